What follows belongs to an exercise in optimizing a design on an open flow for small area, a short achievable clock period and few clock cycles; a production flow would make more cautious choices. Where RTL was checked, it was by simulation tests only, not by an equivalence proof against the original. The runs stand in the order in which they began. Some may have run side by side, so a run need not build on the results above it, and the first need not be the original design. Some runs may be left out. An edit can pass the tests and still lose a function that they never use. Only the layout flow was run in runs 2, 7, 11 to 16 and 19 to 22; the RTL was not checked for function there.

===== flow/design.v =====
module keccak(clk, reset, in, in_ready, is_last, byte_num, buffer_full, out, out_ready);
    input              clk, reset;
    input      [31:0]  in;
    input              in_ready, is_last;
    input      [1:0]   byte_num;
    output             buffer_full;  
    output     [511:0] out;
    output reg         out_ready;
    reg                state;     
    wire       [575:0] padder_out,
                       padder_out_1;  
    wire               padder_out_ready;
    wire               f_ack;
    wire      [1599:0] f_out;
    wire               f_out_ready;
    wire       [511:0] out1;       
    reg        [22:0]  i;          
    genvar w, b;
    assign out1 = f_out[1599:1599-511];
    always @ (posedge clk)
      if (reset)
        i <= 0;
      else
        i <= {i[21:0], state & f_ack};
    always @ (posedge clk)
      if (reset)
        state <= 0;
      else if (is_last & in_ready & (~ buffer_full))  
        state <= 1;
    generate
      for(w=0; w<8; w=w+1)
        begin : L0
          for(b=0; b<8; b=b+1)
            begin : L1
              assign out[(((w)*64 + (b)*8) + 7):((w)*64 + (b)*8)] = out1[(((w)*64 + (7-b)*8) + 7):((w)*64 + (7-b)*8)];
            end
        end
    endgenerate
    generate
      for(w=0; w<9; w=w+1)
        begin : L2
          for(b=0; b<8; b=b+1)
            begin : L3
              assign padder_out[(((w)*64 + (b)*8) + 7):((w)*64 + (b)*8)] = padder_out_1[(((w)*64 + (7-b)*8) + 7):((w)*64 + (7-b)*8)];
            end
        end
    endgenerate
    always @ (posedge clk)
      if (reset)
        out_ready <= 0;
      else if (i[22])
        out_ready <= 1;
    padder
      padder_ (clk, reset, in, in_ready, is_last, byte_num, buffer_full, padder_out_1, padder_out_ready, f_ack);
    f_permutation
      f_permutation_ (clk, reset, padder_out, padder_out_ready, f_ack, f_out, f_out_ready);
endmodule
module padder(clk, reset, in, in_ready, is_last, byte_num, buffer_full, out, out_ready, f_ack);
    input              clk, reset;
    input      [31:0]  in;
    input              in_ready, is_last;
    input      [1:0]   byte_num;
    output             buffer_full;  
    output reg [575:0] out;          
    output             out_ready;    
    input              f_ack;        
    reg                state;       
    reg                done;         
    reg        [17:0]  i;             
    wire       [31:0]  v0;           
    reg        [31:0]  v1;           
    wire               accept,       
                       update;
    assign buffer_full = i[17]; 
    assign out_ready = buffer_full;
    assign accept = (~ state) & in_ready & (~ buffer_full);  
    assign update = (accept | (state & (~ buffer_full))) & (~ done);  
    always @ (posedge clk)
      if (reset)
        out <= 0;
      else if (update)
        out <= {out[575-32:0], v1};
    always @ (posedge clk)
      if (reset)
        i <= 0;
      else if (f_ack | update)
        i <= {i[16:0], 1'b1} & {18{~ f_ack}};
    always @ (posedge clk)
      if (reset)
        state <= 0;
      else if (accept & is_last)  
        state <= 1;
    always @ (posedge clk)
      if (reset)
        done <= 0;
      else if (state & out_ready)
        done <= 1;
    padder1 p0 (in, byte_num, v0);
    always @ (*)
      begin
        if (state)
          begin
            v1 = 0;
            v1[7] = v1[7] | i[16];  
          end
        else if (is_last == 0)
          v1 = in;
        else
          begin
            v1 = v0;
            v1[7] = v1[7] | i[16];
          end
      end
endmodule
module padder1(in, byte_num, out);
    input      [31:0] in;
    input      [1:0]  byte_num;
    output reg [31:0] out;
    always @ (*)
      case (byte_num)
        0: out = 32'h6000000;
        1: out = {in[31:24], 24'h060000};
        2: out = {in[31:16], 16'h0600};
        3: out = {in[31:8],   8'h06};
      endcase
endmodule
module f_permutation(clk, reset, in, in_ready, ack, out, out_ready);
    input               clk, reset;
    input      [575:0]  in;
    input               in_ready;
    output              ack;
    output reg [1599:0] out;
    output reg          out_ready;
    reg        [22:0]   i;  
    wire       [1599:0] round_in, round_out;
    wire       [63:0]   rc;  
    wire                update;
    wire                accept;
    reg                 calc;  
    assign accept = in_ready & (~ calc);  
    always @ (posedge clk)
      if (reset) i <= 0;
      else       i <= {i[21:0], accept};
    always @ (posedge clk)
      if (reset) calc <= 0;
      else       calc <= (calc & (~ i[22])) | accept;
    assign update = calc | accept;
    assign ack = accept;
    always @ (posedge clk)
      if (reset)
        out_ready <= 0;
      else if (accept)
        out_ready <= 0;
      else if (i[22])  
        out_ready <= 1;
    assign round_in = accept ? {in ^ out[1599:1599-575], out[1599-576:0]} : out;
    rconst
      rconst_ ({i, accept}, rc);
    round
      round_ (round_in, rc, round_out);
    always @ (posedge clk)
      if (reset)
        out <= 0;
      else if (update)
        out <= round_out;
endmodule
module rconst(i, rc);
    input      [23:0] i;
    output reg [63:0] rc;
    always @ (i)
      begin
        rc = 0;
        rc[0] = i[0] | i[4] | i[5] | i[6] | i[7] | i[10] | i[12] | i[13] | i[14] | i[15] | i[20] | i[22];
        rc[1] = i[1] | i[2] | i[4] | i[8] | i[11] | i[12] | i[13] | i[15] | i[16] | i[18] | i[19];
        rc[3] = i[2] | i[4] | i[7] | i[8] | i[9] | i[10] | i[11] | i[12] | i[13] | i[14] | i[18] | i[19] | i[23];
        rc[7] = i[1] | i[2] | i[4] | i[6] | i[8] | i[9] | i[12] | i[13] | i[14] | i[17] | i[20] | i[21];
        rc[15] = i[1] | i[2] | i[3] | i[4] | i[6] | i[7] | i[10] | i[12] | i[14] | i[15] | i[16] | i[18] | i[20] | i[21] | i[23];
        rc[31] = i[3] | i[5] | i[6] | i[10] | i[11] | i[12] | i[19] | i[20] | i[22] | i[23];
        rc[63] = i[2] | i[3] | i[6] | i[7] | i[13] | i[14] | i[15] | i[16] | i[17] | i[19] | i[20] | i[21] | i[23];
      end
endmodule
module round(in, round_const, out);
    input  [1599:0] in;
    input  [63:0]   round_const;
    output [1599:0] out;
    wire   [63:0]   a[4:0][4:0];
    wire   [63:0]   b[4:0];
    wire   [63:0]   c[4:0][4:0], d[4:0][4:0], e[4:0][4:0], f[4:0][4:0], g[4:0][4:0];
    genvar x, y;
    generate
      for(y=0; y<5; y=y+1)
        begin : L0
          for(x=0; x<5; x=x+1)
            begin : L1
              assign a[x][y] = in[1599 - 64*(5*y+x) : 1599 - 64*(5*y+x) - 63];
            end
        end
    endgenerate
    generate
      for(x=0; x<5; x=x+1)
        begin : L2
          assign b[x] = a[x][0] ^ a[x][1] ^ a[x][2] ^ a[x][3] ^ a[x][4];
        end
    endgenerate
    generate
      for(y=0; y<5; y=y+1)
        begin : L3
          for(x=0; x<5; x=x+1)
            begin : L4
              assign c[x][y] = a[x][y] ^ b[(x == 0 ? 4 : x - 1)] ^ {b[(x == 4 ? 0 : x + 1)][62:0], b[(x == 4 ? 0 : x + 1)][63]};
            end
        end
    endgenerate
    assign d[0][0] = c[0][0];
    assign d[1][0] = {c[1][0][62:0], c[1][0][63]};
    assign d[2][0] = {c[2][0][63-62:0], c[2][0][63:63-62+1]};
    assign d[3][0] = {c[3][0][63-28:0], c[3][0][63:63-28+1]};
    assign d[4][0] = {c[4][0][63-27:0], c[4][0][63:63-27+1]};
    assign d[0][1] = {c[0][1][63-36:0], c[0][1][63:63-36+1]};
    assign d[1][1] = {c[1][1][63-44:0], c[1][1][63:63-44+1]};
    assign d[2][1] = {c[2][1][63-6:0], c[2][1][63:63-6+1]};
    assign d[3][1] = {c[3][1][63-55:0], c[3][1][63:63-55+1]};
    assign d[4][1] = {c[4][1][63-20:0], c[4][1][63:63-20+1]};
    assign d[0][2] = {c[0][2][63-3:0], c[0][2][63:63-3+1]};
    assign d[1][2] = {c[1][2][63-10:0], c[1][2][63:63-10+1]};
    assign d[2][2] = {c[2][2][63-43:0], c[2][2][63:63-43+1]};
    assign d[3][2] = {c[3][2][63-25:0], c[3][2][63:63-25+1]};
    assign d[4][2] = {c[4][2][63-39:0], c[4][2][63:63-39+1]};
    assign d[0][3] = {c[0][3][63-41:0], c[0][3][63:63-41+1]};
    assign d[1][3] = {c[1][3][63-45:0], c[1][3][63:63-45+1]};
    assign d[2][3] = {c[2][3][63-15:0], c[2][3][63:63-15+1]};
    assign d[3][3] = {c[3][3][63-21:0], c[3][3][63:63-21+1]};
    assign d[4][3] = {c[4][3][63-8:0], c[4][3][63:63-8+1]};
    assign d[0][4] = {c[0][4][63-18:0], c[0][4][63:63-18+1]};
    assign d[1][4] = {c[1][4][63-2:0], c[1][4][63:63-2+1]};
    assign d[2][4] = {c[2][4][63-61:0], c[2][4][63:63-61+1]};
    assign d[3][4] = {c[3][4][63-56:0], c[3][4][63:63-56+1]};
    assign d[4][4] = {c[4][4][63-14:0], c[4][4][63:63-14+1]};
    assign e[0][0] = d[0][0];
    assign e[0][2] = d[1][0];
    assign e[0][4] = d[2][0];
    assign e[0][1] = d[3][0];
    assign e[0][3] = d[4][0];
    assign e[1][3] = d[0][1];
    assign e[1][0] = d[1][1];
    assign e[1][2] = d[2][1];
    assign e[1][4] = d[3][1];
    assign e[1][1] = d[4][1];
    assign e[2][1] = d[0][2];
    assign e[2][3] = d[1][2];
    assign e[2][0] = d[2][2];
    assign e[2][2] = d[3][2];
    assign e[2][4] = d[4][2];
    assign e[3][4] = d[0][3];
    assign e[3][1] = d[1][3];
    assign e[3][3] = d[2][3];
    assign e[3][0] = d[3][3];
    assign e[3][2] = d[4][3];
    assign e[4][2] = d[0][4];
    assign e[4][4] = d[1][4];
    assign e[4][1] = d[2][4];
    assign e[4][3] = d[3][4];
    assign e[4][0] = d[4][4];
    generate
      for(y=0; y<5; y=y+1)
        begin : L5
          for(x=0; x<5; x=x+1)
            begin : L6
              assign f[x][y] = e[x][y] ^ ((~ e[(x == 4 ? 0 : x + 1)][y]) & e[(x == 3 ? 0 : x == 4 ? 1 : x + 2)][y]);
            end
        end
    endgenerate
    generate
      for(x=0; x<64; x=x+1)
        begin : L60
          if(x==0 || x==1 || x==3 || x==7 || x==15 || x==31 || x==63)
            assign g[0][0][x] = f[0][0][x] ^ round_const[x];
          else
            assign g[0][0][x] = f[0][0][x];
        end
    endgenerate
    generate
      for(y=0; y<5; y=y+1)
        begin : L7
          for(x=0; x<5; x=x+1)
            begin : L8
              if(x!=0 || y!=0)
                assign g[x][y] = f[x][y];
            end
        end
    endgenerate
    generate
      for(y=0; y<5; y=y+1)
        begin : L99
          for(x=0; x<5; x=x+1)
            begin : L100
              assign out[1599 - 64*(5*y+x) : 1599 - 64*(5*y+x) - 63] = g[x][y];
            end
        end
    endgenerate
endmodule

===== flow/run.sh =====
#!/bin/bash
# synth_recipe.tcl (not shown) runs the flow's synth.tcl, then flattens the netlist and writes it again
# the make line also repeats each setting of config.mk as NAME=value (left out here)
make -C /OpenROAD-flow-scripts/flow DESIGN_CONFIG=/design/flow/config.mk WORK_HOME=/design/flow/orfs CLKGATE_MAP_FILE= SYNTH_SCRIPT=/design/flow/synth_recipe.tcl finish

===== flow/config.mk =====
export PLATFORM = sky130hd
export DESIGN_NAME = keccak
export DESIGN_NICKNAME = keccak
export VERILOG_FILES = /design/flow/design.v
export SDC_FILE = /design/flow/constraint.sdc
export NUM_CORES = 8
export LEC_CHECK = 0
export CAP_MARGIN = 20
export CORE_MARGIN = 2
export CORE_UTILIZATION = 25
export GPL_ROUTABILITY_DRIVEN = 1
export PLACE_DENSITY = 0.35
export SLEW_MARGIN = 20

===== flow/constraint.sdc =====
create_clock -name core_clock -period 5.5 [get_ports {clk}]
set_input_delay 1.1000 -clock core_clock [delete_from_list [all_inputs] [get_ports {clk}]]
set_output_delay 1.1000 -clock core_clock [all_outputs]
set_load 0.01 [all_outputs]

==> impl_metrics.csv, run 1 <==
group,metric,value,unit
floorplan,die_h,819,microns
critical_path,worst-setup-path-type,"flip-flop to flip-flop",
route,ant_nets,0,
sta,setup_viol,0,
clocking,clkSlewWorstSetupHoldPaths,0.06,ns
sta,final.setup.worst_slack,0.670,ns
route,routed_via_density,5.71,
clocking,root_buffer,"clkbuf_16",
clocking,clkSinkCount,2245,
route,wl_met1,691000,microns
logic_synthesis,synth_area,166000,sq um
route,top_layer_used,"met5",
cells_and_area,area_growth_syn_to_layout,23.6,%
clocking,clk_latency,1.11,ns
placed_design,finalWeightedCongestion,1.15,
logic_synthesis,yosys.cell_count.top_type,"nand2_1",
route,drt_iter0_drc,27543,
logic_synthesis,ys_warn_count,6,
min_path,hold_depth,1,
critical_path,arrival,5.82,ns
route,post_drt_wl_per_cell,65.4,microns
placed_design,port_buffers,551,
floorplan,io_pins,552,
logic_synthesis,netlist_top_cells_count,"2253 x nand2_1, 2245 x dfxtp_1, 1824 x xnor3_1, 1731 x nor2_1, 1620 x xnor2_1",
critical_path,end_kind,"flip-flop",
route,detail_route.wirelength,1810000,microns
logic_synthesis,synthFlopType,"dfxtp_1",
logic_synthesis,synth_seq_cells,2245,
sta,hold_violations,0,
floorplan,std_cell_rows,299,
run,maxCapViolations,0,
floorplan,die_area,671000,sq um
sta,fin_skew,0.0882,ns
sta,min_period_over_period,87.8,%
critical_path,cp-startpoint,"padder_.i[17]",
logic_synthesis,synth_seq_area_share,27.1,%
clocking,ctsHtreeMaxLevel,5,
sta,slew_viol_final,0,
clocking,clock_path_buffers,4,
logic_synthesis,synth_cells,16902,
floorplan,initial_utilization,25.1,%
cells_and_area,drive_gt1_share,15.8,%
route,drt_first_pass_iters,6,
critical_path,cp-start-kind,"flip-flop",
floorplan,die_w,819,microns
placed_design,hpwl,1580000,microns
logic_synthesis,postSynth.asyncResetShare,0,%
critical_path,cp.required,6.49,ns
floorplan,core,663000,sq um
critical_path,critical_path.max_fanout,25,
route,vias,157767,
clocking,cts_buffers,332,
clocking,post_cts_buffers,0,
run_status,status,"finished clean",
logic_synthesis,synthTopCellsByArea,"dfxtp_1 27%, xnor3_1 25%, xnor2_1 8.5%, xor2_1 8.1%, nand2_1 5.1%",
placed_design,post-place-ws,0.965,ns
min_path,hp-start,"i[13]",
logic_synthesis,syn_area_per_cell,9.83,sq um
min_path,hold_path_class,"flip-flop to flip-flop",
min_path,worstHoldEndpoint,"i[14]",
sta,slew_headroom,3.14,%
critical_path,r2r_start,"padder_.i[17]",
route,dr_wl_met3,213000,microns
critical_path,r2r-end,"f_permutation_.out[1194]",
route,route.detailed.drc,0,
logic_synthesis,synth.distinct_cells,61,
cells_and_area,n_fill_cell,69230,
clocking,cts_tree,"built",
critical_path,worst-r2r-setup-slack,0.67,ns
route,wl_met2,684000,microns
sta,rsz0062_at_grt,"false",
global_routing,grt_max_degree,183,
logic_synthesis,synth_edf_count,0,
critical_path,rr_worst_depth,8,
logic_synthesis,synth_top_area_cell,"dfxtp_1",
clocking,ctsResizeCount,0,
sta,tightest_slew,1.45,ns
global_routing,antenna_found_initial,372,
sta,max_freq,207,MHz
clocking,hold_buffers,0,
global_routing,grt_overflow,0,
cells_and_area,nets,18218,
sta,fin_crit,4.83,ns
global_routing,grt.total_usage,52.0,%
logic_synthesis,synth_top_area_share,27.1,%
global_routing,grt_pass1_vias,132721,
global_routing,grt_first_pass_wirelength,2100000,microns
## critical path, cell delays in order (launching register included)
cell and delay [ns]:
dfxtp_4 0.60, buf_12 0.31, nand3b_1 0.17, xor2_1 0.61, xnor3_1 0.93, xnor3_1 1.13, xnor2_1 0.35, buf_4 0.23
a211oi_1 0.21
## stage by stage
step | hold WS [ns] | instances | util [%] | area (sq um) | TNS [ns]
3_3_place_gp | 0.415 | 26682 | 29.0 | 192000 | -2.42
2_1_floorplan | 0.411 | 16902 | - | 166000 | 0
6_report | 0.432 | 27625 | 31.0 | 205000 | 0
4_1_cts | 0.423 | 27312 | 30.9 | 204000 | 0
5_1_grt | 0.459 | 27364 | 30.9 | 205000 | 0
3_5_place_dp | 0.420 | 26725 | 29.2 | 193000 | 0
## layer usage
metal / vias to the layer above / track usage [%]
met5: - / 0.170
met4: 84 / 52.1
met1: 82861 / 62.3
met3: 2950 / 21.5
li1: 59452 / -
met2: 12420 / 67.8
## worst max path at each step
stage,endpoint,slack (ns),cells past startpoint
4_1_cts,f_permutation_.out[1037],0.94,9
5_1_grt,f_permutation_.out[1037],0.84,9
2_1_floorplan,f_permutation_.out[550],2.59,8
6_report,f_permutation_.out[1194],0.67,8
3_5_place_dp,f_permutation_.out[1037],0.97,9
3_3_place_gp,f_permutation_.out[1197],-0.53,9
## layout by cell type (no fill, tap or decap), types with 76 or more instances in the layout
| cell type | instances |
|---|---|
| a211oi_1 | 912 |
| a21oi_1 | 623 |
| buf_12 | 213 |
| buf_4 | 1744 |
| clkbuf_16 | 333 |
| clkbuf_8 | 76 |
| clkdlybuf4s50_1 | 550 |
| dfxtp_1 | 2200 |
| diode_2 | 313 |
| nand2_1 | 2252 |
| nand2b_1 | 145 |
| nand3_1 | 646 |
| nand3b_1 | 107 |
| nor2_1 | 1728 |
| nor2b_1 | 257 |
| o21ai_0 | 584 |
| or3_1 | 152 |
| xnor2_1 | 1556 |
| xnor3_1 | 1719 |
| xnor3_2 | 106 |
| xor2_1 | 1527 |
| xor3_1 | 96 |
## final cells by class
cell class,count,area [sq um],share of cell area (%)
well taps,8879,11100,5.41
inverters,14,60.1,0.0293
flip-flops and latches,2245,45000,21.9
clock inverters,103,1480,0.723
clock buffers,484,9660,4.71
repair buffers,2551,23700,11.5
diodes,313,783,0.382
multi-input cells,13036,113000,55.3
## sequential cells by signal, summed over array words and instances, names as in the netlist, 18 cells and up
register	count
padder_.i	18
padder_.out	576
f_permutation_.out	1600
i	23
f_permutation_.i	23
## kinds of logic after synthesis
| group | share of synthesized area (%) |
|---|---|
| AOI/OAI and AO/OA | 8.90 |
| xor gates and xnor gates | 44.6 |
| buffers and inverters | 5.14 |
| DFF | 27.1 |
| muxes | 0.0181 |
| and+or+nand+nor | 14.3 |
Testbench counts, summed over its fixed seeds: cycles 8,440.
Power of run 1 is not shown: the default activity estimate is doubtful for this run.
==> run 2: changes to the inputs <==
==> flow/design.v (replaced) <==
module keccak(clk, reset, in, in_ready, is_last, byte_num, buffer_full, out, out_ready);
    input              clk, reset;
    input      [31:0]  in;
    input              in_ready, is_last;
    input      [1:0]   byte_num;
    output             buffer_full;
    output     [511:0] out;
    output reg         out_ready;
    reg       [1599:0] st;      
    reg        [4:0]   wc;      
    reg        [4:0]   rnd;     
    reg                perm;    
    reg                fin;     
    wire               accept = in_ready & ~buffer_full;
    wire               blk_end = accept & (is_last | (wc == 5'd17));
    wire       [31:0]  padded, word;
    wire       [63:0]  rc;
    wire     [1599:0]  round_out;
    assign buffer_full = perm | fin;
    padder1 padder1_ (in, byte_num, padded);
    assign word = is_last ? padded : in;
    rconst rconst_ (rnd, rc);
    round  round_  (st, rc, round_out);
    always @ (posedge clk)
      if (reset) begin
        wc <= 0; rnd <= 0; perm <= 0; fin <= 0; out_ready <= 0;
      end else begin
        if (accept)
          wc <= blk_end ? 5'd0 : wc + 5'd1;
        if (blk_end)
          perm <= 1;
        if (accept & is_last)
          fin <= 1;
        if (perm) begin
          rnd <= (rnd == 5'd23) ? 5'd0 : rnd + 5'd1;
          if (rnd == 5'd23) begin
            perm <= 0;
            if (fin) out_ready <= 1;
          end
        end
      end
    genvar j;
    generate
      for (j = 0; j < 18; j = j + 1) begin : ABS
        always @ (posedge clk)
          if (reset)
            st[32*j +: 32] <= 0;
          else if (perm)
            st[32*j +: 32] <= round_out[32*j +: 32];
          else if (accept && wc == j)
            st[32*j +: 32] <= st[32*j +: 32]
                            ^ {word[7:0], word[15:8], word[23:16], word[31:24]}
                            ^ {(j == 17) & is_last, 31'b0};
          else if (accept && is_last && j == 17)
            st[32*j + 31] <= ~st[32*j + 31];    
      end
    endgenerate
    always @ (posedge clk)
      if (reset)
        st[1599:576] <= 0;
      else if (perm)
        st[1599:576] <= round_out[1599:576];
    generate
      for (j = 0; j < 64; j = j + 1) begin : OUT
        assign out[511-8*j -: 8] = st[8*j +: 8];
      end
    endgenerate
endmodule
module padder1(in, byte_num, out);
    input      [31:0] in;
    input      [1:0]  byte_num;
    output reg [31:0] out;
    always @ (*)
      case (byte_num)
        2'd0: out = 32'h06000000;
        2'd1: out = {in[31:24], 24'h060000};
        2'd2: out = {in[31:16], 16'h0600};
        default: out = {in[31:8], 8'h06};
      endcase
endmodule
module rconst(r, rc);
    input      [4:0]  r;
    output reg [63:0] rc;
    always @ (*)
      case (r)
        5'd0:    rc = 64'h0000000000000001;
        5'd1:    rc = 64'h0000000000008082;
        5'd2:    rc = 64'h800000000000808A;
        5'd3:    rc = 64'h8000000080008000;
        5'd4:    rc = 64'h000000000000808B;
        5'd5:    rc = 64'h0000000080000001;
        5'd6:    rc = 64'h8000000080008081;
        5'd7:    rc = 64'h8000000000008009;
        5'd8:    rc = 64'h000000000000008A;
        5'd9:    rc = 64'h0000000000000088;
        5'd10:   rc = 64'h0000000080008009;
        5'd11:   rc = 64'h000000008000000A;
        5'd12:   rc = 64'h000000008000808B;
        5'd13:   rc = 64'h800000000000008B;
        5'd14:   rc = 64'h8000000000008089;
        5'd15:   rc = 64'h8000000000008003;
        5'd16:   rc = 64'h8000000000008002;
        5'd17:   rc = 64'h8000000000000080;
        5'd18:   rc = 64'h000000000000800A;
        5'd19:   rc = 64'h800000008000000A;
        5'd20:   rc = 64'h8000000080008081;
        5'd21:   rc = 64'h8000000000008080;
        5'd22:   rc = 64'h0000000080000001;
        5'd23:   rc = 64'h8000000080008008;
        default: rc = 64'h0;
      endcase
endmodule
module round(in, round_const, out);
    input  [1599:0] in;
    input  [63:0]   round_const;
    output [1599:0] out;
    wire   [63:0]   c[0:4], d[0:4], b[0:24];
    genvar x, y;
    function integer rho;
        input integer k;
        case (k)
          0: rho = 0;   1: rho = 1;   2: rho = 62;  3: rho = 28;  4: rho = 27;
          5: rho = 36;  6: rho = 44;  7: rho = 6;   8: rho = 55;  9: rho = 20;
          10: rho = 3;  11: rho = 10; 12: rho = 43; 13: rho = 25; 14: rho = 39;
          15: rho = 41; 16: rho = 45; 17: rho = 15; 18: rho = 21; 19: rho = 8;
          20: rho = 18; 21: rho = 2;  22: rho = 61; 23: rho = 56; default: rho = 14;
        endcase
    endfunction
    generate
      for (x = 0; x < 5; x = x + 1) begin : TC
        assign c[x] = in[64*x +: 64] ^ in[64*(x+5) +: 64] ^ in[64*(x+10) +: 64]
                    ^ in[64*(x+15) +: 64] ^ in[64*(x+20) +: 64];
      end
      for (x = 0; x < 5; x = x + 1) begin : TD
        assign d[x] = c[(x+4)%5] ^ {c[(x+1)%5][62:0], c[(x+1)%5][63]};
      end
    endgenerate
    generate
      for (y = 0; y < 5; y = y + 1) begin : RY
        for (x = 0; x < 5; x = x + 1) begin : RX
          wire [63:0] t = in[64*(x+5*y) +: 64] ^ d[x];
          wire [127:0] tt = {t, t} << rho(x+5*y);
          assign b[y + 5*((2*x+3*y)%5)] = tt[127:64];
        end
      end
    endgenerate
    generate
      for (y = 0; y < 5; y = y + 1) begin : CY
        for (x = 0; x < 5; x = x + 1) begin : CX
          if (x == 0 && y == 0)
            assign out[0 +: 64] = b[0] ^ (~b[1] & b[2]) ^ round_const;
          else
            assign out[64*(x+5*y) +: 64] = b[x+5*y] ^ (~b[(x+1)%5+5*y] & b[(x+2)%5+5*y]);
        end
      end
    endgenerate
endmodule
==> run 2 against run 1 <==
Still clean. Cell count is 23% lower. Sequential share of layout area decreased by 2.2 points. Worst setup slack gained 0.73 ns. Maximum frequency up 18%. Utilization decreased by 2.0 points. Flip-flop and latch count down 625. Clock skew fell by 0.0055 ns. Die area is 14% lower. Critical path type unchanged. Highest routed layer unchanged.
==> impl_metrics.csv, run 2 <==
group,metric,value,unit
run_status,status,"finished clean",
logic_synthesis,yosys.cell_count.top_type,"nor2_1",
logic_synthesis,synth_top_area_share,23.7,%
critical_path,critical_path.max_fanout,10,
logic_synthesis,synth_top_area_cell,"xnor3_1",
logic_synthesis,synthTopCellsByArea,"xnor3_1 24%, dfxtp_1 23%, xnor2_1 11%, a211oi_1 6.8%, xor3_1 6.5%",
global_routing,grt_pass1_vias,100532,
floorplan,io_pins,552,
route,post_drt_wl_per_cell,56.1,microns
critical_path,worst-setup-path-type,"flip-flop to flip-flop",
clocking,ctsResizeCount,0,
sta,rsz0062_at_grt,"false",
placed_design,hpwl,1020000,microns
clocking,cts_tree,"built",
run,maxCapViolations,0,
placed_design,post-place-ws,1.05,ns
placed_design,placement.cell_area,156000,sq um
clocking,clkSinkCount,1620,
logic_synthesis,synth_area,143000,sq um
floorplan,die_w,759,microns
cells_and_area,final_common_cell,"nor2_1",
logic_synthesis,synthFlopType,"dfxtp_1",
cells_and_area,area_growth_syn_to_layout,15.4,%
sta,fin_crit,4.10,ns
logic_synthesis,synth_edf_count,0,
logic_synthesis,synth_cells,13296,
clocking,hold_buffers,0,
critical_path,cp.required,6.34,ns
cells_and_area,regMostFlops,"st",
cells_and_area,n_fill_cell,59139,
global_routing,grt_first_pass_wirelength,1430000,microns
logic_synthesis,netlist_top_cells_count,"1850 x nor2_1, 1722 x xnor2_1, 1620 x dfxtp_1, 1499 x xnor3_1, 1299 x a211oi_1",
route,vias,115118,
sta,setup_viol,0,
clocking,root_buffer,"clkbuf_16",
clocking,post_cts_buffers,0,
clocking,cts_buffers,242,
sta,hold_violations,0,
logic_synthesis,synth_seq_area_share,22.8,%
clocking,clock_path_buffers,4,
cells_and_area,nets,13535,
floorplan,std_cell_rows,277,
sta,min_period_over_period,74.6,%
sta,max_freq,244,MHz
route,route.detailed.drc,0,
sta,fin_skew,0.0827,ns
logic_synthesis,ys_warn_count,4,
min_path,hold_path_class,"flip-flop to flip-flop",
logic_synthesis,synth_seq_cells,1620,
route,drt_first_pass_iters,7,
global_routing,grt_overflow,0,
placed_design,port_buffers,551,
critical_path,cp-start-kind,"flip-flop",
cells_and_area,layout_common_cells,"1839 x nor2_1, 1722 x xnor2_1, 1619 x dfxtp_1",
sta,tightest_slew,1.41,ns
floorplan,core,568000,sq um
cells_and_area,utilization,28.9,%
global_routing,grt_max_degree,217,
route,ant_nets,0,
placed_design,finalWeightedCongestion,1.10,
sta,setup_tns,0,ns
clocking,clkSlewWorstSetupHoldPaths,0.06,ns
logic_synthesis,synth.distinct_cells,59,
sta,slew_viol_final,0,
floorplan,die_h,759,microns
floorplan,initial_utilization,25.1,%
clocking,ctsHtreeMaxLevel,4,
sta,final.setup.worst_slack,1.40,ns
floorplan,die_area,576000,sq um
sta,slew_headroom,6.10,%
critical_path,end_kind,"flip-flop",
logic_synthesis,postSynth.asyncResetShare,0,%
cells_and_area,final_area,165000,sq um
clocking,clk_latency,1.08,ns
route,routed_via_density,5.40,
global_routing,antenna_found_initial,211,
logic_synthesis,syn_area_per_cell,10.7,sq um
route,detail_route.wirelength,1190000,microns
cells_and_area,largest_register_ffs,1600,
route,drt_iter0_drc,19275,
cells_and_area,drive_gt1_share,10.4,%
global_routing,grt.total_usage,40.0,%
critical_path,arrival,4.95,ns
## run 2: changes by cell type in the layout (fill, tap and decap cells not counted), sizes merged, moves of 140 or more
cell / delta
a211oi: +387
nand2: -1658
buf: -1408
xor2: -1174
xnor3: -292
xnor2: +394
o21ai: -295
nand2b: +459
xor3: +276
dfxtp: -625
diode: -216
nand3: -604
a31oi: +140
a21oi: -244
## run 2: worst paths after layout
kind	start	to	slack (ns)	cells past startpoint
min	st[1419]	st[1419]	0.51	2
max	st[450]	st[1146]	1.40	6
max reg2reg	st[450]	st[1146]	1.40	6
min reg2reg	st[1419]	st[1419]	0.51	2
## run 2: cell type report
cell class	instances	area (sq um)	area share, %
repair buffers	1143	10400	6.35
flip-flops and latches	1620	32400	19.7
inverters	87	327	0.198
well taps	7533	9430	5.73
multi-input cells	10390	104000	63.0
clock inverters	57	717	0.436
clock buffers	384	7330	4.45
diodes	97	243	0.148
## run 2: metal layers
layer / up-vias / global-route usage, % / routed length [microns]
met1: 60135 / 50.9 / 478000
met5: - / 0 / 369
met3: 1536 / 13.3 / 130000
met4: 54 / 32.7 / 122000
met2: 7279 / 54.5 / 466000
li1: 46114 / - / -
## run 2: critical path, stage by stage, from the launching register on
cell and delay, ns:
dfxtp_1 0.58, xnor3_1 0.50, xnor2_4 0.59, xor3_1 1.04
nand2b_1 0.15, xnor2_1 0.81, a211oi_1 0.17
## run 2: stage by stage
step | std cells | hold WS (ns)
global placement | 20773 | 0.490
finish | 21311 | 0.508
floorplan | 13296 | 0.474
detailed placement | 20773 | 0.494
global route | 21215 | 0.521
CTS | 21214 | 0.506
## run 2: logic make-up after synthesis
group	after synthesis	share of synthesized area, %
XOR/XNOR	4414	49.6
AND/OR/NAND/NOR	3662	11.7
AO/OA/AOI/OAI	2300	11.0
flip-flops	1620	22.8
buffers and inverters	1286	4.75
adder cells (fa/ha/maj)	13	0.114
multiplexers	1	0.00702
Power of run 2 is left out: the tool's default activity adds up to more than one toggle a clock period on the data nets, which glitch-free logic cannot reach.
==> run 3: changes to the inputs <==
--- a/flow/design.v
+++ b/flow/design.v
@@ -15,5 +15,7 @@
     wire               blk_end = accept & (is_last | (wc == 5'd17));
-    wire       [31:0]  padded, word;
+    wire       [31:0]  padded, word, w;
     wire       [63:0]  rc;
-    wire     [1599:0]  round_out;
+    wire     [1599:0]  chi_out, round_out, absorbed, st_next;
+    wire               p = perm & ~reset;      
+    wire               h = ~perm & ~reset;     
     assign buffer_full = perm | fin;
@@ -21,4 +23,6 @@
     assign word = is_last ? padded : in;
+    assign w = {word[7:0], word[15:8], word[23:16], word[31:24]};
     rconst rconst_ (rnd, rc);
-    round  round_  (st, rc, round_out);
+    round  round_  (st, chi_out);
+    assign round_out = {chi_out[1599:64], chi_out[63:0] ^ rc};
     always @ (posedge clk)
@@ -41,16 +45,18 @@
       end
-    genvar j;
+    genvar j, k;
     generate
       for (j = 0; j < 18; j = j + 1) begin : ABS
-        always @ (posedge clk)
-          if (reset)
-            st[32*j +: 32] <= 0;
-          else if (perm)
-            st[32*j +: 32] <= round_out[32*j +: 32];
-          else if (accept && wc == j)
-            st[32*j +: 32] <= st[32*j +: 32]
-                            ^ {word[7:0], word[15:8], word[23:16], word[31:24]}
-                            ^ {(j == 17) & is_last, 31'b0};
-          else if (accept && is_last && j == 17)
-            st[32*j + 31] <= ~st[32*j + 31];    
+        wire e = accept & (wc == j);
+        for (k = 0; k < 32; k = k + 1) begin : B
+          if (j == 17 && k == 31)
+            assign absorbed[32*j + k] = st[32*j + k] ^ (w[k] & e) ^ (accept & is_last);
+          else
+            kab ab (st[32*j + k], w[k], e, absorbed[32*j + k]);
+        end
+      end
+    endgenerate
+    assign absorbed[1599:576] = st[1599:576];
+    generate
+      for (j = 0; j < 1600; j = j + 1) begin : NX
+        knx nx (p, round_out[j], h, absorbed[j], st_next[j]);
       end
@@ -58,6 +64,3 @@
     always @ (posedge clk)
-      if (reset)
-        st[1599:576] <= 0;
-      else if (perm)
-        st[1599:576] <= round_out[1599:576];
+      st <= st_next;
     generate
@@ -79,2 +82,12 @@
       endcase
+endmodule
+module knx(p, r, h, s, y);
+    input p, r, h, s;
+    output y;
+    assign y = (p & r) | (h & s);
+endmodule
+module kab(s, w, e, y);
+    input s, w, e;
+    output y;
+    assign y = s ^ (w & e);
 endmodule
@@ -112,8 +125,31 @@
 endmodule
-module round(in, round_const, out);
+module kx2(a, b, y);
+    input a, b;
+    output y;
+    assign y = a ^ b;
+endmodule
+module kxn(a, b, y);
+    input a, b;
+    output y;
+    assign y = ~(a ^ b);
+endmodule
+module kan(b, c, y);
+    input b, c;
+    output y;
+    assign y = b | ~c;
+endmodule
+module kchi(a, b, c, y);
+    input a, b, c;
+    output y;
+    wire t;
+    kan an (b, c, t);
+    kxn xo (a, t, y);
+endmodule
+module round(in, out);
     input  [1599:0] in;
-    input  [63:0]   round_const;
     output [1599:0] out;
-    wire   [63:0]   c[0:4], d[0:4], b[0:24];
-    genvar x, y;
+    wire   [63:0]   c01[0:4], c23[0:4], c4[0:4], c[0:4], d[0:4];
+    wire   [63:0]   b[0:24];
+    wire [1599:0]   t;
+    genvar x, y, z;
     function integer rho;
@@ -130,25 +166,27 @@
       for (x = 0; x < 5; x = x + 1) begin : TC
-        assign c[x] = in[64*x +: 64] ^ in[64*(x+5) +: 64] ^ in[64*(x+10) +: 64]
-                    ^ in[64*(x+15) +: 64] ^ in[64*(x+20) +: 64];
+        for (z = 0; z < 64; z = z + 1) begin : Z
+          kx2 x01 (in[64*x + z],      in[64*(x+5) + z],  c01[x][z]);
+          kx2 x23 (in[64*(x+10) + z], in[64*(x+15) + z], c23[x][z]);
+          kx2 x03 (c01[x][z], c23[x][z], c4[x][z]);
+          kx2 x04 (c4[x][z], in[64*(x+20) + z], c[x][z]);
+        end
       end
       for (x = 0; x < 5; x = x + 1) begin : TD
-        assign d[x] = c[(x+4)%5] ^ {c[(x+1)%5][62:0], c[(x+1)%5][63]};
+        for (z = 0; z < 64; z = z + 1) begin : Z
+          kx2 xd (c[(x+4)%5][z], c[(x+1)%5][(z+63)%64], d[x][z]);
+        end
       end
-    endgenerate
-    generate
       for (y = 0; y < 5; y = y + 1) begin : RY
         for (x = 0; x < 5; x = x + 1) begin : RX
-          wire [63:0] t = in[64*(x+5*y) +: 64] ^ d[x];
-          wire [127:0] tt = {t, t} << rho(x+5*y);
-          assign b[y + 5*((2*x+3*y)%5)] = tt[127:64];
+          for (z = 0; z < 64; z = z + 1) begin : Z
+            kx2 xt (in[64*(x+5*y) + z], d[x][z], t[64*(x+5*y) + z]);
+          end
+          assign b[y + 5*((2*x+3*y)%5)] = {t[64*(x+5*y) +: 64], t[64*(x+5*y) +: 64]} >> (64 - rho(x+5*y));
         end
       end
-    endgenerate
-    generate
       for (y = 0; y < 5; y = y + 1) begin : CY
         for (x = 0; x < 5; x = x + 1) begin : CX
-          if (x == 0 && y == 0)
-            assign out[0 +: 64] = b[0] ^ (~b[1] & b[2]) ^ round_const;
-          else
-            assign out[64*(x+5*y) +: 64] = b[x+5*y] ^ (~b[(x+1)%5+5*y] & b[(x+2)%5+5*y]);
+          for (z = 0; z < 64; z = z + 1) begin : Z
+            kchi ch (b[x+5*y][z], b[(x+1)%5+5*y][z], b[(x+2)%5+5*y][z], out[64*(x+5*y) + z]);
+          end
         end
--- a/flow/config.mk
+++ b/flow/config.mk
@@ -13 +13,2 @@
 export SLEW_MARGIN = 20
+export SYNTH_HIERARCHICAL = 1
==> run 3 against run 2 <==
Still clean. Die area down 21%. Critical path depth up 3. Worst setup slack worse by 0.61 ns. Hold slack worse by 0.041 ns. Sequential share of layout area up 3.2 points. Maximum frequency down 13%. Global-route usage up 0.36 points. Register-to-register slack worse by 0.61 ns. Non-clock buffer count up 407. Largest cell class unchanged. Highest routed layer unchanged.
==> impl_metrics.csv, run 3 <==
group,metric,value,unit
run_status,status,"finished clean",
floorplan,core,446000,sq um
critical_path,cp.required,6.43,ns
critical_path,worst-setup-path-type,"flip-flop to flip-flop",
run,maxCapViolations,0,
clocking,cts_buffers,234,
sta,setup_tns,0,ns
global_routing,grt_max_degree,125,
floorplan,std_cell_rows,245,
logic_synthesis,ys_warn_count,10,
cells_and_area,final_common_cell,"xor2_1",
sta,tightest_slew,1.40,ns
route,vias,98968,
cells_and_area,nets,12931,
clocking,post_cts_buffers,0,
critical_path,rr_worst_depth,9,
global_routing,antenna_found_initial,140,
cells_and_area,area_growth_syn_to_layout,25.6,%
floorplan,initial_utilization,25.1,%
floorplan,die_w,673,microns
cells_and_area,regMostFlops,"st",
logic_synthesis,synth_seq_area_share,28.8,%
sta,slew_headroom,6.47,%
sta,final.setup.worst_slack,0.781,ns
logic_synthesis,synth_area,112000,sq um
route,detail_route.wirelength,948000,microns
clocking,cts_tree,"built",
critical_path,critical_path.max_fanout,5,
sta,fin_crit,4.72,ns
placed_design,port_buffers,551,
route,post_drt_wl_per_cell,49.6,microns
critical_path,end_kind,"flip-flop",
logic_synthesis,synth_top_area_share,28.8,%
floorplan,io_pins,552,
global_routing,grt_overflow,0,
clocking,ctsResizeCount,0,
floorplan,die_h,673,microns
route,route.detailed.drc,0,
logic_synthesis,synth_seq_cells,1613,
cells_and_area,drive_gt1_share,14.1,%
logic_synthesis,syn_area_per_cell,9.64,sq um
sta,fin_skew,0.0617,ns
global_routing,grt_pass1_vias,91522,
sta,whs,0.467,ns
clocking,hold_buffers,0,
cells_and_area,n_fill_cell,46343,
min_path,hold_depth,2,
cells_and_area,largest_register_ffs,1600,
clocking,clk_latency,1.02,ns
sta,rsz0062_at_grt,"false",
logic_synthesis,synthFlopType,"dfxtp_1",
sta,hold_violations,0,
sta,setup_viol,0,
sta,min_period_over_period,85.8,%
route,drt_iter0_drc,13161,
critical_path,cp-start-kind,"flip-flop",
cells_and_area,ff_latch_area,32300,sq um
floorplan,die_area,453000,sq um
critical_path,arrival,5.65,ns
logic_synthesis,synth.distinct_cells,53,
route,ant_nets,0,
route,routed_via_density,5.18,
clocking,clock_path_buffers,4,
route,drt_first_pass_iters,5,
logic_synthesis,synthTopCellsByArea,"dfxtp_1 29%, xor2_1 26%, xnor2_1 17%, a22o_1 13%, nand2b_1 9.0%",
clocking,clkSinkCount,1613,
logic_synthesis,postSynth.asyncResetShare,0,%
logic_synthesis,yosys.cell_count.top_type,"xor2_1",
logic_synthesis,synth_cells,11624,
clocking,ctsHtreeMaxLevel,4,
cells_and_area,layout_common_cells,"2871 x xor2_1, 2177 x xnor2_1, 1613 x dfxtp_1",
placed_design,hpwl,814000,microns
critical_path,worst-r2r-setup-slack,0.78,ns
min_path,hold_path_class,"flip-flop to flip-flop",
logic_synthesis,synth_top_area_cell,"dfxtp_1",
global_routing,grt.total_usage,40.4,%
placed_design,finalWeightedCongestion,1.06,
logic_synthesis,synth_edf_count,0,
cells_and_area,multi_input_area,79100,sq um
clocking,root_buffer,"clkbuf_16",
sta,max_freq,212,MHz
clocking,clkSlewWorstSetupHoldPaths,0.06,ns
placed_design,post-place-ws,1.03,ns
sta,slew_viol_final,0,
global_routing,grt_first_pass_wirelength,1150000,microns
logic_synthesis,netlist_top_cells_count,"3266 x xor2_1, 2177 x xnor2_1, 1613 x dfxtp_1, 1606 x nand2b_1, 1601 x a22o_1",
## run 3: cell count changes in the layout (fill, tap and decap cells not counted), sizes merged, moves of 371 or more
cell / previous run / this run
xor2: 452 / 3266
nor2: 1850 / 26
a22o: 0 / 1601
xnor3: 1533 / 0
a211oi: 1299 / 0
nand2b: 605 / 1606
buf: 593 / 999
xor3: 387 / 0
a21oi: 379 / 8
## run 3: Yosys stat by module, one instance, submodules excluded, a selection
module / flops+latches / area [sq um] / copies in the design / cells
keccak: 1613 / 37600 / 1 / 2320
kxn: 0 / 8.76 / 1600 / 1
knx: 0 / 8.76 / 1600 / 1
kan: 0 / 6.26 / 1600 / 1
rconst: 0 / 862 / 1 / 113
kab: 0 / 12.5 / 575 / 2
padder1: 0 / 278 / 1 / 41
kx2: 0 / 8.76 / 3200 / 1
## run 3: layout make-up
class,instances,area share (%)
Clock buffer,360,5.08
Sequential cell,1613,22.9
Inverter,11,0.0293
Timing Repair Buffer,1550,9.78
Clock inverter,63,0.467
Tap cell,5928,5.27
Antenna cell,106,0.188
Multi-Input combinational cell,9470,56.2
## run 3: cell families (layout without fill, tap and decap cells)
logic type	Yosys count	in the layout	synth area share, %
AO/OA/AOI/OAI	1629	1629	12.7
XOR/XNOR	5443	5443	42.6
adder cells (fa/ha/maj)	13	13	0.145
buffers and inverters	602	1984	3.98
flip-flops	1613	1613	28.8
multiplexers	39	39	0.402
other	2	169	0.00670
AND/OR/NAND/NOR	2283	2283	11.4
## run 3: critical path: stages (launching register included)
cell and delay (ns):
dfxtp_1 0.57, xor2_1 0.25, xor2_1 0.20, xor2_1 0.86
xor2_1 0.93, xor2_2 0.26, buf_4 0.32, nand2b_1 0.11
xnor2_1 0.80, a22o_1 0.26
## run 3: final timing paths
check,start,endpoint
worst max register to register,st[1263],st[1128]
worst max-delay path,st[1263],st[1128]
worst min-delay path,out_ready,out_ready
worst min register to register,out_ready,out_ready
## run 3: layer usage
metal	track usage [%]	up-vias	wire length (microns)
met5	0	-	318
met4	26.9	48	74900
met3	11.5	1193	84600
met2	58.6	5457	391000
met1	51.8	51856	397000
li1	-	40414	-
## run 3: metrics by stage
| step | area (sq um) | instances | util (%) |
|---|---|---|---|
| floorplan | 112000 | 11685 | - |
| global placement | 132000 | 18567 | 29.6 |
| detailed placement | 132000 | 18570 | 29.7 |
| CTS | 140000 | 18993 | 31.5 |
| global route | 140000 | 18997 | 31.5 |
| finish | 141000 | 19101 | 31.6 |
Testbench counts for the RTL of run 3, summed over its fixed seeds: cycles 7,568.
Power of run 3 is left out for the same reason.
==> run 4: changes to the inputs <==
--- a/flow/config.mk
+++ b/flow/config.mk
@@ -9,5 +9,7 @@
 export CORE_MARGIN = 2
-export CORE_UTILIZATION = 25
+export CORE_UTILIZATION = 50
 export GPL_ROUTABILITY_DRIVEN = 1
-export PLACE_DENSITY = 0.35
+export GPL_TIMING_DRIVEN = 1
+export PLACE_DENSITY = 0.6
+export SETUP_SLACK_MARGIN = 1.5
 export SLEW_MARGIN = 20
==> run 4 against run 3 <==
Cell count shrank 18%. Worst setup slack improved by 0.24 ns. Synthesized cell count stayed put. Critical path depth fell by 1. Die area decreased by 50%. Highest routed layer unchanged. Routed wire length down 22%. Clock skew down 0.021 ns. Now fails the layout checks on capacitance limit, slew limit. Flip-flop and latch count unchanged. Critical endpoint is now st[679].
==> impl_metrics.csv, run 4 <==
group,metric,value,unit
logic_synthesis,netlist_top_cells_count,"3266 x xor2_1, 2177 x xnor2_1, 1613 x dfxtp_1, 1606 x nand2b_1, 1601 x a22o_1",
critical_path,crit_path_frequent_cell,"xor2_1",
cells_and_area,n_fill_cell,19715,
logic_synthesis,synth_cells,11624,
cells_and_area,nets,12411,
critical_path,cpPeakStageDelay,1.03,ns
floorplan,die_area,228000,sq um
logic_synthesis,synth_edf_count,0,
critical_path,arrival,5.32,ns
placed_design,port_buffers,551,
logic_synthesis,synth.distinct_cells,53,
run_status,check.faults,"capacitance limit, slew limit",
clocking,cts_tree,"built",
route,route.detailed.drc,0,
clocking,root_buffer,"clkbuf_16",
critical_path,end_kind,"flip-flop",
critical_path,cp-start-kind,"flip-flop",
cells_and_area,largest_register_ffs,1600,
global_routing,grt_first_pass_wirelength,934000,microns
floorplan,initial_utilization,50.3,%
route,post_drt_wl_per_cell,47.6,microns
run,maxCapViolations,4,
cells_and_area,final_common_cell,"xor2_1",
clocking,clkSlewWorstSetupHoldPaths,0.06,ns
logic_synthesis,synth_area,112000,sq um
cells_and_area,final_area,131000,sq um
critical_path,critical_path.max_fanout,5,
sta,setup_viol,0,
logic_synthesis,synth_top_area_share,28.8,%
critical_path,cp.required,6.34,ns
sta,hold_violations,0,
cells_and_area,area_growth_syn_to_layout,16.9,%
sta,min_period_over_period,81.4,%
critical_path,worst-setup-path-type,"flip-flop to flip-flop",
route,ant_nets,0,
logic_synthesis,yosys.cell_count.top_type,"xor2_1",
clocking,clock_path_buffers,3,
logic_synthesis,synthTopCellsByArea,"dfxtp_1 29%, xor2_1 26%, xnor2_1 17%, a22o_1 13%, nand2b_1 9.0%",
sta,fin_crit,4.48,ns
global_routing,grt.total_usage,62.2,%
route,detail_route.wirelength,742000,microns
placed_design,post-place-ws,0.652,ns
critical_path,slowest_stage,"xor2_1",
min_path,hold_path_class,"flip-flop to flip-flop",
placed_design,hpwl,617000,microns
logic_synthesis,synthFlopType,"dfxtp_1",
cells_and_area,layout_common_cells,"3013 x xor2_1, 2171 x xnor2_1, 1613 x dfxtp_1",
sta,fin_skew,0.0412,ns
clocking,clkSinkCount,1613,
floorplan,die_h,477,microns
sta,rsz0062_at_grt,"true",
clocking,cts_buffers,191,
sta,tightest_slew,1.58,ns
sta,slew_headroom,-5.69,%
logic_synthesis,synth_top_area_cell,"dfxtp_1",
global_routing,grt_max_degree,97,
placed_design,finalWeightedCongestion,1.24,
sta,max_freq,223,MHz
clocking,clk_latency,0.91,ns
logic_synthesis,postSynth.asyncResetShare,0,%
route,drt_first_pass_iters,10,
floorplan,io_pins,552,
logic_synthesis,synth_seq_cells,1613,
logic_synthesis,syn_area_per_cell,9.64,sq um
sta,slew_viol_final,8,
sta,final.setup.worst_slack,1.02,ns
logic_synthesis,synth_seq_area_share,28.8,%
global_routing,grt_overflow,0,
placed_design,placement.cell_area,123000,sq um
floorplan,std_cell_rows,173,
global_routing,antenna_found_initial,96,
run_status,status,"finished with violations",
cells_and_area,regMostFlops,"st",
route,vias,105108,
floorplan,core,223000,sq um
route,routed_via_density,6.74,
floorplan,die_w,477,microns
cells_and_area,drive_gt1_share,9.31,%
sta,setup_tns,0,ns
global_routing,grt_pass1_vias,93234,
route,drt_iter0_drc,18872,
logic_synthesis,ys_warn_count,10,
critical_path,crit_path_cell_trace,"xor2_1 -> xor2_1 -> xor2_1 -> xor2_1 -> xor2_1 -> nand2b_1 -> xnor2_1 -> a22o_1",
clocking,ctsHtreeMaxLevel,4,
==> run 4: path summary, 6_finish.rpt <==
check	from	end	slack, ns	depth (start not counted)
setup / recovery	st[269]	st[679]	1.02	8
hold / removal	out_ready	out_ready	0.47	2
setup reg to reg	st[269]	st[679]	1.02	8
hold reg to reg	out_ready	out_ready	0.47	2
==> run 4: through the flow <==
stage	instances	utilization [%]	hold slack, ns
3_5_place_dp	15138	55.4	0.457
4_1_cts	15490	58.4	0.471
6_report	15586	58.8	0.470
2_1_floorplan	11685	-	0.470
5_1_grt	15500	58.8	0.533
3_3_place_gp	15135	55.3	0.448
==> run 4: final cells by class <==
cell class	count	area, sq um	area share (%)
tap	2975	3720	2.84
sequential	1613	32300	24.7
antenna	92	230	0.176
inverter	11	41.3	0.0315
clock inverter	68	786	0.600
multi-input combinational	9470	78000	59.5
clock buffer	284	5660	4.32
timing repair buffer	1073	10200	7.82
==> run 4: logic make-up (layout without fill, tap and decap cells) <==
family                     count (synthesis)  count (layout)  share of synthesized area, %
and+or+nand+nor                         2283            2283                          11.4
muxes                                     39              39                         0.402
AOI/OAI and AO/OA                       1629            1629                          12.7
adders and majority gates                 13              13                         0.145
buffers and inverters                    602            1436                          3.98
xor gates and xnor gates                5443            5443                          42.6
DFF                                     1613            1613                          28.8
other                                      2             155                       0.00670
==> run 4: worst max-delay path: cells and delay by family, from the launching register on <==
family | cells | cell delay (ns)
compound gates | 1 | 0.19
xor+xnor | 6 | 3.32
flops | 1 | 0.74
simple gates | 1 | 0.16
==> run 4: modules after synthesis, one instance, submodules excluded, a selection <==
module   times used  cell area, sq um  cells  flops+latches
keccak            1             37600   2320           1613
rconst            1               862    113              0
padder1           1               278     41              0
kab             575              12.5      2              0
knx            1600              8.76      1              0
kxn            1600              8.76      1              0
kx2            3200              8.76      1              0
==> run 4: timing repair <==
item,4_1_cts,5_1_grt
hold buffers,0,0
setup endpoints to repair,24,76
gates resized for setup,18,44
buffers inserted,0,4
pin swaps,0,1
==> run 4: routing by layer <==
metal  share of wire (%)  GRT usage (%)
met2                  36           78.9
met3                  18           39.2
met4                  13           63.6
met1                  33           66.7
met5                0.47           7.58
Power of run 4 is left out for the same reason.
==> run 5: changes to the inputs <==
--- a/flow/config.mk
+++ b/flow/config.mk
@@ -13,3 +13,2 @@
 export PLACE_DENSITY = 0.6
-export SETUP_SLACK_MARGIN = 1.5
 export SLEW_MARGIN = 20
==> run 5 against run 4 <==
Still fails the layout checks on capacitance limit, slew limit. Die area did not move. Routed wire length about the same. Utilization down 0.22 points. Non-clock buffer count down 1. Sequential share of layout area is 0.093 points higher. Clock skew fell by 0.0094 ns. Design area shrank 0.37%. Hold slack better by 0.0047 ns. Flip-flop and latch count stayed put. Critical path type unchanged. Critical endpoint is now st[964]. Highest routed layer unchanged.
==> impl_metrics.csv, run 5 <==
group,metric,value,unit
run,maxCapViolations,6,
logic_synthesis,yosys.cell_count.top_type,"xor2_1",
logic_synthesis,synth_cells,11624,
logic_synthesis,postSynth.asyncResetShare,0,%
clocking,clkSlewWorstSetupHoldPaths,0.06,ns
floorplan,std_cell_rows,173,
sta,max_freq,208,MHz
logic_synthesis,synth_compound_area_share,12.7,%
logic_synthesis,syn_area_per_cell,9.64,sq um
critical_path,worst-setup-path-type,"flip-flop to flip-flop",
global_routing,grt_max_degree,97,
sta,setup_tns,0,ns
critical_path,cp-start-kind,"flip-flop",
floorplan,die_w,477,microns
floorplan,core,223000,sq um
placed_design,finalWeightedCongestion,1.24,
sta,slew_headroom,-1.82,%
sta,fin_skew,0.0318,ns
critical_path,arrival,5.59,ns
logic_synthesis,synth_area,112000,sq um
logic_synthesis,yosys.area_share.adder,0.145,%
route,drt_first_pass_iters,7,
cells_and_area,n_fill_cell,19743,
cells_and_area,layout_common_cells,"3051 x xor2_1, 2176 x xnor2_1, 1613 x dfxtp_1",
route,drt_iter0_drc,19147,
clocking,cts_tree,"built",
logic_synthesis,ys_warn_count,10,
cells_and_area,nets,12410,
logic_synthesis,synth-simple-area-share,11.4,%
logic_synthesis,synth-xor-area-share,42.6,%
logic_synthesis,synth_edf_count,0,
global_routing,grt_pass1_vias,93207,
logic_synthesis,synth_seq_cells,1613,
logic_synthesis,synth_top_family_by_area,"XOR/XNOR gates",
logic_synthesis,netlist_top_cells_count,"3266 x xor2_1, 2177 x xnor2_1, 1613 x dfxtp_1, 1606 x nand2b_1, 1601 x a22o_1",
min_path,hold_path_class,"flip-flop to flip-flop",
route,vias,104419,
logic_synthesis,synthTopCellsByArea,"dfxtp_1 29%, xor2_1 26%, xnor2_1 17%, a22o_1 13%, nand2b_1 9.0%",
critical_path,end_kind,"flip-flop",
clocking,clk_latency,0.90,ns
clocking,clkSinkCount,1613,
cells_and_area,final_common_cell,"xor2_1",
placed_design,port_buffers,551,
sta,fin_crit,4.81,ns
cells_and_area,largest_register_ffs,1600,
run_status,status,"finished with violations",
clocking,post_cts_buffers,0,
clocking,hold_buffers,0,
logic_synthesis,synth_seq_area_share,28.8,%
sta,rsz0062_at_grt,"false",
clocking,clock_path_buffers,3,
floorplan,die_h,477,microns
logic_synthesis,synth_top_area_cell,"dfxtp_1",
clocking,root_buffer,"clkbuf_16",
min_path,hold_depth,2,
floorplan,initial_utilization,50.3,%
sta,setup_viol,0,
clocking,ctsHtreeMaxLevel,4,
global_routing,grt_first_pass_wirelength,933000,microns
route,routed_via_density,6.70,
logic_synthesis,synth_top_area_share,28.8,%
global_routing,grt_overflow,0,
placed_design,hpwl,617000,microns
route,route.detailed.drc,0,
route,ant_nets,0,
global_routing,antenna_found_initial,86,
route,detail_route.wirelength,741000,microns
global_routing,grt.total_usage,62.1,%
route,post_drt_wl_per_cell,47.6,microns
sta,min_period_over_period,87.4,%
sta,hold_violations,0,
critical_path,rr_worst_depth,8,
clocking,cts_buffers,191,
critical_path,cp.required,6.28,ns
clocking,ctsResizeCount,0,
logic_synthesis,synthMuxAreaShare,0.402,%
sta,slew_viol_final,16,
cells_and_area,regMostFlops,"st",
floorplan,die_area,228000,sq um
cells_and_area,area_growth_syn_to_layout,16.5,%
sta,tightest_slew,1.52,ns
cells_and_area,drive_gt1_share,8.96,%
logic_synthesis,synth.distinct_cells,53,
logic_synthesis,synthFlopType,"dfxtp_1",
floorplan,io_pins,552,
critical_path,critical_path.max_fanout,5,
run_status,check.faults,"capacitance limit, slew limit",
[run 5: changes by cell type in the layout (fill, tap and decap cells not counted)]
| cell | previous run | this run |
|---|---|---|
| buf_12 | 62 | 61 |
| buf_16 | 2 | 3 |
| buf_4 | 458 | 455 |
| buf_6 | 0 | 1 |
| buf_8 | 0 | 1 |
| diode_2 | 92 | 81 |
| mux2_2 | 33 | 34 |
| mux2_4 | 2 | 1 |
| xnor2_1 | 2171 | 2176 |
| xnor2_2 | 4 | 1 |
| xnor2_4 | 2 | 0 |
| xor2_1 | 3013 | 3051 |
| xor2_2 | 220 | 193 |
| xor2_4 | 33 | 22 |
[run 5: metal layers]
layer	track usage [%]	part of all wire (%)
met5	5.17	0.33
met4	63.4	13
met3	38.5	18
met2	79.0	36
met1	67.3	33
[run 5: worst paths after layout]
kind	start	endpoint	slack, ns
worst min register to register	out_ready	out_ready	0.47
worst max register to register	st[1055]	st[964]	0.69
worst max-delay path	st[1055]	st[964]	0.69
worst min-delay path	out_ready	out_ready	0.47
[run 5: kinds of logic after synthesis]
logic type      after synthesis
flops                      1613
mux                          39
simple gates               2283
buf+inv                     602
other cells                   2
xor+xnor                   5443
compound gates             1629
fa+ha+maj                    13
[run 5: worst max-delay path, stage by stage, from the launching register on]
cell      delay (ns)
dfxtp_1         0.44
xor2_1          0.62
xor2_1          0.35
xor2_1          0.67
xor2_1          0.79
xor2_1          1.07
nand2b_1        0.23
xnor2_1         0.21
a22o_1          0.30
[run 5: cell type report]
| class | count | area [sq um] | share of cell area (%) |
|---|---|---|---|
| multi-input cells | 9470 | 77500 | 59.4 |
| flip-flops and latches | 1613 | 32300 | 24.8 |
| repair buffers | 1072 | 10300 | 7.86 |
| clock buffers | 284 | 5660 | 4.34 |
| well taps | 2975 | 3720 | 2.85 |
| clock inverters | 68 | 786 | 0.602 |
| diodes | 81 | 203 | 0.155 |
| inverters | 11 | 41.3 | 0.0316 |
[run 5: metrics by stage]
stage               cell area [sq um]  hold WS (ns)  cells  setup slack, ns  utilization, %
floorplan                      112000         0.470  11685           -13.93               -
global placement               123000         0.448  15135            0.691            55.3
detailed placement             123000         0.457  15138            0.652            55.4
CTS                            130000         0.471  15490             1.20            58.3
global route                   130000         0.533  15503             1.09            58.5
finish                         130000         0.475  15574            0.695            58.6
[run 5: Yosys stat by module, one instance, submodules excluded, excerpt]
module   times used  flops+latches
kan            1600              0
keccak            1           1613
knx            1600              0
kx2            3200              0
kxn            1600              0
padder1           1              0
Power of run 5 is left out for the same reason.
==> run 6: changes to the inputs <==
--- a/flow/config.mk
+++ b/flow/config.mk
@@ -7,9 +7,9 @@
 export LEC_CHECK = 0
-export CAP_MARGIN = 20
+export CAP_MARGIN = 40
 export CORE_MARGIN = 2
-export CORE_UTILIZATION = 50
+export CORE_UTILIZATION = 40
 export GPL_ROUTABILITY_DRIVEN = 1
 export GPL_TIMING_DRIVEN = 1
-export PLACE_DENSITY = 0.6
-export SLEW_MARGIN = 20
+export PLACE_DENSITY = 0.5
+export SLEW_MARGIN = 60
 export SYNTH_HIERARCHICAL = 1
==> run 6 against run 5 <==
The layout fails its checks (antenna rules). Clock skew up 0.025 ns. Critical path depth is 2 higher. Hold slack worse by 0.014 ns. Routed wire length is 6.1% higher. Design area rose by 17%. Maximum frequency rose by 22%. First-iteration DRC count shrank 17%. Cell count increased by 6.2%. Sequential share of layout area fell by 3.6 points. Clock-buffer cell count rose by 18. Critical endpoint is now st[795]. Largest cell class unchanged.
==> impl_metrics.csv, run 6 <==
group,metric,value,unit
clocking,clk_latency,0.98,ns
logic_synthesis,synth_area,112000,sq um
route,vias,101273,
logic_synthesis,postSynth.asyncResetShare,0,%
critical_path,path_buf_inv,2,
sta,tightest_slew,0.738,ns
critical_path,crit_path_frequent_cell,"xor2_1",
critical_path,arrival,4.78,ns
clocking,root_buffer,"clkbuf_16",
floorplan,die_w,533,microns
clocking,hold_buffers,0,
run,maxCapViolations,0,
sta,max_freq,254,MHz
critical_path,critPathTopFamily,"XOR/XNOR gates",
sta,fin_crit,3.94,ns
sta,slew_headroom,50.8,%
clocking,ctsHtreeMaxLevel,4,
global_routing,grt_pass1_vias,92609,
sta,setup_tns,0,ns
cells_and_area,stdcell_count,16544,
run_status,check.faults,"antenna rules",
critical_path,cp-start-kind,"flip-flop",
sta,setup_viol,0,
logic_synthesis,synth_seq_area_share,28.8,%
route,route.detailed.drc,0,
floorplan,std_cell_rows,194,
run_status,status,"finished with violations",
floorplan,io_pins,552,
clocking,cts_tree,"built",
min_path,hold_path_class,"flip-flop to flip-flop",
logic_synthesis,synthTopCellsByArea,"dfxtp_1 29%, xor2_1 26%, xnor2_1 17%, a22o_1 13%, nand2b_1 9.0%",
critical_path,critical_path.max_fanout,4,
floorplan,die_area,284000,sq um
floorplan,core,279000,sq um
cells_and_area,layout_common_cells,"2144 x xnor2_1, 1786 x xor2_1, 1606 x nand2b_1",
cells_and_area,final_area,153000,sq um
logic_synthesis,synth_top_area_share,28.8,%
logic_synthesis,synth_top_area_cell,"dfxtp_1",
clocking,post_cts_buffers,0,
global_routing,grt.total_usage,53.6,%
route,ant_nets,1,
critical_path,cp.required,6.34,ns
cells_and_area,area_growth_syn_to_layout,36.3,%
placed_design,placement.cell_area,144000,sq um
clocking,clkSlewWorstSetupHoldPaths,0.06,ns
critical_path,slowest_stage,"dfxtp_1",
placed_design,port_buffers,551,
floorplan,initial_utilization,40.2,%
clocking,ctsResizeCount,0,
min_path,hp-start,"out_ready",
route,post_drt_wl_per_cell,47.5,microns
cells_and_area,n_fill_cell,23812,
critical_path,cpPeakStageDelay,0.57,ns
logic_synthesis,ys_warn_count,10,
logic_synthesis,synth_seq_cells,1613,
logic_synthesis,synth_cells,11624,
logic_synthesis,syn_area_per_cell,9.64,sq um
floorplan,die_h,533,microns
route,drt_iter0_drc,15870,
critical_path,end_kind,"flip-flop",
sta,slew_viol_final,0,
sta,min_period_over_period,71.6,%
cells_and_area,nets,12631,
route,detail_route.wirelength,786000,microns
cells_and_area,largest_register_ffs,1600,
global_routing,grt_max_degree,107,
sta,fin_skew,0.0565,ns
cells_and_area,utilization,54.8,%
critical_path,crit_path_cell_trace,"xor2_1 -> xor2_1 -> xor2_2 -> xor2_2 -> buf_4 -> xor2_1 -> buf_4 -> nand2b_1 -> xnor2_1 -> a22o_1",
critical_path,cp-startpoint,"st[338]",
cells_and_area,drive_gt1_share,21.0,%
route,drt_first_pass_iters,6,
sta,hold_violations,0,
placed_design,dp_cells,16061,
placed_design,finalWeightedCongestion,1.18,
placed_design,hpwl,669000,microns
clocking,clkSinkCount,1613,
logic_synthesis,synthFlopType,"dfxtp_1",
route,routed_via_density,6.12,
critical_path,r2r_start,"st[338]",
clocking,clock_path_buffers,4,
global_routing,antenna_found_initial,86,
sta,rsz0062_at_grt,"false",
logic_synthesis,netlist_top_cells_count,"3266 x xor2_1, 2177 x xnor2_1, 1613 x dfxtp_1, 1606 x nand2b_1, 1601 x a22o_1",
global_routing,grt_first_pass_wirelength,987000,microns
clocking,cts_buffers,209,
global_routing,grt_overflow,0,
logic_synthesis,yosys.cell_count.top_type,"xor2_1",
critical_path,worst-setup-path-type,"flip-flop to flip-flop",
logic_synthesis,synth_edf_count,0,
cells_and_area,final_common_cell,"xnor2_1",
logic_synthesis,synth.distinct_cells,53,
cells_and_area,regMostFlops,"st",
run 6: cell types whose count changed in the layout (fill, tap and decap cells not counted), sizes merged, moves of 5 or more:
cell,previous run,this run
buf,522,726
clkbuf,284,304
clkinv,37,52
clkinvlp,9,3
inv,20,15
run 6: area by class of cell:
type	count	area, sq um	share of cell area, %
Clock inverter	71	682	0.447
Timing Repair Buffer	1275	13100	8.61
Multi-Input combinational cell	9470	95400	62.5
Clock buffer	302	6270	4.11
Sequential cell	1613	32300	21.2
Tap cell	3724	4660	3.05
Antenna cell	78	195	0.128
Inverter	11	41.3	0.0270
run 6: worst paths after layout:
| kind | to | slack [ns] | depth (start not counted) |
|---|---|---|---|
| worst max-delay path | st[795] | 1.56 | 10 |
| worst min-delay path | out_ready | 0.46 | 2 |
| worst max register to register | st[795] | 1.56 | 10 |
| worst min register to register | out_ready | 0.46 | 2 |
run 6: tightest hold or removal path: stages, from the launching register on:
cell and delay (ns):
dfxtp_1 0.32, a21oi_1 0.04, nor2_1 0.07
run 6: logic make-up after synthesis:
kind of cell / Yosys count / synth area share [%]
xor+xnor: 5443 / 42.6
simple gates: 2283 / 11.4
compound gates: 1629 / 12.7
flops: 1613 / 28.8
buf+inv: 602 / 3.98
mux: 39 / 0.402
fa+ha+maj: 13 / 0.145
other cells: 2 / 0.00670
run 6: per-layer routing:
layer	up-vias	global-route usage, %	part of all wire, %
met1	52052	63.0	36
met4	34	48.9	11
li1	38960	-	-
met3	2060	26.1	15
met2	8167	70.9	38
met5	-	0.416	0.054
run 6: modules after synthesis (local to each module, per instance), a selection:
module	times used	flip-flops and latches	cell area, sq um	cells
kxn	1600	0	8.76	1
padder1	1	0	278	41
kab	575	0	12.5	2
knx	1600	0	8.76	1
rconst	1	0	862	113
kan	1600	0	6.26	1
kx2	3200	0	8.76	1
keccak	1	1613	37600	2320
run 6: stage by stage:
stage	hold slack [ns]	worst slack, ns
final	0.461	1.56
after global routing	0.500	1.62
after detailed placement	0.457	1.29
after CTS	0.470	1.81
after floorplan	0.470	-13.93
after global placement	0.459	0.944
Power of run 6 is left out for the same reason.
==> run 7: changes to the inputs <==
==> flow/design.v: back to that of run 2 <==
--- a/flow/config.mk
+++ b/flow/config.mk
@@ -7,3 +7,3 @@
 export LEC_CHECK = 0
-export CAP_MARGIN = 40
+export CAP_MARGIN = 30
 export CORE_MARGIN = 2
@@ -13,3 +13,3 @@
 export PLACE_DENSITY = 0.5
-export SLEW_MARGIN = 60
-export SYNTH_HIERARCHICAL = 1
+export SETUP_SLACK_MARGIN = 2.5
+export SLEW_MARGIN = 30
==> run 7 against run 6 <==
Now clean on timing, DRC and antenna. Flip-flop and latch count rose by 7. Critical path type is now input port to flip-flop. Utilization fell by 6.7 points. Synthesized cell count rose by 14%. Maximum frequency rose by 21%. First-iteration DRC count rose by 64%. Global-route usage rose by 4.7 points. Via count rose by 28%. Register-to-register slack improved by 0.72 ns.
==> impl_metrics.csv, run 7 <==
group,metric,value,unit
floorplan,io_pins,552,
global_routing,antenna_found_initial,211,
cells_and_area,area_growth_syn_to_layout,19.7,%
global_routing,grt_max_degree,244,
clocking,clkSlewWorstSetupHoldPaths,0.06,ns
floorplan,std_cell_rows,219,
clocking,clkSinkCount,1620,
floorplan,core,355000,sq um
min_path,hold_depth,2,
sta,setup_tns,0,ns
clocking,clock_path_buffers,4,
route,route.detailed.drc,0,
critical_path,critical_path.max_fanout,7,
route,ant_nets,0,
logic_synthesis,synth_top_family_by_area,"XOR/XNOR gates",
logic_synthesis,synth.distinct_cells,59,
sta,rsz0062_at_grt,"true",
logic_synthesis,ys_warn_count,4,
cells_and_area,nets,14079,
route,dr_wl_met3,202000,microns
logic_synthesis,postSynth.asyncResetShare,0,%
logic_synthesis,synth_area,143000,sq um
critical_path,rr_worst_depth,5,
min_path,hold_path_class,"flip-flop to flip-flop",
route,vias,130101,
global_routing,grt_overflow,0,
logic_synthesis,synth_seq_area_share,22.8,%
min_path,worstHoldEndpoint,"out_ready",
cells_and_area,largest_register_ffs,1600,
sta,hold_violations,0,
logic_synthesis,synth_seq_cells,1620,
clocking,root_buffer,"clkbuf_16",
placed_design,finalWeightedCongestion,1.24,
logic_synthesis,syn_area_per_cell,10.7,sq um
route,routed_via_density,6.77,
floorplan,die_area,361000,sq um
cells_and_area,layout_common_cells,"1837 x nor2_1, 1706 x xnor2_1, 1299 x a211oi_1",
critical_path,end_kind,"flip-flop",
logic_synthesis,synth_top_area_cell,"xnor3_1",
logic_synthesis,yosys.area_share.adder,0.114,%
critical_path,cp-start-kind,"input port",
cells_and_area,final_common_cell,"nor2_1",
critical_path,r2r_start,"st[668]",
sta,fin_crit,3.27,ns
logic_synthesis,synth-xor-area-share,49.6,%
logic_synthesis,synth-simple-area-share,11.7,%
clocking,ctsHtreeMaxLevel,4,
critical_path,worst-r2r-setup-slack,2.28,ns
floorplan,die_w,601,microns
global_routing,grt.total_usage,58.3,%
cells_and_area,regMostFlops,"st",
critical_path,worst-setup-path-type,"input port to flip-flop",
route,detail_route.wirelength,1100000,microns
logic_synthesis,synthTopCellsByArea,"xnor3_1 24%, dfxtp_1 23%, xnor2_1 11%, a211oi_1 6.8%, xor3_1 6.5%",
sta,max_freq,306,MHz
route,drt_iter0_drc,26070,
logic_synthesis,synth_top_area_share,23.7,%
sta,slew_headroom,16.1,%
floorplan,die_h,601,microns
route,wl_met1,351000,microns
cells_and_area,drive_gt1_share,21.1,%
critical_path,cp.required,6.42,ns
logic_synthesis,synthFlopType,"dfxtp_1",
route,drt_first_pass_iters,10,
global_routing,grt_pass1_vias,110540,
floorplan,initial_utilization,40.1,%
route,wl_met2,400000,microns
sta,min_period_over_period,59.4,%
global_routing,grt_first_pass_wirelength,1330000,microns
logic_synthesis,synth_cells,13296,
min_path,hp-start,"out_ready",
critical_path,r2r-end,"st[1412]",
sta,slew_viol_final,0,
logic_synthesis,yosys.cell_count.top_type,"nor2_1",
logic_synthesis,synth_compound_area_share,11.0,%
placed_design,hpwl,888000,microns
sta,fin_skew,0.0763,ns
sta,setup_viol,0,
route,top_layer_used,"met5",
run,maxCapViolations,0,
clocking,cts_tree,"built",
clocking,cts_buffers,221,
route,post_drt_wl_per_cell,57.1,microns
logic_synthesis,synthMuxAreaShare,0.00702,%
logic_synthesis,synth_edf_count,0,
critical_path,arrival,4.18,ns
logic_synthesis,netlist_top_cells_count,"1850 x nor2_1, 1722 x xnor2_1, 1620 x dfxtp_1, 1499 x xnor3_1, 1299 x a211oi_1",
sta,tightest_slew,1.26,ns
clocking,clk_latency,1.05,ns
run_status,status,"finished clean",
placed_design,port_buffers,551,
run 7: what timing repair did:
item,4_1_cts,5_1_grt
gates cloned,1,3
buffers inserted,622,166
gates resized for setup,1749,181
hold endpoints to repair,0,0
endpoints found under the setup margin,1946,465
pin swaps,181,51
hold buffers,0,0
run 7: final cells by class:
| type | count | area (sq um) |
|---|---|---|
| fillers | 32281 | 185000 |
| multi-input cells | 10391 | 105000 |
| flip-flops and latches | 1620 | 33700 |
| repair buffers | 1707 | 16900 |
| clock buffers | 330 | 6550 |
| well taps | 4751 | 5940 |
| clock inverters | 70 | 1120 |
| diodes | 258 | 646 |
| inverters | 87 | 327 |
run 7: stage by stage:
| step | instances | hold slack, ns | instance area, sq um | utilization (%) | setup WS (ns) |
|---|---|---|---|---|---|
| after floorplan | 13296 | 0.474 | 143000 | - | 2.51 |
| after detailed placement | 17759 | 0.468 | 151000 | 42.6 | 1.18 |
| after CTS | 18782 | 0.484 | 168000 | 47.2 | 2.48 |
| final | 19214 | 0.474 | 171000 | 48.0 | 2.23 |
| after global routing | 18975 | 0.530 | 170000 | 47.8 | 2.39 |
| after global placement | 17750 | 0.463 | 151000 | 42.5 | 1.01 |
run 7: worst max-delay path by stage:
stage	from	endpoint	slack (ns)	cells after the start
global placement	in_ready	st[237]	1.01	9
global route	perm	round_.round_const[7]	2.39	11
CTS	in[4]	st[348]	2.48	7
floorplan	in_ready	st[178]	2.51	9
detailed placement	in_ready	st[276]	1.18	9
finish	in[4]	st[252]	2.23	7
run 7: metal layers:
metal	GRT usage, %	vias up
li1	-	47427
met1	60.9	64369
met2	73.9	14075
met3	40.4	4132
met4	59.3	98
met5	5.44	-
run 7: critical path, cell delays in order:
cell	delay, ns
clkdlybuf4s50_1	0.82
nor2b_2	0.85
nand2_2	0.57
nor2_1	0.36
xor2_1	0.17
nor2_1	0.05
a211oi_1	0.25
run 7: kinds of logic after synthesis:
logic type      after synthesis
compound gates             2300
xor+xnor                   4414
fa+ha+maj                    13
buf+inv                    1286
flops                      1620
mux                           1
simple gates               3662
Power of run 7 is left out for the same reason.
==> run 8: changes to the inputs <==
==> flow/design.v: back to that of run 3 <==
--- a/flow/config.mk
+++ b/flow/config.mk
@@ -10,2 +10,3 @@
 export CORE_UTILIZATION = 40
+export CTS_BUF_LIST = sky130_fd_sc_hd__clkbuf_4 sky130_fd_sc_hd__clkbuf_8
 export GPL_ROUTABILITY_DRIVEN = 1
@@ -13,3 +14,4 @@
 export PLACE_DENSITY = 0.5
-export SETUP_SLACK_MARGIN = 2.5
+export SETUP_SLACK_MARGIN = 2.0
 export SLEW_MARGIN = 30
+export SYNTH_HIERARCHICAL = 1
==> run 8 against run 7 <==
Hold slack worse by 0.0093 ns. First-iteration DRC count down 39%. Still clean. Die area down 21%. Critical path type is now flip-flop to flip-flop. Routed wire length down 28%. Register-to-register slack worse by 0.65 ns. Via count down 23%. Global-route usage down 5.0 points. Clock-buffer cell count up 224.
==> impl_metrics.csv, run 8 <==
group,metric,value,unit
run_status,status,"finished clean",
logic_synthesis,yosys.cell_count.top_type,"xor2_1",
cells_and_area,nets,12594,
placed_design,finalWeightedCongestion,1.18,
cells_and_area,largest_register_ffs,1600,
critical_path,worst-r2r-setup-slack,1.63,ns
cells_and_area,n_fill_cell,25542,
sta,tightest_slew,1.29,ns
clocking,cts_buffers,331,
cells_and_area,ff_latch_area,32300,sq um
critical_path,slowest_stage,"xnor2_1",
logic_synthesis,synth_seq_area_share,28.8,%
logic_synthesis,synthTopCellsByArea,"dfxtp_1 29%, xor2_1 26%, xnor2_1 17%, a22o_1 13%, nand2b_1 9.0%",
critical_path,r2r_start,"st[257]",
floorplan,std_cell_rows,194,
logic_synthesis,synth_top_area_share,28.8,%
route,drt_first_pass_iters,8,
route,routed_via_density,6.05,
cells_and_area,area_growth_syn_to_layout,27.1,%
critical_path,rr_worst_depth,8,
floorplan,die_w,533,microns
critical_path,cp.required,6.55,ns
logic_synthesis,netlist_top_cells_count,"3266 x xor2_1, 2177 x xnor2_1, 1613 x dfxtp_1, 1606 x nand2b_1, 1601 x a22o_1",
floorplan,io_pins,552,
route,route.detailed.drc,0,
critical_path,cp-startpoint,"st[257]",
clocking,clock_path_buffers,4,
global_routing,grt_max_degree,156,
route,post_drt_wl_per_cell,47.4,microns
global_routing,grt_first_pass_wirelength,981000,microns
cells_and_area,final_common_cell,"xor2_1",
clocking,hold_buffers,0,
clocking,ctsHtreeMaxLevel,5,
sta,final.setup.worst_slack,1.63,ns
critical_path,worst-setup-path-type,"flip-flop to flip-flop",
logic_synthesis,synthFlopType,"dfxtp_1",
cells_and_area,multi_input_area,87200,sq um
sta,min_period_over_period,70.3,%
placed_design,post-place-ws,1.29,ns
run,maxCapViolations,0,
logic_synthesis,synth.distinct_cells,53,
critical_path,crit_path_end,"st[1146]",
global_routing,grt.total_usage,53.3,%
logic_synthesis,synth_edf_count,0,
min_path,hold_path_class,"flip-flop to flip-flop",
sta,fin_skew,0.0576,ns
sta,slew_headroom,13.4,%
critical_path,path_buf_inv,0,
floorplan,die_area,284000,sq um
logic_synthesis,synth_cells,11624,
sta,max_freq,259,MHz
logic_synthesis,synth_top_area_cell,"dfxtp_1",
cells_and_area,regMostFlops,"st",
logic_synthesis,syn_area_per_cell,9.64,sq um
clocking,cts_tree,"built",
critical_path,arrival,4.92,ns
global_routing,grt_overflow,0,
clocking,root_buffer,"clkbuf_8",
placed_design,hpwl,663000,microns
sta,setup_tns,0,ns
route,drt_iter0_drc,15940,
critical_path,path_depth,8,
sta,rsz0062_at_grt,"true",
critical_path,crit_path_frequent_cell,"xor2_1",
global_routing,antenna_found_initial,112,
floorplan,initial_utilization,40.2,%
logic_synthesis,postSynth.asyncResetShare,0,%
sta,slew_viol_final,0,
logic_synthesis,synth_seq_cells,1613,
floorplan,die_h,533,microns
logic_synthesis,ys_warn_count,10,
global_routing,grt_pass1_vias,91660,
clocking,clk_latency,1.15,ns
critical_path,end_kind,"flip-flop",
route,detail_route.wirelength,787000,microns
placed_design,port_buffers,551,
critical_path,critPathTopFamily,"XOR/XNOR gates",
route,vias,100563,
route,ant_nets,0,
clocking,clkSinkCount,1613,
cells_and_area,layout_common_cells,"2232 x xor2_1, 2151 x xnor2_1, 1606 x nand2b_1",
sta,setup_viol,0,
critical_path,cpPeakStageDelay,0.74,ns
sta,fin_crit,3.87,ns
critical_path,crit_path_cell_trace,"xor2_1 -> xor2_1 -> xor2_1 -> xor2_1 -> xor2_2 -> nand2b_1 -> xnor2_1 -> a22o_1",
floorplan,core,279000,sq um
cells_and_area,drive_gt1_share,18.2,%
logic_synthesis,synth_area,112000,sq um
critical_path,r2r-end,"st[1146]",
clocking,clkSlewWorstSetupHoldPaths,0.06,ns
sta,hold_violations,0,
critical_path,cp-start-kind,"flip-flop",
critical_path,critical_path.max_fanout,5,
run 8: per-stage QoR:
stage	hold WS, ns	util [%]	cells	instance area [sq um]
floorplan	0.470	-	11685	112000
global placement	0.459	44.6	15900	124000
detailed placement	0.462	45.5	15905	127000
CTS	0.475	49.8	16504	139000
global route	0.513	51.0	16536	142000
finish	0.464	51.1	16612	142000
run 8: kinds of logic (layout without fill, tap and decap cells):
family / Yosys count / after routing / synth area share [%]
XOR/XNOR: 5443 / 5443 / 42.6
AND/OR/NAND/NOR: 2283 / 2283 / 11.4
other: 2 / 148 / 0.00670
multiplexers: 39 / 39 / 0.402
buffers and inverters: 602 / 1720 / 3.98
AO/OA/AOI/OAI: 1629 / 1629 / 12.7
flip-flops: 1613 / 1613 / 28.8
adder cells (fa/ha/maj): 13 / 13 / 0.145
run 8: Yosys stat by module (local to each module, per instance), a selection:
module / copies in the design / flops+latches / cells / cell area, sq um
kxn: 1600 / 0 / 1 / 8.76
kan: 1600 / 0 / 1 / 6.26
rconst: 1 / 0 / 113 / 862
kab: 575 / 0 / 2 / 12.5
keccak: 1 / 1613 / 2320 / 37600
kx2: 3200 / 0 / 1 / 8.76
padder1: 1 / 0 / 41 / 278
knx: 1600 / 0 / 1 / 8.76
run 8: final cells by class:
type	count	area share [%]
antenna	85	0.149
clock buffer	554	4.92
clock inverter	39	0.199
inverter	11	0.0290
multi-input combinational	9470	61.2
sequential	1613	22.7
tap	3724	3.27
timing repair buffer	1116	7.49
run 8: how the worst min path moves through the flow:
| stage | start | to | cells after the start |
|---|---|---|---|
| 3_3_place_gp | out_ready | out_ready | 2 |
| 2_1_floorplan | wc[4] | wc[4] | 2 |
| 6_report | out_ready | out_ready | 2 |
| 4_1_cts | out_ready | out_ready | 2 |
| 5_1_grt | out_ready | out_ready | 2 |
| 3_5_place_dp | out_ready | out_ready | 2 |
run 8: worst min-delay path, delay by kind of cell (launching register included):
kind,cells,cell delay (ns)
flops,1,0.32
compound gates,1,0.04
simple gates,1,0.07
run 8: what timing repair did:
item,in CTS,in global routing
gates resized for setup,587,311
setup endpoints to repair,934,612
buffers inserted,6,23
pin swaps,7,37
run 8: routing by layer:
metal,wire (microns),part of all wire (%),GRT usage (%),up-vias
met5,445,0.057,0.433,-
met4,90100,11,48.2,36
met3,117000,15,24.8,1999
met2,297000,38,70.6,7984
met1,283000,36,63.3,51372
li1,-,-,-,39172
Testbench counts for the RTL of run 8, summed over its fixed seeds: cycles 7,568.
Power of run 8 is left out for the same reason.
==> run 9: changes to the inputs <==
--- a/flow/config.mk
+++ b/flow/config.mk
@@ -9,8 +9,7 @@
 export CORE_MARGIN = 2
-export CORE_UTILIZATION = 40
-export CTS_BUF_LIST = sky130_fd_sc_hd__clkbuf_4 sky130_fd_sc_hd__clkbuf_8
+export CORE_UTILIZATION = 45
 export GPL_ROUTABILITY_DRIVEN = 1
 export GPL_TIMING_DRIVEN = 1
-export PLACE_DENSITY = 0.5
-export SETUP_SLACK_MARGIN = 2.0
+export PLACE_DENSITY = 0.55
+export SETUP_SLACK_MARGIN = 2.5
 export SLEW_MARGIN = 30
==> run 9 against run 8 <==
Maximum frequency is 18% higher. Flip-flop and latch count stayed put. Synthesized area stayed put. Critical path depth is 3 higher. Die area is 11% lower. Clock skew is 0.033 ns lower. Via count is 9.7% higher. Critical endpoint is now st[817]. Global-route usage is 7.4 points higher.
==> impl_metrics.csv, run 9 <==
group,metric,value,unit
run_status,status,"finished clean",
critical_path,critical_path.max_fanout,3,
sta,whs,0.492,ns
critical_path,cp-start-kind,"flip-flop",
logic_synthesis,synth_top_area_cell,"dfxtp_1",
cells_and_area,nets,13510,
sta,rsz0062_at_grt,"true",
placed_design,port_buffers,551,
critical_path,path_buf_inv,3,
sta,fin_crit,3.27,ns
route,post_drt_wl_per_cell,46.8,microns
cells_and_area,drive_gt1_share,32.1,%
global_routing,grt.total_usage,60.7,%
sta,slew_headroom,19.0,%
logic_synthesis,synthFlopType,"dfxtp_1",
global_routing,antenna_found_initial,91,
route,detail_route.wirelength,798000,microns
sta,min_period_over_period,59.5,%
logic_synthesis,synth_top_area_share,28.8,%
logic_synthesis,netlist_top_cells_count,"3266 x xor2_1, 2177 x xnor2_1, 1613 x dfxtp_1, 1606 x nand2b_1, 1601 x a22o_1",
sta,tightest_slew,1.22,ns
sta,setup_tns,0,ns
global_routing,grt_max_degree,91,
floorplan,core,248000,sq um
clocking,cts_buffers,196,
placed_design,hpwl,644000,microns
min_path,hold_path_class,"flip-flop to flip-flop",
critical_path,cpPeakStageDelay,0.42,ns
floorplan,io_pins,552,
route,route.detailed.drc,0,
route,vias,110302,
critical_path,cp-startpoint,"st[927]",
clocking,ctsHtreeMaxLevel,4,
logic_synthesis,synth.distinct_cells,53,
route,drt_iter0_drc,18834,
floorplan,die_w,503,microns
placed_design,finalWeightedCongestion,1.23,
critical_path,arrival,4.13,ns
route,routed_via_density,6.47,
cells_and_area,largest_register_ffs,1600,
sta,fin_skew,0.0246,ns
floorplan,die_area,253000,sq um
critical_path,crit_path_cell_trace,"xor2_2 -> xor2_2 -> xor2_2 -> buf_4 -> buf_4 -> xor2_4 -> buf_4 -> xor2_4 -> nand2b_1 -> xnor2_1 -> a22o_1",
clocking,root_buffer,"clkbuf_16",
clocking,clock_path_buffers,3,
sta,slew_viol_final,0,
logic_synthesis,synth_cells,11624,
floorplan,initial_utilization,45.2,%
logic_synthesis,ys_warn_count,10,
run,maxCapViolations,0,
global_routing,grt_pass1_vias,100295,
clocking,clkSlewWorstSetupHoldPaths,0.06,ns
global_routing,grt_first_pass_wirelength,998000,microns
critical_path,critPathTopFamily,"XOR/XNOR gates",
clocking,clkSinkCount,1613,
logic_synthesis,synthTopCellsByArea,"dfxtp_1 29%, xor2_1 26%, xnor2_1 17%, a22o_1 13%, nand2b_1 9.0%",
clocking,cts_tree,"built",
floorplan,std_cell_rows,183,
logic_synthesis,postSynth.asyncResetShare,0,%
clocking,hold_buffers,0,
route,ant_nets,0,
critical_path,r2r_start,"st[927]",
critical_path,cp.required,6.36,ns
cells_and_area,final_common_cell,"xnor2_1",
sta,max_freq,306,MHz
critical_path,worst-setup-path-type,"flip-flop to flip-flop",
global_routing,grt_overflow,0,
min_path,hp-start,"out_ready",
clocking,clk_latency,0.92,ns
route,drt_first_pass_iters,9,
critical_path,end_kind,"flip-flop",
logic_synthesis,synth_edf_count,0,
sta,hold_violations,0,
logic_synthesis,synth_seq_cells,1613,
sta,setup_viol,0,
critical_path,slowest_stage,"dfxtp_2",
logic_synthesis,synth_area,112000,sq um
cells_and_area,layout_common_cells,"2083 x xnor2_1, 1605 x nand2b_1, 1600 x a22o_1",
floorplan,die_h,503,microns
logic_synthesis,syn_area_per_cell,9.64,sq um
logic_synthesis,yosys.cell_count.top_type,"xor2_1",
cells_and_area,regMostFlops,"st",
logic_synthesis,synth_seq_area_share,28.8,%
cells_and_area,area_growth_syn_to_layout,51.0,%
[run 9: cell count changes in the layout (fill, tap and decap cells not counted), sizes merged]
cell,before,now
clkdlybuf4s50,549,261
dlygate4sd2,0,211
dlymetal6s2s,0,77
bufinv,2,13
diode,85,106
clkinvlp,11,4
clkdlybuf4s15,0,1
clkbuf,554,288
clkinv,23,44
buf,567,1617
inv,14,18
[run 9: per-layer routing]
metal / GRT usage, % / wire [microns]
met5: 1.88 / 2690
met4: 62.7 / 109000
met3: 37.2 / 141000
met2: 78.2 / 293000
met1: 65.1 / 253000
[run 9: cell families (layout without fill, tap and decap cells)]
family	after synthesis	count (layout)	share of synthesized area (%)
other cells	2	169	0.00670
simple gates	2283	2283	11.4
buf+inv	602	2534	3.98
fa+ha+maj	13	13	0.145
compound gates	1629	1629	12.7
flops	1613	1613	28.8
mux	39	39	0.402
xor+xnor	5443	5443	42.6
[run 9: modules after synthesis (local to each module, per instance), excerpt]
module,flip-flops and latches,cell area [sq um],cells inside
keccak,1613,37600,2320
rconst,0,862,113
padder1,0,278,41
kab,0,12.5,2
knx,0,8.76,1
kx2,0,8.76,1
kxn,0,8.76,1
kan,0,6.26,1
[run 9: path summary, 6_finish.rpt]
| kind | depth (start not counted) | slack, ns | endpoint |
|---|---|---|---|
| worst max register to register | 11 | 2.23 | st[817] |
| worst min-delay path | 2 | 0.49 | out_ready |
| worst max-delay path | 11 | 2.23 | st[817] |
| worst min register to register | 2 | 0.49 | out_ready |
[run 9: cell type report]
type                    count  area (sq um)
clock buffers             288          5810
multi-input cells        9470        101000
well taps                3330          4170
fillers                 17976         78800
inverters                  11          41.3
repair buffers           2167         23900
clock inverters            68           751
diodes                    106           265
flip-flops and latches   1613         33600
[run 9: per-stage QoR]
| stage | area (sq um) | instances | utilization, % | setup WS [ns] |
|---|---|---|---|---|
| final | 169000 | 17053 | 68.2 | 2.23 |
| after global routing | 169000 | 16959 | 68.1 | 2.20 |
| after CTS | 161000 | 16581 | 64.9 | 2.32 |
| after detailed placement | 126000 | 15491 | 50.7 | 1.07 |
| after global placement | 123000 | 15485 | 49.8 | 0.753 |
| after floorplan | 112000 | 11685 | - | -13.93 |
[run 9: what timing repair did]
| action | CTS | global route |
|---|---|---|
| resized for setup | 3031 | 499 |
| gates cloned | 1 | 0 |
| setup endpoints to repair | 2108 | 1143 |
| pin swaps | 321 | 154 |
| buffers inserted | 733 | 366 |
[run 9: worst min-delay path: cells and delay by family, from the launching register on]
kind	cells	cell delay [ns]
flip-flops	1	0.33
AND/OR/NAND/NOR	1	0.08
AO/OA/AOI/OAI	1	0.04
Power of run 9 is left out for the same reason.
==> run 10: changes to the inputs <==
--- a/flow/config.mk
+++ b/flow/config.mk
@@ -9,6 +9,6 @@
 export CORE_MARGIN = 2
-export CORE_UTILIZATION = 45
+export CORE_UTILIZATION = 40
 export GPL_ROUTABILITY_DRIVEN = 1
 export GPL_TIMING_DRIVEN = 1
-export PLACE_DENSITY = 0.55
+export PLACE_DENSITY = 0.5
 export SETUP_SLACK_MARGIN = 2.5
==> run 10 against run 9 <==
Synthesized cell count unchanged. Utilization down 7.7 points. Cell count rose by 2.4%. Sequential share of layout area about the same. Still clean. Maximum frequency rose by 2.8%. Clock skew rose by 0.028 ns. Design area down 0.15%. Global-route usage shrank 5.8 points. Register-to-register slack gained 0.09 ns. First-iteration DRC count fell by 15%. Critical path depth fell by 3. Synthesized area stayed put.
==> impl_metrics.csv, run 10 <==
group,metric,value,unit
sta,max_freq,314,MHz
global_routing,grt_pass1_vias,96244,
floorplan,die_w,533,microns
critical_path,crit_path_cell_trace,"xor2_1 -> xor2_1 -> xor2_2 -> xor2_2 -> xor2_2 -> nand2b_1 -> xnor2_2 -> a22o_1",
placed_design,finalWeightedCongestion,1.18,
floorplan,die_h,533,microns
cells_and_area,drive_gt1_share,32.0,%
global_routing,grt_overflow,0,
global_routing,met1_usage,62.7,%
clocking,clkSinkCount,1613,
sta,min_period_over_period,57.9,%
sta,slew_viol_final,0,
sta,whs,0.466,ns
logic_synthesis,syn_area_per_cell,9.64,sq um
floorplan,io_pins,552,
global_routing,grt.total_usage,54.9,%
min_path,hp-start,"out_ready",
sta,fin_skew,0.0530,ns
critical_path,worst-setup-path-type,"flip-flop to flip-flop",
global_routing,grt_busiest_layer,"met2",
sta,final.setup.worst_slack,2.32,ns
clocking,hold_buffers,0,
route,drt_first_pass_iters,8,
placed_design,port_buffers,551,
route,vias,105290,
logic_synthesis,synth_top_area_share,28.8,%
sta,rsz0062_at_grt,"true",
sta,slew_headroom,19.7,%
placed_design,hpwl,663000,microns
clocking,ctsHtreeMaxLevel,4,
global_routing,antenna_found_initial,127,
route,post_drt_wl_per_cell,46.3,microns
critical_path,arrival,4.06,ns
cells_and_area,area_growth_syn_to_layout,50.8,%
global_routing,use_met3,28.7,%
logic_synthesis,synth_cells,11624,
logic_synthesis,synthTopCellsByArea,"dfxtp_1 29%, xor2_1 26%, xnor2_1 17%, a22o_1 13%, nand2b_1 9.0%",
critical_path,crit_path_frequent_cell,"xor2_2",
global_routing,grt_max_degree,156,
route,ant_nets,0,
clocking,clock_path_buffers,4,
run_status,status,"finished clean",
logic_synthesis,synth_seq_area_share,28.8,%
logic_synthesis,ys_warn_count,10,
route,detail_route.wirelength,808000,microns
cells_and_area,regMostFlops,"st",
sta,tightest_slew,1.21,ns
run,maxCapViolations,0,
sta,fin_crit,3.18,ns
cells_and_area,largest_register_ffs,1600,
clocking,root_buffer,"clkbuf_16",
clocking,cts_buffers,208,
logic_synthesis,synthFlopType,"dfxtp_1",
logic_synthesis,synth_edf_count,0,
clocking,clk_latency,0.96,ns
clocking,cts_tree,"built",
logic_synthesis,synth_top_area_cell,"dfxtp_1",
floorplan,core,279000,sq um
critical_path,cp-start-kind,"flip-flop",
sta,setup_tns,0,ns
cells_and_area,layout_common_cells,"2106 x xnor2_1, 1605 x nand2b_1, 1600 x a22o_1",
logic_synthesis,netlist_top_cells_count,"3266 x xor2_1, 2177 x xnor2_1, 1613 x dfxtp_1, 1606 x nand2b_1, 1601 x a22o_1",
critical_path,worst-r2r-setup-slack,2.32,ns
global_routing,grt_first_pass_wirelength,1010000,microns
critical_path,cp-startpoint,"st[1090]",
critical_path,r2r_start,"st[1090]",
critical_path,critical_path.max_fanout,3,
clocking,clkSlewWorstSetupHoldPaths,0.06,ns
floorplan,initial_utilization,40.2,%
route,route.detailed.drc,0,
floorplan,die_area,284000,sq um
critical_path,cp.required,6.38,ns
cells_and_area,nets,13513,
min_path,hold_depth,2,
sta,hold_violations,0,
placed_design,post-place-ws,1.29,ns
sta,setup_viol,0,
logic_synthesis,synth_area,112000,sq um
cells_and_area,final_common_cell,"xnor2_1",
logic_synthesis,synth.distinct_cells,53,
critical_path,end_kind,"flip-flop",
critical_path,slowest_stage,"xor2_2",
min_path,hold_path_class,"flip-flop to flip-flop",
logic_synthesis,yosys.cell_count.top_type,"xor2_1",
critical_path,rr_worst_depth,8,
logic_synthesis,postSynth.asyncResetShare,0,%
global_routing,grt_util_met2,71.9,%
floorplan,std_cell_rows,194,
logic_synthesis,synth_seq_cells,1613,
critical_path,cpPeakStageDelay,0.54,ns
route,drt_iter0_drc,16031,
route,routed_via_density,6.03,
[run 10: cell type report]
class / count / area (sq um)
multi-input cells: 9470 / 100000
flip-flops and latches: 1613 / 33600
clock inverters: 58 / 533
fillers: 22683 / 110000
clock buffers: 317 / 6210
diodes: 112 / 280
inverters: 11 / 41.3
repair buffers: 2158 / 23400
well taps: 3724 / 4660
[run 10: Yosys stat by module, one instance, submodules excluded, excerpt]
module / flip-flops and latches / cells inside
kxn: 0 / 1
padder1: 0 / 41
kab: 0 / 2
kx2: 0 / 1
keccak: 1613 / 2320
knx: 0 / 1
kan: 0 / 1
rconst: 0 / 113
[run 10: kinds of logic (layout without fill, tap and decap cells)]
family,Yosys count,in the layout,synth area share (%)
AOI/OAI and AO/OA,1629,1629,12.7
and+or+nand+nor,2283,2283,11.4
DFF,1613,1613,28.8
xor gates and xnor gates,5443,5443,42.6
other,2,175,0.00670
buffers and inverters,602,2544,3.98
adders and majority gates,13,13,0.145
muxes,39,39,0.402
[run 10: worst paths after layout]
| kind | to |
|---|---|
| worst max-delay path | st[1146] |
| worst min-delay path | out_ready |
| worst max register to register | st[1146] |
| worst min register to register | out_ready |
[run 10: repair_timing]
action,4_1_cts,5_1_grt
endpoints found under the setup margin,2113,1174
gates resized for setup,3238,385
setup buffers,711,358
pin swaps,346,158
[run 10: layer usage]
metal	vias up	share of wire, %
met2	8495	38
li1	40619	-
met5	-	0.17
met1	53786	34
met3	2346	16
met4	44	12
[run 10: metrics by stage]
step	util, %	std cells	cell area [sq um]
after floorplan	-	11685	112000
after global placement	44.6	15900	124000
after detailed placement	45.5	15905	127000
after CTS	58.0	16991	162000
after global routing	60.5	17361	169000
final	60.6	17463	169000
[run 10: critical path: cells and delay by family, from the launching register on]
kind            cells  cell delay (ns)
simple gates        1             0.19
flops               1             0.44
xor+xnor            6             2.24
compound gates      1             0.23
Power of run 10 is left out for the same reason.
==> run 11: changes to the inputs <==
--- a/flow/design.v
+++ b/flow/design.v
@@ -13,10 +13,13 @@
     reg                fin;     
-    wire               accept = in_ready & ~buffer_full;
+    reg                bf;      
+    wire               accept = in_ready & ~bf;
     wire               blk_end = accept & (is_last | (wc == 5'd17));
+    wire               last_rnd = perm & (rnd == 5'd23);
+    wire               perm_n = blk_end | (perm & ~last_rnd);
+    wire               fin_n = fin | (accept & is_last);
     wire       [31:0]  padded, word, w;
     wire       [63:0]  rc;
-    wire     [1599:0]  chi_out, round_out, absorbed, st_next;
-    wire               p = perm & ~reset;      
-    wire               h = ~perm & ~reset;     
-    assign buffer_full = perm | fin;
+    wire     [1599:0]  round_out, absorbed, st_next;
+    wire       [63:0]  p, h;    
+    assign buffer_full = bf;
     padder1 padder1_ (in, byte_num, padded);
@@ -25,7 +28,6 @@
     rconst rconst_ (rnd, rc);
-    round  round_  (st, chi_out);
-    assign round_out = {chi_out[1599:64], chi_out[63:0] ^ rc};
+    round  round_  (st, rc, round_out);
     always @ (posedge clk)
       if (reset) begin
-        wc <= 0; rnd <= 0; perm <= 0; fin <= 0; out_ready <= 0;
+        wc <= 0; rnd <= 0; perm <= 0; fin <= 0; bf <= 0; out_ready <= 0;
       end else begin
@@ -33,13 +35,9 @@
           wc <= blk_end ? 5'd0 : wc + 5'd1;
-        if (blk_end)
-          perm <= 1;
-        if (accept & is_last)
-          fin <= 1;
-        if (perm) begin
-          rnd <= (rnd == 5'd23) ? 5'd0 : rnd + 5'd1;
-          if (rnd == 5'd23) begin
-            perm <= 0;
-            if (fin) out_ready <= 1;
-          end
-        end
+        perm <= perm_n;
+        fin <= fin_n;
+        bf <= perm_n | fin_n;
+        if (perm)
+          rnd <= last_rnd ? 5'd0 : rnd + 5'd1;
+        if (last_rnd & fin)
+          out_ready <= 1;
       end
@@ -59,4 +57,7 @@
     generate
+      for (j = 0; j < 64; j = j + 1) begin : CT
+        kctl ct (perm, reset, p[j], h[j]);
+      end
       for (j = 0; j < 1600; j = j + 1) begin : NX
-        knx nx (p, round_out[j], h, absorbed[j], st_next[j]);
+        knx nx (p[j % 64], round_out[j], h[j % 64], absorbed[j], st_next[j]);
       end
@@ -92,2 +93,8 @@
     assign y = s ^ (w & e);
+endmodule
+module kctl(perm, reset, p, h);
+    input perm, reset;
+    output p, h;
+    assign p = perm & ~reset;
+    assign h = ~perm & ~reset;
 endmodule
@@ -147,4 +154,5 @@
 endmodule
-module round(in, out);
+module round(in, rc, out);
     input  [1599:0] in;
+    input  [63:0]   rc;      
     output [1599:0] out;
@@ -153,2 +161,3 @@
     wire [1599:0]   t;
+    wire   [63:0]   b0;      
     genvar x, y, z;
@@ -186,2 +195,11 @@
       end
+      for (z = 0; z < 64; z = z + 1) begin : IO
+        if (z == 0 || z == 1 || z == 3 || z == 7 || z == 15 || z == 31 || z == 63) begin : K
+          wire ar;
+          kx2 xa (in[z], rc[z], ar);
+          kx2 xb (ar, d[0][z], b0[z]);
+        end else begin : N
+          assign b0[z] = b[0][z];
+        end
+      end
       for (y = 0; y < 5; y = y + 1) begin : CY
@@ -189,3 +207,3 @@
           for (z = 0; z < 64; z = z + 1) begin : Z
-            kchi ch (b[x+5*y][z], b[(x+1)%5+5*y][z], b[(x+2)%5+5*y][z], out[64*(x+5*y) + z]);
+            kchi ch ((x == 0 && y == 0) ? b0[z] : b[x+5*y][z], b[(x+1)%5+5*y][z], b[(x+2)%5+5*y][z], out[64*(x+5*y) + z]);
           end
==> run 11 against run 10 <==
Still clean on timing, DRC and antenna. Clock-buffer cell count shrank 11. Sequential share of layout area about the same. Design area about the same. Non-clock buffer count is 89 lower. Hold slack better by 0.021 ns. Flip-flop and latch count rose by 1. Die area is 0.28% higher. Global-route usage rose by 0.72 points. Cell count decreased by 0.52%. Synthesized area rose by 0.28%. Largest cell class unchanged.
==> impl_metrics.csv, run 11 <==
group,metric,value,unit
run,maxCapViolations,0,
floorplan,std_cell_rows,194,
sta,setup_viol,0,
route,drt_iter0_drc,16342,
critical_path,cp.required,6.37,ns
cells_and_area,nets,13450,
clocking,clock_path_buffers,4,
clocking,clkSlewWorstSetupHoldPaths,0.06,ns
run_status,status,"finished clean",
cells_and_area,layout_common_cells,"2092 x xnor2_1, 1608 x nand2b_1, 1601 x a22o_1",
critical_path,cp-start-kind,"flip-flop",
sta,tightest_slew,1.09,ns
cells_and_area,ff_latch_area,33600,sq um
critical_path,arrival,4.03,ns
sta,setup_tns,0,ns
logic_synthesis,synth_cells,11649,
floorplan,die_area,285000,sq um
route,routed_via_density,6.11,
route,drt_first_pass_iters,7,
cells_and_area,n_fill_cell,22590,
sta,slew_headroom,27.2,%
cells_and_area,area_growth_syn_to_layout,50.3,%
clocking,clk_latency,0.96,ns
sta,fin_skew,0.0424,ns
placed_design,finalWeightedCongestion,1.19,
sta,max_freq,316,MHz
placed_design,hpwl,680000,microns
critical_path,crit_path_cell_trace,"xor2_1 -> xor2_1 -> xor2_4 -> buf_12 -> xor2_4 -> buf_12 -> xor2_2 -> nand2b_1 -> xnor2_1 -> a22o_1",
logic_synthesis,synth_area,112000,sq um
floorplan,core,279000,sq um
sta,fin_crit,3.16,ns
clocking,cts_buffers,207,
cells_and_area,final_common_cell,"xnor2_1",
global_routing,grt_overflow,0,
placed_design,dp_cells,15918,
global_routing,grt_first_pass_wirelength,1020000,microns
global_routing,antenna_found_initial,118,
placed_design,port_buffers,551,
floorplan,io_pins,552,
route,route.detailed.drc,0,
cells_and_area,stdcell_count,17372,
critical_path,cpPeakStageDelay,0.51,ns
sta,hold_violations,0,
global_routing,grt_pass1_vias,96698,
cells_and_area,multi_input_area,101000,sq um
route,detail_route.wirelength,820000,microns
clocking,clkSinkCount,1614,
cells_and_area,largest_register_ffs,1600,
min_path,hold_path_class,"flip-flop to flip-flop",
floorplan,initial_utilization,40.2,%
clocking,root_buffer,"clkbuf_16",
clocking,ctsHtreeMaxLevel,4,
sta,slew_viol_final,0,
global_routing,grt_max_degree,55,
cells_and_area,drive_gt1_share,32.0,%
global_routing,grt.total_usage,55.6,%
route,vias,106157,
logic_synthesis,syn_area_per_cell,9.64,sq um
floorplan,die_h,534,microns
sta,min_period_over_period,57.5,%
critical_path,worst-setup-path-type,"flip-flop to flip-flop",
route,post_drt_wl_per_cell,47.2,microns
floorplan,die_w,534,microns
route,ant_nets,0,
sta,rsz0062_at_grt,"true",
critical_path,slowest_stage,"dfxtp_1",
clocking,cts_tree,"built",
critical_path,end_kind,"flip-flop",
logic_synthesis,ys_warn_count,10,
critical_path,critical_path.max_fanout,5,
cells_and_area,regMostFlops,"st",
## run 11: final timing paths
check / start / endpoint / slack [ns] / depth (start not counted)
hold reg to reg: out_ready / out_ready / 0.49 / 2
hold / removal: out_ready / out_ready / 0.49 / 2
setup / recovery: st[342] / st[387] / 2.34 / 10
setup reg to reg: st[342] / st[387] / 2.34 / 10
## run 11: layout make-up
cell class | instances | area share, %
multi-input cells | 9494 | 60.0
flip-flops and latches | 1614 | 19.9
repair buffers | 2069 | 13.2
clock buffers | 306 | 3.63
well taps | 3724 | 2.76
clock inverters | 58 | 0.388
diodes | 94 | 0.139
inverters | 13 | 0.0319
## run 11: through the flow
step,utilization (%),setup WS (ns),instance area [sq um],hold slack [ns]
global placement,44.8,1.04,125000,0.463
finish,60.4,2.34,169000,0.486
detailed placement,45.5,1.26,127000,0.473
floorplan,-,2.45,112000,0.449
CTS,58.0,2.23,162000,0.490
global route,60.3,2.36,169000,0.501
## run 11: repair_timing
item                                     CTS  global route
buffers inserted                         685           309
gates resized for setup                 3267           335
pin swaps                                347           129
hold buffers                               0             0
endpoints found under the setup margin  2108          1035
## run 11: routing by layer
metal / GRT usage [%] / vias up / routed length (microns)
met5: 3.00 / - / 1230
met4: 54.0 / 52 / 101000
met3: 28.4 / 2429 / 131000
met2: 72.5 / 8870 / 308000
met1: 63.8 / 54096 / 280000
li1: - / 40710 / -
## run 11: worst max-delay path, delay by kind of cell, from the launching register on
kind / cells / cell delay, ns
xor gates and xnor gates: 6 / 1.90
DFF: 1 / 0.51
AOI/OAI and AO/OA: 1 / 0.20
buffers and inverters: 2 / 0.32
and+or+nand+nor: 1 / 0.13
Power of run 11 is left out for the same reason.
==> run 12: changes to the inputs <==
--- a/flow/design.v
+++ b/flow/design.v
@@ -19,3 +19,3 @@
     wire               fin_n = fin | (accept & is_last);
-    wire       [31:0]  padded, word, w;
+    wire       [31:0]  word, w;
     wire       [63:0]  rc;
@@ -24,4 +24,3 @@
     assign buffer_full = bf;
-    padder1 padder1_ (in, byte_num, padded);
-    assign word = is_last ? padded : in;
+    padder1 padder1_ (in, is_last, byte_num, word);
     assign w = {word[7:0], word[15:8], word[23:16], word[31:24]};
@@ -72,13 +71,15 @@
 endmodule
-module padder1(in, byte_num, out);
+module padder1(in, is_last, byte_num, out);
     input      [31:0] in;
+    input             is_last;
     input      [1:0]  byte_num;
-    output reg [31:0] out;
-    always @ (*)
-      case (byte_num)
-        2'd0: out = 32'h06000000;
-        2'd1: out = {in[31:24], 24'h060000};
-        2'd2: out = {in[31:16], 16'h0600};
-        default: out = {in[31:8], 8'h06};
-      endcase
+    output     [31:0] out;
+    genvar b;
+    generate
+      for (b = 0; b < 4; b = b + 1) begin : B
+        wire keep = ~is_last | (byte_num > b);
+        wire pad  = is_last & (byte_num == b);
+        assign out[31-8*b -: 8] = (in[31-8*b -: 8] & {8{keep}}) | (8'h06 & {8{pad}});
+      end
+    endgenerate
 endmodule
==> flow/flow/run.sh (new file) <==
#!/bin/bash
# The standard ORFS flow (standard.sh), with plain buffers instead of
# delay cells on the ports. The make output goes to flow.log; each ORFS step
# keeps its own log under orfs/logs.
set -euo pipefail
export BUFFER_PORTS_ARGS="-buffer_cell sky130_fd_sc_hd__buf_2"
bash standard.sh > flow.log 2>&1
==> flow/standard.sh (new file) <==
#!/bin/bash
# synth_recipe.tcl (not shown) runs the flow's synth.tcl, then flattens the netlist and writes it again
# the make line also repeats each setting of config.mk as NAME=value (left out here)
make -C /OpenROAD-flow-scripts/flow DESIGN_CONFIG=/design/flow/config.mk WORK_HOME=/design/flow/orfs CLKGATE_MAP_FILE= SYNTH_SCRIPT=/design/flow/synth_recipe.tcl "${@:-finish}"
removed: flow/run.sh
==> run 12 against run 11 <==
Worst setup slack better by 0.0022 ns. Synthesized area fell by 0.62%. Utilization fell by 0.62 points. Die area down 0.62%. Clock skew grew 0.0066 ns. First-iteration DRC count is 0.62% lower. Flip-flop and latch count stayed put. Critical path depth decreased by 3. Clock-buffer cell count rose by 21. Maximum frequency about the same. Cell count fell by 0.22%. Largest cell class unchanged.
==> impl_metrics.csv, run 12 <==
group,metric,value,unit
clocking,clkSlewWorstSetupHoldPaths,0.06,ns
sta,setup_tns,0,ns
route,post_drt_wl_per_cell,48.1,microns
global_routing,grt_max_degree,61,
global_routing,grt_pass1_vias,96618,
sta,hold_violations,0,
floorplan,die_h,532,microns
clocking,clkSinkCount,1614,
run,maxCapViolations,0,
sta,slew_viol_final,0,
clocking,clk_latency,0.96,ns
logic_synthesis,synth_cells,11613,
logic_synthesis,syn_area_per_cell,9.61,sq um
sta,max_freq,317,MHz
sta,slew_headroom,25.1,%
route,detail_route.wirelength,834000,microns
placed_design,hpwl,696000,microns
floorplan,core,277000,sq um
logic_synthesis,synth_area,112000,sq um
sta,fin_crit,3.16,ns
cells_and_area,regMostFlops,"st",
cells_and_area,nets,13443,
sta,tightest_slew,1.12,ns
cells_and_area,layout_common_cells,"2084 x xnor2_1, 1609 x nand2b_1, 1600 x a22o_1",
logic_synthesis,ys_warn_count,9,
clocking,clock_path_buffers,4,
route,drt_iter0_drc,16241,
route,routed_via_density,6.11,
cells_and_area,final_common_cell,"xnor2_1",
route,drt_first_pass_iters,8,
clocking,cts_tree,"built",
clocking,cts_buffers,209,
critical_path,cp.required,6.32,ns
floorplan,die_area,283000,sq um
critical_path,critical_path.max_fanout,5,
global_routing,grt_first_pass_wirelength,1040000,microns
floorplan,io_pins,552,
cells_and_area,multi_input_area,101000,sq um
critical_path,cp-start-kind,"flip-flop",
cells_and_area,drive_gt1_share,34.1,%
sta,fin_skew,0.0490,ns
clocking,root_buffer,"clkbuf_16",
floorplan,die_w,532,microns
sta,setup_viol,0,
clocking,ctsHtreeMaxLevel,4,
critical_path,worst-setup-path-type,"flip-flop to flip-flop",
global_routing,grt_overflow,0,
sta,min_period_over_period,57.4,%
cells_and_area,ff_latch_area,32600,sq um
cells_and_area,n_fill_cell,22822,
placed_design,port_buffers,551,
critical_path,arrival,3.98,ns
route,vias,105923,
route,ant_nets,0,
critical_path,end_kind,"flip-flop",
global_routing,antenna_found_initial,101,
global_routing,grt.total_usage,56.6,%
floorplan,initial_utilization,40.3,%
route,route.detailed.drc,0,
min_path,hold_path_class,"flip-flop to flip-flop",
cells_and_area,largest_register_ffs,1600,
run_status,status,"finished clean",
floorplan,std_cell_rows,193,
placed_design,finalWeightedCongestion,1.19,
sta,rsz0062_at_grt,"true",
cells_and_area,area_growth_syn_to_layout,48.4,%
-- run 12: final cells by class --
cell class | count | area share [%]
repair buffers | 2090 | 12.2
flip-flops and latches | 1614 | 19.7
multi-input cells | 9462 | 61.0
clock inverters | 40 | 0.303
well taps | 3705 | 2.80
clock buffers | 327 | 3.82
inverters | 15 | 0.0370
diodes | 80 | 0.121
-- run 12: metal layers --
| metal | routed length (microns) | vias to the layer above | global-route usage [%] |
|---|---|---|---|
| li1 | - | 40604 | - |
| met1 | 280000 | 54149 | 62.8 |
| met2 | 313000 | 8550 | 73.9 |
| met3 | 134000 | 2588 | 31.3 |
| met4 | 106000 | 32 | 57.2 |
| met5 | 465 | - | 0.692 |
-- run 12: worst paths after layout --
kind | startpoint | to | slack (ns) | cells after the start
max reg2reg | st[1525] | st[131] | 2.34 | 7
max | st[1525] | st[131] | 2.34 | 7
min reg2reg | out_ready | out_ready | 0.48 | 2
min | out_ready | out_ready | 0.48 | 2
-- run 12: worst max-delay path: stages, from the launching register on --
cell	delay, ns
dfxtp_1	1.06
xor2_2	0.30
xor2_1	0.20
buf_4	0.28
xor2_4	0.64
nand2b_1	0.17
xnor2_1	0.17
a22o_1	0.21
-- run 12: repair_timing --
item,in CTS,in global routing
endpoints found under the setup margin,1602,1215
setup buffers,616,376
hold buffers,0,0
pin swaps,299,137
gates resized for setup,2096,504
-- run 12: stage by stage --
step / cells / cell area [sq um] / util (%) / hold WS (ns) / setup slack, ns
after floorplan: 11613 / 112000 / - / 0.449 / 2.41
after global placement: 15881 / 122000 / 43.9 / 0.464 / -0.130
after detailed placement: 15894 / 124000 / 44.9 / 0.472 / 1.33
after CTS: 16877 / 158000 / 56.9 / 0.486 / 2.25
after global routing: 17262 / 165000 / 59.7 / 0.540 / 2.37
final: 17333 / 166000 / 59.8 / 0.480 / 2.34
Power of run 12 is left out for the same reason.
==> run 13: changes to the inputs <==
--- a/flow/design.v
+++ b/flow/design.v
@@ -17,3 +17,5 @@
     wire               last_rnd = perm & (rnd == 5'd23);
+    wire               spec = accept & is_last & (byte_num == 2'd0);
     wire               perm_n = blk_end | (perm & ~last_rnd);
+    wire               go = perm | spec;    
     wire               fin_n = fin | (accept & is_last);
@@ -21,3 +23,3 @@
     wire       [63:0]  rc;
-    wire     [1599:0]  round_out, absorbed, st_next;
+    wire     [1599:0]  round_out, absorbed, st_next, pf;
     wire       [63:0]  p, h;    
@@ -27,3 +29,3 @@
     rconst rconst_ (rnd, rc);
-    round  round_  (st, rc, round_out);
+    round  round_  (st, pf, rc, round_out);
     always @ (posedge clk)
@@ -39,2 +41,4 @@
           rnd <= last_rnd ? 5'd0 : rnd + 5'd1;
+        else if (spec)
+          rnd <= 5'd1;
         if (last_rnd & fin)
@@ -56,4 +60,14 @@
     generate
+      for (j = 0; j < 1600; j = j + 1) begin : PF
+        if (j < 576 && (j % 32 == 1 || j % 32 == 2))
+          assign pf[j] = spec & (wc == j / 32);
+        else if (j == 575)
+          assign pf[j] = spec;
+        else
+          assign pf[j] = 1'b0;
+      end
+    endgenerate
+    generate
       for (j = 0; j < 64; j = j + 1) begin : CT
-        kctl ct (perm, reset, p[j], h[j]);
+        kctl ct (go, reset, p[j], h[j]);
       end
@@ -155,4 +169,5 @@
 endmodule
-module round(in, rc, out);
+module round(in, pf, rc, out);
     input  [1599:0] in;
+    input  [1599:0] pf;     
     input  [63:0]   rc;      
@@ -163,2 +178,5 @@
     wire   [63:0]   b0;      
+    wire   [63:0]   fc[0:4], fd[0:4];   
+    wire [1599:0]   g;       
+    wire [1599:0]   ae;      
     genvar x, y, z;
@@ -174,3 +192,36 @@
     endfunction
-    generate
+    function canflip;
+        input integer lane, z;
+        canflip = (lane <= 8 && (z == 1 || z == 2 || z == 33 || z == 34)) || (lane == 8 && z == 63);
+    endfunction
+    function colflip;
+        input integer x, z;
+        colflip = canflip(x, z) || canflip(x+5, z) || canflip(x+10, z) || canflip(x+15, z) || canflip(x+20, z);
+    endfunction
+    function gflip;
+        input integer x, y, z;
+        gflip = canflip(x+5*y, z) || colflip((x+4)%5, z) || colflip((x+1)%5, (z+63)%64);
+    endfunction
+    generate
+      for (x = 0; x < 5; x = x + 1) begin : FC
+        for (z = 0; z < 64; z = z + 1) begin : Z
+          if (colflip(x, z))
+            assign fc[x][z] = pf[64*x + z] ^ pf[64*(x+5) + z] ^ pf[64*(x+10) + z]
+                            ^ pf[64*(x+15) + z] ^ pf[64*(x+20) + z];
+          else
+            assign fc[x][z] = 1'b0;
+          assign fd[x][z] = fc[(x+4)%5][z] ^ fc[(x+1)%5][(z+63)%64];
+        end
+      end
+      for (y = 0; y < 5; y = y + 1) begin : GY
+        for (x = 0; x < 5; x = x + 1) begin : GX
+          for (z = 0; z < 64; z = z + 1) begin : Z
+            assign g[64*(x+5*y) + z] = pf[64*(x+5*y) + z] ^ fd[x][z];
+            if (gflip(x, y, z))
+              kx2 xg (in[64*(x+5*y) + z], g[64*(x+5*y) + z], ae[64*(x+5*y) + z]);
+            else
+              assign ae[64*(x+5*y) + z] = in[64*(x+5*y) + z];
+          end
+        end
+      end
       for (x = 0; x < 5; x = x + 1) begin : TC
@@ -191,3 +242,3 @@
           for (z = 0; z < 64; z = z + 1) begin : Z
-            kx2 xt (in[64*(x+5*y) + z], d[x][z], t[64*(x+5*y) + z]);
+            kx2 xt (ae[64*(x+5*y) + z], d[x][z], t[64*(x+5*y) + z]);
           end
@@ -199,3 +250,6 @@
           wire ar;
-          kx2 xa (in[z], rc[z], ar);
+          if (gflip(0, 0, z))
+            kx2 xa (in[z], g[z] ^ rc[z], ar);
+          else
+            kx2 xa (in[z], rc[z], ar);
           kx2 xb (ar, d[0][z], b0[z]);
--- a/flow/config.mk
+++ b/flow/config.mk
@@ -10,2 +10,4 @@
 export CORE_UTILIZATION = 40
+export CTS_CLUSTER_DIAMETER = 100
+export CTS_CLUSTER_SIZE = 30
 export GPL_ROUTABILITY_DRIVEN = 1
==> run 13 against run 12 <==
Largest cell class unchanged. Clock skew rose by 0.025 ns. Critical endpoint is now st[714]. Design area up 5.4%. Via count up 5.6%. Highest routed layer unchanged. Critical path depth rose by 8. Still clean on timing, DRC and antenna. Worst setup slack worse by 0.75 ns. First-iteration DRC count is 7.4% higher. Clock-buffer cell count is 198 lower. Register-to-register slack got worse by 0.75 ns. Non-clock buffer count up 409. Sequential share of layout area down 0.92 points. Critical path type unchanged.
==> impl_metrics.csv, run 13 <==
group,metric,value,unit
run_status,status,"finished clean",
logic_synthesis,syn_area_per_cell,9.69,sq um
cells_and_area,ff_latch_area,32800,sq um
critical_path,critical_path.max_fanout,6,
global_routing,grt_overflow,0,
floorplan,die_h,544,microns
clocking,cts_buffers,120,
critical_path,cp-start-kind,"flip-flop",
critical_path,rr_worst_depth,15,
route,ant_nets,0,
floorplan,die_area,296000,sq um
sta,final.setup.worst_slack,1.59,ns
route,drt_first_pass_iters,8,
clocking,cts_tree,"built",
critical_path,slowest_stage,"xor2_4",
critical_path,path_depth,15,
placed_design,port_buffers,551,
global_routing,grt.total_usage,57.0,%
critical_path,crit_path_frequent_cell,"buf_6",
sta,hold_violations,0,
sta,setup_viol,0,
clocking,clkSlewWorstSetupHoldPaths,0.10,ns
min_path,hold_path_class,"flip-flop to flip-flop",
route,routed_via_density,6.07,
critical_path,cp.required,6.34,ns
critical_path,cpPeakStageDelay,0.43,ns
sta,fin_crit,3.91,ns
global_routing,grt_pass1_vias,101030,
sta,max_freq,256,MHz
cells_and_area,regMostFlops,"st",
logic_synthesis,synth_cells,12050,
floorplan,initial_utilization,40.2,%
critical_path,crit_path_cell_trace,"inv_6 -> ha_4 -> nand2b_4 -> or3_4 -> buf_6 -> nor2_4 -> xnor3_2 -> xnor2_4 -> xnor3_1 -> xor2_2 -> xor2_4 -> buf_6 -> nand2b_1 -> xnor2_1 -> a22o_1",
cells_and_area,multi_input_area,109000,sq um
critical_path,worst-setup-path-type,"flip-flop to flip-flop",
critical_path,end_kind,"flip-flop",
sta,tightest_slew,1.29,ns
logic_synthesis,ys_warn_count,9,
cells_and_area,nets,14389,
placed_design,post-place-ws,-0.0277,ns
floorplan,std_cell_rows,198,
logic_synthesis,synth_area,117000,sq um
clocking,clock_path_buffers,4,
critical_path,crit_path_end,"st[714]",
cells_and_area,area_growth_syn_to_layout,49.5,%
critical_path,worst-r2r-setup-slack,1.59,ns
clocking,clkSinkCount,1614,
clocking,clk_latency,1.01,ns
global_routing,antenna_found_initial,109,
min_path,hp-start,"out_ready",
cells_and_area,layout_common_cells,"1996 x xnor2_1, 1705 x xor2_1, 1600 x a22o_1",
critical_path,arrival,4.75,ns
route,route.detailed.drc,0,
placed_design,hpwl,725000,microns
cells_and_area,largest_register_ffs,1600,
sta,setup_tns,0,ns
critical_path,r2r-end,"st[714]",
sta,min_period_over_period,71.1,%
floorplan,core,291000,sq um
sta,fin_skew,0.0736,ns
sta,slew_headroom,14.3,%
global_routing,grt_first_pass_wirelength,1080000,microns
route,detail_route.wirelength,875000,microns
run,maxCapViolations,0,
cells_and_area,n_fill_cell,23846,
global_routing,grt_max_degree,62,
sta,whs,0.531,ns
cells_and_area,drive_gt1_share,38.3,%
clocking,root_buffer,"clkbuf_16",
critical_path,path_buf_inv,3,
route,vias,111869,
critical_path,cp-startpoint,"wc[0]",
critical_path,critPathTopFamily,"XOR/XNOR gates",
floorplan,io_pins,552,
clocking,ctsHtreeMaxLevel,3,
route,drt_iter0_drc,17449,
critical_path,r2r_start,"wc[0]",
sta,slew_viol_final,0,
sta,rsz0062_at_grt,"true",
floorplan,die_w,544,microns
placed_design,finalWeightedCongestion,1.18,
cells_and_area,final_common_cell,"xnor2_1",
route,post_drt_wl_per_cell,47.5,microns
==> run 13: routing by layer <==
metal | vias up | GRT usage [%] | part of all wire, %
met5 | - | 1.07 | 0.21
met4 | 48 | 56.5 | 13
met3 | 2545 | 30.1 | 16
met2 | 9384 | 73.9 | 37
met1 | 57158 | 64.8 | 34
li1 | 42734 | - | -
==> run 13: what timing repair did <==
action / CTS / global route
hold buffers: 0 / 0
cloned: 1 / 0
gates resized for setup: 2552 / 902
setup endpoints to repair: 1620 / 1369
pin swaps: 487 / 335
endpoints found under the hold margin: 0 / 0
setup buffers: 809 / 409
==> run 13: worst register-to-register path, cell delays in order, from the launching register on <==
cell and delay (ns):
dfxtp_4 0.40, inv_6 0.08, ha_4 0.14, nand2b_4 0.05
or3_4 0.40, buf_6 0.15, nor2_4 0.17, xnor3_2 0.41
xnor2_4 0.30, xnor3_1 0.35, xor2_2 0.24, xor2_4 0.43
buf_6 0.23, nand2b_1 0.10, xnor2_1 0.14, a22o_1 0.20
==> run 13: cell type report <==
type / instances / share of cell area, %
Antenna cell: 89 / 0.128
Clock buffer: 129 / 1.78
Clock inverter: 90 / 0.726
Inverter: 16 / 0.0444
Multi-Input combinational cell: 10087 / 62.4
Sequential cell: 1614 / 18.8
Tap cell: 3900 / 2.79
Timing Repair Buffer: 2499 / 13.3
==> run 13: stage by stage <==
step                      util (%)  instance area [sq um]  cells
after floorplan                  -                 118000  12242
after global placement        44.5                 129000  16893
after detailed placement      45.2                 131000  16897
after CTS                     56.6                 165000  17926
after global routing          60.0                 174000  18345
final                         60.0                 175000  18424
==> run 13: worst min-delay path by stage <==
stage                     end  slack [ns]  depth (start not counted)
floorplan                 fin        0.45                          2
global placement    out_ready        0.48                          2
detailed placement  out_ready        0.48                          2
CTS                 out_ready        0.51                          2
global route        out_ready        0.56                          2
finish              out_ready        0.53                          2
Power of run 13 is left out for the same reason.
==> run 14: changes to the inputs <==
--- a/flow/config.mk
+++ b/flow/config.mk
@@ -10,4 +10,2 @@
 export CORE_UTILIZATION = 40
-export CTS_CLUSTER_DIAMETER = 100
-export CTS_CLUSTER_SIZE = 30
 export GPL_ROUTABILITY_DRIVEN = 1
==> run 14 against run 13 <==
Still clean on timing, DRC and antenna. Maximum frequency rose by 0.35%. Synthesized area stayed put. Cell count up 1.2%. Die area stayed put. Design area up 1.9%. Critical path depth is 1 higher. Non-clock buffer count grew 21. Synthesized cell count unchanged. Routed wire length up 0.52%. First-iteration DRC count shrank 4.9%. Sequential share of layout area down 0.41 points. Clock skew fell by 0.0089 ns.
==> impl_metrics.csv, run 14 <==
group,metric,value,unit
route,detail_route.wirelength,879000,microns
cells_and_area,drive_gt1_share,38.7,%
clocking,clock_path_buffers,4,
critical_path,r2r_start,"wc[1]",
min_path,hp-start,"out_ready",
cells_and_area,layout_common_cells,"1977 x xnor2_1, 1701 x xor2_1, 1600 x a22o_1",
run_status,status,"finished clean",
critical_path,crit_path_cell_trace,"inv_4 -> ha_4 -> nand2b_4 -> or3_4 -> buf_6 -> nor2_4 -> buf_6 -> xnor3_2 -> xnor2_4 -> xnor3_1 -> xor2_1 -> xor2_1 -> buf_4 -> nand2b_4 -> xnor2_2 -> a22o_1",
critical_path,worst-r2r-setup-slack,1.60,ns
clocking,clk_latency,0.98,ns
floorplan,core,291000,sq um
placed_design,dp_cells,16897,
critical_path,worst-setup-path-type,"flip-flop to flip-flop",
clocking,clkSinkCount,1614,
placed_design,hpwl,725000,microns
clocking,root_buffer,"clkbuf_16",
sta,hold_violations,0,
clocking,cts_buffers,210,
critical_path,end_kind,"flip-flop",
route,vias,112807,
cells_and_area,multi_input_area,109000,sq um
global_routing,antenna_found_initial,109,
logic_synthesis,ys_warn_count,9,
min_path,hold_path_class,"flip-flop to flip-flop",
sta,slew_viol_final,0,
route,ant_nets,0,
route,drt_iter0_drc,16600,
floorplan,io_pins,552,
critical_path,cp-startpoint,"wc[1]",
floorplan,initial_utilization,40.2,%
route,post_drt_wl_per_cell,47.2,microns
logic_synthesis,synth_area,117000,sq um
cells_and_area,stdcell_count,18638,
floorplan,die_w,544,microns
sta,fin_crit,3.90,ns
critical_path,arrival,4.73,ns
floorplan,std_cell_rows,198,
global_routing,grt.total_usage,57.3,%
floorplan,die_h,544,microns
placed_design,port_buffers,551,
critical_path,slowest_stage,"or3_4",
logic_synthesis,syn_area_per_cell,9.69,sq um
cells_and_area,area_growth_syn_to_layout,52.4,%
sta,final.setup.worst_slack,1.60,ns
global_routing,grt_max_degree,62,
critical_path,critPathTopFamily,"XOR/XNOR gates",
cells_and_area,final_common_cell,"xnor2_1",
critical_path,cp.required,6.34,ns
cells_and_area,regMostFlops,"st",
placed_design,post-place-ws,-0.0277,ns
sta,tightest_slew,1.38,ns
run,maxCapViolations,0,
min_path,worstHoldEndpoint,"out_ready",
floorplan,die_area,296000,sq um
critical_path,path_buf_inv,4,
min_path,hold_depth,2,
clocking,clkSlewWorstSetupHoldPaths,0.06,ns
route,route.detailed.drc,0,
critical_path,cp-start-kind,"flip-flop",
cells_and_area,n_fill_cell,23491,
cells_and_area,largest_register_ffs,1600,
sta,whs,0.511,ns
route,routed_via_density,6.05,
critical_path,rr_worst_depth,16,
sta,setup_viol,0,
placed_design,finalWeightedCongestion,1.18,
cells_and_area,nets,14502,
sta,rsz0062_at_grt,"true",
sta,slew_headroom,7.67,%
global_routing,grt_overflow,0,
critical_path,cpPeakStageDelay,0.49,ns
global_routing,grt_first_pass_wirelength,1090000,microns
sta,fin_skew,0.0647,ns
sta,min_period_over_period,70.8,%
route,drt_first_pass_iters,6,
global_routing,grt_pass1_vias,102860,
critical_path,r2r-end,"st[543]",
clocking,cts_tree,"built",
logic_synthesis,synth_cells,12050,
critical_path,critical_path.max_fanout,6,
clocking,ctsHtreeMaxLevel,4,
sta,max_freq,257,MHz
cells_and_area,ff_latch_area,32700,sq um
run 14: through the flow:
step	setup TNS, ns	utilization [%]	area (sq um)
finish	0	61.2	178000
global route	0	61.1	178000
CTS	0	57.7	168000
detailed placement	-0.0376	45.2	131000
global placement	-1.07	44.5	129000
floorplan	0	-	118000
run 14: cell type report:
class	instances	share of cell area, %
Clock buffer	321	3.58
Antenna cell	117	0.164
Inverter	16	0.0457
Multi-Input combinational cell	10089	61.4
Timing Repair Buffer	2520	13.3
Sequential cell	1614	18.4
Tap cell	3900	2.74
Clock inverter	61	0.346
run 14: per-layer routing:
layer,up-vias,track usage [%],routed length [microns]
li1,43073,-,-
met1,57563,64.6,296000
met2,9447,74.1,329000
met3,2698,31.1,146000
met4,26,56.9,109000
met5,-,2.53,540
run 14: worst max-delay path by stage:
stage                     slack, ns  depth (start not counted)  endpoint
final                          1.60                         16   st[543]
after global routing           1.60                         17   st[680]
after CTS                      1.74                         15   st[177]
after detailed placement      -0.03                         13   st[778]
after global placement        -0.42                         13   st[176]
after floorplan                1.36                          4     st[0]
run 14: worst min-delay path: cells and delay by family, from the launching register on:
family           cells  cell delay (ns)
flip-flops           1             0.35
AND/OR/NAND/NOR      1             0.07
AO/OA/AOI/OAI        1             0.05
run 14: repair_timing:
item / in CTS / in global routing
resized for setup: 2573 / 878
buffers inserted: 836 / 403
pin swaps: 511 / 338
hold buffers: 0 / 0
gates cloned: 3 / 0
setup endpoints to repair: 1611 / 1366
Power of run 14 is left out for the same reason.
==> run 15: changes to the inputs <==
--- a/flow/design.v
+++ b/flow/design.v
@@ -23,3 +23,4 @@
     wire       [63:0]  rc;
-    wire     [1599:0]  round_out, absorbed, st_next, pf;
+    wire     [1599:0]  round_out, absorbed, st_next;
+    wire       [17:0]  wsel;
     wire       [63:0]  p, h;    
@@ -29,3 +30,3 @@
     rconst rconst_ (rnd, rc);
-    round  round_  (st, pf, rc, round_out);
+    round  round_  (st, spec, wsel, rc, round_out);
     always @ (posedge clk)
@@ -60,9 +61,4 @@
     generate
-      for (j = 0; j < 1600; j = j + 1) begin : PF
-        if (j < 576 && (j % 32 == 1 || j % 32 == 2))
-          assign pf[j] = spec & (wc == j / 32);
-        else if (j == 575)
-          assign pf[j] = spec;
-        else
-          assign pf[j] = 1'b0;
+      for (j = 0; j < 18; j = j + 1) begin : WS
+        assign wsel[j] = (wc == j);
       end
@@ -169,5 +165,6 @@
 endmodule
-module round(in, pf, rc, out);
+module round(in, spec, wsel, rc, out);
     input  [1599:0] in;
-    input  [1599:0] pf;     
+    input           spec;    
+    input  [17:0]   wsel;    
     input  [63:0]   rc;      
@@ -178,3 +175,2 @@
     wire   [63:0]   b0;      
-    wire   [63:0]   fc[0:4], fd[0:4];   
     wire [1599:0]   g;       
@@ -192,25 +188,170 @@
     endfunction
-    function canflip;
-        input integer lane, z;
-        canflip = (lane <= 8 && (z == 1 || z == 2 || z == 33 || z == 34)) || (lane == 8 && z == 63);
-    endfunction
-    function colflip;
-        input integer x, z;
-        colflip = canflip(x, z) || canflip(x+5, z) || canflip(x+10, z) || canflip(x+15, z) || canflip(x+20, z);
-    endfunction
-    function gflip;
-        input integer x, y, z;
-        gflip = canflip(x+5*y, z) || colflip((x+4)%5, z) || colflip((x+1)%5, (z+63)%64);
+    function [17:0] gmask;
+        input integer i;     
+        case (i)
+          1: gmask = 18'h00101;
+          2: gmask = 18'h01105;
+          3: gmask = 18'h01004;
+          33: gmask = 18'h00202;
+          34: gmask = 18'h0220a;
+          35: gmask = 18'h02008;
+          65: gmask = 18'h00405;
+          66: gmask = 18'h04415;
+          67: gmask = 18'h04010;
+          97: gmask = 18'h0080a;
+          98: gmask = 18'h0882a;
+          99: gmask = 18'h08020;
+          128: gmask = 18'h3ffff;
+          129: gmask = 18'h01014;
+          130: gmask = 18'h11054;
+          131: gmask = 18'h10040;
+          161: gmask = 18'h02028;
+          162: gmask = 18'h220a8;
+          163: gmask = 18'h20080;
+          193: gmask = 18'h04050;
+          194: gmask = 18'h04150;
+          195: gmask = 18'h00100;
+          225: gmask = 18'h080a0;
+          226: gmask = 18'h082a0;
+          227: gmask = 18'h00200;
+          257: gmask = 18'h10140;
+          258: gmask = 18'h10541;
+          259: gmask = 18'h00401;
+          289: gmask = 18'h20280;
+          290: gmask = 18'h20a82;
+          291: gmask = 18'h00802;
+          319: gmask = 18'h3ffff;
+          321: gmask = 18'h00500;
+          322: gmask = 18'h01504;
+          323: gmask = 18'h01004;
+          353: gmask = 18'h00a00;
+          354: gmask = 18'h02a08;
+          355: gmask = 18'h02008;
+          385: gmask = 18'h01401;
+          386: gmask = 18'h05411;
+          387: gmask = 18'h04010;
+          417: gmask = 18'h02802;
+          418: gmask = 18'h0a822;
+          419: gmask = 18'h08020;
+          448: gmask = 18'h3ffff;
+          449: gmask = 18'h05004;
+          450: gmask = 18'h15044;
+          451: gmask = 18'h10040;
+          481: gmask = 18'h0a008;
+          482: gmask = 18'h2a088;
+          483: gmask = 18'h20080;
+          513: gmask = 18'h14010;
+          514: gmask = 18'h14110;
+          515: gmask = 18'h00100;
+          545: gmask = 18'h28020;
+          546: gmask = 18'h28220;
+          547: gmask = 18'h00200;
+          575: gmask = 18'h3ffff;
+          577: gmask = 18'h10040;
+          578: gmask = 18'h10441;
+          579: gmask = 18'h00401;
+          609: gmask = 18'h20080;
+          610: gmask = 18'h20882;
+          611: gmask = 18'h00802;
+          639: gmask = 18'h3ffff;
+          641: gmask = 18'h00100;
+          642: gmask = 18'h01104;
+          643: gmask = 18'h01004;
+          673: gmask = 18'h00200;
+          674: gmask = 18'h02208;
+          675: gmask = 18'h02008;
+          705: gmask = 18'h00401;
+          706: gmask = 18'h04411;
+          707: gmask = 18'h04010;
+          737: gmask = 18'h00802;
+          738: gmask = 18'h08822;
+          739: gmask = 18'h08020;
+          768: gmask = 18'h3ffff;
+          769: gmask = 18'h01004;
+          770: gmask = 18'h11044;
+          771: gmask = 18'h10040;
+          801: gmask = 18'h02008;
+          802: gmask = 18'h22088;
+          803: gmask = 18'h20080;
+          833: gmask = 18'h04010;
+          834: gmask = 18'h04110;
+          835: gmask = 18'h00100;
+          865: gmask = 18'h08020;
+          866: gmask = 18'h08220;
+          867: gmask = 18'h00200;
+          897: gmask = 18'h10040;
+          898: gmask = 18'h10441;
+          899: gmask = 18'h00401;
+          929: gmask = 18'h20080;
+          930: gmask = 18'h20882;
+          931: gmask = 18'h00802;
+          959: gmask = 18'h3ffff;
+          961: gmask = 18'h00100;
+          962: gmask = 18'h01104;
+          963: gmask = 18'h01004;
+          993: gmask = 18'h00200;
+          994: gmask = 18'h02208;
+          995: gmask = 18'h02008;
+          1025: gmask = 18'h00401;
+          1026: gmask = 18'h04411;
+          1027: gmask = 18'h04010;
+          1057: gmask = 18'h00802;
+          1058: gmask = 18'h08822;
+          1059: gmask = 18'h08020;
+          1088: gmask = 18'h3ffff;
+          1089: gmask = 18'h01004;
+          1090: gmask = 18'h11044;
+          1091: gmask = 18'h10040;
+          1121: gmask = 18'h02008;
+          1122: gmask = 18'h22088;
+          1123: gmask = 18'h20080;
+          1153: gmask = 18'h04010;
+          1154: gmask = 18'h04110;
+          1155: gmask = 18'h00100;
+          1185: gmask = 18'h08020;
+          1186: gmask = 18'h08220;
+          1187: gmask = 18'h00200;
+          1217: gmask = 18'h10040;
+          1218: gmask = 18'h10441;
+          1219: gmask = 18'h00401;
+          1249: gmask = 18'h20080;
+          1250: gmask = 18'h20882;
+          1251: gmask = 18'h00802;
+          1279: gmask = 18'h3ffff;
+          1281: gmask = 18'h00100;
+          1282: gmask = 18'h01104;
+          1283: gmask = 18'h01004;
+          1313: gmask = 18'h00200;
+          1314: gmask = 18'h02208;
+          1315: gmask = 18'h02008;
+          1345: gmask = 18'h00401;
+          1346: gmask = 18'h04411;
+          1347: gmask = 18'h04010;
+          1377: gmask = 18'h00802;
+          1378: gmask = 18'h08822;
+          1379: gmask = 18'h08020;
+          1408: gmask = 18'h3ffff;
+          1409: gmask = 18'h01004;
+          1410: gmask = 18'h11044;
+          1411: gmask = 18'h10040;
+          1441: gmask = 18'h02008;
+          1442: gmask = 18'h22088;
+          1443: gmask = 18'h20080;
+          1473: gmask = 18'h04010;
+          1474: gmask = 18'h04110;
+          1475: gmask = 18'h00100;
+          1505: gmask = 18'h08020;
+          1506: gmask = 18'h08220;
+          1507: gmask = 18'h00200;
+          1537: gmask = 18'h10040;
+          1538: gmask = 18'h10441;
+          1539: gmask = 18'h00401;
+          1569: gmask = 18'h20080;
+          1570: gmask = 18'h20882;
+          1571: gmask = 18'h00802;
+          1599: gmask = 18'h3ffff;
+          default: gmask = 18'h00000;
+        endcase
     endfunction
     generate
-      for (x = 0; x < 5; x = x + 1) begin : FC
-        for (z = 0; z < 64; z = z + 1) begin : Z
-          if (colflip(x, z))
-            assign fc[x][z] = pf[64*x + z] ^ pf[64*(x+5) + z] ^ pf[64*(x+10) + z]
-                            ^ pf[64*(x+15) + z] ^ pf[64*(x+20) + z];
-          else
-            assign fc[x][z] = 1'b0;
-          assign fd[x][z] = fc[(x+4)%5][z] ^ fc[(x+1)%5][(z+63)%64];
-        end
-      end
       for (y = 0; y < 5; y = y + 1) begin : GY
@@ -218,7 +359,9 @@
           for (z = 0; z < 64; z = z + 1) begin : Z
-            assign g[64*(x+5*y) + z] = pf[64*(x+5*y) + z] ^ fd[x][z];
-            if (gflip(x, y, z))
+            if (gmask(64*(x+5*y) + z) != 18'd0) begin : F
+              assign g[64*(x+5*y) + z] = spec & |(wsel & gmask(64*(x+5*y) + z));
               kx2 xg (in[64*(x+5*y) + z], g[64*(x+5*y) + z], ae[64*(x+5*y) + z]);
-            else
+            end else begin : N
+              assign g[64*(x+5*y) + z] = 1'b0;
               assign ae[64*(x+5*y) + z] = in[64*(x+5*y) + z];
+            end
           end
@@ -250,3 +393,3 @@
           wire ar;
-          if (gflip(0, 0, z))
+          if (gmask(z) != 18'd0)
             kx2 xa (in[z], g[z] ^ rc[z], ar);
==> flow/flow/run.sh (replaced) <==
#!/bin/bash
# The standard ORFS flow (standard.sh), with plain buffers instead of
# delay cells on the ports and a clock tree without dummy loads. The make output
# goes to flow.log; each ORFS step keeps its own log under orfs/logs.
set -euo pipefail
export BUFFER_PORTS_ARGS="-buffer_cell sky130_fd_sc_hd__buf_2"
export CTS_ARGS="-sink_clustering_enable -repair_clock_nets -dont_use_dummy_load -sink_clustering_size 20 -sink_clustering_max_diameter 80"
bash standard.sh > flow.log 2>&1
==> run 15 against run 14 <==
Clock skew rose by 0.012 ns. Still clean. Highest routed layer unchanged. Critical endpoint is now st[775]. Utilization fell by 1.8 points. Non-clock buffer count fell by 131. Global-route usage rose by 0.41 points. Register-to-register slack improved by 0.36 ns. Critical path depth fell by 2. Sequential share of layout area rose by 1.2 points.
==> impl_metrics.csv, run 15 <==
group,metric,value,unit
run_status,status,"finished clean",
sta,max_freq,282,MHz
clocking,ctsHtreeMaxLevel,4,
sta,fin_skew,0.0766,ns
route,vias,110690,
global_routing,antenna_found_initial,115,
route,detail_route.wirelength,865000,microns
cells_and_area,area_growth_syn_to_layout,47.3,%
clocking,clkSinkCount,1614,
cells_and_area,largest_register_ffs,1600,
global_routing,grt_max_degree,61,
clocking,cts_tree,"built",
critical_path,critPathTopFamily,"simple AND/OR/NAND/NOR gates",
sta,setup_viol,0,
critical_path,arrival,4.32,ns
critical_path,cpPeakStageDelay,0.57,ns
min_path,hold_path_class,"flip-flop to flip-flop",
global_routing,grt_pass1_vias,99333,
clocking,clkSlewWorstSetupHoldPaths,0.09,ns
sta,rsz0062_at_grt,"true",
route,drt_first_pass_iters,17,
critical_path,crit_path_cell_trace,"inv_4 -> nand2_8 -> nor2_2 -> or4_4 -> nor4_4 -> a41oi_2 -> buf_12 -> buf_16 -> xor2_2 -> xor2_1 -> buf_4 -> nand2b_4 -> xnor2_1 -> a22o_1",
cells_and_area,layout_common_cells,"2101 x xnor2_1, 1600 x a22o_1, 1584 x nand2b_1, 1584 x xor2_1, 1305 x buf_4",
floorplan,std_cell_rows,195,
clocking,clock_path_buffers,4,
placed_design,hpwl,714000,microns
floorplan,die_area,289000,sq um
critical_path,cp.required,6.28,ns
sta,setup_tns,0,ns
critical_path,cp-start-kind,"flip-flop",
cells_and_area,final_common_cell,"xnor2_1",
sta,slew_headroom,18.4,%
critical_path,slowest_stage,"or4_4",
cells_and_area,regMostFlops,"st",
logic_synthesis,synth_area,114000,sq um
clocking,cts_buffers,149,
global_routing,grt_first_pass_wirelength,1070000,microns
global_routing,grt_overflow,0,
sta,slew_viol_final,0,
route,drt_iter0_drc,17459,
floorplan,core,283000,sq um
cells_and_area,nets,13962,
critical_path,worst-setup-path-type,"flip-flop to flip-flop",
cells_and_area,drive_gt1_share,36.3,%
logic_synthesis,syn_area_per_cell,9.58,sq um
route,post_drt_wl_per_cell,48.6,microns
global_routing,grt.total_usage,57.7,%
placed_design,port_buffers,551,
critical_path,end_kind,"flip-flop",
critical_path,path_buf_inv,4,
cells_and_area,n_fill_cell,23404,
sta,tightest_slew,1.22,ns
placed_design,finalWeightedCongestion,1.22,
clocking,clk_latency,0.94,ns
floorplan,die_w,538,microns
route,routed_via_density,6.22,
clocking,root_buffer,"clkbuf_16",
sta,fin_crit,3.54,ns
clocking,hold_buffers,0,
floorplan,initial_utilization,40.3,%
floorplan,io_pins,552,
critical_path,critical_path.max_fanout,6,
run,maxCapViolations,0,
sta,min_period_over_period,64.4,%
route,ant_nets,0,
sta,hold_violations,0,
floorplan,die_h,538,microns
logic_synthesis,synth_cells,11896,
route,route.detailed.drc,0,
logic_synthesis,ys_warn_count,9,
run 15: per-stage QoR:
step,instances,cell area [sq um],worst slack [ns],hold WS [ns],util [%]
finish,17787,168000,1.96,0.526,59.4
global placement,16309,125000,0.506,0.471,44.2
floorplan,11896,114000,1.34,0.448,-
detailed placement,16316,127000,0.684,0.500,45.0
global route,17658,168000,1.98,0.541,59.3
CTS,17198,158000,1.82,0.524,55.9
run 15: cell type report:
class | count | area (sq um) | area share, %
multi-input combinational | 9734 | 104000 | 61.8
sequential | 1614 | 32800 | 19.6
timing repair buffer | 2389 | 22500 | 13.4
tap | 3743 | 4680 | 2.79
clock buffer | 149 | 3730 | 2.22
antenna | 135 | 338 | 0.201
inverter | 23 | 108 | 0.0641
run 15: worst paths after layout:
kind,startpoint,slack (ns),depth (start not counted),to
setup reg to reg,wc[4],1.96,14,st[775]
hold reg to reg,out_ready,0.53,2,out_ready
hold / removal,out_ready,0.53,2,out_ready
setup / recovery,wc[4],1.96,14,st[775]
run 15: per-layer routing:
metal / routed length, microns / up-vias / track usage, % / part of all wire (%)
li1: - / 41740 / - / -
met1: 292000 / 56372 / 64.5 / 34
met2: 320000 / 9721 / 74.2 / 37
met3: 143000 / 2811 / 33.1 / 17
met4: 108000 / 46 / 57.3 / 12
met5: 2220 / - / 2.55 / 0.26
run 15: worst reg2reg max path, delay by kind of cell (launching register included):
family                    cells  cell delay, ns
DFF                           1            0.44
AOI/OAI and AO/OA             2            0.42
xor gates and xnor gates      3            0.53
and+or+nand+nor               5            1.31
buffers and inverters         4            0.73
run 15: repair_timing:
action | in CTS | in global routing
cloned | 0 | 4
pin swaps | 358 | 228
resized for setup | 2202 | 763
setup endpoints to repair | 1612 | 1329
setup buffers | 733 | 449
Power of run 15 is left out for the same reason.
==> run 16: changes to the inputs <==
==> flow/flow/run.sh (replaced) <==
#!/bin/bash
# The standard ORFS flow (standard.sh), with plain buffers instead of
# delay cells on the ports. The make output goes to flow.log; each ORFS step
# keeps its own log under orfs/logs.
set -euo pipefail
export BUFFER_PORTS_ARGS="-buffer_cell sky130_fd_sc_hd__buf_2"
bash standard.sh > flow.log 2>&1
==> run 16 against run 15 <==
Synthesized area unchanged. Critical path depth increased by 1. Non-clock buffer count decreased by 20. Design area increased by 1.7%. Cell count increased by 1.2%. Register-to-register slack improved by 0.05 ns. Flip-flop and latch count unchanged. Clock-buffer cell count increased by 176. First-iteration DRC count increased by 1.0%. Still clean.
==> impl_metrics.csv, run 16 <==
group,metric,value,unit
sta,slew_viol_final,0,
sta,tightest_slew,1.16,ns
clocking,cts_tree,"built",
global_routing,antenna_found_initial,127,
global_routing,grt_max_degree,61,
critical_path,crit_path_cell_trace,"inv_2 -> ha_4 -> nand2_4 -> nor2_4 -> or4_4 -> nor4_4 -> a41oi_2 -> buf_12 -> buf_16 -> buf_12 -> xor2_4 -> xor2_2 -> nand2b_1 -> xnor2_2 -> a22o_1",
sta,hold_violations,0,
sta,slew_headroom,22.5,%
clocking,ctsHtreeMaxLevel,4,
floorplan,die_area,289000,sq um
floorplan,die_w,538,microns
route,drt_iter0_drc,17638,
critical_path,cp.required,6.33,ns
run_status,status,"finished clean",
clocking,clk_latency,0.97,ns
floorplan,core,283000,sq um
critical_path,crit_path_frequent_cell,"buf_12",
route,routed_via_density,6.21,
logic_synthesis,synth_cells,11896,
critical_path,worst-setup-path-type,"flip-flop to flip-flop",
critical_path,critical_path.max_fanout,5,
route,vias,111838,
route,route.detailed.drc,0,
sta,min_period_over_period,63.5,%
cells_and_area,nets,13999,
floorplan,die_h,538,microns
critical_path,path_depth,15,
placed_design,port_buffers,551,
cells_and_area,largest_register_ffs,1600,
run,maxCapViolations,0,
floorplan,initial_utilization,40.3,%
clocking,clock_path_buffers,4,
critical_path,arrival,4.32,ns
critical_path,rr_worst_depth,15,
cells_and_area,area_growth_syn_to_layout,49.8,%
critical_path,cp-start-kind,"flip-flop",
logic_synthesis,synth_area,114000,sq um
sta,max_freq,286,MHz
placed_design,hpwl,714000,microns
global_routing,grt.total_usage,57.8,%
clocking,hold_buffers,0,
clocking,clkSinkCount,1614,
clocking,root_buffer,"clkbuf_16",
cells_and_area,final_common_cell,"xnor2_1",
placed_design,post-place-ws,0.684,ns
floorplan,std_cell_rows,195,
route,ant_nets,0,
sta,setup_viol,0,
route,drt_first_pass_iters,8,
cells_and_area,regMostFlops,"st",
cells_and_area,layout_common_cells,"2099 x xnor2_1, 1607 x xor2_1, 1600 x a22o_1",
global_routing,grt_pass1_vias,99816,
clocking,cts_buffers,209,
global_routing,grt_overflow,0,
placed_design,finalWeightedCongestion,1.22,
sta,rsz0062_at_grt,"true",
critical_path,cpPeakStageDelay,0.58,ns
floorplan,io_pins,552,
sta,fin_crit,3.49,ns
sta,final.setup.worst_slack,2.01,ns
logic_synthesis,ys_warn_count,9,
sta,fin_skew,0.0455,ns
sta,setup_tns,0,ns
clocking,clkSlewWorstSetupHoldPaths,0.06,ns
logic_synthesis,syn_area_per_cell,9.58,sq um
route,post_drt_wl_per_cell,48.1,microns
route,detail_route.wirelength,867000,microns
min_path,hold_depth,2,
critical_path,critPathTopFamily,"simple AND/OR/NAND/NOR gates",
min_path,hold_path_class,"flip-flop to flip-flop",
global_routing,grt_first_pass_wirelength,1070000,microns
critical_path,path_buf_inv,4,
critical_path,slowest_stage,"or4_4",
critical_path,end_kind,"flip-flop",
cells_and_area,drive_gt1_share,36.4,%
-- run 16: final timing paths --
kind / startpoint / endpoint / slack, ns
setup / recovery: wc[1] / st[1178] / 2.01
hold / removal: out_ready / out_ready / 0.52
setup reg to reg: wc[1] / st[1178] / 2.01
hold reg to reg: out_ready / out_ready / 0.52
-- run 16: per-stage QoR --
| step | area [sq um] | hold slack, ns | instances | util [%] |
|---|---|---|---|---|
| after floorplan | 114000 | 0.448 | 11896 | - |
| after global placement | 125000 | 0.471 | 16309 | 44.2 |
| after detailed placement | 127000 | 0.500 | 16316 | 45.0 |
| after CTS | 161000 | 0.517 | 17397 | 56.9 |
| after global routing | 170000 | 0.533 | 17867 | 60.3 |
| final | 171000 | 0.516 | 18006 | 60.4 |
-- run 16: worst reg2reg max path: stages, from the launching register on --
cell      delay (ns)
dfxtp_4         0.38
inv_2           0.06
ha_4            0.16
nand2_4         0.10
nor2_4          0.07
or4_4           0.58
nor4_4          0.33
a41oi_2         0.21
buf_12          0.20
buf_16          0.19
buf_12          0.15
xor2_4          0.16
xor2_2          0.24
nand2b_1        0.14
xnor2_2         0.18
a22o_1          0.22
-- run 16: final cells by class --
cell class | instances | area (sq um)
Inverter | 23 | 109
Antenna cell | 153 | 383
Fill cell | 23157 | 112000
Tap cell | 3743 | 4680
Timing Repair Buffer | 2369 | 22700
Multi-Input combinational cell | 9731 | 103000
Clock buffer | 325 | 6370
Sequential cell | 1614 | 32800
Clock inverter | 48 | 507
-- run 16: metal layers --
metal	routed length (microns)	vias to the layer above	GRT usage [%]
li1	-	42053	-
met4	109000	44	58.1
met2	320000	10096	73.7
met3	144000	2967	33.4
met1	292000	56678	64.5
met5	2210	-	3.45
-- run 16: what timing repair did --
item | 4_1_cts | 5_1_grt
setup buffers | 708 | 455
endpoints found under the hold margin | 0 | 0
setup endpoints to repair | 1618 | 1372
gates cloned | 0 | 1
resized for setup | 2171 | 698
pin swaps | 353 | 219
Power of run 16 is left out for the same reason.
==> run 17: changes to the inputs <==
--- a/flow/design.v
+++ b/flow/design.v
@@ -9,3 +9,3 @@
     reg       [1599:0] st;      
-    reg        [4:0]   wc;      
+    reg        [17:0]  wsel;    
     reg        [4:0]   rnd;     
@@ -15,3 +15,3 @@
     wire               accept = in_ready & ~bf;
-    wire               blk_end = accept & (is_last | (wc == 5'd17));
+    wire               blk_end = accept & (is_last | wsel[17]);
     wire               last_rnd = perm & (rnd == 5'd23);
@@ -24,3 +24,2 @@
     wire     [1599:0]  round_out, absorbed, st_next;
-    wire       [17:0]  wsel;
     wire       [63:0]  p, h;    
@@ -33,6 +32,6 @@
       if (reset) begin
-        wc <= 0; rnd <= 0; perm <= 0; fin <= 0; bf <= 0; out_ready <= 0;
+        wsel <= 18'd1; rnd <= 0; perm <= 0; fin <= 0; bf <= 0; out_ready <= 0;
       end else begin
         if (accept)
-          wc <= blk_end ? 5'd0 : wc + 5'd1;
+          wsel <= blk_end ? 18'd1 : {wsel[16:0], 1'b0};
         perm <= perm_n;
@@ -50,3 +49,3 @@
       for (j = 0; j < 18; j = j + 1) begin : ABS
-        wire e = accept & (wc == j);
+        wire e = accept & wsel[j];
         for (k = 0; k < 32; k = k + 1) begin : B
@@ -61,7 +60,2 @@
     generate
-      for (j = 0; j < 18; j = j + 1) begin : WS
-        assign wsel[j] = (wc == j);
-      end
-    endgenerate
-    generate
       for (j = 0; j < 64; j = j + 1) begin : CT
==> flow/flow/run.sh (replaced) <==
#!/bin/bash
# The standard ORFS flow (standard.sh), with plain buffers instead of
# delay cells on the ports and a clock tree without dummy loads. The make output
# goes to flow.log; each ORFS step keeps its own log under orfs/logs.
set -euo pipefail
export BUFFER_PORTS_ARGS="-buffer_cell sky130_fd_sc_hd__buf_2"
export CTS_ARGS="-sink_clustering_enable -repair_clock_nets -dont_use_dummy_load -sink_clustering_size 20 -sink_clustering_max_diameter 80"
bash standard.sh > flow.log 2>&1
--- a/flow/config.mk
+++ b/flow/config.mk
@@ -13,3 +13,3 @@
 export PLACE_DENSITY = 0.5
-export SETUP_SLACK_MARGIN = 2.5
+export SETUP_SLACK_MARGIN = 2.0
 export SLEW_MARGIN = 30
==> run 17 against run 16 <==
Still clean on timing, DRC and antenna. Critical path depth shrank 7. Clock-buffer cell count decreased by 175. Maximum frequency shrank 9.0%. Worst setup slack lost 0.34 ns. Sequential share of layout area rose by 4.0 points. Synthesized area rose by 0.23%. Synthesized cell count is essentially flat. Flip-flop and latch count grew 13. Design area down 18%. Critical endpoint is now st[1114].
==> impl_metrics.csv, run 17 <==
group,metric,value,unit
route,routed_via_density,6.32,
sta,final.setup.worst_slack,1.66,ns
floorplan,std_cell_rows,196,
placed_design,port_buffers,551,
global_routing,grt.total_usage,57.0,%
sta,setup_tns,0,ns
cells_and_area,layout_common_cells,"2339 x xor2_1, 2154 x xnor2_1, 1619 x dfxtp_1",
critical_path,cp.required,6.31,ns
clocking,cts_buffers,150,
cells_and_area,final_common_cell,"xor2_1",
placed_design,post-place-ws,0.916,ns
logic_synthesis,ys_warn_count,9,
sta,min_period_over_period,69.7,%
critical_path,arrival,4.64,ns
clocking,root_buffer,"clkbuf_16",
route,detail_route.wirelength,857000,microns
cells_and_area,regMostFlops,"st",
floorplan,die_w,538,microns
placed_design,hpwl,729000,microns
sta,rsz0062_at_grt,"true",
global_routing,grt_max_degree,56,
route,drt_first_pass_iters,7,
global_routing,grt_first_pass_wirelength,1060000,microns
logic_synthesis,syn_area_per_cell,9.60,sq um
sta,slew_headroom,20.6,%
critical_path,worst-setup-path-type,"flip-flop to flip-flop",
run_status,status,"finished clean",
clocking,hold_buffers,0,
global_routing,antenna_found_initial,118,
global_routing,grt_pass1_vias,94776,
route,route.detailed.drc,0,
cells_and_area,largest_register_ffs,1600,
critical_path,cp-start-kind,"flip-flop",
run,maxCapViolations,0,
sta,setup_viol,0,
sta,slew_viol_final,0,
floorplan,io_pins,552,
sta,fin_skew,0.0732,ns
floorplan,initial_utilization,40.1,%
critical_path,end_kind,"flip-flop",
cells_and_area,nets,12797,
cells_and_area,area_growth_syn_to_layout,22.8,%
clocking,cts_tree,"built",
placed_design,finalWeightedCongestion,1.18,
floorplan,die_area,290000,sq um
logic_synthesis,synth_area,114000,sq um
clocking,clkSlewWorstSetupHoldPaths,0.09,ns
floorplan,core,285000,sq um
route,vias,104895,
sta,fin_crit,3.84,ns
clocking,clock_path_buffers,4,
route,ant_nets,0,
clocking,clk_latency,0.94,ns
sta,tightest_slew,1.19,ns
cells_and_area,n_fill_cell,26369,
min_path,hold_path_class,"flip-flop to flip-flop",
sta,max_freq,261,MHz
cells_and_area,drive_gt1_share,20.8,%
route,post_drt_wl_per_cell,51.6,microns
critical_path,critical_path.max_fanout,5,
route,drt_iter0_drc,17481,
clocking,clkSinkCount,1627,
global_routing,grt_overflow,0,
floorplan,die_h,538,microns
clocking,ctsHtreeMaxLevel,4,
logic_synthesis,synth_cells,11897,
sta,hold_violations,0,
==> run 17: layer usage <==
metal / wire [microns] / vias up / GRT usage [%] / share of wire, %
li1: - / 39843 / - / -
met1: 297000 / 53297 / 64.4 / 35
met2: 314000 / 9172 / 73.3 / 37
met3: 137000 / 2545 / 31.2 / 16
met4: 108000 / 38 / 56.6 / 13
met5: 1660 / - / 1.78 / 0.19
==> run 17: path summary, 6_finish.rpt <==
| path | depth (start not counted) | endpoint | slack, ns | startpoint |
|---|---|---|---|---|
| max | 8 | st[1114] | 1.66 | st[202] |
| min | 2 | out_ready | 0.49 | out_ready |
| max reg2reg | 8 | st[1114] | 1.66 | st[202] |
| min reg2reg | 2 | out_ready | 0.49 | out_ready |
==> run 17: area by class of cell <==
type | instances | area, sq um | share of cell area, %
multi-input combinational | 9720 | 90200 | 64.3
clock buffer | 150 | 3750 | 2.68
timing repair buffer | 1235 | 8740 | 6.23
antenna | 97 | 243 | 0.173
tap | 3762 | 4710 | 3.36
inverter | 17 | 67.6 | 0.0482
sequential | 1627 | 32600 | 23.2
==> run 17: repair_timing <==
| action | in CTS | in global routing |
|---|---|---|
| setup buffers | 15 | 42 |
| resized for setup | 558 | 330 |
| pin swaps | 20 | 49 |
| endpoints found under the setup margin | 959 | 701 |
==> run 17: metrics by stage <==
stage	hold WS, ns	cells	util (%)	area [sq um]
floorplan	0.445	11897	-	114000
global placement	0.458	16292	44.0	125000
detailed placement	0.465	16302	44.8	128000
CTS	0.486	16467	47.9	136000
global route	0.531	16518	49.2	140000
finish	0.486	16608	49.3	140000
==> run 17: worst max-delay path, stage by stage, from the launching register on <==
cell      delay [ns]
dfxtp_1         0.63
xor2_1          0.23
xor2_1          0.23
xor2_1          0.57
xor2_2          0.50
xor2_1          0.93
nand2b_1        0.22
xnor2_1         0.15
a22o_1          0.24
Testbench counts for the RTL of run 17, summed over its fixed seeds: cycles 7,376.
Power of run 17 is left out for the same reason.
==> run 18: changes to the inputs <==
--- a/flow/config.mk
+++ b/flow/config.mk
@@ -13,3 +13,3 @@
 export PLACE_DENSITY = 0.5
-export SETUP_SLACK_MARGIN = 2.0
+export SETUP_SLACK_MARGIN = 2.5
 export SLEW_MARGIN = 30
==> run 18 against run 17 <==
Still clean. First-iteration DRC count rose by 4.7%. Critical path depth up 1. Synthesized area unchanged. Routed wire length increased by 3.1%. Die area unchanged. Hold slack worse by 0.0044 ns. Sequential share of layout area fell by 3.4 points. Synthesized cell count unchanged. Clock skew rose by 0.0053 ns. Clock-buffer cell count did not move. Global-route usage grew 1.7 points. Via count grew 6.3%. Critical path type unchanged. Highest routed layer unchanged.
==> impl_metrics.csv, run 18 <==
group,metric,value,unit
logic_synthesis,synth_area,114000,sq um
logic_synthesis,synth_cells,11897,
clocking,clkSinkCount,1627,
floorplan,initial_utilization,40.1,%
critical_path,worst-r2r-setup-slack,2.30,ns
cells_and_area,drive_gt1_share,34.6,%
clocking,cts_buffers,150,
sta,tightest_slew,1.22,ns
logic_synthesis,syn_area_per_cell,9.60,sq um
critical_path,arrival,4.04,ns
cells_and_area,final_common_cell,"xnor2_1",
sta,setup_viol,0,
placed_design,post-place-ws,0.916,ns
clocking,cts_tree,"built",
global_routing,grt.total_usage,58.7,%
route,vias,111464,
sta,min_period_over_period,58.1,%
placed_design,dp_cells,16302,
logic_synthesis,ys_warn_count,9,
run,maxCapViolations,0,
sta,slew_headroom,18.6,%
global_routing,grt_overflow,0,
cells_and_area,nets,13849,
floorplan,io_pins,552,
min_path,hold_depth,2,
critical_path,rr_worst_depth,9,
cells_and_area,layout_common_cells,"2108 x xnor2_1, 1634 x xor2_1, 1605 x nand2b_1",
clocking,clock_path_buffers,4,
min_path,hold_path_class,"flip-flop to flip-flop",
clocking,root_buffer,"clkbuf_16",
cells_and_area,stdcell_count,17679,
route,drt_iter0_drc,18299,
sta,fin_crit,3.20,ns
sta,rsz0062_at_grt,"true",
route,detail_route.wirelength,884000,microns
route,ant_nets,0,
floorplan,core,285000,sq um
cells_and_area,area_growth_syn_to_layout,46.0,%
route,route.detailed.drc,0,
placed_design,hpwl,729000,microns
min_path,worstHoldEndpoint,"out_ready",
critical_path,cp.required,6.34,ns
clocking,ctsHtreeMaxLevel,4,
cells_and_area,n_fill_cell,23488,
global_routing,grt_first_pass_wirelength,1100000,microns
global_routing,grt_pass1_vias,100271,
sta,slew_viol_final,0,
run_status,status,"finished clean",
route,post_drt_wl_per_cell,50.0,microns
placed_design,port_buffers,551,
critical_path,cp-start-kind,"flip-flop",
sta,setup_tns,0,ns
route,drt_first_pass_iters,6,
min_path,hp-start,"out_ready",
clocking,clkSlewWorstSetupHoldPaths,0.09,ns
sta,hold_violations,0,
critical_path,critical_path.max_fanout,4,
critical_path,worst-setup-path-type,"flip-flop to flip-flop",
sta,fin_skew,0.0785,ns
sta,final.setup.worst_slack,2.30,ns
floorplan,die_w,538,microns
placed_design,finalWeightedCongestion,1.18,
clocking,clk_latency,0.95,ns
cells_and_area,largest_register_ffs,1600,
critical_path,r2r-end,"st[1205]",
sta,max_freq,313,MHz
global_routing,antenna_found_initial,128,
critical_path,r2r_start,"st[316]",
critical_path,end_kind,"flip-flop",
floorplan,die_h,538,microns
route,routed_via_density,6.30,
global_routing,grt_max_degree,68,
floorplan,die_area,290000,sq um
floorplan,std_cell_rows,196,
cells_and_area,regMostFlops,"st",
-- run 18: routing by layer --
metal | global-route usage (%) | part of all wire (%) | vias up
li1 | - | - | 41561
met1 | 65.4 | 33 | 56746
met2 | 75.0 | 37 | 10183
met3 | 33.3 | 17 | 2928
met4 | 60.2 | 13 | 46
met5 | 2.32 | 0.11 | -
-- run 18: metrics by stage --
stage | hold slack [ns] | util, % | area (sq um)
final | 0.481 | 58.6 | 167000
after global routing | 0.528 | 58.5 | 167000
after CTS | 0.486 | 55.7 | 159000
after detailed placement | 0.465 | 44.8 | 128000
after global placement | 0.458 | 44.0 | 125000
after floorplan | 0.445 | - | 114000
-- run 18: cell type report --
type,count,area [sq um],share of cell area [%]
multi-input cells,9736,103000,61.6
flip-flops and latches,1627,33000,19.8
repair buffers,2271,22200,13.3
well taps,3762,4710,2.82
clock buffers,150,3750,2.25
diodes,116,290,0.174
inverters,17,87.6,0.0525
-- run 18: what timing repair did --
action / 4_1_cts / 5_1_grt
resized for setup: 2106 / 562
gates cloned: 17 / 1
endpoints found under the setup margin: 1608 / 1231
pin swaps: 328 / 139
hold buffers: 0 / 0
buffers inserted: 718 / 372
-- run 18: worst max-delay path, stage by stage, from the launching register on --
cell and delay (ns):
dfxtp_1 0.57, xor2_1 0.28, xor2_1 0.39, xor2_4 0.38, xor2_4 0.35, xor2_2 0.17, buf_4 0.42, nand2b_1 0.20
xnor2_1 0.13, a22o_1 0.23
-- run 18: worst max-delay path by stage --
stage                startpoint       end  cells after the start
finish                  st[316]  st[1205]                      9
global route            st[316]  st[1205]                      9
CTS                     st[435]  st[1240]                      9
detailed placement  byte_num[1]  st[1221]                     12
global placement    byte_num[1]   st[972]                     11
floorplan           byte_num[1]     st[0]                      4
Power of run 18 is left out for the same reason.
==> run 19: changes to the inputs <==
--- a/flow/design.v
+++ b/flow/design.v
@@ -23,3 +23,4 @@
     wire       [63:0]  rc;
-    wire     [1599:0]  round_out, absorbed, st_next;
+    wire     [1599:0]  bo, absorbed, st_next;
+    wire       [6:0]   b0r;
     wire       [63:0]  p, h;    
@@ -29,3 +30,3 @@
     rconst rconst_ (rnd, rc);
-    round  round_  (st, spec, wsel, rc, round_out);
+    round  round_  (st, spec, wsel, rc, bo, b0r);
     always @ (posedge clk)
@@ -64,3 +65,8 @@
       for (j = 0; j < 1600; j = j + 1) begin : NX
-        knx nx (p[j % 64], round_out[j], h[j % 64], absorbed[j], st_next[j]);
+        localparam integer L = j / 64, Z = j % 64, X = L % 5, Y = L / 5;
+        localparam integer R = (Z == 0) ? 0 : (Z == 1) ? 1 : (Z == 3) ? 2 : (Z == 7) ? 3
+                             : (Z == 15) ? 4 : (Z == 31) ? 5 : (Z == 63) ? 6 : -1;
+        wire a = (L == 0 && R >= 0) ? b0r[R < 0 ? 0 : R] : bo[j];
+        knx nx (p[Z], a, bo[64*((X+1)%5 + 5*Y) + Z], bo[64*((X+2)%5 + 5*Y) + Z],
+                h[Z], absorbed[j], st_next[j]);
       end
@@ -89,6 +95,19 @@
 endmodule
-module knx(p, r, h, s, y);
-    input p, r, h, s;
+module ksel(p, a, h, s, y);
+    input p, a, h, s;
     output y;
-    assign y = (p & r) | (h & s);
+    assign y = (p & a) | (h & s);
+endmodule
+module kpn(p, b, c, y);
+    input p, b, c;
+    output y;
+    assign y = p & ~b & c;
+endmodule
+module knx(p, a, b, c, h, s, y);
+    input p, a, b, c, h, s;
+    output y;
+    wire u, v;
+    ksel sl (p, a, h, s, u);
+    kpn  pn (p, b, c, v);
+    kx2  xo (u, v, y);
 endmodule
@@ -142,20 +161,3 @@
 endmodule
-module kxn(a, b, y);
-    input a, b;
-    output y;
-    assign y = ~(a ^ b);
-endmodule
-module kan(b, c, y);
-    input b, c;
-    output y;
-    assign y = b | ~c;
-endmodule
-module kchi(a, b, c, y);
-    input a, b, c;
-    output y;
-    wire t;
-    kan an (b, c, t);
-    kxn xo (a, t, y);
-endmodule
-module round(in, spec, wsel, rc, out);
+module round(in, spec, wsel, rc, bo, b0r);
     input  [1599:0] in;
@@ -164,3 +166,4 @@
     input  [63:0]   rc;      
-    output [1599:0] out;
+    output [1599:0] bo;     
+    output [6:0]    b0r;    
     wire   [63:0]   c01[0:4], c23[0:4], c4[0:4], c[0:4], d[0:4];
@@ -396,9 +399,6 @@
       end
-      for (y = 0; y < 5; y = y + 1) begin : CY
-        for (x = 0; x < 5; x = x + 1) begin : CX
-          for (z = 0; z < 64; z = z + 1) begin : Z
-            kchi ch ((x == 0 && y == 0) ? b0[z] : b[x+5*y][z], b[(x+1)%5+5*y][z], b[(x+2)%5+5*y][z], out[64*(x+5*y) + z]);
-          end
-        end
+      for (x = 0; x < 25; x = x + 1) begin : BO
+        assign bo[64*x +: 64] = b[x];
       end
+      assign b0r = {b0[63], b0[31], b0[15], b0[7], b0[3], b0[1], b0[0]};
     endgenerate
==> run 19 against run 18 <==
Still clean on timing, DRC and antenna. Flip-flop and latch count unchanged. Worst setup slack worse by 0.11 ns. Cell count hardly changed. Global-route usage down 1.5 points. Maximum frequency fell by 3.3%. Design area fell by 0.68%. Via count grew 3.9%. Critical path type unchanged.
==> impl_metrics.csv, run 19 <==
group,metric,value,unit
run_status,status,"finished clean",
clocking,clock_path_buffers,4,
cells_and_area,utilization,56.3,%
clocking,clkSinkCount,1627,
floorplan,die_area,300000,sq um
route,vias,115771,
min_path,hold_path_class,"flip-flop to flip-flop",
sta,hold_violations,0,
critical_path,cp-start-kind,"flip-flop",
sta,slew_headroom,18.7,%
critical_path,cp.required,6.31,ns
placed_design,finalWeightedCongestion,1.18,
clocking,cts_buffers,151,
placed_design,port_buffers,551,
route,drt_first_pass_iters,6,
global_routing,antenna_found_initial,200,
cells_and_area,largest_register_ffs,1600,
cells_and_area,layout_common_cells,"3375 x xor2_1, 1600 x a22o_1, 1599 x and3b_1",
sta,fin_crit,3.30,ns
logic_synthesis,synth_cells,11897,
route,routed_via_density,6.55,
sta,rsz0062_at_grt,"true",
sta,fin_skew,0.0529,ns
clocking,ctsHtreeMaxLevel,4,
floorplan,die_h,548,microns
global_routing,grt.total_usage,57.2,%
floorplan,die_w,548,microns
clocking,clkSlewWorstSetupHoldPaths,0.09,ns
logic_synthesis,synth_area,118000,sq um
placed_design,hpwl,738000,microns
global_routing,grt_first_pass_wirelength,1100000,microns
critical_path,critical_path.max_fanout,9,
sta,max_freq,303,MHz
route,detail_route.wirelength,897000,microns
critical_path,arrival,4.12,ns
sta,min_period_over_period,60.1,%
logic_synthesis,ys_warn_count,9,
floorplan,initial_utilization,40.2,%
global_routing,grt_overflow,0,
clocking,cts_tree,"built",
sta,slew_viol_final,0,
critical_path,worst-setup-path-type,"flip-flop to flip-flop",
cells_and_area,nets,13563,
sta,setup_viol,0,
critical_path,end_kind,"flip-flop",
floorplan,io_pins,552,
run,maxCapViolations,0,
floorplan,core,294000,sq um
clocking,hold_buffers,0,
cells_and_area,area_growth_syn_to_layout,40.1,%
clocking,root_buffer,"clkbuf_16",
clocking,clk_latency,0.94,ns
route,route.detailed.drc,0,
cells_and_area,drive_gt1_share,30.6,%
cells_and_area,n_fill_cell,25088,
route,ant_nets,0,
sta,tightest_slew,1.22,ns
global_routing,grt_max_degree,54,
logic_synthesis,syn_area_per_cell,9.94,sq um
global_routing,grt_pass1_vias,101045,
route,drt_iter0_drc,18685,
route,post_drt_wl_per_cell,50.7,microns
cells_and_area,regMostFlops,"st",
floorplan,std_cell_rows,199,
cells_and_area,final_common_cell,"xor2_1",
run 19: final cells by class:
cell class	count	area, sq um	area share, %
Antenna cell	251	628	0.379
Timing Repair Buffer	1948	18900	11.4
Tap cell	3919	4900	2.96
Inverter	17	80.1	0.0483
Clock buffer	151	3780	2.28
Sequential cell	1627	32800	19.8
Multi-Input combinational cell	9772	105000	63.1
run 19: final timing paths:
kind / start / endpoint / slack (ns) / cells after the start
max: wsel[1] / st[1334] / 2.20 / 9
min: out_ready / out_ready / 0.47 / 2
max reg2reg: wsel[1] / st[1334] / 2.20 / 9
min reg2reg: out_ready / out_ready / 0.47 / 2
run 19: routing by layer:
metal	track usage, %	part of all wire [%]	vias up
li1	-	-	42964
met4	56.7	12	60
met3	31.8	16	2927
met2	73.1	37	10986
met1	65.0	34	58834
met5	2.15	0.22	-
run 19: stage by stage:
| stage | area, sq um | worst slack (ns) | hold WS [ns] | TNS (ns) | cells |
|---|---|---|---|---|---|
| floorplan | 118000 | 1.25 | 0.445 | 0 | 11897 |
| global placement | 129000 | -0.201 | 0.452 | -0.577 | 16462 |
| detailed placement | 132000 | 0.349 | 0.461 | 0 | 16488 |
| global route | 165000 | 2.31 | 0.488 | 0 | 17451 |
| CTS | 158000 | 2.26 | 0.473 | 0 | 17089 |
| finish | 166000 | 2.20 | 0.471 | 0 | 17685 |
run 19: critical path: stages, from the launching register on:
cell,delay [ns]
dfxtp_2,0.52
or4_4,0.73
nor4_4,0.31
a41oi_4,0.19
clkbuf_16,0.26
xor2_4,0.23
xor2_4,0.31
buf_6,0.18
and3b_2,0.23
xor2_2,0.16
run 19: what timing repair did:
item | 4_1_cts | 5_1_grt
setup endpoints to repair | 1613 | 1213
buffers inserted | 422 | 291
pin swaps | 262 | 144
gates cloned | 28 | 26
endpoints found under the hold margin | 0 | 0
resized for setup | 1861 | 380
Power of run 19 is left out for the same reason.
==> run 20: changes to the inputs <==
--- a/flow/design.v
+++ b/flow/design.v
@@ -10,2 +10,3 @@
     reg        [17:0]  wsel;    
+    reg        [55:0]  gsel;    
     reg        [4:0]   rnd;     
@@ -30,9 +31,79 @@
     rconst rconst_ (rnd, rc);
-    round  round_  (st, spec, wsel, rc, bo, b0r);
+    round  round_  (st, spec, gsel, rc, bo, b0r);
+    function [17:0] gmk;
+        input integer k;
+        case (k)
+          0: gmk = 18'h00100;
+          1: gmk = 18'h00101;
+          2: gmk = 18'h00200;
+          3: gmk = 18'h00202;
+          4: gmk = 18'h00401;
+          5: gmk = 18'h00405;
+          6: gmk = 18'h00500;
+          7: gmk = 18'h00802;
+          8: gmk = 18'h0080a;
+          9: gmk = 18'h00a00;
+          10: gmk = 18'h01004;
+          11: gmk = 18'h01014;
+          12: gmk = 18'h01104;
+          13: gmk = 18'h01105;
+          14: gmk = 18'h01401;
+          15: gmk = 18'h01504;
+          16: gmk = 18'h02008;
+          17: gmk = 18'h02028;
+          18: gmk = 18'h02208;
+          19: gmk = 18'h0220a;
+          20: gmk = 18'h02802;
+          21: gmk = 18'h02a08;
+          22: gmk = 18'h04010;
+          23: gmk = 18'h04050;
+          24: gmk = 18'h04110;
+          25: gmk = 18'h04150;
+          26: gmk = 18'h04411;
+          27: gmk = 18'h04415;
+          28: gmk = 18'h05004;
+          29: gmk = 18'h05411;
+          30: gmk = 18'h08020;
+          31: gmk = 18'h080a0;
+          32: gmk = 18'h08220;
+          33: gmk = 18'h082a0;
+          34: gmk = 18'h08822;
+          35: gmk = 18'h0882a;
+          36: gmk = 18'h0a008;
+          37: gmk = 18'h0a822;
+          38: gmk = 18'h10040;
+          39: gmk = 18'h10140;
+          40: gmk = 18'h10441;
+          41: gmk = 18'h10541;
+          42: gmk = 18'h11044;
+          43: gmk = 18'h11054;
+          44: gmk = 18'h14010;
+          45: gmk = 18'h14110;
+          46: gmk = 18'h15044;
+          47: gmk = 18'h20080;
+          48: gmk = 18'h20280;
+          49: gmk = 18'h20882;
+          50: gmk = 18'h20a82;
+          51: gmk = 18'h22088;
+          52: gmk = 18'h220a8;
+          53: gmk = 18'h28020;
+          54: gmk = 18'h28220;
+          55: gmk = 18'h2a088;
+          default: gmk = 18'h00000;
+        endcase
+    endfunction
+    wire       [17:0]  wsel_n = reset ? 18'd1 : ~accept ? wsel : blk_end ? 18'd1 : {wsel[16:0], 1'b0};
+    genvar q;
+    generate
+      for (q = 0; q < 56; q = q + 1) begin : GS
+        always @ (posedge clk)
+          gsel[q] <= |(wsel_n & gmk(q));
+      end
+    endgenerate
+    always @ (posedge clk)
+      wsel <= wsel_n;
     always @ (posedge clk)
       if (reset) begin
-        wsel <= 18'd1; rnd <= 0; perm <= 0; fin <= 0; bf <= 0; out_ready <= 0;
+        rnd <= 0; perm <= 0; fin <= 0; bf <= 0; out_ready <= 0;
       end else begin
-        if (accept)
-          wsel <= blk_end ? 18'd1 : {wsel[16:0], 1'b0};
         perm <= perm_n;
@@ -161,6 +232,6 @@
 endmodule
-module round(in, spec, wsel, rc, bo, b0r);
+module round(in, spec, gsel, rc, bo, b0r);
     input  [1599:0] in;
     input           spec;    
-    input  [17:0]   wsel;    
+    input  [55:0]   gsel;    
     input  [63:0]   rc;      
@@ -185,167 +256,167 @@
     endfunction
-    function [17:0] gmask;
+    function integer gidx;
         input integer i;     
         case (i)
-          1: gmask = 18'h00101;
-          2: gmask = 18'h01105;
-          3: gmask = 18'h01004;
-          33: gmask = 18'h00202;
-          34: gmask = 18'h0220a;
-          35: gmask = 18'h02008;
-          65: gmask = 18'h00405;
-          66: gmask = 18'h04415;
-          67: gmask = 18'h04010;
-          97: gmask = 18'h0080a;
-          98: gmask = 18'h0882a;
-          99: gmask = 18'h08020;
-          128: gmask = 18'h3ffff;
-          129: gmask = 18'h01014;
-          130: gmask = 18'h11054;
-          131: gmask = 18'h10040;
-          161: gmask = 18'h02028;
-          162: gmask = 18'h220a8;
-          163: gmask = 18'h20080;
-          193: gmask = 18'h04050;
-          194: gmask = 18'h04150;
-          195: gmask = 18'h00100;
-          225: gmask = 18'h080a0;
-          226: gmask = 18'h082a0;
-          227: gmask = 18'h00200;
-          257: gmask = 18'h10140;
-          258: gmask = 18'h10541;
-          259: gmask = 18'h00401;
-          289: gmask = 18'h20280;
-          290: gmask = 18'h20a82;
-          291: gmask = 18'h00802;
-          319: gmask = 18'h3ffff;
-          321: gmask = 18'h00500;
-          322: gmask = 18'h01504;
-          323: gmask = 18'h01004;
-          353: gmask = 18'h00a00;
-          354: gmask = 18'h02a08;
-          355: gmask = 18'h02008;
-          385: gmask = 18'h01401;
-          386: gmask = 18'h05411;
-          387: gmask = 18'h04010;
-          417: gmask = 18'h02802;
-          418: gmask = 18'h0a822;
-          419: gmask = 18'h08020;
-          448: gmask = 18'h3ffff;
-          449: gmask = 18'h05004;
-          450: gmask = 18'h15044;
-          451: gmask = 18'h10040;
-          481: gmask = 18'h0a008;
-          482: gmask = 18'h2a088;
-          483: gmask = 18'h20080;
-          513: gmask = 18'h14010;
-          514: gmask = 18'h14110;
-          515: gmask = 18'h00100;
-          545: gmask = 18'h28020;
-          546: gmask = 18'h28220;
-          547: gmask = 18'h00200;
-          575: gmask = 18'h3ffff;
-          577: gmask = 18'h10040;
-          578: gmask = 18'h10441;
-          579: gmask = 18'h00401;
-          609: gmask = 18'h20080;
-          610: gmask = 18'h20882;
-          611: gmask = 18'h00802;
-          639: gmask = 18'h3ffff;
-          641: gmask = 18'h00100;
-          642: gmask = 18'h01104;
-          643: gmask = 18'h01004;
-          673: gmask = 18'h00200;
-          674: gmask = 18'h02208;
-          675: gmask = 18'h02008;
-          705: gmask = 18'h00401;
-          706: gmask = 18'h04411;
-          707: gmask = 18'h04010;
-          737: gmask = 18'h00802;
-          738: gmask = 18'h08822;
-          739: gmask = 18'h08020;
-          768: gmask = 18'h3ffff;
-          769: gmask = 18'h01004;
-          770: gmask = 18'h11044;
-          771: gmask = 18'h10040;
-          801: gmask = 18'h02008;
-          802: gmask = 18'h22088;
-          803: gmask = 18'h20080;
-          833: gmask = 18'h04010;
-          834: gmask = 18'h04110;
-          835: gmask = 18'h00100;
-          865: gmask = 18'h08020;
-          866: gmask = 18'h08220;
-          867: gmask = 18'h00200;
-          897: gmask = 18'h10040;
-          898: gmask = 18'h10441;
-          899: gmask = 18'h00401;
-          929: gmask = 18'h20080;
-          930: gmask = 18'h20882;
-          931: gmask = 18'h00802;
-          959: gmask = 18'h3ffff;
-          961: gmask = 18'h00100;
-          962: gmask = 18'h01104;
-          963: gmask = 18'h01004;
-          993: gmask = 18'h00200;
-          994: gmask = 18'h02208;
-          995: gmask = 18'h02008;
-          1025: gmask = 18'h00401;
-          1026: gmask = 18'h04411;
-          1027: gmask = 18'h04010;
-          1057: gmask = 18'h00802;
-          1058: gmask = 18'h08822;
-          1059: gmask = 18'h08020;
-          1088: gmask = 18'h3ffff;
-          1089: gmask = 18'h01004;
-          1090: gmask = 18'h11044;
-          1091: gmask = 18'h10040;
-          1121: gmask = 18'h02008;
-          1122: gmask = 18'h22088;
-          1123: gmask = 18'h20080;
-          1153: gmask = 18'h04010;
-          1154: gmask = 18'h04110;
-          1155: gmask = 18'h00100;
-          1185: gmask = 18'h08020;
-          1186: gmask = 18'h08220;
-          1187: gmask = 18'h00200;
-          1217: gmask = 18'h10040;
-          1218: gmask = 18'h10441;
-          1219: gmask = 18'h00401;
-          1249: gmask = 18'h20080;
-          1250: gmask = 18'h20882;
-          1251: gmask = 18'h00802;
-          1279: gmask = 18'h3ffff;
-          1281: gmask = 18'h00100;
-          1282: gmask = 18'h01104;
-          1283: gmask = 18'h01004;
-          1313: gmask = 18'h00200;
-          1314: gmask = 18'h02208;
-          1315: gmask = 18'h02008;
-          1345: gmask = 18'h00401;
-          1346: gmask = 18'h04411;
-          1347: gmask = 18'h04010;
-          1377: gmask = 18'h00802;
-          1378: gmask = 18'h08822;
-          1379: gmask = 18'h08020;
-          1408: gmask = 18'h3ffff;
-          1409: gmask = 18'h01004;
-          1410: gmask = 18'h11044;
-          1411: gmask = 18'h10040;
-          1441: gmask = 18'h02008;
-          1442: gmask = 18'h22088;
-          1443: gmask = 18'h20080;
-          1473: gmask = 18'h04010;
-          1474: gmask = 18'h04110;
-          1475: gmask = 18'h00100;
-          1505: gmask = 18'h08020;
-          1506: gmask = 18'h08220;
-          1507: gmask = 18'h00200;
-          1537: gmask = 18'h10040;
-          1538: gmask = 18'h10441;
-          1539: gmask = 18'h00401;
-          1569: gmask = 18'h20080;
-          1570: gmask = 18'h20882;
-          1571: gmask = 18'h00802;
-          1599: gmask = 18'h3ffff;
-          default: gmask = 18'h00000;
+          1: gidx = 1;
+          2: gidx = 13;
+          3: gidx = 10;
+          33: gidx = 3;
+          34: gidx = 19;
+          35: gidx = 16;
+          65: gidx = 5;
+          66: gidx = 27;
+          67: gidx = 22;
+          97: gidx = 8;
+          98: gidx = 35;
+          99: gidx = 30;
+          128: gidx = 56;
+          129: gidx = 11;
+          130: gidx = 43;
+          131: gidx = 38;
+          161: gidx = 17;
+          162: gidx = 52;
+          163: gidx = 47;
+          193: gidx = 23;
+          194: gidx = 25;
+          195: gidx = 0;
+          225: gidx = 31;
+          226: gidx = 33;
+          227: gidx = 2;
+          257: gidx = 39;
+          258: gidx = 41;
+          259: gidx = 4;
+          289: gidx = 48;
+          290: gidx = 50;
+          291: gidx = 7;
+          319: gidx = 56;
+          321: gidx = 6;
+          322: gidx = 15;
+          323: gidx = 10;
+          353: gidx = 9;
+          354: gidx = 21;
+          355: gidx = 16;
+          385: gidx = 14;
+          386: gidx = 29;
+          387: gidx = 22;
+          417: gidx = 20;
+          418: gidx = 37;
+          419: gidx = 30;
+          448: gidx = 56;
+          449: gidx = 28;
+          450: gidx = 46;
+          451: gidx = 38;
+          481: gidx = 36;
+          482: gidx = 55;
+          483: gidx = 47;
+          513: gidx = 44;
+          514: gidx = 45;
+          515: gidx = 0;
+          545: gidx = 53;
+          546: gidx = 54;
+          547: gidx = 2;
+          575: gidx = 56;
+          577: gidx = 38;
+          578: gidx = 40;
+          579: gidx = 4;
+          609: gidx = 47;
+          610: gidx = 49;
+          611: gidx = 7;
+          639: gidx = 56;
+          641: gidx = 0;
+          642: gidx = 12;
+          643: gidx = 10;
+          673: gidx = 2;
+          674: gidx = 18;
+          675: gidx = 16;
+          705: gidx = 4;
+          706: gidx = 26;
+          707: gidx = 22;
+          737: gidx = 7;
+          738: gidx = 34;
+          739: gidx = 30;
+          768: gidx = 56;
+          769: gidx = 10;
+          770: gidx = 42;
+          771: gidx = 38;
+          801: gidx = 16;
+          802: gidx = 51;
+          803: gidx = 47;
+          833: gidx = 22;
+          834: gidx = 24;
+          835: gidx = 0;
+          865: gidx = 30;
+          866: gidx = 32;
+          867: gidx = 2;
+          897: gidx = 38;
+          898: gidx = 40;
+          899: gidx = 4;
+          929: gidx = 47;
+          930: gidx = 49;
+          931: gidx = 7;
+          959: gidx = 56;
+          961: gidx = 0;
+          962: gidx = 12;
+          963: gidx = 10;
+          993: gidx = 2;
+          994: gidx = 18;
+          995: gidx = 16;
+          1025: gidx = 4;
+          1026: gidx = 26;
+          1027: gidx = 22;
+          1057: gidx = 7;
+          1058: gidx = 34;
+          1059: gidx = 30;
+          1088: gidx = 56;
+          1089: gidx = 10;
+          1090: gidx = 42;
+          1091: gidx = 38;
+          1121: gidx = 16;
+          1122: gidx = 51;
+          1123: gidx = 47;
+          1153: gidx = 22;
+          1154: gidx = 24;
+          1155: gidx = 0;
+          1185: gidx = 30;
+          1186: gidx = 32;
+          1187: gidx = 2;
+          1217: gidx = 38;
+          1218: gidx = 40;
+          1219: gidx = 4;
+          1249: gidx = 47;
+          1250: gidx = 49;
+          1251: gidx = 7;
+          1279: gidx = 56;
+          1281: gidx = 0;
+          1282: gidx = 12;
+          1283: gidx = 10;
+          1313: gidx = 2;
+          1314: gidx = 18;
+          1315: gidx = 16;
+          1345: gidx = 4;
+          1346: gidx = 26;
+          1347: gidx = 22;
+          1377: gidx = 7;
+          1378: gidx = 34;
+          1379: gidx = 30;
+          1408: gidx = 56;
+          1409: gidx = 10;
+          1410: gidx = 42;
+          1411: gidx = 38;
+          1441: gidx = 16;
+          1442: gidx = 51;
+          1443: gidx = 47;
+          1473: gidx = 22;
+          1474: gidx = 24;
+          1475: gidx = 0;
+          1505: gidx = 30;
+          1506: gidx = 32;
+          1507: gidx = 2;
+          1537: gidx = 38;
+          1538: gidx = 40;
+          1539: gidx = 4;
+          1569: gidx = 47;
+          1570: gidx = 49;
+          1571: gidx = 7;
+          1599: gidx = 56;
+          default: gidx = -1;
         endcase
@@ -356,4 +427,7 @@
           for (z = 0; z < 64; z = z + 1) begin : Z
-            if (gmask(64*(x+5*y) + z) != 18'd0) begin : F
-              assign g[64*(x+5*y) + z] = spec & |(wsel & gmask(64*(x+5*y) + z));
+            if (gidx(64*(x+5*y) + z) >= 0) begin : F
+              if (gidx(64*(x+5*y) + z) == 56)
+                assign g[64*(x+5*y) + z] = spec;
+              else
+                assign g[64*(x+5*y) + z] = spec & gsel[gidx(64*(x+5*y) + z) % 56];
               kx2 xg (in[64*(x+5*y) + z], g[64*(x+5*y) + z], ae[64*(x+5*y) + z]);
@@ -390,3 +464,3 @@
           wire ar;
-          if (gmask(z) != 18'd0)
+          if (gidx(z) >= 0)
             kx2 xa (in[z], g[z] ^ rc[z], ar);
==> run 20 against run 19 <==
Cell count grew 0.93%. Clock skew is 0.0085 ns higher. Hold slack gained 0.028 ns.
==> impl_metrics.csv, run 20 <==
group,metric,value,unit
cells_and_area,drive_gt1_share,30.4,%
cells_and_area,n_fill_cell,25202,
critical_path,r2r_start,"bf",
global_routing,antenna_found_initial,233,
sta,tightest_slew,1.35,ns
clocking,root_buffer,"clkbuf_16",
floorplan,die_area,304000,sq um
floorplan,die_h,551,microns
cells_and_area,regMostFlops,"st",
route,drt_iter0_drc,18821,
sta,setup_tns,0,ns
route,vias,116584,
sta,fin_skew,0.0614,ns
clocking,clk_latency,0.95,ns
floorplan,die_w,551,microns
route,drt_first_pass_iters,6,
sta,max_freq,299,MHz
sta,hold_violations,0,
sta,whs,0.498,ns
route,detail_route.wirelength,912000,microns
critical_path,arrival,4.18,ns
clocking,clkSlewWorstSetupHoldPaths,0.06,ns
logic_synthesis,ys_warn_count,9,
logic_synthesis,synth_cells,12004,
clocking,ctsHtreeMaxLevel,4,
min_path,hold_path_class,"flip-flop to flip-flop",
run,maxCapViolations,0,
sta,slew_headroom,10.1,%
cells_and_area,area_growth_syn_to_layout,40.6,%
floorplan,io_pins,552,
cells_and_area,nets,13676,
floorplan,initial_utilization,40.3,%
floorplan,std_cell_rows,200,
critical_path,r2r-end,"st[948]",
clocking,clock_path_buffers,4,
cells_and_area,layout_common_cells,"3339 x xor2_1, 1600 x and3b_1, 1600 x a22o_1",
sta,fin_crit,3.35,ns
critical_path,cp.required,6.33,ns
sta,min_period_over_period,60.9,%
route,dr_wl_met3,149000,microns
critical_path,rr_worst_depth,7,
global_routing,grt_first_pass_wirelength,1110000,microns
cells_and_area,ff_latch_area,33800,sq um
route,post_drt_wl_per_cell,51.1,microns
route,wl_met1,308000,microns
route,routed_via_density,6.53,
global_routing,grt_overflow,0,
min_path,hold_depth,2,
placed_design,port_buffers,551,
cells_and_area,final_common_cell,"xor2_1",
cells_and_area,multi_input_area,106000,sq um
clocking,hold_buffers,0,
route,top_layer_used,"met5",
route,ant_nets,0,
critical_path,worst-r2r-setup-slack,2.25,ns
sta,rsz0062_at_grt,"true",
critical_path,worst-setup-path-type,"input port to flip-flop",
critical_path,critical_path.max_fanout,65,
critical_path,end_kind,"flip-flop",
clocking,cts_buffers,151,
cells_and_area,largest_register_ffs,1600,
clocking,clkSinkCount,1681,
route,wl_met2,340000,microns
global_routing,grt_max_degree,59,
logic_synthesis,syn_area_per_cell,9.97,sq um
min_path,hp-start,"out_ready",
critical_path,cp-startpoint,"is_last",
sta,slew_viol_final,0,
global_routing,grt_pass1_vias,101035,
global_routing,grt.total_usage,57.5,%
sta,setup_viol,0,
run_status,status,"finished clean",
clocking,cts_tree,"built",
floorplan,core,297000,sq um
placed_design,hpwl,746000,microns
critical_path,cp-start-kind,"input port",
logic_synthesis,synth_area,120000,sq um
route,route.detailed.drc,0,
min_path,worstHoldEndpoint,"out_ready",
placed_design,finalWeightedCongestion,1.16,
-- run 20: critical path, cell delays in order --
cell and delay (ns):
buf_2 0.25, buf_6 0.30, a31oi_4 0.16, clkinvlp_4 0.14
buf_12 0.22, buf_4 0.44, nor2b_4 0.52, and3b_1 0.27
xor2_1 0.20
-- run 20: cell type report --
| type | instances | share of cell area (%) |
|---|---|---|
| clock buffer | 151 | 2.25 |
| tap | 3939 | 2.93 |
| timing repair buffer | 1943 | 11.1 |
| multi-input combinational | 9814 | 63.1 |
| antenna | 282 | 0.419 |
| sequential | 1681 | 20.1 |
| inverter | 39 | 0.117 |
-- run 20: repair_timing --
| action | 4_1_cts | 5_1_grt |
|---|---|---|
| gates cloned | 39 | 27 |
| setup buffers | 416 | 331 |
| gates resized for setup | 1836 | 402 |
| setup endpoints to repair | 1606 | 1299 |
| pin swaps | 266 | 137 |
-- run 20: through the flow --
step | setup slack [ns] | util (%) | instances | instance area [sq um]
after CTS | 2.26 | 53.7 | 17191 | 160000
after global placement | 0.820 | 44.0 | 16574 | 131000
after detailed placement | 0.859 | 44.9 | 16585 | 134000
after global routing | 2.29 | 56.4 | 17607 | 168000
after floorplan | 0.898 | - | 12004 | 120000
final | 2.15 | 56.6 | 17849 | 168000
-- run 20: metal layers --
layer,GRT usage [%],vias up
met3,31.9,3070
met1,64.5,59236
met2,74.0,10927
li1,-,43279
met4,58.2,72
met5,1.28,-
-- run 20: how the worst max path moves through the flow --
stage | to | slack, ns | cells after the start
2_1_floorplan | st[0] | 0.90 | 8
3_3_place_gp | st[272] | 0.82 | 11
3_5_place_dp | st[779] | 0.86 | 9
5_1_grt | st[909] | 2.29 | 9
6_report | st[909] | 2.15 | 9
4_1_cts | st[1202] | 2.26 | 9
Power of run 20 is left out for the same reason.
==> run 21: changes to the inputs <==
--- a/flow/config.mk
+++ b/flow/config.mk
@@ -10,3 +10,3 @@
 export CORE_UTILIZATION = 40
-export GPL_ROUTABILITY_DRIVEN = 1
+export GPL_ROUTABILITY_DRIVEN = 0
 export GPL_TIMING_DRIVEN = 1
==> run 21 against run 20 <==
Critical path depth is 1 lower. Synthesized area stayed put. Flip-flop and latch count stayed put. Worst setup slack better by 0.052 ns.
==> impl_metrics.csv, run 21 <==
group,metric,value,unit
sta,hold_violations,0,
clocking,cts_tree,"built",
global_routing,grt_overflow,0,
clocking,clk_latency,0.95,ns
floorplan,die_h,551,microns
cells_and_area,largest_register_ffs,1600,
critical_path,critical_path.max_fanout,5,
placed_design,hpwl,676000,microns
global_routing,antenna_found_initial,212,
critical_path,worst-r2r-setup-slack,2.20,ns
cells_and_area,n_fill_cell,25327,
sta,min_period_over_period,59.9,%
min_path,hold_path_class,"flip-flop to flip-flop",
cells_and_area,regMostFlops,"st",
clocking,clkSlewWorstSetupHoldPaths,0.08,ns
route,detail_route.wirelength,862000,microns
sta,fin_skew,0.113,ns
clocking,root_buffer,"clkbuf_16",
critical_path,arrival,4.06,ns
global_routing,grt.total_usage,53.6,%
sta,slew_viol_final,0,
run_status,status,"finished clean",
floorplan,die_area,304000,sq um
placed_design,port_buffers,551,
logic_synthesis,synth_area,120000,sq um
min_path,hp-start,"fin",
sta,tightest_slew,1.26,ns
clocking,cts_buffers,143,
logic_synthesis,syn_area_per_cell,9.97,sq um
route,post_drt_wl_per_cell,48.6,microns
min_path,hold_depth,2,
cells_and_area,layout_common_cells,"3419 x xor2_1, 1600 x and3b_1, 1600 x a22o_1",
cells_and_area,final_common_cell,"xor2_1",
clocking,hold_buffers,0,
critical_path,worst-setup-path-type,"flip-flop to flip-flop",
clocking,clkSinkCount,1681,
min_path,worstHoldEndpoint,"bf",
clocking,ctsHtreeMaxLevel,4,
critical_path,rr_worst_depth,8,
sta,setup_viol,0,
cells_and_area,ff_latch_area,33800,sq um
sta,fin_crit,3.30,ns
sta,rsz0062_at_grt,"true",
cells_and_area,nets,13516,
global_routing,grt_first_pass_wirelength,1050000,microns
route,drt_first_pass_iters,12,
critical_path,cp.required,6.26,ns
sta,setup_tns,0,ns
floorplan,std_cell_rows,200,
route,routed_via_density,6.68,
sta,slew_headroom,16.1,%
route,ant_nets,0,
route,route.detailed.drc,0,
global_routing,grt_max_degree,68,
floorplan,initial_utilization,40.3,%
logic_synthesis,synth_cells,12004,
floorplan,core,297000,sq um
global_routing,grt_pass1_vias,99461,
cells_and_area,drive_gt1_share,29.0,%
cells_and_area,area_growth_syn_to_layout,38.2,%
critical_path,end_kind,"flip-flop",
floorplan,die_w,551,microns
cells_and_area,multi_input_area,105000,sq um
critical_path,cp-start-kind,"flip-flop",
critical_path,r2r-end,"st[1245]",
floorplan,io_pins,552,
clocking,clock_path_buffers,4,
route,drt_iter0_drc,21409,
sta,max_freq,303,MHz
route,vias,118625,
logic_synthesis,ys_warn_count,9,
critical_path,r2r_start,"st[514]",
run,maxCapViolations,0,
[run 21: area by class of cell]
type                            instances  share of cell area, %
Multi-Input combinational cell       9857                   63.7
Sequential cell                      1681                   20.5
Timing Repair Buffer                 1748                   10.0
Tap cell                             3939                   2.98
Clock buffer                          143                   2.16
Antenna cell                          345                  0.522
Inverter                               39                  0.114
[run 21: timing repair]
action,CTS,global route
endpoints found under the setup margin,1611,1354
gates resized for setup,1798,443
setup buffers,298,377
endpoints found under the hold margin,0,0
pin swaps,219,139
gates cloned,49,61
[run 21: worst max-delay path: stages, from the launching register on]
cell     delay [ns]
dfxtp_2        0.65
xor2_1         0.23
xor2_1         0.40
xor2_2         0.41
xor2_4         0.41
xor2_1         0.33
buf_4          0.30
and3b_1        0.22
xor2_1         0.14
[run 21: worst max-delay path by stage]
stage                           start       end  slack, ns  depth (start not counted)
after floorplan              in_ready     st[0]       0.90                          8
after global placement    byte_num[1]  st[1338]       0.35                          8
after detailed placement  byte_num[0]  st[1138]       0.74                          9
after CTS                     is_last   st[678]       2.28                          8
after global routing          st[481]  st[1132]       2.33                          9
final                         st[514]  st[1245]       2.20                          8
[run 21: routing by layer]
layer / track usage, % / wire length, microns
met5: 6.05 / 2820
met4: 55.4 / 111000
met3: 33.7 / 153000
met2: 67.0 / 312000
met1: 58.5 / 282000
[run 21: stage by stage]
step | instances | utilization, % | hold WS, ns | cell area (sq um) | worst slack (ns)
6_report | 17752 | 55.6 | 0.496 | 165000 | 2.20
5_1_grt | 17467 | 55.4 | 0.548 | 165000 | 2.33
4_1_cts | 16954 | 52.2 | 0.498 | 155000 | 2.28
3_5_place_dp | 16464 | 44.3 | 0.473 | 132000 | 0.736
3_3_place_gp | 16458 | 43.4 | 0.474 | 129000 | 0.349
2_1_floorplan | 12004 | - | 0.453 | 120000 | 0.898
Power of run 21 is left out for the same reason.
==> run 22: changes to the inputs <==
--- a/flow/flow/run.sh
+++ b/flow/flow/run.sh
@@ -6,2 +6,3 @@
 export BUFFER_PORTS_ARGS="-buffer_cell sky130_fd_sc_hd__buf_2"
+export GLOBAL_PLACEMENT_ARGS="-timing_driven_nets_percentage 50 -timing_driven_net_weight_max 5"
 export CTS_ARGS="-sink_clustering_enable -repair_clock_nets -dont_use_dummy_load -sink_clustering_size 20 -sink_clustering_max_diameter 80"
--- a/flow/config.mk
+++ b/flow/config.mk
@@ -10,3 +10,3 @@
 export CORE_UTILIZATION = 40
-export GPL_ROUTABILITY_DRIVEN = 0
+export GPL_ROUTABILITY_DRIVEN = 1
 export GPL_TIMING_DRIVEN = 1
==> run 22 against run 21 <==
Still clean on timing, DRC and antenna. Worst setup slack better by 0.085 ns. Sequential share of layout area hardly changed. Critical path depth is 1 higher. Global-route usage is 4.2 points higher. Cell count is 0.18% higher. Clock-buffer cell count is 10 higher. Maximum frequency is 2.7% higher. Non-clock buffer count is 66 higher. Design area hardly changed. Critical path type unchanged.
==> impl_metrics.csv, run 22 <==
group,metric,value,unit
run_status,status,"finished clean",
sta,slew_viol_final,0,
placed_design,port_buffers,551,
placed_design,finalWeightedCongestion,1.20,
sta,tightest_slew,1.24,ns
clocking,cts_buffers,153,
logic_synthesis,ys_warn_count,9,
cells_and_area,nets,13551,
floorplan,die_area,304000,sq um
cells_and_area,regMostFlops,"st",
sta,max_freq,311,MHz
cells_and_area,area_growth_syn_to_layout,38.3,%
cells_and_area,drive_gt1_share,29.2,%
cells_and_area,largest_register_ffs,1600,
route,wl_met2,339000,microns
global_routing,grt_overflow,0,
logic_synthesis,synth_area,120000,sq um
route,drt_iter0_drc,19719,
critical_path,cp-start-kind,"flip-flop",
clocking,cts_tree,"built",
critical_path,worst-setup-path-type,"flip-flop to flip-flop",
critical_path,slowest_stage,"nor2_2",
sta,min_period_over_period,58.4,%
global_routing,grt_pass1_vias,101451,
cells_and_area,n_fill_cell,25672,
clocking,hold_buffers,0,
sta,fin_skew,0.0595,ns
critical_path,cpPeakStageDelay,0.56,ns
cells_and_area,layout_common_cells,"3397 x xor2_1, 1600 x and3b_1, 1600 x a22o_1",
sta,slew_headroom,17.6,%
global_routing,antenna_found_initial,253,
route,ant_nets,0,
critical_path,critical_path.max_fanout,89,
clocking,ctsHtreeMaxLevel,4,
global_routing,grt.total_usage,57.9,%
clocking,root_buffer,"clkbuf_16",
route,dr_wl_met3,154000,microns
placed_design,hpwl,750000,microns
route,detail_route.wirelength,916000,microns
cells_and_area,final_common_cell,"xor2_1",
logic_synthesis,synth_cells,12004,
sta,setup_tns,0,ns
clocking,clock_path_buffers,4,
clocking,clkSlewWorstSetupHoldPaths,0.09,ns
logic_synthesis,syn_area_per_cell,9.97,sq um
sta,rsz0062_at_grt,"true",
clocking,clk_latency,0.94,ns
floorplan,initial_utilization,40.3,%
sta,fin_crit,3.21,ns
floorplan,core,297000,sq um
critical_path,arrival,4.06,ns
route,vias,118254,
route,routed_via_density,6.65,
sta,setup_viol,0,
critical_path,cp.required,6.35,ns
route,wl_met1,306000,microns
run,maxCapViolations,0,
critical_path,crit_path_frequent_cell,"buf_12",
route,drt_first_pass_iters,7,
route,top_layer_used,"met5",
global_routing,grt_max_degree,73,
min_path,hold_path_class,"flip-flop to flip-flop",
clocking,clkSinkCount,1681,
global_routing,grt_first_pass_wirelength,1120000,microns
route,post_drt_wl_per_cell,51.5,microns
sta,hold_violations,0,
critical_path,crit_path_cell_trace,"and2b_4 -> a31oi_4 -> clkinvlp_4 -> buf_12 -> buf_12 -> nor2_2 -> buf_4 -> a22o_1 -> xor2_1",
floorplan,die_w,551,microns
floorplan,die_h,551,microns
route,route.detailed.drc,0,
floorplan,io_pins,552,
floorplan,std_cell_rows,200,
critical_path,end_kind,"flip-flop",
-- run 22: cell type report --
class | count | area (sq um) | area share, %
inverter | 39 | 173 | 0.104
clock buffer | 153 | 3830 | 2.31
timing repair buffer | 1814 | 17100 | 10.3
antenna | 342 | 856 | 0.517
sequential | 1681 | 33800 | 20.4
multi-input combinational | 9816 | 105000 | 63.3
tap | 3939 | 4930 | 2.98
-- run 22: worst paths after layout --
kind / startpoint / to / slack, ns / cells past startpoint
hold reg to reg: out_ready / out_ready / 0.51 / 2
hold / removal: out_ready / out_ready / 0.51 / 2
setup reg to reg: bf / st[927] / 2.29 / 9
setup / recovery: bf / st[927] / 2.29 / 9
-- run 22: metrics by stage --
step | setup slack, ns | utilization [%] | instance area (sq um) | std cells | hold slack (ns)
finish | 2.29 | 55.7 | 165000 | 17784 | 0.505
global route | 2.39 | 55.4 | 165000 | 17477 | 0.536
CTS | 2.38 | 52.7 | 157000 | 17039 | 0.496
detailed placement | 0.707 | 44.9 | 133000 | 16554 | 0.476
global placement | 0.705 | 44.1 | 131000 | 16543 | 0.467
floorplan | 0.898 | - | 120000 | 12004 | 0.453
-- run 22: metal layers --
metal	global-route usage, %	vias to the layer above
li1	-	43150
met1	64.0	59846
met2	73.7	11796
met3	34.0	3382
met4	59.5	80
met5	1.84	-
-- run 22: critical path: cells and delay by family (launching register included) --
family | cells | cell delay [ns]
xor gates and xnor gates | 1 | 0.17
AOI/OAI and AO/OA | 2 | 0.39
buffers and inverters | 4 | 0.92
and+or+nand+nor | 2 | 0.79
DFF | 1 | 0.39
-- run 22: timing repair --
action / CTS / global route
endpoints found under the setup margin: 1616 / 1182
setup buffers: 282 / 369
gates cloned: 50 / 17
gates resized for setup: 1700 / 361
pin swaps: 222 / 175
Power of run 22 is left out for the same reason.
==> run 23: changes to the inputs <==
--- a/flow/design.v
+++ b/flow/design.v
@@ -20,3 +20,3 @@
     wire               perm_n = blk_end | (perm & ~last_rnd);
-    wire               go = perm | spec;    
+    wire       [7:0]   go;      
     wire               fin_n = fin | (accept & is_last);
@@ -26,3 +26,3 @@
     wire       [6:0]   b0r;
-    wire       [63:0]  p, h;    
+    wire       [63:0]  p, p2, h;    
     assign buffer_full = bf;
@@ -132,4 +132,7 @@
     generate
+      for (j = 0; j < 8; j = j + 1) begin : GO
+        kgo g (perm, bf, in_ready, is_last, byte_num, go[j]);
+      end
       for (j = 0; j < 64; j = j + 1) begin : CT
-        kctl ct (go, reset, p[j], h[j]);
+        kctl ct (go[j / 8], reset, p[j], p2[j], h[j]);
       end
@@ -140,3 +143,3 @@
         wire a = (L == 0 && R >= 0) ? b0r[R < 0 ? 0 : R] : bo[j];
-        knx nx (p[Z], a, bo[64*((X+1)%5 + 5*Y) + Z], bo[64*((X+2)%5 + 5*Y) + Z],
+        knx nx (p[Z], p2[Z], a, bo[64*((X+1)%5 + 5*Y) + Z], bo[64*((X+2)%5 + 5*Y) + Z],
                 h[Z], absorbed[j], st_next[j]);
@@ -176,4 +179,4 @@
 endmodule
-module knx(p, a, b, c, h, s, y);
-    input p, a, b, c, h, s;
+module knx(p, p2, a, b, c, h, s, y);
+    input p, p2, a, b, c, h, s;
     output y;
@@ -181,3 +184,3 @@
     ksel sl (p, a, h, s, u);
-    kpn  pn (p, b, c, v);
+    kpn  pn (p2, b, c, v);
     kx2  xo (u, v, y);
@@ -189,7 +192,19 @@
 endmodule
-module kctl(perm, reset, p, h);
-    input perm, reset;
-    output p, h;
-    assign p = perm & ~reset;
-    assign h = ~perm & ~reset;
+module kgo(perm, bf, in_ready, is_last, byte_num, go);
+    input perm, bf, in_ready, is_last;
+    input [1:0] byte_num;
+    output go;
+    assign go = perm | (in_ready & ~bf & is_last & (byte_num == 2'd0));
+endmodule
+module kp(go, reset, p);
+    input go, reset;
+    output p;
+    assign p = go & ~reset;
+endmodule
+module kctl(go, reset, p, p2, h);
+    input go, reset;
+    output p, p2, h;
+    kp k1 (go, reset, p);
+    kp k2 (go, reset, p2);
+    assign h = ~go & ~reset;
 endmodule
--- a/flow/flow/run.sh
+++ b/flow/flow/run.sh
@@ -6,3 +6,2 @@
 export BUFFER_PORTS_ARGS="-buffer_cell sky130_fd_sc_hd__buf_2"
-export GLOBAL_PLACEMENT_ARGS="-timing_driven_nets_percentage 50 -timing_driven_net_weight_max 5"
 export CTS_ARGS="-sink_clustering_enable -repair_clock_nets -dont_use_dummy_load -sink_clustering_size 20 -sink_clustering_max_diameter 80"
==> run 23 against run 22 <==
Critical path type unchanged. Clock skew rose by 0.0047 ns. First-iteration DRC count fell by 3.4%. Design area rose by 1.3%.
==> impl_metrics.csv, run 23 <==
group,metric,value,unit
sta,min_period_over_period,58.1,%
logic_synthesis,syn_area_per_cell,9.98,sq um
min_path,hold_path_class,"flip-flop to flip-flop",
sta,max_freq,313,MHz
cells_and_area,nets,13622,
route,top_layer_used,"met5",
route,drt_iter0_drc,19052,
clocking,clkSlewWorstSetupHoldPaths,0.09,ns
sta,fin_crit,3.19,ns
floorplan,initial_utilization,40.2,%
cells_and_area,stdcell_count,17853,
critical_path,path_buf_inv,1,
sta,hold_violations,0,
global_routing,grt_max_degree,57,
placed_design,hpwl,764000,microns
placed_design,finalWeightedCongestion,1.16,
global_routing,grt_pass1_vias,102932,
route,ant_nets,0,
critical_path,critPathTopFamily,"XOR/XNOR gates",
route,dr_wl_met3,151000,microns
route,drt_first_pass_iters,9,
sta,final.setup.worst_slack,2.31,ns
floorplan,die_area,306000,sq um
logic_synthesis,synth_cells,12103,
global_routing,grt.total_usage,57.9,%
placed_design,port_buffers,551,
logic_synthesis,ys_warn_count,9,
route,wl_met2,342000,microns
cells_and_area,drive_gt1_share,30.0,%
cells_and_area,largest_register_ffs,1600,
clocking,root_buffer,"clkbuf_16",
cells_and_area,area_growth_syn_to_layout,38.7,%
logic_synthesis,synth_area,121000,sq um
critical_path,end_kind,"flip-flop",
sta,setup_tns,0,ns
critical_path,crit_path_cell_trace,"xor2_1 -> xor2_1 -> xor2_2 -> xor2_1 -> buf_4 -> xor2_4 -> and3b_1 -> xor2_1",
clocking,clock_path_buffers,4,
global_routing,grt_overflow,0,
route,vias,118110,
floorplan,core,300000,sq um
sta,rsz0062_at_grt,"true",
critical_path,worst-setup-path-type,"flip-flop to flip-flop",
run_status,status,"finished clean",
cells_and_area,layout_common_cells,"3348 x xor2_1, 1600 x a22o_1, 1599 x and3b_1",
critical_path,cpPeakStageDelay,0.57,ns
critical_path,critical_path.max_fanout,5,
sta,whs,0.493,ns
floorplan,io_pins,552,
run,maxCapViolations,0,
clocking,cts_buffers,155,
clocking,hold_buffers,0,
sta,setup_viol,0,
critical_path,cp-start-kind,"flip-flop",
route,post_drt_wl_per_cell,51.9,microns
clocking,cts_tree,"built",
clocking,ctsHtreeMaxLevel,4,
floorplan,die_h,554,microns
route,detail_route.wirelength,927000,microns
clocking,clk_latency,0.94,ns
global_routing,grt_first_pass_wirelength,1140000,microns
sta,slew_viol_final,0,
cells_and_area,n_fill_cell,25657,
floorplan,die_w,554,microns
route,route.detailed.drc,0,
critical_path,arrival,3.99,ns
critical_path,cp.required,6.30,ns
placed_design,dp_cells,16673,
route,routed_via_density,6.62,
critical_path,crit_path_frequent_cell,"xor2_1",
sta,fin_skew,0.0641,ns
floorplan,std_cell_rows,201,
route,wl_met1,317000,microns
global_routing,antenna_found_initial,211,
cells_and_area,regMostFlops,"st",
cells_and_area,final_common_cell,"xor2_1",
sta,slew_headroom,21.5,%
clocking,clkSinkCount,1681,
sta,tightest_slew,1.17,ns
placed_design,post-place-ws,0.917,ns
critical_path,slowest_stage,"dfxtp_1",
[run 23: worst register-to-register path: stages (launching register included)]
cell	delay, ns
dfxtp_1	0.57
xor2_1	0.42
xor2_1	0.28
xor2_2	0.45
xor2_1	0.19
buf_4	0.34
xor2_4	0.40
and3b_1	0.26
xor2_1	0.16
[run 23: per-layer routing]
metal | GRT usage, % | up-vias
li1 | - | 43371
met2 | 73.7 | 11361
met4 | 58.4 | 62
met3 | 31.5 | 3091
met1 | 66.1 | 60225
met5 | 0.453 | -
[run 23: path summary, 6_finish.rpt]
check / startpoint / to / slack (ns) / cells past startpoint
hold reg to reg: out_ready / out_ready / 0.49 / 2
setup / recovery: st[385] / st[389] / 2.31 / 8
hold / removal: out_ready / out_ready / 0.49 / 2
setup reg to reg: st[385] / st[389] / 2.31 / 8
[run 23: layout make-up]
cell class | count | area [sq um] | share of cell area, %
Clock buffer | 155 | 3880 | 2.31
Timing Repair Buffer | 1834 | 17500 | 10.5
Antenna cell | 321 | 803 | 0.479
Inverter | 15 | 56.3 | 0.0336
Multi-Input combinational cell | 9889 | 106000 | 63.5
Tap cell | 3958 | 4950 | 2.96
Sequential cell | 1681 | 33900 | 20.2
[run 23: metrics by stage]
| stage | util (%) | area (sq um) |
|---|---|---|
| after floorplan | - | 121000 |
| after global placement | 44.0 | 132000 |
| after detailed placement | 44.9 | 135000 |
| after CTS | 53.3 | 160000 |
| after global routing | 55.5 | 167000 |
| final | 55.8 | 168000 |
[run 23: what timing repair did]
action                                   CTS  global route
resized for setup                       1763           357
cloned                                     3            20
pin swaps                                277           144
endpoints found under the setup margin  1604          1243
setup buffers                            378           303
hold endpoints to repair                   0             0
Testbench counts for the RTL of run 23, summed over its fixed seeds: cycles 7,376.
Power of run 23 is left out for the same reason.
==> run 24: changes to the inputs <==
--- a/flow/flow/run.sh
+++ b/flow/flow/run.sh
@@ -6,2 +6,3 @@
 export BUFFER_PORTS_ARGS="-buffer_cell sky130_fd_sc_hd__buf_2"
+export GLOBAL_PLACEMENT_ARGS="-timing_driven_nets_percentage 50 -timing_driven_net_weight_max 5"
 export CTS_ARGS="-sink_clustering_enable -repair_clock_nets -dont_use_dummy_load -sink_clustering_size 20 -sink_clustering_max_diameter 80"
--- a/flow/config.mk
+++ b/flow/config.mk
@@ -10,3 +10,3 @@
 export CORE_UTILIZATION = 40
-export GPL_ROUTABILITY_DRIVEN = 1
+export GPL_ROUTABILITY_DRIVEN = 0
 export GPL_TIMING_DRIVEN = 1
==> run 24 against run 23 <==
Hold slack is essentially flat. Register-to-register slack lost 0.32 ns. Largest cell class unchanged. Global-route usage shrank 4.2 points. Clock-buffer cell count shrank 8. Flip-flop and latch count is the same. Die area is the same. Synthesized cell count is the same. Critical path depth is the same. Critical path type unchanged. Synthesized area is the same.
==> impl_metrics.csv, run 24 <==
group,metric,value,unit
sta,max_freq,285,MHz
cells_and_area,final_common_cell,"xor2_1",
sta,setup_tns,0,ns
critical_path,crit_path_frequent_cell,"xor2_1",
route,ant_nets,0,
clocking,cts_buffers,147,
min_path,hold_path_class,"flip-flop to flip-flop",
critical_path,crit_path_cell_trace,"xor2_1 -> xor2_1 -> xor2_2 -> buf_4 -> xor2_4 -> xor2_4 -> and3b_1 -> xor2_1",
sta,fin_crit,3.51,ns
route,drt_iter0_drc,19574,
floorplan,die_w,554,microns
sta,tightest_slew,1.15,ns
critical_path,cpPeakStageDelay,0.90,ns
cells_and_area,ff_latch_area,33800,sq um
placed_design,hpwl,698000,microns
clocking,cts_tree,"built",
floorplan,die_area,306000,sq um
critical_path,cp.required,6.33,ns
global_routing,grt_first_pass_wirelength,1070000,microns
critical_path,end_kind,"flip-flop",
cells_and_area,n_fill_cell,25704,
clocking,root_buffer,"clkbuf_16",
cells_and_area,layout_common_cells,"3341 x xor2_1, 1600 x and3b_1, 1600 x a22o_1",
sta,setup_viol,0,
cells_and_area,drive_gt1_share,28.7,%
run_status,status,"finished clean",
cells_and_area,area_growth_syn_to_layout,37.3,%
logic_synthesis,syn_area_per_cell,9.98,sq um
sta,min_period_over_period,63.9,%
sta,hold_violations,0,
route,post_drt_wl_per_cell,48.8,microns
global_routing,grt_pass1_vias,100872,
sta,slew_headroom,23.5,%
logic_synthesis,ys_warn_count,9,
run,maxCapViolations,0,
clocking,clkSinkCount,1681,
sta,fin_skew,0.112,ns
sta,slew_viol_final,0,
global_routing,grt.total_usage,53.7,%
route,route.detailed.drc,0,
logic_synthesis,synth_cells,12103,
cells_and_area,largest_register_ffs,1600,
global_routing,grt_max_degree,48,
clocking,hold_buffers,0,
critical_path,critical_path.max_fanout,5,
route,detail_route.wirelength,861000,microns
floorplan,io_pins,552,
cells_and_area,multi_input_area,107000,sq um
critical_path,critPathTopFamily,"XOR/XNOR gates",
cells_and_area,nets,13421,
logic_synthesis,synth_area,121000,sq um
critical_path,arrival,4.34,ns
placed_design,port_buffers,551,
critical_path,path_buf_inv,1,
clocking,clkSlewWorstSetupHoldPaths,0.09,ns
floorplan,die_h,554,microns
sta,rsz0062_at_grt,"true",
route,drt_first_pass_iters,10,
floorplan,initial_utilization,40.2,%
global_routing,grt_overflow,0,
clocking,clock_path_buffers,4,
critical_path,cp-start-kind,"flip-flop",
route,vias,116896,
route,routed_via_density,6.63,
placed_design,post-place-ws,0.952,ns
floorplan,core,300000,sq um
clocking,clk_latency,0.95,ns
cells_and_area,regMostFlops,"st",
clocking,ctsHtreeMaxLevel,4,
floorplan,std_cell_rows,201,
critical_path,worst-setup-path-type,"flip-flop to flip-flop",
sta,final.setup.worst_slack,1.99,ns
global_routing,antenna_found_initial,210,
critical_path,slowest_stage,"xor2_4",
==> run 24: worst paths after layout <==
check	startpoint	to	slack, ns	cells past startpoint
setup / recovery	st[273]	st[622]	1.99	8
hold / removal	out_ready	out_ready	0.49	2
setup reg to reg	st[273]	st[622]	1.99	8
hold reg to reg	out_ready	out_ready	0.49	2
==> run 24: cell type report <==
type                       count  share of cell area [%]
multi-input combinational   9879                    64.5
sequential                  1681                    20.4
timing repair buffer        1651                    9.49
tap                         3958                    2.99
clock buffer                 147                    2.22
antenna                      300                   0.453
inverter                      15                  0.0339
==> run 24: worst register-to-register path, cell delays in order, from the launching register on <==
cell and delay (ns):
dfxtp_2 0.61, xor2_1 0.23, xor2_1 0.26, xor2_2 0.26, buf_4 0.20, xor2_4 0.44, xor2_4 0.91, and3b_1 0.32
xor2_1 0.15
==> run 24: repair_timing <==
action                                  4_1_cts  5_1_grt
cloned                                        0       12
resized for setup                          1780      426
pin swaps                                   210      175
setup buffers                               259      402
endpoints found under the setup margin     1590     1257
endpoints found under the hold margin         0        0
==> run 24: layer usage <==
metal  vias up  GRT usage, %  wire, microns
met5         -          6.14           5090
met4        84          56.3         113000
met3      3511          35.5         154000
met2     11751          66.5         310000
met1     58563          57.5         280000
li1      42987             -              -
==> run 24: per-stage QoR <==
step	instance area [sq um]	hold WS (ns)	utilization [%]	cells
after CTS	156000	0.491	51.9	16916
after detailed placement	133000	0.477	44.3	16510
after floorplan	121000	0.446	-	12103
final	166000	0.493	55.2	17631
after global routing	165000	0.503	55.0	17378
after global placement	130000	0.479	43.4	16490
Power of run 24 is left out for the same reason.
==> run 25: changes to the inputs <==
--- a/flow/config.mk
+++ b/flow/config.mk
@@ -10,3 +10,3 @@
 export CORE_UTILIZATION = 40
-export GPL_ROUTABILITY_DRIVEN = 0
+export GPL_ROUTABILITY_DRIVEN = 1
 export GPL_TIMING_DRIVEN = 1
==> run 25 against run 24 <==
Hold slack got worse by 0.012 ns. Register-to-register slack improved by 0.24 ns. Synthesized area did not move. Critical path depth rose by 1. Maximum frequency rose by 7.4%. Non-clock buffer count rose by 173. Sequential share of layout area fell by 0.18 points. First-iteration DRC count rose by 2.0%. Clock skew fell by 0.034 ns. Critical path type unchanged. Cell count rose by 1.3%.
==> impl_metrics.csv, run 25 <==
group,metric,value,unit
run_status,status,"finished clean",
placed_design,finalWeightedCongestion,1.16,
critical_path,cp-startpoint,"st[211]",
cells_and_area,largest_register_ffs,1600,
critical_path,critical_path.max_fanout,5,
sta,min_period_over_period,59.4,%
cells_and_area,multi_input_area,107000,sq um
critical_path,arrival,4.12,ns
logic_synthesis,syn_area_per_cell,9.98,sq um
sta,fin_skew,0.0785,ns
floorplan,die_w,554,microns
sta,setup_tns,0,ns
floorplan,io_pins,552,
route,top_layer_used,"met5",
floorplan,die_area,306000,sq um
critical_path,end_kind,"flip-flop",
route,detail_route.wirelength,949000,microns
sta,slew_headroom,21.3,%
global_routing,antenna_found_initial,252,
global_routing,grt_pass1_vias,102775,
clocking,cts_buffers,156,
sta,hold_violations,0,
critical_path,worst-setup-path-type,"flip-flop to flip-flop",
cells_and_area,nets,13624,
route,dr_wl_met3,158000,microns
critical_path,r2r_start,"st[211]",
clocking,hold_buffers,0,
route,ant_nets,0,
min_path,hp-start,"out_ready",
critical_path,critPathTopFamily,"XOR/XNOR gates",
critical_path,cp.required,6.35,ns
clocking,clkSinkCount,1681,
cells_and_area,layout_common_cells,"3369 x xor2_1, 1600 x and3b_1, 1600 x a22o_1",
sta,max_freq,306,MHz
logic_synthesis,synth_cells,12103,
cells_and_area,n_fill_cell,25655,
floorplan,std_cell_rows,201,
clocking,ctsHtreeMaxLevel,4,
route,post_drt_wl_per_cell,53.1,microns
route,drt_first_pass_iters,8,
sta,whs,0.481,ns
critical_path,crit_path_frequent_cell,"xor2_1",
placed_design,post-place-ws,1.11,ns
min_path,hold_path_class,"flip-flop to flip-flop",
critical_path,path_buf_inv,2,
global_routing,grt_max_degree,64,
route,route.detailed.drc,0,
route,wl_met1,320000,microns
clocking,clk_latency,0.96,ns
run,maxCapViolations,0,
critical_path,cpPeakStageDelay,0.62,ns
placed_design,port_buffers,551,
critical_path,cp-start-kind,"flip-flop",
critical_path,slowest_stage,"xor2_2",
cells_and_area,regMostFlops,"st",
sta,final.setup.worst_slack,2.23,ns
floorplan,initial_utilization,40.2,%
floorplan,die_h,554,microns
global_routing,grt_first_pass_wirelength,1160000,microns
sta,rsz0062_at_grt,"true",
cells_and_area,ff_latch_area,33800,sq um
route,wl_met2,351000,microns
clocking,clkSlewWorstSetupHoldPaths,0.10,ns
cells_and_area,final_common_cell,"xor2_1",
placed_design,hpwl,780000,microns
global_routing,grt.total_usage,59.1,%
critical_path,crit_path_cell_trace,"buf_4 -> xor2_1 -> xor2_1 -> xor2_2 -> buf_4 -> xor2_4 -> xor2_2 -> and3b_1 -> xor2_1",
floorplan,core,300000,sq um
sta,tightest_slew,1.18,ns
logic_synthesis,synth_area,121000,sq um
global_routing,grt_overflow,0,
cells_and_area,area_growth_syn_to_layout,38.5,%
route,vias,119018,
logic_synthesis,ys_warn_count,9,
clocking,cts_tree,"built",
cells_and_area,drive_gt1_share,29.5,%
clocking,root_buffer,"clkbuf_16",
route,drt_iter0_drc,19957,
sta,setup_viol,0,
route,routed_via_density,6.67,
sta,fin_crit,3.27,ns
clocking,clock_path_buffers,4,
sta,slew_viol_final,0,
## run 25: worst paths after layout
| check | endpoint | slack [ns] | depth (start not counted) |
|---|---|---|---|
| worst max-delay path | st[1123] | 2.23 | 9 |
| worst min-delay path | out_ready | 0.48 | 2 |
| worst max register to register | st[1123] | 2.23 | 9 |
| worst min register to register | out_ready | 0.48 | 2 |
## run 25: repair_timing
| action | 4_1_cts | 5_1_grt |
|---|---|---|
| gates cloned | 9 | 25 |
| pin swaps | 241 | 154 |
| setup endpoints to repair | 1598 | 1203 |
| setup buffers | 338 | 342 |
| resized for setup | 1632 | 398 |
| endpoints found under the hold margin | 0 | 0 |
## run 25: stage by stage
stage / util (%) / instance area (sq um) / instances
floorplan: - / 121000 / 12103
global placement: 44.2 / 133000 / 16650
detailed placement: 45.0 / 135000 / 16664
CTS: 52.8 / 159000 / 17167
global route: 55.5 / 167000 / 17546
finish: 55.7 / 167000 / 17856
## run 25: layer usage
metal / up-vias / global-route usage [%]
li1: 43449 / -
met5: - / 0.344
met4: 58 / 60.9
met2: 11681 / 75.0
met1: 60684 / 66.1
met3: 3146 / 33.7
## run 25: area by class of cell
type | instances | area share (%)
well taps | 3958 | 2.96
multi-input cells | 9900 | 63.7
diodes | 322 | 0.481
clock buffers | 156 | 2.33
inverters | 15 | 0.0336
flip-flops and latches | 1681 | 20.2
repair buffers | 1824 | 10.3
## run 25: tightest hold or removal path, delay by kind of cell (launching register included)
family             cells  cell delay, ns
DFF                    1            0.33
AOI/OAI and AO/OA      1            0.05
and+or+nand+nor        1            0.07
Power of run 25 is left out for the same reason.
==> run 26: changes to the inputs <==
==> flow/flow/run.sh (replaced) <==
#!/bin/bash
# The standard ORFS flow (standard.sh): synthesis unchanged, then the
# layout with plain buffers instead of delay cells on the ports, a clock tree
# without dummy loads, and no x4 XOR cells (timing repair buffers long nets
# instead). The make output goes to synth.log and flow.log; each ORFS step keeps
# its own log under orfs/logs.
set -euo pipefail
bash standard.sh synth > synth.log 2>&1
export DONT_USE_CELLS="sky130_fd_sc_hd__xor2_4 sky130_fd_sc_hd__xnor2_4"
export BUFFER_PORTS_ARGS="-buffer_cell sky130_fd_sc_hd__buf_2"
export CTS_ARGS="-sink_clustering_enable -repair_clock_nets -dont_use_dummy_load -sink_clustering_size 20 -sink_clustering_max_diameter 80"
bash standard.sh > flow.log 2>&1
==> run 26 against run 25 <==
Routed wire length decreased by 2.3%. Worst setup slack improved by 0.077 ns. Register-to-register slack improved by 0.08 ns. Still clean on timing, DRC and antenna. Synthesized cell count unchanged. Highest routed layer unchanged. Utilization increased by 0.059 points. Die area unchanged. Design area increased by 0.11%. Critical endpoint is now st[389].
==> impl_metrics.csv, run 26 <==
group,metric,value,unit
sta,rsz0062_at_grt,"true",
sta,fin_skew,0.0641,ns
critical_path,slowest_stage,"dfxtp_1",
critical_path,r2r_start,"st[385]",
cells_and_area,layout_common_cells,"3348 x xor2_1, 1600 x a22o_1, 1599 x and3b_1",
critical_path,cp-start-kind,"flip-flop",
global_routing,grt_overflow,0,
clocking,root_buffer,"clkbuf_16",
route,route.detailed.drc,0,
min_path,hold_path_class,"flip-flop to flip-flop",
sta,slew_headroom,21.5,%
global_routing,grt_pass1_vias,102932,
clocking,cts_tree,"built",
critical_path,cp.required,6.30,ns
critical_path,worst-r2r-setup-slack,2.31,ns
cells_and_area,ff_latch_area,33900,sq um
cells_and_area,area_growth_syn_to_layout,38.7,%
cells_and_area,drive_gt1_share,30.0,%
min_path,hold_depth,2,
route,routed_via_density,6.62,
route,ant_nets,0,
critical_path,critPathTopFamily,"XOR/XNOR gates",
critical_path,r2r-end,"st[389]",
sta,max_freq,313,MHz
clocking,clkSinkCount,1681,
route,drt_first_pass_iters,9,
sta,min_period_over_period,58.1,%
placed_design,port_buffers,551,
cells_and_area,nets,13622,
placed_design,finalWeightedCongestion,1.16,
route,drt_iter0_drc,19052,
cells_and_area,regMostFlops,"st",
route,vias,118110,
route,post_drt_wl_per_cell,51.9,microns
placed_design,hpwl,764000,microns
critical_path,cpPeakStageDelay,0.57,ns
cells_and_area,final_common_cell,"xor2_1",
logic_synthesis,ys_warn_count,9,
route,detail_route.wirelength,927000,microns
sta,whs,0.493,ns
min_path,worstHoldEndpoint,"out_ready",
cells_and_area,n_fill_cell,25657,
critical_path,path_buf_inv,1,
logic_synthesis,syn_area_per_cell,9.98,sq um
critical_path,rr_worst_depth,8,
clocking,clk_latency,0.94,ns
clocking,clkSlewWorstSetupHoldPaths,0.09,ns
floorplan,die_w,554,microns
floorplan,die_area,306000,sq um
critical_path,worst-setup-path-type,"flip-flop to flip-flop",
global_routing,grt_first_pass_wirelength,1140000,microns
critical_path,end_kind,"flip-flop",
floorplan,die_h,554,microns
global_routing,grt_max_degree,57,
sta,tightest_slew,1.17,ns
sta,slew_viol_final,0,
critical_path,crit_path_cell_trace,"xor2_1 -> xor2_1 -> xor2_2 -> xor2_1 -> buf_4 -> xor2_4 -> and3b_1 -> xor2_1",
floorplan,io_pins,552,
run_status,status,"finished clean",
run,maxCapViolations,0,
min_path,hp-start,"out_ready",
sta,hold_violations,0,
clocking,cts_buffers,155,
critical_path,critical_path.max_fanout,5,
sta,setup_tns,0,ns
floorplan,initial_utilization,40.2,%
sta,setup_viol,0,
sta,fin_crit,3.19,ns
logic_synthesis,synth_area,121000,sq um
floorplan,std_cell_rows,201,
floorplan,core,300000,sq um
cells_and_area,largest_register_ffs,1600,
cells_and_area,multi_input_area,106000,sq um
global_routing,grt.total_usage,57.9,%
clocking,ctsHtreeMaxLevel,4,
critical_path,crit_path_frequent_cell,"xor2_1",
global_routing,antenna_found_initial,211,
logic_synthesis,synth_cells,12103,
critical_path,arrival,3.99,ns
clocking,clock_path_buffers,4,
==> run 26: cell count changes in the layout (fill, tap and decap cells not counted), moves of 11 or more <==
| cell | before | now |
|---|---|---|
| buf_12 | 385 | 396 |
| dfxtp_1 | 1586 | 1532 |
| dfxtp_2 | 94 | 144 |
| nor2b_4 | 159 | 144 |
| xor2_1 | 3369 | 3348 |
| xor2_2 | 690 | 718 |
==> run 26: per-layer routing <==
| layer | vias to the layer above | part of all wire [%] | routed length, microns | global-route usage (%) |
|---|---|---|---|---|
| li1 | 43371 | - | - | - |
| met1 | 60225 | 34 | 317000 | 66.1 |
| met2 | 11361 | 37 | 342000 | 73.7 |
| met3 | 3091 | 16 | 151000 | 31.5 |
| met4 | 62 | 12 | 115000 | 58.4 |
| met5 | - | 0.17 | 1590 | 0.453 |
==> run 26: layout make-up <==
type | instances | share of cell area (%)
multi-input combinational | 9889 | 63.5
sequential | 1681 | 20.2
timing repair buffer | 1834 | 10.5
tap | 3958 | 2.96
clock buffer | 155 | 2.31
antenna | 321 | 0.479
inverter | 15 | 0.0336
==> run 26: worst max path at each step <==
stage,from,to,depth (start not counted)
global route,st[284],st[1216],8
global placement,is_last,st[777],9
finish,st[385],st[389],8
CTS,st[496],st[713],7
floorplan,in_ready,st[1036],12
detailed placement,is_last,st[605],11
==> run 26: what timing repair did <==
action                     4_1_cts  5_1_grt
cloned                           3       20
hold buffers                     0        0
gates resized for setup       1763      357
setup buffers                  378      303
pin swaps                      277      144
setup endpoints to repair     1604     1243
==> run 26: tightest hold or removal path: cells and delay by family (launching register included) <==
kind | cells | cell delay (ns)
and+or+nand+nor | 1 | 0.07
AOI/OAI and AO/OA | 1 | 0.05
DFF | 1 | 0.34
==> run 26: through the flow <==
step | instances | area [sq um] | worst slack (ns) | util (%)
3_5_place_dp | 16673 | 135000 | 0.917 | 44.9
6_report | 17853 | 168000 | 2.31 | 55.8
4_1_cts | 17209 | 160000 | 2.44 | 53.3
3_3_place_gp | 16661 | 132000 | 0.496 | 44.0
2_1_floorplan | 12103 | 121000 | 2.08 | -
5_1_grt | 17548 | 167000 | 2.40 | 55.5
Power of run 26 is left out for the same reason.
==> run 27: changes to the inputs <==
--- a/flow/config.mk
+++ b/flow/config.mk
@@ -13,3 +13,3 @@
 export PLACE_DENSITY = 0.5
-export SETUP_SLACK_MARGIN = 2.5
+export SETUP_SLACK_MARGIN = 3.0
 export SLEW_MARGIN = 30
==> run 27 against run 26 <==
The run now fails in global routing. Synthesized area is the same. Synthesized cell count unchanged.
==> impl_metrics.csv, run 27 <==
group,metric,value,unit
clocking,cts_buffers,151,
clocking,clkSinkCount,1681,
placed_design,placement.cell_area,134000,sq um
sta,crit_endpoint,"st[777]$_DFF_P_/D",
floorplan,std_cell_rows,201,
logic_synthesis,ys_warn_count,9,
run_status,status,"aborted with a tool error",
placed_design,port_buffers,551,
global_routing,grt.total_usage,73.2,%
run_status,error_message,"[ERROR GRT-0232] Routing congestion too high. Check the congestion heatmap in the GUI.",
floorplan,io_pins,552,
logic_synthesis,synth_area,121000,sq um
logic_synthesis,syn_area_per_cell,9.98,sq um
placed_design,finalWeightedCongestion,1.15,
global_routing,grt_overflow,21,
sta,worst-ep-kind,"register data pin",
clocking,clock_path_buffers,4,
floorplan,die_h,554,microns
logic_synthesis,synth_cells,12103,
floorplan,die_w,554,microns
floorplan,initial_utilization,40.2,%
placed_design,hpwl,756000,microns
run_status,stop_stage,"global routing",
placed_design,dp_cells,16619,
clocking,root_buffer,"clkbuf_16",
global_routing,grt_max_degree,57,
clocking,ctsHtreeMaxLevel,4,
[run 27: per-layer routing]
metal | GRT overflow | global-route usage, %
met5 | 0 | 27.4
met4 | 12 | 74.1
met3 | 0 | 58.4
met2 | 9 | 89.6
met1 | 0 | 72.6
[run 27: through the flow]
stage / hold slack (ns) / setup slack, ns
4_1_cts: 0.488 / 2.76
3_5_place_dp: 0.466 / 0.814
3_3_place_gp: 0.466 / 0.644
2_1_floorplan: 0.446 / 2.08
[run 27: worst max-delay path by stage]
stage                  start          end  slack, ns  cells past startpoint
detailed placement  in_ready     st[1072]       0.81                     10
CTS                       bf  buffer_full       2.76                      3
floorplan           in_ready     st[1036]       2.08                     12
global placement    in_ready      st[542]       0.64                     10
[run 27: repair_timing]
action / CTS
endpoints found under the setup margin: 2120
pin swaps: 1102
gates cloned: 163
buffers inserted: 2703
hold buffers: 0
gates resized for setup: 5967
hold endpoints to repair: 0
==> run 28: changes to the inputs <==
==> flow/flow/run.sh (replaced) <==
#!/bin/bash
# The standard ORFS flow (standard.sh), with plain buffers instead of
# delay cells on the ports and a clock tree without dummy loads. The make output
# goes to flow.log; each ORFS step keeps its own log under orfs/logs.
set -euo pipefail
export BUFFER_PORTS_ARGS="-buffer_cell sky130_fd_sc_hd__buf_2"
export CTS_ARGS="-sink_clustering_enable -repair_clock_nets -dont_use_dummy_load -sink_clustering_size 20 -sink_clustering_max_diameter 80"
bash standard.sh > flow.log 2>&1
--- a/flow/config.mk
+++ b/flow/config.mk
@@ -12,4 +12,4 @@
 export GPL_TIMING_DRIVEN = 1
-export PLACE_DENSITY = 0.5
-export SETUP_SLACK_MARGIN = 3.0
+export PLACE_DENSITY = 0.6
+export SETUP_SLACK_MARGIN = 2.5
 export SLEW_MARGIN = 30
==> run 28 against run 27 <==
The run now finishes clean. Synthesized cell count is the same. Synthesized area is the same.
==> impl_metrics.csv, run 28 <==
group,metric,value,unit
sta,tightest_slew,1.18,ns
floorplan,core,300000,sq um
critical_path,arrival,4.05,ns
sta,slew_headroom,21.2,%
logic_synthesis,syn_area_per_cell,9.98,sq um
sta,min_period_over_period,59.2,%
cells_and_area,utilization,55.7,%
critical_path,cpPeakStageDelay,0.62,ns
critical_path,rr_worst_depth,8,
logic_synthesis,synth_cells,12103,
sta,fin_crit,3.25,ns
global_routing,grt_first_pass_wirelength,1140000,microns
floorplan,die_w,554,microns
cells_and_area,final_common_cell,"xor2_1",
sta,max_freq,307,MHz
run,maxCapViolations,0,
route,routed_via_density,6.52,
floorplan,std_cell_rows,201,
route,post_drt_wl_per_cell,52.5,microns
cells_and_area,drive_gt1_share,30.1,%
floorplan,io_pins,552,
route,ant_nets,0,
floorplan,die_h,554,microns
critical_path,r2r-end,"st[1370]",
cells_and_area,regMostFlops,"st",
floorplan,initial_utilization,40.2,%
global_routing,antenna_found_initial,230,
logic_synthesis,ys_warn_count,9,
min_path,hold_path_class,"flip-flop to flip-flop",
global_routing,grt_max_degree,40,
critical_path,critical_path.max_fanout,5,
floorplan,die_area,306000,sq um
cells_and_area,final_area,167000,sq um
clocking,cts_buffers,157,
clocking,clock_path_buffers,4,
clocking,clk_latency,0.94,ns
global_routing,grt_pass1_vias,99498,
critical_path,worst-setup-path-type,"flip-flop to flip-flop",
route,drt_first_pass_iters,6,
placed_design,port_buffers,551,
clocking,root_buffer,"clkbuf_16",
cells_and_area,layout_common_cells,"3383 x xor2_1, 1600 x and3b_1, 1600 x a22o_1",
critical_path,crit_path_cell_trace,"xor2_1 -> xor2_1 -> xor2_2 -> xor2_4 -> buf_12 -> xor2_2 -> and3b_1 -> xor2_1",
route,vias,116467,
clocking,hold_buffers,0,
route,detail_route.wirelength,939000,microns
placed_design,placement.cell_area,136000,sq um
placed_design,hpwl,776000,microns
sta,setup_tns,0,ns
critical_path,crit_path_frequent_cell,"xor2_1",
sta,hold_violations,0,
critical_path,crit_path_end,"st[1370]",
critical_path,r2r_start,"st[370]",
cells_and_area,largest_register_ffs,1600,
critical_path,cp-start-kind,"flip-flop",
logic_synthesis,synth_area,121000,sq um
sta,whs,0.476,ns
clocking,clkSinkCount,1681,
route,route.detailed.drc,0,
global_routing,grt_overflow,0,
placed_design,finalWeightedCongestion,1.17,
critical_path,slowest_stage,"dfxtp_1",
run_status,status,"finished clean",
route,drt_iter0_drc,20031,
sta,setup_viol,0,
sta,fin_skew,0.0570,ns
critical_path,cp-startpoint,"st[370]",
cells_and_area,nets,13697,
clocking,cts_tree,"built",
clocking,ctsHtreeMaxLevel,4,
sta,slew_viol_final,0,
clocking,clkSlewWorstSetupHoldPaths,0.08,ns
cells_and_area,area_growth_syn_to_layout,38.5,%
critical_path,end_kind,"flip-flop",
critical_path,cp.required,6.29,ns
global_routing,grt.total_usage,58.5,%
sta,rsz0062_at_grt,"true",
critical_path,worst-r2r-setup-slack,2.25,ns
==> run 28: routing by layer <==
metal	global-route usage (%)	part of all wire [%]	up-vias
met2	73.3	36	10898
met1	68.1	35	59175
met4	58.3	12	82
li1	-	-	43451
met5	3.30	0.24	-
met3	31.5	17	2861
==> run 28: final cells by class <==
type	count	area, sq um
multi-input cells	9893	106000
inverters	15	56.3
well taps	3958	4950
diodes	269	673
clock buffers	157	3930
fillers	26094	133000
repair buffers	1903	17900
flip-flops and latches	1681	33900
==> run 28: worst min path at each step <==
stage,from,to,slack (ns),cells past startpoint
2_1_floorplan,fin,fin,0.45,2
3_3_place_gp,out_ready,out_ready,0.46,2
3_5_place_dp,out_ready,out_ready,0.47,2
4_1_cts,out_ready,out_ready,0.48,2
5_1_grt,fin,bf,0.52,2
6_report,out_ready,out_ready,0.48,2
==> run 28: timing repair <==
| action | CTS | global route |
|---|---|---|
| hold endpoints to repair | 0 | 0 |
| resized for setup | 1741 | 322 |
| gates cloned | 1 | 26 |
| buffers inserted | 355 | 319 |
| pin swaps | 265 | 138 |
| endpoints found under the setup margin | 1598 | 1094 |
==> run 28: through the flow <==
step                setup slack [ns]  cells
detailed placement             0.961  16749
global route                    2.34  17623
global placement               0.514  16743
finish                          2.25  17876
floorplan                       2.08  12103
CTS                             2.39  17262
==> run 28: worst max-delay path: cells and delay by family (launching register included) <==
family                    cells  cell delay, ns
xor gates and xnor gates      6            2.01
DFF                           1            0.62
and+or+nand+nor               1            0.29
buffers and inverters         1            0.17
Power of run 28 is left out for the same reason.
==> run 29: changes to the inputs <==
==> flow/flow/run.sh (replaced) <==
#!/bin/bash
# The standard ORFS flow (standard.sh): synthesis unchanged, then the
# layout with plain buffers instead of delay cells on the ports, a clock tree
# without dummy loads, and no x4 XOR cells (timing repair buffers long nets
# instead). The make output goes to synth.log and flow.log; each ORFS step keeps
# its own log under orfs/logs.
set -euo pipefail
bash standard.sh synth > synth.log 2>&1
# the platform's don't-use list plus the x4 XOR cells
dont=$(python3 -c 'import re,sys; s=open(sys.argv[1]).read(); m=re.search(r"export DONT_USE_CELLS \+=((?:.*\\\n)*.*\n)", s); print(" ".join(m.group(1).replace("\\\n", " ").split()))' "$FLOW_HOME/platforms/sky130hd/config.mk")
dont="$dont sky130_fd_sc_hd__xor2_4 sky130_fd_sc_hd__xnor2_4"
echo "DONT_USE_CELLS=$dont" > dont_use.log
export BUFFER_PORTS_ARGS="-buffer_cell sky130_fd_sc_hd__buf_2"
export CTS_ARGS="-sink_clustering_enable -repair_clock_nets -dont_use_dummy_load -sink_clustering_size 20 -sink_clustering_max_diameter 80"
bash standard.sh "DONT_USE_CELLS=$dont" finish > flow.log 2>&1
--- a/flow/config.mk
+++ b/flow/config.mk
@@ -12,3 +12,3 @@
 export GPL_TIMING_DRIVEN = 1
-export PLACE_DENSITY = 0.6
+export PLACE_DENSITY = 0.5
 export SETUP_SLACK_MARGIN = 2.5
==> run 29 against run 28 <==
Utilization fell by 2.8 points. First-iteration DRC count shrank 0.85%. Hold slack improved by 0.011 ns. Synthesized area stayed put. Register-to-register slack worse by 0.09 ns. Worst setup slack lost 0.089 ns. Flip-flop and latch count unchanged.
==> impl_metrics.csv, run 29 <==
group,metric,value,unit
run_status,status,"finished clean",
critical_path,worst-setup-path-type,"flip-flop to flip-flop",
floorplan,core,300000,sq um
global_routing,grt_max_degree,57,
floorplan,initial_utilization,40.2,%
cells_and_area,area_growth_syn_to_layout,31.5,%
logic_synthesis,syn_area_per_cell,9.98,sq um
route,post_drt_wl_per_cell,51.1,microns
critical_path,cp-start-kind,"flip-flop",
logic_synthesis,ys_warn_count,9,
run,maxCapViolations,0,
critical_path,slowest_stage,"dfxtp_1",
placed_design,finalWeightedCongestion,1.16,
sta,setup_viol,0,
global_routing,grt_overflow,0,
cells_and_area,drive_gt1_share,29.7,%
clocking,cts_buffers,156,
route,ant_nets,0,
critical_path,cp.required,6.35,ns
global_routing,grt.total_usage,57.6,%
critical_path,crit_path_cell_trace,"xor2_1 -> xor2_1 -> xor2_2 -> xor2_1 -> buf_4 -> xor2_2 -> a22o_1 -> xor2_1",
critical_path,critical_path.max_fanout,7,
route,drt_iter0_drc,19861,
clocking,ctsHtreeMaxLevel,4,
min_path,hp-start,"out_ready",
route,vias,117284,
critical_path,crit_path_frequent_cell,"xor2_1",
critical_path,critPathTopFamily,"XOR/XNOR gates",
global_routing,antenna_found_initial,219,
critical_path,rr_worst_depth,8,
floorplan,die_area,306000,sq um
min_path,worstHoldEndpoint,"out_ready",
cells_and_area,layout_common_cells,"3548 x xor2_1, 1605 x dfxtp_1, 1600 x a22o_1",
floorplan,die_w,554,microns
cells_and_area,largest_register_ffs,1600,
route,detail_route.wirelength,925000,microns
cells_and_area,nets,13955,
sta,rsz0062_at_grt,"true",
cells_and_area,final_common_cell,"xor2_1",
critical_path,r2r-end,"st[1368]",
logic_synthesis,synth_cells,12103,
critical_path,path_depth,8,
route,route.detailed.drc,0,
cells_and_area,n_fill_cell,27004,
global_routing,grt_first_pass_wirelength,1140000,microns
sta,slew_headroom,16.8,%
sta,min_period_over_period,60.8,%
critical_path,r2r_start,"st[161]",
sta,fin_crit,3.34,ns
clocking,clock_path_buffers,4,
floorplan,std_cell_rows,201,
floorplan,io_pins,552,
sta,whs,0.487,ns
floorplan,die_h,554,microns
critical_path,end_kind,"flip-flop",
critical_path,worst-r2r-setup-slack,2.16,ns
placed_design,hpwl,764000,microns
clocking,clk_latency,0.94,ns
logic_synthesis,synth_area,121000,sq um
clocking,clkSlewWorstSetupHoldPaths,0.08,ns
sta,fin_skew,0.0845,ns
sta,tightest_slew,1.24,ns
min_path,hold_depth,2,
min_path,hold_path_class,"flip-flop to flip-flop",
sta,max_freq,299,MHz
critical_path,arrival,4.19,ns
sta,slew_viol_final,0,
route,drt_first_pass_iters,9,
critical_path,cpPeakStageDelay,0.68,ns
global_routing,grt_pass1_vias,102968,
clocking,cts_tree,"built",
route,routed_via_density,6.48,
critical_path,path_buf_inv,1,
sta,setup_tns,0,ns
cells_and_area,regMostFlops,"st",
placed_design,port_buffers,551,
sta,hold_violations,0,
clocking,root_buffer,"clkbuf_16",
clocking,clkSinkCount,1681,
[run 29: routing by layer]
metal | track usage [%] | wire length [microns] | up-vias | share of wire [%]
met2 | 73.8 | 340000 | 10736 | 37
li1 | - | - | 43769 | -
met1 | 66.0 | 319000 | 59923 | 34
met5 | 0 | 1930 | - | 0.21
met4 | 57.7 | 115000 | 74 | 12
met3 | 30.5 | 150000 | 2782 | 16
[run 29: layout make-up]
type	instances	area (sq um)	area share, %
inverters	15	56.3	0.0354
flip-flops and latches	1681	33800	21.2
multi-input cells	9894	94800	59.7
clock buffers	156	3900	2.46
diodes	232	581	0.365
repair buffers	2161	20800	13.1
well taps	3958	4950	3.12
[run 29: stage by stage]
| stage | util [%] | worst slack [ns] | cells | instance area (sq um) |
|---|---|---|---|---|
| 4_1_cts | 51.1 | 2.37 | 17543 | 153000 |
| 3_5_place_dp | 45.0 | 0.803 | 16768 | 135000 |
| 5_1_grt | 52.7 | 2.28 | 17875 | 158000 |
| 2_1_floorplan | - | 2.08 | 12103 | 121000 |
| 3_3_place_gp | 44.0 | 0.479 | 16670 | 132000 |
| 6_report | 52.9 | 2.16 | 18097 | 159000 |
[run 29: what timing repair did]
action,in CTS,in global routing
pin swaps,375,125
setup buffers,616,294
gates cloned,3,25
setup endpoints to repair,1595,946
hold buffers,0,0
gates resized for setup,872,186
[run 29: worst reg2reg max path, delay by kind of cell, from the launching register on]
family | cells | cell delay [ns]
flops | 1 | 0.68
xor+xnor | 6 | 2.01
compound gates | 1 | 0.29
buf+inv | 1 | 0.34
[run 29: worst max-delay path by stage]
| stage | slack (ns) | end | start |
|---|---|---|---|
| after floorplan | 2.08 | st[1036] | in_ready |
| after global placement | 0.48 | st[777] | is_last |
| after detailed placement | 0.80 | st[605] | is_last |
| after CTS | 2.37 | st[1591] | st[441] |
| after global routing | 2.28 | st[1368] | st[161] |
| final | 2.16 | st[1368] | st[161] |
Power of run 29 is left out for the same reason.
==> run 30: changes to the inputs <==
--- a/flow/flow/run.sh
+++ b/flow/flow/run.sh
@@ -13,2 +13,3 @@
 export BUFFER_PORTS_ARGS="-buffer_cell sky130_fd_sc_hd__buf_2"
+export GLOBAL_PLACEMENT_ARGS="-timing_driven_nets_percentage 50 -timing_driven_net_weight_max 5"
 export CTS_ARGS="-sink_clustering_enable -repair_clock_nets -dont_use_dummy_load -sink_clustering_size 20 -sink_clustering_max_diameter 80"
==> run 30 against run 29 <==
Synthesized area unchanged. Clock-buffer cell count decreased by 1. Cell count increased by 0.29%. Flip-flop and latch count unchanged. Die area unchanged. First-iteration DRC count increased by 0.55%. Maximum frequency increased by 4.5%. Highest routed layer unchanged. Still clean. Critical path depth unchanged.
==> impl_metrics.csv, run 30 <==
group,metric,value,unit
global_routing,antenna_found_initial,233,
clocking,clkSinkCount,1681,
route,drt_iter0_drc,19971,
route,route.detailed.drc,0,
critical_path,arrival,3.99,ns
global_routing,met1_usage,65.9,%
sta,setup_tns,0,ns
sta,hold_violations,0,
clocking,clkSlewWorstSetupHoldPaths,0.09,ns
cells_and_area,nets,13960,
sta,setup_viol,0,
route,post_drt_wl_per_cell,52.4,microns
critical_path,r2r-end,"st[1361]",
route,routed_via_density,6.58,
global_routing,grt.total_usage,59.0,%
min_path,hp-start,"out_ready",
critical_path,rr_worst_depth,8,
floorplan,io_pins,552,
route,detail_route.wirelength,951000,microns
critical_path,critical_path.max_fanout,5,
sta,fin_crit,3.20,ns
global_routing,grt_pass1_vias,103798,
route,ant_nets,0,
clocking,clk_latency,0.94,ns
critical_path,crit_path_cell_trace,"xor2_1 -> xor2_1 -> xor2_2 -> xor2_1 -> buf_4 -> xor2_2 -> and3b_1 -> xor2_1",
cells_and_area,area_growth_syn_to_layout,31.7,%
run_status,status,"finished clean",
sta,max_freq,313,MHz
critical_path,r2r_start,"st[234]",
sta,fin_skew,0.0692,ns
global_routing,use_met3,33.8,%
clocking,hold_buffers,0,
global_routing,grt_max_degree,64,
logic_synthesis,synth_area,121000,sq um
floorplan,std_cell_rows,201,
sta,tightest_slew,1.21,ns
clocking,cts_buffers,155,
floorplan,die_w,554,microns
cells_and_area,regMostFlops,"st",
floorplan,die_h,554,microns
global_routing,grt_busiest_layer,"met2",
critical_path,cp.required,6.29,ns
sta,rsz0062_at_grt,"true",
min_path,worstHoldEndpoint,"out_ready",
sta,min_period_over_period,58.1,%
sta,slew_viol_final,0,
critical_path,crit_path_frequent_cell,"xor2_1",
min_path,hold_depth,2,
critical_path,path_buf_inv,1,
placed_design,port_buffers,551,
run,maxCapViolations,0,
clocking,root_buffer,"clkbuf_16",
floorplan,initial_utilization,40.2,%
cells_and_area,final_common_cell,"xor2_1",
critical_path,cpPeakStageDelay,0.69,ns
critical_path,worst-r2r-setup-slack,2.30,ns
placed_design,hpwl,780000,microns
placed_design,finalWeightedCongestion,1.16,
cells_and_area,largest_register_ffs,1600,
route,vias,119505,
cells_and_area,n_fill_cell,26995,
sta,whs,0.478,ns
critical_path,slowest_stage,"dfxtp_1",
floorplan,core,300000,sq um
global_routing,grt_util_met2,75.2,%
global_routing,grt_first_pass_wirelength,1160000,microns
clocking,ctsHtreeMaxLevel,4,
clocking,cts_tree,"built",
clocking,clock_path_buffers,4,
global_routing,grt_overflow,0,
logic_synthesis,ys_warn_count,9,
critical_path,critPathTopFamily,"XOR/XNOR gates",
floorplan,die_area,306000,sq um
route,drt_first_pass_iters,8,
sta,slew_headroom,19.6,%
min_path,hold_path_class,"flip-flop to flip-flop",
critical_path,cp-start-kind,"flip-flop",
cells_and_area,layout_common_cells,"3524 x xor2_1, 1616 x dfxtp_1, 1600 x and3b_1, 1600 x a22o_1, 1453 x xor2_2",
logic_synthesis,syn_area_per_cell,9.98,sq um
critical_path,end_kind,"flip-flop",
cells_and_area,drive_gt1_share,29.9,%
critical_path,worst-setup-path-type,"flip-flop to flip-flop",
logic_synthesis,synth_cells,12103,
## run 30: worst reg2reg max path, cell delays in order, from the launching register on
cell     delay, ns
dfxtp_1       0.69
xor2_1        0.22
xor2_1        0.28
xor2_2        0.41
xor2_1        0.19
buf_4         0.23
xor2_2        0.61
and3b_1       0.27
xor2_1        0.16
## run 30: layout make-up
cell class / instances / area [sq um] / share of cell area [%]
timing repair buffer: 2140 / 20500 / 12.9
tap: 3958 / 4950 / 3.11
sequential: 1681 / 33700 / 21.2
multi-input combinational: 9921 / 95300 / 59.9
inverter: 15 / 56.3 / 0.0354
clock buffer: 155 / 3880 / 2.44
antenna: 280 / 701 / 0.440
## run 30: worst max path at each step
stage             start        to  slack (ns)  cells after the start
2_1_floorplan  in_ready  st[1036]        2.08                     12
3_3_place_gp   in_ready  st[1145]        0.54                     12
3_5_place_dp   in_ready  st[1209]        0.52                     12
4_1_cts         st[713]   st[655]        2.40                      9
5_1_grt              bf  st[1359]        2.36                      7
6_report        st[234]  st[1361]        2.30                      8
## run 30: timing repair
| action | in CTS | in global routing |
|---|---|---|
| gates cloned | 11 | 46 |
| setup endpoints to repair | 1592 | 940 |
| setup buffers | 585 | 304 |
| gates resized for setup | 879 | 199 |
| pin swaps | 366 | 116 |
## run 30: per-stage QoR
stage               area, sq um  setup slack (ns)  std cells  util, %
floorplan                121000              2.08      12103        -
global placement         133000             0.541      16669     44.1
detailed placement       135000             0.521      16768     45.1
CTS                      154000              2.40      17519     51.2
global route             158000              2.36      17885     52.8
finish                   159000              2.30      18150     53.0
## run 30: metal layers
metal	share of wire, %	wire length, microns	vias to the layer above
li1	-	-	43843
met1	34	322000	60777
met2	36	347000	11621
met3	17	160000	3216
met4	13	121000	48
met5	0.11	1060	-
Power of run 30 is left out for the same reason.
==> run 31: changes to the inputs <==
--- a/flow/flow/run.sh
+++ b/flow/flow/run.sh
@@ -13,3 +13,3 @@
 export BUFFER_PORTS_ARGS="-buffer_cell sky130_fd_sc_hd__buf_2"
-export GLOBAL_PLACEMENT_ARGS="-timing_driven_nets_percentage 50 -timing_driven_net_weight_max 5"
+export GLOBAL_PLACEMENT_ARGS="-timing_driven_nets_percentage 100 -timing_driven_net_weight_max 16 -timing_driven_net_reweight_overflow {79 70 60 50 40 30 20}"
 export CTS_ARGS="-sink_clustering_enable -repair_clock_nets -dont_use_dummy_load -sink_clustering_size 20 -sink_clustering_max_diameter 80"
==> run 31 against run 30 <==
Still clean. Register-to-register slack better by 0.03 ns. Routed wire length is 6.6% lower. Utilization decreased by 0.28 points.
==> impl_metrics.csv, run 31 <==
group,metric,value,unit
clocking,root_buffer,"clkbuf_16",
min_path,hp-start,"fin",
cells_and_area,nets,13828,
cells_and_area,layout_common_cells,"3528 x xor2_1, 1607 x dfxtp_1, 1600 x and3b_1, 1600 x a22o_1, 1449 x xor2_2",
critical_path,r2r_start,"st[1265]",
clocking,clock_path_buffers,4,
route,drt_iter0_drc,19007,
placed_design,port_buffers,551,
route,routed_via_density,6.36,
floorplan,initial_utilization,40.2,%
sta,whs,0.481,ns
route,route.detailed.drc,0,
min_path,hold_path_class,"flip-flop to flip-flop",
critical_path,cp-start-kind,"flip-flop",
clocking,cts_buffers,157,
global_routing,antenna_found_initial,221,
sta,rsz0062_at_grt,"true",
logic_synthesis,syn_area_per_cell,9.98,sq um
critical_path,critical_path.max_fanout,5,
run,maxCapViolations,0,
sta,setup_tns,0,ns
floorplan,die_area,306000,sq um
cells_and_area,largest_register_ffs,1600,
floorplan,std_cell_rows,201,
route,post_drt_wl_per_cell,49.4,microns
placed_design,finalWeightedCongestion,1.12,
critical_path,rr_worst_depth,8,
sta,fin_crit,3.17,ns
sta,max_freq,315,MHz
critical_path,cp.required,6.30,ns
sta,min_period_over_period,57.6,%
cells_and_area,stdcell_count,17975,
cells_and_area,area_growth_syn_to_layout,31.0,%
critical_path,r2r-end,"st[436]",
floorplan,io_pins,552,
critical_path,arrival,3.97,ns
global_routing,grt_pass1_vias,100512,
cells_and_area,regMostFlops,"st",
placed_design,dp_cells,16691,
run_status,status,"finished clean",
critical_path,end_kind,"flip-flop",
floorplan,core,300000,sq um
global_routing,grt_first_pass_wirelength,1100000,microns
global_routing,grt_max_degree,53,
route,vias,114334,
cells_and_area,drive_gt1_share,29.2,%
clocking,clk_latency,0.93,ns
cells_and_area,final_common_cell,"xor2_1",
floorplan,die_h,554,microns
route,ant_nets,0,
critical_path,worst-r2r-setup-slack,2.33,ns
clocking,clkSlewWorstSetupHoldPaths,0.07,ns
sta,hold_violations,0,
route,drt_first_pass_iters,6,
sta,setup_viol,0,
sta,slew_viol_final,0,
clocking,cts_tree,"built",
route,detail_route.wirelength,888000,microns
sta,fin_skew,0.0817,ns
global_routing,grt.total_usage,55.6,%
min_path,hold_depth,2,
logic_synthesis,synth_cells,12103,
sta,slew_headroom,26.0,%
floorplan,die_w,554,microns
clocking,ctsHtreeMaxLevel,4,
logic_synthesis,synth_area,121000,sq um
clocking,clkSinkCount,1681,
sta,tightest_slew,1.11,ns
global_routing,grt_overflow,0,
logic_synthesis,ys_warn_count,9,
min_path,worstHoldEndpoint,"fin",
placed_design,hpwl,733000,microns
critical_path,worst-setup-path-type,"flip-flop to flip-flop",
==> run 31: changes by cell type in the layout (fill, tap and decap cells not counted), sizes merged <==
cell	before	now
diode	280	237
buf	2139	2045
nor2b	204	164
clkbuf	156	158
==> run 31: worst max path at each step <==
| stage | slack [ns] | from | endpoint | depth (start not counted) |
|---|---|---|---|---|
| after floorplan | 2.08 | in_ready | st[1036] | 12 |
| after global routing | 2.43 | is_last | st[372] | 8 |
| final | 2.33 | st[1265] | st[436] | 8 |
| after global placement | 0.91 | in_ready | st[432] | 10 |
| after CTS | 2.41 | st[203] | st[521] | 7 |
| after detailed placement | 0.95 | in_ready | st[207] | 10 |
==> run 31: area by class of cell <==
cell class | count | area [sq um]
Sequential cell | 1681 | 33700
Antenna cell | 237 | 593
Tap cell | 3958 | 4950
Clock buffer | 157 | 3930
Multi-Input combinational cell | 9881 | 94800
Timing Repair Buffer | 2046 | 20200
Fill cell | 27131 | 142000
Inverter | 15 | 56.3
==> run 31: metrics by stage <==
step,setup WS (ns),util (%),area (sq um)
floorplan,2.08,-,121000
global route,2.43,52.5,158000
CTS,2.41,51.1,153000
detailed placement,0.946,44.8,134000
global placement,0.913,43.8,132000
finish,2.33,52.7,158000
==> run 31: per-layer routing <==
metal	wire length [microns]	part of all wire, %	track usage (%)	vias to the layer above
li1	-	-	-	43463
met1	314000	35	65.4	58548
met2	333000	37	71.9	9748
met3	135000	15	26.6	2529
met4	106000	12	54.6	46
met5	352	0.040	0.203	-
==> run 31: critical path, cell delays in order (launching register included) <==
cell and delay, ns:
dfxtp_1 0.42, xor2_1 0.42, xor2_1 0.28, xor2_2 0.51, xor2_2 0.23, buf_12 0.17, xor2_2 0.51, and3b_1 0.26
xor2_1 0.23
==> run 31: repair_timing <==
item	in CTS	in global routing
gates resized for setup	908	165
endpoints found under the setup margin	1600	973
hold buffers	0	0
buffers inserted	593	282
pin swaps	397	134
cloned	2	12
Power of run 31 is left out for the same reason.
==> run 32: changes to the inputs <==
--- a/flow/flow/run.sh
+++ b/flow/flow/run.sh
@@ -13,3 +13,3 @@
 export BUFFER_PORTS_ARGS="-buffer_cell sky130_fd_sc_hd__buf_2"
-export GLOBAL_PLACEMENT_ARGS="-timing_driven_nets_percentage 100 -timing_driven_net_weight_max 16 -timing_driven_net_reweight_overflow {79 70 60 50 40 30 20}"
+export GLOBAL_PLACEMENT_ARGS="-timing_driven_nets_percentage 100 -timing_driven_net_weight_max 8 -timing_driven_net_reweight_overflow {79 64 49 29 20}"
 export CTS_ARGS="-sink_clustering_enable -repair_clock_nets -dont_use_dummy_load -sink_clustering_size 20 -sink_clustering_max_diameter 80"
==> run 32 against run 31 <==
Cell count hardly changed. Synthesized area did not move. Synthesized cell count is the same. Routed wire length up 0.44%. Critical path type unchanged.
==> impl_metrics.csv, run 32 <==
group,metric,value,unit
logic_synthesis,synth_area,121000,sq um
route,detail_route.wirelength,892000,microns
global_routing,met1_usage,64.5,%
critical_path,rr_worst_depth,7,
cells_and_area,multi_input_area,94600,sq um
global_routing,grt_busiest_layer,"met2",
cells_and_area,area_growth_syn_to_layout,30.4,%
min_path,hp-start,"fin",
global_routing,grt_first_pass_wirelength,1100000,microns
cells_and_area,n_fill_cell,27216,
cells_and_area,final_common_cell,"xor2_1",
route,ant_nets,0,
clocking,hold_buffers,0,
cells_and_area,regMostFlops,"st",
min_path,worstHoldEndpoint,"fin",
floorplan,core,300000,sq um
sta,rsz0062_at_grt,"true",
cells_and_area,drive_gt1_share,28.9,%
sta,tightest_slew,0.961,ns
global_routing,grt_max_degree,63,
sta,slew_viol_final,0,
route,post_drt_wl_per_cell,49.6,microns
sta,min_period_over_period,57.6,%
placed_design,hpwl,735000,microns
floorplan,die_area,306000,sq um
sta,setup_tns,0,ns
clocking,clk_latency,0.94,ns
global_routing,use_met3,27.7,%
sta,hold_violations,0,
critical_path,cp-start-kind,"flip-flop",
route,routed_via_density,6.41,
global_routing,grt_overflow,0,
run,maxCapViolations,0,
min_path,hold_depth,2,
critical_path,end_kind,"flip-flop",
floorplan,initial_utilization,40.2,%
floorplan,die_w,554,microns
critical_path,worst-r2r-setup-slack,2.33,ns
run_status,status,"finished clean",
placed_design,port_buffers,551,
critical_path,cp.required,6.29,ns
cells_and_area,nets,13825,
cells_and_area,layout_common_cells,"3571 x xor2_1, 1615 x dfxtp_1, 1600 x and3b_1, 1600 x a22o_1, 1406 x xor2_2",
global_routing,grt.total_usage,55.7,%
route,drt_first_pass_iters,8,
cells_and_area,ff_latch_area,33700,sq um
placed_design,finalWeightedCongestion,1.14,
route,drt_iter0_drc,19656,
logic_synthesis,synth_cells,12103,
logic_synthesis,ys_warn_count,9,
sta,fin_skew,0.0664,ns
global_routing,grt_util_met2,72.1,%
critical_path,r2r-end,"st[1595]",
cells_and_area,largest_register_ffs,1600,
logic_synthesis,syn_area_per_cell,9.98,sq um
floorplan,std_cell_rows,201,
sta,slew_headroom,35.7,%
clocking,cts_tree,"built",
clocking,ctsHtreeMaxLevel,4,
global_routing,grt_pass1_vias,100739,
clocking,clock_path_buffers,4,
clocking,cts_buffers,155,
sta,setup_viol,0,
route,vias,115204,
critical_path,critical_path.max_fanout,4,
floorplan,io_pins,552,
min_path,hold_path_class,"flip-flop to flip-flop",
sta,max_freq,316,MHz
critical_path,arrival,3.96,ns
clocking,clkSinkCount,1681,
critical_path,r2r_start,"st[252]",
critical_path,worst-setup-path-type,"flip-flop to flip-flop",
route,route.detailed.drc,0,
global_routing,antenna_found_initial,228,
sta,fin_crit,3.17,ns
clocking,clkSlewWorstSetupHoldPaths,0.07,ns
clocking,root_buffer,"clkbuf_16",
floorplan,die_h,554,microns
run 32: changes by cell type in the layout (fill, tap and decap cells not counted), moves of 6 or more:
cell / delta
buf_4: +32
buf_12: -24
xor2_2: -43
nor2b_4: +6
dfxtp_2: -10
diode_2: +13
dfxtp_1: +8
xor2_1: +43
buf_8: -13
and2_2: -6
run 32: how the worst max path moves through the flow:
stage	from	end	slack, ns	cells after the start
after floorplan	in_ready	st[1036]	2.08	12
after CTS	st[269]	st[1285]	2.18	8
after global routing	st[329]	st[1393]	2.43	7
after global placement	in_ready	st[375]	1.0	10
final	st[252]	st[1595]	2.33	7
after detailed placement	in_ready	st[375]	0.96	10
run 32: through the flow:
step | setup slack, ns | utilization [%] | hold slack, ns | area [sq um] | std cells
CTS | 2.18 | 50.7 | 0.491 | 152000 | 17422
global route | 2.43 | 52.3 | 0.498 | 157000 | 17739
detailed placement | 0.964 | 44.7 | 0.472 | 134000 | 16718
floorplan | 2.08 | - | 0.446 | 121000 | 12103
finish | 2.33 | 52.5 | 0.484 | 158000 | 17985
global placement | 0.997 | 43.8 | 0.463 | 132000 | 16636
run 32: layer usage:
metal  vias to the layer above  wire length, microns  share of wire [%]
li1                      43538                     -                  -
met1                     58805                313000                 35
met2                     10213                334000                 37
met3                      2606                138000                 16
met4                        42                106000                 12
met5                         -                   631              0.071
run 32: cell type report:
class	count	share of cell area (%)
diodes	250	0.397
clock buffers	155	2.46
inverters	15	0.0357
multi-input cells	9890	60.0
flip-flops and latches	1681	21.4
well taps	3958	3.14
repair buffers	2036	12.5
run 32: timing repair:
item	4_1_cts	5_1_grt
gates resized for setup	899	167
setup buffers	546	292
pin swaps	358	123
setup endpoints to repair	1601	1114
gates cloned	3	20
run 32: worst max-delay path, stage by stage, from the launching register on:
cell	delay [ns]
dfxtp_1	0.54
xor2_1	0.22
xor2_1	0.24
xor2_2	0.51
xor2_2	0.31
xor2_1	0.78
and3b_1	0.28
xor2_1	0.16
Power of run 32 is left out for the same reason.
==> run 33: changes to the inputs <==
--- a/flow/config.mk
+++ b/flow/config.mk
@@ -13,3 +13,3 @@
 export PLACE_DENSITY = 0.5
-export SETUP_SLACK_MARGIN = 2.5
+export SETUP_SLACK_MARGIN = 2.75
 export SLEW_MARGIN = 30
==> run 33 against run 32 <==
Die area is the same. Still clean on timing, DRC and antenna. Synthesized cell count stayed put. Highest routed layer unchanged. Clock skew is 0.013 ns higher.
==> impl_metrics.csv, run 33 <==
group,metric,value,unit
logic_synthesis,synth_area,121000,sq um
logic_synthesis,ys_warn_count,9,
floorplan,core,300000,sq um
cells_and_area,ff_latch_area,34200,sq um
global_routing,grt_max_degree,72,
critical_path,end_kind,"flip-flop",
critical_path,path_buf_inv,2,
route,drt_first_pass_iters,8,
placed_design,hpwl,739000,microns
clocking,clock_path_buffers,4,
cells_and_area,stdcell_count,18734,
floorplan,std_cell_rows,201,
global_routing,grt_overflow,0,
floorplan,die_w,554,microns
min_path,hold_path_class,"flip-flop to flip-flop",
cells_and_area,nets,14536,
sta,fin_skew,0.0797,ns
run,maxCapViolations,0,
route,drt_iter0_drc,18151,
placed_design,finalWeightedCongestion,1.14,
critical_path,r2r_start,"st[402]",
critical_path,crit_path_frequent_cell,"xor2_1",
floorplan,io_pins,552,
clocking,cts_buffers,155,
route,ant_nets,0,
route,vias,119801,
critical_path,arrival,3.77,ns
global_routing,grt_first_pass_wirelength,1130000,microns
floorplan,die_h,554,microns
sta,hold_violations,0,
clocking,root_buffer,"clkbuf_16",
critical_path,cp-startpoint,"st[402]",
floorplan,die_area,306000,sq um
sta,setup_viol,0,
global_routing,antenna_found_initial,242,
sta,slew_headroom,34.4,%
min_path,hp-start,"fin",
sta,fin_crit,2.94,ns
route,route.detailed.drc,0,
sta,max_freq,340,MHz
critical_path,critPathTopFamily,"XOR/XNOR gates",
critical_path,worst-setup-path-type,"flip-flop to flip-flop",
clocking,cts_tree,"built",
sta,tightest_slew,0.973,ns
route,routed_via_density,6.39,
clocking,clkSlewWorstSetupHoldPaths,0.09,ns
cells_and_area,drive_gt1_share,36.6,%
placed_design,port_buffers,551,
critical_path,crit_path_cell_trace,"xor2_1 -> xor2_1 -> xor2_2 -> buf_4 -> xor2_1 -> buf_4 -> xor2_2 -> and3b_1 -> xor2_1",
cells_and_area,n_fill_cell,26077,
cells_and_area,layout_common_cells,"3278 x xor2_1, 1699 x xor2_2, 1600 x and3b_1, 1600 x a22o_1, 1321 x buf_4",
run_status,status,"finished clean",
clocking,clk_latency,0.94,ns
critical_path,cp-start-kind,"flip-flop",
cells_and_area,area_growth_syn_to_layout,40.0,%
route,post_drt_wl_per_cell,49.1,microns
floorplan,initial_utilization,40.2,%
cells_and_area,regMostFlops,"st",
global_routing,grt.total_usage,57.2,%
placed_design,dp_cells,16721,
sta,min_period_over_period,53.5,%
logic_synthesis,syn_area_per_cell,9.98,sq um
global_routing,grt_pass1_vias,105838,
critical_path,cpPeakStageDelay,0.53,ns
logic_synthesis,synth_cells,12103,
sta,setup_tns,0,ns
critical_path,critical_path.max_fanout,5,
clocking,hold_buffers,0,
route,detail_route.wirelength,920000,microns
sta,rsz0062_at_grt,"true",
sta,slew_viol_final,0,
clocking,clkSinkCount,1681,
cells_and_area,multi_input_area,98100,sq um
critical_path,slowest_stage,"dfxtp_2",
cells_and_area,final_common_cell,"xor2_1",
cells_and_area,largest_register_ffs,1600,
clocking,ctsHtreeMaxLevel,4,
critical_path,cp.required,6.33,ns
-- run 33: metal layers --
layer  track usage (%)  wire, microns  vias to the layer above
met5             0.578           1100                        -
met4              56.8         111000                       80
met3              30.7         149000                     2856
met2              73.3         341000                    10766
met1              65.4         318000                    61216
li1                  -              -                    44883
-- run 33: final timing paths --
kind,to,slack [ns],cells after the start
worst max-delay path,st[125],2.56,9
worst max register to register,st[125],2.56,9
worst min register to register,bf,0.50,2
worst min-delay path,bf,0.50,2
-- run 33: tightest hold or removal path, stage by stage (launching register included) --
cell and delay (ns):
dfxtp_1 0.32, inv_1 0.07, a31oi_1 0.06
-- run 33: final cells by class --
cell class	instances	share of cell area, %
sequential	1681	20.2
clock buffer	155	2.29
timing repair buffer	2656	16.1
inverter	15	0.0333
tap	3958	2.93
antenna	288	0.426
multi-input combinational	9981	58.0
-- run 33: what timing repair did --
| action | 4_1_cts | 5_1_grt |
|---|---|---|
| cloned | 76 | 42 |
| pin swaps | 601 | 113 |
| buffers inserted | 1214 | 237 |
| endpoints found under the setup margin | 1858 | 1372 |
| gates resized for setup | 1485 | 388 |
-- run 33: stage by stage --
step	util, %	area [sq um]	setup slack, ns	hold WS, ns
finish	56.3	169000	2.56	0.498
global route	56.1	169000	2.61	0.555
CTS	54.6	164000	2.61	0.506
detailed placement	44.9	135000	1.00	0.479
global placement	43.9	132000	1.09	0.468
floorplan	-	121000	2.08	0.446
Power of run 33 is left out for the same reason.
==> run 34: changes to the inputs <==
--- a/flow/flow/run.sh
+++ b/flow/flow/run.sh
@@ -10,3 +10,3 @@
 dont=$(python3 -c 'import re,sys; s=open(sys.argv[1]).read(); m=re.search(r"export DONT_USE_CELLS \+=((?:.*\\\n)*.*\n)", s); print(" ".join(m.group(1).replace("\\\n", " ").split()))' "$FLOW_HOME/platforms/sky130hd/config.mk")
-dont="$dont sky130_fd_sc_hd__xor2_4 sky130_fd_sc_hd__xnor2_4"
+dont="$dont sky130_fd_sc_hd__xor2_4 sky130_fd_sc_hd__xnor2_4 sky130_fd_sc_hd__buf_12 sky130_fd_sc_hd__buf_16"
 echo "DONT_USE_CELLS=$dont" > dont_use.log
--- a/flow/config.mk
+++ b/flow/config.mk
@@ -13,3 +13,3 @@
 export PLACE_DENSITY = 0.5
-export SETUP_SLACK_MARGIN = 2.75
+export SETUP_SLACK_MARGIN = 2.5
 export SLEW_MARGIN = 30
==> run 34 against run 33 <==
Clock skew fell by 0.0039 ns. Synthesized area did not move. Utilization fell by 5.3 points. Critical path type unchanged.
==> impl_metrics.csv, run 34 <==
group,metric,value,unit
sta,hold_violations,0,
cells_and_area,ff_latch_area,33800,sq um
sta,slew_headroom,22.6,%
critical_path,crit_path_cell_trace,"xor2_1 -> xor2_1 -> xor2_1 -> xor2_2 -> buf_2 -> xor2_2 -> and3b_1 -> xor2_1",
critical_path,path_depth,8,
logic_synthesis,synth_area,121000,sq um
cells_and_area,largest_register_ffs,1600,
cells_and_area,area_growth_syn_to_layout,26.8,%
logic_synthesis,syn_area_per_cell,9.98,sq um
global_routing,grt.total_usage,55.9,%
clocking,root_buffer,"clkbuf_16",
route,route.detailed.drc,0,
critical_path,worst-setup-path-type,"flip-flop to flip-flop",
critical_path,arrival,3.95,ns
route,drt_iter0_drc,18095,
cells_and_area,n_fill_cell,28044,
cells_and_area,multi_input_area,95300,sq um
floorplan,initial_utilization,40.2,%
placed_design,hpwl,741000,microns
critical_path,end_kind,"flip-flop",
route,vias,116030,
critical_path,cp-startpoint,"st[1256]",
clocking,ctsHtreeMaxLevel,4,
sta,min_period_over_period,57.5,%
cells_and_area,regMostFlops,"st",
clocking,clkSlewWorstSetupHoldPaths,0.08,ns
critical_path,critical_path.max_fanout,3,
floorplan,die_h,554,microns
clocking,clkSinkCount,1681,
route,ant_nets,0,
floorplan,core,300000,sq um
cells_and_area,nets,14084,
critical_path,crit_path_end,"st[427]",
route,drt_first_pass_iters,8,
clocking,cts_tree,"built",
global_routing,grt_max_degree,55,
global_routing,grt_overflow,0,
critical_path,worst-r2r-setup-slack,2.34,ns
sta,slew_viol_final,0,
route,post_drt_wl_per_cell,49.0,microns
floorplan,std_cell_rows,201,
run_status,status,"finished clean",
sta,setup_viol,0,
sta,final.setup.worst_slack,2.34,ns
critical_path,cp-start-kind,"flip-flop",
sta,setup_tns,0,ns
route,detail_route.wirelength,895000,microns
floorplan,die_w,554,microns
global_routing,grt_pass1_vias,101348,
sta,fin_skew,0.0758,ns
logic_synthesis,ys_warn_count,9,
placed_design,port_buffers,551,
placed_design,finalWeightedCongestion,1.14,
placed_design,dp_cells,16738,
floorplan,io_pins,552,
clocking,cts_buffers,155,
critical_path,path_buf_inv,1,
cells_and_area,layout_common_cells,"3520 x xor2_1, 1600 x and3b_1, 1600 x a22o_1",
run,maxCapViolations,0,
sta,rsz0062_at_grt,"true",
sta,tightest_slew,1.16,ns
critical_path,critPathTopFamily,"XOR/XNOR gates",
cells_and_area,drive_gt1_share,30.7,%
critical_path,r2r-end,"st[427]",
cells_and_area,utilization,51.0,%
global_routing,grt_first_pass_wirelength,1100000,microns
cells_and_area,final_common_cell,"xor2_1",
clocking,clock_path_buffers,4,
floorplan,die_area,306000,sq um
min_path,hold_path_class,"flip-flop to flip-flop",
critical_path,r2r_start,"st[1256]",
cells_and_area,stdcell_count,18285,
clocking,clk_latency,0.95,ns
placed_design,post-place-ws,0.971,ns
logic_synthesis,synth_cells,12103,
sta,fin_crit,3.16,ns
route,routed_via_density,6.35,
critical_path,cpPeakStageDelay,0.53,ns
global_routing,antenna_found_initial,242,
critical_path,slowest_stage,"xor2_1",
sta,max_freq,316,MHz
critical_path,crit_path_frequent_cell,"xor2_1",
critical_path,cp.required,6.28,ns
critical_path,rr_worst_depth,8,
-- run 34: how the worst min path moves through the flow --
stage	from	endpoint	slack [ns]	depth (start not counted)
detailed placement	fin	fin	0.47	2
finish	fin	fin	0.48	2
floorplan	fin	fin	0.45	2
CTS	fin	fin	0.48	2
global placement	out_ready	out_ready	0.47	2
global route	fin	fin	0.53	2
-- run 34: layout make-up --
class | instances | share of cell area [%]
flip-flops and latches | 1681 | 22.0
diodes | 291 | 0.475
inverters | 15 | 0.0367
repair buffers | 2274 | 9.48
well taps | 3958 | 3.23
clock buffers | 155 | 2.53
multi-input cells | 9911 | 62.2
-- run 34: repair_timing --
item / CTS / global route
pin swaps: 398 / 114
hold buffers: 0 / 0
gates cloned: 19 / 25
gates resized for setup: 1020 / 226
buffers inserted: 737 / 320
endpoints found under the setup margin: 1606 / 1236
-- run 34: worst register-to-register path, delay by kind of cell, from the launching register on --
family / cells / cell delay [ns]
xor+xnor: 6 / 2.07
buf+inv: 1 / 0.24
simple gates: 1 / 0.28
flops: 1 / 0.42
-- run 34: per-stage QoR --
stage	instance area [sq um]	hold slack, ns
floorplan	121000	0.446
global placement	130000	0.469
detailed placement	133000	0.472
CTS	149000	0.482
global route	153000	0.533
finish	153000	0.476
-- run 34: routing by layer --
| layer | global-route usage (%) | vias up | wire [microns] |
|---|---|---|---|
| li1 | - | 44069 | - |
| met1 | 64.7 | 59477 | 315000 |
| met2 | 72.6 | 9908 | 335000 |
| met3 | 27.6 | 2506 | 137000 |
| met4 | 55.2 | 70 | 108000 |
| met5 | 1.75 | - | 847 |
Power of run 34 is left out for the same reason.
==> run 35: changes to the inputs <==
--- a/flow/flow/run.sh
+++ b/flow/flow/run.sh
@@ -10,3 +10,3 @@
 dont=$(python3 -c 'import re,sys; s=open(sys.argv[1]).read(); m=re.search(r"export DONT_USE_CELLS \+=((?:.*\\\n)*.*\n)", s); print(" ".join(m.group(1).replace("\\\n", " ").split()))' "$FLOW_HOME/platforms/sky130hd/config.mk")
-dont="$dont sky130_fd_sc_hd__xor2_4 sky130_fd_sc_hd__xnor2_4 sky130_fd_sc_hd__buf_12 sky130_fd_sc_hd__buf_16"
+dont="$dont sky130_fd_sc_hd__xor2_4 sky130_fd_sc_hd__xnor2_4 sky130_fd_sc_hd__buf_12 sky130_fd_sc_hd__buf_16 sky130_fd_sc_hd__buf_8"
 echo "DONT_USE_CELLS=$dont" > dont_use.log
==> run 35 against run 34 <==
Clock-buffer cell count increased by 1. Maximum frequency up 0.92%. Hold slack improved by 0.0089 ns. Register-to-register slack gained 0.03 ns. First-iteration DRC count fell by 0.97%. Clock skew fell by 0.0030 ns. Flip-flop and latch count stayed put. Highest routed layer unchanged. Still clean on timing, DRC and antenna. Global-route usage shrank 0.31 points. Via count decreased by 0.73%. Die area unchanged. Non-clock buffer count increased by 151.
==> impl_metrics.csv, run 35 <==
group,metric,value,unit
placed_design,port_buffers,551,
cells_and_area,regMostFlops,"st",
logic_synthesis,syn_area_per_cell,9.98,sq um
clocking,cts_buffers,156,
clocking,hold_buffers,0,
floorplan,io_pins,552,
global_routing,antenna_found_initial,214,
run_status,status,"finished clean",
critical_path,rr_worst_depth,8,
global_routing,grt_max_degree,43,
route,ant_nets,0,
placed_design,hpwl,741000,microns
global_routing,grt_util_met2,71.6,%
route,vias,115187,
global_routing,use_met3,28.1,%
cells_and_area,n_fill_cell,28061,
cells_and_area,final_common_cell,"xor2_1",
floorplan,die_w,554,microns
global_routing,grt_first_pass_wirelength,1100000,microns
sta,rsz0062_at_grt,"true",
floorplan,die_h,554,microns
clocking,clk_latency,0.94,ns
run,maxCapViolations,0,
critical_path,worst-setup-path-type,"flip-flop to flip-flop",
critical_path,arrival,3.93,ns
min_path,hold_path_class,"flip-flop to flip-flop",
placed_design,placement.cell_area,133000,sq um
logic_synthesis,synth_area,121000,sq um
critical_path,critical_path.max_fanout,38,
logic_synthesis,ys_warn_count,9,
cells_and_area,largest_register_ffs,1600,
route,route.detailed.drc,0,
critical_path,cp.required,6.29,ns
route,drt_iter0_drc,17919,
sta,max_freq,319,MHz
floorplan,initial_utilization,40.2,%
clocking,ctsHtreeMaxLevel,4,
cells_and_area,nets,14226,
sta,slew_headroom,20.8,%
global_routing,grt_overflow,0,
sta,slew_viol_final,0,
sta,fin_skew,0.0728,ns
global_routing,grt.total_usage,55.6,%
global_routing,grt_pass1_vias,101674,
critical_path,end_kind,"flip-flop",
global_routing,met1_usage,64.6,%
clocking,clkSinkCount,1681,
critical_path,cp-start-kind,"flip-flop",
cells_and_area,area_growth_syn_to_layout,26.2,%
cells_and_area,layout_common_cells,"3441 x xor2_1, 2128 x buf_2, 1600 x and3b_1, 1600 x a22o_1, 1558 x dfxtp_1",
min_path,hold_depth,2,
sta,whs,0.485,ns
placed_design,post-place-ws,0.748,ns
clocking,cts_tree,"built",
cells_and_area,final_area,152000,sq um
sta,setup_tns,0,ns
logic_synthesis,synth_cells,12103,
cells_and_area,drive_gt1_share,32.3,%
route,routed_via_density,6.28,
clocking,clkSlewWorstSetupHoldPaths,0.08,ns
global_routing,grt_busiest_layer,"met2",
sta,tightest_slew,1.19,ns
clocking,clock_path_buffers,4,
floorplan,std_cell_rows,201,
sta,min_period_over_period,57.0,%
route,post_drt_wl_per_cell,48.3,microns
floorplan,die_area,306000,sq um
clocking,root_buffer,"clkbuf_16",
route,drt_first_pass_iters,6,
sta,fin_crit,3.14,ns
sta,hold_violations,0,
placed_design,finalWeightedCongestion,1.14,
floorplan,core,300000,sq um
sta,setup_viol,0,
route,detail_route.wirelength,887000,microns
sta,final.setup.worst_slack,2.36,ns
[run 35: routing by layer]
metal / up-vias / part of all wire (%)
met4: 46 / 12
met1: 59006 / 35
met5: - / 0.076
met3: 2373 / 16
li1: 44175 / -
met2: 9587 / 37
[run 35: stage by stage]
stage | util [%] | instances
2_1_floorplan | - | 12103
3_3_place_gp | 43.3 | 16624
3_5_place_dp | 44.3 | 16740
4_1_cts | 49.4 | 17736
5_1_grt | 50.6 | 18154
6_report | 50.8 | 18351
[run 35: area by class of cell]
| type | instances | area [sq um] | share of cell area, % |
|---|---|---|---|
| Antenna cell | 215 | 538 | 0.353 |
| Clock buffer | 156 | 3900 | 2.56 |
| Multi-Input combinational cell | 9901 | 95800 | 62.8 |
| Sequential cell | 1681 | 33800 | 22.2 |
| Timing Repair Buffer | 2425 | 13400 | 8.77 |
| Tap cell | 3958 | 4950 | 3.25 |
| Inverter | 15 | 56.3 | 0.0369 |
[run 35: critical path: stages (launching register included)]
cell and delay, ns:
dfxtp_4 0.44, nor2b_4 0.17, buf_6 0.30, and2_2 0.25, buf_2 0.79, nand2_1 0.38
xnor2_1 0.22, a22o_1 0.19, xor2_1 0.13
[run 35: what timing repair did]
action                     in CTS  in global routing
hold endpoints to repair        0                  0
buffers inserted              820                386
setup endpoints to repair    1612               1218
resized for setup            1115                303
gates cloned                   20                 14
pin swaps                     437                118
[run 35: final timing paths]
kind              slack [ns]  startpoint  endpoint
setup / recovery        2.36          bf    st[51]
hold reg to reg         0.48         fin       fin
hold / removal          0.48         fin       fin
setup reg to reg        2.36          bf    st[51]
Power of run 35 is left out for the same reason.
==> run 36: changes to the inputs <==
--- a/flow/flow/run.sh
+++ b/flow/flow/run.sh
@@ -10,3 +10,3 @@
 dont=$(python3 -c 'import re,sys; s=open(sys.argv[1]).read(); m=re.search(r"export DONT_USE_CELLS \+=((?:.*\\\n)*.*\n)", s); print(" ".join(m.group(1).replace("\\\n", " ").split()))' "$FLOW_HOME/platforms/sky130hd/config.mk")
-dont="$dont sky130_fd_sc_hd__xor2_4 sky130_fd_sc_hd__xnor2_4 sky130_fd_sc_hd__buf_12 sky130_fd_sc_hd__buf_16 sky130_fd_sc_hd__buf_8"
+dont="$dont sky130_fd_sc_hd__xor2_4 sky130_fd_sc_hd__xnor2_4 sky130_fd_sc_hd__buf_12 sky130_fd_sc_hd__buf_16 sky130_fd_sc_hd__xor2_2 sky130_fd_sc_hd__xnor2_2"
 echo "DONT_USE_CELLS=$dont" > dont_use.log
==> run 36 against run 35 <==
Clock-buffer cell count grew 1. Utilization decreased by 2.9 points. Synthesized cell count unchanged. Routed wire length grew 0.74%. Clock skew up 0.014 ns. Worst setup slack worse by 0.051 ns. Global-route usage shrank 0.14 points. Largest cell class unchanged.
==> impl_metrics.csv, run 36 <==
group,metric,value,unit
floorplan,die_h,554,microns
clocking,root_buffer,"clkbuf_16",
critical_path,critical_path.max_fanout,4,
cells_and_area,stdcell_count,18659,
critical_path,crit_path_cell_trace,"xor2_1 -> xor2_1 -> xor2_1 -> xor2_1 -> buf_4 -> buf_4 -> xor2_1 -> buf_2 -> and3b_1 -> xor2_1",
route,detail_route.wirelength,893000,microns
clocking,cts_tree,"built",
route,routed_via_density,6.36,
clocking,clkSlewWorstSetupHoldPaths,0.09,ns
floorplan,io_pins,552,
route,vias,118614,
logic_synthesis,ys_warn_count,9,
placed_design,port_buffers,551,
critical_path,path_depth,10,
route,drt_first_pass_iters,6,
cells_and_area,largest_register_ffs,1600,
floorplan,die_w,554,microns
critical_path,critPathTopFamily,"XOR/XNOR gates",
route,post_drt_wl_per_cell,47.9,microns
sta,setup_tns,0,ns
logic_synthesis,synth_cells,12103,
cells_and_area,nets,14500,
cells_and_area,layout_common_cells,"4975 x xor2_1, 1612 x buf_2, 1610 x dfxtp_1",
critical_path,cp.required,6.32,ns
clocking,clkSinkCount,1681,
critical_path,arrival,4.00,ns
critical_path,slowest_stage,"dfxtp_1",
floorplan,core,300000,sq um
critical_path,cpPeakStageDelay,0.62,ns
logic_synthesis,syn_area_per_cell,9.98,sq um
global_routing,grt_pass1_vias,102558,
clocking,ctsHtreeMaxLevel,4,
global_routing,grt_max_degree,66,
sta,slew_viol_final,0,
critical_path,rr_worst_depth,10,
clocking,clock_path_buffers,4,
sta,tightest_slew,1.22,ns
sta,min_period_over_period,58.0,%
sta,setup_viol,0,
cells_and_area,final_common_cell,"xor2_1",
route,route.detailed.drc,0,
run,maxCapViolations,0,
cells_and_area,area_growth_syn_to_layout,19.1,%
critical_path,cp-start-kind,"flip-flop",
critical_path,crit_path_frequent_cell,"xor2_1",
global_routing,antenna_found_initial,255,
critical_path,path_buf_inv,3,
sta,rsz0062_at_grt,"true",
min_path,hold_path_class,"flip-flop to flip-flop",
sta,fin_crit,3.19,ns
floorplan,die_area,306000,sq um
clocking,cts_buffers,157,
floorplan,std_cell_rows,201,
route,drt_iter0_drc,19479,
global_routing,grt_overflow,0,
global_routing,grt_first_pass_wirelength,1100000,microns
placed_design,finalWeightedCongestion,1.14,
floorplan,initial_utilization,40.2,%
sta,max_freq,314,MHz
placed_design,hpwl,743000,microns
logic_synthesis,synth_area,121000,sq um
sta,slew_headroom,18.9,%
placed_design,dp_cells,16977,
clocking,clk_latency,0.96,ns
critical_path,end_kind,"flip-flop",
cells_and_area,regMostFlops,"st",
run_status,status,"finished clean",
critical_path,worst-setup-path-type,"flip-flop to flip-flop",
global_routing,grt.total_usage,55.4,%
route,ant_nets,0,
clocking,hold_buffers,0,
min_path,hold_depth,2,
sta,fin_skew,0.0871,ns
sta,hold_violations,0,
cells_and_area,drive_gt1_share,22.5,%
[run 36: final timing paths]
check / start / end / slack, ns
max: st[290] / st[966] / 2.31
min: out_ready / out_ready / 0.48
max reg2reg: st[290] / st[966] / 2.31
min reg2reg: out_ready / out_ready / 0.48
[run 36: timing repair]
item	in CTS	in global routing
hold endpoints to repair	0	0
setup endpoints to repair	1601	1117
setup buffers	1014	233
pin swaps	472	69
cloned	21	7
resized for setup	114	161
[run 36: cell type report]
class | count | area [sq um]
timing repair buffer | 2704 | 16400
fill | 29362 | 156000
clock buffer | 157 | 3930
sequential | 1681 | 33800
multi-input combinational | 9895 | 84200
antenna | 249 | 623
inverter | 15 | 56.3
tap | 3958 | 4950
[run 36: worst min-delay path, cell delays in order, from the launching register on]
cell and delay, ns:
dfxtp_1 0.33, a41oi_1 0.05, nor2_1 0.07
[run 36: stage by stage]
step | area, sq um | setup slack (ns) | utilization [%] | hold WS [ns]
floorplan | 121000 | 2.08 | - | 0.446
global placement | 129000 | 1.01 | 42.9 | 0.470
detailed placement | 130000 | 0.923 | 43.4 | 0.474
CTS | 141000 | 2.50 | 47.0 | 0.492
global route | 143000 | 2.48 | 47.7 | 0.514
finish | 144000 | 2.31 | 47.9 | 0.482
[run 36: layer usage]
metal  part of all wire (%)  GRT usage [%]
met2                     37           72.2
met3                     15           26.8
met1                     36           64.3
met5                   0.12           1.36
met4                     12           54.6
Power of run 36 is left out for the same reason.
==> run 37: changes to the inputs <==
--- a/flow/flow/run.sh
+++ b/flow/flow/run.sh
@@ -10,3 +10,3 @@
 dont=$(python3 -c 'import re,sys; s=open(sys.argv[1]).read(); m=re.search(r"export DONT_USE_CELLS \+=((?:.*\\\n)*.*\n)", s); print(" ".join(m.group(1).replace("\\\n", " ").split()))' "$FLOW_HOME/platforms/sky130hd/config.mk")
-dont="$dont sky130_fd_sc_hd__xor2_4 sky130_fd_sc_hd__xnor2_4 sky130_fd_sc_hd__buf_12 sky130_fd_sc_hd__buf_16 sky130_fd_sc_hd__xor2_2 sky130_fd_sc_hd__xnor2_2"
+dont="$dont sky130_fd_sc_hd__xor2_4 sky130_fd_sc_hd__xnor2_4 sky130_fd_sc_hd__buf_12 sky130_fd_sc_hd__buf_16 sky130_fd_sc_hd__xor2_2 sky130_fd_sc_hd__xnor2_2 sky130_fd_sc_hd__buf_8"
 echo "DONT_USE_CELLS=$dont" > dont_use.log
==> run 37 against run 36 <==
Critical path depth fell by 2. Utilization fell by 0.33 points. Cell count rose by 0.72%. Sequential share of layout area rose by 0.20 points. Synthesized area did not move. Maximum frequency fell by 1.8%. Worst setup slack got worse by 0.058 ns. Register-to-register slack got worse by 0.06 ns. Via count rose by 0.39%. First-iteration DRC count fell by 6.1%. Die area did not move. Clock-buffer cell count fell by 2.
==> impl_metrics.csv, run 37 <==
group,metric,value,unit
cells_and_area,utilization,47.6,%
cells_and_area,drive_gt1_share,23.6,%
sta,setup_tns,0,ns
critical_path,r2r_start,"st[328]",
floorplan,die_area,306000,sq um
clocking,clock_path_buffers,4,
min_path,hold_path_class,"flip-flop to flip-flop",
critical_path,end_kind,"flip-flop",
clocking,clk_latency,0.93,ns
cells_and_area,regMostFlops,"st",
run_status,status,"finished clean",
sta,min_period_over_period,59.0,%
cells_and_area,area_growth_syn_to_layout,18.3,%
global_routing,grt_pass1_vias,103168,
clocking,cts_tree,"built",
run,maxCapViolations,0,
cells_and_area,ff_latch_area,33800,sq um
sta,fin_crit,3.25,ns
route,route.detailed.drc,0,
critical_path,cp.required,6.26,ns
global_routing,antenna_found_initial,221,
logic_synthesis,synth_cells,12103,
sta,max_freq,308,MHz
placed_design,finalWeightedCongestion,1.15,
cells_and_area,final_common_cell,"xor2_1",
route,drt_first_pass_iters,6,
route,ant_nets,0,
placed_design,hpwl,743000,microns
sta,fin_skew,0.0737,ns
critical_path,critical_path.max_fanout,4,
clocking,root_buffer,"clkbuf_16",
critical_path,rr_worst_depth,8,
clocking,clkSlewWorstSetupHoldPaths,0.08,ns
sta,hold_violations,0,
sta,slew_headroom,18.2,%
route,routed_via_density,6.34,
floorplan,std_cell_rows,201,
global_routing,grt_max_degree,39,
logic_synthesis,syn_area_per_cell,9.98,sq um
clocking,hold_buffers,0,
global_routing,grt_first_pass_wirelength,1100000,microns
sta,slew_viol_final,0,
floorplan,die_h,554,microns
cells_and_area,nets,14647,
clocking,clkSinkCount,1681,
sta,tightest_slew,1.23,ns
route,post_drt_wl_per_cell,47.4,microns
route,detail_route.wirelength,890000,microns
floorplan,die_w,554,microns
placed_design,port_buffers,551,
critical_path,arrival,4.00,ns
route,vias,119082,
global_routing,grt.total_usage,55.1,%
logic_synthesis,ys_warn_count,9,
logic_synthesis,synth_area,121000,sq um
cells_and_area,multi_input_area,84500,sq um
critical_path,cp-startpoint,"st[328]",
critical_path,crit_path_end,"st[1392]",
route,drt_iter0_drc,18288,
clocking,ctsHtreeMaxLevel,4,
global_routing,grt_overflow,0,
critical_path,worst-r2r-setup-slack,2.25,ns
sta,setup_viol,0,
clocking,cts_buffers,155,
floorplan,io_pins,552,
sta,rsz0062_at_grt,"true",
critical_path,cp-start-kind,"flip-flop",
floorplan,core,300000,sq um
critical_path,worst-setup-path-type,"flip-flop to flip-flop",
cells_and_area,layout_common_cells,"4975 x xor2_1, 2477 x buf_2, 1600 x and3b_1, 1600 x a22o_1, 1579 x dfxtp_1",
cells_and_area,largest_register_ffs,1600,
critical_path,r2r-end,"st[1392]",
floorplan,initial_utilization,40.2,%
cells_and_area,n_fill_cell,29531,
run 37: timing repair:
action	in CTS	in global routing
setup endpoints to repair	1606	1115
pin swaps	506	78
gates resized for setup	136	247
gates cloned	24	30
buffers inserted	1100	234
run 37: layout make-up:
class                   count  area share (%)
well taps                3958            3.47
multi-input cells        9920            59.1
inverters                  15          0.0394
flip-flops and latches   1681            23.7
clock buffers             155            2.71
repair buffers           2828            10.6
diodes                    236           0.413
run 37: through the flow:
stage / setup slack [ns] / hold slack [ns] / std cells / area (sq um)
4_1_cts: 2.50 / 0.472 / 18293 / 140000
3_5_place_dp: 0.730 / 0.470 / 17014 / 130000
6_report: 2.25 / 0.456 / 18793 / 143000
5_1_grt: 2.33 / 0.477 / 18571 / 142000
3_3_place_gp: 0.801 / 0.463 / 16842 / 129000
2_1_floorplan: 2.08 / 0.446 / 12103 / 121000
run 37: worst min path at each step:
stage                      to  startpoint  depth (start not counted)
global route               bf         fin                          2
CTS                        bf         fin                          2
global placement    out_ready   out_ready                          2
finish                     bf         fin                          2
detailed placement        fin         fin                          2
floorplan                 fin         fin                          2
run 37: routing by layer:
metal | routed length (microns) | GRT usage (%)
met1 | 318000 | 64.0
met2 | 330000 | 71.7
met3 | 135000 | 26.5
met4 | 106000 | 54.1
met5 | 833 | 0.422
run 37: worst max-delay path, stage by stage, from the launching register on:
cell,delay (ns)
dfxtp_1,0.56
xor2_1,0.23
xor2_1,0.20
xor2_1,0.61
xor2_1,0.23
buf_2,0.18
xor2_1,0.67
and3b_1,0.27
xor2_1,0.15
Power of run 37 is left out for the same reason.
==> run 38: changes to the inputs <==
--- a/flow/flow/run.sh
+++ b/flow/flow/run.sh
@@ -10,3 +10,3 @@
 dont=$(python3 -c 'import re,sys; s=open(sys.argv[1]).read(); m=re.search(r"export DONT_USE_CELLS \+=((?:.*\\\n)*.*\n)", s); print(" ".join(m.group(1).replace("\\\n", " ").split()))' "$FLOW_HOME/platforms/sky130hd/config.mk")
-dont="$dont sky130_fd_sc_hd__xor2_4 sky130_fd_sc_hd__xnor2_4 sky130_fd_sc_hd__buf_12 sky130_fd_sc_hd__buf_16 sky130_fd_sc_hd__xor2_2 sky130_fd_sc_hd__xnor2_2 sky130_fd_sc_hd__buf_8"
+dont="$dont sky130_fd_sc_hd__xor2_4 sky130_fd_sc_hd__xnor2_4 sky130_fd_sc_hd__buf_12 sky130_fd_sc_hd__buf_16 sky130_fd_sc_hd__xor2_2 sky130_fd_sc_hd__xnor2_2 sky130_fd_sc_hd__buf_8 sky130_fd_sc_hd__nor2b_4 sky130_fd_sc_hd__nor2_4 sky130_fd_sc_hd__and2_4 sky130_fd_sc_hd__dfxtp_4"
 echo "DONT_USE_CELLS=$dont" > dont_use.log
==> run 38 against run 37 <==
Die area stayed put. Clock-buffer cell count unchanged. Hold slack improved by 0.048 ns. Largest cell class unchanged. Sequential share of layout area fell by 0.13 points. Highest routed layer unchanged. Flip-flop and latch count unchanged. Critical path depth rose by 2. Still clean on timing, DRC and antenna. Design area grew 0.42%. Cell count grew 0.65%. Synthesized cell count unchanged.
==> impl_metrics.csv, run 38 <==
group,metric,value,unit
run_status,status,"finished clean",
floorplan,die_w,554,microns
critical_path,worst-setup-path-type,"flip-flop to flip-flop",
cells_and_area,nets,14739,
sta,slew_headroom,19.9,%
logic_synthesis,synth_cells,12103,
global_routing,grt_first_pass_wirelength,1100000,microns
cells_and_area,area_growth_syn_to_layout,18.8,%
sta,setup_tns,0,ns
route,drt_iter0_drc,19846,
sta,fin_skew,0.0732,ns
critical_path,end_kind,"flip-flop",
cells_and_area,drive_gt1_share,23.9,%
clocking,root_buffer,"clkbuf_16",
critical_path,arrival,3.99,ns
placed_design,port_buffers,551,
clocking,clkSlewWorstSetupHoldPaths,0.09,ns
min_path,hold_path_class,"flip-flop to flip-flop",
clocking,cts_tree,"built",
cells_and_area,final_common_cell,"xor2_1",
critical_path,crit_path_frequent_cell,"xor2_1",
sta,min_period_over_period,57.7,%
logic_synthesis,syn_area_per_cell,9.98,sq um
cells_and_area,multi_input_area,84200,sq um
clocking,ctsHtreeMaxLevel,4,
sta,rsz0062_at_grt,"true",
critical_path,path_depth,10,
sta,fin_crit,3.17,ns
clocking,cts_buffers,155,
cells_and_area,n_fill_cell,29398,
run,maxCapViolations,0,
route,post_drt_wl_per_cell,47.1,microns
critical_path,slowest_stage,"dfxtp_1",
route,routed_via_density,6.32,
global_routing,grt_pass1_vias,102286,
floorplan,die_h,554,microns
cells_and_area,largest_register_ffs,1600,
floorplan,initial_utilization,40.2,%
cells_and_area,ff_latch_area,33800,sq um
cells_and_area,layout_common_cells,"4975 x xor2_1, 2510 x buf_2, 1600 x and3b_1, 1600 x a22o_1, 1596 x dfxtp_1",
global_routing,grt.total_usage,55.0,%
clocking,clkSinkCount,1681,
placed_design,hpwl,745000,microns
placed_design,finalWeightedCongestion,1.14,
floorplan,io_pins,552,
critical_path,rr_worst_depth,10,
floorplan,std_cell_rows,201,
floorplan,core,300000,sq um
clocking,clk_latency,0.94,ns
floorplan,die_area,306000,sq um
route,ant_nets,0,
global_routing,grt_max_degree,45,
logic_synthesis,synth_area,121000,sq um
sta,hold_violations,0,
route,detail_route.wirelength,891000,microns
sta,max_freq,315,MHz
cells_and_area,regMostFlops,"st",
route,vias,119577,
critical_path,critPathTopFamily,"XOR/XNOR gates",
critical_path,cp-start-kind,"flip-flop",
clocking,hold_buffers,0,
sta,slew_viol_final,0,
critical_path,crit_path_cell_trace,"xor2_1 -> xor2_1 -> xor2_1 -> xor2_1 -> buf_2 -> buf_2 -> xor2_1 -> buf_4 -> and3b_1 -> xor2_1",
critical_path,cpPeakStageDelay,0.67,ns
route,route.detailed.drc,0,
global_routing,antenna_found_initial,257,
placed_design,dp_cells,17067,
global_routing,grt_overflow,0,
clocking,clock_path_buffers,4,
sta,setup_viol,0,
sta,tightest_slew,1.20,ns
route,drt_first_pass_iters,8,
critical_path,path_buf_inv,3,
min_path,hold_depth,2,
cells_and_area,stdcell_count,18916,
critical_path,critical_path.max_fanout,4,
critical_path,cp.required,6.32,ns
logic_synthesis,ys_warn_count,9,
[run 38: cell types whose count changed in the layout (fill, tap and decap cells not counted), sizes merged]
cell	previous run	this run
buf	2718	2798
nor2b	204	201
diode	236	267
and2	82	83
clkbuf	264	278
[run 38: per-layer routing]
metal / track usage [%] / up-vias / wire [microns]
li1: - / 46744 / -
met4: 54.8 / 74 / 106000
met5: 0.594 / - / 532
met2: 71.6 / 10190 / 332000
met1: 64.3 / 60114 / 318000
met3: 25.7 / 2455 / 135000
[run 38: cell type report]
class                      instances  share of cell area (%)
tap                             3958                    3.45
multi-input combinational       9918                    58.7
timing repair buffer            2922                    11.1
inverter                          15                  0.0392
antenna                          267                   0.466
sequential                      1681                    23.5
clock buffer                     155                    2.70
[run 38: path summary, 6_finish.rpt]
kind / to / from / slack [ns]
setup / recovery: st[797] / st[213] / 2.33
hold reg to reg: bf / fin / 0.50
hold / removal: bf / fin / 0.50
setup reg to reg: st[797] / st[213] / 2.33
[run 38: per-stage QoR]
step                      worst slack (ns)  util, %  hold slack (ns)  area [sq um]
after global placement               0.749     42.9            0.493        129000
after detailed placement             0.798     43.4            0.480        130000
after global routing                  2.43     47.6            0.516        143000
final                                 2.33     47.8            0.503        143000
after CTS                             2.45     46.8            0.493        140000
after floorplan                       2.00        -            0.446        121000
[run 38: what timing repair did]
action	CTS	global route
cloned	18	36
resized for setup	150	232
pin swaps	474	84
buffers inserted	1094	274
endpoints found under the setup margin	1599	1229
[run 38: worst min-delay path: stages, from the launching register on]
cell,delay (ns)
dfxtp_1,0.33
inv_1,0.07
a31oi_1,0.06
Power of run 38 is left out for the same reason.
==> run 39: changes to the inputs <==
--- a/flow/flow/run.sh
+++ b/flow/flow/run.sh
@@ -10,3 +10,3 @@
 dont=$(python3 -c 'import re,sys; s=open(sys.argv[1]).read(); m=re.search(r"export DONT_USE_CELLS \+=((?:.*\\\n)*.*\n)", s); print(" ".join(m.group(1).replace("\\\n", " ").split()))' "$FLOW_HOME/platforms/sky130hd/config.mk")
-dont="$dont sky130_fd_sc_hd__xor2_4 sky130_fd_sc_hd__xnor2_4 sky130_fd_sc_hd__buf_12 sky130_fd_sc_hd__buf_16 sky130_fd_sc_hd__xor2_2 sky130_fd_sc_hd__xnor2_2 sky130_fd_sc_hd__buf_8 sky130_fd_sc_hd__nor2b_4 sky130_fd_sc_hd__nor2_4 sky130_fd_sc_hd__and2_4 sky130_fd_sc_hd__dfxtp_4"
+dont="$dont sky130_fd_sc_hd__xor2_4 sky130_fd_sc_hd__xnor2_4 sky130_fd_sc_hd__buf_12 sky130_fd_sc_hd__buf_16 sky130_fd_sc_hd__xor2_2 sky130_fd_sc_hd__xnor2_2"
 echo "DONT_USE_CELLS=$dont" > dont_use.log
--- a/flow/config.mk
+++ b/flow/config.mk
@@ -7,3 +7,3 @@
 export LEC_CHECK = 0
-export CAP_MARGIN = 30
+export CAP_MARGIN = 15
 export CORE_MARGIN = 2
@@ -14,3 +14,3 @@
 export SETUP_SLACK_MARGIN = 2.5
-export SLEW_MARGIN = 30
+export SLEW_MARGIN = 15
 export SYNTH_HIERARCHICAL = 1
==> run 39 against run 38 <==
Synthesized cell count unchanged. Critical path type unchanged. Routed wire length rose by 0.42%. Die area unchanged. Still clean on timing, DRC and antenna. Cell count shrank 1.3%. Highest routed layer unchanged.
==> impl_metrics.csv, run 39 <==
group,metric,value,unit
route,drt_first_pass_iters,8,
cells_and_area,layout_common_cells,"4975 x xor2_1, 1666 x buf_2, 1604 x dfxtp_1",
critical_path,critical_path.max_fanout,3,
placed_design,post-place-ws,0.938,ns
global_routing,grt_first_pass_wirelength,1100000,microns
sta,setup_tns,0,ns
cells_and_area,utilization,47.9,%
placed_design,hpwl,742000,microns
sta,fin_skew,0.0821,ns
placed_design,port_buffers,551,
cells_and_area,drive_gt1_share,22.7,%
route,drt_iter0_drc,19562,
global_routing,antenna_found_initial,246,
clocking,root_buffer,"clkbuf_16",
clocking,clk_latency,0.96,ns
route,routed_via_density,6.35,
run,maxCapViolations,0,
cells_and_area,final_common_cell,"xor2_1",
global_routing,grt.total_usage,55.5,%
critical_path,cp-start-kind,"flip-flop",
critical_path,end_kind,"flip-flop",
floorplan,core,300000,sq um
cells_and_area,nets,14522,
sta,rsz0062_at_grt,"true",
global_routing,grt_overflow,0,
global_routing,grt_pass1_vias,101953,
placed_design,finalWeightedCongestion,1.14,
cells_and_area,regMostFlops,"st",
critical_path,cp.required,6.32,ns
sta,setup_viol,0,
sta,max_freq,318,MHz
logic_synthesis,ys_warn_count,9,
sta,min_period_over_period,57.1,%
route,detail_route.wirelength,895000,microns
clocking,hold_buffers,0,
floorplan,initial_utilization,40.2,%
global_routing,grt_max_degree,64,
sta,fin_crit,3.14,ns
clocking,clkSinkCount,1681,
min_path,hold_path_class,"flip-flop to flip-flop",
floorplan,std_cell_rows,201,
clocking,cts_tree,"built",
sta,final.setup.worst_slack,2.36,ns
critical_path,worst-setup-path-type,"flip-flop to flip-flop",
sta,slew_viol_final,0,
critical_path,arrival,3.96,ns
clocking,clkSlewWorstSetupHoldPaths,0.08,ns
clocking,cts_buffers,154,
cells_and_area,area_growth_syn_to_layout,18.9,%
cells_and_area,largest_register_ffs,1600,
route,post_drt_wl_per_cell,47.9,microns
clocking,ctsHtreeMaxLevel,4,
logic_synthesis,synth_area,121000,sq um
run_status,status,"finished clean",
clocking,clock_path_buffers,4,
floorplan,io_pins,552,
floorplan,die_area,306000,sq um
floorplan,die_h,554,microns
sta,slew_headroom,8.24,%
route,vias,118658,
route,route.detailed.drc,0,
floorplan,die_w,554,microns
logic_synthesis,syn_area_per_cell,9.98,sq um
sta,hold_violations,0,
route,ant_nets,0,
logic_synthesis,synth_cells,12103,
sta,tightest_slew,1.38,ns
==> run 39: final timing paths <==
kind,from,to,slack (ns),cells after the start
setup / recovery,st[1128],st[705],2.36,8
hold / removal,out_ready,out_ready,0.48,2
setup reg to reg,st[1128],st[705],2.36,8
hold reg to reg,out_ready,out_ready,0.48,2
==> run 39: layout make-up <==
cell class / count / area (sq um)
Fill cell: 29358 / 157000
Multi-Input combinational cell: 9896 / 84000
Sequential cell: 1681 / 33800
Timing Repair Buffer: 2728 / 16400
Tap cell: 3958 / 4950
Clock buffer: 154 / 3850
Antenna cell: 244 / 611
Inverter: 15 / 60.1
==> run 39: stage by stage <==
stage | area [sq um] | hold slack [ns] | cells
finish | 144000 | 0.482 | 18676
global route | 143000 | 0.506 | 18443
CTS | 141000 | 0.485 | 18150
detailed placement | 129000 | 0.467 | 16840
global placement | 129000 | 0.470 | 16831
floorplan | 121000 | 0.446 | 12103
==> run 39: timing repair <==
action	4_1_cts	5_1_grt
resized for setup	110	194
endpoints found under the setup margin	1603	1232
setup buffers	1146	256
gates cloned	10	20
pin swaps	566	82
==> run 39: worst max-delay path: stages, from the launching register on <==
cell     delay, ns
dfxtp_1       0.41
xor2_1        0.41
xor2_1        0.22
xor2_1        0.45
xor2_1        0.19
buf_4         0.16
xor2_1        0.80
and3b_1       0.28
xor2_1        0.15
==> run 39: metal layers <==
metal  global-route usage [%]  vias to the layer above  share of wire [%]
li1                         -                    46260                  -
met4                     54.5                       48                 12
met1                     65.0                    59977                 35
met3                     25.6                     2418                 15
met2                     72.5                     9955                 37
met5                    0.781                        -               0.13
Power of run 39 is left out for the same reason.
==> run 40: changes to the inputs <==
--- a/flow/config.mk
+++ b/flow/config.mk
@@ -7,3 +7,3 @@
 export LEC_CHECK = 0
-export CAP_MARGIN = 15
+export CAP_MARGIN = 30
 export CORE_MARGIN = 2
@@ -13,4 +13,4 @@
 export PLACE_DENSITY = 0.5
-export SETUP_SLACK_MARGIN = 2.5
-export SLEW_MARGIN = 15
+export SETUP_SLACK_MARGIN = 3.0
+export SLEW_MARGIN = 30
 export SYNTH_HIERARCHICAL = 1
==> run 40 against run 39 <==
Still clean. Design area increased by 25%. Maximum frequency up 7.8%. Synthesized cell count did not move. Routed wire length is 12% higher. Global-route usage increased by 5.3 points. Flip-flop and latch count did not move. Critical path type unchanged.
==> impl_metrics.csv, run 40 <==
group,metric,value,unit
sta,slew_viol_final,0,
placed_design,post-place-ws,1.05,ns
clocking,clk_latency,0.97,ns
clocking,root_buffer,"clkbuf_16",
min_path,worstHoldEndpoint,"fin",
logic_synthesis,synth_cells,12103,
run,maxCapViolations,0,
floorplan,core,300000,sq um
placed_design,hpwl,742000,microns
logic_synthesis,syn_area_per_cell,9.98,sq um
critical_path,cp-start-kind,"flip-flop",
clocking,cts_buffers,153,
critical_path,worst-r2r-setup-slack,2.58,ns
critical_path,worst-setup-path-type,"flip-flop to flip-flop",
route,post_drt_wl_per_cell,46.1,microns
sta,rsz0062_at_grt,"true",
min_path,hold_depth,2,
floorplan,initial_utilization,40.2,%
critical_path,crit_path_cell_trace,"nor2b_4 -> nand2_4 -> nor3_4 -> buf_6 -> buf_8 -> and2_4 -> xor2_1 -> xor2_1 -> buf_6 -> and3b_1 -> xor2_1",
critical_path,slowest_stage,"xor2_1",
clocking,clkSinkCount,1681,
cells_and_area,nets,17622,
critical_path,cp.required,6.34,ns
critical_path,end_kind,"flip-flop",
floorplan,std_cell_rows,201,
sta,fin_crit,2.92,ns
run_status,status,"finished clean",
route,vias,139371,
clocking,hold_buffers,0,
sta,setup_tns,0,ns
cells_and_area,final_common_cell,"xor2_1",
min_path,hold_path_class,"flip-flop to flip-flop",
sta,tightest_slew,0.973,ns
global_routing,grt.total_usage,60.7,%
sta,slew_headroom,35.0,%
critical_path,rr_worst_depth,11,
critical_path,critPathTopFamily,"XOR/XNOR gates",
global_routing,antenna_found_initial,200,
critical_path,path_buf_inv,3,
cells_and_area,regMostFlops,"st",
global_routing,grt_overflow,0,
cells_and_area,largest_register_ffs,1600,
clocking,clkSlewWorstSetupHoldPaths,0.08,ns
sta,min_period_over_period,53.0,%
critical_path,cpPeakStageDelay,0.67,ns
route,detail_route.wirelength,1000000,microns
placed_design,port_buffers,551,
min_path,hp-start,"fin",
critical_path,r2r-end,"st[648]",
logic_synthesis,synth_area,121000,sq um
sta,setup_viol,0,
route,route.detailed.drc,0,
clocking,cts_tree,"built",
critical_path,critical_path.max_fanout,6,
route,drt_first_pass_iters,9,
critical_path,arrival,3.76,ns
floorplan,io_pins,552,
cells_and_area,drive_gt1_share,41.0,%
global_routing,grt_max_degree,77,
route,routed_via_density,6.40,
sta,max_freq,343,MHz
global_routing,grt_pass1_vias,117939,
placed_design,finalWeightedCongestion,1.15,
floorplan,die_area,306000,sq um
route,drt_iter0_drc,24573,
cells_and_area,area_growth_syn_to_layout,48.4,%
cells_and_area,layout_common_cells,"4975 x xor2_1, 1933 x buf_6, 1774 x buf_4",
sta,hold_violations,0,
critical_path,r2r_start,"bf",
sta,fin_skew,0.0886,ns
clocking,ctsHtreeMaxLevel,4,
critical_path,crit_path_frequent_cell,"xor2_1",
global_routing,grt_first_pass_wirelength,1220000,microns
floorplan,die_w,554,microns
floorplan,die_h,554,microns
sta,final.setup.worst_slack,2.58,ns
clocking,clock_path_buffers,4,
route,ant_nets,0,
logic_synthesis,ys_warn_count,9,
[run 40: timing repair]
item | in CTS | in global routing
pin swaps | 1134 | 2180
buffers inserted | 3077 | 1055
setup endpoints to repair | 2114 | 1867
cloned | 212 | 70
gates resized for setup | 3124 | 1842
[run 40: metrics by stage]
stage / instances / utilization (%) / instance area (sq um) / hold slack (ns)
detailed placement: 16964 / 43.4 / 130000 / 0.460
finish: 21765 / 59.7 / 179000 / 0.475
CTS: 20406 / 55.1 / 165000 / 0.476
floorplan: 12103 / - / 121000 / 0.446
global placement: 16836 / 43.0 / 129000 / 0.472
global route: 21565 / 59.5 / 179000 / 0.500
[run 40: cell type report]
cell class	instances	area (sq um)
Antenna cell	233	583
Clock buffer	153	3830
Fill cell	26278	121000
Inverter	15	56.3
Multi-Input combinational cell	10121	87400
Sequential cell	1681	36100
Tap cell	3958	4950
Timing Repair Buffer	5604	46400
[run 40: metal layers]
layer	vias to the layer above	global-route usage (%)	routed length (microns)
met1	68505	65.4	329000
met3	4410	37.4	178000
met4	96	64.0	135000
met2	13543	77.2	357000
met5	-	2.88	4040
li1	52817	-	-
[run 40: how the worst max path moves through the flow]
stage | from | end | slack, ns | cells past startpoint
detailed placement | is_last | st[1336] | 1.05 | 11
floorplan | in_ready | st[1036] | 2.08 | 12
CTS | st[386] | st[648] | 2.74 | 10
finish | bf | st[648] | 2.58 | 11
global placement | in_ready | st[366] | 0.94 | 9
global route | in_ready | st[648] | 2.61 | 12
[run 40: tightest hold or removal path: cells and delay by family, from the launching register on]
| family | cells | cell delay, ns |
|---|---|---|
| flip-flops | 1 | 0.30 |
| buffers and inverters | 1 | 0.06 |
| AO/OA/AOI/OAI | 1 | 0.05 |
Power of run 40 is left out for the same reason.
==> run 41: changes to the inputs <==
--- a/flow/flow/run.sh
+++ b/flow/flow/run.sh
@@ -10,3 +10,3 @@
 dont=$(python3 -c 'import re,sys; s=open(sys.argv[1]).read(); m=re.search(r"export DONT_USE_CELLS \+=((?:.*\\\n)*.*\n)", s); print(" ".join(m.group(1).replace("\\\n", " ").split()))' "$FLOW_HOME/platforms/sky130hd/config.mk")
-dont="$dont sky130_fd_sc_hd__xor2_4 sky130_fd_sc_hd__xnor2_4 sky130_fd_sc_hd__buf_12 sky130_fd_sc_hd__buf_16 sky130_fd_sc_hd__xor2_2 sky130_fd_sc_hd__xnor2_2"
+dont="$dont sky130_fd_sc_hd__xor2_4 sky130_fd_sc_hd__xnor2_4 sky130_fd_sc_hd__buf_12 sky130_fd_sc_hd__buf_16 sky130_fd_sc_hd__xor2_2 sky130_fd_sc_hd__xnor2_2 sky130_fd_sc_hd__buf_8 sky130_fd_sc_hd__nor2b_4 sky130_fd_sc_hd__nor2_4 sky130_fd_sc_hd__and2_4 sky130_fd_sc_hd__dfxtp_4"
 echo "DONT_USE_CELLS=$dont" > dont_use.log
--- a/flow/config.mk
+++ b/flow/config.mk
@@ -13,3 +13,3 @@
 export PLACE_DENSITY = 0.5
-export SETUP_SLACK_MARGIN = 3.0
+export SETUP_SLACK_MARGIN = 2.75
 export SLEW_MARGIN = 30
==> run 41 against run 40 <==
Hold slack improved by 0.026 ns. Flip-flop and latch count stayed put. Sequential share of layout area rose by 2.6 points. Register-to-register slack lost 0.16 ns. Non-clock buffer count down 1824. Clock skew fell by 0.022 ns. Critical path depth down 1.
==> impl_metrics.csv, run 41 <==
group,metric,value,unit
run_status,status,"finished clean",
placed_design,hpwl,755000,microns
clocking,clkSlewWorstSetupHoldPaths,0.08,ns
global_routing,grt.total_usage,56.4,%
sta,min_period_over_period,56.1,%
route,ant_nets,0,
sta,fin_crit,3.09,ns
route,drt_first_pass_iters,6,
route,vias,124223,
logic_synthesis,ys_warn_count,9,
placed_design,finalWeightedCongestion,1.15,
sta,slew_headroom,22.5,%
critical_path,cp-start-kind,"input port",
min_path,hp-start,"fin",
cells_and_area,layout_common_cells,"4975 x xor2_1, 2835 x buf_2, 1600 x a22o_1",
cells_and_area,area_growth_syn_to_layout,25.0,%
clocking,cts_tree,"built",
sta,rsz0062_at_grt,"true",
clocking,cts_buffers,156,
critical_path,end_kind,"flip-flop",
cells_and_area,drive_gt1_share,31.0,%
min_path,hold_depth,2,
sta,fin_skew,0.0666,ns
cells_and_area,n_fill_cell,29104,
floorplan,core,300000,sq um
global_routing,grt_overflow,0,
critical_path,worst-r2r-setup-slack,2.42,ns
global_routing,grt_max_degree,39,
route,detail_route.wirelength,918000,microns
min_path,worstHoldEndpoint,"fin",
global_routing,grt_first_pass_wirelength,1120000,microns
critical_path,r2r-end,"st[542]",
critical_path,r2r_start,"bf",
floorplan,die_w,554,microns
sta,hold_violations,0,
floorplan,die_area,306000,sq um
route,post_drt_wl_per_cell,46.3,microns
sta,tightest_slew,1.16,ns
critical_path,arrival,3.90,ns
clocking,hold_buffers,0,
logic_synthesis,synth_cells,12103,
run,maxCapViolations,0,
global_routing,grt_pass1_vias,105825,
critical_path,rr_worst_depth,10,
critical_path,critical_path.max_fanout,9,
clocking,root_buffer,"clkbuf_16",
route,drt_iter0_drc,19913,
sta,max_freq,324,MHz
cells_and_area,largest_register_ffs,1600,
clocking,clkSinkCount,1681,
cells_and_area,final_common_cell,"xor2_1",
min_path,hold_path_class,"flip-flop to flip-flop",
placed_design,port_buffers,551,
sta,setup_tns,0,ns
clocking,ctsHtreeMaxLevel,4,
route,route.detailed.drc,0,
clocking,clock_path_buffers,4,
logic_synthesis,syn_area_per_cell,9.98,sq um
sta,slew_viol_final,0,
sta,setup_viol,0,
floorplan,std_cell_rows,201,
cells_and_area,nets,15642,
critical_path,worst-setup-path-type,"input port to flip-flop",
floorplan,die_h,554,microns
floorplan,initial_utilization,40.2,%
cells_and_area,regMostFlops,"st",
global_routing,antenna_found_initial,253,
clocking,clk_latency,0.94,ns
route,routed_via_density,6.26,
logic_synthesis,synth_area,121000,sq um
critical_path,cp.required,6.31,ns
floorplan,io_pins,552,
-- run 41: cell type report --
cell class,count,area (sq um),area share (%)
multi-input cells,9962,84800,56.2
flip-flops and latches,1681,34300,22.7
repair buffers,3780,22300,14.7
well taps,3958,4950,3.28
clock buffers,156,3900,2.58
diodes,294,736,0.487
inverters,15,56.3,0.0373
-- run 41: metrics by stage --
step	cells	instance area (sq um)	setup WS [ns]	util, %	hold WS (ns)
detailed placement	17092	131000	0.819	43.5	0.486
finish	19846	151000	2.41	50.3	0.501
CTS	18888	145000	2.64	48.2	0.501
global route	19585	150000	2.55	50.1	0.513
floorplan	12103	121000	2.00	-	0.446
global placement	16863	129000	0.836	42.9	0.471
-- run 41: critical path, stage by stage --
cell and delay, ns:
buf_2 0.28, nand2_4 0.09, nor3_4 0.20, buf_6 0.12, and2_2 0.24, xor2_1 0.93
xor2_1 0.30, buf_6 0.27, and3b_1 0.21, xor2_1 0.14
-- run 41: repair_timing --
action	in CTS	in global routing
pin swaps	644	300
resized for setup	693	854
gates cloned	51	47
setup endpoints to repair	1855	1477
setup buffers	1589	615
-- run 41: how the worst max path moves through the flow --
| stage | from | slack, ns | end |
|---|---|---|---|
| after floorplan | in_ready | 2.00 | st[291] |
| after global placement | in_ready | 0.84 | st[389] |
| after detailed placement | in_ready | 0.82 | st[1338] |
| after CTS | bf | 2.64 | st[779] |
| after global routing | bf | 2.55 | st[175] |
| final | is_last | 2.41 | st[542] |
-- run 41: layer usage --
layer	GRT usage (%)	part of all wire [%]
met1	64.3	35
met2	72.9	37
met3	29.1	16
met4	56.7	12
met5	0.719	0.14
Power of run 41 is left out for the same reason.
==> run 42: changes to the inputs <==
--- a/flow/flow/run.sh
+++ b/flow/flow/run.sh
@@ -10,3 +10,3 @@
 dont=$(python3 -c 'import re,sys; s=open(sys.argv[1]).read(); m=re.search(r"export DONT_USE_CELLS \+=((?:.*\\\n)*.*\n)", s); print(" ".join(m.group(1).replace("\\\n", " ").split()))' "$FLOW_HOME/platforms/sky130hd/config.mk")
-dont="$dont sky130_fd_sc_hd__xor2_4 sky130_fd_sc_hd__xnor2_4 sky130_fd_sc_hd__buf_12 sky130_fd_sc_hd__buf_16 sky130_fd_sc_hd__xor2_2 sky130_fd_sc_hd__xnor2_2 sky130_fd_sc_hd__buf_8 sky130_fd_sc_hd__nor2b_4 sky130_fd_sc_hd__nor2_4 sky130_fd_sc_hd__and2_4 sky130_fd_sc_hd__dfxtp_4"
+dont="$dont sky130_fd_sc_hd__xor2_4 sky130_fd_sc_hd__xnor2_4 sky130_fd_sc_hd__buf_12 sky130_fd_sc_hd__buf_16 sky130_fd_sc_hd__xor2_2 sky130_fd_sc_hd__xnor2_2"
 echo "DONT_USE_CELLS=$dont" > dont_use.log
==> run 42 against run 41 <==
Clock-buffer cell count is 4 lower. Clock skew is 0.0025 ns lower. Cell count fell by 2.7%. Register-to-register slack improved by 0.15 ns. Routed wire length barely moved. Hold slack worse by 0.026 ns. Worst setup slack better by 0.15 ns. Synthesized area is the same. Critical endpoint is now st[794].
==> impl_metrics.csv, run 42 <==
group,metric,value,unit
floorplan,core,300000,sq um
sta,setup_tns,0,ns
critical_path,cp-startpoint,"reset",
sta,fin_skew,0.0641,ns
critical_path,slowest_stage,"buf_6",
global_routing,grt_max_degree,46,
floorplan,std_cell_rows,201,
cells_and_area,final_common_cell,"xor2_1",
cells_and_area,nets,15126,
cells_and_area,largest_register_ffs,1600,
sta,slew_viol_final,0,
clocking,clkSinkCount,1681,
sta,min_period_over_period,53.4,%
cells_and_area,regMostFlops,"st",
floorplan,die_h,554,microns
route,drt_first_pass_iters,6,
global_routing,grt.total_usage,56.6,%
global_routing,antenna_found_initial,231,
run_status,status,"finished clean",
clocking,ctsHtreeMaxLevel,4,
critical_path,cp-start-kind,"input port",
critical_path,end_kind,"flip-flop",
logic_synthesis,synth_area,121000,sq um
critical_path,cp.required,6.29,ns
route,route.detailed.drc,0,
critical_path,critPathTopFamily,"buffers and inverters",
sta,tightest_slew,1.16,ns
critical_path,r2r_start,"st[465]",
critical_path,path_buf_inv,2,
sta,max_freq,341,MHz
sta,fin_crit,2.94,ns
critical_path,arrival,3.73,ns
critical_path,critical_path.max_fanout,40,
cells_and_area,drive_gt1_share,28.3,%
route,routed_via_density,6.36,
critical_path,crit_path_cell_trace,"buf_8 -> buf_6 -> nor2b_4 -> a22o_1 -> xor2_1",
route,detail_route.wirelength,919000,microns
cells_and_area,layout_common_cells,"4975 x xor2_1, 1600 x a22o_1, 1597 x and3b_1",
floorplan,io_pins,552,
floorplan,die_area,306000,sq um
cells_and_area,area_growth_syn_to_layout,24.7,%
route,ant_nets,0,
logic_synthesis,ys_warn_count,9,
floorplan,initial_utilization,40.2,%
critical_path,cpPeakStageDelay,0.83,ns
critical_path,worst-setup-path-type,"input port to flip-flop",
placed_design,hpwl,744000,microns
global_routing,grt_overflow,0,
route,post_drt_wl_per_cell,47.6,microns
placed_design,port_buffers,551,
global_routing,grt_first_pass_wirelength,1130000,microns
logic_synthesis,syn_area_per_cell,9.98,sq um
global_routing,grt_pass1_vias,106107,
route,vias,122881,
clocking,clk_latency,0.94,ns
min_path,hold_path_class,"flip-flop to flip-flop",
run,maxCapViolations,0,
placed_design,finalWeightedCongestion,1.16,
sta,setup_viol,0,
floorplan,die_w,554,microns
route,drt_iter0_drc,19994,
logic_synthesis,synth_cells,12103,
sta,hold_violations,0,
clocking,clock_path_buffers,4,
cells_and_area,n_fill_cell,28803,
clocking,cts_buffers,152,
sta,slew_headroom,22.9,%
sta,rsz0062_at_grt,"true",
min_path,hp-start,"out_ready",
clocking,root_buffer,"clkbuf_16",
clocking,cts_tree,"built",
clocking,clkSlewWorstSetupHoldPaths,0.07,ns
## run 42: final timing paths
check	to	slack, ns	depth (start not counted)
min reg2reg	out_ready	0.48	2
max reg2reg	st[1288]	2.57	9
min	out_ready	0.48	2
max	st[794]	2.56	5
## run 42: tightest hold or removal path, delay by kind of cell (launching register included)
family / cells / cell delay (ns)
AOI/OAI and AO/OA: 1 / 0.05
DFF: 1 / 0.33
and+or+nand+nor: 1 / 0.07
## run 42: what timing repair did
action	4_1_cts	5_1_grt
pin swaps	650	202
cloned	53	39
endpoints found under the setup margin	1860	1425
gates resized for setup	658	711
hold buffers	0	0
setup buffers	1460	359
## run 42: metrics by stage
stage | util [%] | worst slack, ns | hold WS, ns | std cells | instance area, sq um
floorplan | - | 2.08 | 0.446 | 12103 | 121000
global placement | 42.9 | 0.969 | 0.474 | 16857 | 129000
detailed placement | 43.3 | 0.877 | 0.470 | 16972 | 130000
CTS | 48.5 | 2.72 | 0.486 | 18637 | 146000
global route | 49.9 | 2.57 | 0.536 | 19047 | 150000
finish | 50.2 | 2.56 | 0.475 | 19315 | 151000
## run 42: cell type report
| cell class | instances | area (sq um) | area share [%] |
|---|---|---|---|
| multi-input cells | 9955 | 85000 | 56.5 |
| flip-flops and latches | 1681 | 34400 | 22.9 |
| repair buffers | 3275 | 21600 | 14.4 |
| well taps | 3958 | 4950 | 3.29 |
| clock buffers | 152 | 3800 | 2.53 |
| diodes | 279 | 698 | 0.464 |
| inverters | 15 | 56.3 | 0.0374 |
## run 42: layer usage
layer,up-vias,global-route usage [%],share of wire [%]
met3,2845,29.8,16
met1,61680,64.4,35
met2,10705,73.1,37
met5,-,0.703,0.25
li1,47573,-,-
met4,78,56.4,12
Power of run 42 is left out for the same reason.
==> run 43: changes to the inputs <==
--- a/flow/flow/run.sh
+++ b/flow/flow/run.sh
@@ -14,2 +14,3 @@
 export GLOBAL_PLACEMENT_ARGS="-timing_driven_nets_percentage 100 -timing_driven_net_weight_max 8 -timing_driven_net_reweight_overflow {79 64 49 29 20}"
+export SKIP_GATE_CLONING=1
 export CTS_ARGS="-sink_clustering_enable -repair_clock_nets -dont_use_dummy_load -sink_clustering_size 20 -sink_clustering_max_diameter 80"
==> run 43 against run 42 <==
Global-route usage shrank 0.41 points. First-iteration DRC count grew 0.92%. Non-clock buffer count grew 106. Largest cell class unchanged.
==> impl_metrics.csv, run 43 <==
group,metric,value,unit
sta,hold_violations,0,
clocking,clk_latency,0.93,ns
sta,min_period_over_period,53.4,%
floorplan,die_h,554,microns
logic_synthesis,synth_cells,12103,
global_routing,grt_pass1_vias,106029,
critical_path,cpPeakStageDelay,0.39,ns
cells_and_area,layout_common_cells,"4975 x xor2_1, 1600 x a22o_1, 1596 x and3b_1",
floorplan,initial_utilization,40.2,%
placed_design,hpwl,744000,microns
critical_path,slowest_stage,"dfxtp_4",
cells_and_area,stdcell_count,19312,
clocking,clkSinkCount,1681,
sta,setup_tns,0,ns
floorplan,core,300000,sq um
critical_path,worst-setup-path-type,"flip-flop to flip-flop",
critical_path,critPathTopFamily,"XOR/XNOR gates",
sta,whs,0.476,ns
global_routing,grt.total_usage,56.2,%
clocking,clkSlewWorstSetupHoldPaths,0.08,ns
clocking,cts_tree,"built",
global_routing,grt_overflow,0,
critical_path,cp-start-kind,"flip-flop",
clocking,root_buffer,"clkbuf_16",
route,post_drt_wl_per_cell,47.1,microns
cells_and_area,drive_gt1_share,28.4,%
sta,fin_skew,0.0483,ns
logic_synthesis,synth_area,121000,sq um
route,ant_nets,0,
placed_design,dp_cells,16972,
route,routed_via_density,6.33,
logic_synthesis,ys_warn_count,9,
critical_path,path_buf_inv,2,
min_path,hold_path_class,"flip-flop to flip-flop",
floorplan,io_pins,552,
cells_and_area,regMostFlops,"st",
critical_path,cp.required,6.31,ns
cells_and_area,area_growth_syn_to_layout,24.4,%
sta,rsz0062_at_grt,"true",
sta,tightest_slew,1.13,ns
cells_and_area,multi_input_area,83900,sq um
sta,final.setup.worst_slack,2.56,ns
cells_and_area,largest_register_ffs,1600,
placed_design,port_buffers,551,
logic_synthesis,syn_area_per_cell,9.98,sq um
critical_path,critical_path.max_fanout,5,
route,drt_iter0_drc,20178,
route,vias,122168,
sta,slew_viol_final,0,
global_routing,antenna_found_initial,248,
run,maxCapViolations,0,
placed_design,post-place-ws,0.877,ns
critical_path,crit_path_frequent_cell,"xor2_1",
cells_and_area,ff_latch_area,34400,sq um
floorplan,die_w,554,microns
clocking,cts_buffers,152,
cells_and_area,final_common_cell,"xor2_1",
clocking,clock_path_buffers,4,
global_routing,grt_max_degree,39,
global_routing,grt_first_pass_wirelength,1120000,microns
critical_path,crit_path_cell_trace,"xor2_1 -> xor2_1 -> xor2_1 -> xor2_1 -> buf_4 -> xor2_1 -> buf_4 -> and3b_1 -> xor2_1",
sta,slew_headroom,24.4,%
critical_path,end_kind,"flip-flop",
clocking,hold_buffers,0,
sta,setup_viol,0,
floorplan,die_area,306000,sq um
cells_and_area,n_fill_cell,28762,
placed_design,finalWeightedCongestion,1.16,
run_status,status,"finished clean",
route,route.detailed.drc,0,
floorplan,std_cell_rows,201,
clocking,ctsHtreeMaxLevel,4,
sta,fin_crit,2.94,ns
sta,max_freq,340,MHz
cells_and_area,nets,15144,
route,detail_route.wirelength,910000,microns
route,drt_first_pass_iters,6,
critical_path,arrival,3.75,ns
run 43: final cells by class:
cell class              count  share of cell area [%]
clock buffers             152                    2.53
multi-input cells        9867                    55.8
repair buffers           3381                    15.0
flip-flops and latches   1681                    22.9
inverters                  15                  0.0400
diodes                    258                   0.430
well taps                3958                    3.30
run 43: worst paths after layout:
check | end | startpoint | slack [ns] | cells past startpoint
setup / recovery | st[1288] | st[465] | 2.56 | 9
hold / removal | out_ready | out_ready | 0.48 | 2
setup reg to reg | st[1288] | st[465] | 2.56 | 9
hold reg to reg | out_ready | out_ready | 0.48 | 2
run 43: worst min-delay path: stages (launching register included):
cell and delay, ns:
dfxtp_1 0.33, a41oi_1 0.05, nor2_1 0.07
run 43: per-stage QoR:
step           instance area [sq um]  util, %
3_5_place_dp                  130000     43.3
4_1_cts                       145000     48.4
3_3_place_gp                  129000     42.9
6_report                      150000     50.0
2_1_floorplan                 121000        -
5_1_grt                       150000     49.8
run 43: timing repair:
item	CTS	global route
resized for setup	615	673
endpoints found under the setup margin	1860	1371
buffers inserted	1529	401
pin swaps	652	219
run 43: per-layer routing:
metal	part of all wire, %	GRT usage (%)	routed length (microns)	up-vias
met5	0.071	0.625	647	-
met4	12	56.4	110000	54
met3	16	27.8	142000	2735
met2	37	72.6	335000	10591
met1	35	64.9	322000	61280
li1	-	-	-	47508
Power of run 43 is left out for the same reason.
==> run 44: changes to the inputs <==
--- a/flow/flow/run.sh
+++ b/flow/flow/run.sh
@@ -10,3 +10,3 @@
 dont=$(python3 -c 'import re,sys; s=open(sys.argv[1]).read(); m=re.search(r"export DONT_USE_CELLS \+=((?:.*\\\n)*.*\n)", s); print(" ".join(m.group(1).replace("\\\n", " ").split()))' "$FLOW_HOME/platforms/sky130hd/config.mk")
-dont="$dont sky130_fd_sc_hd__xor2_4 sky130_fd_sc_hd__xnor2_4 sky130_fd_sc_hd__buf_12 sky130_fd_sc_hd__buf_16 sky130_fd_sc_hd__xor2_2 sky130_fd_sc_hd__xnor2_2"
+dont="$dont sky130_fd_sc_hd__xor2_4 sky130_fd_sc_hd__xnor2_4 sky130_fd_sc_hd__buf_12 sky130_fd_sc_hd__buf_16 sky130_fd_sc_hd__xor2_2 sky130_fd_sc_hd__xnor2_2 sky130_fd_sc_hd__buf_6 sky130_fd_sc_hd__nor2b_4 sky130_fd_sc_hd__nor2_4 sky130_fd_sc_hd__and2_4 sky130_fd_sc_hd__dfxtp_4"
 echo "DONT_USE_CELLS=$dont" > dont_use.log
==> run 44 against run 43 <==
Synthesized cell count did not move. Flip-flop and latch count did not move. Register-to-register slack got worse by 0.04 ns. Maximum frequency fell by 1.5%. Critical path depth grew 1. Critical endpoint is now st[895]. Largest cell class unchanged. Highest routed layer unchanged.
==> impl_metrics.csv, run 44 <==
group,metric,value,unit
run_status,status,"finished clean",
logic_synthesis,synth_cells,12103,
clocking,clkSlewWorstSetupHoldPaths,0.07,ns
sta,slew_headroom,17.5,%
sta,whs,0.476,ns
global_routing,grt_overflow,0,
clocking,ctsHtreeMaxLevel,4,
clocking,clkSinkCount,1681,
run,maxCapViolations,0,
critical_path,cp.required,6.27,ns
logic_synthesis,synth_area,121000,sq um
placed_design,placement.cell_area,131000,sq um
route,route.detailed.drc,0,
global_routing,antenna_found_initial,253,
clocking,cts_tree,"built",
sta,setup_tns,0,ns
sta,slew_viol_final,0,
critical_path,end_kind,"flip-flop",
global_routing,grt.total_usage,56.0,%
floorplan,io_pins,552,
route,detail_route.wirelength,910000,microns
floorplan,initial_utilization,40.2,%
route,vias,124413,
sta,hold_violations,0,
route,drt_first_pass_iters,6,
critical_path,cp-start-kind,"flip-flop",
floorplan,die_w,554,microns
cells_and_area,largest_register_ffs,1600,
floorplan,std_cell_rows,201,
logic_synthesis,ys_warn_count,9,
sta,tightest_slew,1.24,ns
clocking,hold_buffers,0,
cells_and_area,area_growth_syn_to_layout,25.5,%
sta,final.setup.worst_slack,2.52,ns
cells_and_area,layout_common_cells,"4975 x xor2_1, 3051 x buf_2, 1600 x a22o_1",
sta,fin_crit,2.98,ns
critical_path,critical_path.max_fanout,4,
placed_design,finalWeightedCongestion,1.15,
cells_and_area,regMostFlops,"st",
sta,min_period_over_period,54.2,%
global_routing,grt_max_degree,44,
route,post_drt_wl_per_cell,45.6,microns
floorplan,die_h,554,microns
placed_design,port_buffers,551,
critical_path,arrival,3.76,ns
sta,fin_skew,0.0715,ns
clocking,root_buffer,"clkbuf_16",
clocking,clock_path_buffers,4,
cells_and_area,final_common_cell,"xor2_1",
floorplan,die_area,306000,sq um
global_routing,grt_first_pass_wirelength,1120000,microns
placed_design,post-place-ws,1.01,ns
global_routing,grt_pass1_vias,105723,
logic_synthesis,syn_area_per_cell,9.98,sq um
route,drt_iter0_drc,19938,
cells_and_area,nets,15817,
route,routed_via_density,6.23,
placed_design,hpwl,751000,microns
clocking,clk_latency,0.94,ns
floorplan,core,300000,sq um
cells_and_area,final_area,152000,sq um
sta,rsz0062_at_grt,"true",
route,ant_nets,0,
cells_and_area,drive_gt1_share,31.8,%
clocking,cts_buffers,157,
critical_path,worst-setup-path-type,"flip-flop to flip-flop",
sta,max_freq,335,MHz
min_path,hold_path_class,"flip-flop to flip-flop",
sta,setup_viol,0,
## run 44: final timing paths
kind | start | to | slack [ns] | cells after the start
hold reg to reg | out_ready | out_ready | 0.48 | 2
hold / removal | out_ready | out_ready | 0.48 | 2
setup / recovery | st[748] | st[895] | 2.52 | 10
setup reg to reg | st[748] | st[895] | 2.52 | 10
## run 44: metal layers
layer | up-vias | global-route usage, % | share of wire [%]
met5 | - | 2.36 | 0.12
li1 | 48826 | - | -
met2 | 10580 | 72.6 | 37
met3 | 2699 | 27.6 | 16
met1 | 62246 | 64.6 | 35
met4 | 62 | 55.6 | 12
## run 44: critical path, stage by stage, from the launching register on
cell,delay (ns)
dfxtp_2,0.42
xor2_1,0.26
xor2_1,0.22
xor2_1,0.27
buf_2,0.22
xor2_1,0.16
buf_4,0.15
xor2_1,0.44
buf_4,0.33
and3b_1,0.22
xor2_1,0.14
## run 44: timing repair
item,in CTS,in global routing
resized for setup,650,874
setup buffers,1695,784
pin swaps,642,336
setup endpoints to repair,1828,1497
## run 44: area by class of cell
class | instances | area [sq um]
clock buffer | 157 | 3930
antenna | 235 | 588
sequential | 1681 | 34300
multi-input combinational | 9867 | 83500
timing repair buffer | 4049 | 24300
fill | 29113 | 149000
inverter | 15 | 56.3
tap | 3958 | 4950
## run 44: stage by stage
| step | utilization [%] | cells |
|---|---|---|
| 3_3_place_gp | 42.9 | 16885 |
| 6_report | 50.5 | 19962 |
| 4_1_cts | 48.2 | 18939 |
| 5_1_grt | 50.3 | 19756 |
| 3_5_place_dp | 43.5 | 17087 |
| 2_1_floorplan | - | 12103 |
Power of run 44 is left out for the same reason.
==> run 45: changes to the inputs <==
--- a/flow/flow/run.sh
+++ b/flow/flow/run.sh
@@ -10,3 +10,3 @@
 dont=$(python3 -c 'import re,sys; s=open(sys.argv[1]).read(); m=re.search(r"export DONT_USE_CELLS \+=((?:.*\\\n)*.*\n)", s); print(" ".join(m.group(1).replace("\\\n", " ").split()))' "$FLOW_HOME/platforms/sky130hd/config.mk")
-dont="$dont sky130_fd_sc_hd__xor2_4 sky130_fd_sc_hd__xnor2_4 sky130_fd_sc_hd__buf_12 sky130_fd_sc_hd__buf_16 sky130_fd_sc_hd__xor2_2 sky130_fd_sc_hd__xnor2_2 sky130_fd_sc_hd__buf_6 sky130_fd_sc_hd__nor2b_4 sky130_fd_sc_hd__nor2_4 sky130_fd_sc_hd__and2_4 sky130_fd_sc_hd__dfxtp_4"
+dont="$dont sky130_fd_sc_hd__xor2_4 sky130_fd_sc_hd__xnor2_4 sky130_fd_sc_hd__buf_12 sky130_fd_sc_hd__buf_16 sky130_fd_sc_hd__xor2_2 sky130_fd_sc_hd__xnor2_2"
 echo "DONT_USE_CELLS=$dont" > dont_use.log
--- a/flow/config.mk
+++ b/flow/config.mk
@@ -10,3 +10,3 @@
 export CORE_UTILIZATION = 40
-export GPL_ROUTABILITY_DRIVEN = 1
+export GPL_ROUTABILITY_DRIVEN = 0
 export GPL_TIMING_DRIVEN = 1
==> run 45 against run 44 <==
Utilization decreased by 1.2 points. Hold slack improved by 0.012 ns. Via count decreased by 3.2%. Largest cell class unchanged.
==> impl_metrics.csv, run 45 <==
group,metric,value,unit
clocking,root_buffer,"clkbuf_16",
cells_and_area,largest_register_ffs,1600,
global_routing,use_met3,28.3,%
sta,setup_tns,0,ns
floorplan,die_area,306000,sq um
clocking,cts_tree,"built",
cells_and_area,stdcell_count,19071,
placed_design,port_buffers,551,
global_routing,grt_pass1_vias,103398,
global_routing,grt_busiest_layer,"met2",
clocking,clk_latency,0.93,ns
logic_synthesis,synth_cells,12103,
logic_synthesis,ys_warn_count,9,
route,ant_nets,0,
route,detail_route.wirelength,826000,microns
sta,fin_crit,3.08,ns
clocking,clkSlewWorstSetupHoldPaths,0.09,ns
route,drt_iter0_drc,20532,
placed_design,hpwl,667000,microns
cells_and_area,nets,14899,
global_routing,grt_first_pass_wirelength,1030000,microns
global_routing,met1_usage,57.3,%
critical_path,critical_path.max_fanout,3,
global_routing,grt.total_usage,50.9,%
sta,max_freq,325,MHz
critical_path,worst-setup-path-type,"flip-flop to flip-flop",
floorplan,core,300000,sq um
placed_design,dp_cells,16826,
run,maxCapViolations,0,
route,routed_via_density,6.31,
critical_path,r2r_start,"st[398]",
cells_and_area,utilization,49.3,%
sta,slew_viol_final,0,
cells_and_area,final_common_cell,"xor2_1",
cells_and_area,drive_gt1_share,26.6,%
floorplan,die_w,554,microns
critical_path,worst-r2r-setup-slack,2.42,ns
route,drt_first_pass_iters,9,
clocking,hold_buffers,0,
sta,hold_violations,0,
sta,setup_viol,0,
global_routing,grt_util_met2,65.2,%
clocking,cts_buffers,142,
route,vias,120414,
floorplan,io_pins,552,
sta,min_period_over_period,56.0,%
run_status,status,"finished clean",
floorplan,die_h,554,microns
logic_synthesis,syn_area_per_cell,9.98,sq um
sta,tightest_slew,1.17,ns
sta,fin_skew,0.119,ns
critical_path,cp-start-kind,"flip-flop",
critical_path,rr_worst_depth,11,
min_path,hold_depth,2,
floorplan,initial_utilization,40.2,%
sta,rsz0062_at_grt,"true",
global_routing,grt_overflow,0,
cells_and_area,regMostFlops,"st",
critical_path,arrival,3.87,ns
critical_path,end_kind,"flip-flop",
min_path,worstHoldEndpoint,"fin",
sta,slew_headroom,22.1,%
clocking,ctsHtreeMaxLevel,4,
critical_path,cp.required,6.30,ns
floorplan,std_cell_rows,201,
clocking,clkSinkCount,1681,
route,post_drt_wl_per_cell,43.3,microns
min_path,hold_path_class,"flip-flop to flip-flop",
global_routing,antenna_found_initial,229,
cells_and_area,area_growth_syn_to_layout,22.5,%
logic_synthesis,synth_area,121000,sq um
critical_path,r2r-end,"st[660]",
global_routing,grt_max_degree,42,
route,route.detailed.drc,0,
min_path,hp-start,"fin",
clocking,clock_path_buffers,4,
cells_and_area,layout_common_cells,"4975 x xor2_1, 1600 x and3b_1, 1600 x a22o_1",
[run 45: worst max-delay path by stage]
| stage | depth (start not counted) | start | endpoint | slack, ns |
|---|---|---|---|---|
| 6_report | 11 | st[398] | st[660] | 2.42 |
| 3_5_place_dp | 10 | in_ready | st[47] | 1.02 |
| 4_1_cts | 10 | st[398] | st[1117] | 2.61 |
| 3_3_place_gp | 8 | byte_num[1] | st[205] | 1.04 |
| 5_1_grt | 11 | st[328] | st[349] | 2.54 |
| 2_1_floorplan | 12 | in_ready | st[1036] | 2.08 |
[run 45: final cells by class]
type,count,area [sq um]
clock buffers,142,3550
flip-flops and latches,1681,34300
repair buffers,3146,20600
multi-input cells,9867,83900
fillers,28697,152000
well taps,3958,4950
diodes,262,656
inverters,15,56.3
[run 45: metrics by stage]
| step | worst slack [ns] | area [sq um] | hold slack (ns) |
|---|---|---|---|
| global placement | 1.04 | 128000 | 0.462 |
| floorplan | 2.08 | 121000 | 0.446 |
| detailed placement | 1.02 | 129000 | 0.466 |
| finish | 2.42 | 148000 | 0.487 |
| global route | 2.54 | 147000 | 0.514 |
| CTS | 2.61 | 144000 | 0.488 |
[run 45: timing repair]
item,CTS,global route
pin swaps,703,184
setup endpoints to repair,1807,1315
hold endpoints to repair,0,0
resized for setup,461,488
buffers inserted,1471,369
[run 45: layer usage]
metal	wire [microns]	up-vias
li1	-	47024
met2	299000	10773
met5	3010	-
met4	104000	96
met1	280000	59423
met3	140000	3098
[run 45: worst max-delay path, stage by stage (launching register included)]
cell	delay, ns
dfxtp_2	0.33
xor2_1	0.68
xor2_1	0.23
xor2_1	0.22
buf_2	0.16
xor2_1	0.23
buf_2	0.16
buf_6	0.12
xor2_1	0.24
buf_6	0.24
and3b_1	0.21
xor2_1	0.14
Power of run 45 is left out for the same reason.
==> run 46: changes to the inputs <==
--- a/flow/flow/run.sh
+++ b/flow/flow/run.sh
@@ -1,10 +1,12 @@
 #!/bin/bash
-# The standard ORFS flow (standard.sh): synthesis unchanged, then the
-# layout with plain buffers instead of delay cells on the ports, a clock tree
-# without dummy loads, and no x4 XOR cells (timing repair buffers long nets
-# instead). The make output goes to synth.log and flow.log; each ORFS step keeps
-# its own log under orfs/logs.
+# The standard ORFS flow (standard.sh) with the standard synthesis
+# unchanged; for the layout steps only:
+# - plain buf_2 cells (not delay cells) as the port buffers;
+# - timing-driven global placement weighting every net by its criticality;
+# - a clock tree without dummy loads.
+# The make output goes to synth.log and flow.log; each ORFS step keeps its own
+# log under orfs/logs.
 set -euo pipefail
 bash standard.sh synth > synth.log 2>&1
-# the platform's don't-use list plus the x4 XOR cells
+# the platform's don't-use list plus the cells above
 dont=$(python3 -c 'import re,sys; s=open(sys.argv[1]).read(); m=re.search(r"export DONT_USE_CELLS \+=((?:.*\\\n)*.*\n)", s); print(" ".join(m.group(1).replace("\\\n", " ").split()))' "$FLOW_HOME/platforms/sky130hd/config.mk")
--- a/flow/config.mk
+++ b/flow/config.mk
@@ -10,3 +10,3 @@
 export CORE_UTILIZATION = 40
-export GPL_ROUTABILITY_DRIVEN = 0
+export GPL_ROUTABILITY_DRIVEN = 1
 export GPL_TIMING_DRIVEN = 1
==> run 46 against run 45 <==
Still clean. Via count grew 1.5%. Sequential share of layout area shrank 0.25 points. Worst setup slack gained 0.14 ns. Die area is the same. Clock-buffer cell count grew 10. Design area grew 1.6%. Hold slack lost 0.012 ns. Register-to-register slack gained 0.14 ns. Critical endpoint is now st[1288]. Largest cell class unchanged. Highest routed layer unchanged.
==> impl_metrics.csv, run 46 <==
group,metric,value,unit
logic_synthesis,ys_warn_count,9,
floorplan,io_pins,552,
cells_and_area,area_growth_syn_to_layout,24.4,%
cells_and_area,n_fill_cell,28762,
sta,setup_viol,0,
logic_synthesis,syn_area_per_cell,9.98,sq um
sta,hold_violations,0,
global_routing,grt_max_degree,39,
cells_and_area,layout_common_cells,"4975 x xor2_1, 1600 x a22o_1, 1596 x and3b_1",
floorplan,die_area,306000,sq um
critical_path,end_kind,"flip-flop",
clocking,clkSlewWorstSetupHoldPaths,0.08,ns
min_path,hp-start,"out_ready",
cells_and_area,ff_latch_area,34400,sq um
clocking,ctsHtreeMaxLevel,4,
route,post_drt_wl_per_cell,47.1,microns
route,route.detailed.drc,0,
cells_and_area,drive_gt1_share,28.4,%
critical_path,r2r-end,"st[1288]",
min_path,worstHoldEndpoint,"out_ready",
logic_synthesis,synth_cells,12103,
min_path,hold_depth,2,
sta,setup_tns,0,ns
min_path,hold_path_class,"flip-flop to flip-flop",
sta,tightest_slew,1.13,ns
critical_path,arrival,3.75,ns
critical_path,critical_path.max_fanout,5,
sta,fin_crit,2.94,ns
cells_and_area,largest_register_ffs,1600,
clocking,clkSinkCount,1681,
global_routing,antenna_found_initial,248,
clocking,hold_buffers,0,
sta,min_period_over_period,53.4,%
cells_and_area,multi_input_area,83900,sq um
global_routing,grt_first_pass_wirelength,1120000,microns
critical_path,cp-start-kind,"flip-flop",
critical_path,cp.required,6.31,ns
floorplan,die_w,554,microns
cells_and_area,final_common_cell,"xor2_1",
critical_path,r2r_start,"st[465]",
floorplan,initial_utilization,40.2,%
critical_path,rr_worst_depth,9,
clocking,clock_path_buffers,4,
cells_and_area,nets,15144,
floorplan,std_cell_rows,201,
clocking,clk_latency,0.93,ns
critical_path,worst-r2r-setup-slack,2.56,ns
route,ant_nets,0,
floorplan,die_h,554,microns
clocking,cts_buffers,152,
critical_path,worst-setup-path-type,"flip-flop to flip-flop",
clocking,root_buffer,"clkbuf_16",
global_routing,grt.total_usage,56.2,%
sta,fin_skew,0.0483,ns
logic_synthesis,synth_area,121000,sq um
cells_and_area,regMostFlops,"st",
placed_design,hpwl,744000,microns
run_status,status,"finished clean",
sta,max_freq,340,MHz
sta,rsz0062_at_grt,"true",
sta,slew_headroom,24.4,%
route,vias,122168,
route,drt_iter0_drc,20178,
global_routing,grt_overflow,0,
placed_design,finalWeightedCongestion,1.16,
clocking,cts_tree,"built",
route,drt_first_pass_iters,6,
global_routing,grt_pass1_vias,106029,
placed_design,port_buffers,551,
run,maxCapViolations,0,
route,detail_route.wirelength,910000,microns
sta,slew_viol_final,0,
floorplan,core,300000,sq um
route,routed_via_density,6.33,
## run 46: layer usage
metal	vias up	share of wire (%)	global-route usage, %
met5	-	0.071	0.625
met4	54	12	56.4
met1	61280	35	64.9
met2	10591	37	72.6
met3	2735	16	27.8
li1	47508	-	-
## run 46: metrics by stage
| stage | std cells | hold slack, ns | util (%) | area (sq um) | setup slack [ns] |
|---|---|---|---|---|---|
| 6_report | 19312 | 0.476 | 50.0 | 150000 | 2.56 |
| 5_1_grt | 19067 | 0.523 | 49.8 | 150000 | 2.63 |
| 4_1_cts | 18653 | 0.486 | 48.4 | 145000 | 2.68 |
| 3_5_place_dp | 16972 | 0.470 | 43.3 | 130000 | 0.877 |
| 3_3_place_gp | 16857 | 0.474 | 42.9 | 129000 | 0.969 |
| 2_1_floorplan | 12103 | 0.446 | - | 121000 | 2.08 |
## run 46: worst max path at each step
stage                   from        to  slack (ns)  cells past startpoint
floorplan           in_ready  st[1036]        2.08                     12
global placement     is_last   st[231]        0.97                     10
detailed placement   is_last   st[231]        0.88                     10
CTS                       bf   st[647]        2.68                     13
global route         st[265]   st[614]        2.63                     10
finish               st[465]  st[1288]        2.56                      9
## run 46: worst max-delay path: stages (launching register included)
cell     delay, ns
dfxtp_4       0.39
xor2_1        0.38
xor2_1        0.37
xor2_1        0.31
xor2_1        0.19
buf_4         0.19
xor2_1        0.37
buf_4         0.28
and3b_1       0.20
xor2_1        0.14
## run 46: cell type report
type / instances / area share, %
antenna: 258 / 0.430
clock buffer: 152 / 2.53
inverter: 15 / 0.0400
multi-input combinational: 9867 / 55.8
sequential: 1681 / 22.9
tap: 3958 / 3.30
timing repair buffer: 3381 / 15.0
## run 46: timing repair
action / CTS / global route
resized for setup: 615 / 673
buffers inserted: 1529 / 401
setup endpoints to repair: 1860 / 1371
pin swaps: 652 / 219
hold endpoints to repair: 0 / 0
Power of run 46 is left out for the same reason.
==> run 47: changes to the inputs <==
--- a/flow/config.mk
+++ b/flow/config.mk
@@ -13,3 +13,3 @@
 export PLACE_DENSITY = 0.5
-export SETUP_SLACK_MARGIN = 2.75
+export SETUP_SLACK_MARGIN = 2.9
 export SLEW_MARGIN = 30
==> run 47 against run 46 <==
Still clean on timing, DRC and antenna. Clock-buffer cell count rose by 2. Flip-flop and latch count did not move. Cell count rose by 5.8%. Critical path type unchanged.
==> impl_metrics.csv, run 47 <==
group,metric,value,unit
logic_synthesis,ys_warn_count,9,
min_path,hp-start,"out_ready",
floorplan,std_cell_rows,201,
floorplan,io_pins,552,
placed_design,placement.cell_area,130000,sq um
clocking,cts_buffers,154,
global_routing,grt.total_usage,56.8,%
global_routing,antenna_found_initial,253,
cells_and_area,final_area,162000,sq um
cells_and_area,largest_register_ffs,1600,
cells_and_area,n_fill_cell,28089,
sta,fin_crit,3.11,ns
route,ant_nets,0,
placed_design,port_buffers,551,
clocking,ctsHtreeMaxLevel,4,
route,route.detailed.drc,0,
floorplan,core,300000,sq um
sta,setup_viol,0,
cells_and_area,drive_gt1_share,35.8,%
min_path,hold_depth,2,
clocking,cts_tree,"built",
route,detail_route.wirelength,934000,microns
route,post_drt_wl_per_cell,45.7,microns
critical_path,cpPeakStageDelay,0.95,ns
sta,rsz0062_at_grt,"true",
sta,slew_viol_final,0,
floorplan,die_h,554,microns
cells_and_area,regMostFlops,"st",
logic_synthesis,synth_cells,12103,
clocking,clkSinkCount,1681,
route,drt_first_pass_iters,6,
sta,fin_skew,0.0907,ns
global_routing,grt_first_pass_wirelength,1130000,microns
sta,setup_tns,0,ns
clocking,clkSlewWorstSetupHoldPaths,0.08,ns
critical_path,cp-start-kind,"flip-flop",
floorplan,die_w,554,microns
logic_synthesis,synth_area,121000,sq um
run_status,status,"finished clean",
route,vias,128263,
global_routing,met1_usage,63.6,%
sta,whs,0.472,ns
critical_path,cp.required,6.32,ns
critical_path,crit_path_frequent_cell,"xor2_1",
critical_path,worst-setup-path-type,"flip-flop to flip-flop",
sta,slew_headroom,19.0,%
floorplan,initial_utilization,40.2,%
global_routing,grt_busiest_layer,"met2",
critical_path,r2r-end,"st[1136]",
critical_path,arrival,3.93,ns
sta,max_freq,321,MHz
sta,min_period_over_period,56.6,%
global_routing,grt_overflow,0,
min_path,hold_path_class,"flip-flop to flip-flop",
cells_and_area,multi_input_area,84000,sq um
placed_design,post-place-ws,1.06,ns
critical_path,critical_path.max_fanout,5,
critical_path,rr_worst_depth,10,
critical_path,r2r_start,"bf",
clocking,clock_path_buffers,4,
critical_path,end_kind,"flip-flop",
route,routed_via_density,6.28,
global_routing,grt_pass1_vias,108538,
global_routing,grt_max_degree,38,
placed_design,finalWeightedCongestion,1.17,
min_path,worstHoldEndpoint,"out_ready",
global_routing,use_met3,29.4,%
critical_path,worst-r2r-setup-slack,2.39,ns
cells_and_area,final_common_cell,"xor2_1",
route,drt_iter0_drc,20993,
clocking,clk_latency,0.96,ns
sta,final.setup.worst_slack,2.39,ns
clocking,root_buffer,"clkbuf_16",
cells_and_area,ff_latch_area,35800,sq um
critical_path,slowest_stage,"xor2_1",
critical_path,crit_path_cell_trace,"nor2b_4 -> nand2_4 -> nor3_4 -> buf_8 -> and2_4 -> xor2_1 -> xor2_1 -> buf_6 -> and3b_1 -> xor2_1",
floorplan,die_area,306000,sq um
cells_and_area,nets,16245,
global_routing,grt_util_met2,74.5,%
cells_and_area,area_growth_syn_to_layout,34.1,%
sta,hold_violations,0,
placed_design,hpwl,734000,microns
logic_synthesis,syn_area_per_cell,9.98,sq um
sta,tightest_slew,1.21,ns
run,maxCapViolations,0,
cells_and_area,layout_common_cells,"4975 x xor2_1, 1878 x buf_4, 1757 x buf_2",
-- run 47: layout make-up --
class	instances	area share [%]
multi-input combinational	9867	51.9
sequential	1681	22.1
timing repair buffer	4480	20.1
tap	3958	3.06
clock buffer	154	2.38
antenna	282	0.436
inverter	15	0.0348
-- run 47: per-layer routing --
layer / part of all wire (%) / vias up
li1: - / 49808
met1: 34 / 63921
met4: 13 / 68
met3: 16 / 3164
met5: 0.10 / -
met2: 37 / 11302
-- run 47: critical path, delay by kind of cell, from the launching register on --
| family | cells | cell delay [ns] |
|---|---|---|
| xor gates and xnor gates | 3 | 1.35 |
| DFF | 1 | 0.38 |
| and+or+nand+nor | 5 | 0.87 |
| buffers and inverters | 2 | 0.40 |
-- run 47: through the flow --
step / util, % / instances
finish: 54.0 / 20437
global route: 53.7 / 20176
CTS: 50.7 / 19281
detailed placement: 43.3 / 16954
global placement: 42.9 / 16809
floorplan: - / 12103
-- run 47: what timing repair did --
| action | 4_1_cts | 5_1_grt |
|---|---|---|
| buffers inserted | 2173 | 871 |
| endpoints found under the hold margin | 0 | 0 |
| gates resized for setup | 1741 | 1195 |
| setup endpoints to repair | 2120 | 1542 |
| hold buffers | 0 | 0 |
| pin swaps | 852 | 1121 |
-- run 47: how the worst max path moves through the flow --
stage	from	to	slack (ns)	depth (start not counted)
finish	bf	st[1136]	2.39	10
floorplan	in_ready	st[1036]	2.08	12
global placement	byte_num[1]	st[47]	0.88	9
CTS	bf	st[1136]	2.72	10
detailed placement	in_ready	st[156]	1.06	10
global route	bf	st[1136]	2.47	10
Power of run 47 is left out for the same reason.
==> run 48: changes to the inputs <==
--- a/flow/config.mk
+++ b/flow/config.mk
@@ -12,4 +12,4 @@
 export GPL_TIMING_DRIVEN = 1
-export PLACE_DENSITY = 0.5
-export SETUP_SLACK_MARGIN = 2.9
+export PLACE_DENSITY = 0.42
+export SETUP_SLACK_MARGIN = 2.75
 export SLEW_MARGIN = 30
==> run 48 against run 47 <==
Synthesized area unchanged. Utilization down 4.0 points. Global-route usage down 1.3 points. Clock-buffer cell count unchanged. Die area is the same. Hold slack gained 0.012 ns. Critical path depth fell by 2. Register-to-register slack about the same. Synthesized cell count did not move. Still clean. Routed wire length decreased by 3.6%. First-iteration DRC count shrank 5.5%. Sequential share of layout area up 0.76 points.
==> impl_metrics.csv, run 48 <==
group,metric,value,unit
run_status,status,"finished clean",
sta,tightest_slew,1.16,ns
min_path,hold_path_class,"flip-flop to flip-flop",
route,ant_nets,0,
clocking,cts_buffers,154,
cells_and_area,regMostFlops,"st",
route,post_drt_wl_per_cell,46.6,microns
placed_design,finalWeightedCongestion,1.14,
route,route.detailed.drc,0,
floorplan,core,300000,sq um
critical_path,cp.required,6.27,ns
route,vias,120800,
logic_synthesis,synth_cells,12103,
global_routing,grt_pass1_vias,104548,
placed_design,port_buffers,551,
clocking,clkSinkCount,1681,
floorplan,die_area,306000,sq um
sta,min_period_over_period,56.7,%
global_routing,grt_overflow,0,
critical_path,worst-setup-path-type,"flip-flop to flip-flop",
route,detail_route.wirelength,900000,microns
route,drt_first_pass_iters,6,
route,routed_via_density,6.26,
cells_and_area,drive_gt1_share,28.2,%
cells_and_area,n_fill_cell,28929,
critical_path,path_depth,8,
critical_path,crit_path_frequent_cell,"xor2_1",
logic_synthesis,ys_warn_count,9,
critical_path,critPathTopFamily,"XOR/XNOR gates",
clocking,hold_buffers,0,
global_routing,grt_max_degree,54,
critical_path,arrival,3.89,ns
sta,fin_crit,3.12,ns
critical_path,slowest_stage,"xor2_1",
clocking,cts_tree,"built",
clocking,clkSlewWorstSetupHoldPaths,0.08,ns
global_routing,antenna_found_initial,263,
critical_path,cp-start-kind,"flip-flop",
critical_path,end_kind,"flip-flop",
sta,hold_violations,0,
clocking,clock_path_buffers,4,
critical_path,rr_worst_depth,8,
floorplan,die_h,554,microns
clocking,ctsHtreeMaxLevel,4,
global_routing,grt.total_usage,55.5,%
run,maxCapViolations,0,
critical_path,cpPeakStageDelay,0.86,ns
cells_and_area,area_growth_syn_to_layout,24.3,%
sta,setup_tns,0,ns
sta,setup_viol,0,
placed_design,hpwl,736000,microns
critical_path,crit_path_cell_trace,"xor2_1 -> xor2_1 -> xor2_1 -> xor2_1 -> xor2_1 -> buf_6 -> and3b_1 -> xor2_1",
logic_synthesis,syn_area_per_cell,9.98,sq um
clocking,clk_latency,0.96,ns
floorplan,initial_utilization,40.2,%
min_path,hold_depth,2,
floorplan,die_w,554,microns
logic_synthesis,synth_area,121000,sq um
cells_and_area,nets,15146,
cells_and_area,layout_common_cells,"4975 x xor2_1, 1600 x a22o_1, 1598 x and3b_1",
sta,rsz0062_at_grt,"true",
sta,slew_headroom,22.9,%
floorplan,io_pins,552,
critical_path,path_buf_inv,1,
floorplan,std_cell_rows,201,
sta,max_freq,321,MHz
global_routing,grt_first_pass_wirelength,1110000,microns
route,drt_iter0_drc,19839,
sta,fin_skew,0.0994,ns
clocking,root_buffer,"clkbuf_16",
critical_path,critical_path.max_fanout,3,
cells_and_area,final_common_cell,"xor2_1",
sta,slew_viol_final,0,
cells_and_area,largest_register_ffs,1600,
## run 48: cell count changes in the layout (fill, tap and decap cells not counted), moves of 72 or more
cell,previous run,this run
buf_6,674,169
dfxtp_1,856,1272
buf_4,1878,1490
dfxtp_4,460,76
buf_2,1757,1541
clkbuf_4,79,151
## run 48: area by class of cell
cell class / count / area (sq um) / share of cell area (%)
diodes: 252 / 631 / 0.420
clock buffers: 154 / 3850 / 2.57
inverters: 15 / 56.3 / 0.0375
multi-input cells: 9867 / 83900 / 55.9
flip-flops and latches: 1681 / 34400 / 22.9
well taps: 3958 / 4950 / 3.30
repair buffers: 3381 / 22400 / 14.9
## run 48: per-layer routing
| layer | wire length, microns | global-route usage [%] | vias to the layer above | part of all wire (%) |
|---|---|---|---|---|
| met1 | 318000 | 64.8 | 60734 | 35 |
| li1 | - | - | 47485 | - |
| met5 | 1440 | 1.61 | - | 0.16 |
| met2 | 332000 | 72.2 | 9971 | 37 |
| met3 | 139000 | 26.0 | 2530 | 15 |
| met4 | 108000 | 54.5 | 80 | 12 |
## run 48: timing repair
action | 4_1_cts | 5_1_grt
setup buffers | 1506 | 453
gates resized for setup | 609 | 584
pin swaps | 660 | 246
endpoints found under the setup margin | 1845 | 1389
## run 48: stage by stage
| stage | hold slack (ns) | instances | area (sq um) | worst slack (ns) | utilization, % |
|---|---|---|---|---|---|
| after floorplan | 0.446 | 12103 | 121000 | 2.08 | - |
| after global placement | 0.461 | 16813 | 129000 | 0.992 | 42.9 |
| after detailed placement | 0.469 | 16943 | 130000 | 0.977 | 43.3 |
| after CTS | 0.487 | 18603 | 145000 | 2.72 | 48.3 |
| after global routing | 0.510 | 19090 | 150000 | 2.48 | 49.8 |
| final | 0.484 | 19308 | 150000 | 2.38 | 50.0 |
## run 48: final timing paths
check / startpoint / endpoint / slack, ns
worst max-delay path: st[320] / st[1244] / 2.38
worst min-delay path: out_ready / out_ready / 0.48
worst max register to register: st[320] / st[1244] / 2.38
worst min register to register: out_ready / out_ready / 0.48
## run 48: tightest hold or removal path: cells and delay by family (launching register included)
kind               cells  cell delay (ns)
DFF                    1             0.33
and+or+nand+nor        1             0.07
AOI/OAI and AO/OA      1             0.05
Power of run 48 is left out for the same reason.
==> run 49: changes to the inputs <==
--- a/flow/config.mk
+++ b/flow/config.mk
@@ -9,6 +9,6 @@
 export CORE_MARGIN = 2
-export CORE_UTILIZATION = 40
+export CORE_UTILIZATION = 50
 export GPL_ROUTABILITY_DRIVEN = 1
 export GPL_TIMING_DRIVEN = 1
-export PLACE_DENSITY = 0.42
+export PLACE_DENSITY = 0.6
 export SETUP_SLACK_MARGIN = 2.75
==> run 49 against run 48 <==
Hold slack better by 0.046 ns. Register-to-register slack worse by 0.11 ns. Global-route usage is 8.6 points higher. Cell count is 4.5% lower. Flip-flop and latch count stayed put. Critical path depth is 2 higher. Maximum frequency is 3.4% lower. Utilization is 12 points higher. Sequential share of layout area is 0.18 points higher. Clock-buffer cell count is 8 lower. Synthesized cell count stayed put. Still clean on timing, DRC and antenna.
==> impl_metrics.csv, run 49 <==
group,metric,value,unit
critical_path,cp-start-kind,"flip-flop",
clocking,clk_latency,0.89,ns
route,vias,127309,
logic_synthesis,synth_cells,12103,
critical_path,worst-setup-path-type,"flip-flop to flip-flop",
cells_and_area,area_growth_syn_to_layout,22.6,%
cells_and_area,multi_input_area,83900,sq um
min_path,hold_path_class,"flip-flop to flip-flop",
cells_and_area,final_common_cell,"xor2_1",
placed_design,finalWeightedCongestion,1.23,
cells_and_area,ff_latch_area,34200,sq um
route,post_drt_wl_per_cell,45.8,microns
clocking,clkSlewWorstSetupHoldPaths,0.08,ns
floorplan,initial_utilization,50.3,%
floorplan,core,240000,sq um
route,drt_iter0_drc,23642,
sta,setup_viol,0,
global_routing,grt.total_usage,64.1,%
route,routed_via_density,6.91,
route,ant_nets,0,
floorplan,die_h,496,microns
placed_design,port_buffers,551,
critical_path,cpPeakStageDelay,0.79,ns
critical_path,cp.required,6.26,ns
cells_and_area,layout_common_cells,"4975 x xor2_1, 1600 x a22o_1, 1596 x and3b_1",
critical_path,critPathTopFamily,"XOR/XNOR gates",
sta,min_period_over_period,58.7,%
critical_path,slowest_stage,"xor2_1",
logic_synthesis,syn_area_per_cell,9.98,sq um
sta,fin_skew,0.0666,ns
global_routing,grt_first_pass_wirelength,1040000,microns
sta,tightest_slew,1.29,ns
route,drt_first_pass_iters,13,
global_routing,grt_pass1_vias,106699,
floorplan,io_pins,552,
sta,max_freq,310,MHz
run,maxCapViolations,0,
cells_and_area,regMostFlops,"st",
clocking,clock_path_buffers,3,
run_status,status,"finished clean",
critical_path,path_buf_inv,3,
clocking,clkSinkCount,1681,
floorplan,die_area,246000,sq um
sta,rsz0062_at_grt,"true",
global_routing,antenna_found_initial,175,
critical_path,crit_path_frequent_cell,"xor2_1",
sta,setup_tns,0,ns
sta,slew_headroom,13.9,%
sta,slew_viol_final,0,
cells_and_area,n_fill_cell,20832,
clocking,ctsHtreeMaxLevel,4,
floorplan,die_w,496,microns
sta,hold_violations,0,
global_routing,grt_overflow,0,
critical_path,end_kind,"flip-flop",
clocking,cts_buffers,146,
critical_path,critical_path.max_fanout,3,
sta,fin_crit,3.23,ns
route,detail_route.wirelength,844000,microns
critical_path,crit_path_cell_trace,"xor2_1 -> xor2_1 -> xor2_1 -> xor2_1 -> buf_4 -> buf_6 -> xor2_1 -> buf_2 -> and3b_1 -> xor2_1",
global_routing,grt_max_degree,57,
clocking,root_buffer,"clkbuf_16",
clocking,hold_buffers,0,
critical_path,arrival,3.98,ns
cells_and_area,largest_register_ffs,1600,
clocking,cts_tree,"built",
cells_and_area,drive_gt1_share,27.1,%
placed_design,hpwl,672000,microns
floorplan,std_cell_rows,180,
cells_and_area,nets,15050,
logic_synthesis,ys_warn_count,9,
logic_synthesis,synth_area,121000,sq um
route,route.detailed.drc,0,
[run 49: repair_timing]
action | in CTS | in global routing
resized for setup | 326 | 652
endpoints found under the hold margin | 0 | 0
buffers inserted | 1446 | 510
pin swaps | 676 | 182
endpoints found under the setup margin | 1693 | 1471
cloned | 0 | 0
[run 49: final timing paths]
path	start	slack, ns	depth (start not counted)	to
setup / recovery	st[979]	2.27	10	st[448]
hold / removal	fin	0.53	2	fin
setup reg to reg	st[979]	2.27	10	st[448]
hold reg to reg	fin	0.53	2	fin
[run 49: final cells by class]
type                            count  area share, %
Multi-Input combinational cell   9867           56.6
Timing Repair Buffer             3293           14.7
Clock buffer                      146           2.47
Inverter                           15         0.0380
Antenna cell                      243          0.411
Sequential cell                  1681           23.1
Tap cell                         3185           2.69
[run 49: stage by stage]
stage	setup WS (ns)	instances	hold WS (ns)	util [%]	area, sq um
floorplan	2.08	12103	0.446	-	121000
global placement	1.08	15934	0.468	52.9	127000
detailed placement	1.01	16084	0.470	53.5	129000
CTS	2.68	17676	0.484	59.3	143000
global route	2.51	18227	0.537	61.4	148000
finish	2.27	18430	0.530	61.6	148000
[run 49: worst register-to-register path, cell delays in order, from the launching register on]
cell     delay (ns)
dfxtp_2        0.46
xor2_1         0.21
xor2_1         0.19
xor2_1         0.28
xor2_1         0.28
buf_4          0.18
buf_6          0.09
xor2_1         0.79
buf_2          0.29
and3b_1        0.19
xor2_1         0.14
[run 49: per-layer routing]
metal	GRT usage (%)	vias to the layer above	share of wire, %
met5	4.79	-	0.47
met1	68.0	62264	32
li1	-	47292	-
met4	66.1	90	14
met3	42.2	4466	19
met2	81.1	13197	35
Power of run 49 is left out for the same reason.

==> afterwards: timing with drivers on the ports <==
Ports are ideal in the flow. The routed layouts listed here were re-timed in OpenROAD. Step 1 (the two cells are an assumption about what drives the block):
set clk [get_ports {clk}]
set_driving_cell -lib_cell sky130_fd_sc_hd__clkbuf_16 $clk
set_driving_cell -lib_cell sky130_fd_sc_hd__buf_2 [delete_from_list [all_inputs] $clk]
Step 2 adds t to the input delays and takes it off the output delays; t is the mean of the earliest and latest rising clock arrival at the registers after step 1. Input paths then give back, and output paths get back, about the clock's delay inside the block. a / b / c = ideal / step 1 / step 2; a / b = the first two.
run	t (ns)	setup slack, ns	slew at the worst register clock pin (ns)	pins driven straight from the clock port
run 1	1.234	0.670 / 0.670 / 0.670	0.07 / 0.07	1
run 2	1.175	1.395 / 1.395 / 0.829	0.07 / 0.07	1
run 3	1.117	0.781 / 0.781 / 0.781	0.07 / 0.07	1
run 4	1.002	1.021 / 1.021 / 0.426	0.07 / 0.07	1
run 5	1.003	0.695 / 0.695 / 0.260	0.07 / 0.07	1
run 6	1.062	1.561 / 1.561 / 1.212	0.07 / 0.07	1
run 7	1.145	2.233 / 2.282 / 1.192	0.07 / 0.07	1
run 8	1.238	1.632 / 1.632 / 1.197	0.07 / 0.07	1
run 9	1.036	2.228 / 2.228 / 1.539	0.07 / 0.07	1
run 10	1.051	2.317 / 2.317 / 1.549	0.07 / 0.07	1
run 11	1.057	2.339 / 2.339 / 1.402	0.07 / 0.07	1
run 12	1.052	2.341 / 2.341 / 1.644	0.07 / 0.07	1
run 13	1.098	1.590 / 1.590 / 0.605	0.12 / 0.12	1
run 14	1.070	1.604 / 1.604 / 0.635	0.07 / 0.07	1
run 15	1.020	1.960 / 1.960 / 1.561	0.10 / 0.10	1
run 16	1.067	2.009 / 2.009 / 1.454	0.07 / 0.07	1
run 17	1.026	1.664 / 1.664 / 1.139	0.10 / 0.10	1
run 18	1.030	2.303 / 2.303 / 1.483	0.09 / 0.09	1
run 19	1.031	2.195 / 2.195 / 1.552	0.10 / 0.10	1
run 20	1.048	2.152 / 2.247 / 1.204	0.10 / 0.10	1
run 21	1.022	2.203 / 2.203 / 1.443	0.10 / 0.10	1
run 22	1.038	2.289 / 2.289 / 1.396	0.10 / 0.10	1
run 23	1.032	2.307 / 2.307 / 1.535	0.10 / 0.10	1
run 24	1.028	1.988 / 1.988 / 1.487	0.10 / 0.10	1
run 25	1.050	2.231 / 2.231 / 1.524	0.10 / 0.10	1
run 26	1.032	2.307 / 2.307 / 1.535	0.10 / 0.10	1
run 28	1.044	2.246 / 2.246 / 1.468	0.10 / 0.10	1
run 29	1.020	2.157 / 2.157 / 1.468	0.10 / 0.10	1
run 30	1.032	2.302 / 2.302 / 1.402	0.10 / 0.10	1
run 31	1.014	2.330 / 2.330 / 1.554	0.09 / 0.09	1
run 32	1.028	2.331 / 2.314 / 1.507	0.10 / 0.10	1
run 33	1.021	2.559 / 2.559 / 1.654	0.10 / 0.10	1
run 34	1.027	2.335 / 2.335 / 1.466	0.09 / 0.09	1
run 35	1.030	2.364 / 2.347 / 1.453	0.10 / 0.10	1
run 36	1.030	2.313 / 2.313 / 1.524	0.10 / 0.10	1
run 37	1.015	2.255 / 2.255 / 1.446	0.10 / 0.10	1
run 38	1.019	2.326 / 2.326 / 1.472	0.09 / 0.09	1
run 39	1.038	2.358 / 2.358 / 1.506	0.10 / 0.10	1
run 40	1.050	2.585 / 2.585 / 1.612	0.10 / 0.10	1
run 41	1.032	2.412 / 2.418 / 1.425	0.10 / 0.10	1
run 42	1.024	2.565 / 2.559 / 1.610	0.09 / 0.09	1
run 43	1.029	2.561 / 2.561 / 1.774	0.10 / 0.10	1
run 44	1.028	2.517 / 2.517 / 1.649	0.10 / 0.10	1
run 45	0.999	2.423 / 2.423 / 1.728	0.10 / 0.10	1
run 46	1.029	2.561 / 2.561 / 1.774	0.10 / 0.10	1
run 47	1.034	2.387 / 2.387 / 1.426	0.10 / 0.10	1
run 48	1.026	2.384 / 2.384 / 1.506	0.10 / 0.10	1
run 49	0.973	2.273 / 2.273 / 1.646	0.10 / 0.10	1
For run 7, which loses most, drivers alone change the setup slack by +0.049 ns; drivers and shift together by -1.041 ns.
